This design comes from an exercise in tuning for small area and a short achievable clock period on the open sky130 flow, not from production work.
Where RTL was checked, it was by simulation tests only, not by an equivalence proof against the original.
Order is by start time. A run may have started before the one above it ended, and the first run may already hold edits.
Not every run is shown, and edits may drop behaviour that the tests do not exercise.
For runs 3 to 6, 13, 29, 30, 40, 45 and 46, only the layout was checked, not whether the RTL still works.
Power figures rest on the tool's default switching activity, not on a simulated workload.

### flow/run.sh
#!/bin/bash
# synth_recipe.tcl (not shown) runs the flow's synth.tcl, then flattens the netlist and writes it again
# the make line also repeats each setting of config.mk as NAME=value (left out here)
make -C /OpenROAD-flow-scripts/flow DESIGN_CONFIG=/design/flow/config.mk WORK_HOME=/design/flow/orfs CLKGATE_MAP_FILE= SYNTH_SCRIPT=/design/flow/synth_recipe.tcl finish
### flow/config.mk
export PLATFORM = sky130hd
export DESIGN_NAME = alu8_top
export DESIGN_NICKNAME = alu8_top
export VERILOG_FILES = /design/flow/design.v
export SDC_FILE = /design/flow/constraint.sdc
export NUM_CORES = 4
export LEC_CHECK = 0
export CAP_MARGIN = 20
export CORE_MARGIN = 2
export CORE_UTILIZATION = 40
export SLEW_MARGIN = 20
### flow/constraint.sdc
create_clock -name core_clock -period 6.0 [get_ports {clk}]
set_input_delay 1.2000 -clock core_clock [delete_from_list [all_inputs] [get_ports {clk}]]
set_output_delay 1.2000 -clock core_clock [all_outputs]
set_load 0.01 [all_outputs]
### flow/design.v
`timescale 1ns / 1ns
module alu8_top(
    input            clk,
    input      [7:0] regA,
    input      [7:0] regB,
    input      [4:0] opcode,
    input      [7:0] flagsIn,
    output reg [7:0] res,
    output reg [7:0] flagsOut
);
    reg [7:0] regA_q, regB_q, flagsIn_q;
    reg [4:0] opcode_q;
    wire [7:0] res_d, flagsOut_d;
    alu8 u_alu(
        .regA(regA_q),
        .regB(regB_q),
        .opcode(opcode_q),
        .flagsIn(flagsIn_q),
        .res(res_d),
        .flagsOut(flagsOut_d)
    );
    always @(posedge clk) begin
        regA_q    <= regA;
        regB_q    <= regB;
        opcode_q  <= opcode;
        flagsIn_q <= flagsIn;
        res       <= res_d;
        flagsOut  <= flagsOut_d;
    end
endmodule

`timescale 1ns / 1ns
module alu8(
    input [7:0] regA, regB,
    input [4:0] opcode,
    input [7:0] flagsIn,
    output reg [7:0] res,
    output reg [7:0] flagsOut
);
    localparam OP_ADD  = 5'b00000;
    localparam OP_ADC  = 5'b00001;
    localparam OP_SUB  = 5'b00010;
    localparam OP_SBC  = 5'b00011;
    localparam OP_CP   = 5'b00100;
    localparam OP_AND  = 5'b00101;
    localparam OP_OR   = 5'b00110;
    localparam OP_XOR  = 5'b00111;
    localparam OP_RL   = 5'b01000;
    localparam OP_RR   = 5'b01001;
    localparam OP_RLA  = 5'b01010;
    localparam OP_RRA  = 5'b01011;
    localparam OP_RLC  = 5'b01100;
    localparam OP_RRC  = 5'b01101;
    localparam OP_RLCA = 5'b01110;
    localparam OP_RRCA = 5'b01111;
    localparam OP_SLA  = 5'b10000;
    localparam OP_SRA  = 5'b10001;
    localparam OP_SRL  = 5'b10010;
    localparam OP_SWAP = 5'b10011;
    localparam OP_BIT  = 5'b10100;
    localparam OP_RES  = 5'b10101;
    localparam OP_SET  = 5'b10110;
    localparam OP_CCF  = 5'b10111;
    localparam OP_SCF  = 5'b11000;
    localparam OP_DAA  = 5'b11001;
    localparam OP_CPL  = 5'b11010;
    reg [4:0] low, high;
    reg [7:0] offsetDAA;
    wire carryInEnable = ((opcode == OP_ADC) || (opcode == OP_SBC)) ? (flagsIn[4]) : 1'b0;
    always @* begin
        res       = 8'b0;
        flagsOut  = 8'b0;
        low       = 5'b0;
        high      = 5'b0;
        offsetDAA = 8'b0;
        case (opcode)
            OP_ADD, OP_ADC: begin
                low = {1'b0, regA[3:0]} + {1'b0, regB[3:0]} + {4'b0000, carryInEnable};
                high = {1'b0, regA[7:4]} + {1'b0, regB[7:4]} + {4'b0000, low[4]};
                {flagsOut[4], res} = {high, low[3:0]};  
                flagsOut[5] = low[4];
                if (res == 0) 
                    flagsOut[7] = 1;
                flagsOut[6] = 0;
            end
            OP_SUB, OP_SBC: begin
                low = {1'b0, regA[3:0]} - {1'b0, regB[3:0]} - {4'b0000, carryInEnable};
                high = {1'b0, regA[7:4]} - {1'b0, regB[7:4]} - {4'b0000, low[4]};
                {flagsOut[4], res} = {high, low[3:0]};  
                flagsOut[5] = low[4];
                if (res == 0) 
                    flagsOut[7] = 1;
                flagsOut[6] = 1;
            end
            OP_CP: begin
                low = {1'b0, regA[3:0]} - {1'b0, regB[3:0]} - {4'b0000, carryInEnable};
                high = {1'b0, regA[7:4]} - {1'b0, regB[7:4]} - {4'b0000, low[4]};
                flagsOut[4] = high[4];
                flagsOut[5] = low[4];
                if ({high[3:0], low[3:0]} == 0)
                    flagsOut[7] = 1;
                flagsOut[6] = 1;
            end
            OP_AND: begin
                res = regA & regB;
                flagsOut[4] = 0;
                flagsOut[5] = 1;
                if (res == 0) 
                    flagsOut[7] = 1;
                flagsOut[6] = 0;
            end
            OP_OR: begin
                res = regA | regB;
                flagsOut[4] = 0;
                flagsOut[5] = 0;
                if (res == 0) 
                    flagsOut[7] = 1;
                flagsOut[6] = 0;
            end
            OP_XOR: begin
                res = regA ^ regB;
                flagsOut[4] = 0;
                flagsOut[5] = 0;
                if (res == 0) 
                    flagsOut[7] = 1;
                flagsOut[6] = 0;
            end
            OP_RL, OP_RLA: begin
                {flagsOut[4], res} = {regA, flagsIn[4]};
                flagsOut[5] = 0;
                flagsOut[7] = (res == 0 && opcode == OP_RL) ? 1'b1 : 1'b0;
                flagsOut[6] = 0;
            end
            OP_RR, OP_RRA: begin 
                {res, flagsOut[4]} = {flagsIn[4], regA};
                flagsOut[5] = 0;
                flagsOut[7] = (res == 0 && opcode == OP_RR) ? 1'b1 : 1'b0;
                flagsOut[6] = 0;
            end
            OP_RLC, OP_RLCA: begin
                {flagsOut[4], res} = {regA, regA[7]};
                flagsOut[5] = 0;
                flagsOut[7] = (res == 0 && opcode == OP_RLC) ? 1'b1 : 1'b0;
                flagsOut[6] = 0;
            end
            OP_RRC, OP_RRCA: begin 
                {res, flagsOut[4]} = {regA[0], regA};
                flagsOut[5] = 0;
                flagsOut[7] = (res == 0 && opcode == OP_RRC) ? 1'b1 : 1'b0;
                flagsOut[6] = 0;
            end
            OP_SLA: begin
                {flagsOut[4], res} = regA << 1;
                flagsOut[5] = 0;
                flagsOut[7] = (res == 0) ? 1'b1 : 1'b0;
                flagsOut[6] = 0;
            end
            OP_SRA, OP_SRL: begin
                {res, flagsOut[4]} = (opcode == OP_SRA) ? {regA[7], regA} : {1'b0, regA};
                flagsOut[5] = 0;
                flagsOut[7] = (res == 0) ? 1'b1 : 1'b0;
                flagsOut[6] = 0;
            end
            OP_SWAP: begin
                res = {regA[3:0], regA[7:4]};
                flagsOut[5] = 0;
                flagsOut[7] = (res == 0) ? 1'b1 : 1'b0;
                flagsOut[6] = 0;
            end
            OP_BIT: begin
                flagsOut[5] = 0;
                flagsOut[6] = 0;
                flagsOut[7] = !(regA[regB[2:0]]);
            end
            OP_RES: begin
                res = regA;
                res[regB[2:0]] = 0;
            end
            OP_SET: begin
                res = regA;
                res[regB[2:0]] = 1;
            end
            OP_CCF: begin
                flagsOut[4] = !flagsIn[4];
                flagsOut[5] = 0;
                flagsOut[6] = 0;
            end
            OP_SCF: begin
                flagsOut[4] = 1;
                flagsOut[5] = 0;
                flagsOut[6] = 0;
            end
            OP_DAA: begin
                if (((flagsIn[6] == 0) && (regA & 8'hF) > 8'h09) || (flagsIn[5] == 1)) begin
                    offsetDAA = offsetDAA | 8'h06;
                end
                if (((flagsIn[6] == 0) && (regA & 8'hF) > 8'h99) || (flagsIn[4] == 1)) begin
                    offsetDAA = offsetDAA | 8'h60;
                end
                if (flagsIn[6] == 0) begin
                    res = regA + offsetDAA;
                end else begin
                    res = regA - offsetDAA;
                    flagsOut[4] = 1;
                end
                flagsOut[5] = 0;
                flagsOut[6] = flagsIn[6];
                flagsOut[7] = !(regA[regB[2:0]]);
            end
            OP_CPL: begin
                res = ~regA;
                flagsOut[5] = 1;
                flagsOut[6] = 1;
            end
            default: begin
            end
        endcase
    end
endmodule
==> results of run 1 <==
[how the worst min path moves through the flow]
stage / from / to / slack [ns] / cells after the start
4_1_cts: flagsIn_q[6] / flagsOut[6] / 0.67 / 2
3_5_place_dp: flagsIn_q[6] / flagsOut[6] / 0.66 / 2
5_1_grt: flagsIn_q[6] / flagsOut[6] / 0.70 / 2
6_report: flagsIn_q[6] / flagsOut[6] / 0.66 / 2
3_3_place_gp: flagsIn_q[6] / flagsOut[6] / 0.66 / 2
2_1_floorplan: regA_q[3] / res[3] / 0.62 / 3
[power by group through the flow]
stage | Combinational (W) | Sequential, W | Clock, W
floorplan | 0.000165 | 0.000280 | 0
global placement | 0.000239 | 0.000292 | 0
detailed placement | 0.000240 | 0.000292 | 0
CTS | 0.000242 | 0.000287 | 0.000195
global route | 0.000266 | 0.000290 | 0.000208
finish | 0.000247 | 0.000287 | 0.000187
[cell usage after synthesis (all sizes together), types with 4 or more instances]
library cell / count
a211o: 4
a21o: 4
a21oi: 25
a221oi: 11
a31oi: 7
buf: 17
clkbuf: 7
dfxtp: 36
fa: 8
ha: 40
inv: 27
nand2: 21
nand2b: 5
nand3: 7
nand4: 7
nor2: 37
nor2b: 6
nor3: 11
nor4: 8
o21ai: 17
o22ai: 7
or4: 4
xnor2: 12
xor2: 8
[sequential cells by signal, summed over array words and instances (netlist names)]
signal,count
regB_q,8
regA_q,8
opcode_q,5
flagsIn_q,3
flagsOut,4
res,8
[metal layers]
layer	wire, µm	share of wire [%]	vias up	GRT usage, %
met3	827	8.0	26	3.45
met5	0	0	-	0
met1	4450	43	1450	33.0
met2	4790	46	173	38.7
li1	-	-	1435	-
met4	244	2.4	0	7.00
[metrics by stage]
stage,total power [W],cell area [µm²],hold WS [ns],utilization (%)
after global routing,0.000764,3690,0.702,47.3
after detailed placement,0.000533,3600,0.657,46.1
after global placement,0.000531,3600,0.662,46.1
after CTS,0.000724,3690,0.669,47.3
after floorplan,0.000445,3250,0.618,-
final,0.000721,3690,0.664,47.3
[layout make-up]
type	count	area [µm²]
fill	768	4110
clock buffer	7	86.3
inverter	27	101
sequential	36	721
timing repair buffer	37	368
multi-input combinational	303	2280
tap	102	128
clock inverter	1	7.51
[cells by family (layout without fill, tap and decap cells)]
logic type	count (synthesis)	in the layout	share of synthesized area [%]
and+or+nand+nor	125	125	20.8
AOI/OAI and AO/OA	99	99	20.3
buffers and inverters	51	72	7.68
adders and majority gates	48	48	20.4
DFF	36	36	22.2
xor gates and xnor gates	20	20	5.41
muxes	7	7	3.01
other	1	4	0.116
[critical path, cell delays in order, from the launching register on]
cell	delay, ns
dfxtp_1	0.46
inv_1	0.15
nor2_1	0.19
nand3_1	0.19
fa_1	0.47
fa_1	0.46
o21a_1	0.21
nor2_1	0.17
xnor2_1	0.21
fa_1	0.50
ha_1	0.20
o21ai_0	0.15
nand2_1	0.10
xor2_1	0.18
o2bb2ai_1	0.14
or4_1	0.43
a211o_1	0.24
==> impl_summary.txt, run 1 <==
----------------------------------------------------
[Logic synthesis]
  Cell types with the largest area share after synthesis ... dfxtp_1, ha_1, fa_1, nor2_1, a21oi_1
  Warning count from the yosys run ... 2
  Unique masters post-synth ... 62
  Post-synth top area cell ... dfxtp_1
  FFs w/ async S/R, synth ... 0%
  Area share of the largest cell type after synthesis ... 22.2%
  Number of enable-type register cells in the synthesized netlist ... 0
  FF+latch count, synth ... 36
  Synth Cell Area ... 0.00324 mm²
  Gate count after technology mapping ... 387
  Per-instance average area after synthesis ... 8.37 µm²
  Share of synthesized area occupied by flip-flops and latches ... 22.2%
  Top FF cell, synth ... dfxtp_1

[Critical path]
  Critical path type ... reg -> reg
  Endpoint of the worst setup timing path ... res[7]
  Reg-to-reg startpoint ... flagsIn_q[4]
  Endpoint class of the critical path ... flop
  Startpoint kind of the worst setup timing path ... flop
  Worst R2R Path Depth ... 16
  Highest fanout seen on the critical path ... 5
  R2R Setup Slk ... 1.43 ns
  Start point of the critical path ... flagsIn_q[4]
  Critical Path RT ... 6.19 ns
  Endpoint of the worst-slack reg-to-reg timing path ... res[7]
  Crit path arrival time ... 4.76 ns

[Flow run]
  Max-capacitance violation count ... 0

[Floorplanning]
  Die height ... 94.0 µm
  Rows ... 32
  Area enclosed by the die boundary ... 0.00884 mm²
  Die width ... 94.0 µm
  Starting density of the core ... 41.5%
  Core area ... 0.00781 mm²
  I/O pin count ... 46

[Route]
  Total vias in the final route ... 3,084
  Drt initial violations ... 333
  DR WL/cell ... 20.1 µm
  Remaining design rule violation count ... 0
  Total wire length after detailed routing ... 10.3 mm
  Detailed-route vias per instance ... 6.01
  Number of iterations in the first detailed-routing pass ... 5
  Count of nets left with antenna violations after detail routing ... 0

[Timing]
  Final Worst Setup Slack ... 1.43 ns
  Final Hold Viols ... 0
  Max Freq ... 219 MHz
  Worst Clk Skew ... 0.00366 ns
  Setup TNS ... 0 ns
  Remaining max-slew budget at the tightest pin ... 34.4%
  Setup Viol. Count Final ... 0
  Minimum period implied by the final worst setup slack ... 4.57 ns
  Share of the cycle needed by the critical path after routing ... 76.2%
  RSZ-0062 raised after global routing ... false
  Worst Max-Slew Pin Slew ... 0.979 ns
  Final max-slew violation count ... 0

[Finish]
  Antenna diode instance count ... 0
  Commonest non-fill, non-tap cell in the layout ... ha_1
  Non-filler instance count after layout ... 513
  Fraction of final layout cells sized beyond drive strength 1 ... 5.35%
  Net count, final ... 488
  Growth of design area from synthesis to finish ... 14.0%
  Most frequent cells in the layout ... ha_1, nor2_1, dfxtp_1, clkdlybuf4s50_1, inv_1

[Place]
  Detailed placement HPWL ... 7.56 mm
  Pre-CTS setup slack ... 1.51 ns
  Input/output buffers ... 36
  GPL Wtd Cong ... 0.922
  Placed cells ... 505

[GRT]
  Total routing resource utilization after global routing ... 23.9%
  Number of global-route vias before repair ... 2,786
  Total global routing overflow ... 0
  Largest net degree at the start of global routing ... 20
  Global-route wire length before repair ... 15.9 mm
  Initial antenna violation count ... 0

[Worst hold path]
  Type of the tightest min-delay check ... reg -> reg

[Power and ir drop]
  Net switching power figure ... 0.000254 W
  Cell leakage power ... 1.54 nW
  Power share of the clock group ... 25.9%
  Sequential cell fraction of total power ... 39.9%
  Switching Fraction ... 35.2%
  Maximum resistive drop on vdd ... 92.2 µV
  Comb power frac ... 34.3%
  Cell Pwr Density ... 195 mW/mm²
  Power Internal ... 0.000467 W

[Clocking]
  Max Root-Sink Buffers ... 2
  Post-CTS Setup Inserts ... 0
  Hold-fix buffers, CTS ... 0
  Root cell of the clock tree ... clkbuf_8
  Number of H-tree levels ... 2
  CTS tree ... built
  Clock transition at the register clock pins on the worst setup and hold paths after CTS ... 0.08 ns
  Number of clock sinks seen by CTS ... 36
  Total clock buffers created by CTS ... 5
  Gates resized, CTS repair ... 0
  Clock latency at the later pin of the worst-skew pair ... 0.30 ns

[Outcome]
  Run status ... timing/DRC/antenna clean

----------------------------------------------------
==> run 2: changes to the inputs <==
==> flow/design.v (replaced) <==
`timescale 1ns / 1ns
module alu8_top(
    input            clk,
    input      [7:0] regA,
    input      [7:0] regB,
    input      [4:0] opcode,
    input      [7:0] flagsIn,
    output reg [7:0] res,
    output reg [7:0] flagsOut
);
    reg [7:0] regA_q, regB_q, flagsIn_q;
    reg [4:0] opcode_q;
    wire [7:0] res_d, flagsOut_d;
    alu8 u_alu(
        .regA(regA_q),
        .regB(regB_q),
        .opcode(opcode_q),
        .flagsIn(flagsIn_q),
        .res(res_d),
        .flagsOut(flagsOut_d)
    );
    always @(posedge clk) begin
        regA_q    <= regA;
        regB_q    <= regB;
        opcode_q  <= opcode;
        flagsIn_q <= flagsIn;
        res       <= res_d;
        flagsOut  <= flagsOut_d;
    end
endmodule

`timescale 1ns / 1ns
module alu8(
    input [7:0] regA, regB,
    input [4:0] opcode,
    input [7:0] flagsIn,
    output [7:0] res,
    output [7:0] flagsOut
);
    wire [7:0] A = regA;
    wire [7:0] B = regB;
    wire [4:0] op = opcode;
    wire cin = flagsIn[4];
    wire hin = flagsIn[5];
    wire nin = flagsIn[6];
    wire hi0 = ~op[4] & ~op[3];            
    wire opArith = hi0 & ~(op[2] & (op[1] | op[0]));   
    wire opAddSub = hi0 & ~op[2];           
    wire opAND = hi0 & op[2] & ~op[1] & op[0];
    wire opOR  = hi0 & op[2] & op[1] & ~op[0];
    wire opXOR = hi0 & op[2] & op[1] & op[0];
    wire opRot = ~op[4] & op[3];            
    wire opSLA = op == 5'd16;
    wire opSRA = op == 5'd17;
    wire opSRL = op == 5'd18;
    wire opSWAP = op == 5'd19;
    wire opBIT = op == 5'd20;
    wire opRES = op == 5'd21;
    wire opSET = op == 5'd22;
    wire opCCF = op == 5'd23;
    wire opSCF = op == 5'd24;
    wire opDAA = op == 5'd25;
    wire opCPL = op == 5'd26;
    wire opLeft  = (opRot & ~op[0]) | opSLA;
    wire opRight = (opRot & op[0]) | opSRA | opSRL;
    wire daaLo = (~nin & A[3] & (A[2] | A[1])) | hin;
    wire daaHi = cin;
    wire sub = opDAA ? nin : (op[1] | op[2]);
    wire useC = ~op[2] & op[0] & ~opDAA;
    wire [7:0] Bop = opDAA ? {1'b0, daaHi, daaHi, 1'b0, 1'b0, daaLo, daaLo, 1'b0} : B;
    wire [7:0] bx = Bop ^ {8{sub}};
    wire c0 = sub ^ (useC & cin);
    wire [4:0] lo = {1'b0, A[3:0]} + {1'b0, bx[3:0]} + {4'b0, c0};
    wire [4:0] hi = {1'b0, A[7:4]} + {1'b0, bx[7:4]} + {4'b0, lo[4]};
    wire [7:0] sum = {hi[3:0], lo[3:0]};
    wire hc = lo[4] ^ sub;
    wire cc = hi[4] ^ sub;
    wire [7:0] p = A ^ bx;
    wire [7:0] t = A | bx;
    wire sumZ = &(~(p ^ {t[6:0], c0}));
    wire lbit = ~op[4] & (op[2] ? A[7] : cin);
    wire rbit = op[4] ? (~op[1] & A[7]) : (op[2] ? A[0] : cin);
    wire [7:0] bsel = 8'b1 << B[2:0];
    wire [7:0] resset = opSET ? (A | bsel) : (A & ~bsel);
    wire [7:0] other =
          ({8{opAND}} & (A & B))
        | ({8{opOR}}  & (A | B))
        | ({8{opXOR}} & (A ^ B))
        | ({8{opLeft}} & {A[6:0], lbit})
        | ({8{opRight}} & {rbit, A[7:1]})
        | ({8{opSWAP}} & {A[3:0], A[7:4]})
        | ({8{opRES | opSET}} & resset)
        | ({8{opCPL}} & ~A);
    assign res = ({8{opAddSub | opDAA}} & sum) | other;
    wire bitZ = ~A[B[2:0]];
    wire otherZEn = (hi0 & op[2] & (op[1] | op[0])) | (opRot & ~op[1]) | opSLA | opSRA | opSRL | opSWAP;
    wire fZ = (opArith & sumZ) | (otherZEn & ~|other) | ((opBIT | opDAA) & bitZ);
    wire fN = (opArith & sub) | opCPL | (opDAA & nin);
    wire fH = (opArith & hc) | opAND | opCPL;
    wire fC = (opArith & cc) | (opLeft & A[7]) | (opRight & A[0]) | (opCCF & ~cin) | opSCF | (opDAA & nin);
    assign flagsOut = {fZ, fN, fH, fC, 4'b0};
endmodule
==> impl_summary.txt, run 2 <==
----------------------------------------------------
[Critical path]
  Cell depth of the worst setup path ... 17
  Worst R2R Path Depth ... 17
  Slowest stage cell on the critical path ... nor2b_2
  Reg-to-reg startpoint ... opcode_q[0]
  Startpoint kind of the worst setup timing path ... flop
  Endpoint of the worst setup timing path ... flagsOut[4]
  Family with the most delay on the worst path ... adder cells
  Critical path type ... reg -> reg
  Highest fanout seen on the critical path ... 8
  Crit path arrival time ... 4.60 ns
  Critical Path RT ... 6.15 ns
  Worst stage delay on the critical path ... 0.45 ns
  R2R Setup Slk ... 1.55 ns
  Cell breakdown of the critical path ... nor2b_2, nand3_1, nor2_1, nor2_1, a31o_2, fa_1, fa_1, a21o_1, a21o_1, fa_1, inv_1, fa_1, inv_1, a21o_1, a21oi_1, xnor2_1, o211ai_1
  Start point of the critical path ... opcode_q[0]
  Most prevalent standard cell on the critical path ... fa_1
  Endpoint of the worst-slack reg-to-reg timing path ... flagsOut[4]
  Endpoint class of the critical path ... flop
  Worst path bufs/invs ... 2

[GRT]
  Total routing resource utilization after global routing ... 21.6%
  Largest net degree at the start of global routing ... 26
  Global-route wire length before repair ... 12.8 mm
  Number of global-route vias before repair ... 2,435
  Total global routing overflow ... 0
  Initial antenna violation count ... 0

[Timing]
  Final max-slew violation count ... 0
  Final hold slack ... 0.694 ns
  Setup TNS ... 0 ns
  Final Hold Viols ... 0
  Share of the cycle needed by the critical path after routing ... 74.2%
  Setup Viol. Count Final ... 0
  Worst Max-Slew Pin Slew ... 0.967 ns
  Worst Clk Skew ... 0.00472 ns
  Max Freq ... 225 MHz
  Remaining max-slew budget at the tightest pin ... 33.9%
  Final Worst Setup Slack ... 1.55 ns
  Minimum period implied by the final worst setup slack ... 4.45 ns
  RSZ-0062 raised after global routing ... false

[Logic synthesis]
  FF+latch count, synth ... 36
  Cell types with the largest area share after synthesis ... dfxtp_1, ha_1, inv_1, xor2_1, fa_1
  Per-instance average area after synthesis ... 8.75 µm²
  Gate count after technology mapping ... 332
  Post-synth top area cell ... dfxtp_1
  Ranking of synthesized cells by instance count ... dfxtp_1, ha_1, inv_1, nor2_1, nand2_1
  Unique masters post-synth ... 67
  FFs w/ async S/R, synth ... 0%
  Number of enable-type register cells in the synthesized netlist ... 0
  Most frequently used cell type in the post-synthesis netlist ... dfxtp_1
  Top FF cell, synth ... dfxtp_1
  Share of synthesized area occupied by flip-flops and latches ... 24.8%
  Area share of the largest cell type after synthesis ... 24.8%
  Synth Cell Area ... 0.00291 mm²
  Warning count from the yosys run ... 1

[Power and ir drop]
  Cell Pwr Density ... 190 mW/mm²
  Switching Fraction ... 32.4%
  Cell leakage power ... 1.44 nW
  Maximum resistive drop on vdd ... 88.5 µV
  Sequential cell fraction of total power ... 43.7%
  Power Internal ... 0.000435 W
  Net switching power figure ... 0.000209 W
  Comb power frac ... 30.9%
  Power share of the clock group ... 25.4%
  Sum of internal, switching and leakage power ... 0.000645 W

[Finish]
  Antenna diode instance count ... 0
  Net count, final ... 424
  Fraction of final layout cells sized beyond drive strength 1 ... 8.03%
  Largest registers ... regA_q (8), regB_q (8), res (8)
  Fill cell instance count of the final layout ... 699
  Final core utilization ... 47.5%
  Final non-filler cell area ... 0.00339 mm²
  Non-filler instance count after layout ... 460
  Growth of design area from synthesis to finish ... 16.6%
  Most frequent cells in the layout ... dfxtp_1, clkdlybuf4s50_1, ha_1

[Floorplanning]
  Area enclosed by the die boundary ... 0.00796 mm²
  Die height ... 89.2 µm
  Starting density of the core ... 40.7%
  Core area ... 0.00714 mm²
  I/O pin count ... 46
  Rows ... 31
  Die width ... 89.2 µm

[Route]
  Total wire length after detailed routing ... 8.12 mm
  Total vias in the final route ... 2,622
  Detailed-route vias per instance ... 5.70
  Count of nets left with antenna violations after detail routing ... 0
  Remaining design rule violation count ... 0
  Number of iterations in the first detailed-routing pass ... 5
  Drt initial violations ... 198
  DR WL/cell ... 17.7 µm

[Place]
  Detailed placement HPWL ... 5.99 mm
  Input/output buffers ... 36
  Standard cell area after detailed placement ... 0.00331 mm²
  GPL Wtd Cong ... 0.927
  Placed cells ... 453
  Pre-CTS setup slack ... 1.57 ns

[Worst hold path]
  Type of the tightest min-delay check ... reg -> reg

[Clocking]
  Number of H-tree levels ... 2
  Total clock buffers created by CTS ... 5
  CTS tree ... built
  Clock latency at the later pin of the worst-skew pair ... 0.29 ns
  Root cell of the clock tree ... clkbuf_8
  Number of clock sinks seen by CTS ... 36
  Hold-fix buffers, CTS ... 0
  Post-CTS Setup Inserts ... 0
  Gates resized, CTS repair ... 0
  Clock transition at the register clock pins on the worst setup and hold paths after CTS ... 0.07 ns
  Max Root-Sink Buffers ... 2

[Flow run]
  Max-capacitance violation count ... 0

[Outcome]
  Run status ... timing/DRC/antenna clean

----------------------------------------------------
## run 2: cell types whose count changed after synthesis, sizes merged, moves of 7 or more
cell,before,now
a211oi,3,10
a21oi,25,14
a221oi,11,2
a31oi,7,0
ha,40,29
nor2,37,18
## run 2: worst register-to-register path, cell delays in order (launching register included)
cell and delay (ns):
dfxtp_1 0.32, nor2b_2 0.45, nand3_1 0.19, nor2_1 0.37
nor2_1 0.08, a31o_2 0.27, fa_1 0.44, fa_1 0.45
a21o_1 0.18, a21o_1 0.21, fa_1 0.43, inv_1 0.09
fa_1 0.21, inv_1 0.05, a21o_1 0.18, a21oi_1 0.17
xnor2_1 0.13, o211ai_1 0.09
## run 2: per-layer routing
metal  vias to the layer above  track usage (%)  share of wire [%]
met5                         -                0                  0
met4                         0             10.7                4.0
met3                        31             4.99                7.0
met2                       115             33.4                 45
met1                      1224             28.1                 44
li1                       1252                -                  -
## run 2: power by group through the flow
stage	Clock, W	Combinational [W]	Sequential (W)
finish	0.000164	0.000199	0.000281
global route	0.000180	0.000220	0.000284
CTS	0.000170	0.000197	0.000281
detailed placement	0	0.000196	0.000286
global placement	0	0.000196	0.000286
floorplan	0	0.000130	0.000283
## run 2: final cells by class
class | count | area, µm² | share of cell area [%]
flip-flops and latches | 36 | 721 | 21.3
well taps | 99 | 124 | 3.65
clock inverters | 1 | 5.00 | 0.148
multi-input cells | 249 | 1960 | 57.8
clock buffers | 6 | 72.6 | 2.14
repair buffers | 42 | 405 | 12.0
inverters | 27 | 101 | 2.99
## run 2: cells by family (layout without fill, tap and decap cells)
family / after synthesis / count (layout) / share of synthesized area [%]
other: 1 / 4 / 0.129
buffers and inverters: 50 / 76 / 8.14
AOI/OAI and AO/OA: 82 / 82 / 22.3
and+or+nand+nor: 104 / 104 / 20.4
DFF: 36 / 36 / 24.8
adders and majority gates: 33 / 33 / 15.2
muxes: 9 / 9 / 3.96
xor gates and xnor gates: 17 / 17 / 5.12
## run 2: worst min path at each step
| stage | startpoint | to | slack (ns) | cells past startpoint |
|---|---|---|---|---|
| 2_1_floorplan | flagsIn_q[6] | flagsOut[6] | 0.54 | 2 |
| 3_3_place_gp | flagsIn_q[6] | flagsOut[4] | 0.67 | 2 |
| 3_5_place_dp | flagsIn_q[6] | flagsOut[4] | 0.67 | 2 |
| 4_1_cts | flagsIn_q[6] | flagsOut[4] | 0.68 | 2 |
| 5_1_grt | flagsIn_q[6] | flagsOut[4] | 0.70 | 2 |
| 6_report | flagsIn_q[6] | flagsOut[4] | 0.69 | 2 |
==> run 3: changes to the inputs <==
==> flow/design.v (replaced) <==
`timescale 1ns / 1ns
module alu8_top(
    input            clk,
    input      [7:0] regA,
    input      [7:0] regB,
    input      [4:0] opcode,
    input      [7:0] flagsIn,
    output reg [7:0] res,
    output reg [7:0] flagsOut
);
    reg [7:0] regA_q, regB_q, flagsIn_q;
    reg [4:0] opcode_q;
    wire [7:0] res_d, flagsOut_d;
    alu8 u_alu(
        .regA(regA_q),
        .regB(regB_q),
        .opcode(opcode_q),
        .flagsIn(flagsIn_q),
        .res(res_d),
        .flagsOut(flagsOut_d)
    );
    always @(posedge clk) begin
        regA_q    <= regA;
        regB_q    <= regB;
        opcode_q  <= opcode;
        flagsIn_q <= flagsIn;
        res       <= res_d;
        flagsOut  <= flagsOut_d;
    end
endmodule

`timescale 1ns / 1ns
module alu8(
    input [7:0] regA, regB,
    input [4:0] opcode,
    input [7:0] flagsIn,
    output [7:0] res,
    output [7:0] flagsOut
);
    wire [7:0] A = regA;
    wire [7:0] B = regB;
    wire [4:0] op = opcode;
    wire cin = flagsIn[4];
    wire hin = flagsIn[5];
    wire nin = flagsIn[6];
    wire hi0 = ~op[4] & ~op[3];                         
    wire opArith = hi0 & ~(op[2] & (op[1] | op[0]));    
    wire opAddSub = hi0 & ~op[2];                       
    wire opAND = hi0 & op[2] & ~op[1] & op[0];
    wire opOR  = hi0 & op[2] & op[1] & ~op[0];
    wire opXOR = hi0 & op[2] & op[1] & op[0];
    wire opRot = ~op[4] & op[3];                        
    wire hi2 = op[4] & ~op[3];                          
    wire opSLA  = hi2 & (op[2:0] == 3'd0);
    wire opSRx  = hi2 & ~op[2] & (op[1] ^ op[0]);       
    wire opSWAP = hi2 & (op[2:0] == 3'd3);
    wire opBIT  = hi2 & (op[2:0] == 3'd4);
    wire opRES  = hi2 & (op[2:0] == 3'd5);
    wire opSET  = hi2 & (op[2:0] == 3'd6);
    wire opCCF  = hi2 & (op[2:0] == 3'd7);
    wire hi3 = op[4] & op[3];                           
    wire opSCF = hi3 & (op[2:0] == 3'd0);
    wire opDAA = hi3 & (op[2:0] == 3'd1);
    wire opCPL = hi3 & (op[2:0] == 3'd2);
    wire opLeft  = (opRot & ~op[0]) | opSLA;
    wire opRight = (opRot & op[0]) | opSRx;
    wire sub = op[1] | op[2];
    wire c0 = sub ^ (~op[2] & op[0] & cin);
    wire [7:0] bx = B ^ {8{sub}};
    wire [7:0] g = A & bx;
    wire [7:0] t = A | bx;
    wire [7:0] p = A ^ bx;
    wire [8:0] c;
    assign c[0] = c0;
    genvar i;
    generate
        for (i = 0; i < 8; i = i + 1) begin : carry
            assign c[i+1] = g[i] | (t[i] & c[i]);
        end
    endgenerate
    wire [7:0] sum = p ^ c[7:0];
    wire hc = c[4] ^ sub;
    wire cc = c[8] ^ sub;
    wire sumZ = &(~(p ^ {t[6:0], c0}));
    wire daaLo = (~nin & A[3] & (A[2] | A[1])) | hin;
    wire [7:0] dOff = {1'b0, cin, cin, 1'b0, 1'b0, daaLo, daaLo, 1'b0} ^ {8{nin}};
    wire [7:0] dg = A & dOff;
    wire [7:0] dt = A | dOff;
    wire [8:0] dc;
    assign dc[0] = nin;
    generate
        for (i = 0; i < 8; i = i + 1) begin : dcarry
            assign dc[i+1] = dg[i] | (dt[i] & dc[i]);
        end
    endgenerate
    wire [7:0] daaRes = A ^ dOff ^ dc[7:0];
    wire lbit = ~op[4] & (op[2] ? A[7] : cin);
    wire rbit = op[4] ? (~op[1] & A[7]) : (op[2] ? A[0] : cin);
    wire [7:0] bsel = 8'b1 << B[2:0];
    wire [7:0] resset = opSET ? (A | bsel) : (A & ~bsel);
    wire [7:0] other =
          ({8{opAND}} & (A & B))
        | ({8{opOR}}  & (A | B))
        | ({8{opXOR}} & (A ^ B))
        | ({8{opLeft}} & {A[6:0], lbit})
        | ({8{opRight}} & {rbit, A[7:1]})
        | ({8{opSWAP}} & {A[3:0], A[7:4]})
        | ({8{opRES | opSET}} & resset)
        | ({8{opCPL}} & ~A);
    assign res = ({8{opAddSub}} & sum) | ({8{opDAA}} & daaRes) | other;
    wire bitZ = ~A[B[2:0]];
    wire otherZEn = (hi0 & op[2] & (op[1] | op[0])) | (opRot & ~op[1]) | opSLA | opSRx | opSWAP;
    wire fZ = (opArith & sumZ) | (otherZEn & ~|other) | ((opBIT | opDAA) & bitZ);
    wire fN = (opArith & sub) | opCPL | (opDAA & nin);
    wire fH = (opArith & hc) | opAND | opCPL;
    wire fC = (opArith & cc) | (opLeft & A[7]) | (opRight & A[0]) | (opCCF & ~cin) | opSCF | (opDAA & nin);
    assign flagsOut = {fZ, fN, fH, fC, 4'b0};
endmodule
==> flow/flow/run.sh (new file) <==
#!/bin/bash
set -o pipefail
bash standard.sh ADDER_MAP_FILE= ABC_AREA=1 "BUFFER_PORTS_ARGS=-buffer_cell sky130_fd_sc_hd__buf_1" finish > flow_make.log 2>&1
==> flow/standard.sh (new file) <==
#!/bin/bash
# synth_recipe.tcl (not shown) runs the flow's synth.tcl, then flattens the netlist and writes it again
# the make line also repeats each setting of config.mk as NAME=value (left out here)
make -C /OpenROAD-flow-scripts/flow DESIGN_CONFIG=/design/flow/config.mk WORK_HOME=/design/flow/orfs CLKGATE_MAP_FILE= SYNTH_SCRIPT=/design/flow/synth_recipe.tcl "${@:-finish}"
--- a/flow/config.mk
+++ b/flow/config.mk
@@ -8,4 +8,5 @@
 export CAP_MARGIN = 20
 export CORE_MARGIN = 2
 export CORE_UTILIZATION = 40
+export SETUP_SLACK_MARGIN = 4.2
 export SLEW_MARGIN = 20
removed: flow/run.sh
==> impl_summary.txt, run 3 <==
----------------------------------------------------
[Outcome]
  Run status ... timing/DRC/antenna clean

[Logic synthesis]
  Area share of the largest cell type after synthesis ... 27.1%
  FFs w/ async S/R, synth ... 0%
  Top FF cell, synth ... dfxtp_1
  Cell types with the largest area share after synthesis ... dfxtp_1, nand2_1, nand3_1, nor2_1, inv_1
  Synth Cell Area ... 0.00266 mm²
  Warning count from the yosys run ... 1
  FF+latch count, synth ... 36
  Unique masters post-synth ... 45
  Post-synth top area cell ... dfxtp_1
  Ranking of synthesized cells by instance count ... nand2_1, nand3_1, dfxtp_1, nor2_1, inv_1
  Per-instance average area after synthesis ... 6.61 µm²
  Share of synthesized area occupied by flip-flops and latches ... 27.1%
  Number of enable-type register cells in the synthesized netlist ... 0
  Most frequently used cell type in the post-synthesis netlist ... nand2_1
  Gate count after technology mapping ... 402

[Timing]
  Share of the cycle needed by the critical path after routing ... 32.2%
  Minimum period implied by the final worst setup slack ... 1.93 ns
  Remaining max-slew budget at the tightest pin ... 56.5%
  Setup TNS ... 0 ns
  Worst Max-Slew Pin Slew ... 0.651 ns
  RSZ-0062 raised after global routing ... true
  Setup Viol. Count Final ... 0
  Worst Clk Skew ... 0.0153 ns
  Max Freq ... 517 MHz
  Final Hold Viols ... 0
  Final max-slew violation count ... 0

[Place]
  Detailed placement HPWL ... 6.41 mm
  GPL Wtd Cong ... 0.939
  Input/output buffers ... 36

[Floorplanning]
  Starting density of the core ... 41.6%
  Core area ... 0.00639 mm²
  Rows ... 29
  Die width ... 85.5 µm
  I/O pin count ... 46
  Area enclosed by the die boundary ... 0.00731 mm²
  Die height ... 85.5 µm

[Route]
  Total wire length after detailed routing ... 9.40 mm
  Total vias in the final route ... 3,199
  Topmost layer with routed signal wires ... met4
  DR WL/cell ... 17.2 µm
  Detailed-route vias per instance ... 5.85
  Met1 WL ... 3.64 mm
  Met3 Routed Length ... 986 µm
  Drt initial violations ... 336
  Number of iterations in the first detailed-routing pass ... 5
  Remaining design rule violation count ... 0
  Count of nets left with antenna violations after detail routing ... 0
  Wire length on met2 ... 4.49 mm

[Power and ir drop]
  Sum of internal, switching and leakage power ... 0.000820 W
  Cell Pwr Density ... 222 mW/mm²
  Cell leakage power ... 1.66 nW
  Maximum resistive drop on vdd ... 128 µV

[Finish]
  Net count, final ... 499
  Most frequent cells in the layout ... nand2_1, nor2_1, nand3_1
  Antenna diode instance count ... 0
  Commonest non-fill, non-tap cell in the layout ... nand2_1
  Largest registers ... regA_q (8), regB_q (8), res (8)
  Fraction of final layout cells sized beyond drive strength 1 ... 37.2%
  Growth of design area from synthesis to finish ... 39.3%
  Final core utilization ... 58.0%

[GRT]
  Largest net degree at the start of global routing ... 14
  Total global routing overflow ... 0
  Initial antenna violation count ... 0
  Number of global-route vias before repair ... 2,709
  Global-route wire length before repair ... 13.8 mm
  Total routing resource utilization after global routing ... 24.4%

[Critical path]
  Family with the most delay on the worst path ... flip-flops
  Highest fanout seen on the critical path ... 1
  Cell breakdown of the critical path ... buf_2
  Endpoint class of the critical path ... output port
  Crit path arrival time ... 0.73 ns
  R2R Setup Slk ... 4.07 ns
  Startpoint kind of the worst setup timing path ... flop
  Worst path bufs/invs ... 1
  Slowest stage cell on the critical path ... dfxtp_1
  Worst stage delay on the critical path ... 0.30 ns
  Critical path type ... reg -> out
  Critical Path RT ... 4.80 ns

[Clocking]
  Number of H-tree levels ... 2
  Hold-fix buffers, CTS ... 0
  Total clock buffers created by CTS ... 5
  Clock latency at the later pin of the worst-skew pair ... 0.30 ns
  Max Root-Sink Buffers ... 2
  Clock transition at the register clock pins on the worst setup and hold paths after CTS ... 0.09 ns
  Number of clock sinks seen by CTS ... 36
  Root cell of the clock tree ... clkbuf_8
  CTS tree ... built

[Worst hold path]
  Type of the tightest min-delay check ... reg -> reg

[Flow run]
  Max-capacitance violation count ... 0

----------------------------------------------------
-- run 3: changes by cell type in the layout (fill, tap and decap cells not counted), moves of 13 or more --
cell | previous run | this run
buf_1 | 0 | 24
buf_4 | 6 | 27
clkdlybuf4s50_1 | 36 | 0
dfxtp_1 | 36 | 23
ha_1 | 29 | 0
inv_2 | 0 | 13
nand2_1 | 16 | 70
nand2_2 | 0 | 18
nand3_1 | 9 | 30
nand3_2 | 0 | 25
-- run 3: power by group --
part | switching (W) | internal (W)
clock | 0.0000991 | 0.000208
sequential | 0.0000205 | 0.000256
combinational | 0.000143 | 0.0000934
-- run 3: path summary, 6_finish.rpt --
check,endpoint,cells past startpoint,start
worst max-delay path,res[3],1,res[3]
worst min-delay path,res[5],4,regA_q[1]
worst max register to register,flagsOut[7],13,opcode_q[1]
worst min register to register,res[5],4,regA_q[1]
-- run 3: layout make-up --
type                            instances  area [µm²]
Fill cell                             595        2690
Clock inverter                          3        90.1
Inverter                               42         183
Clock buffer                            5        68.8
Tap cell                               77        96.3
Multi-Input combinational cell        313        2050
Sequential cell                        36         762
Timing Repair Buffer                   71         452
-- run 3: through the flow --
| step | setup WS [ns] | instance area [µm²] | instances | hold WS [ns] |
|---|---|---|---|---|
| after floorplan | 4.35 | 2670 | 405 | 0.603 |
| after global placement | 3.71 | 2800 | 504 | 0.724 |
| after CTS | 4.06 | 3250 | 522 | 0.731 |
| after global routing | 3.97 | 3700 | 547 | 0.751 |
| after detailed placement | 3.74 | 2800 | 504 | 0.717 |
| final | 4.07 | 3700 | 547 | 0.702 |
-- run 3: cell families after synthesis --
kind of cell	after synthesis	share of synthesized area, %
buffers and inverters	56	9.60
and+or+nand+nor	218	39.5
xor gates and xnor gates	13	4.85
DFF	36	27.1
other	1	0.141
AOI/OAI and AO/OA	78	18.8
-- run 3: timing repair --
item | 4_1_cts | 5_1_grt
cloned | 0 | 0
endpoints found under the hold margin | 0 | 0
setup buffers | 10 | 25
gates resized for setup | 73 | 66
pin swaps | 12 | 23
endpoints found under the setup margin | 24 | 22
-- run 3: metal layers --
metal	GRT usage, %	vias up
li1	-	1513
met1	32.8	1459
met2	39.6	198
met3	4.14	29
met4	8.08	0
met5	0	-
==> run 4: changes to the inputs <==
--- a/flow/config.mk
+++ b/flow/config.mk
@@ -8,5 +8,4 @@
 export CAP_MARGIN = 20
 export CORE_MARGIN = 2
 export CORE_UTILIZATION = 40
-export SETUP_SLACK_MARGIN = 4.2
 export SLEW_MARGIN = 20
==> impl_summary.txt, run 4 <==
----------------------------------------------------
[Place]
  GPL Wtd Cong ... 0.939
  Detailed placement HPWL ... 6.41 mm
  Input/output buffers ... 36

[Power and ir drop]
  Power Internal ... 0.000525 W
  Sequential cell fraction of total power ... 37.0%
  Net switching power figure ... 0.000228 W
  Maximum resistive drop on vdd ... 123 µV
  Cell Pwr Density ... 254 mW/mm²
  Switching Fraction ... 30.3%
  Power share of the clock group ... 40.5%
  Comb power frac ... 22.5%
  Cell leakage power ... 1.32 nW

[Floorplanning]
  Area enclosed by the die boundary ... 0.00731 mm²
  Rows ... 29
  Starting density of the core ... 41.6%
  Core area ... 0.00639 mm²
  Die width ... 85.5 µm
  Die height ... 85.5 µm
  I/O pin count ... 46

[Finish]
  Most frequent cells in the layout ... nand2_1, nand3_1, dfxtp_1, buf_1, nor2_1
  Final core utilization ... 46.4%
  Fill cell instance count of the final layout ... 677
  Net count, final ... 464
  Antenna diode instance count ... 0
  Fraction of final layout cells sized beyond drive strength 1 ... 11.3%
  Commonest non-fill, non-tap cell in the layout ... nand2_1
  Largest registers ... regA_q (8), regB_q (8), res (8)
  Growth of design area from synthesis to finish ... 11.4%

[Logic synthesis]
  Post-synth top area cell ... dfxtp_1
  Largest family of logic cells by synthesized area ... simple AND/OR/NAND/NOR gates
  Synth Cell Area ... 0.00266 mm²
  Area fraction in and, or, nand and nor cells after synthesis ... 39.5%
  Gate count after technology mapping ... 402
  Top FF cell, synth ... dfxtp_1
  Compound-cell area share of the yosys netlist ... 18.8%
  Ranking of synthesized cells by instance count ... nand2_1, nand3_1, dfxtp_1, nor2_1, inv_1
  Most frequently used cell type in the post-synthesis netlist ... nand2_1
  FFs w/ async S/R, synth ... 0%
  Area share of the largest cell type after synthesis ... 27.1%
  Portion of netlist area occupied by mux cells ... 0%
  Share of synthesized area occupied by flip-flops and latches ... 27.1%
  Number of enable-type register cells in the synthesized netlist ... 0
  Unique masters post-synth ... 45
  Area share of fa/ha/maj cells after synthesis ... 0%
  FF+latch count, synth ... 36
  Warning count from the yosys run ... 1
  Per-instance average area after synthesis ... 6.61 µm²
  XOR/XNOR share of the synthesized area ... 4.85%
  Cell types with the largest area share after synthesis ... dfxtp_1, nand2_1, nand3_1, nor2_1, inv_1

[Outcome]
  Run status ... timing/DRC/antenna clean

[Clocking]
  Clock transition at the register clock pins on the worst setup and hold paths after CTS ... 0.09 ns
  Gates resized, CTS repair ... 0
  CTS tree ... built
  Hold-fix buffers, CTS ... 0
  Root cell of the clock tree ... clkbuf_8
  Post-CTS Setup Inserts ... 0
  Clock latency at the later pin of the worst-skew pair ... 0.30 ns
  Number of H-tree levels ... 2
  Total clock buffers created by CTS ... 5
  Number of clock sinks seen by CTS ... 36
  Max Root-Sink Buffers ... 2

[Route]
  Number of iterations in the first detailed-routing pass ... 5
  DR WL/cell ... 16.1 µm
  Total vias in the final route ... 2,917
  Detailed-route vias per instance ... 5.70
  Drt initial violations ... 267
  Remaining design rule violation count ... 0
  Count of nets left with antenna violations after detail routing ... 0
  Total wire length after detailed routing ... 8.25 mm

[Critical path]
  Startpoint kind of the worst setup timing path ... flop
  Critical path type ... reg -> reg
  Endpoint class of the critical path ... flop
  Critical Path RT ... 6.20 ns
  Highest fanout seen on the critical path ... 10
  Crit path arrival time ... 2.58 ns

[GRT]
  Initial antenna violation count ... 0
  Total global routing overflow ... 0
  Total routing resource utilization after global routing ... 23.1%
  Largest net degree at the start of global routing ... 14
  Number of global-route vias before repair ... 2,521
  Global-route wire length before repair ... 13.1 mm

[Worst hold path]
  Type of the tightest min-delay check ... reg -> reg

[Timing]
  Worst Max-Slew Pin Slew ... 0.633 ns
  Max Freq ... 419 MHz
  Share of the cycle needed by the critical path after routing ... 39.8%
  RSZ-0062 raised after global routing ... false
  Remaining max-slew budget at the tightest pin ... 56.7%
  Setup Viol. Count Final ... 0
  Worst Clk Skew ... 0.0133 ns
  Minimum period implied by the final worst setup slack ... 2.39 ns
  Final max-slew violation count ... 0
  Final Hold Viols ... 0
  Setup TNS ... 0 ns
  Final hold slack ... 0.764 ns

[Flow run]
  Max-capacitance violation count ... 0

----------------------------------------------------
==> run 4: cell counts after synthesis <==
No cell type changed its count.
==> run 4: power groups by stage <==
stage / combinational (W) / clock, W / sequential [W]
after global placement: 0.000166 / 0 / 0.000284
after floorplan: 0.000129 / 0 / 0.000278
final: 0.000169 / 0.000305 / 0.000279
after global routing: 0.000188 / 0.000321 / 0.000281
after detailed placement: 0.000166 / 0 / 0.000284
after CTS: 0.000167 / 0.000311 / 0.000278
==> run 4: cells by family (layout without fill, tap and decap cells) <==
family | Yosys count | count (layout)
simple gates | 218 | 218
compound gates | 78 | 78
buf+inv | 56 | 86
flops | 36 | 36
xor+xnor | 13 | 13
other cells | 1 | 4
==> run 4: critical path, stage by stage (launching register included) <==
cell and delay [ns]:
dfxtp_1 0.59, inv_2 0.11, nand2_1 0.09, inv_1 0.07, nand2_1 0.15, inv_2 0.08
o21ai_1 0.13, o211ai_1 0.14, nor4_1 0.49, inv_1 0.09, nor2_1 0.25, nand2_1 0.08
==> run 4: cell type report <==
type,instances,area [µm²],area share (%)
clock buffers,5,68.8,2.32
inverters,42,158,5.32
multi-input cells,313,1690,57.2
clock inverters,3,90.1,3.04
flip-flops and latches,36,721,24.3
repair buffers,36,135,4.56
well taps,77,96.3,3.25
==> run 4: metal layers <==
metal,up-vias,part of all wire (%),global-route usage (%)
li1,1438,-,-
met1,1312,43,31.9
met2,149,45,36.4
met3,18,9.6,4.52
met4,0,2.1,6.93
met5,-,0,0
==> run 4: worst paths after layout <==
kind | depth (start not counted) | slack (ns) | to | startpoint
max | 11 | 3.61 | res[7] | opcode_q[0]
min | 5 | 0.76 | res[1] | flagsIn_q[5]
max reg2reg | 11 | 3.61 | res[7] | opcode_q[0]
min reg2reg | 5 | 0.76 | res[1] | flagsIn_q[5]
==> run 4: metrics by stage <==
step	area [µm²]	worst slack, ns	power (W)	cells
CTS	2960	3.71	0.000756	512
floorplan	2670	4.35	0.000407	405
global placement	2800	3.71	0.000450	504
detailed placement	2800	3.74	0.000450	504
finish	2960	3.61	0.000753	512
global route	2960	3.44	0.000790	512
==> run 5: changes to the inputs <==
==> flow/design.v (replaced) <==
`timescale 1ns / 1ns
module alu8_top(
    input            clk,
    input      [7:0] regA,
    input      [7:0] regB,
    input      [4:0] opcode,
    input      [7:0] flagsIn,
    output reg [7:0] res,
    output reg [7:0] flagsOut
);
    reg [7:0] regA_q, regB_q, flagsIn_q;
    reg [4:0] opcode_q;
    wire [7:0] res_d, flagsOut_d;
    alu8 u_alu(
        .regA(regA_q),
        .regB(regB_q),
        .opcode(opcode_q),
        .flagsIn(flagsIn_q),
        .res(res_d),
        .flagsOut(flagsOut_d)
    );
    always @(posedge clk) begin
        regA_q    <= regA;
        regB_q    <= regB;
        opcode_q  <= opcode;
        flagsIn_q <= flagsIn;
        res       <= res_d;
        flagsOut  <= flagsOut_d;
    end
endmodule

`timescale 1ns / 1ns
module alu8(
    input [7:0] regA, regB,
    input [4:0] opcode,
    input [7:0] flagsIn,
    output [7:0] res,
    output [7:0] flagsOut
);
    wire [7:0] A = regA;
    wire [7:0] B = regB;
    wire [4:0] op = opcode;
    wire cin = flagsIn[4];
    wire hin = flagsIn[5];
    wire nin = flagsIn[6];
    wire hi0 = ~op[4] & ~op[3];                         
    wire opAdd   = hi0 & ~op[2] & ~op[1];               
    wire opSub   = hi0 & ~op[2] & op[1];                
    wire opCP    = hi0 & op[2] & ~op[1] & ~op[0];       
    wire opAND   = hi0 & op[2] & ~op[1] & op[0];        
    wire opOR    = hi0 & op[2] & op[1] & ~op[0];        
    wire opXOR   = hi0 & op[2] & op[1] & op[0];         
    wire opRot   = ~op[4] & op[3];                      
    wire hi2 = op[4] & ~op[3];                          
    wire opSLA  = hi2 & (op[2:0] == 3'd0);
    wire opSRx  = hi2 & ~op[2] & (op[1] ^ op[0]);       
    wire opSWAP = hi2 & (op[2:0] == 3'd3);
    wire opBIT  = hi2 & (op[2:0] == 3'd4);
    wire opRES  = hi2 & (op[2:0] == 3'd5);
    wire opSET  = hi2 & (op[2:0] == 3'd6);
    wire opCCF  = hi2 & (op[2:0] == 3'd7);
    wire hi3 = op[4] & op[3];                           
    wire opSCF = hi3 & (op[2:0] == 3'd0);
    wire opDAA = hi3 & (op[2:0] == 3'd1);
    wire opCPL = hi3 & (op[2:0] == 3'd2);
    wire opArith = opAdd | opSub | opCP;
    wire sub     = opSub | opCP;
    wire opLeft  = (opRot & ~op[0]) | opSLA;
    wire opRight = (opRot & op[0]) | opSRx;
    wire daaLo = (~nin & A[3] & (A[2] | A[1])) | hin;
    wire [7:0] dOff = {1'b0, cin, cin, 1'b0, 1'b0, daaLo, daaLo, 1'b0} ^ {8{nin}};
    wire [7:0] bsel = 8'b1 << B[2:0];
    wire yB  = opAdd | opAND | opOR | opXOR;            
    wire yNB = sub;                                     
    wire [7:0] Y = ({8{yB}} & B) | ({8{yNB}} & ~B) | {8{opCPL}}
                 | ({8{opDAA}} & dOff) | ({8{opSET}} & bsel) | ({8{opRES}} & ~bsel);
    wire c0 = (opAdd & op[0] & cin) | (opSub & ~(op[0] & cin)) | opCP | (opDAA & nin);
    wire [7:0] g = A & Y;
    wire [7:0] t = A | Y;
    wire [7:0] p = A ^ Y;
    wire [8:0] c;
    assign c[0] = c0;
    genvar i;
    generate
        for (i = 0; i < 8; i = i + 1) begin : carry
            assign c[i+1] = g[i] | (t[i] & c[i]);
        end
    endgenerate
    wire [7:0] sum = p ^ c[7:0];
    wire sumZ = &(~(p ^ {t[6:0], c0}));
    wire lbit = ~op[4] & (op[2] ? A[7] : cin);
    wire rbit = op[4] ? (~op[1] & A[7]) : (op[2] ? A[0] : cin);
    wire sumEn = opAdd | opSub | opDAA;
    wire [7:0] other =
          ({8{opAND | opRES}} & g)
        | ({8{opOR | opSET}} & t)
        | ({8{opXOR | opCPL}} & p)
        | ({8{opLeft}} & {A[6:0], lbit})
        | ({8{opRight}} & {rbit, A[7:1]})
        | ({8{opSWAP}} & {A[3:0], A[7:4]});
    assign res = ({8{sumEn}} & sum) | other;
    wire bitZ = ~A[B[2:0]];
    wire otherZEn = opAND | opOR | opXOR | (opRot & ~op[1]) | opSLA | opSRx | opSWAP;
    wire fZ = (opArith & sumZ) | (otherZEn & ~|other) | ((opBIT | opDAA) & bitZ);
    wire fN = sub | opCPL | (opDAA & nin);
    wire fH = (opArith & (c[4] ^ sub)) | opAND | opCPL;
    wire fC = (opArith & (c[8] ^ sub)) | (opLeft & A[7]) | (opRight & A[0]) | (opCCF & ~cin) | opSCF | (opDAA & nin);
    assign flagsOut = {fZ, fN, fH, fC, 4'b0};
endmodule
==> flow/flow/run.sh (replaced) <==
#!/bin/bash
# Own layout flow: the standard ORFS flow (standard.sh), with
#  - adder-cell extraction (ADDER_MAP_FILE) off, so ABC maps all logic,
#  - ABC run with flow/abc.script instead of ORFS's abc_speed/abc_area,
#  - port buffers of a chosen cell, and CTS without dummy loads.
# Each tool's output goes to its own log under orfs/logs; make's output
# goes to flow_make.log.
set -o pipefail
HERE=$(pwd)
source "$HERE/flow/settings.sh"
# ORFS synth.tcl with only the ABC script changed
sed "s#log_cmd abc {\*}\$abc_args#log_cmd abc -script $HERE/flow/abc.script {*}[lrange \$abc_args 2 end]#" \
    "$FLOW_HOME/scripts/synth.tcl" > "$HERE/synth_mod.tcl"
grep -q "flow/abc.script" "$HERE/synth_mod.tcl" || { echo "synth.tcl patch failed"; exit 1; }
# The standard flow's synthesis script, sourcing the patched synth.tcl
sed "s#\$::env(SCRIPTS_DIR)/synth.tcl#$HERE/synth_mod.tcl#" synth_recipe.tcl > "$HERE/my_synth.tcl"
grep -q "synth_mod.tcl" "$HERE/my_synth.tcl" || { echo "synth_recipe.tcl patch failed"; exit 1; }
bash standard.sh SYNTH_SCRIPT="$HERE/my_synth.tcl" ADDER_MAP_FILE= \
    "BUFFER_PORTS_ARGS=$BUFFER_PORTS_ARGS" "CTS_ARGS=$CTS_ARGS" $EXTRA finish > flow_make.log 2>&1
==> flow/flow/abc.script (new file) <==
strash
dch
map -B 0.9
topo
stime -c
buffer -c
upsize -c
dnsize -c
==> flow/flow/settings.sh (new file) <==
BUFFER_PORTS_ARGS="-buffer_cell sky130_fd_sc_hd__buf_1"
CTS_ARGS="-sink_clustering_enable -repair_clock_nets -dont_use_dummy_load"
EXTRA=""
--- a/flow/config.mk
+++ b/flow/config.mk
@@ -8,4 +8,5 @@
 export CAP_MARGIN = 20
 export CORE_MARGIN = 2
 export CORE_UTILIZATION = 40
+export SETUP_SLACK_MARGIN = 3.9
 export SLEW_MARGIN = 20
==> impl_summary.txt, run 5 <==
----------------------------------------------------
[Floorplanning]
  Die width ... 82.1 µm
  Core area ... 0.00592 mm²
  Area enclosed by the die boundary ... 0.00673 mm²
  Die height ... 82.1 µm
  Rows ... 28
  I/O pin count ... 46
  Starting density of the core ... 41.2%

[Worst hold path]
  Origin of the worst min-delay path ... regA_q[0]
  Type of the tightest min-delay check ... reg -> reg

[Logic synthesis]
  XOR/XNOR share of the synthesized area ... 1.80%
  Synth Cell Area ... 0.00244 mm²
  Post-synth top area cell ... dfxtp_1
  Top FF cell, synth ... dfxtp_1
  Area share of the largest cell type after synthesis ... 29.6%
  Area share of fa/ha/maj cells after synthesis ... 0%
  Portion of netlist area occupied by mux cells ... 0%
  Ranking of synthesized cells by instance count ... nand2_1, dfxtp_1, nand3_1, nor2_1, inv_1
  Largest family of logic cells by synthesized area ... simple AND/OR/NAND/NOR gates
  Most frequently used cell type in the post-synthesis netlist ... nand2_1
  Per-instance average area after synthesis ... 7.04 µm²
  Share of synthesized area occupied by flip-flops and latches ... 29.6%
  Warning count from the yosys run ... 1
  Area fraction in and, or, nand and nor cells after synthesis ... 37.8%
  Number of enable-type register cells in the synthesized netlist ... 0
  Compound-cell area share of the yosys netlist ... 21.7%
  Cell types with the largest area share after synthesis ... dfxtp_1, nand2_1, nand3_1, nand3_2, nor2_1
  Gate count after technology mapping ... 346
  Unique masters post-synth ... 49
  FFs w/ async S/R, synth ... 0%
  FF+latch count, synth ... 36

[Finish]
  Fill cell instance count of the final layout ... 540
  Most frequent cells in the layout ... nand2_1, buf_4, buf_1
  Net count, final ... 462
  Growth of design area from synthesis to finish ... 42.8%
  Final core utilization ... 58.8%
  Antenna diode instance count ... 0
  Fraction of final layout cells sized beyond drive strength 1 ... 42.8%
  Largest registers ... regA_q (8), regB_q (8), res (8)
  Commonest non-fill, non-tap cell in the layout ... nand2_1

[Clocking]
  Hold-fix buffers, CTS ... 0
  Number of H-tree levels ... 2
  Max Root-Sink Buffers ... 2
  Clock latency at the later pin of the worst-skew pair ... 0.29 ns
  CTS tree ... built
  Root cell of the clock tree ... clkbuf_8
  Total clock buffers created by CTS ... 5
  Number of clock sinks seen by CTS ... 36
  Clock transition at the register clock pins on the worst setup and hold paths after CTS ... 0.08 ns

[Critical path]
  Highest fanout seen on the critical path ... 6
  Worst path bufs/invs ... 2
  Cell breakdown of the critical path ... nor2_4, buf_6, nand3_4, nand2_4, buf_6, a21oi_2, o2111ai_2, or2_4, nand3_2, nand3_2, nand3_2, nand3_2, nand3_2, nand3_2, nand3_2, nand2_1
  Cell depth of the worst setup path ... 16
  Most prevalent standard cell on the critical path ... nand3_2
  Critical Path RT ... 6.17 ns
  R2R Setup Slk ... 3.69 ns
  Critical path type ... reg -> reg
  Reg-to-reg startpoint ... opcode_q[4]
  Worst stage delay on the critical path ... 0.40 ns
  Startpoint kind of the worst setup timing path ... flop
  Crit path arrival time ... 2.48 ns
  Endpoint class of the critical path ... flop
  Family with the most delay on the worst path ... simple AND/OR/NAND/NOR gates
  Slowest stage cell on the critical path ... dfxtp_4
  Endpoint of the worst-slack reg-to-reg timing path ... flagsOut[4]
  Endpoint of the worst setup timing path ... flagsOut[4]
  Start point of the critical path ... opcode_q[4]
  Worst R2R Path Depth ... 16

[GRT]
  Global-route wire length before repair ... 13.0 mm
  GR Util met2 ... 42.7%
  Met3 GRT Util ... 4.84%
  Number of global-route vias before repair ... 2,654
  Total global routing overflow ... 0
  Met1 Track Usage GR ... 31.8%
  Initial antenna violation count ... 0
  Grt peak-use layer ... met2
  Total routing resource utilization after global routing ... 25.7%
  Largest net degree at the start of global routing ... 13

[Timing]
  Remaining max-slew budget at the tightest pin ... 60.3%
  RSZ-0062 raised after global routing ... true
  Max Freq ... 432 MHz
  Final max-slew violation count ... 0
  Worst Max-Slew Pin Slew ... 0.588 ns
  Minimum period implied by the final worst setup slack ... 2.31 ns
  Worst Clk Skew ... 0.0142 ns
  Setup Viol. Count Final ... 0
  Final hold slack ... 0.620 ns
  Setup TNS ... 0 ns
  Final Hold Viols ... 0
  Share of the cycle needed by the critical path after routing ... 38.6%

[Power and ir drop]
  Maximum resistive drop on vdd ... 121 µV
  Switching Fraction ... 35.3%
  Net switching power figure ... 0.000230 W
  Comb power frac ... 34.2%
  Power Internal ... 0.000421 W
  Cell Pwr Density ... 187 mW/mm²
  Power share of the clock group ... 23.6%
  Cell leakage power ... 1.52 nW
  Sequential cell fraction of total power ... 42.2%
  Sum of internal, switching and leakage power ... 0.000651 W

[Outcome]
  Run status ... timing/DRC/antenna clean

[Route]
  Drt initial violations ... 340
  Number of iterations in the first detailed-routing pass ... 5
  Total wire length after detailed routing ... 8.60 mm
  Total vias in the final route ... 2,851
  Detailed-route vias per instance ... 5.65
  DR WL/cell ... 17.0 µm
  Count of nets left with antenna violations after detail routing ... 0
  Remaining design rule violation count ... 0

[Place]
  GPL Wtd Cong ... 1.02
  Input/output buffers ... 36
  Detailed placement HPWL ... 5.44 mm

[Flow run]
  Max-capacitance violation count ... 0

----------------------------------------------------
[run 5: changes by cell type after synthesis, moves of 4 or more]
cell,previous run,this run
nand2_1,87,61
o31ai_1,0,4
inv_1,31,26
buf_2,6,2
o21ai_1,3,9
a21oi_1,19,13
xor2_1,9,4
o211ai_1,7,1
nand3_1,54,34
nand2_2,9,14
nor4_1,5,1
nor2_1,34,29
or2_4,4,0
nand3_2,3,12
[run 5: timing repair]
action / in CTS / in global routing
resized for setup: 76 / 44
endpoints found under the hold margin: 0 / 0
setup buffers: 31 / 18
pin swaps: 22 / 25
endpoints found under the setup margin: 11 / 11
[run 5: area by class of cell]
type / instances / area [µm²] / area share (%)
timing repair buffer: 85 / 533 / 15.3
tap: 75 / 93.8 / 2.70
multi-input combinational: 264 / 1860 / 53.5
sequential: 36 / 751 / 21.6
clock buffer: 5 / 68.8 / 1.98
inverter: 40 / 173 / 4.96
[run 5: power groups by stage]
stage          clock network, W  registers (W)  logic, W
2_1_floorplan                 0       0.000279  0.000114
3_3_place_gp                  0       0.000278  0.000153
3_5_place_dp                  0       0.000278  0.000153
4_1_cts                0.000160       0.000273  0.000192
5_1_grt                0.000171       0.000277  0.000241
6_report               0.000154       0.000275  0.000222
[run 5: worst min path at each step]
| stage | end | slack (ns) | depth (start not counted) |
|---|---|---|---|
| 3_3_place_gp | flagsOut[4] | 0.57 | 2 |
| 3_5_place_dp | flagsOut[4] | 0.56 | 2 |
| 5_1_grt | flagsOut[4] | 0.66 | 2 |
| 6_report | flagsOut[4] | 0.62 | 2 |
| 2_1_floorplan | flagsOut[4] | 0.47 | 2 |
| 4_1_cts | flagsOut[4] | 0.61 | 2 |
[run 5: cells by family after synthesis]
group	Yosys count
simple gates	175
compound gates	80
buf+inv	49
flops	36
xor+xnor	5
other cells	1
[run 5: layer usage]
layer	part of all wire (%)	vias to the layer above
met5	0	-
met4	5.6	0
met3	6.7	45
met2	48	150
met1	40	1303
li1	-	1353
[run 5: metrics by stage]
stage | setup slack (ns) | instance area (µm²) | instances
floorplan | 3.98 | 2450 | 349
global placement | 3.29 | 2610 | 451
detailed placement | 3.27 | 2610 | 451
CTS | 3.81 | 3180 | 487
global route | 3.57 | 3480 | 505
finish | 3.69 | 3480 | 505
[run 5: worst register-to-register path, stage by stage (launching register included)]
cell and delay, ns:
dfxtp_4 0.40, nor2_4 0.07, buf_6 0.13, nand3_4 0.10, nand2_4 0.09, buf_6 0.13
a21oi_2 0.11, o2111ai_2 0.15, or2_4 0.33, nand3_2 0.09, nand3_2 0.09, nand3_2 0.11
nand3_2 0.09, nand3_2 0.07, nand3_2 0.06, nand3_2 0.10, nand2_1 0.07
==> run 6: changes to the inputs <==
==> flow/flow/abc.script (replaced) <==
strash
dch -f
map -D 1600
topo
stime -c
buffer -c
upsize -D 1600
dnsize -D 1600
--- a/flow/config.mk
+++ b/flow/config.mk
@@ -8,5 +8,4 @@
 export CAP_MARGIN = 20
 export CORE_MARGIN = 2
 export CORE_UTILIZATION = 40
-export SETUP_SLACK_MARGIN = 3.9
 export SLEW_MARGIN = 20
==> impl_summary.txt, run 6 <==
----------------------------------------------------
[GRT]
  Global-route wire length before repair ... 10.0 mm
  Number of global-route vias before repair ... 2,079
  Initial antenna violation count ... 0
  Met1 Track Usage GR ... 27.5%
  Total global routing overflow ... 0
  Grt peak-use layer ... met2
  GR Util met2 ... 33.6%
  Largest net degree at the start of global routing ... 13
  Total routing resource utilization after global routing ... 21.1%
  Met3 GRT Util ... 4.02%

[Finish]
  Antenna diode instance count ... 0
  Fill cell instance count of the final layout ... 599
  Final non-filler cell area ... 0.00245 mm²
  Growth of design area from synthesis to finish ... 11.0%
  Final core utilization ... 45.4%
  Area occupied by registers ... 721 µm²
  Area of the multi-input gates ... 0.00128 mm²
  Largest registers ... regA_q (8), regB_q (8), res (8)
  Commonest non-fill, non-tap cell in the layout ... nand2_1
  Net count, final ... 389
  Most frequent cells in the layout ... nand2_1, inv_1, dfxtp_1, buf_1, nor2_1
  Fraction of final layout cells sized beyond drive strength 1 ... 7.28%

[Route]
  Drt initial violations ... 246
  Total wire length after detailed routing ... 6.37 mm
  Total vias in the final route ... 2,385
  DR WL/cell ... 14.8 µm
  Detailed-route vias per instance ... 5.56
  Count of nets left with antenna violations after detail routing ... 0
  Remaining design rule violation count ... 0
  Number of iterations in the first detailed-routing pass ... 5

[Critical path]
  Endpoint class of the critical path ... flop
  Critical Path RT ... 6.14 ns
  Highest fanout seen on the critical path ... 12
  Worst R2R Path Depth ... 12
  Slowest stage cell on the critical path ... a2111oi_0
  Critical path type ... reg -> reg
  Crit path arrival time ... 3.51 ns
  Worst stage delay on the critical path ... 0.62 ns
  Cell breakdown of the critical path ... nor3_2, a22oi_2, o21ai_1, nand3b_1, or2_1, nand2_2, nor2_1, a2111oi_0, nand3_1, nor4_1, nand2_1, o311ai_1
  Startpoint kind of the worst setup timing path ... flop

[Place]
  Standard cell area after detailed placement ... 0.00238 mm²
  GPL Wtd Cong ... 0.938
  Input/output buffers ... 36
  Detailed placement HPWL ... 5.03 mm

[Clocking]
  Clock latency at the later pin of the worst-skew pair ... 0.28 ns
  Number of H-tree levels ... 2
  Gates resized, CTS repair ... 0
  Post-CTS Setup Inserts ... 0
  Hold-fix buffers, CTS ... 0
  Max Root-Sink Buffers ... 2
  Total clock buffers created by CTS ... 5
  CTS tree ... built
  Clock transition at the register clock pins on the worst setup and hold paths after CTS ... 0.07 ns
  Number of clock sinks seen by CTS ... 36
  Root cell of the clock tree ... clkbuf_8

[Outcome]
  Run status ... timing/DRC/antenna clean

[Worst hold path]
  Type of the tightest min-delay check ... reg -> reg
  Worst hold path cell count ... 2

[Logic synthesis]
  Most frequently used cell type in the post-synthesis netlist ... nand2_1
  FF+latch count, synth ... 36
  Warning count from the yosys run ... 1
  Synth Cell Area ... 0.00221 mm²
  FFs w/ async S/R, synth ... 0%
  Cell types with the largest area share after synthesis ... dfxtp_1, nand2_1, nand3_1, inv_1, nor2_1
  Area share of the largest cell type after synthesis ... 32.6%
  Unique masters post-synth ... 42
  Number of enable-type register cells in the synthesized netlist ... 0
  Post-synth top area cell ... dfxtp_1
  Top FF cell, synth ... dfxtp_1
  Ranking of synthesized cells by instance count ... nand2_1, inv_1, dfxtp_1, nor2_1, nand3_1
  Gate count after technology mapping ... 323
  Share of synthesized area occupied by flip-flops and latches ... 32.6%
  Per-instance average area after synthesis ... 6.84 µm²

[Timing]
  Max Freq ... 297 MHz
  Final Hold Viols ... 0
  Final hold slack ... 0.619 ns
  Worst Max-Slew Pin Slew ... 0.937 ns
  Remaining max-slew budget at the tightest pin ... 37.0%
  Minimum period implied by the final worst setup slack ... 3.37 ns
  Setup TNS ... 0 ns
  Worst Clk Skew ... 0.0110 ns
  Final max-slew violation count ... 0
  Setup Viol. Count Final ... 0
  Share of the cycle needed by the critical path after routing ... 56.2%
  RSZ-0062 raised after global routing ... false

[Power and ir drop]
  Cell leakage power ... 1.07 nW
  Maximum resistive drop on vdd ... 111 µV
  Cell Pwr Density ... 227 mW/mm²

[Floorplanning]
  Die height ... 78.3 µm
  Area enclosed by the die boundary ... 0.00613 mm²
  I/O pin count ... 46
  Starting density of the core ... 40.9%
  Rows ... 27
  Core area ... 0.00541 mm²
  Die width ... 78.3 µm

[Flow run]
  Max-capacitance violation count ... 0

----------------------------------------------------
==> run 6: changes by cell type after synthesis, moves of 6 or more <==
cell,before,now
nand3_1,34,28
nor2_1,29,35
nand2_2,14,3
a21oi_1,13,22
o21ai_0,17,10
o21ai_1,9,1
inv_2,13,4
inv_1,26,37
nand3_2,12,1
==> run 6: logic make-up (layout without fill, tap and decap cells) <==
kind of cell	count (synthesis)	after routing	share of synthesized area, %
AND/OR/NAND/NOR	146	146	29.6
other	1	4	0.170
flip-flops	36	36	32.6
AO/OA/AOI/OAI	84	84	25.9
XOR/XNOR	5	5	1.98
buffers and inverters	51	82	9.74
==> run 6: path summary, 6_finish.rpt <==
check	start	slack (ns)	end
min	regA_q[3]	0.62	res[2]
max	opcode_q[4]	2.63	flagsOut[7]
min reg2reg	regA_q[3]	0.62	res[2]
max reg2reg	opcode_q[4]	2.63	flagsOut[7]
==> run 6: routing by layer <==
| metal | vias to the layer above | routed length (µm) |
|---|---|---|
| li1 | 1191 | - |
| met1 | 1065 | 2820 |
| met2 | 115 | 2910 |
| met3 | 14 | 444 |
| met4 | 0 | 198 |
| met5 | - | 0 |
==> run 6: worst max-delay path, delay by kind of cell, from the launching register on <==
kind / cells / cell delay [ns]
compound gates: 4 / 1.40
flops: 1 / 0.50
simple gates: 8 / 1.33
==> run 6: cell type report <==
type / instances / area share (%)
Multi-Input combinational cell: 239 / 52.4
Sequential cell: 36 / 29.4
Inverter: 41 / 6.27
Timing Repair Buffer: 36 / 5.51
Tap cell: 72 / 3.67
Clock buffer: 5 / 2.80
==> run 6: per-stage QoR <==
| stage | std cells | setup slack [ns] | power, W |
|---|---|---|---|
| after floorplan | 326 | 3.62 | 0.000373 |
| after detailed placement | 424 | 2.76 | 0.000409 |
| after global placement | 424 | 2.76 | 0.000408 |
| after global routing | 429 | 2.46 | 0.000590 |
| final | 429 | 2.63 | 0.000557 |
| after CTS | 429 | 2.72 | 0.000560 |
==> run 6: where the power goes <==
group	internal [W]	leakage (nW)	switching (W)
clock network	0.0000747	0.0359	0.0000758
registers	0.000258	0.302	0.0000144
logic	0.0000455	0.729	0.0000887
==> run 7: changes to the inputs <==
--- a/flow/design.v
+++ b/flow/design.v
@@ -78,14 +78,20 @@
     wire [7:0] g = A & Y;
     wire [7:0] t = A | Y;
     wire [7:0] p = A ^ Y;
-    wire [8:0] c;
-    assign c[0] = c0;
-    genvar i;
-    generate
-        for (i = 0; i < 8; i = i + 1) begin : carry
-            assign c[i+1] = g[i] | (t[i] & c[i]);
-        end
-    endgenerate
+    wire g0 = g[0] | (t[0] & c0);
+    wire G10 = g[1] | (t[1] & g0);
+    wire G32 = g[3] | (t[3] & g[2]), P32 = t[3] & t[2];
+    wire G54 = g[5] | (t[5] & g[4]), P54 = t[5] & t[4];
+    wire G76 = g[7] | (t[7] & g[6]), P76 = t[7] & t[6];
+    wire G20 = g[2] | (t[2] & G10);
+    wire G30 = G32 | (P32 & G10);
+    wire G64 = g[6] | (t[6] & G54), P64 = t[6] & P54;
+    wire G74 = G76 | (P76 & G54), P74 = P76 & P54;
+    wire G40 = g[4] | (t[4] & G30);
+    wire G50 = G54 | (P54 & G30);
+    wire G60 = G64 | (P64 & G30);
+    wire G70 = G74 | (P74 & G30);
+    wire [8:0] c = {G70, G60, G50, G40, G30, G20, G10, g0, c0};
     wire [7:0] sum = p ^ c[7:0];
     wire sumZ = &(~(p ^ {t[6:0], c0}));
     wire lbit = ~op[4] & (op[2] ? A[7] : cin);
==> flow/flow/abc.script (replaced) <==
strash
dch
map -B 0.9
topo
stime -c
buffer -c
upsize -c
dnsize -c
--- a/flow/config.mk
+++ b/flow/config.mk
@@ -8,4 +8,5 @@
 export CAP_MARGIN = 20
 export CORE_MARGIN = 2
 export CORE_UTILIZATION = 40
+export SETUP_SLACK_MARGIN = 3.9
 export SLEW_MARGIN = 20
==> impl_summary.txt, run 7 <==
----------------------------------------------------
[Outcome]
  Run status ... timing/DRC/antenna clean

[GRT]
  Number of global-route vias before repair ... 2,335
  Total routing resource utilization after global routing ... 21.7%
  Initial antenna violation count ... 0
  Largest net degree at the start of global routing ... 11
  Global-route wire length before repair ... 11.2 mm
  Total global routing overflow ... 0

[Worst hold path]
  Origin of the worst min-delay path ... regA_q[7]
  Type of the tightest min-delay check ... reg -> reg
  Worst hold path cell count ... 2
  Capture endpoint of the worst hold path ... flagsOut[4]

[Route]
  Remaining design rule violation count ... 0
  Number of iterations in the first detailed-routing pass ... 5
  DR WL/cell ... 14.0 µm
  Count of nets left with antenna violations after detail routing ... 0
  Detailed-route vias per instance ... 5.36
  Drt initial violations ... 260
  Total wire length after detailed routing ... 7.56 mm
  Total vias in the final route ... 2,898

[Timing]
  Setup Viol. Count Final ... 0
  Minimum period implied by the final worst setup slack ... 2.10 ns
  RSZ-0062 raised after global routing ... true
  Setup TNS ... 0 ns
  Final max-slew violation count ... 0
  Final Hold Viols ... 0
  Worst Clk Skew ... 0.00386 ns
  Share of the cycle needed by the critical path after routing ... 34.9%
  Final Worst Setup Slack ... 3.90 ns
  Remaining max-slew budget at the tightest pin ... 65.5%
  Worst Max-Slew Pin Slew ... 0.511 ns
  Max Freq ... 477 MHz

[Place]
  GPL Wtd Cong ... 0.940
  Detailed placement HPWL ... 5.40 mm
  Input/output buffers ... 36
  Pre-CTS setup slack ... 3.79 ns

[Logic synthesis]
  Synth Cell Area ... 0.00248 mm²
  Top FF cell, synth ... dfxtp_1
  FF+latch count, synth ... 36
  Cell types with the largest area share after synthesis ... dfxtp_1, nand2_1, nand3_1, nor2_1, inv_1
  FFs w/ async S/R, synth ... 0%
  Unique masters post-synth ... 32
  Per-instance average area after synthesis ... 6.15 µm²
  Share of synthesized area occupied by flip-flops and latches ... 29.1%
  Gate count after technology mapping ... 403
  Post-synth top area cell ... dfxtp_1
  Area share of the largest cell type after synthesis ... 29.1%
  Ranking of synthesized cells by instance count ... nand2_1, nand3_1, nor2_1, dfxtp_1, inv_1
  Number of enable-type register cells in the synthesized netlist ... 0
  Most frequently used cell type in the post-synthesis netlist ... nand2_1
  Warning count from the yosys run ... 1

[Critical path]
  Crit path arrival time ... 2.27 ns
  Slowest stage cell on the critical path ... o21ai_1
  Highest fanout seen on the critical path ... 7
  Worst stage delay on the critical path ... 0.43 ns
  Worst R2R Path Depth ... 12
  Reg-to-reg startpoint ... opcode_q[2]
  Family with the most delay on the worst path ... compound AO/OA/AOI/OAI gates
  Most prevalent standard cell on the critical path ... nand3_1
  Critical path type ... reg -> reg
  Startpoint kind of the worst setup timing path ... flop
  Endpoint class of the critical path ... flop
  Critical Path RT ... 6.18 ns
  Worst path bufs/invs ... 1
  Endpoint of the worst-slack reg-to-reg timing path ... flagsOut[7]
  Cell breakdown of the critical path ... inv_2, nand3_1, o21ai_1, o21ai_0, o21ai_0, a21oi_1, nand3_1, nor2_2, nand2_1, nor2_1, nand3_1, nand3_1
  R2R Setup Slk ... 3.90 ns

[Finish]
  Most frequent cells in the layout ... nand2_1, nand3_1, inv_1, buf_1, nor2_1
  Final core utilization ... 54.8%
  Fill cell instance count of the final layout ... 578
  Growth of design area from synthesis to finish ... 31.7%
  Antenna diode instance count ... 0
  Commonest non-fill, non-tap cell in the layout ... nand2_1
  Largest registers ... regA_q (8), regB_q (8), res (8)
  Net count, final ... 498
  Fraction of final layout cells sized beyond drive strength 1 ... 26.8%

[Floorplanning]
  I/O pin count ... 46
  Rows ... 28
  Die height ... 82.7 µm
  Die width ... 82.7 µm
  Area enclosed by the die boundary ... 0.00685 mm²
  Core area ... 0.00596 mm²
  Starting density of the core ... 41.6%

[Clocking]
  Clock latency at the later pin of the worst-skew pair ... 0.29 ns
  Clock transition at the register clock pins on the worst setup and hold paths after CTS ... 0.07 ns
  Max Root-Sink Buffers ... 2
  Total clock buffers created by CTS ... 5
  CTS tree ... built
  Number of clock sinks seen by CTS ... 36
  Number of H-tree levels ... 2
  Root cell of the clock tree ... clkbuf_8

[Power and ir drop]
  Maximum resistive drop on vdd ... 106 µV
  Cell leakage power ... 1.54 nW
  Cell Pwr Density ... 191 mW/mm²

[Flow run]
  Max-capacitance violation count ... 0

----------------------------------------------------
run 7: changes by cell type after synthesis, moves of 6 or more:
cell,before,now
nor2_1,35,43
o21ai_1,1,14
inv_2,4,12
nand2_2,3,9
nand3_2,1,9
nand2_1,61,111
nand3_1,28,49
run 7: layout make-up:
class / count / area [µm²] / area share [%]
well taps: 75 / 93.8 / 2.87
inverters: 48 / 188 / 5.75
repair buffers: 62 / 334 / 10.2
flip-flops and latches: 36 / 743 / 22.8
clock buffers: 5 / 68.8 / 2.11
multi-input cells: 315 / 1840 / 56.3
run 7: logic make-up after synthesis:
group / after synthesis / synth area share [%]
buffers and inverters: 56 / 9.74
muxes: 1 / 0.404
and+or+nand+nor: 244 / 46.0
AOI/OAI and AO/OA: 62 / 13.6
xor gates and xnor gates: 3 / 1.06
DFF: 36 / 29.1
other: 1 / 0.151
run 7: worst max-delay path by stage:
stage	slack, ns	endpoint	from	depth (start not counted)
3_5_place_dp	3.79	res[2]	opcode_q[1]	13
6_report	3.90	flagsOut[7]	opcode_q[2]	12
3_3_place_gp	3.76	res[7]	opcode_q[4]	13
5_1_grt	3.75	flagsOut[7]	opcode_q[3]	14
2_1_floorplan	4.19	res[2]	opcode_q[1]	14
4_1_cts	3.90	flagsOut[7]	opcode_q[0]	13
run 7: metal layers:
layer	GRT usage, %	vias to the layer above	share of wire [%]
met1	28.6	1287	42
met2	35.5	153	47
met3	4.24	20	7.5
li1	-	1438	-
met4	7.54	0	3.1
met5	0	-	0
run 7: worst reg2reg max path: stages, from the launching register on:
cell and delay [ns]:
dfxtp_4 0.39, inv_2 0.14, nand3_1 0.16, o21ai_1 0.43, o21ai_0 0.21, o21ai_0 0.14, a21oi_1 0.07, nand3_1 0.13
nor2_2 0.07, nand2_1 0.07, nor2_1 0.04, nand3_1 0.06, nand3_1 0.06
run 7: repair_timing:
| action | 4_1_cts | 5_1_grt |
|---|---|---|
| hold buffers | 0 | 0 |
| resized for setup | 6 | 83 |
| setup buffers | 7 | 19 |
| cloned | 0 | 1 |
| pin swaps | 2 | 29 |
| setup endpoints to repair | 10 | 10 |
run 7: per-stage QoR:
step	hold slack, ns	total power, W	cells	cell area [µm²]
finish	0.607	0.000623	541	3270
global route	0.618	0.000660	541	3270
CTS	0.604	0.000590	521	2790
detailed placement	0.589	0.000430	509	2660
global placement	0.589	0.000428	509	2660
floorplan	0.501	0.000392	406	2490
run 7: where the power goes:
group          internal, W  total [W]  leakage [nW]  switching, W
registers         0.000258   0.000274         0.304     0.0000163
logic            0.0000698   0.000193          1.20      0.000123
clock network    0.0000749   0.000157        0.0359     0.0000818
==> run 8: changes to the inputs <==
--- a/flow/config.mk
+++ b/flow/config.mk
@@ -8,5 +8,5 @@
 export CAP_MARGIN = 20
 export CORE_MARGIN = 2
 export CORE_UTILIZATION = 40
-export SETUP_SLACK_MARGIN = 3.9
+export SETUP_SLACK_MARGIN = 3.6
 export SLEW_MARGIN = 20
==> impl_summary.txt, run 8 <==
----------------------------------------------------
[Outcome]
  Run status ... timing/DRC/antenna clean

[Place]
  GPL Wtd Cong ... 0.940
  Input/output buffers ... 36
  Pre-CTS setup slack ... 3.79 ns
  Placed cells ... 509
  Detailed placement HPWL ... 5.40 mm

[Worst hold path]
  Capture endpoint of the worst hold path ... flagsOut[4]
  Origin of the worst min-delay path ... regA_q[7]
  Type of the tightest min-delay check ... reg -> reg
  Worst hold path cell count ... 2

[Power and ir drop]
  Cell leakage power ... 1.34 nW
  Maximum resistive drop on vdd ... 98.1 µV
  Sum of internal, switching and leakage power ... 0.000583 W
  Cell Pwr Density ... 212 mW/mm²

[Floorplanning]
  Die width ... 82.7 µm
  Core area ... 0.00596 mm²
  Rows ... 28
  Starting density of the core ... 41.6%
  I/O pin count ... 46
  Die height ... 82.7 µm
  Area enclosed by the die boundary ... 0.00685 mm²

[Timing]
  Final max-slew violation count ... 0
  Final Hold Viols ... 0
  Setup Viol. Count Final ... 0
  Setup TNS ... 0 ns
  Worst Clk Skew ... 0.00312 ns
  RSZ-0062 raised after global routing ... false
  Share of the cycle needed by the critical path after routing ... 36.2%
  Remaining max-slew budget at the tightest pin ... 61.1%
  Final Worst Setup Slack ... 3.83 ns
  Max Freq ... 460 MHz
  Minimum period implied by the final worst setup slack ... 2.17 ns
  Worst Max-Slew Pin Slew ... 0.583 ns

[Critical path]
  Crit path arrival time ... 2.35 ns
  Highest fanout seen on the critical path ... 6
  Endpoint of the worst-slack reg-to-reg timing path ... res[7]
  Startpoint kind of the worst setup timing path ... flop
  Critical Path RT ... 6.18 ns
  R2R Setup Slk ... 3.83 ns
  Critical path type ... reg -> reg
  Worst R2R Path Depth ... 16
  Endpoint class of the critical path ... flop
  Reg-to-reg startpoint ... opcode_q[3]

[Finish]
  Antenna diode instance count ... 0
  Fraction of final layout cells sized beyond drive strength 1 ... 11.8%
  Growth of design area from synthesis to finish ... 10.6%
  Net count, final ... 472
  Most frequent cells in the layout ... nand2_1, nand3_1, nor2_1
  Non-filler instance count after layout ... 515
  Largest registers ... regA_q (8), regB_q (8), res (8)
  Commonest non-fill, non-tap cell in the layout ... nand2_1

[Logic synthesis]
  Most frequently used cell type in the post-synthesis netlist ... nand2_1
  Per-instance average area after synthesis ... 6.15 µm²
  Ranking of synthesized cells by instance count ... nand2_1, nand3_1, nor2_1, dfxtp_1, inv_1
  FF+latch count, synth ... 36
  Number of enable-type register cells in the synthesized netlist ... 0
  Gate count after technology mapping ... 403
  FFs w/ async S/R, synth ... 0%
  Post-synth top area cell ... dfxtp_1
  Unique masters post-synth ... 32
  Area share of the largest cell type after synthesis ... 29.1%
  Synth Cell Area ... 0.00248 mm²
  Warning count from the yosys run ... 1
  Top FF cell, synth ... dfxtp_1
  Share of synthesized area occupied by flip-flops and latches ... 29.1%
  Cell types with the largest area share after synthesis ... dfxtp_1, nand2_1, nand3_1, nor2_1, inv_1

[Route]
  Total wire length after detailed routing ... 6.86 mm
  Drt initial violations ... 178
  Remaining design rule violation count ... 0
  Number of iterations in the first detailed-routing pass ... 5
  Count of nets left with antenna violations after detail routing ... 0
  DR WL/cell ... 13.3 µm
  Total vias in the final route ... 2,703
  Detailed-route vias per instance ... 5.25

[Clocking]
  Max Root-Sink Buffers ... 2
  Hold-fix buffers, CTS ... 0
  Clock transition at the register clock pins on the worst setup and hold paths after CTS ... 0.07 ns
  CTS tree ... built
  Total clock buffers created by CTS ... 5
  Number of clock sinks seen by CTS ... 36
  Root cell of the clock tree ... clkbuf_8
  Clock latency at the later pin of the worst-skew pair ... 0.28 ns
  Number of H-tree levels ... 2

[GRT]
  Largest net degree at the start of global routing ... 11
  Total global routing overflow ... 0
  Total routing resource utilization after global routing ... 21.5%
  Number of global-route vias before repair ... 2,287
  Global-route wire length before repair ... 11.1 mm
  Initial antenna violation count ... 0

[Flow run]
  Max-capacitance violation count ... 0

----------------------------------------------------
run 8: critical path, cell delays in order, from the launching register on:
cell	delay, ns
dfxtp_1	0.47
nor2_4	0.09
buf_4	0.15
nand3_2	0.10
nand2_2	0.10
nand2_1	0.07
nand3_1	0.10
nor2_1	0.24
nand2_2	0.13
nand2_1	0.10
inv_2	0.04
nand3_2	0.09
nand2_2	0.10
nand2_1	0.09
nand3_1	0.06
nand3_1	0.08
nand2_1	0.05
run 8: metrics by stage:
step | hold slack (ns) | util (%) | cell area (µm²)
global placement | 0.589 | 44.6 | 2660
detailed placement | 0.589 | 44.6 | 2660
global route | 0.618 | 46.1 | 2740
floorplan | 0.501 | - | 2490
CTS | 0.604 | 45.8 | 2730
finish | 0.606 | 46.1 | 2740
run 8: power breakdown:
group / total [W] / switching [W] / internal [W]
registers: 0.000273 / 0.0000147 / 0.000259
logic: 0.000155 / 0.000103 / 0.0000514
clock network: 0.000155 / 0.0000801 / 0.0000748
total: 0.000583 / 0.000198 / 0.000385
run 8: final cells by class:
| type | instances | area (µm²) |
|---|---|---|
| Sequential cell | 36 | 726 |
| Fill cell | 632 | 3210 |
| Timing Repair Buffer | 37 | 143 |
| Clock buffer | 5 | 68.8 |
| Multi-Input combinational cell | 314 | 1530 |
| Tap cell | 75 | 93.8 |
| Inverter | 48 | 180 |
run 8: kinds of logic after synthesis:
group,Yosys count,synth area share (%)
other cells,1,0.151
flops,36,29.1
xor+xnor,3,1.06
simple gates,244,46.0
compound gates,62,13.6
buf+inv,56,9.74
mux,1,0.404
run 8: worst max path at each step:
stage / end / startpoint / slack (ns)
CTS: flagsOut[4] / opcode_q[2] / 3.77
floorplan: res[2] / opcode_q[1] / 4.19
detailed placement: res[2] / opcode_q[1] / 3.79
finish: res[7] / opcode_q[3] / 3.83
global route: flagsOut[7] / opcode_q[3] / 3.61
global placement: res[7] / opcode_q[4] / 3.76
run 8: routing by layer:
layer	vias up	global-route usage [%]	wire (µm)
li1	1383	-	-
met1	1184	28.4	3030
met2	122	35.1	3130
met3	14	4.24	562
met4	0	7.05	132
met5	-	0	0
run 8: repair_timing:
item	4_1_cts	5_1_grt
endpoints found under the setup margin	0	7
setup buffers	0	1
gates resized for setup	0	5
==> run 9: changes to the inputs <==
--- a/flow/config.mk
+++ b/flow/config.mk
@@ -8,5 +8,5 @@
 export CAP_MARGIN = 20
 export CORE_MARGIN = 2
 export CORE_UTILIZATION = 40
-export SETUP_SLACK_MARGIN = 3.6
+export SETUP_SLACK_MARGIN = 3.3
 export SLEW_MARGIN = 20
==> impl_summary.txt, run 9 <==
----------------------------------------------------
[Power and ir drop]
  Maximum resistive drop on vdd ... 97.7 µV
  Power share of the clock group ... 26.5%
  Cell Pwr Density ... 213 mW/mm²
  Net switching power figure ... 0.000197 W
  Comb power frac ... 26.5%
  Sequential cell fraction of total power ... 46.9%
  Power Internal ... 0.000384 W
  Switching Fraction ... 33.9%
  Cell leakage power ... 1.34 nW

[Logic synthesis]
  Area share of the largest cell type after synthesis ... 29.1%
  Number of enable-type register cells in the synthesized netlist ... 0
  Synth Cell Area ... 0.00248 mm²
  Most frequently used cell type in the post-synthesis netlist ... nand2_1
  Top FF cell, synth ... dfxtp_1
  Per-instance average area after synthesis ... 6.15 µm²
  Cell types with the largest area share after synthesis ... dfxtp_1, nand2_1, nand3_1, nor2_1, inv_1
  Ranking of synthesized cells by instance count ... nand2_1, nand3_1, nor2_1, dfxtp_1, inv_1
  Unique masters post-synth ... 32
  Share of synthesized area occupied by flip-flops and latches ... 29.1%
  Warning count from the yosys run ... 1
  Post-synth top area cell ... dfxtp_1
  FF+latch count, synth ... 36
  Gate count after technology mapping ... 403
  FFs w/ async S/R, synth ... 0%

[Finish]
  Antenna diode instance count ... 0
  Final core utilization ... 45.8%
  Commonest non-fill, non-tap cell in the layout ... nand2_1
  Most frequent cells in the layout ... nand2_1, nand3_1, nor2_1
  Largest registers ... regA_q (8), regB_q (8), res (8)
  Net count, final ... 471
  Growth of design area from synthesis to finish ... 9.99%
  Fill cell instance count of the final layout ... 633
  Fraction of final layout cells sized beyond drive strength 1 ... 10.5%

[Critical path]
  Most prevalent standard cell on the critical path ... nand2_1
  Family with the most delay on the worst path ... simple AND/OR/NAND/NOR gates
  Critical path type ... reg -> reg
  Slowest stage cell on the critical path ... dfxtp_1
  Worst stage delay on the critical path ... 0.42 ns
  Startpoint kind of the worst setup timing path ... flop
  Cell breakdown of the critical path ... nor2_4, nand3_2, nand2_4, inv_2, nor2_1, nor2_1, nand2_2, nand2_2, nand3_1, nand3_2, nand2_2, nand2_1, nand2_1, nand2_1, nand3_1, nand2_1
  Highest fanout seen on the critical path ... 9
  Critical Path RT ... 6.17 ns
  Worst path bufs/invs ... 1
  Crit path arrival time ... 2.44 ns
  Endpoint class of the critical path ... flop

[Floorplanning]
  Die width ... 82.7 µm
  Starting density of the core ... 41.6%
  Die height ... 82.7 µm
  Area enclosed by the die boundary ... 0.00685 mm²
  I/O pin count ... 46
  Rows ... 28
  Core area ... 0.00596 mm²

[Timing]
  Minimum period implied by the final worst setup slack ... 2.27 ns
  Setup TNS ... 0 ns
  Worst Max-Slew Pin Slew ... 0.612 ns
  Share of the cycle needed by the critical path after routing ... 37.8%
  Remaining max-slew budget at the tightest pin ... 59.2%
  Worst Clk Skew ... 0.00162 ns
  Max Freq ... 441 MHz
  RSZ-0062 raised after global routing ... false
  Setup Viol. Count Final ... 0
  Final max-slew violation count ... 0
  Final Hold Viols ... 0

[GRT]
  Total routing resource utilization after global routing ... 21.5%
  Global-route wire length before repair ... 11.1 mm
  Largest net degree at the start of global routing ... 11
  Number of global-route vias before repair ... 2,287
  Initial antenna violation count ... 0
  Total global routing overflow ... 0

[Route]
  Remaining design rule violation count ... 0
  Drt initial violations ... 234
  Number of iterations in the first detailed-routing pass ... 5
  Count of nets left with antenna violations after detail routing ... 0
  Total wire length after detailed routing ... 6.85 mm
  Detailed-route vias per instance ... 5.27
  DR WL/cell ... 13.3 µm
  Total vias in the final route ... 2,708

[Clocking]
  Clock transition at the register clock pins on the worst setup and hold paths after CTS ... 0.07 ns
  Number of H-tree levels ... 2
  Total clock buffers created by CTS ... 5
  Gates resized, CTS repair ... 0
  CTS tree ... built
  Number of clock sinks seen by CTS ... 36
  Hold-fix buffers, CTS ... 0
  Clock latency at the later pin of the worst-skew pair ... 0.28 ns
  Max Root-Sink Buffers ... 2
  Post-CTS Setup Inserts ... 0
  Root cell of the clock tree ... clkbuf_8

[Place]
  GPL Wtd Cong ... 0.940
  Detailed placement HPWL ... 5.40 mm
  Input/output buffers ... 36

[Worst hold path]
  Type of the tightest min-delay check ... reg -> reg

[Flow run]
  Max-capacitance violation count ... 0

[Outcome]
  Run status ... timing/DRC/antenna clean

----------------------------------------------------
[run 9: cell types whose count changed in the layout (fill, tap and decap cells not counted)]
cell     previous run  this run
buf_4               1         0
dfxtp_2             4         0
dfxtp_1            32        36
o21ai_2             1         0
o21ai_1            13        14
[run 9: cells by family after synthesis]
logic type,after synthesis,synth area share [%]
flops,36,29.1
xor+xnor,3,1.06
compound gates,62,13.6
other cells,1,0.151
mux,1,0.404
simple gates,244,46.0
buf+inv,56,9.74
[run 9: layer usage]
| metal | part of all wire [%] | global-route usage [%] |
|---|---|---|
| met1 | 43 | 28.4 |
| met2 | 45 | 35.1 |
| met3 | 9.0 | 4.24 |
| met4 | 2.2 | 7.05 |
| met5 | 0 | 0 |
[run 9: final cells by class]
type / instances / area, µm² / share of cell area, %
inverters: 48 / 180 / 6.61
repair buffers: 36 / 135 / 4.95
multi-input cells: 314 / 1530 / 56.1
clock buffers: 5 / 68.8 / 2.52
flip-flops and latches: 36 / 721 / 26.4
well taps: 75 / 93.8 / 3.44
[run 9: path summary, 6_finish.rpt]
path	start	endpoint	slack [ns]	cells past startpoint
setup / recovery	opcode_q[4]	res[7]	3.73	16
hold / removal	regA_q[7]	flagsOut[4]	0.61	2
setup reg to reg	opcode_q[4]	res[7]	3.73	16
hold reg to reg	regA_q[7]	flagsOut[4]	0.61	2
[run 9: power groups by stage]
| stage | sequential, W | combinational, W | clock (W) |
|---|---|---|---|
| floorplan | 0.000278 | 0.000114 | 0 |
| global placement | 0.000278 | 0.000150 | 0 |
| detailed placement | 0.000278 | 0.000152 | 0 |
| CTS | 0.000272 | 0.000152 | 0.000162 |
| global route | 0.000276 | 0.000174 | 0.000170 |
| finish | 0.000273 | 0.000154 | 0.000154 |
[run 9: metrics by stage]
step	instances	power, W	hold slack [ns]	setup WS (ns)	cell area (µm²)
after floorplan	406	0.000392	0.501	4.19	2490
after global placement	509	0.000428	0.589	3.76	2660
after detailed placement	509	0.000430	0.589	3.79	2660
after CTS	514	0.000586	0.604	3.77	2730
after global routing	514	0.000620	0.618	3.51	2730
final	514	0.000581	0.613	3.73	2730
[run 9: worst min-delay path, stage by stage, from the launching register on]
cell,delay (ns)
dfxtp_1,0.41
a21oi_1,0.12
nand2_1,0.06
==> run 10: changes to the inputs <==
==> flow/flow/settings.sh (replaced) <==
BUFFER_PORTS_ARGS="-buffer_cell sky130_fd_sc_hd__buf_1"
CTS_ARGS="-sink_clustering_enable -repair_clock_nets -dont_use_dummy_load"
EXTRA=""
CTS_ARGS="-sink_clustering_enable -repair_clock_nets -dont_use_dummy_load -root_buf sky130_fd_sc_hd__clkbuf_16 -buf_list sky130_fd_sc_hd__clkbuf_16 -sink_clustering_size 50 -sink_clustering_max_diameter 300"
--- a/flow/config.mk
+++ b/flow/config.mk
@@ -8,5 +8,5 @@
 export CAP_MARGIN = 20
 export CORE_MARGIN = 2
 export CORE_UTILIZATION = 40
-export SETUP_SLACK_MARGIN = 3.3
+export SETUP_SLACK_MARGIN = 3.6
 export SLEW_MARGIN = 20
==> impl_summary.txt, run 10 <==
----------------------------------------------------
[Place]
  GPL Wtd Cong ... 0.940
  Input/output buffers ... 36
  Detailed placement HPWL ... 5.40 mm

[Logic synthesis]
  Per-instance average area after synthesis ... 6.15 µm²
  Gate count after technology mapping ... 403
  Number of enable-type register cells in the synthesized netlist ... 0
  Share of synthesized area occupied by flip-flops and latches ... 29.1%
  Area share of the largest cell type after synthesis ... 29.1%
  Synth Cell Area ... 0.00248 mm²
  FFs w/ async S/R, synth ... 0%
  Warning count from the yosys run ... 1
  Ranking of synthesized cells by instance count ... nand2_1, nand3_1, nor2_1, dfxtp_1, inv_1
  Most frequently used cell type in the post-synthesis netlist ... nand2_1
  Top FF cell, synth ... dfxtp_1
  FF+latch count, synth ... 36
  Cell types with the largest area share after synthesis ... dfxtp_1, nand2_1, nand3_1, nor2_1, inv_1
  Unique masters post-synth ... 32
  Post-synth top area cell ... dfxtp_1

[Timing]
  Minimum period implied by the final worst setup slack ... 2.20 ns
  Setup TNS ... 0 ns
  Max Freq ... 455 MHz
  Final max-slew violation count ... 0
  Final hold slack ... 0.605 ns
  RSZ-0062 raised after global routing ... false
  Worst Clk Skew ... 0.00253 ns
  Worst Max-Slew Pin Slew ... 0.585 ns
  Share of the cycle needed by the critical path after routing ... 36.6%
  Final Hold Viols ... 0
  Setup Viol. Count Final ... 0
  Remaining max-slew budget at the tightest pin ... 61.0%

[Power and ir drop]
  Sequential cell fraction of total power ... 41.4%
  Sum of internal, switching and leakage power ... 0.000662 W
  Switching Fraction ... 30.9%
  Cell leakage power ... 1.37 nW
  Comb power frac ... 23.5%
  Cell Pwr Density ... 236 mW/mm²
  Power share of the clock group ... 35.1%
  Net switching power figure ... 0.000205 W
  Power Internal ... 0.000457 W
  Maximum resistive drop on vdd ... 112 µV

[Critical path]
  Critical Path RT ... 6.16 ns
  Crit path arrival time ... 2.36 ns
  Critical path type ... reg -> reg
  Highest fanout seen on the critical path ... 6
  Endpoint class of the critical path ... flop
  Startpoint kind of the worst setup timing path ... flop

[Floorplanning]
  Core area ... 0.00596 mm²
  I/O pin count ... 46
  Starting density of the core ... 41.6%
  Rows ... 28
  Die height ... 82.7 µm
  Area enclosed by the die boundary ... 0.00685 mm²
  Die width ... 82.7 µm

[Route]
  Detailed-route vias per instance ... 5.27
  Total wire length after detailed routing ... 6.85 mm
  DR WL/cell ... 13.3 µm
  Total vias in the final route ... 2,712
  Remaining design rule violation count ... 0
  Drt initial violations ... 187
  Number of iterations in the first detailed-routing pass ... 6
  Count of nets left with antenna violations after detail routing ... 0

[Clocking]
  Clock transition at the register clock pins on the worst setup and hold paths after CTS ... 0.05 ns
  Number of clock sinks seen by CTS ... 36
  Number of H-tree levels ... 2
  Total clock buffers created by CTS ... 5
  Hold-fix buffers, CTS ... 0
  Clock latency at the later pin of the worst-skew pair ... 0.27 ns
  CTS tree ... built
  Root cell of the clock tree ... clkbuf_16
  Max Root-Sink Buffers ... 2

[Finish]
  Most frequent cells in the layout ... nand2_1, nand3_1, nor2_1
  Fill cell instance count of the final layout ... 624
  Net count, final ... 472
  Commonest non-fill, non-tap cell in the layout ... nand2_1
  Antenna diode instance count ... 0
  Largest registers ... regA_q (8), regB_q (8), res (8)
  Growth of design area from synthesis to finish ... 13.0%
  Fraction of final layout cells sized beyond drive strength 1 ... 11.8%

[Outcome]
  Run status ... timing/DRC/antenna clean

[GRT]
  Global-route wire length before repair ... 11.1 mm
  Total global routing overflow ... 0
  Initial antenna violation count ... 0
  Total routing resource utilization after global routing ... 21.6%
  Largest net degree at the start of global routing ... 11
  Number of global-route vias before repair ... 2,292

[Worst hold path]
  Type of the tightest min-delay check ... reg -> reg

[Flow run]
  Max-capacitance violation count ... 0

----------------------------------------------------
[run 10: cell counts after synthesis]
Identical to the previous run, type by type.
[run 10: path summary, 6_finish.rpt]
path	slack, ns	to	start	depth (start not counted)
worst min-delay path	0.60	flagsOut[4]	regA_q[7]	2
worst max register to register	3.80	res[7]	opcode_q[3]	16
worst max-delay path	3.80	res[7]	opcode_q[3]	16
worst min register to register	0.60	flagsOut[4]	regA_q[7]	2
[run 10: layer usage]
metal / wire (µm) / up-vias / part of all wire (%) / global-route usage [%]
met5: 0 / - / 0 / 0
met4: 160 / 0 / 2.3 / 7.38
met3: 595 / 18 / 8.7 / 4.67
met2: 3080 / 139 / 45 / 35.0
met1: 3010 / 1173 / 44 / 28.3
li1: - / 1382 / - / -
[run 10: layout make-up]
cell class	count	area [µm²]	share of cell area, %
repair buffers	37	143	5.09
flip-flops and latches	36	724	25.9
inverters	48	180	6.43
well taps	75	93.8	3.35
clock buffers	5	125	4.47
multi-input cells	314	1540	54.8
[run 10: logic make-up after synthesis]
| group | count (synthesis) | share of synthesized area (%) |
|---|---|---|
| AOI/OAI and AO/OA | 62 | 13.6 |
| DFF | 36 | 29.1 |
| muxes | 1 | 0.404 |
| other | 1 | 0.151 |
| and+or+nand+nor | 244 | 46.0 |
| xor gates and xnor gates | 3 | 1.06 |
| buffers and inverters | 56 | 9.74 |
[run 10: worst max-delay path: stages, from the launching register on]
cell and delay [ns]:
dfxtp_1 0.48, nor2_4 0.10, buf_4 0.15, nand3_2 0.11, nand2_2 0.10, nand2_1 0.07, nand3_1 0.10, nor2_1 0.23
nand2_2 0.13, nand2_1 0.10, inv_2 0.04, nand3_2 0.09, nand2_2 0.10, nand2_1 0.09, nand3_1 0.06, nand3_1 0.08
nand2_1 0.05
[run 10: power by group through the flow]
stage	Sequential [W]	Clock, W	Combinational, W
final	0.000274	0.000233	0.000155
after global routing	0.000277	0.000249	0.000176
after CTS	0.000273	0.000241	0.000152
after detailed placement	0.000278	0	0.000152
after global placement	0.000278	0	0.000150
after floorplan	0.000278	0	0.000114
[run 10: through the flow]
stage | setup WS (ns) | util (%) | instance area, µm² | cells
after detailed placement | 3.79 | 44.6 | 2660 | 509
after CTS | 3.77 | 46.7 | 2780 | 514
final | 3.80 | 47.0 | 2800 | 515
after global placement | 3.76 | 44.6 | 2660 | 509
after floorplan | 4.19 | - | 2490 | 406
after global routing | 3.62 | 47.0 | 2800 | 515
[run 10: what timing repair did]
action / in CTS / in global routing
buffers inserted: 0 / 1
hold endpoints to repair: 0 / 0
gates resized for setup: 0 / 5
setup endpoints to repair: 0 / 7
==> run 11: changes to the inputs <==
==> flow/flow/settings.sh (replaced) <==
BUFFER_PORTS_ARGS="-buffer_cell sky130_fd_sc_hd__buf_1"
CTS_ARGS="-sink_clustering_enable -repair_clock_nets -dont_use_dummy_load"
EXTRA=""
--- a/flow/config.mk
+++ b/flow/config.mk
@@ -7,6 +7,7 @@
 export LEC_CHECK = 0
 export CAP_MARGIN = 20
 export CORE_MARGIN = 2
-export CORE_UTILIZATION = 40
+export CORE_UTILIZATION = 65
+export PLACE_DENSITY = 0.75
 export SETUP_SLACK_MARGIN = 3.6
 export SLEW_MARGIN = 20
==> impl_summary.txt, run 11 <==
----------------------------------------------------
[Timing]
  Final max-slew violation count ... 0
  Minimum period implied by the final worst setup slack ... 2.17 ns
  Remaining max-slew budget at the tightest pin ... 60.7%
  Setup Viol. Count Final ... 0
  Final Worst Setup Slack ... 3.83 ns
  Setup TNS ... 0 ns
  RSZ-0062 raised after global routing ... false
  Max Freq ... 461 MHz
  Share of the cycle needed by the critical path after routing ... 36.1%
  Worst Max-Slew Pin Slew ... 0.590 ns
  Worst Clk Skew ... 0.0123 ns
  Final Hold Viols ... 0

[Place]
  Detailed placement HPWL ... 5.44 mm
  Input/output buffers ... 36
  Placed cells ... 482
  Pre-CTS setup slack ... 3.73 ns
  GPL Wtd Cong ... 1.00

[Critical path]
  Cell breakdown of the critical path ... inv_1, nand2_1, nor2_1, inv_1, nand2_1, nand2_1, a21oi_1, nand2_1, nand2_1, inv_2, nor2_2, nand2_1, nand3_1, nor2_1, nand3_1, nand3_1
  Critical path type ... reg -> reg
  Startpoint kind of the worst setup timing path ... flop
  Reg-to-reg startpoint ... regB_q[0]
  Most prevalent standard cell on the critical path ... nand2_1
  Worst R2R Path Depth ... 16
  Crit path arrival time ... 2.34 ns
  Worst stage delay on the critical path ... 0.37 ns
  R2R Setup Slk ... 3.83 ns
  Highest fanout seen on the critical path ... 6
  Endpoint of the worst-slack reg-to-reg timing path ... flagsOut[7]
  Critical Path RT ... 6.17 ns
  Endpoint class of the critical path ... flop
  Slowest stage cell on the critical path ... dfxtp_1

[Floorplanning]
  Die height ... 65.8 µm
  I/O pin count ... 46
  Starting density of the core ... 67.7%
  Rows ... 22
  Area enclosed by the die boundary ... 0.00433 mm²
  Die width ... 65.8 µm
  Core area ... 0.00366 mm²

[Worst hold path]
  Capture endpoint of the worst hold path ... flagsOut[4]
  Worst hold path cell count ... 2
  Type of the tightest min-delay check ... reg -> reg
  Origin of the worst min-delay path ... regA_q[7]

[Route]
  Remaining design rule violation count ... 0
  Detailed-route vias per instance ... 5.75
  DR WL/cell ... 14.0 µm
  Total wire length after detailed routing ... 6.82 mm
  Total vias in the final route ... 2,806
  Drt initial violations ... 293
  Count of nets left with antenna violations after detail routing ... 0
  Number of iterations in the first detailed-routing pass ... 6

[GRT]
  Total global routing overflow ... 0
  Total routing resource utilization after global routing ... 34.3%
  Largest net degree at the start of global routing ... 13
  Initial antenna violation count ... 0
  Global-route wire length before repair ... 11.3 mm
  Number of global-route vias before repair ... 2,529

[Finish]
  Antenna diode instance count ... 0
  Non-filler instance count after layout ... 488
  Growth of design area from synthesis to finish ... 9.38%
  Net count, final ... 472
  Fraction of final layout cells sized beyond drive strength 1 ... 11.8%
  Most frequent cells in the layout ... nand2_1, nand3_1, nor2_1
  Commonest non-fill, non-tap cell in the layout ... nand2_1
  Fill cell instance count of the final layout ... 317
  Largest registers ... regA_q (8), regB_q (8), res (8)

[Logic synthesis]
  Area share of the largest cell type after synthesis ... 29.1%
  Synth Cell Area ... 0.00248 mm²
  FFs w/ async S/R, synth ... 0%
  Most frequently used cell type in the post-synthesis netlist ... nand2_1
  Cell types with the largest area share after synthesis ... dfxtp_1, nand2_1, nand3_1, nor2_1, inv_1
  Unique masters post-synth ... 32
  Share of synthesized area occupied by flip-flops and latches ... 29.1%
  FF+latch count, synth ... 36
  Top FF cell, synth ... dfxtp_1
  Warning count from the yosys run ... 1
  Post-synth top area cell ... dfxtp_1
  Per-instance average area after synthesis ... 6.15 µm²
  Ranking of synthesized cells by instance count ... nand2_1, nand3_1, nor2_1, dfxtp_1, inv_1
  Gate count after technology mapping ... 403
  Number of enable-type register cells in the synthesized netlist ... 0

[Outcome]
  Run status ... timing/DRC/antenna clean

[Clocking]
  Max Root-Sink Buffers ... 2
  CTS tree ... built
  Number of clock sinks seen by CTS ... 36
  Root cell of the clock tree ... clkbuf_8
  Number of H-tree levels ... 2
  Clock transition at the register clock pins on the worst setup and hold paths after CTS ... 0.07 ns
  Hold-fix buffers, CTS ... 0
  Total clock buffers created by CTS ... 5
  Clock latency at the later pin of the worst-skew pair ... 0.29 ns

[Power and ir drop]
  Cell Pwr Density ... 214 mW/mm²
  Maximum resistive drop on vdd ... 188 µV
  Cell leakage power ... 1.34 nW

[Flow run]
  Max-capacitance violation count ... 0

----------------------------------------------------
## run 11: cell counts after synthesis
Identical to the previous run, type by type.
## run 11: final cells by class
| class | count | area (µm²) | area share (%) |
|---|---|---|---|
| timing repair buffer | 37 | 143 | 5.26 |
| tap | 48 | 60.1 | 2.21 |
| clock buffer | 5 | 68.8 | 2.54 |
| multi-input combinational | 314 | 1530 | 56.5 |
| inverter | 48 | 180 | 6.64 |
| sequential | 36 | 727 | 26.8 |
## run 11: kinds of logic (layout without fill, tap and decap cells)
kind of cell    count (synthesis)  in the layout  share of synthesized area, %
compound gates                 62             62                          13.6
buf+inv                        56             90                          9.74
flops                          36             36                          29.1
simple gates                  244            244                          46.0
xor+xnor                        3              3                          1.06
other cells                     1              4                         0.151
mux                             1              1                         0.404
## run 11: critical path, delay by kind of cell (launching register included)
family	cells	cell delay [ns]
AND/OR/NAND/NOR	12	1.22
flip-flops	1	0.37
buffers and inverters	3	0.27
AO/OA/AOI/OAI	1	0.20
## run 11: power by group
group	total, W	switching, W	internal (W)
Sequential	0.000274	0.0000149	0.000259
Clock	0.000152	0.0000770	0.0000747
Combinational	0.000156	0.000105	0.0000510
## run 11: how the worst max path moves through the flow
stage                 from           to  slack, ns  depth (start not counted)
2_1_floorplan  opcode_q[1]       res[2]       4.19                         14
3_3_place_gp   opcode_q[1]  flagsOut[7]       3.77                         13
3_5_place_dp   opcode_q[1]       res[2]       3.73                         13
4_1_cts        opcode_q[1]       res[2]       3.71                         13
5_1_grt        opcode_q[2]  flagsOut[7]       3.60                         14
6_report         regB_q[0]  flagsOut[7]       3.83                         16
## run 11: through the flow
stage          power (W)  hold slack, ns  utilization (%)  area (µm²)
2_1_floorplan   0.000392           0.501                -        2490
3_3_place_gp    0.000425           0.545             71.7        2630
3_5_place_dp    0.000430           0.558             71.7        2630
4_1_cts         0.000578           0.577             73.6        2690
5_1_grt         0.000614           0.661             74.1        2710
6_report        0.000581           0.586             74.1        2710
## run 11: per-layer routing
metal / wire (µm) / GRT usage, % / vias to the layer above
met4: 227 / 15.1 / 0
met1: 2770 / 44.6 / 1210
met3: 738 / 6.85 / 29
li1: - / - / 1387
met2: 3090 / 54.7 / 180
met5: 0 / 0 / -
## run 11: timing repair
action                     in CTS  in global routing
buffers inserted                0                  1
setup endpoints to repair       0                  9
resized for setup               0                  6
==> run 12: changes to the inputs <==
==> flow/flow/abc.script (replaced) <==
strash
dch
map -B 0.9
topo
--- a/flow/config.mk
+++ b/flow/config.mk
@@ -7,7 +7,6 @@
 export LEC_CHECK = 0
 export CAP_MARGIN = 20
 export CORE_MARGIN = 2
-export CORE_UTILIZATION = 65
-export PLACE_DENSITY = 0.75
+export CORE_UTILIZATION = 40
 export SETUP_SLACK_MARGIN = 3.6
 export SLEW_MARGIN = 20
==> impl_summary.txt, run 12 <==
----------------------------------------------------
[Outcome]
  Run status ... timing/DRC/antenna clean

[Timing]
  Final Hold Viols ... 0
  Worst Max-Slew Pin Slew ... 0.639 ns
  Setup TNS ... 0 ns
  Share of the cycle needed by the critical path after routing ... 37.5%
  RSZ-0062 raised after global routing ... true
  Worst Clk Skew ... 0.0149 ns
  Setup Viol. Count Final ... 0
  Minimum period implied by the final worst setup slack ... 2.25 ns
  Final max-slew violation count ... 0
  Max Freq ... 444 MHz
  Remaining max-slew budget at the tightest pin ... 57.4%

[Clocking]
  Hold-fix buffers, CTS ... 0
  Clock latency at the later pin of the worst-skew pair ... 0.29 ns
  Clock transition at the register clock pins on the worst setup and hold paths after CTS ... 0.07 ns
  Root cell of the clock tree ... clkbuf_8
  Number of clock sinks seen by CTS ... 36
  Number of H-tree levels ... 2
  Total clock buffers created by CTS ... 5
  CTS tree ... built
  Max Root-Sink Buffers ... 2

[Finish]
  Fraction of final layout cells sized beyond drive strength 1 ... 14.5%
  Fill cell instance count of the final layout ... 580
  Growth of design area from synthesis to finish ... 22.8%
  Area occupied by registers ... 736 µm²
  Non-filler instance count after layout ... 521
  Commonest non-fill, non-tap cell in the layout ... nand2_1
  Area of the multi-input gates ... 0.00157 mm²
  Antenna diode instance count ... 0
  Most frequent cells in the layout ... nand2_1, nand3_1, clkinv_1
  Net count, final ... 481
  Largest registers ... regA_q (8), regB_q (8), res (8)

[Logic synthesis]
  FFs w/ async S/R, synth ... 0%
  Synth Cell Area ... 0.00233 mm²
  Top FF cell, synth ... dfxtp_1
  Share of synthesized area occupied by flip-flops and latches ... 30.9%
  Ranking of synthesized cells by instance count ... nand2_1, nand3_1, nor2_1, clkinv_1, dfxtp_1
  Unique masters post-synth ... 20
  Area share of the largest cell type after synthesis ... 30.9%
  Gate count after technology mapping ... 399
  Post-synth top area cell ... dfxtp_1
  FF+latch count, synth ... 36
  Per-instance average area after synthesis ... 5.84 µm²
  Most frequently used cell type in the post-synthesis netlist ... nand2_1
  Number of enable-type register cells in the synthesized netlist ... 0
  Cell types with the largest area share after synthesis ... dfxtp_1, nand2_1, nand3_1, nor2_1, clkinv_1
  Warning count from the yosys run ... 1

[Route]
  Number of iterations in the first detailed-routing pass ... 5
  Drt initial violations ... 204
  Remaining design rule violation count ... 0
  Count of nets left with antenna violations after detail routing ... 0
  Detailed-route vias per instance ... 5.26
  DR WL/cell ... 13.5 µm
  Total wire length after detailed routing ... 7.05 mm
  Total vias in the final route ... 2,742

[Critical path]
  Startpoint kind of the worst setup timing path ... flop
  Slowest stage cell on the critical path ... dfxtp_4
  R2R Setup Slk ... 3.75 ns
  Critical Path RT ... 6.17 ns
  Cell breakdown of the critical path ... clkinvlp_4, nand2_4, nand3b_1, nand2_2, nor2_2, nand2_1, nand2_2, clkinv_1, a21oi_2, a21oi_1, or2_2, nand3_1, nand3_1
  Crit path arrival time ... 2.42 ns
  Endpoint class of the critical path ... flop
  Critical path type ... reg -> reg
  Worst stage delay on the critical path ... 0.42 ns
  Highest fanout seen on the critical path ... 8

[GRT]
  Number of global-route vias before repair ... 2,366
  Global-route wire length before repair ... 11.3 mm
  Total routing resource utilization after global routing ... 23.0%
  Initial antenna violation count ... 0
  Total global routing overflow ... 0
  Largest net degree at the start of global routing ... 13

[Floorplanning]
  Core area ... 0.00557 mm²
  Area enclosed by the die boundary ... 0.00645 mm²
  I/O pin count ... 46
  Die width ... 80.3 µm
  Rows ... 27
  Starting density of the core ... 41.8%
  Die height ... 80.3 µm

[Power and ir drop]
  Cell Pwr Density ... 205 mW/mm²
  Cell leakage power ... 1.26 nW
  Sum of internal, switching and leakage power ... 0.000587 W
  Maximum resistive drop on vdd ... 91.3 µV

[Place]
  Detailed placement HPWL ... 5.33 mm
  Placed cells ... 506
  Input/output buffers ... 36
  GPL Wtd Cong ... 0.965

[Flow run]
  Max-capacitance violation count ... 0

[Worst hold path]
  Type of the tightest min-delay check ... reg -> reg

----------------------------------------------------
==> run 12: changes by cell type in the layout (fill, tap and decap cells not counted), moves of 3 or more <==
cell / change
dfxtp_4: +3
inv_1: -36
o21ai_1: -12
nor2_2: +3
o21ai_0: +10
buf_4: +8
inv_2: -9
nor2_1: -3
clkinv_1: +41
==> run 12: final timing paths <==
kind              depth (start not counted)          end   startpoint
setup / recovery                         13       res[2]  opcode_q[1]
hold / removal                            2  flagsOut[4]    regA_q[7]
setup reg to reg                         13       res[2]  opcode_q[1]
hold reg to reg                           2  flagsOut[4]    regA_q[7]
==> run 12: layout make-up <==
| cell class | count | share of cell area (%) |
|---|---|---|
| multi-input cells | 315 | 55.0 |
| repair buffers | 45 | 7.08 |
| well taps | 72 | 3.15 |
| inverters | 48 | 6.65 |
| clock buffers | 5 | 2.40 |
| flip-flops and latches | 36 | 25.7 |
==> run 12: stage by stage <==
step	util, %	setup slack [ns]	area [µm²]	hold WS [ns]
6_report	51.3	3.75	2860	0.626
4_1_cts	48.4	3.62	2700	0.621
3_3_place_gp	45.5	3.04	2540	0.593
5_1_grt	51.3	3.58	2860	0.678
2_1_floorplan	-	3.82	2340	0.508
3_5_place_dp	45.5	3.09	2540	0.590
==> run 12: cells by family after synthesis <==
kind of cell | count (synthesis) | share of synthesized area [%]
buffers and inverters | 52 | 9.02
other | 1 | 0.161
flip-flops | 36 | 30.9
multiplexers | 1 | 0.430
XOR/XNOR | 3 | 1.13
AO/OA/AOI/OAI | 62 | 14.3
AND/OR/NAND/NOR | 244 | 44.0
==> run 12: per-layer routing <==
| metal | track usage [%] | share of wire (%) |
|---|---|---|
| met5 | 0 | 0 |
| met4 | 6.95 | 2.2 |
| met3 | 4.27 | 7.3 |
| met2 | 38.6 | 46 |
| met1 | 29.7 | 44 |
==> run 12: critical path, delay by kind of cell, from the launching register on <==
| kind | cells | cell delay, ns |
|---|---|---|
| AOI/OAI and AO/OA | 2 | 0.26 |
| DFF | 1 | 0.42 |
| and+or+nand+nor | 9 | 1.21 |
| buffers and inverters | 2 | 0.22 |
==> run 12: power breakdown <==
part | internal, W | total [W] | leakage, nW | switching, W
Combinational | 0.0000545 | 0.000161 | 0.920 | 0.000106
Sequential | 0.000258 | 0.000274 | 0.303 | 0.0000156
Clock | 0.0000747 | 0.000153 | 0.0359 | 0.0000780
Total | 0.000387 | 0.000587 | 1.26 | 0.000200
==> run 12: timing repair <==
item                                    in CTS  in global routing
cloned                                       0                  1
pin swaps                                    0                  6
buffers inserted                             0                  9
endpoints found under the setup margin      10                  9
gates resized for setup                     30                 31
==> run 13: changes to the inputs <==
==> flow/design.v: back to that of run 3 <==
==> flow/flow/abc.script (replaced) <==
strash
dch
map -B 0.9
topo
stime -c
buffer -c
upsize -c
dnsize -c
==> impl_summary.txt, run 13 <==
----------------------------------------------------
[Finish]
  Most frequent cells in the layout ... nand2_1, nand3_1, buf_1
  Commonest non-fill, non-tap cell in the layout ... nand2_1
  Fill cell instance count of the final layout ... 688
  Growth of design area from synthesis to finish ... 8.80%
  Net count, final ... 464
  Largest registers ... regA_q (8), regB_q (8), res (8)
  Antenna diode instance count ... 0
  Fraction of final layout cells sized beyond drive strength 1 ... 11.6%
  Non-filler instance count after layout ... 509

[Floorplanning]
  I/O pin count ... 46
  Core area ... 0.00639 mm²
  Starting density of the core ... 41.6%
  Area enclosed by the die boundary ... 0.00731 mm²
  Die height ... 85.5 µm
  Rows ... 29
  Die width ... 85.5 µm

[GRT]
  Global-route wire length before repair ... 12.9 mm
  Largest net degree at the start of global routing ... 14
  Number of global-route vias before repair ... 2,532
  Initial antenna violation count ... 0
  Total global routing overflow ... 0
  Total routing resource utilization after global routing ... 22.9%

[Route]
  Total wire length after detailed routing ... 8.21 mm
  DR WL/cell ... 16.1 µm
  Drt initial violations ... 272
  Remaining design rule violation count ... 0
  Count of nets left with antenna violations after detail routing ... 0
  Number of iterations in the first detailed-routing pass ... 5
  Total vias in the final route ... 2,908
  Detailed-route vias per instance ... 5.71

[Power and ir drop]
  Cell Pwr Density ... 210 mW/mm²
  Maximum resistive drop on vdd ... 115 µV
  Cell leakage power ... 1.29 nW

[Place]
  Detailed placement HPWL ... 6.41 mm
  GPL Wtd Cong ... 0.939
  Input/output buffers ... 36
  Placed cells ... 504

[Logic synthesis]
  Cell types with the largest area share after synthesis ... dfxtp_1, nand2_1, nand3_1, nor2_1, inv_1
  Per-instance average area after synthesis ... 6.61 µm²
  FFs w/ async S/R, synth ... 0%
  Number of enable-type register cells in the synthesized netlist ... 0
  Share of synthesized area occupied by flip-flops and latches ... 27.1%
  FF+latch count, synth ... 36
  Warning count from the yosys run ... 1
  Synth Cell Area ... 0.00266 mm²
  Gate count after technology mapping ... 402
  Unique masters post-synth ... 45
  Top FF cell, synth ... dfxtp_1
  Area share of the largest cell type after synthesis ... 27.1%
  Post-synth top area cell ... dfxtp_1
  Most frequently used cell type in the post-synthesis netlist ... nand2_1
  Ranking of synthesized cells by instance count ... nand2_1, nand3_1, dfxtp_1, nor2_1, inv_1

[Critical path]
  Critical path type ... reg -> reg
  Startpoint kind of the worst setup timing path ... flop
  Endpoint class of the critical path ... flop
  Crit path arrival time ... 2.37 ns
  Highest fanout seen on the critical path ... 11
  Critical Path RT ... 6.14 ns

[Clocking]
  Number of clock sinks seen by CTS ... 36
  CTS tree ... built
  Hold-fix buffers, CTS ... 0
  Total clock buffers created by CTS ... 5
  Clock latency at the later pin of the worst-skew pair ... 0.29 ns
  Clock transition at the register clock pins on the worst setup and hold paths after CTS ... 0.07 ns
  Number of H-tree levels ... 2
  Gates resized, CTS repair ... 0
  Root cell of the clock tree ... clkbuf_8
  Post-CTS Setup Inserts ... 0
  Max Root-Sink Buffers ... 2

[Worst hold path]
  Type of the tightest min-delay check ... reg -> reg

[Timing]
  Worst Clk Skew ... 0.0136 ns
  Share of the cycle needed by the critical path after routing ... 37.2%
  Final Hold Viols ... 0
  Setup Viol. Count Final ... 0
  Max Freq ... 448 MHz
  Final hold slack ... 0.758 ns
  Remaining max-slew budget at the tightest pin ... 44.4%
  RSZ-0062 raised after global routing ... false
  Worst Max-Slew Pin Slew ... 0.813 ns
  Setup TNS ... 0 ns
  Minimum period implied by the final worst setup slack ... 2.23 ns
  Final max-slew violation count ... 0

[Flow run]
  Max-capacitance violation count ... 0

[Outcome]
  Run status ... timing/DRC/antenna clean

----------------------------------------------------
==> run 13: final timing paths <==
path / from / endpoint / slack (ns) / cells past startpoint
setup / recovery: opcode_q[1] / flagsOut[4] / 3.77 / 11
hold / removal: flagsIn_q[5] / res[1] / 0.76 / 5
hold reg to reg: flagsIn_q[5] / res[1] / 0.76 / 5
setup reg to reg: opcode_q[1] / flagsOut[4] / 3.77 / 11
==> run 13: area by class of cell <==
class	instances	area (µm²)	share of cell area, %
multi-input cells	313	1710	59.2
flip-flops and latches	36	722	25.0
inverters	42	158	5.45
repair buffers	36	135	4.67
well taps	77	96.3	3.33
clock buffers	5	68.8	2.38
==> run 13: cells by family (layout without fill, tap and decap cells) <==
family | count (synthesis) | in the layout | share of synthesized area, %
buffers and inverters | 56 | 83 | 9.60
flip-flops | 36 | 36 | 27.1
other | 1 | 4 | 0.141
XOR/XNOR | 13 | 13 | 4.85
AND/OR/NAND/NOR | 218 | 218 | 39.5
AO/OA/AOI/OAI | 78 | 78 | 18.8
==> run 13: worst max-delay path, stage by stage (launching register included) <==
cell and delay, ns:
dfxtp_1 0.42, nor2_4 0.39, xor2_1 0.14, or2_2 0.34, nand3_1 0.11, nand3_1 0.10, nand3_1 0.11, nand3_1 0.09
nand3_1 0.12, nand3_1 0.09, nand3_1 0.09, nand3_1 0.08
==> run 13: where the power goes <==
group / switching [W] / total, W / internal (W)
sequential: 0.0000210 / 0.000279 / 0.000258
clock: 0.0000821 / 0.000157 / 0.0000749
combinational: 0.000111 / 0.000170 / 0.0000593
total: 0.000214 / 0.000606 / 0.000392
==> run 13: metal layers <==
| layer | track usage, % | part of all wire [%] |
|---|---|---|
| met1 | 31.2 | 42 |
| met2 | 36.6 | 46 |
| met3 | 4.62 | 10 |
| met4 | 6.64 | 1.9 |
| met5 | 0 | 0 |
==> run 13: stage by stage <==
| step | area (µm²) | utilization, % | total power (W) | setup WS [ns] |
|---|---|---|---|---|
| after floorplan | 2670 | - | 0.000407 | 4.35 |
| after global placement | 2800 | 43.9 | 0.000450 | 3.71 |
| after detailed placement | 2800 | 43.9 | 0.000450 | 3.74 |
| after CTS | 2870 | 45.0 | 0.000607 | 3.72 |
| after global routing | 2890 | 45.3 | 0.000643 | 3.60 |
| final | 2890 | 45.3 | 0.000606 | 3.77 |
==> run 14: changes to the inputs <==
==> flow/design.v: back to that of run 7 <==
==> flow/flow/abc.script (replaced) <==
strash
balance; rewrite; refactor; balance; rewrite; rewrite -z; balance; refactor -z; rewrite -z; balance
balance; rewrite; refactor; balance; rewrite; rewrite -z; balance; refactor -z; rewrite -z; balance
dch
map -B 0.9
topo
stime -c
buffer -c
upsize -c
dnsize -c
==> impl_summary.txt, run 14 <==
----------------------------------------------------
[Logic synthesis]
  Most frequently used cell type in the post-synthesis netlist ... nand2_1
  Number of enable-type register cells in the synthesized netlist ... 0
  FFs w/ async S/R, synth ... 0%
  Top FF cell, synth ... dfxtp_1
  FF+latch count, synth ... 36
  Area share of the largest cell type after synthesis ... 28.5%
  Per-instance average area after synthesis ... 6.31 µm²
  Warning count from the yosys run ... 1
  Cell types with the largest area share after synthesis ... dfxtp_1, nand2_1, nand3_1, inv_1, nand3_2
  Share of synthesized area occupied by flip-flops and latches ... 28.5%
  Gate count after technology mapping ... 400
  Synth Cell Area ... 0.00252 mm²
  Ranking of synthesized cells by instance count ... nand2_1, inv_1, nand3_1, dfxtp_1, nor2_1
  Unique masters post-synth ... 34
  Post-synth top area cell ... dfxtp_1

[Timing]
  Final Hold Viols ... 0
  Max Freq ... 455 MHz
  Final max-slew violation count ... 0
  Minimum period implied by the final worst setup slack ... 2.20 ns
  Setup TNS ... 0 ns
  Remaining max-slew budget at the tightest pin ... 62.3%
  Setup Viol. Count Final ... 0
  RSZ-0062 raised after global routing ... false
  Share of the cycle needed by the critical path after routing ... 36.6%
  Worst Max-Slew Pin Slew ... 0.562 ns
  Worst Clk Skew ... 0.0180 ns

[Critical path]
  Critical Path RT ... 6.16 ns
  Critical path type ... reg -> reg
  Reg-to-reg startpoint ... opcode_q[3]
  Worst R2R Path Depth ... 13
  Start point of the critical path ... opcode_q[3]
  Endpoint of the worst setup timing path ... flagsOut[4]
  Worst path bufs/invs ... 1
  Worst stage delay on the critical path ... 0.48 ns
  Highest fanout seen on the critical path ... 7
  Endpoint of the worst-slack reg-to-reg timing path ... flagsOut[4]
  R2R Setup Slk ... 3.80 ns
  Family with the most delay on the worst path ... simple AND/OR/NAND/NOR gates
  Cell depth of the worst setup path ... 13
  Slowest stage cell on the critical path ... dfxtp_1
  Endpoint class of the critical path ... flop
  Cell breakdown of the critical path ... nor2_4, nand3_1, nand2_2, o21ai_1, nand4_1, nand2_1, inv_1, nand3_2, nand2_2, nand2_2, nand2_1, nand3_1, nand3_1
  Startpoint kind of the worst setup timing path ... flop
  Crit path arrival time ... 2.35 ns

[Floorplanning]
  Starting density of the core ... 41.9%
  Die height ... 83.5 µm
  I/O pin count ... 46
  Rows ... 28
  Core area ... 0.00603 mm²
  Area enclosed by the die boundary ... 0.00696 mm²
  Die width ... 83.5 µm

[Place]
  GPL Wtd Cong ... 0.964
  Placed cells ... 506
  Input/output buffers ... 36
  Detailed placement HPWL ... 5.75 mm

[Route]
  Count of nets left with antenna violations after detail routing ... 0
  Total vias in the final route ... 2,751
  DR WL/cell ... 14.0 µm
  Remaining design rule violation count ... 0
  Total wire length after detailed routing ... 7.14 mm
  Number of iterations in the first detailed-routing pass ... 5
  Drt initial violations ... 285
  Detailed-route vias per instance ... 5.37

[Power and ir drop]
  Cell leakage power ... 1.41 nW
  Cell Pwr Density ... 212 mW/mm²
  Maximum resistive drop on vdd ... 102 µV

[Finish]
  Commonest non-fill, non-tap cell in the layout ... nand2_1
  Fill cell instance count of the final layout ... 649
  Non-filler instance count after layout ... 512
  Net count, final ... 469
  Fraction of final layout cells sized beyond drive strength 1 ... 14.6%
  Area occupied by registers ... 726 µm²
  Growth of design area from synthesis to finish ... 10.3%
  Antenna diode instance count ... 0
  Most frequent cells in the layout ... nand2_1, inv_1, nand3_1
  Area of the multi-input gates ... 0.00156 mm²
  Largest registers ... regA_q (8), regB_q (8), res (8)

[Clocking]
  Max Root-Sink Buffers ... 2
  Number of H-tree levels ... 2
  Number of clock sinks seen by CTS ... 36
  Root cell of the clock tree ... clkbuf_8
  Total clock buffers created by CTS ... 5
  Clock latency at the later pin of the worst-skew pair ... 0.29 ns
  Clock transition at the register clock pins on the worst setup and hold paths after CTS ... 0.07 ns
  Hold-fix buffers, CTS ... 0
  CTS tree ... built

[Flow run]
  Max-capacitance violation count ... 0

[GRT]
  Initial antenna violation count ... 0
  Number of global-route vias before repair ... 2,455
  Largest net degree at the start of global routing ... 12
  Total global routing overflow ... 0
  Total routing resource utilization after global routing ... 21.1%
  Global-route wire length before repair ... 11.8 mm

[Outcome]
  Run status ... timing/DRC/antenna clean

[Worst hold path]
  Type of the tightest min-delay check ... reg -> reg

----------------------------------------------------
[run 14: report_power, final]
group | leakage (nW) | internal, W | total [W] | switching (W)
clock network | 0.0359 | 0.0000748 | 0.000156 | 0.0000814
logic | 1.07 | 0.0000528 | 0.000159 | 0.000106
registers | 0.302 | 0.000259 | 0.000274 | 0.0000158
total | 1.41 | 0.000386 | 0.000590 | 0.000203
[run 14: worst reg2reg max path, cell delays in order (launching register included)]
cell     delay [ns]
dfxtp_1        0.48
nor2_4         0.09
nand3_1        0.16
nand2_2        0.18
o21ai_1        0.25
nand4_1        0.23
nand2_1        0.13
inv_1          0.05
nand3_2        0.09
nand2_2        0.11
nand2_2        0.10
nand2_1        0.07
nand3_1        0.07
nand3_1        0.08
[run 14: per-stage QoR]
stage	worst slack [ns]	utilization [%]	hold WS (ns)	instance area (µm²)	total power [W]
global placement	3.70	44.9	0.655	2700	0.000433
global route	3.61	46.2	0.776	2790	0.000630
CTS	3.68	46.0	0.686	2770	0.000594
finish	3.80	46.2	0.705	2790	0.000590
floorplan	4.21	-	0.541	2540	0.000395
detailed placement	3.69	44.9	0.655	2700	0.000435
[run 14: worst min path at each step]
stage,startpoint,end,depth (start not counted)
6_report,regA_q[7],flagsOut[4],2
5_1_grt,regA_q[7],flagsOut[4],2
4_1_cts,regA_q[7],flagsOut[4],2
3_5_place_dp,regA_q[7],flagsOut[4],2
3_3_place_gp,regA_q[7],flagsOut[4],2
2_1_floorplan,regA_q[7],flagsOut[4],2
[run 14: area by class of cell]
cell class	count	share of cell area (%)
clock buffers	5	2.47
inverters	52	7.01
multi-input cells	307	56.0
flip-flops and latches	36	26.1
well taps	75	3.37
repair buffers	37	5.12
[run 14: timing repair]
item / in CTS / in global routing
buffers inserted: 0 / 1
gates resized for setup: 0 / 4
endpoints found under the setup margin: 0 / 6
[run 14: logic make-up after synthesis]
| family | Yosys count | synth area share [%] |
|---|---|---|
| AND/OR/NAND/NOR | 233 | 44.4 |
| AO/OA/AOI/OAI | 68 | 16.1 |
| buffers and inverters | 60 | 10.2 |
| other | 1 | 0.149 |
| flip-flops | 36 | 28.5 |
| XOR/XNOR | 2 | 0.694 |
[run 14: routing by layer]
layer  track usage, %  share of wire, %
met5                0                 0
met4             9.53               3.9
met3             3.46               8.1
met2             32.6                43
met1             28.8                45
==> run 15: too many edits to list; what changed since run 14 <==
new, not shown: flow/flow/alu8_syn.v
==> flow/flow/run.sh (replaced) <==
#!/bin/bash
# Own layout flow: the standard ORFS flow (standard.sh) on an equivalent
# description of alu8 (flow/alu8_syn.v) whose adder datapath is given as
# sky130 cells; the wrapper alu8_top is taken unchanged from design.v.
#  - adder-cell extraction (ADDER_MAP_FILE) off,
#  - ABC run with flow/abc.script instead of ORFS's abc_speed/abc_area,
#  - port buffers of a chosen cell, and CTS without dummy loads.
# Each tool's output goes to its own log under orfs/logs; make's output
# goes to flow_make.log.
set -o pipefail
HERE=$(pwd)
source "$HERE/flow/settings.sh"
# design: the wrapper module from design.v, then flow/alu8_syn.v
awk '/^[ \t]*module[ \t]+alu8_top/{p=1} p{print} p&&/^[ \t]*endmodule/{exit}' design.v > "$HERE/design_syn.v"
grep -q "module alu8_top" "$HERE/design_syn.v" || { echo "wrapper extraction failed"; exit 1; }
cat "$HERE/flow/alu8_syn.v" >> "$HERE/design_syn.v"
# ORFS synth.tcl with only the ABC script changed
sed "s#log_cmd abc {\*}\$abc_args#log_cmd abc -script $HERE/flow/abc.script {*}[lrange \$abc_args 2 end]#" \
    "$FLOW_HOME/scripts/synth.tcl" > "$HERE/synth_mod.tcl"
grep -q "flow/abc.script" "$HERE/synth_mod.tcl" || { echo "synth.tcl patch failed"; exit 1; }
sed "s#\$::env(SCRIPTS_DIR)/synth.tcl#$HERE/synth_mod.tcl#" synth_recipe.tcl > "$HERE/my_synth.tcl"
grep -q "synth_mod.tcl" "$HERE/my_synth.tcl" || { echo "synth_recipe.tcl patch failed"; exit 1; }
bash standard.sh VERILOG_FILES="$HERE/design_syn.v" SYNTH_SCRIPT="$HERE/my_synth.tcl" ADDER_MAP_FILE= \
    "BUFFER_PORTS_ARGS=$BUFFER_PORTS_ARGS" "CTS_ARGS=$CTS_ARGS" $EXTRA finish > flow_make.log 2>&1
==> flow/flow/abc.script (replaced) <==
strash
dch
map -B 0.9
topo
stime -c
buffer -c
upsize -c
dnsize -c
==> impl_summary.txt, run 15 <==
----------------------------------------------------
[Critical path]
  Crit path arrival time ... 2.58 ns
  Startpoint kind of the worst setup timing path ... flop
  Slowest stage cell on the critical path ... dfxtp_4
  Critical path type ... reg -> reg
  Start point of the critical path ... opcode_q[1]
  Highest fanout seen on the critical path ... 8
  Most prevalent standard cell on the critical path ... nor2_2
  Family with the most delay on the worst path ... compound AO/OA/AOI/OAI gates
  Cell breakdown of the critical path ... xor2_4, buf_12, xor2_2, nor2_2, nor2_2, nand2_1, o21ai_4, a21oi_2, xnor2_1, a2111oi_1, o221ai_1
  Worst stage delay on the critical path ... 0.36 ns
  Critical Path RT ... 6.16 ns
  Cell depth of the worst setup path ... 11
  R2R Setup Slk ... 3.58 ns
  Endpoint of the worst-slack reg-to-reg timing path ... flagsOut[4]
  Worst R2R Path Depth ... 11
  Endpoint of the worst setup timing path ... flagsOut[4]
  Worst path bufs/invs ... 1
  Reg-to-reg startpoint ... opcode_q[1]
  Endpoint class of the critical path ... flop

[Power and ir drop]
  Cell leakage power ... 1.46 nW
  Sum of internal, switching and leakage power ... 0.000708 W
  Maximum resistive drop on vdd ... 109 µV
  Cell Pwr Density ... 214 mW/mm²

[Floorplanning]
  I/O pin count ... 46
  Die width ... 86.0 µm
  Rows ... 29
  Die height ... 86.0 µm
  Starting density of the core ... 41.8%
  Core area ... 0.00642 mm²
  Area enclosed by the die boundary ... 0.00739 mm²

[Timing]
  Setup TNS ... 0 ns
  Worst Max-Slew Pin Slew ... 0.686 ns
  Final Hold Viols ... 0
  RSZ-0062 raised after global routing ... true
  Setup Viol. Count Final ... 0
  Worst Clk Skew ... 0.0150 ns
  Share of the cycle needed by the critical path after routing ... 40.4%
  Remaining max-slew budget at the tightest pin ... 54.2%
  Final max-slew violation count ... 0
  Max Freq ... 412 MHz
  Minimum period implied by the final worst setup slack ... 2.42 ns

[Clocking]
  Max Root-Sink Buffers ... 2
  Total clock buffers created by CTS ... 5
  CTS tree ... built
  Number of clock sinks seen by CTS ... 36
  Hold-fix buffers, CTS ... 0
  Clock latency at the later pin of the worst-skew pair ... 0.30 ns
  Root cell of the clock tree ... clkbuf_8
  Number of H-tree levels ... 2
  Clock transition at the register clock pins on the worst setup and hold paths after CTS ... 0.08 ns

[Logic synthesis]
  Area share of the largest cell type after synthesis ... 26.8%
  Warning count from the yosys run ... 1
  Gate count after technology mapping ... 419
  Cell types with the largest area share after synthesis ... dfxtp_1, nand2_1, xor2_1, nand3_1, inv_1
  FF+latch count, synth ... 36
  FFs w/ async S/R, synth ... 0%
  Number of enable-type register cells in the synthesized netlist ... 0
  Synth Cell Area ... 0.00269 mm²
  Per-instance average area after synthesis ... 6.41 µm²
  Top FF cell, synth ... dfxtp_1
  Post-synth top area cell ... dfxtp_1
  Most frequently used cell type in the post-synthesis netlist ... nand2_1
  Share of synthesized area occupied by flip-flops and latches ... 26.8%
  Unique masters post-synth ... 31
  Ranking of synthesized cells by instance count ... nand2_1, nand3_1, inv_1, nor2_1, dfxtp_1

[GRT]
  Met3 GRT Util ... 4.43%
  GR Util met2 ... 35.9%
  Total global routing overflow ... 0
  Total routing resource utilization after global routing ... 23.3%
  Global-route wire length before repair ... 13.4 mm
  Largest net degree at the start of global routing ... 13
  Grt peak-use layer ... met2
  Number of global-route vias before repair ... 2,759
  Met1 Track Usage GR ... 31.7%
  Initial antenna violation count ... 0

[Flow run]
  Max-capacitance violation count ... 0

[Route]
  Count of nets left with antenna violations after detail routing ... 0
  Detailed-route vias per instance ... 5.38
  DR WL/cell ... 15.1 µm
  Number of iterations in the first detailed-routing pass ... 5
  Total wire length after detailed routing ... 8.23 mm
  Total vias in the final route ... 2,925
  Remaining design rule violation count ... 0
  Drt initial violations ... 177

[Finish]
  Antenna diode instance count ... 0
  Fraction of final layout cells sized beyond drive strength 1 ... 18.0%
  Net count, final ... 499
  Largest registers ... regA_q (8), regB_q (8), res (8)
  Commonest non-fill, non-tap cell in the layout ... nand2_1
  Most frequent cells in the layout ... nand2_1, nand3_1, inv_1
  Growth of design area from synthesis to finish ... 23.1%

[Place]
  Detailed placement HPWL ... 6.03 mm
  GPL Wtd Cong ... 0.953
  Input/output buffers ... 36

[Outcome]
  Run status ... timing/DRC/antenna clean

[Worst hold path]
  Type of the tightest min-delay check ... reg -> reg

----------------------------------------------------
-- run 15: cells by family (layout without fill, tap and decap cells) --
kind of cell,after synthesis,after routing,share of synthesized area (%)
other cells,1,4,0.140
compound gates,69,69,14.4
buf+inv,62,107,9.68
simple gates,214,214,36.9
xor+xnor,37,37,12.1
flops,36,36,26.8
-- run 15: final cells by class --
type / instances / area, µm²
flip-flops and latches: 36 / 732
fillers: 666 / 3110
well taps: 77 / 96.3
multi-input cells: 324 / 1970
repair buffers: 48 / 241
clock buffers: 5 / 68.8
inverters: 54 / 203
-- run 15: metrics by stage --
step	area, µm²	hold WS (ns)	utilization (%)	instances	worst slack, ns
floorplan	2740	0.637	-	422	3.47
global placement	2910	0.732	45.4	527	2.79
detailed placement	2910	0.733	45.4	527	2.76
CTS	3150	0.742	49.0	539	3.60
global route	3310	0.792	51.5	544	3.49
finish	3310	0.761	51.5	544	3.58
-- run 15: worst min-delay path by stage --
stage                   to    startpoint  cells past startpoint  slack (ns)
2_1_floorplan  flagsOut[4]  flagsIn_q[4]                      3        0.64
3_3_place_gp   flagsOut[4]   opcode_q[4]                      2        0.73
3_5_place_dp   flagsOut[4]   opcode_q[4]                      2        0.73
4_1_cts        flagsOut[4]   opcode_q[4]                      2        0.74
5_1_grt        flagsOut[4]   opcode_q[4]                      2        0.79
6_report       flagsOut[4]   opcode_q[4]                      2        0.76
-- run 15: per-layer routing --
metal,vias up,share of wire [%]
li1,1456,-
met1,1320,45
met2,125,44
met3,24,7.6
met4,0,3.2
met5,-,0
-- run 15: power breakdown --
group          switching, W  total (W)  leakage (nW)  internal [W]
Sequential        0.0000241   0.000284         0.303      0.000260
Clock             0.0000822   0.000157        0.0359     0.0000748
Combinational      0.000162   0.000267          1.12      0.000105
-- run 15: repair_timing --
item / 4_1_cts / 5_1_grt
gates resized for setup: 24 / 24
endpoints found under the hold margin: 0 / 0
pin swaps: 5 / 5
buffers inserted: 7 / 5
setup endpoints to repair: 10 / 4
-- run 15: worst min-delay path, stage by stage (launching register included) --
cell	delay, ns
dfxtp_1	0.37
nand3_1	0.19
o221ai_1	0.14
==> run 16: changes to the inputs <==
--- a/flow/config.mk
+++ b/flow/config.mk
@@ -8,5 +8,5 @@
 export CAP_MARGIN = 20
 export CORE_MARGIN = 2
 export CORE_UTILIZATION = 40
-export SETUP_SLACK_MARGIN = 3.6
+export SETUP_SLACK_MARGIN = 3.9
 export SLEW_MARGIN = 20
==> impl_summary.txt, run 16 <==
----------------------------------------------------
[Route]
  DR WL/cell ... 15.1 µm
  Total wire length after detailed routing ... 8.30 mm
  Detailed-route vias per instance ... 5.41
  Remaining design rule violation count ... 0
  Count of nets left with antenna violations after detail routing ... 0
  Drt initial violations ... 149
  Total vias in the final route ... 2,980
  Number of iterations in the first detailed-routing pass ... 5

[Flow run]
  Max-capacitance violation count ... 0

[Timing]
  Share of the cycle needed by the critical path after routing ... 40.4%
  Minimum period implied by the final worst setup slack ... 2.42 ns
  Max Freq ... 413 MHz
  RSZ-0062 raised after global routing ... true
  Remaining max-slew budget at the tightest pin ... 62.9%
  Worst Max-Slew Pin Slew ... 0.556 ns
  Worst Clk Skew ... 0.0192 ns
  Setup TNS ... 0 ns
  Final Hold Viols ... 0
  Final max-slew violation count ... 0
  Final hold slack ... 0.730 ns
  Setup Viol. Count Final ... 0

[Floorplanning]
  I/O pin count ... 46
  Core area ... 0.00642 mm²
  Die height ... 86.0 µm
  Rows ... 29
  Starting density of the core ... 41.8%
  Area enclosed by the die boundary ... 0.00739 mm²
  Die width ... 86.0 µm

[GRT]
  Global-route wire length before repair ... 13.5 mm
  Number of global-route vias before repair ... 2,763
  Initial antenna violation count ... 0
  Total routing resource utilization after global routing ... 23.4%
  Largest net degree at the start of global routing ... 13
  Total global routing overflow ... 0

[Logic synthesis]
  Gate count after technology mapping ... 419
  Per-instance average area after synthesis ... 6.41 µm²
  Top FF cell, synth ... dfxtp_1
  Unique masters post-synth ... 31
  Area share of fa/ha/maj cells after synthesis ... 0%
  Post-synth top area cell ... dfxtp_1
  FF+latch count, synth ... 36
  Area fraction in and, or, nand and nor cells after synthesis ... 36.9%
  Area share of the largest cell type after synthesis ... 26.8%
  FFs w/ async S/R, synth ... 0%
  Most frequently used cell type in the post-synthesis netlist ... nand2_1
  Share of synthesized area occupied by flip-flops and latches ... 26.8%
  Largest family of logic cells by synthesized area ... simple AND/OR/NAND/NOR gates
  Synth Cell Area ... 0.00269 mm²
  XOR/XNOR share of the synthesized area ... 12.1%
  Ranking of synthesized cells by instance count ... nand2_1, nand3_1, inv_1, nor2_1, dfxtp_1
  Compound-cell area share of the yosys netlist ... 14.4%
  Warning count from the yosys run ... 1
  Portion of netlist area occupied by mux cells ... 0%
  Cell types with the largest area share after synthesis ... dfxtp_1, nand2_1, xor2_1, nand3_1, inv_1
  Number of enable-type register cells in the synthesized netlist ... 0

[Power and ir drop]
  Switching Fraction ... 37.9%
  Sum of internal, switching and leakage power ... 0.000724 W
  Maximum resistive drop on vdd ... 106 µV
  Power Internal ... 0.000450 W
  Comb power frac ... 39.2%
  Sequential cell fraction of total power ... 39.2%
  Net switching power figure ... 0.000274 W
  Power share of the clock group ... 21.6%
  Cell Pwr Density ... 207 mW/mm²
  Cell leakage power ... 1.51 nW

[Worst hold path]
  Type of the tightest min-delay check ... reg -> reg
  Worst hold path cell count ... 2
  Origin of the worst min-delay path ... opcode_q[4]
  Capture endpoint of the worst hold path ... flagsOut[4]

[Critical path]
  Crit path arrival time ... 2.58 ns
  Endpoint class of the critical path ... flop
  Startpoint kind of the worst setup timing path ... flop
  Critical path type ... reg -> reg
  R2R Setup Slk ... 3.58 ns
  Worst R2R Path Depth ... 11
  Endpoint of the worst-slack reg-to-reg timing path ... flagsOut[4]
  Critical Path RT ... 6.16 ns
  Reg-to-reg startpoint ... opcode_q[2]
  Highest fanout seen on the critical path ... 3

[Finish]
  Growth of design area from synthesis to finish ... 30.3%
  Final core utilization ... 54.5%
  Fraction of final layout cells sized beyond drive strength 1 ... 22.6%
  Commonest non-fill, non-tap cell in the layout ... nand2_1
  Most frequent cells in the layout ... nand2_1, nand3_1, inv_1
  Net count, final ... 506
  Largest registers ... regA_q (8), regB_q (8), res (8)
  Non-filler instance count after layout ... 551
  Antenna diode instance count ... 0

[Clocking]
  Number of H-tree levels ... 2
  Root cell of the clock tree ... clkbuf_8
  Clock latency at the later pin of the worst-skew pair ... 0.29 ns
  Max Root-Sink Buffers ... 2
  CTS tree ... built
  Number of clock sinks seen by CTS ... 36
  Clock transition at the register clock pins on the worst setup and hold paths after CTS ... 0.08 ns
  Total clock buffers created by CTS ... 5

[Place]
  Detailed placement HPWL ... 6.05 mm
  GPL Wtd Cong ... 0.953
  Input/output buffers ... 36
  Placed cells ... 527

[Outcome]
  Run status ... timing/DRC/antenna clean

----------------------------------------------------
==> run 16: changes by cell type in the layout (fill, tap and decap cells not counted), moves of 3 or more <==
cell	delta
dfxtp_4	+3
o21ai_0	-3
inv_1	-3
nand2_1	-3
inv_4	+3
nand2_2	+3
xor2_4	+3
buf_4	+6
==> run 16: stage by stage <==
step / area, µm² / setup slack [ns]
after CTS: 3290 / 3.63
after detailed placement: 2910 / 2.72
after floorplan: 2740 / 3.47
after global placement: 2910 / 2.79
after global routing: 3500 / 3.48
final: 3500 / 3.58
==> run 16: kinds of logic (layout without fill, tap and decap cells) <==
kind of cell           after synthesis  count (layout)
AND/OR/NAND/NOR                    214             214
AO/OA/AOI/OAI                       69              69
buffers and inverters               62             114
XOR/XNOR                            37              37
flip-flops                          36              36
other                                1               4
==> run 16: repair_timing <==
action                     4_1_cts  5_1_grt
buffers inserted                 9       10
gates resized for setup         45       34
hold buffers                     0        0
setup endpoints to repair       11        8
pin swaps                        4       14
==> run 16: power by group through the flow <==
| stage | logic, W | clock network, W | registers [W] |
|---|---|---|---|
| after floorplan | 0.000165 | 0 | 0.000285 |
| after global placement | 0.000213 | 0 | 0.000288 |
| after detailed placement | 0.000214 | 0 | 0.000288 |
| after CTS | 0.000254 | 0.000162 | 0.000283 |
| after global routing | 0.000312 | 0.000173 | 0.000287 |
| final | 0.000284 | 0.000156 | 0.000284 |
==> run 16: critical path, cell delays in order, from the launching register on <==
cell,delay [ns]
dfxtp_4,0.36
xor2_4,0.22
buf_12,0.17
xor2_4,0.20
nor2_4,0.07
o21ai_4,0.20
a21oi_4,0.10
o21ai_2,0.20
a21oi_2,0.09
xnor2_1,0.13
a2111oi_1,0.37
o221ai_1,0.19
==> run 16: routing by layer <==
metal,track usage (%),share of wire [%],vias up
met5,0,0,-
met4,9.81,2.3,0
met3,4.14,8.0,18
met2,35.7,45,130
met1,32.4,45,1349
li1,-,-,1483
==> run 16: final cells by class <==
| cell class | instances | area, µm² |
|---|---|---|
| repair buffers | 55 | 307 |
| multi-input cells | 324 | 2070 |
| fillers | 656 | 2920 |
| clock buffers | 5 | 68.8 |
| well taps | 77 | 96.3 |
| inverters | 54 | 214 |
| flip-flops and latches | 36 | 742 |
==> run 16: worst max-delay path by stage <==
stage	slack, ns	startpoint	cells past startpoint	endpoint
after floorplan	3.47	opcode_q[2]	11	flagsOut[4]
after global placement	2.79	opcode_q[2]	10	flagsOut[4]
after detailed placement	2.72	opcode_q[2]	10	flagsOut[4]
after global routing	3.48	opcode_q[2]	11	flagsOut[4]
final	3.58	opcode_q[2]	11	flagsOut[4]
after CTS	3.63	opcode_q[1]	11	flagsOut[4]
==> run 17: changes to the inputs <==
==> flow/flow/abc.script (replaced) <==
strash
dch -f
amap
topo
--- a/flow/flow/alu8_syn.v
+++ b/flow/flow/alu8_syn.v
@@ -45,7 +45,7 @@
     wire opRight = (opRot & op[0]) | opSRx;
 
     // adder controls: Y = B ^ sub, carry in c0 (valid for opcodes 0..4)
-    wire sub = op[1] ^ op[2];
+    wire sub = op[1] | op[2];
     wire c0 = sub ^ (op[0] & ~op[2] & cin);
     wire nc0 = ~c0;
     wire nen_s = ~opAddSub;
@@ -125,7 +125,16 @@
     wire z7;
     wire nzA;
     wire nzB;
-    wire sumZ;
+    wire nh;
+    wire nx;
+    wire fZ;
+    wire fH;
+    wire fC;
+    wire nArith;
+    wire nZrest;
+    wire nHrest;
+    wire nCrest;
+    wire [7:0] nM;
     sky130_fd_sc_hd__xor2_1 h1 (.A(B[0]), .B(sub), .X(Y0));
     sky130_fd_sc_hd__nand2_1 h2 (.A(A[0]), .B(Y0), .Y(ng0));
     sky130_fd_sc_hd__nor2_1 h3 (.A(A[0]), .B(Y0), .Y(nt0));
@@ -209,25 +218,32 @@
     sky130_fd_sc_hd__xor2_1 h81 (.A(p7), .B(nt6), .X(z7));
     sky130_fd_sc_hd__nand4_1 h82 (.A(ns0), .B(z1), .C(z2), .D(z3), .Y(nzA));
     sky130_fd_sc_hd__nand4_1 h83 (.A(z4), .B(z5), .C(z6), .D(z7), .Y(nzB));
-    sky130_fd_sc_hd__nor2_1 h84 (.A(nzA), .B(nzB), .Y(sumZ));
+    sky130_fd_sc_hd__o31ai_1 h84 (.A1(nArith), .A2(nzA), .A3(nzB), .B1(nZrest), .Y(fZ));
+    sky130_fd_sc_hd__xnor2_1 h85 (.A(c4), .B(sub), .Y(nh));
+    sky130_fd_sc_hd__o21ai_1 h86 (.A1(nArith), .A2(nh), .B1(nHrest), .Y(fH));
+    sky130_fd_sc_hd__xor2_1 h87 (.A(nc8), .B(sub), .X(nx));
+    sky130_fd_sc_hd__o21ai_1 h88 (.A1(nArith), .A2(nx), .B1(nCrest), .Y(fC));
 
     wire [7:0] t = ~{nt7, nt6, nt5, nt4, nt3, nt2, nt1, nt0};
     wire [7:0] p = {p7, p6, p5, p4, p3, p2, p1, p0};
 
-    // DAA: A +/- {cin ? 6 : 0, lo ? 6 : 0}
+    // DAA: A +/- {cin ? 6 : 0, lo ? 6 : 0}, low nibble worked out by hand
     wire daaLo = (~nin & A[3] & (A[2] | A[1])) | hin;
-    wire [7:0] dOff = {1'b0, cin, cin, 1'b0, 1'b0, daaLo, daaLo, 1'b0} ^ {8{nin}};
-    wire [7:0] dg = A & dOff;
-    wire [7:0] dt = A | dOff;
-    wire [8:0] dc;
-    assign dc[0] = nin;
+    wire [3:0] dLo;
+    assign dLo[0] = A[0];
+    assign dLo[1] = A[1] ^ daaLo;
+    assign dLo[2] = A[2] ^ (daaLo & ~(A[1] ^ nin));
+    assign dLo[3] = A[3] ^ (daaLo & (nin ? ~(A[1] & A[2]) : (A[1] | A[2])));
+    wire dK = nin ? (hin & ~A[3] & ~(A[2] & A[1])) : (A[3] & (A[2] | A[1]));
+    // high nibble: A[7:4] + {N, C^N, C^N, N} + (N ? ~borrow : carry)
+    wire dCN = cin ^ nin;
+    wire dc4 = nin ^ dK;
+    wire dc5 = (A[4] & nin) | (A[4] & dc4) | (nin & dc4);
+    wire dc6 = (A[5] & dCN) | (A[5] & dc5) | (dCN & dc5);
+    wire dc7 = (A[6] & dCN) | (A[6] & dc6) | (dCN & dc6);
+    wire [3:0] dHi = {A[7] ^ nin ^ dc7, A[6] ^ dCN ^ dc6, A[5] ^ dCN ^ dc5, A[4] ^ nin ^ dc4};
+    wire [7:0] daaRes = {dHi, dLo};
     genvar i;
-    generate
-        for (i = 0; i < 8; i = i + 1) begin : dcarry
-            assign dc[i+1] = dg[i] | (dt[i] & dc[i]);
-        end
-    endgenerate
-    wire [7:0] daaRes = A ^ dOff ^ dc[7:0];
 
     // shifts / rotates
     wire lbit = ~op[4] & (op[2] ? A[7] : cin);
@@ -240,23 +256,24 @@
     // results of everything but ADD/ADC/SUB/SBC (Y = B for OR and XOR)
     wire [7:0] M =
           ({8{opAND}} & (A & B))
-        | ({8{opOR}}  & t)
-        | ({8{opXOR}} & p)
+        | ({8{opOR}}  & (A | B))
+        | ({8{opXOR}} & ~p)
         | ({8{opLeft}} & {A[6:0], lbit})
         | ({8{opRight}} & {rbit, A[7:1]})
         | ({8{opSWAP}} & {A[3:0], A[7:4]})
         | ({8{opRES | opSET}} & resset)
         | ({8{opDAA}} & daaRes)
         | ({8{opCPL}} & ~A);
-    wire [7:0] nM = ~M;
+    assign nM = ~M;
 
     wire bitZ = ~A[B[2:0]];
     wire otherZEn = opAND | opOR | opXOR | (opRot & ~op[1]) | opSLA | opSRx | opSWAP;
 
-    wire fZ = (opArith & sumZ) | (otherZEn & ~|M) | ((opBIT | opDAA) & bitZ);
+    assign nArith = ~opArith;
+    assign nZrest = ~((otherZEn & ~|M) | ((opBIT | opDAA) & bitZ));
+    assign nHrest = ~(opAND | opCPL);
+    assign nCrest = ~((opLeft & A[7]) | (opRight & A[0]) | (opCCF & ~cin) | opSCF | (opDAA & nin));
     wire fN = (opArith & sub) | opCPL | (opDAA & nin);
-    wire fH = (opArith & (c4 ^ sub)) | opAND | opCPL;
-    wire fC = (opArith & (nc8 ^ ~sub)) | (opLeft & A[7]) | (opRight & A[0]) | (opCCF & ~cin) | opSCF | (opDAA & nin);
 
     assign flagsOut = {fZ, fN, fH, fC, 4'b0};
 
==> impl_summary.txt, run 17 <==
----------------------------------------------------
[Critical path]
  Startpoint kind of the worst setup timing path ... flop
  Critical Path RT ... 6.20 ns
  Endpoint class of the critical path ... flop
  Crit path arrival time ... 2.75 ns
  Highest fanout seen on the critical path ... 8
  Critical path type ... reg -> reg

[Flow run]
  Max-capacitance violation count ... 0

[Worst hold path]
  Type of the tightest min-delay check ... reg -> reg

[Floorplanning]
  Die width ... 80.3 µm
  Area enclosed by the die boundary ... 0.00645 mm²
  I/O pin count ... 46
  Core area ... 0.00557 mm²
  Rows ... 27
  Starting density of the core ... 41.8%
  Die height ... 80.3 µm

[Route]
  DR WL/cell ... 16.5 µm
  Topmost layer with routed signal wires ... met4
  Wire length on met2 ... 3.86 mm
  Met3 Routed Length ... 566 µm
  Remaining design rule violation count ... 0
  Total wire length after detailed routing ... 8.00 mm
  Total vias in the final route ... 2,747
  Count of nets left with antenna violations after detail routing ... 0
  Drt initial violations ... 227
  Detailed-route vias per instance ... 5.65
  Number of iterations in the first detailed-routing pass ... 5
  Met1 WL ... 3.45 mm

[Logic synthesis]
  Area share of the largest cell type after synthesis ... 30.9%
  Cell types with the largest area share after synthesis ... dfxtp_1, xor2_1, nor2_1, o21ai_0, clkinv_1
  Warning count from the yosys run ... 1
  Gate count after technology mapping ... 335
  Post-synth top area cell ... dfxtp_1
  Unique masters post-synth ... 31
  Synth Cell Area ... 0.00233 mm²
  Number of enable-type register cells in the synthesized netlist ... 0
  Top FF cell, synth ... dfxtp_1
  Ranking of synthesized cells by instance count ... nor2_1, dfxtp_1, clkinv_1, o21ai_0, xor2_1
  FF+latch count, synth ... 36
  Share of synthesized area occupied by flip-flops and latches ... 30.9%
  Per-instance average area after synthesis ... 6.96 µm²
  FFs w/ async S/R, synth ... 0%
  Most frequently used cell type in the post-synthesis netlist ... nor2_1

[Timing]
  Minimum period implied by the final worst setup slack ... 2.55 ns
  RSZ-0062 raised after global routing ... true
  Remaining max-slew budget at the tightest pin ... 61.6%
  Max Freq ... 392 MHz
  Final max-slew violation count ... 0
  Share of the cycle needed by the critical path after routing ... 42.5%
  Worst Clk Skew ... 0.00437 ns
  Setup Viol. Count Final ... 0
  Worst Max-Slew Pin Slew ... 0.569 ns
  Final Worst Setup Slack ... 3.45 ns
  Setup TNS ... 0 ns
  Final hold slack ... 0.612 ns
  Final Hold Viols ... 0

[Finish]
  Area occupied by registers ... 752 µm²
  Final core utilization ... 62.1%
  Growth of design area from synthesis to finish ... 48.5%
  Fill cell instance count of the final layout ... 508
  Commonest non-fill, non-tap cell in the layout ... nor2_1
  Largest registers ... regA_q (8), regB_q (8), res (8)
  Antenna diode instance count ... 0
  Net count, final ... 446
  Fraction of final layout cells sized beyond drive strength 1 ... 31.6%
  Area of the multi-input gates ... 0.00193 mm²
  Most frequent cells in the layout ... nor2_1, buf_1, buf_4

[Place]
  Input/output buffers ... 36
  Pre-CTS setup slack ... 3.11 ns
  GPL Wtd Cong ... 0.968
  Detailed placement HPWL ... 5.31 mm

[GRT]
  Global-route wire length before repair ... 12.0 mm
  Largest net degree at the start of global routing ... 12
  Total routing resource utilization after global routing ... 23.8%
  Total global routing overflow ... 0
  Initial antenna violation count ... 0
  Number of global-route vias before repair ... 2,440

[Clocking]
  Number of H-tree levels ... 2
  Max Root-Sink Buffers ... 2
  Root cell of the clock tree ... clkbuf_8
  Clock latency at the later pin of the worst-skew pair ... 0.29 ns
  CTS tree ... built
  Number of clock sinks seen by CTS ... 36
  Total clock buffers created by CTS ... 5
  Clock transition at the register clock pins on the worst setup and hold paths after CTS ... 0.07 ns

[Power and ir drop]
  Cell leakage power ... 1.26 nW
  Sum of internal, switching and leakage power ... 0.000682 W
  Maximum resistive drop on vdd ... 103 µV
  Cell Pwr Density ... 197 mW/mm²

[Outcome]
  Run status ... timing/DRC/antenna clean

----------------------------------------------------
==> run 17: kinds of logic (layout without fill, tap and decap cells) <==
logic type	count (synthesis)	in the layout	share of synthesized area, %
flip-flops	36	36	30.9
other	1	4	0.161
AND/OR/NAND/NOR	111	111	20.4
buffers and inverters	44	120	7.73
AO/OA/AOI/OAI	110	110	28.4
XOR/XNOR	33	33	12.4
==> run 17: metrics by stage <==
| stage | cell area, µm² | instances |
|---|---|---|
| 6_report | 3460 | 486 |
| 3_5_place_dp | 2660 | 442 |
| 3_3_place_gp | 2660 | 442 |
| 5_1_grt | 3460 | 486 |
| 4_1_cts | 3100 | 470 |
| 2_1_floorplan | 2470 | 338 |
==> run 17: final timing paths <==
kind	to	cells past startpoint	start	slack, ns
worst max-delay path	flagsOut[7]	12	opcode_q[1]	3.45
worst min-delay path	flagsOut[6]	2	opcode_q[2]	0.61
worst max register to register	flagsOut[7]	12	opcode_q[1]	3.45
worst min register to register	flagsOut[6]	2	opcode_q[2]	0.61
==> run 17: area by class of cell <==
class | instances | share of cell area (%)
multi-input cells | 258 | 55.7
inverters | 40 | 5.24
repair buffers | 75 | 12.8
well taps | 72 | 2.60
clock buffers | 5 | 1.99
flip-flops and latches | 36 | 21.7
==> run 17: report_power, final <==
group	internal (W)	switching [W]	total [W]	leakage, nW
logic	0.000110	0.000135	0.000245	0.924
clock network	0.0000748	0.0000806	0.000155	0.0359
registers	0.000258	0.0000228	0.000281	0.305
total	0.000444	0.000238	0.000682	1.26
==> run 17: worst max-delay path, stage by stage (launching register included) <==
cell	delay (ns)
dfxtp_4	0.37
nor2_4	0.17
inv_8	0.09
buf_4	0.17
xor2_4	0.18
xor2_2	0.17
or2_0	0.15
o311ai_1	0.13
nor4_2	0.40
nand4_1	0.19
nor3_2	0.25
a31oi_1	0.09
o31ai_1	0.09
==> run 17: repair_timing <==
action	in CTS	in global routing
resized for setup	49	54
pin swaps	18	19
setup buffers	23	16
endpoints found under the setup margin	11	11
hold buffers	0	0
==> run 17: routing by layer <==
metal | GRT usage, % | up-vias
met4 | 4.41 | 0
met3 | 3.48 | 16
met1 | 32.8 | 1271
met2 | 39.7 | 130
li1 | - | 1330
met5 | 0 | -
==> run 18: changes to the inputs <==
--- a/flow/config.mk
+++ b/flow/config.mk
@@ -8,5 +8,5 @@
 export CAP_MARGIN = 20
 export CORE_MARGIN = 2
 export CORE_UTILIZATION = 40
-export SETUP_SLACK_MARGIN = 3.9
+export SETUP_SLACK_MARGIN = 3.6
 export SLEW_MARGIN = 20
==> impl_summary.txt, run 18 <==
----------------------------------------------------
[Finish]
  Growth of design area from synthesis to finish ... 36.9%
  Most frequent cells in the layout ... nor2_1, buf_1, buf_4
  Non-filler instance count after layout ... 481
  Net count, final ... 441
  Largest registers ... regA_q (8), regB_q (8), res (8)
  Fraction of final layout cells sized beyond drive strength 1 ... 22.7%
  Area occupied by registers ... 742 µm²
  Antenna diode instance count ... 0
  Final non-filler cell area ... 0.00319 mm²
  Commonest non-fill, non-tap cell in the layout ... nor2_1
  Fill cell instance count of the final layout ... 569
  Area of the multi-input gates ... 0.00172 mm²

[Place]
  Detailed placement HPWL ... 5.19 mm
  Placed cells ... 442
  Standard cell area after detailed placement ... 0.00259 mm²
  GPL Wtd Cong ... 0.950
  Input/output buffers ... 36

[Floorplanning]
  Die width ... 80.3 µm
  Core area ... 0.00557 mm²
  Die height ... 80.3 µm
  Area enclosed by the die boundary ... 0.00645 mm²
  Rows ... 27
  Starting density of the core ... 41.8%
  I/O pin count ... 46

[GRT]
  Total global routing overflow ... 0
  Largest net degree at the start of global routing ... 12
  Number of global-route vias before repair ... 2,445
  Initial antenna violation count ... 0
  Total routing resource utilization after global routing ... 24.0%
  Global-route wire length before repair ... 11.9 mm

[Logic synthesis]
  Per-instance average area after synthesis ... 6.96 µm²
  Share of synthesized area occupied by flip-flops and latches ... 30.9%
  FFs w/ async S/R, synth ... 0%
  Cell types with the largest area share after synthesis ... dfxtp_1, xor2_1, nor2_1, o21ai_0, clkinv_1
  Most frequently used cell type in the post-synthesis netlist ... nor2_1
  Synth Cell Area ... 0.00233 mm²
  Warning count from the yosys run ... 1
  FF+latch count, synth ... 36
  Post-synth top area cell ... dfxtp_1
  Number of enable-type register cells in the synthesized netlist ... 0
  Ranking of synthesized cells by instance count ... nor2_1, dfxtp_1, clkinv_1, o21ai_0, xor2_1
  Gate count after technology mapping ... 335
  Unique masters post-synth ... 31
  Top FF cell, synth ... dfxtp_1
  Area share of the largest cell type after synthesis ... 30.9%

[Clocking]
  Root cell of the clock tree ... clkbuf_8
  Clock transition at the register clock pins on the worst setup and hold paths after CTS ... 0.07 ns
  Max Root-Sink Buffers ... 2
  Number of clock sinks seen by CTS ... 36
  Total clock buffers created by CTS ... 5
  CTS tree ... built
  Number of H-tree levels ... 2
  Hold-fix buffers, CTS ... 0
  Clock latency at the later pin of the worst-skew pair ... 0.30 ns

[Timing]
  Minimum period implied by the final worst setup slack ... 2.63 ns
  Max Freq ... 380 MHz
  Setup TNS ... 0 ns
  Final max-slew violation count ... 0
  Share of the cycle needed by the critical path after routing ... 43.9%
  Worst Max-Slew Pin Slew ... 0.566 ns
  Final Hold Viols ... 0
  Setup Viol. Count Final ... 0
  Remaining max-slew budget at the tightest pin ... 61.8%
  RSZ-0062 raised after global routing ... true
  Worst Clk Skew ... 0.0127 ns

[Power and ir drop]
  Cell Pwr Density ... 206 mW/mm²
  Power share of the clock group ... 23.5%
  Sequential cell fraction of total power ... 42.5%
  Comb power frac ... 33.9%
  Switching Fraction ... 34.3%
  Net switching power figure ... 0.000225 W
  Cell leakage power ... 1.18 nW
  Maximum resistive drop on vdd ... 110 µV
  Power Internal ... 0.000431 W

[Critical path]
  Highest fanout seen on the critical path ... 7
  Endpoint class of the critical path ... flop
  Critical Path RT ... 6.19 ns
  R2R Setup Slk ... 3.37 ns
  Crit path arrival time ... 2.83 ns
  Startpoint kind of the worst setup timing path ... flop
  Worst stage delay on the critical path ... 0.37 ns
  Worst path bufs/invs ... 3
  Cell breakdown of the critical path ... nor2_4, buf_4, clkinv_2, buf_4, xor2_2, xor2_1, o221ai_1, a2111oi_4, nand4_1, nor3_2, a31oi_1, o31ai_1
  Critical path type ... reg -> reg
  Slowest stage cell on the critical path ... dfxtp_2
  Family with the most delay on the worst path ... compound AO/OA/AOI/OAI gates
  Most prevalent standard cell on the critical path ... buf_4

[Route]
  Count of nets left with antenna violations after detail routing ... 0
  Total vias in the final route ... 2,675
  DR WL/cell ... 15.7 µm
  Drt initial violations ... 254
  Number of iterations in the first detailed-routing pass ... 5
  Detailed-route vias per instance ... 5.56
  Total wire length after detailed routing ... 7.58 mm
  Remaining design rule violation count ... 0

[Flow run]
  Max-capacitance violation count ... 0

[Outcome]
  Run status ... timing/DRC/antenna clean

[Worst hold path]
  Type of the tightest min-delay check ... reg -> reg

----------------------------------------------------
==> run 18: worst paths after layout <==
path                                   from           to  cells after the start
worst min register to register  opcode_q[2]  flagsOut[6]                      3
worst min-delay path            opcode_q[2]  flagsOut[6]                      3
worst max-delay path            opcode_q[1]  flagsOut[7]                     12
worst max register to register  opcode_q[1]  flagsOut[7]                     12
==> run 18: area by class of cell <==
| cell class | instances | area share [%] |
|---|---|---|
| multi-input combinational | 258 | 54.0 |
| timing repair inverter | 1 | 0.157 |
| tap | 72 | 2.82 |
| timing repair buffer | 69 | 12.4 |
| clock buffer | 5 | 2.16 |
| inverter | 40 | 5.22 |
| sequential | 36 | 23.3 |
==> run 18: power groups by stage <==
stage | registers (W) | logic (W) | clock network (W)
after CTS | 0.000277 | 0.000194 | 0.000160
after global routing | 0.000281 | 0.000244 | 0.000173
after global placement | 0.000284 | 0.000154 | 0
final | 0.000279 | 0.000222 | 0.000154
after floorplan | 0.000286 | 0.000114 | 0
after detailed placement | 0.000285 | 0.000156 | 0
==> run 18: per-layer routing <==
layer | part of all wire, % | GRT usage [%] | wire [µm]
met1 | 43 | 32.9 | 3250
met2 | 47 | 37.3 | 3600
met3 | 7.0 | 4.04 | 532
met4 | 2.5 | 10.0 | 191
met5 | 0 | 0 | 0
==> run 18: what timing repair did <==
item	CTS	global route
cloned	1	0
endpoints found under the setup margin	11	10
resized for setup	32	37
pin swaps	14	15
setup buffers	25	8
==> run 18: cells by family (layout without fill, tap and decap cells) <==
logic type,count (synthesis),in the layout,synth area share [%]
buffers and inverters,44,115,7.73
xor gates and xnor gates,33,33,12.4
other,1,4,0.161
and+or+nand+nor,111,111,20.4
AOI/OAI and AO/OA,110,110,28.4
DFF,36,36,30.9
==> run 18: stage by stage <==
stage / setup WS [ns] / hold WS, ns / util (%) / power (W)
6_report: 3.37 / 0.728 / 57.2 / 0.000656
5_1_grt: 3.27 / 0.777 / 57.2 / 0.000698
4_1_cts: 3.40 / 0.658 / 53.3 / 0.000631
3_5_place_dp: 2.93 / 0.628 / 46.5 / 0.000441
3_3_place_gp: 3.00 / 0.634 / 46.5 / 0.000438
2_1_floorplan: 3.61 / 0.538 / - / 0.000400
==> run 18: tightest hold or removal path: stages (launching register included) <==
cell     delay (ns)
dfxtp_4        0.36
nor2_4         0.05
buf_4          0.14
o21ai_0        0.14
==> run 19: changes to the inputs <==
==> flow/flow/abc.script (replaced) <==
strash
dch
map -B 0.9
topo
stime -c
buffer -c
upsize -c
dnsize -c
--- a/flow/flow/alu8_syn.v
+++ b/flow/flow/alu8_syn.v
@@ -131,6 +131,7 @@
     wire fH;
     wire fC;
     wire nArith;
+    wire nArithZ;
     wire nZrest;
     wire nHrest;
     wire nCrest;
@@ -218,7 +219,7 @@
     sky130_fd_sc_hd__xor2_1 h81 (.A(p7), .B(nt6), .X(z7));
     sky130_fd_sc_hd__nand4_1 h82 (.A(ns0), .B(z1), .C(z2), .D(z3), .Y(nzA));
     sky130_fd_sc_hd__nand4_1 h83 (.A(z4), .B(z5), .C(z6), .D(z7), .Y(nzB));
-    sky130_fd_sc_hd__o31ai_1 h84 (.A1(nArith), .A2(nzA), .A3(nzB), .B1(nZrest), .Y(fZ));
+    sky130_fd_sc_hd__o31ai_1 h84 (.A1(nArithZ), .A2(nzA), .A3(nzB), .B1(nZrest), .Y(fZ));
     sky130_fd_sc_hd__xnor2_1 h85 (.A(c4), .B(sub), .Y(nh));
     sky130_fd_sc_hd__o21ai_1 h86 (.A1(nArith), .A2(nh), .B1(nHrest), .Y(fH));
     sky130_fd_sc_hd__xor2_1 h87 (.A(nc8), .B(sub), .X(nx));
@@ -267,10 +268,17 @@
     assign nM = ~M;
 
     wire bitZ = ~A[B[2:0]];
-    wire otherZEn = opAND | opOR | opXOR | (opRot & ~op[1]) | opSLA | opSRx | opSWAP;
 
     assign nArith = ~opArith;
-    assign nZrest = ~((otherZEn & ~|M) | ((opBIT | opDAA) & bitZ));
+    // Z for the ops whose result is not the adder's; XOR's Z is the adder's
+    // zero test (A - B == 0), so only early signals feed this
+    wire [7:0] Msh = ({8{opLeft}} & {A[6:0], lbit})
+                   | ({8{opRight}} & {rbit, A[7:1]})
+                   | ({8{opSWAP}} & {A[3:0], A[7:4]});
+    wire zShift = ((opRot & ~op[1]) | opSLA | opSRx | opSWAP) & ~|Msh;
+    wire zLogic = (opAND & ~|(A & B)) | (opOR & ~|(A | B));
+    assign nZrest = ~(zShift | zLogic | ((opBIT | opDAA) & bitZ));
+    assign nArithZ = ~(opArith | opXOR);
     assign nHrest = ~(opAND | opCPL);
     assign nCrest = ~((opLeft & A[7]) | (opRight & A[0]) | (opCCF & ~cin) | opSCF | (opDAA & nin));
     wire fN = (opArith & sub) | opCPL | (opDAA & nin);
==> impl_summary.txt, run 19 <==
----------------------------------------------------
[Timing]
  Share of the cycle needed by the critical path after routing ... 36.6%
  Setup Viol. Count Final ... 0
  Setup TNS ... 0 ns
  Worst Max-Slew Pin Slew ... 0.597 ns
  Final max-slew violation count ... 0
  Final hold slack ... 0.696 ns
  Minimum period implied by the final worst setup slack ... 2.19 ns
  Worst Clk Skew ... 0.0202 ns
  RSZ-0062 raised after global routing ... false
  Final Hold Viols ... 0
  Remaining max-slew budget at the tightest pin ... 60.1%
  Max Freq ... 456 MHz

[Outcome]
  Run status ... timing/DRC/antenna clean

[Finish]
  Commonest non-fill, non-tap cell in the layout ... nand2_1
  Fraction of final layout cells sized beyond drive strength 1 ... 8.20%
  Fill cell instance count of the final layout ... 673
  Growth of design area from synthesis to finish ... 9.18%
  Most frequent cells in the layout ... nand2_1, nor2_1, inv_1
  Antenna diode instance count ... 0
  Largest registers ... regA_q (8), regB_q (8), res (8)
  Net count, final ... 483

[Power and ir drop]
  Maximum resistive drop on vdd ... 150 µV
  Cell leakage power ... 1.29 nW
  Cell Pwr Density ... 208 mW/mm²

[Critical path]
  R2R Setup Slk ... 3.81 ns
  Worst R2R Path Depth ... 11
  Reg-to-reg startpoint ... opcode_q[2]
  Critical path type ... reg -> reg
  Endpoint of the worst-slack reg-to-reg timing path ... res[7]
  Crit path arrival time ... 2.34 ns
  Highest fanout seen on the critical path ... 10
  Endpoint class of the critical path ... flop
  Critical Path RT ... 6.15 ns
  Startpoint kind of the worst setup timing path ... flop

[Logic synthesis]
  Top FF cell, synth ... dfxtp_1
  Most frequently used cell type in the post-synthesis netlist ... nand2_1
  Area share of the largest cell type after synthesis ... 26.7%
  Cell types with the largest area share after synthesis ... dfxtp_1, nand2_1, xor2_1, nor2_1, inv_1
  Gate count after technology mapping ... 419
  Post-synth top area cell ... dfxtp_1
  FF+latch count, synth ... 36
  Share of synthesized area occupied by flip-flops and latches ... 26.7%
  Per-instance average area after synthesis ... 6.44 µm²
  FFs w/ async S/R, synth ... 0%
  Ranking of synthesized cells by instance count ... nand2_1, nor2_1, inv_1, dfxtp_1, xor2_1
  Synth Cell Area ... 0.00270 mm²
  Number of enable-type register cells in the synthesized netlist ... 0
  Unique masters post-synth ... 39
  Warning count from the yosys run ... 1

[GRT]
  Initial antenna violation count ... 0
  Largest net degree at the start of global routing ... 14
  Number of global-route vias before repair ... 2,648
  GR Util met2 ... 33.5%
  Grt peak-use layer ... met2
  Total global routing overflow ... 0
  Global-route wire length before repair ... 12.8 mm
  Met3 GRT Util ... 4.72%
  Total routing resource utilization after global routing ... 22.2%
  Met1 Track Usage GR ... 30.2%

[Clocking]
  Hold-fix buffers, CTS ... 0
  Clock transition at the register clock pins on the worst setup and hold paths after CTS ... 0.07 ns
  Number of clock sinks seen by CTS ... 36
  Number of H-tree levels ... 2
  Max Root-Sink Buffers ... 2
  Root cell of the clock tree ... clkbuf_8
  Clock latency at the later pin of the worst-skew pair ... 0.29 ns
  Total clock buffers created by CTS ... 5
  CTS tree ... built

[Worst hold path]
  Capture endpoint of the worst hold path ... flagsOut[6]
  Type of the tightest min-delay check ... reg -> reg
  Worst hold path cell count ... 2
  Origin of the worst min-delay path ... opcode_q[1]

[Floorplanning]
  Core area ... 0.00642 mm²
  Starting density of the core ... 42.0%
  Area enclosed by the die boundary ... 0.00742 mm²
  I/O pin count ... 46
  Rows ... 29
  Die height ... 86.1 µm
  Die width ... 86.1 µm

[Route]
  Number of iterations in the first detailed-routing pass ... 5
  Total wire length after detailed routing ... 7.76 mm
  Detailed-route vias per instance ... 5.36
  Total vias in the final route ... 2,832
  Drt initial violations ... 344
  Remaining design rule violation count ... 0
  Count of nets left with antenna violations after detail routing ... 0
  DR WL/cell ... 14.7 µm

[Place]
  Input/output buffers ... 36
  Detailed placement HPWL ... 6.14 mm
  GPL Wtd Cong ... 0.971

[Flow run]
  Max-capacitance violation count ... 0

----------------------------------------------------
## run 19: changes by cell type after synthesis, moves of 5 or more
cell	previous run	this run
nand2_1	23	86
inv_1	8	43
clkinv_1	32	0
nand3_1	6	23
o21ai_0	27	15
nand2_2	0	7
o22ai_1	12	5
a211oi_1	7	2
inv_2	0	5
o211ai_1	0	5
or2_0	5	0
## run 19: report_power, final
group	internal, W	switching, W	leakage (nW)
clock network	0.0000746	0.0000753	0.0359
registers	0.000259	0.0000233	0.302
logic	0.0000666	0.000115	0.950
## run 19: worst max-delay path, stage by stage, from the launching register on
cell     delay [ns]
dfxtp_2        0.37
nor2_2         0.20
inv_4          0.13
xor2_1         0.31
xor2_2         0.28
nor2_1         0.08
nor2_1         0.14
nand3_1        0.10
nor3_1         0.24
nand2_1        0.09
inv_1          0.06
o21ai_1        0.05
## run 19: final cells by class
type	instances	area [µm²]	share of cell area [%]
timing repair buffer	37	143	4.84
clock buffer	5	68.8	2.34
inverter	48	183	6.20
sequential	36	723	24.6
multi-input combinational	325	1730	58.8
tap	77	96.3	3.27
## run 19: cell families after synthesis
kind of cell	count (synthesis)	share of synthesized area, %
DFF	36	26.7
xor gates and xnor gates	38	12.3
AOI/OAI and AO/OA	83	18.2
other	1	0.139
and+or+nand+nor	200	32.3
buffers and inverters	61	10.3
## run 19: repair_timing
action	4_1_cts	5_1_grt
setup buffers	1	0
gates resized for setup	4	5
pin swaps	1	0
endpoints found under the setup margin	8	10
endpoints found under the hold margin	0	0
## run 19: layer usage
layer  vias up  wire length (µm)
met5         -                 0
met4         0               223
met3        16               504
met2       107              3400
met1      1279              3640
li1       1430                 -
## run 19: stage by stage
stage / cell area, µm² / worst slack, ns / utilization, % / std cells / total power [W]
finish: 2950 / 3.81 / 45.9 / 528 / 0.000614
global route: 2950 / 3.63 / 45.9 / 528 / 0.000655
CTS: 2930 / 3.61 / 45.7 / 528 / 0.000617
detailed placement: 2840 / 3.09 / 44.3 / 522 / 0.000462
global placement: 2840 / 3.11 / 44.3 / 522 / 0.000461
floorplan: 2710 / 3.77 / - / 422 / 0.000418
## run 19: worst max path at each step
stage,startpoint,cells past startpoint,end
global route,opcode_q[2],11,res[7]
CTS,opcode_q[2],10,flagsOut[4]
finish,opcode_q[2],11,res[7]
global placement,opcode_q[2],10,flagsOut[4]
detailed placement,opcode_q[2],10,flagsOut[4]
floorplan,opcode_q[2],11,flagsOut[4]
==> run 20: changes to the inputs <==
==> flow/flow/abc.script (replaced) <==
strash
dch -f
map -D 1000
topo
==> impl_summary.txt, run 20 <==
----------------------------------------------------
[Route]
  DR WL/cell ... 14.9 µm
  Detailed-route vias per instance ... 5.61
  Drt initial violations ... 246
  Total wire length after detailed routing ... 7.06 mm
  Remaining design rule violation count ... 0
  Number of iterations in the first detailed-routing pass ... 5
  Count of nets left with antenna violations after detail routing ... 0
  Total vias in the final route ... 2,655

[Power and ir drop]
  Cell leakage power ... 1.06 nW
  Maximum resistive drop on vdd ... 103 µV
  Cell Pwr Density ... 214 mW/mm²

[Timing]
  Worst Clk Skew ... 0.00994 ns
  Max Freq ... 436 MHz
  Worst Max-Slew Pin Slew ... 0.625 ns
  Final max-slew violation count ... 0
  Remaining max-slew budget at the tightest pin ... 58.4%
  Setup Viol. Count Final ... 0
  Final hold slack ... 0.693 ns
  RSZ-0062 raised after global routing ... true
  Minimum period implied by the final worst setup slack ... 2.29 ns
  Share of the cycle needed by the critical path after routing ... 38.2%
  Final Hold Viols ... 0
  Final Worst Setup Slack ... 3.71 ns
  Setup TNS ... 0 ns

[Outcome]
  Run status ... timing/DRC/antenna clean

[Clocking]
  Number of H-tree levels ... 2
  Root cell of the clock tree ... clkbuf_8
  Clock transition at the register clock pins on the worst setup and hold paths after CTS ... 0.07 ns
  Clock latency at the later pin of the worst-skew pair ... 0.30 ns
  Number of clock sinks seen by CTS ... 36
  Max Root-Sink Buffers ... 2
  Hold-fix buffers, CTS ... 0
  CTS tree ... built
  Total clock buffers created by CTS ... 5

[Floorplanning]
  Area enclosed by the die boundary ... 0.00674 mm²
  Rows ... 28
  I/O pin count ... 46
  Core area ... 0.00592 mm²
  Die width ... 82.1 µm
  Die height ... 82.1 µm
  Starting density of the core ... 41.2%

[Critical path]
  Startpoint kind of the worst setup timing path ... flop
  Critical Path RT ... 6.16 ns
  Critical path type ... reg -> reg
  Highest fanout seen on the critical path ... 6
  Endpoint class of the critical path ... flop
  Crit path arrival time ... 2.46 ns

[Place]
  Pre-CTS setup slack ... 3.15 ns
  GPL Wtd Cong ... 0.962
  Detailed placement HPWL ... 5.65 mm
  Input/output buffers ... 36
  Standard cell area after detailed placement ... 0.00265 mm²

[GRT]
  Total global routing overflow ... 0
  Number of global-route vias before repair ... 2,261
  Global-route wire length before repair ... 11.3 mm
  Total routing resource utilization after global routing ... 22.3%
  Largest net degree at the start of global routing ... 12
  Initial antenna violation count ... 0

[Logic synthesis]
  Cell types with the largest area share after synthesis ... dfxtp_1, xor2_1, nand2_1, nor2_1, clkinv_1
  Ranking of synthesized cells by instance count ... nand2_1, nor2_1, dfxtp_1, clkinv_1, xor2_1
  Number of enable-type register cells in the synthesized netlist ... 0
  Gate count after technology mapping ... 355
  Area share of the largest cell type after synthesis ... 29.5%
  Unique masters post-synth ... 32
  Most frequently used cell type in the post-synthesis netlist ... nand2_1
  Top FF cell, synth ... dfxtp_1
  Per-instance average area after synthesis ... 6.88 µm²
  Post-synth top area cell ... dfxtp_1
  Synth Cell Area ... 0.00244 mm²
  Share of synthesized area occupied by flip-flops and latches ... 29.5%
  FF+latch count, synth ... 36
  FFs w/ async S/R, synth ... 0%
  Warning count from the yosys run ... 1

[Finish]
  Fill cell instance count of the final layout ... 650
  Final core utilization ... 48.4%
  Net count, final ... 430
  Final non-filler cell area ... 0.00286 mm²
  Fraction of final layout cells sized beyond drive strength 1 ... 9.05%
  Most frequent cells in the layout ... nand2_1, nor2_1, buf_1
  Commonest non-fill, non-tap cell in the layout ... nand2_1
  Largest registers ... regA_q (8), regB_q (8), res (8)
  Antenna diode instance count ... 0
  Growth of design area from synthesis to finish ... 17.3%

[Flow run]
  Max-capacitance violation count ... 0

[Worst hold path]
  Type of the tightest min-delay check ... reg -> reg

----------------------------------------------------
[run 20: worst max-delay path: stages, from the launching register on]
cell	delay (ns)
dfxtp_1	0.38
nor2_2	0.17
clkinv_2	0.15
xor2_1	0.20
nor2_1	0.21
o21ai_2	0.14
a21oi_4	0.24
o21ai_1	0.12
a21oi_1	0.18
xor2_1	0.28
o21ai_1	0.09
[run 20: cell families after synthesis]
group / share of synthesized area [%]
other cells: 0.154
flops: 29.5
xor+xnor: 12.9
compound gates: 27.3
buf+inv: 7.23
simple gates: 22.9
[run 20: per-stage QoR]
step           total power [W]  cells
2_1_floorplan         0.000404    358
4_1_cts               0.000611    473
5_1_grt               0.000656    473
3_3_place_gp          0.000446    465
6_report              0.000612    473
3_5_place_dp          0.000448    465
[run 20: layout make-up]
| cell class | instances | area, µm² | share of cell area [%] |
|---|---|---|---|
| clock buffers | 5 | 68.8 | 2.40 |
| inverters | 39 | 156 | 5.46 |
| multi-input cells | 279 | 1650 | 57.6 |
| flip-flops and latches | 36 | 724 | 25.3 |
| well taps | 75 | 93.8 | 3.28 |
| repair buffers | 39 | 170 | 5.94 |
[run 20: path summary, 6_finish.rpt]
path                                  start     endpoint  slack [ns]  depth (start not counted)
worst min-delay path            opcode_q[1]  flagsOut[6]        0.69                          2
worst min register to register  opcode_q[1]  flagsOut[6]        0.69                          2
worst max-delay path            opcode_q[2]  flagsOut[4]        3.71                         10
worst max register to register  opcode_q[2]  flagsOut[4]        3.71                         10
[run 20: power by group]
part           total (W)  leakage (nW)  internal, W  switching, W
Combinational   0.000177         0.718    0.0000682      0.000109
Sequential      0.000281         0.302     0.000259     0.0000216
Clock           0.000154        0.0359    0.0000747     0.0000791
Total           0.000612          1.06     0.000402      0.000210
[run 20: layer usage]
metal  routed length, µm  track usage (%)
met5                   0                0
met4                 226             8.33
met3                 535             3.59
met2                3080             34.8
met1                3210             31.0
[run 20: what timing repair did]
item                       CTS  global route
resized for setup            7            22
setup endpoints to repair    9             9
pin swaps                    0             1
setup buffers                3             0
==> run 21: changes to the inputs <==
--- a/flow/flow/alu8_syn.v
+++ b/flow/flow/alu8_syn.v
@@ -46,6 +46,7 @@
 
     // adder controls: Y = B ^ sub, carry in c0 (valid for opcodes 0..4)
     wire sub = op[1] | op[2];
+    assign nsub = ~(op[1] | op[2]);
     wire c0 = sub ^ (op[0] & ~op[2] & cin);
     wire nc0 = ~c0;
     wire nen_s = ~opAddSub;
@@ -125,46 +126,47 @@
     wire z7;
     wire nzA;
     wire nzB;
-    wire nh;
-    wire nx;
     wire fZ;
     wire fH;
     wire fC;
     wire nArith;
     wire nArithZ;
     wire nZrest;
-    wire nHrest;
-    wire nCrest;
+    wire H0;
+    wire H1;
+    wire K0;
+    wire K1;
+    wire nsub;
     wire [7:0] nM;
-    sky130_fd_sc_hd__xor2_1 h1 (.A(B[0]), .B(sub), .X(Y0));
+    sky130_fd_sc_hd__xnor2_1 h1 (.A(B[0]), .B(nsub), .Y(Y0));
     sky130_fd_sc_hd__nand2_1 h2 (.A(A[0]), .B(Y0), .Y(ng0));
     sky130_fd_sc_hd__nor2_1 h3 (.A(A[0]), .B(Y0), .Y(nt0));
     sky130_fd_sc_hd__xor2_1 h4 (.A(A[0]), .B(Y0), .X(p0));
-    sky130_fd_sc_hd__xor2_1 h5 (.A(B[1]), .B(sub), .X(Y1));
+    sky130_fd_sc_hd__xnor2_1 h5 (.A(B[1]), .B(nsub), .Y(Y1));
     sky130_fd_sc_hd__nand2_1 h6 (.A(A[1]), .B(Y1), .Y(ng1));
     sky130_fd_sc_hd__nor2_1 h7 (.A(A[1]), .B(Y1), .Y(nt1));
     sky130_fd_sc_hd__xor2_1 h8 (.A(A[1]), .B(Y1), .X(p1));
-    sky130_fd_sc_hd__xor2_1 h9 (.A(B[2]), .B(sub), .X(Y2));
+    sky130_fd_sc_hd__xnor2_1 h9 (.A(B[2]), .B(nsub), .Y(Y2));
     sky130_fd_sc_hd__nand2_1 h10 (.A(A[2]), .B(Y2), .Y(ng2));
     sky130_fd_sc_hd__nor2_1 h11 (.A(A[2]), .B(Y2), .Y(nt2));
     sky130_fd_sc_hd__xor2_1 h12 (.A(A[2]), .B(Y2), .X(p2));
-    sky130_fd_sc_hd__xor2_1 h13 (.A(B[3]), .B(sub), .X(Y3));
+    sky130_fd_sc_hd__xnor2_1 h13 (.A(B[3]), .B(nsub), .Y(Y3));
     sky130_fd_sc_hd__nand2_1 h14 (.A(A[3]), .B(Y3), .Y(ng3));
     sky130_fd_sc_hd__nor2_1 h15 (.A(A[3]), .B(Y3), .Y(nt3));
     sky130_fd_sc_hd__xor2_1 h16 (.A(A[3]), .B(Y3), .X(p3));
-    sky130_fd_sc_hd__xor2_1 h17 (.A(B[4]), .B(sub), .X(Y4));
+    sky130_fd_sc_hd__xnor2_1 h17 (.A(B[4]), .B(nsub), .Y(Y4));
     sky130_fd_sc_hd__nand2_1 h18 (.A(A[4]), .B(Y4), .Y(ng4));
     sky130_fd_sc_hd__nor2_1 h19 (.A(A[4]), .B(Y4), .Y(nt4));
     sky130_fd_sc_hd__xor2_1 h20 (.A(A[4]), .B(Y4), .X(p4));
-    sky130_fd_sc_hd__xor2_1 h21 (.A(B[5]), .B(sub), .X(Y5));
+    sky130_fd_sc_hd__xnor2_1 h21 (.A(B[5]), .B(nsub), .Y(Y5));
     sky130_fd_sc_hd__nand2_1 h22 (.A(A[5]), .B(Y5), .Y(ng5));
     sky130_fd_sc_hd__nor2_1 h23 (.A(A[5]), .B(Y5), .Y(nt5));
     sky130_fd_sc_hd__xor2_1 h24 (.A(A[5]), .B(Y5), .X(p5));
-    sky130_fd_sc_hd__xor2_1 h25 (.A(B[6]), .B(sub), .X(Y6));
+    sky130_fd_sc_hd__xnor2_1 h25 (.A(B[6]), .B(nsub), .Y(Y6));
     sky130_fd_sc_hd__nand2_1 h26 (.A(A[6]), .B(Y6), .Y(ng6));
     sky130_fd_sc_hd__nor2_1 h27 (.A(A[6]), .B(Y6), .Y(nt6));
     sky130_fd_sc_hd__xor2_1 h28 (.A(A[6]), .B(Y6), .X(p6));
-    sky130_fd_sc_hd__xor2_1 h29 (.A(B[7]), .B(sub), .X(Y7));
+    sky130_fd_sc_hd__xnor2_1 h29 (.A(B[7]), .B(nsub), .Y(Y7));
     sky130_fd_sc_hd__nand2_1 h30 (.A(A[7]), .B(Y7), .Y(ng7));
     sky130_fd_sc_hd__nor2_1 h31 (.A(A[7]), .B(Y7), .Y(nt7));
     sky130_fd_sc_hd__xor2_1 h32 (.A(A[7]), .B(Y7), .X(p7));
@@ -220,10 +222,8 @@
     sky130_fd_sc_hd__nand4_1 h82 (.A(ns0), .B(z1), .C(z2), .D(z3), .Y(nzA));
     sky130_fd_sc_hd__nand4_1 h83 (.A(z4), .B(z5), .C(z6), .D(z7), .Y(nzB));
     sky130_fd_sc_hd__o31ai_1 h84 (.A1(nArithZ), .A2(nzA), .A3(nzB), .B1(nZrest), .Y(fZ));
-    sky130_fd_sc_hd__xnor2_1 h85 (.A(c4), .B(sub), .Y(nh));
-    sky130_fd_sc_hd__o21ai_1 h86 (.A1(nArith), .A2(nh), .B1(nHrest), .Y(fH));
-    sky130_fd_sc_hd__xor2_1 h87 (.A(nc8), .B(sub), .X(nx));
-    sky130_fd_sc_hd__o21ai_1 h88 (.A1(nArith), .A2(nx), .B1(nCrest), .Y(fC));
+    sky130_fd_sc_hd__mux2_1 h85 (.A0(H0), .A1(H1), .S(c4), .X(fH));
+    sky130_fd_sc_hd__mux2_1 h86 (.A0(K1), .A1(K0), .S(nc8), .X(fC));
 
     wire [7:0] t = ~{nt7, nt6, nt5, nt4, nt3, nt2, nt1, nt0};
     wire [7:0] p = {p7, p6, p5, p4, p3, p2, p1, p0};
@@ -267,7 +267,7 @@
         | ({8{opCPL}} & ~A);
     assign nM = ~M;
 
-    wire bitZ = ~A[B[2:0]];
+    wire bitZ = ~|(A & bsel);
 
     assign nArith = ~opArith;
     // Z for the ops whose result is not the adder's; XOR's Z is the adder's
@@ -279,8 +279,13 @@
     wire zLogic = (opAND & ~|(A & B)) | (opOR & ~|(A | B));
     assign nZrest = ~(zShift | zLogic | ((opBIT | opDAA) & bitZ));
     assign nArithZ = ~(opArith | opXOR);
-    assign nHrest = ~(opAND | opCPL);
-    assign nCrest = ~((opLeft & A[7]) | (opRight & A[0]) | (opCCF & ~cin) | opSCF | (opDAA & nin));
+    // H and C flags for each value of the carry out of bit 3 / bit 7
+    wire hRest = opAND | opCPL;
+    wire cRest = (opLeft & A[7]) | (opRight & A[0]) | (opCCF & ~cin) | opSCF | (opDAA & nin);
+    assign H0 = (opArith & sub) | hRest;
+    assign H1 = (opArith & ~sub) | hRest;
+    assign K0 = (opArith & sub) | cRest;
+    assign K1 = (opArith & ~sub) | cRest;
     wire fN = (opArith & sub) | opCPL | (opDAA & nin);
 
     assign flagsOut = {fZ, fN, fH, fC, 4'b0};
--- a/flow/config.mk
+++ b/flow/config.mk
@@ -8,5 +8,5 @@
 export CAP_MARGIN = 20
 export CORE_MARGIN = 2
 export CORE_UTILIZATION = 40
-export SETUP_SLACK_MARGIN = 3.6
+export SETUP_SLACK_MARGIN = 3.8
 export SLEW_MARGIN = 20
==> impl_summary.txt, run 21 <==
----------------------------------------------------
[Critical path]
  Worst path bufs/invs ... 0
  Cell depth of the worst setup path ... 8
  Start point of the critical path ... opcode_q[1]
  Endpoint class of the critical path ... flop
  Family with the most delay on the worst path ... compound AO/OA/AOI/OAI gates
  Worst stage delay on the critical path ... 0.36 ns
  R2R Setup Slk ... 3.88 ns
  Crit path arrival time ... 2.30 ns
  Critical Path RT ... 6.18 ns
  Cell breakdown of the critical path ... nor2_4, a31oi_1, a31oi_1, o21ai_2, a21oi_4, o21ai_2, a21oi_1, mux2_1
  Startpoint kind of the worst setup timing path ... flop
  Endpoint of the worst-slack reg-to-reg timing path ... flagsOut[4]
  Slowest stage cell on the critical path ... dfxtp_2
  Reg-to-reg startpoint ... opcode_q[1]
  Endpoint of the worst setup timing path ... flagsOut[4]
  Worst R2R Path Depth ... 8
  Critical path type ... reg -> reg
  Highest fanout seen on the critical path ... 6

[Timing]
  Worst Max-Slew Pin Slew ... 0.672 ns
  Setup TNS ... 0 ns
  RSZ-0062 raised after global routing ... true
  Minimum period implied by the final worst setup slack ... 2.12 ns
  Max Freq ... 472 MHz
  Final hold slack ... 0.702 ns
  Worst Clk Skew ... 0.0186 ns
  Remaining max-slew budget at the tightest pin ... 54.9%
  Final Hold Viols ... 0
  Final Worst Setup Slack ... 3.88 ns
  Setup Viol. Count Final ... 0
  Share of the cycle needed by the critical path after routing ... 35.3%
  Final max-slew violation count ... 0

[Finish]
  Largest registers ... regA_q (8), regB_q (8), res (8)
  Fill cell instance count of the final layout ... 618
  Area of the multi-input gates ... 0.00170 mm²
  Most frequent cells in the layout ... nand2_1, buf_1, nor2_1, dfxtp_1, a21oi_1
  Antenna diode instance count ... 0
  Net count, final ... 437
  Commonest non-fill, non-tap cell in the layout ... nand2_1
  Non-filler instance count after layout ... 480
  Growth of design area from synthesis to finish ... 20.5%
  Fraction of final layout cells sized beyond drive strength 1 ... 14.3%
  Area occupied by registers ... 736 µm²

[Logic synthesis]
  Cell types with the largest area share after synthesis ... dfxtp_1, nand2_1, xor2_1, nor2_1, a21oi_1
  Area share of the largest cell type after synthesis ... 29.3%
  Ranking of synthesized cells by instance count ... nand2_1, nor2_1, dfxtp_1, clkinv_1, a21oi_1
  Post-synth top area cell ... dfxtp_1
  Share of synthesized area occupied by flip-flops and latches ... 29.3%
  Unique masters post-synth ... 35
  Most frequently used cell type in the post-synthesis netlist ... nand2_1
  Largest family of logic cells by synthesized area ... compound AO/OA/AOI/OAI gates
  Area share of fa/ha/maj cells after synthesis ... 0%
  Synth Cell Area ... 0.00246 mm²
  Number of enable-type register cells in the synthesized netlist ... 0
  Per-instance average area after synthesis ... 6.89 µm²
  Area fraction in and, or, nand and nor cells after synthesis ... 23.0%
  Warning count from the yosys run ... 1
  XOR/XNOR share of the synthesized area ... 12.5%
  Gate count after technology mapping ... 357
  FFs w/ async S/R, synth ... 0%
  Compound-cell area share of the yosys netlist ... 27.2%
  Top FF cell, synth ... dfxtp_1
  Portion of netlist area occupied by mux cells ... 0.916%
  FF+latch count, synth ... 36

[Place]
  Placed cells ... 468
  GPL Wtd Cong ... 0.937
  Pre-CTS setup slack ... 3.34 ns
  Detailed placement HPWL ... 5.63 mm
  Input/output buffers ... 36

[GRT]
  Grt peak-use layer ... met2
  Total global routing overflow ... 0
  Met1 Track Usage GR ... 30.4%
  Met3 GRT Util ... 5.22%
  Largest net degree at the start of global routing ... 13
  GR Util met2 ... 36.7%
  Initial antenna violation count ... 0
  Total routing resource utilization after global routing ... 23.1%
  Global-route wire length before repair ... 11.6 mm
  Number of global-route vias before repair ... 2,294

[Power and ir drop]
  Sequential cell fraction of total power ... 45.1%
  Cell leakage power ... 1.11 nW
  Comb power frac ... 30.4%
  Maximum resistive drop on vdd ... 108 µV
  Power share of the clock group ... 24.5%
  Net switching power figure ... 0.000214 W
  Power Internal ... 0.000408 W
  Switching Fraction ... 34.4%
  Sum of internal, switching and leakage power ... 0.000622 W
  Cell Pwr Density ... 210 mW/mm²

[Clocking]
  Max Root-Sink Buffers ... 2
  Clock latency at the later pin of the worst-skew pair ... 0.29 ns
  Clock transition at the register clock pins on the worst setup and hold paths after CTS ... 0.07 ns
  CTS tree ... built
  Root cell of the clock tree ... clkbuf_8
  Hold-fix buffers, CTS ... 0
  Number of clock sinks seen by CTS ... 36
  Total clock buffers created by CTS ... 5
  Number of H-tree levels ... 2

[Floorplanning]
  Die width ... 82.4 µm
  Starting density of the core ... 41.5%
  Area enclosed by the die boundary ... 0.00679 mm²
  Rows ... 28
  Die height ... 82.4 µm
  Core area ... 0.00592 mm²
  I/O pin count ... 46

[Route]
  Count of nets left with antenna violations after detail routing ... 0
  Detailed-route vias per instance ... 5.67
  DR WL/cell ... 15.9 µm
  Remaining design rule violation count ... 0
  Total wire length after detailed routing ... 7.62 mm
  Drt initial violations ... 205
  Total vias in the final route ... 2,722
  Number of iterations in the first detailed-routing pass ... 5

[Flow run]
  Max-capacitance violation count ... 0

[Worst hold path]
  Type of the tightest min-delay check ... reg -> reg
  Worst hold path cell count ... 2

[Outcome]
  Run status ... timing/DRC/antenna clean

----------------------------------------------------
run 21: power groups by stage:
stage | Clock (W) | Combinational (W) | Sequential [W]
floorplan | 0 | 0.000120 | 0.000286
global placement | 0 | 0.000165 | 0.000284
detailed placement | 0 | 0.000166 | 0.000284
CTS | 0.000159 | 0.000175 | 0.000280
global route | 0.000167 | 0.000208 | 0.000283
finish | 0.000152 | 0.000189 | 0.000280
run 21: worst reg2reg max path, delay by kind of cell, from the launching register on:
| family | cells | cell delay [ns] |
|---|---|---|
| AO/OA/AOI/OAI | 6 | 1.06 |
| flip-flops | 1 | 0.36 |
| multiplexers | 1 | 0.33 |
| AND/OR/NAND/NOR | 1 | 0.26 |
run 21: worst min-delay path by stage:
stage                       from     endpoint  slack (ns)
floorplan           flagsIn_q[5]       res[1]        0.63
global placement       regB_q[5]       res[5]        0.72
detailed placement  flagsIn_q[5]       res[1]        0.73
CTS                 flagsIn_q[6]  flagsOut[6]        0.70
global route        flagsIn_q[6]  flagsOut[6]        0.72
finish              flagsIn_q[6]  flagsOut[6]        0.70
run 21: cells by family (layout without fill, tap and decap cells):
| group | Yosys count | after routing |
|---|---|---|
| other cells | 1 | 4 |
| xor+xnor | 35 | 35 |
| mux | 2 | 2 |
| compound gates | 108 | 108 |
| buf+inv | 42 | 87 |
| simple gates | 133 | 133 |
| flops | 36 | 36 |
run 21: timing repair:
action / 4_1_cts / 5_1_grt
buffers inserted: 4 / 3
pin swaps: 3 / 5
setup endpoints to repair: 11 / 11
hold endpoints to repair: 0 / 0
cloned: 0 / 0
resized for setup: 15 / 33
run 21: cell type report:
| cell class | instances | share of cell area [%] |
|---|---|---|
| clock buffers | 5 | 2.32 |
| inverters | 38 | 5.15 |
| flip-flops and latches | 36 | 24.8 |
| multi-input cells | 282 | 57.5 |
| repair buffers | 44 | 7.01 |
| well taps | 75 | 3.17 |
run 21: metrics by stage:
step                instance area [µm²]  util, %
floorplan                          2480        -
global placement                   2680     45.2
detailed placement                 2680     45.3
CTS                                2820     47.7
global route                       2960     50.0
finish                             2960     50.0
run 21: per-layer routing:
layer / up-vias / share of wire [%]
li1: 1367 / -
met1: 1249 / 46
met2: 95 / 46
met3: 11 / 6.4
met4: 0 / 1.5
met5: - / 0
==> run 22: changes to the inputs <==
--- a/flow/config.mk
+++ b/flow/config.mk
@@ -8,5 +8,5 @@
 export CAP_MARGIN = 20
 export CORE_MARGIN = 2
 export CORE_UTILIZATION = 40
-export SETUP_SLACK_MARGIN = 3.8
+export SETUP_SLACK_MARGIN = 3.6
 export SLEW_MARGIN = 20
==> impl_summary.txt, run 22 <==
----------------------------------------------------
[Timing]
  Minimum period implied by the final worst setup slack ... 2.33 ns
  Setup Viol. Count Final ... 0
  RSZ-0062 raised after global routing ... true
  Share of the cycle needed by the critical path after routing ... 38.8%
  Final Hold Viols ... 0
  Final max-slew violation count ... 0
  Setup TNS ... 0 ns
  Final hold slack ... 0.730 ns
  Max Freq ... 430 MHz
  Worst Clk Skew ... 0.0143 ns
  Worst Max-Slew Pin Slew ... 0.646 ns
  Remaining max-slew budget at the tightest pin ... 56.6%

[Logic synthesis]
  Ranking of synthesized cells by instance count ... nand2_1, nor2_1, dfxtp_1, clkinv_1, a21oi_1
  Warning count from the yosys run ... 1
  Unique masters post-synth ... 35
  Synth Cell Area ... 0.00246 mm²
  Top FF cell, synth ... dfxtp_1
  Number of enable-type register cells in the synthesized netlist ... 0
  Portion of netlist area occupied by mux cells ... 0.916%
  Area fraction in and, or, nand and nor cells after synthesis ... 23.0%
  Per-instance average area after synthesis ... 6.89 µm²
  Gate count after technology mapping ... 357
  FFs w/ async S/R, synth ... 0%
  XOR/XNOR share of the synthesized area ... 12.5%
  Compound-cell area share of the yosys netlist ... 27.2%
  Area share of the largest cell type after synthesis ... 29.3%
  Area share of fa/ha/maj cells after synthesis ... 0%
  Most frequently used cell type in the post-synthesis netlist ... nand2_1
  Post-synth top area cell ... dfxtp_1
  FF+latch count, synth ... 36
  Share of synthesized area occupied by flip-flops and latches ... 29.3%
  Cell types with the largest area share after synthesis ... dfxtp_1, nand2_1, xor2_1, nor2_1, a21oi_1
  Largest family of logic cells by synthesized area ... compound AO/OA/AOI/OAI gates

[Place]
  GPL Wtd Cong ... 0.935
  Detailed placement HPWL ... 5.64 mm
  Input/output buffers ... 36
  Placed cells ... 468

[Worst hold path]
  Type of the tightest min-delay check ... reg -> reg
  Capture endpoint of the worst hold path ... res[1]
  Origin of the worst min-delay path ... flagsIn_q[5]
  Worst hold path cell count ... 4

[Critical path]
  Worst R2R Path Depth ... 8
  Slowest stage cell on the critical path ... dfxtp_2
  Critical Path RT ... 6.18 ns
  Endpoint of the worst-slack reg-to-reg timing path ... flagsOut[4]
  Startpoint kind of the worst setup timing path ... flop
  Endpoint class of the critical path ... flop
  Family with the most delay on the worst path ... compound AO/OA/AOI/OAI gates
  Most prevalent standard cell on the critical path ... o21ai_1
  Highest fanout seen on the critical path ... 7
  Worst path bufs/invs ... 0
  Worst stage delay on the critical path ... 0.38 ns
  Cell breakdown of the critical path ... nor2_4, xnor2_1, nor2_1, o21ai_1, a21oi_2, o21ai_1, a21oi_1, mux2_1
  Critical path type ... reg -> reg
  Reg-to-reg startpoint ... opcode_q[2]
  R2R Setup Slk ... 3.67 ns
  Crit path arrival time ... 2.50 ns

[Finish]
  Growth of design area from synthesis to finish ... 17.2%
  Final core utilization ... 48.6%
  Antenna diode instance count ... 0
  Largest registers ... regA_q (8), regB_q (8), res (8)
  Most frequent cells in the layout ... nand2_1, nor2_1, buf_1
  Fraction of final layout cells sized beyond drive strength 1 ... 10.1%
  Net count, final ... 437
  Commonest non-fill, non-tap cell in the layout ... nand2_1
  Non-filler instance count after layout ... 480

[GRT]
  Initial antenna violation count ... 0
  Largest net degree at the start of global routing ... 12
  Total routing resource utilization after global routing ... 23.7%
  Number of global-route vias before repair ... 2,368
  Global-route wire length before repair ... 12.0 mm
  Total global routing overflow ... 0

[Flow run]
  Max-capacitance violation count ... 0

[Route]
  Detailed-route vias per instance ... 5.67
  Total wire length after detailed routing ... 7.73 mm
  Remaining design rule violation count ... 0
  Topmost layer with routed signal wires ... met4
  Count of nets left with antenna violations after detail routing ... 0
  Met3 Routed Length ... 519 µm
  Drt initial violations ... 287
  Met1 WL ... 3.49 mm
  Total vias in the final route ... 2,722
  Wire length on met2 ... 3.58 mm
  Number of iterations in the first detailed-routing pass ... 8
  DR WL/cell ... 16.1 µm

[Clocking]
  Clock latency at the later pin of the worst-skew pair ... 0.29 ns
  CTS tree ... built
  Clock transition at the register clock pins on the worst setup and hold paths after CTS ... 0.07 ns
  Hold-fix buffers, CTS ... 0
  Root cell of the clock tree ... clkbuf_8
  Number of clock sinks seen by CTS ... 36
  Total clock buffers created by CTS ... 5
  Max Root-Sink Buffers ... 2
  Number of H-tree levels ... 2

[Outcome]
  Run status ... timing/DRC/antenna clean

[Floorplanning]
  Die width ... 82.4 µm
  Core area ... 0.00592 mm²
  Area enclosed by the die boundary ... 0.00679 mm²
  Starting density of the core ... 41.5%
  Rows ... 28
  I/O pin count ... 46
  Die height ... 82.4 µm

[Power and ir drop]
  Sum of internal, switching and leakage power ... 0.000616 W
  Cell leakage power ... 1.07 nW
  Cell Pwr Density ... 214 mW/mm²
  Maximum resistive drop on vdd ... 125 µV

----------------------------------------------------
[run 22: cell counts after synthesis]
Identical to the previous run, type by type.
[run 22: what timing repair did]
| item | in CTS | in global routing |
|---|---|---|
| pin swaps | 1 | 1 |
| setup endpoints to repair | 9 | 11 |
| gates resized for setup | 9 | 17 |
| setup buffers | 1 | 6 |
[run 22: how the worst max path moves through the flow]
stage | startpoint | to | slack, ns | cells after the start
6_report | opcode_q[2] | flagsOut[4] | 3.67 | 8
5_1_grt | opcode_q[2] | flagsOut[4] | 3.52 | 8
4_1_cts | opcode_q[2] | flagsOut[4] | 3.55 | 8
3_5_place_dp | opcode_q[2] | flagsOut[4] | 3.07 | 8
3_3_place_gp | opcode_q[2] | flagsOut[4] | 3.07 | 8
2_1_floorplan | opcode_q[2] | flagsOut[4] | 3.76 | 8
[run 22: kinds of logic (layout without fill, tap and decap cells)]
group / count (synthesis) / in the layout
simple gates: 133 / 133
compound gates: 108 / 108
buf+inv: 42 / 87
flops: 36 / 36
xor+xnor: 35 / 35
mux: 2 / 2
other cells: 1 / 4
[run 22: worst reg2reg max path: stages, from the launching register on]
cell	delay, ns
dfxtp_2	0.38
nor2_4	0.24
xnor2_1	0.20
nor2_1	0.11
o21ai_1	0.32
a21oi_2	0.18
o21ai_1	0.33
a21oi_1	0.14
mux2_1	0.32
[run 22: report_power, final]
| group | switching [W] | internal (W) |
|---|---|---|
| registers | 0.0000210 | 0.000260 |
| logic | 0.000111 | 0.0000700 |
| clock network | 0.0000794 | 0.0000748 |
[run 22: stage by stage]
stage | setup slack [ns] | instance area (µm²)
2_1_floorplan | 3.76 | 2470
3_3_place_gp | 3.07 | 2670
3_5_place_dp | 3.07 | 2680
4_1_cts | 3.55 | 2780
5_1_grt | 3.52 | 2880
6_report | 3.67 | 2880
[run 22: layout make-up]
class	count	area, µm²
Tap cell	75	93.8
Inverter	38	158
Clock buffer	5	68.8
Sequential cell	36	728
Fill cell	630	3040
Multi-Input combinational cell	282	1630
Timing Repair Buffer	44	205
[run 22: layer usage]
| metal | vias to the layer above | track usage, % |
|---|---|---|
| li1 | 1357 | - |
| met1 | 1241 | 33.3 |
| met2 | 106 | 37.7 |
| met3 | 18 | 4.46 |
| met4 | 0 | 5.50 |
| met5 | - | 0 |
==> run 23: changes to the inputs <==
==> flow/flow/alu8_syn.v (replaced) <==
`timescale 1ns / 1ns

// alu8 for layout: the adder (generate/propagate terms, carries, sum, zero
// test and the last gate of each output bit) is given as sky130 cells; the
// rest, including the adder's second operand Y, is left to synthesis.
// Same function as rtl/alu8.v.
module alu8(
    input [7:0] regA, regB,
    input [4:0] opcode,
    input [7:0] flagsIn,

    output [7:0] res,
    output [7:0] flagsOut
);

    wire [7:0] A = regA;
    wire [7:0] B = regB;
    wire [4:0] op = opcode;
    wire cin = flagsIn[4];
    wire hin = flagsIn[5];
    wire nin = flagsIn[6];

    // opcode decode
    wire hi0 = ~op[4] & ~op[3];                        // 0..7
    wire opAdd   = hi0 & ~op[2] & ~op[1];              // 0, 1
    wire opSub   = hi0 & ~op[2] & op[1];               // 2, 3
    wire opCP    = hi0 & op[2] & ~op[1] & ~op[0];      // 4
    wire opAND   = hi0 & op[2] & ~op[1] & op[0];       // 5
    wire opOR    = hi0 & op[2] & op[1] & ~op[0];       // 6
    wire opXOR   = hi0 & op[2] & op[1] & op[0];        // 7
    wire opRot   = ~op[4] & op[3];                     // 8..15
    wire hi2 = op[4] & ~op[3];                         // 16..23
    wire opSLA  = hi2 & (op[2:0] == 3'd0);
    wire opSRx  = hi2 & ~op[2] & (op[1] ^ op[0]);      // 17, 18
    wire opSWAP = hi2 & (op[2:0] == 3'd3);
    wire opBIT  = hi2 & (op[2:0] == 3'd4);
    wire opRES  = hi2 & (op[2:0] == 3'd5);
    wire opSET  = hi2 & (op[2:0] == 3'd6);
    wire opCCF  = hi2 & (op[2:0] == 3'd7);
    wire hi3 = op[4] & op[3];                          // 24..31
    wire opSCF = hi3 & (op[2:0] == 3'd0);
    wire opDAA = hi3 & (op[2:0] == 3'd1);
    wire opCPL = hi3 & (op[2:0] == 3'd2);

    wire opArith = opAdd | opSub | opCP;
    wire sub     = opSub | opCP;
    wire opLeft  = (opRot & ~op[0]) | opSLA;
    wire opRight = (opRot & op[0]) | opSRx;

    // second operand: B for ADD/ADC/AND/OR, ~B for SUB/SBC/CP/XOR (so that
    // XOR's zero flag is the adder's A - B == 0), all ones for CPL, the DAA
    // correction, or the RES/SET bit mask
    wire daaLo = (~nin & A[3] & (A[2] | A[1])) | hin;
    wire [7:0] dOff = {1'b0, cin, cin, 1'b0, 1'b0, daaLo, daaLo, 1'b0} ^ {8{nin}};
    wire [7:0] bsel = 8'b1 << B[2:0];
    wire yB  = opAdd | opAND | opOR;
    wire yNB = sub | opXOR;
    wire [7:0] Y = ({8{yB}} & B) | ({8{yNB}} & ~B) | {8{opCPL}}
                 | ({8{opDAA}} & dOff) | ({8{opSET}} & bsel) | ({8{opRES}} & ~bsel);
    wire c0 = (opAdd & op[0] & cin) | (opSub & ~(op[0] & cin)) | opCP | opXOR | (opDAA & nin);
    assign nc0 = ~c0;
    assign nen_s = ~(opAdd | opSub | opDAA);

        wire ng0;
    wire nt0;
    wire p0;
    wire ng1;
    wire nt1;
    wire p1;
    wire ng2;
    wire nt2;
    wire p2;
    wire ng3;
    wire nt3;
    wire p3;
    wire ng4;
    wire nt4;
    wire p4;
    wire ng5;
    wire nt5;
    wire p5;
    wire ng6;
    wire nt6;
    wire p6;
    wire ng7;
    wire nt7;
    wire p7;
    wire c1;
    wire G21;
    wire T21;
    wire G43;
    wire T43;
    wire G65;
    wire T65;
    wire g1;
    wire t1;
    wire g5;
    wire t5;
    wire nc2;
    wire nc3;
    wire nG63;
    wire nT63;
    wire nG53;
    wire nT53;
    wire nG43;
    wire nT43;
    wire c4;
    wire c5;
    wire c6;
    wire c7;
    wire g7;
    wire t7;
    wire nc8;
    wire ns0;
    wire ns1;
    wire ns2;
    wire ns3;
    wire ns4;
    wire ns5;
    wire ns6;
    wire ns7;
    wire z1;
    wire z2;
    wire z3;
    wire z4;
    wire z5;
    wire z6;
    wire z7;
    wire nzA;
    wire nzB;
    wire fZ;
    wire fH;
    wire fC;
    wire nArith;
    wire nArithZ;
    wire nZrest;
    wire H0;
    wire H1;
    wire K0;
    wire K1;
    wire nc0;
    wire nen_s;
    wire [7:0] nM;
    sky130_fd_sc_hd__nand2_1 h1 (.A(A[0]), .B(Y[0]), .Y(ng0));
    sky130_fd_sc_hd__nor2_1 h2 (.A(A[0]), .B(Y[0]), .Y(nt0));
    sky130_fd_sc_hd__xor2_1 h3 (.A(A[0]), .B(Y[0]), .X(p0));
    sky130_fd_sc_hd__nand2_1 h4 (.A(A[1]), .B(Y[1]), .Y(ng1));
    sky130_fd_sc_hd__nor2_1 h5 (.A(A[1]), .B(Y[1]), .Y(nt1));
    sky130_fd_sc_hd__xor2_1 h6 (.A(A[1]), .B(Y[1]), .X(p1));
    sky130_fd_sc_hd__nand2_1 h7 (.A(A[2]), .B(Y[2]), .Y(ng2));
    sky130_fd_sc_hd__nor2_1 h8 (.A(A[2]), .B(Y[2]), .Y(nt2));
    sky130_fd_sc_hd__xor2_1 h9 (.A(A[2]), .B(Y[2]), .X(p2));
    sky130_fd_sc_hd__nand2_1 h10 (.A(A[3]), .B(Y[3]), .Y(ng3));
    sky130_fd_sc_hd__nor2_1 h11 (.A(A[3]), .B(Y[3]), .Y(nt3));
    sky130_fd_sc_hd__xor2_1 h12 (.A(A[3]), .B(Y[3]), .X(p3));
    sky130_fd_sc_hd__nand2_1 h13 (.A(A[4]), .B(Y[4]), .Y(ng4));
    sky130_fd_sc_hd__nor2_1 h14 (.A(A[4]), .B(Y[4]), .Y(nt4));
    sky130_fd_sc_hd__xor2_1 h15 (.A(A[4]), .B(Y[4]), .X(p4));
    sky130_fd_sc_hd__nand2_1 h16 (.A(A[5]), .B(Y[5]), .Y(ng5));
    sky130_fd_sc_hd__nor2_1 h17 (.A(A[5]), .B(Y[5]), .Y(nt5));
    sky130_fd_sc_hd__xor2_1 h18 (.A(A[5]), .B(Y[5]), .X(p5));
    sky130_fd_sc_hd__nand2_1 h19 (.A(A[6]), .B(Y[6]), .Y(ng6));
    sky130_fd_sc_hd__nor2_1 h20 (.A(A[6]), .B(Y[6]), .Y(nt6));
    sky130_fd_sc_hd__xor2_1 h21 (.A(A[6]), .B(Y[6]), .X(p6));
    sky130_fd_sc_hd__nand2_1 h22 (.A(A[7]), .B(Y[7]), .Y(ng7));
    sky130_fd_sc_hd__nor2_1 h23 (.A(A[7]), .B(Y[7]), .Y(nt7));
    sky130_fd_sc_hd__xor2_1 h24 (.A(A[7]), .B(Y[7]), .X(p7));
    sky130_fd_sc_hd__o21ai_1 h25 (.A1(nt0), .A2(nc0), .B1(ng0), .Y(c1));
    sky130_fd_sc_hd__o21ai_1 h26 (.A1(nt2), .A2(ng1), .B1(ng2), .Y(G21));
    sky130_fd_sc_hd__nor2_1 h27 (.A(nt2), .B(nt1), .Y(T21));
    sky130_fd_sc_hd__o21ai_1 h28 (.A1(nt4), .A2(ng3), .B1(ng4), .Y(G43));
    sky130_fd_sc_hd__nor2_1 h29 (.A(nt4), .B(nt3), .Y(T43));
    sky130_fd_sc_hd__o21ai_1 h30 (.A1(nt6), .A2(ng5), .B1(ng6), .Y(G65));
    sky130_fd_sc_hd__nor2_1 h31 (.A(nt6), .B(nt5), .Y(T65));
    sky130_fd_sc_hd__inv_1 h32 (.A(ng1), .Y(g1));
    sky130_fd_sc_hd__inv_1 h33 (.A(nt1), .Y(t1));
    sky130_fd_sc_hd__inv_1 h34 (.A(ng5), .Y(g5));
    sky130_fd_sc_hd__inv_1 h35 (.A(nt5), .Y(t5));
    sky130_fd_sc_hd__a21oi_1 h36 (.A1(t1), .A2(c1), .B1(g1), .Y(nc2));
    sky130_fd_sc_hd__a21oi_1 h37 (.A1(T21), .A2(c1), .B1(G21), .Y(nc3));
    sky130_fd_sc_hd__a21oi_1 h38 (.A1(T65), .A2(G43), .B1(G65), .Y(nG63));
    sky130_fd_sc_hd__nand2_1 h39 (.A(T65), .B(T43), .Y(nT63));
    sky130_fd_sc_hd__a21oi_1 h40 (.A1(t5), .A2(G43), .B1(g5), .Y(nG53));
    sky130_fd_sc_hd__nand2_1 h41 (.A(t5), .B(T43), .Y(nT53));
    sky130_fd_sc_hd__inv_1 h42 (.A(G43), .Y(nG43));
    sky130_fd_sc_hd__inv_1 h43 (.A(T43), .Y(nT43));
    sky130_fd_sc_hd__o21ai_1 h44 (.A1(nt3), .A2(nc3), .B1(ng3), .Y(c4));
    sky130_fd_sc_hd__o21ai_1 h45 (.A1(nT43), .A2(nc3), .B1(nG43), .Y(c5));
    sky130_fd_sc_hd__o21ai_1 h46 (.A1(nT53), .A2(nc3), .B1(nG53), .Y(c6));
    sky130_fd_sc_hd__o21ai_1 h47 (.A1(nT63), .A2(nc3), .B1(nG63), .Y(c7));
    sky130_fd_sc_hd__inv_1 h48 (.A(ng7), .Y(g7));
    sky130_fd_sc_hd__inv_1 h49 (.A(nt7), .Y(t7));
    sky130_fd_sc_hd__a21oi_1 h50 (.A1(t7), .A2(c7), .B1(g7), .Y(nc8));
    sky130_fd_sc_hd__xor2_1 h51 (.A(p0), .B(nc0), .X(ns0));
    sky130_fd_sc_hd__xnor2_1 h52 (.A(p1), .B(c1), .Y(ns1));
    sky130_fd_sc_hd__xor2_1 h53 (.A(p2), .B(nc2), .X(ns2));
    sky130_fd_sc_hd__xor2_1 h54 (.A(p3), .B(nc3), .X(ns3));
    sky130_fd_sc_hd__xnor2_1 h55 (.A(p4), .B(c4), .Y(ns4));
    sky130_fd_sc_hd__xnor2_1 h56 (.A(p5), .B(c5), .Y(ns5));
    sky130_fd_sc_hd__xnor2_1 h57 (.A(p6), .B(c6), .Y(ns6));
    sky130_fd_sc_hd__xnor2_1 h58 (.A(p7), .B(c7), .Y(ns7));
    sky130_fd_sc_hd__o21ai_1 h59 (.A1(nen_s), .A2(ns0), .B1(nM[0]), .Y(res[0]));
    sky130_fd_sc_hd__o21ai_1 h60 (.A1(nen_s), .A2(ns1), .B1(nM[1]), .Y(res[1]));
    sky130_fd_sc_hd__o21ai_1 h61 (.A1(nen_s), .A2(ns2), .B1(nM[2]), .Y(res[2]));
    sky130_fd_sc_hd__o21ai_1 h62 (.A1(nen_s), .A2(ns3), .B1(nM[3]), .Y(res[3]));
    sky130_fd_sc_hd__o21ai_1 h63 (.A1(nen_s), .A2(ns4), .B1(nM[4]), .Y(res[4]));
    sky130_fd_sc_hd__o21ai_1 h64 (.A1(nen_s), .A2(ns5), .B1(nM[5]), .Y(res[5]));
    sky130_fd_sc_hd__o21ai_1 h65 (.A1(nen_s), .A2(ns6), .B1(nM[6]), .Y(res[6]));
    sky130_fd_sc_hd__o21ai_1 h66 (.A1(nen_s), .A2(ns7), .B1(nM[7]), .Y(res[7]));
    sky130_fd_sc_hd__xor2_1 h67 (.A(p1), .B(nt0), .X(z1));
    sky130_fd_sc_hd__xor2_1 h68 (.A(p2), .B(nt1), .X(z2));
    sky130_fd_sc_hd__xor2_1 h69 (.A(p3), .B(nt2), .X(z3));
    sky130_fd_sc_hd__xor2_1 h70 (.A(p4), .B(nt3), .X(z4));
    sky130_fd_sc_hd__xor2_1 h71 (.A(p5), .B(nt4), .X(z5));
    sky130_fd_sc_hd__xor2_1 h72 (.A(p6), .B(nt5), .X(z6));
    sky130_fd_sc_hd__xor2_1 h73 (.A(p7), .B(nt6), .X(z7));
    sky130_fd_sc_hd__nand4_1 h74 (.A(ns0), .B(z1), .C(z2), .D(z3), .Y(nzA));
    sky130_fd_sc_hd__nand4_1 h75 (.A(z4), .B(z5), .C(z6), .D(z7), .Y(nzB));
    sky130_fd_sc_hd__o31ai_1 h76 (.A1(nArithZ), .A2(nzA), .A3(nzB), .B1(nZrest), .Y(fZ));
    sky130_fd_sc_hd__mux2_1 h77 (.A0(H0), .A1(H1), .S(c4), .X(fH));
    sky130_fd_sc_hd__mux2_1 h78 (.A0(K1), .A1(K0), .S(nc8), .X(fC));

    wire [7:0] g = ~{ng7, ng6, ng5, ng4, ng3, ng2, ng1, ng0};
    wire [7:0] t = ~{nt7, nt6, nt5, nt4, nt3, nt2, nt1, nt0};
    wire [7:0] p = {p7, p6, p5, p4, p3, p2, p1, p0};

    // shifts / rotates
    wire lbit = ~op[4] & (op[2] ? A[7] : cin);
    wire rbit = op[4] ? (~op[1] & A[7]) : (op[2] ? A[0] : cin);
    wire [7:0] Msh = ({8{opLeft}} & {A[6:0], lbit})
                   | ({8{opRight}} & {rbit, A[7:1]})
                   | ({8{opSWAP}} & {A[3:0], A[7:4]});

    // results of everything but ADD/ADC/SUB/SBC/DAA
    wire [7:0] M = ({8{opAND | opRES}} & g)
                 | ({8{opOR | opSET}} & t)
                 | ({8{opXOR}} & ~p)
                 | ({8{opCPL}} & p)
                 | Msh;
    assign nM = ~M;

    // Z for the ops whose Z is not the adder's zero test (early signals only)
    wire bitZ = ~|(A & bsel);
    wire zShift = ((opRot & ~op[1]) | opSLA | opSRx | opSWAP) & ~|Msh;
    wire zLogic = (opAND & ~|(A & B)) | (opOR & ~|(A | B));
    assign nZrest = ~(zShift | zLogic | ((opBIT | opDAA) & bitZ));
    assign nArithZ = ~(opArith | opXOR);

    // H and C flags for each value of the carry out of bit 3 / bit 7
    wire hRest = opAND | opCPL;
    wire cRest = (opLeft & A[7]) | (opRight & A[0]) | (opCCF & ~cin) | opSCF | (opDAA & nin);
    assign H0 = (opArith & sub) | hRest;
    assign H1 = (opArith & ~sub) | hRest;
    assign K0 = (opArith & sub) | cRest;
    assign K1 = (opArith & ~sub) | cRest;
    wire fN = sub | opCPL | (opDAA & nin);

    assign flagsOut = {fZ, fN, fH, fC, 4'b0};

endmodule
==> impl_summary.txt, run 23 <==
----------------------------------------------------
[Finish]
  Area occupied by registers ... 751 µm²
  Most frequent cells in the layout ... nand2_1, buf_1, dfxtp_1
  Final core utilization ... 62.3%
  Antenna diode instance count ... 0
  Area of the multi-input gates ... 0.00195 mm²
  Commonest non-fill, non-tap cell in the layout ... nand2_1
  Fill cell instance count of the final layout ... 456
  Net count, final ... 413
  Largest registers ... regA_q (8), regB_q (8), res (8)
  Growth of design area from synthesis to finish ... 52.7%
  Fraction of final layout cells sized beyond drive strength 1 ... 34.1%

[Logic synthesis]
  Cell types with the largest area share after synthesis ... dfxtp_1, nand2_1, xor2_1, nor2_1, a22oi_1
  Area share of fa/ha/maj cells after synthesis ... 0%
  Post-synth top area cell ... dfxtp_1
  Unique masters post-synth ... 28
  FFs w/ async S/R, synth ... 0%
  Share of synthesized area occupied by flip-flops and latches ... 32.7%
  Top FF cell, synth ... dfxtp_1
  Ranking of synthesized cells by instance count ... nand2_1, nor2_1, dfxtp_1, clkinv_1, xor2_1
  Number of enable-type register cells in the synthesized netlist ... 0
  Warning count from the yosys run ... 1
  Compound-cell area share of the yosys netlist ... 26.1%
  Area fraction in and, or, nand and nor cells after synthesis ... 24.1%
  Per-instance average area after synthesis ... 7.00 µm²
  Most frequently used cell type in the post-synthesis netlist ... nand2_1
  Area share of the largest cell type after synthesis ... 32.7%
  FF+latch count, synth ... 36
  Portion of netlist area occupied by mux cells ... 1.02%
  Gate count after technology mapping ... 315
  XOR/XNOR share of the synthesized area ... 9.13%
  Synth Cell Area ... 0.00221 mm²
  Largest family of logic cells by synthesized area ... compound AO/OA/AOI/OAI gates

[Clocking]
  Max Root-Sink Buffers ... 2
  Root cell of the clock tree ... clkbuf_8
  CTS tree ... built
  Total clock buffers created by CTS ... 5
  Number of H-tree levels ... 2
  Hold-fix buffers, CTS ... 0
  Clock latency at the later pin of the worst-skew pair ... 0.29 ns
  Number of clock sinks seen by CTS ... 36
  Clock transition at the register clock pins on the worst setup and hold paths after CTS ... 0.07 ns

[Timing]
  Share of the cycle needed by the critical path after routing ... 43.0%
  Minimum period implied by the final worst setup slack ... 2.58 ns
  Setup TNS ... 0 ns
  Final max-slew violation count ... 0
  Worst Max-Slew Pin Slew ... 0.966 ns
  Worst Clk Skew ... 0.0136 ns
  RSZ-0062 raised after global routing ... true
  Max Freq ... 387 MHz
  Final Hold Viols ... 0
  Remaining max-slew budget at the tightest pin ... 34.9%
  Setup Viol. Count Final ... 0

[Route]
  Drt initial violations ... 193
  Remaining design rule violation count ... 0
  Count of nets left with antenna violations after detail routing ... 0
  Number of iterations in the first detailed-routing pass ... 5
  Total wire length after detailed routing ... 7.44 mm
  Detailed-route vias per instance ... 5.74
  Total vias in the final route ... 2,601
  DR WL/cell ... 16.4 µm

[GRT]
  Met3 GRT Util ... 3.68%
  Global-route wire length before repair ... 11.6 mm
  GR Util met2 ... 41.1%
  Total routing resource utilization after global routing ... 24.1%
  Grt peak-use layer ... met2
  Total global routing overflow ... 0
  Largest net degree at the start of global routing ... 14
  Met1 Track Usage GR ... 29.8%
  Number of global-route vias before repair ... 2,434
  Initial antenna violation count ... 0

[Floorplanning]
  Starting density of the core ... 40.8%
  Rows ... 27
  I/O pin count ... 46
  Die width ... 78.3 µm
  Area enclosed by the die boundary ... 0.00612 mm²
  Core area ... 0.00541 mm²
  Die height ... 78.3 µm

[Power and ir drop]
  Maximum resistive drop on vdd ... 118 µV
  Cell leakage power ... 1.30 nW
  Cell Pwr Density ... 199 mW/mm²

[Critical path]
  Critical path type ... reg -> reg
  Endpoint of the worst-slack reg-to-reg timing path ... flagsOut[4]
  Crit path arrival time ... 2.76 ns
  Critical Path RT ... 6.18 ns
  Worst R2R Path Depth ... 13
  R2R Setup Slk ... 3.42 ns
  Reg-to-reg startpoint ... opcode_q[2]
  Endpoint class of the critical path ... flop
  Startpoint kind of the worst setup timing path ... flop
  Highest fanout seen on the critical path ... 8

[Worst hold path]
  Capture endpoint of the worst hold path ... flagsOut[6]
  Type of the tightest min-delay check ... reg -> reg
  Worst hold path cell count ... 4
  Origin of the worst min-delay path ... opcode_q[1]

[Place]
  Detailed placement HPWL ... 4.76 mm
  Input/output buffers ... 36
  GPL Wtd Cong ... 0.882

[Outcome]
  Run status ... timing/DRC/antenna clean

[Flow run]
  Max-capacitance violation count ... 0

----------------------------------------------------
## run 23: cell count changes in the layout (fill, tap and decap cells not counted), moves of 11 or more
cell / change
a21oi_1: -18
a22oi_1: +12
buf_4: +16
nand2_1: -14
nor2_1: -18
o21ai_0: -11
## run 23: through the flow
step / worst slack, ns / cell area, µm² / hold WS (ns) / std cells / power (W)
after floorplan: 3.60 / 2320 / 0.628 / 318 / 0.000398
after global placement: 2.92 / 2520 / 0.743 / 422 / 0.000436
after detailed placement: 2.92 / 2520 / 0.731 / 422 / 0.000438
after CTS: 3.54 / 3130 / 0.728 / 446 / 0.000639
after global routing: 3.31 / 3370 / 0.771 / 453 / 0.000703
final: 3.42 / 3370 / 0.735 / 453 / 0.000670
## run 23: how the worst max path moves through the flow
stage                 from     endpoint  slack [ns]  cells past startpoint
2_1_floorplan  opcode_q[2]  flagsOut[4]        3.60                     12
3_3_place_gp   opcode_q[3]  flagsOut[5]        2.92                      9
3_5_place_dp   opcode_q[3]  flagsOut[5]        2.92                      9
4_1_cts        opcode_q[3]  flagsOut[4]        3.54                     11
5_1_grt        opcode_q[2]  flagsOut[4]        3.31                     13
6_report       opcode_q[2]  flagsOut[4]        3.42                     13
## run 23: logic make-up after synthesis
group | after synthesis
simple gates | 127
xor+xnor | 23
buf+inv | 36
other cells | 1
compound gates | 90
flops | 36
mux | 2
## run 23: layer usage
| layer | share of wire (%) | wire length, µm |
|---|---|---|
| met5 | 0 | 0 |
| met4 | 3.2 | 236 |
| met3 | 7.5 | 558 |
| met2 | 49 | 3630 |
| met1 | 40 | 3010 |
## run 23: area by class of cell
type / count / share of cell area [%]
flip-flops and latches: 36 / 22.3
multi-input cells: 246 / 57.8
clock buffers: 5 / 2.04
inverters: 32 / 4.38
well taps: 72 / 2.67
repair buffers: 62 / 10.8
## run 23: timing repair
action,in CTS,in global routing
gates resized for setup,88,39
setup buffers,19,7
setup endpoints to repair,11,11
pin swaps,23,15
## run 23: critical path: stages, from the launching register on
cell       delay, ns
dfxtp_4         0.38
clkinv_4        0.07
nor3_4          0.32
buf_4           0.19
nand2_4         0.07
nand3_4         0.17
nand2_1         0.12
o2111ai_4       0.16
nor2_2          0.12
nor2_2          0.17
nand2_1         0.11
o21ai_4         0.20
a21oi_4         0.10
mux2_4          0.29
## run 23: power breakdown
group | total, W | switching (W) | internal (W)
clock | 0.000155 | 0.0000802 | 0.0000748
combinational | 0.000230 | 0.000130 | 0.000100
sequential | 0.000285 | 0.0000263 | 0.000259
total | 0.000670 | 0.000236 | 0.000434
==> run 24: changes to the inputs <==
--- a/flow/config.mk
+++ b/flow/config.mk
@@ -8,5 +8,5 @@
 export CAP_MARGIN = 20
 export CORE_MARGIN = 2
 export CORE_UTILIZATION = 40
-export SETUP_SLACK_MARGIN = 3.6
+export SETUP_SLACK_MARGIN = 3.8
 export SLEW_MARGIN = 20
==> impl_summary.txt, run 24 <==
----------------------------------------------------
[Route]
  DR WL/cell ... 16.5 µm
  Drt initial violations ... 250
  Remaining design rule violation count ... 0
  Detailed-route vias per instance ... 5.78
  Total wire length after detailed routing ... 7.72 mm
  Count of nets left with antenna violations after detail routing ... 0
  Number of iterations in the first detailed-routing pass ... 7
  Total vias in the final route ... 2,703

[Power and ir drop]
  Sequential cell fraction of total power ... 41.6%
  Comb power frac ... 36.1%
  Switching Fraction ... 35.0%
  Maximum resistive drop on vdd ... 129 µV
  Power share of the clock group ... 22.3%
  Net switching power figure ... 0.000240 W
  Power Internal ... 0.000445 W
  Cell leakage power ... 1.37 nW
  Cell Pwr Density ... 196 mW/mm²

[Timing]
  Setup TNS ... 0 ns
  Share of the cycle needed by the critical path after routing ... 42.7%
  Final Hold Viols ... 0
  RSZ-0062 raised after global routing ... true
  Minimum period implied by the final worst setup slack ... 2.56 ns
  Final Worst Setup Slack ... 3.44 ns
  Worst Max-Slew Pin Slew ... 1.03 ns
  Setup Viol. Count Final ... 0
  Remaining max-slew budget at the tightest pin ... 30.6%
  Final max-slew violation count ... 0
  Max Freq ... 390 MHz
  Worst Clk Skew ... 0.0146 ns

[Place]
  Detailed placement HPWL ... 4.77 mm
  Input/output buffers ... 36
  Pre-CTS setup slack ... 3.01 ns
  GPL Wtd Cong ... 0.887
  Placed cells ... 422

[Logic synthesis]
  Area share of the largest cell type after synthesis ... 32.7%
  Cell types with the largest area share after synthesis ... dfxtp_1, nand2_1, xor2_1, nor2_1, a22oi_1
  Share of synthesized area occupied by flip-flops and latches ... 32.7%
  Top FF cell, synth ... dfxtp_1
  Most frequently used cell type in the post-synthesis netlist ... nand2_1
  Post-synth top area cell ... dfxtp_1
  Gate count after technology mapping ... 315
  FF+latch count, synth ... 36
  Unique masters post-synth ... 28
  Ranking of synthesized cells by instance count ... nand2_1, nor2_1, dfxtp_1, clkinv_1, xor2_1
  Warning count from the yosys run ... 1
  Per-instance average area after synthesis ... 7.00 µm²
  Synth Cell Area ... 0.00221 mm²
  FFs w/ async S/R, synth ... 0%
  Number of enable-type register cells in the synthesized netlist ... 0

[Flow run]
  Max-capacitance violation count ... 0

[Floorplanning]
  I/O pin count ... 46
  Core area ... 0.00541 mm²
  Starting density of the core ... 40.8%
  Rows ... 27
  Die height ... 78.3 µm
  Area enclosed by the die boundary ... 0.00612 mm²
  Die width ... 78.3 µm

[Critical path]
  Endpoint class of the critical path ... flop
  Endpoint of the worst-slack reg-to-reg timing path ... flagsOut[4]
  Worst R2R Path Depth ... 11
  Startpoint kind of the worst setup timing path ... flop
  Critical Path RT ... 6.17 ns
  R2R Setup Slk ... 3.44 ns
  Reg-to-reg startpoint ... opcode_q[4]
  Crit path arrival time ... 2.73 ns
  Critical path type ... reg -> reg
  Highest fanout seen on the critical path ... 8

[GRT]
  Largest net degree at the start of global routing ... 12
  Global-route wire length before repair ... 12.0 mm
  Initial antenna violation count ... 0
  Total global routing overflow ... 0
  Total routing resource utilization after global routing ... 24.9%
  Number of global-route vias before repair ... 2,512

[Worst hold path]
  Worst hold path cell count ... 3
  Origin of the worst min-delay path ... opcode_q[2]
  Type of the tightest min-delay check ... reg -> reg
  Capture endpoint of the worst hold path ... flagsOut[7]

[Clocking]
  Hold-fix buffers, CTS ... 0
  CTS tree ... built
  Number of H-tree levels ... 2
  Number of clock sinks seen by CTS ... 36
  Clock transition at the register clock pins on the worst setup and hold paths after CTS ... 0.07 ns
  Clock latency at the later pin of the worst-skew pair ... 0.28 ns
  Max Root-Sink Buffers ... 2
  Total clock buffers created by CTS ... 5
  Root cell of the clock tree ... clkbuf_8

[Finish]
  Growth of design area from synthesis to finish ... 58.5%
  Non-filler instance count after layout ... 468
  Largest registers ... regA_q (8), regB_q (8), res (8)
  Fraction of final layout cells sized beyond drive strength 1 ... 36.4%
  Antenna diode instance count ... 0
  Fill cell instance count of the final layout ... 459
  Final core utilization ... 64.7%
  Net count, final ... 428
  Most frequent cells in the layout ... nand2_1, buf_4, buf_1
  Commonest non-fill, non-tap cell in the layout ... nand2_1

[Outcome]
  Run status ... timing/DRC/antenna clean

----------------------------------------------------
run 24: cell counts after synthesis:
No cell type changed its count.
run 24: cells by family (layout without fill, tap and decap cells):
group                     Yosys count  count (layout)  synth area share [%]
other                               1               4                 0.170
and+or+nand+nor                   127             127                  24.1
DFF                                36              36                  32.7
xor gates and xnor gates           23              23                  9.13
muxes                               2               2                  1.02
AOI/OAI and AO/OA                  90              90                  26.1
buffers and inverters              36             114                  6.81
run 24: what timing repair did:
item	4_1_cts	5_1_grt
setup buffers	30	11
resized for setup	75	37
setup endpoints to repair	11	11
pin swaps	28	19
run 24: worst max-delay path by stage:
stage                      startpoint          end  slack, ns
final                     opcode_q[4]  flagsOut[4]       3.44
after global routing      opcode_q[4]  flagsOut[4]       3.34
after CTS                 opcode_q[4]  flagsOut[4]       3.55
after detailed placement  opcode_q[3]  flagsOut[5]       3.01
after global placement    opcode_q[3]  flagsOut[5]       3.01
after floorplan           opcode_q[1]  flagsOut[4]       3.68
run 24: area by class of cell:
class	instances	area, µm²	area share (%)
Sequential cell	36	749	21.4
Tap cell	72	90.1	2.58
Clock buffer	5	68.8	1.97
Multi-Input combinational cell	246	1990	57.0
Inverter	32	141	4.04
Timing Repair Buffer	77	454	13.0
run 24: per-layer routing:
metal / wire, µm / GRT usage (%) / share of wire [%]
met5: 0 / 0 / 0
met4: 324 / 10.9 / 4.2
met3: 584 / 4.02 / 7.6
met2: 3880 / 43.9 / 50
met1: 2940 / 29.9 / 38
run 24: power groups by stage:
stage | registers (W) | logic (W) | clock network, W
floorplan | 0.000287 | 0.000114 | 0
global placement | 0.000285 | 0.000154 | 0
detailed placement | 0.000285 | 0.000155 | 0
CTS | 0.000283 | 0.000214 | 0.000158
global route | 0.000287 | 0.000266 | 0.000171
finish | 0.000285 | 0.000247 | 0.000153
run 24: stage by stage:
stage / area [µm²] / power, W / hold WS (ns)
floorplan: 2380 / 0.000401 / 0.641
global placement: 2570 / 0.000439 / 0.710
detailed placement: 2570 / 0.000441 / 0.696
CTS: 3230 / 0.000655 / 0.689
global route: 3500 / 0.000724 / 0.737
finish: 3500 / 0.000685 / 0.690
run 24: worst max-delay path, cell delays in order, from the launching register on:
cell,delay (ns)
dfxtp_4,0.39
nor3_2,0.08
nand2_1,0.11
nand2_2,0.11
nor2_4,0.44
o2111ai_4,0.25
nor2_4,0.22
nor2_4,0.07
a21oi_4,0.22
o21ai_2,0.11
a21oi_2,0.15
mux2_4,0.31
## Run 25: large edit since run 24, in outline
changed, not shown: flow/flow/alu8_syn.v
--- a/flow/config.mk
+++ b/flow/config.mk
@@ -8,5 +8,5 @@
 export CAP_MARGIN = 20
 export CORE_MARGIN = 2
 export CORE_UTILIZATION = 40
-export SETUP_SLACK_MARGIN = 3.8
+export SETUP_SLACK_MARGIN = 3.6
 export SLEW_MARGIN = 20
==> impl_summary.txt, run 25 <==
----------------------------------------------------
[GRT]
  Initial antenna violation count ... 0
  Number of global-route vias before repair ... 2,425
  Grt peak-use layer ... met2
  Met1 Track Usage GR ... 31.4%
  GR Util met2 ... 37.2%
  Global-route wire length before repair ... 11.6 mm
  Met3 GRT Util ... 4.09%
  Total global routing overflow ... 0
  Largest net degree at the start of global routing ... 13
  Total routing resource utilization after global routing ... 23.9%

[Logic synthesis]
  Unique masters post-synth ... 31
  Synth Cell Area ... 0.00223 mm²
  FF+latch count, synth ... 36
  Ranking of synthesized cells by instance count ... nor2_1, nand2_1, dfxtp_1, clkinv_1, o21ai_0
  Area share of the largest cell type after synthesis ... 32.3%
  Cell types with the largest area share after synthesis ... dfxtp_1, xor2_1, nor2_1, nand2_1, o21ai_0
  Number of enable-type register cells in the synthesized netlist ... 0
  Top FF cell, synth ... dfxtp_1
  Warning count from the yosys run ... 1
  Post-synth top area cell ... dfxtp_1
  Share of synthesized area occupied by flip-flops and latches ... 32.3%
  Per-instance average area after synthesis ... 7.32 µm²
  Most frequently used cell type in the post-synthesis netlist ... nor2_1
  Gate count after technology mapping ... 305
  FFs w/ async S/R, synth ... 0%

[Place]
  Standard cell area after detailed placement ... 0.00248 mm²
  Detailed placement HPWL ... 4.76 mm
  Input/output buffers ... 36
  GPL Wtd Cong ... 0.921
  Placed cells ... 412

[Power and ir drop]
  Cell Pwr Density ... 204 mW/mm²
  Power Internal ... 0.000460 W
  Comb power frac ... 39.3%
  Cell leakage power ... 1.36 nW
  Sequential cell fraction of total power ... 39.1%
  Sum of internal, switching and leakage power ... 0.000715 W
  Maximum resistive drop on vdd ... 110 µV
  Switching Fraction ... 35.7%
  Net switching power figure ... 0.000255 W
  Power share of the clock group ... 21.6%

[Route]
  Number of iterations in the first detailed-routing pass ... 5
  DR WL/cell ... 16.3 µm
  Count of nets left with antenna violations after detail routing ... 0
  Drt initial violations ... 201
  Remaining design rule violation count ... 0
  Detailed-route vias per instance ... 5.77
  Total wire length after detailed routing ... 7.56 mm
  Total vias in the final route ... 2,676

[Clocking]
  Clock latency at the later pin of the worst-skew pair ... 0.29 ns
  Number of clock sinks seen by CTS ... 36
  Clock transition at the register clock pins on the worst setup and hold paths after CTS ... 0.07 ns
  Number of H-tree levels ... 2
  Total clock buffers created by CTS ... 5
  Hold-fix buffers, CTS ... 0
  Max Root-Sink Buffers ... 2
  Root cell of the clock tree ... clkbuf_8
  CTS tree ... built

[Critical path]
  Cell depth of the worst setup path ... 14
  Reg-to-reg startpoint ... opcode_q[0]
  Startpoint kind of the worst setup timing path ... flop
  Critical path type ... reg -> reg
  Critical Path RT ... 6.18 ns
  Slowest stage cell on the critical path ... dfxtp_4
  Endpoint class of the critical path ... flop
  Cell breakdown of the critical path ... clkinv_4, nor2_4, nand4_1, nor2_4, nor2_4, o21ai_1, a31oi_1, nand2_2, nor2_4, o21ai_4, a21oi_4, o21ai_4, a21oi_4, mux2_4
  Family with the most delay on the worst path ... compound AO/OA/AOI/OAI gates
  Worst R2R Path Depth ... 14
  Endpoint of the worst setup timing path ... flagsOut[4]
  Crit path arrival time ... 2.69 ns
  R2R Setup Slk ... 3.48 ns
  Most prevalent standard cell on the critical path ... nor2_4
  Worst path bufs/invs ... 1
  Worst stage delay on the critical path ... 0.37 ns
  Start point of the critical path ... opcode_q[0]
  Highest fanout seen on the critical path ... 4
  Endpoint of the worst-slack reg-to-reg timing path ... flagsOut[4]

[Timing]
  Worst Clk Skew ... 0.0131 ns
  Setup TNS ... 0 ns
  Setup Viol. Count Final ... 0
  Final hold slack ... 0.723 ns
  Final max-slew violation count ... 0
  Max Freq ... 397 MHz
  Share of the cycle needed by the critical path after routing ... 42.0%
  RSZ-0062 raised after global routing ... true
  Final Hold Viols ... 0
  Remaining max-slew budget at the tightest pin ... 36.4%
  Minimum period implied by the final worst setup slack ... 2.52 ns
  Worst Max-Slew Pin Slew ... 0.950 ns

[Finish]
  Final non-filler cell area ... 0.00351 mm²
  Most frequent cells in the layout ... buf_4, buf_1, nand2_1, dfxtp_1, nor2_1
  Commonest non-fill, non-tap cell in the layout ... buf_4
  Antenna diode instance count ... 0
  Net count, final ... 424
  Fraction of final layout cells sized beyond drive strength 1 ... 38.3%
  Growth of design area from synthesis to finish ... 57.2%
  Non-filler instance count after layout ... 464
  Largest registers ... regA_q (8), regB_q (8), res (8)

[Floorplanning]
  Die width ... 78.7 µm
  Starting density of the core ... 41.0%
  Die height ... 78.7 µm
  Core area ... 0.00544 mm²
  Area enclosed by the die boundary ... 0.00619 mm²
  Rows ... 27
  I/O pin count ... 46

[Worst hold path]
  Type of the tightest min-delay check ... reg -> reg
  Origin of the worst min-delay path ... opcode_q[1]

[Flow run]
  Max-capacitance violation count ... 0

[Outcome]
  Run status ... timing/DRC/antenna clean

----------------------------------------------------
==> run 25: metrics by stage <==
| stage | worst slack (ns) | utilization, % |
|---|---|---|
| after detailed placement | 2.90 | 45.5 |
| after CTS | 3.54 | 57.4 |
| after floorplan | 3.60 | - |
| after global placement | 2.89 | 45.5 |
| final | 3.48 | 64.5 |
| after global routing | 3.37 | 64.5 |
==> run 25: kinds of logic after synthesis <==
family / Yosys count / synth area share, %
XOR/XNOR: 25 / 9.81
other: 1 / 0.168
AO/OA/AOI/OAI: 91 / 26.0
flip-flops: 36 / 32.3
multiplexers: 11 / 5.04
buffers and inverters: 34 / 6.39
AND/OR/NAND/NOR: 107 / 20.3
==> run 25: timing repair <==
action                                 in CTS  in global routing
setup buffers                              26                 21
setup endpoints to repair                  11                 11
pin swaps                                  25                 36
endpoints found under the hold margin       0                  0
gates resized for setup                    95                 55
==> run 25: worst reg2reg max path: stages (launching register included) <==
cell	delay [ns]
dfxtp_4	0.37
clkinv_4	0.07
nor2_4	0.04
nand4_1	0.16
nor2_4	0.07
nor2_4	0.16
o21ai_1	0.08
a31oi_1	0.20
nand2_2	0.16
nor2_4	0.17
o21ai_4	0.08
a21oi_4	0.23
o21ai_4	0.10
a21oi_4	0.20
mux2_4	0.31
==> run 25: per-layer routing <==
layer	wire (µm)	part of all wire [%]	up-vias
li1	-	-	1270
met4	182	2.4	0
met2	3760	50	134
met1	3090	41	1257
met3	526	7.0	15
met5	0	0	-
==> run 25: area by class of cell <==
type / instances / area (µm²)
sequential: 36 / 752
multi-input combinational: 238 / 1960
tap: 72 / 90.1
inverter: 30 / 131
clock buffer: 5 / 68.8
timing repair buffer: 83 / 512
fill: 446 / 1930
==> run 25: worst min path at each step <==
| stage | to | slack, ns | depth (start not counted) |
|---|---|---|---|
| after floorplan | flagsOut[6] | 0.62 | 2 |
| after global placement | flagsOut[6] | 0.73 | 2 |
| after detailed placement | flagsOut[6] | 0.72 | 2 |
| after CTS | flagsOut[6] | 0.71 | 3 |
| after global routing | flagsOut[6] | 0.76 | 3 |
| final | flagsOut[6] | 0.72 | 3 |
==> run 25: power by group through the flow <==
stage          sequential, W  clock [W]  combinational (W)
6_report            0.000280   0.000155           0.000281
5_1_grt             0.000282   0.000166           0.000303
4_1_cts             0.000282   0.000159           0.000216
3_5_place_dp        0.000284          0           0.000161
3_3_place_gp        0.000284          0           0.000160
2_1_floorplan       0.000287          0           0.000117
==> run 26: changes to the inputs <==
--- a/flow/config.mk
+++ b/flow/config.mk
@@ -8,5 +8,5 @@
 export CAP_MARGIN = 20
 export CORE_MARGIN = 2
 export CORE_UTILIZATION = 40
-export SETUP_SLACK_MARGIN = 3.6
+export SETUP_SLACK_MARGIN = 3.8
 export SLEW_MARGIN = 20
==> impl_summary.txt, run 26 <==
----------------------------------------------------
[Outcome]
  Run status ... timing/DRC/antenna clean

[Place]
  Placed cells ... 412
  Detailed placement HPWL ... 4.76 mm
  Input/output buffers ... 36
  GPL Wtd Cong ... 0.938
  Pre-CTS setup slack ... 2.97 ns

[Power and ir drop]
  Sequential power ... 0.000284 W
  Sum of internal, switching and leakage power ... 0.000730 W
  Cell leakage power ... 1.40 nW
  Comb power frac ... 39.9%
  Net switching power figure ... 0.000260 W
  Power share of the clock group ... 21.2%
  Clock network power ... 0.000155 W
  Largest Pwr Group ... combinational cells
  Power consumed by combinational cells ... 0.000292 W
  Switching Fraction ... 35.6%
  Cell Pwr Density ... 204 mW/mm²
  Power Internal ... 0.000470 W
  Maximum resistive drop on vdd ... 134 µV
  Sequential cell fraction of total power ... 38.9%

[Route]
  DR WL/cell ... 17.0 µm
  Detailed-route vias per instance ... 5.81
  Remaining design rule violation count ... 0
  Number of iterations in the first detailed-routing pass ... 5
  Total wire length after detailed routing ... 8.09 mm
  Count of nets left with antenna violations after detail routing ... 0
  Total vias in the final route ... 2,759
  Drt initial violations ... 175

[Finish]
  Growth of design area from synthesis to finish ... 60.5%
  Antenna diode instance count ... 0
  Fill cell instance count of the final layout ... 433
  Fraction of final layout cells sized beyond drive strength 1 ... 39.7%
  Largest registers ... regA_q (8), regB_q (8), res (8)
  Net count, final ... 435
  Most frequent cells in the layout ... buf_4, buf_1, dfxtp_1
  Non-filler instance count after layout ... 475
  Commonest non-fill, non-tap cell in the layout ... buf_4

[Floorplanning]
  Area enclosed by the die boundary ... 0.00619 mm²
  Die height ... 78.7 µm
  Starting density of the core ... 41.0%
  Core area ... 0.00544 mm²
  Rows ... 27
  I/O pin count ... 46
  Die width ... 78.7 µm

[Critical path]
  Worst R2R Path Depth ... 13
  Endpoint class of the critical path ... flop
  Reg-to-reg startpoint ... opcode_q[0]
  Endpoint of the worst-slack reg-to-reg timing path ... flagsOut[4]
  Endpoint of the worst setup timing path ... flagsOut[4]
  Highest fanout seen on the critical path ... 4
  Startpoint kind of the worst setup timing path ... flop
  Start point of the critical path ... opcode_q[0]
  Critical path type ... reg -> reg
  Crit path arrival time ... 2.81 ns
  Critical Path RT ... 6.18 ns
  R2R Setup Slk ... 3.37 ns

[Timing]
  Setup Viol. Count Final ... 0
  Max Freq ... 380 MHz
  Worst Max-Slew Pin Slew ... 0.854 ns
  RSZ-0062 raised after global routing ... true
  Final hold slack ... 0.694 ns
  Final max-slew violation count ... 0
  Remaining max-slew budget at the tightest pin ... 42.7%
  Worst Clk Skew ... 0.0122 ns
  Minimum period implied by the final worst setup slack ... 2.63 ns
  Final Worst Setup Slack ... 3.37 ns
  Share of the cycle needed by the critical path after routing ... 43.9%
  Setup TNS ... 0 ns
  Final Hold Viols ... 0

[Clocking]
  Number of clock sinks seen by CTS ... 36
  Number of H-tree levels ... 2
  Root cell of the clock tree ... clkbuf_8
  Clock latency at the later pin of the worst-skew pair ... 0.29 ns
  Total clock buffers created by CTS ... 5
  Clock transition at the register clock pins on the worst setup and hold paths after CTS ... 0.07 ns
  Max Root-Sink Buffers ... 2
  CTS tree ... built
  Hold-fix buffers, CTS ... 0

[GRT]
  Largest net degree at the start of global routing ... 12
  Initial antenna violation count ... 0
  Total routing resource utilization after global routing ... 26.3%
  Global-route wire length before repair ... 12.7 mm
  Total global routing overflow ... 0
  Number of global-route vias before repair ... 2,632

[Logic synthesis]
  Post-synth top area cell ... dfxtp_1
  Ranking of synthesized cells by instance count ... nor2_1, nand2_1, dfxtp_1, clkinv_1, o21ai_0
  Gate count after technology mapping ... 305
  Area share of the largest cell type after synthesis ... 32.3%
  Most frequently used cell type in the post-synthesis netlist ... nor2_1
  Warning count from the yosys run ... 1
  Top FF cell, synth ... dfxtp_1
  Cell types with the largest area share after synthesis ... dfxtp_1, xor2_1, nor2_1, nand2_1, o21ai_0
  FF+latch count, synth ... 36
  Number of enable-type register cells in the synthesized netlist ... 0
  FFs w/ async S/R, synth ... 0%
  Unique masters post-synth ... 31
  Per-instance average area after synthesis ... 7.32 µm²
  Share of synthesized area occupied by flip-flops and latches ... 32.3%
  Synth Cell Area ... 0.00223 mm²

[Flow run]
  Max-capacitance violation count ... 0

[Worst hold path]
  Type of the tightest min-delay check ... reg -> reg

----------------------------------------------------
==> run 26: cell count changes in the layout (fill, tap and decap cells not counted), moves of 3 or more <==
| cell | before | now |
|---|---|---|
| o21ai_0 | 7 | 10 |
| clkinv_2 | 5 | 2 |
| nand2_2 | 10 | 13 |
| buf_4 | 43 | 49 |
| o21ai_2 | 5 | 8 |
| clkinv_4 | 2 | 5 |
| a2111oi_2 | 8 | 5 |
| o21ai_1 | 17 | 14 |
| buf_6 | 3 | 9 |
| o21ai_4 | 6 | 3 |
==> run 26: cells by family (layout without fill, tap and decap cells) <==
logic type                Yosys count  in the layout  share of synthesized area (%)
other                               1              4                          0.168
and+or+nand+nor                   107            107                           20.3
DFF                                36             36                           32.3
muxes                              11             11                           5.04
AOI/OAI and AO/OA                  91             91                           26.0
xor gates and xnor gates           25             25                           9.81
buffers and inverters              34            129                           6.39
==> run 26: timing repair <==
action	in CTS	in global routing
setup buffers	51	7
resized for setup	116	25
setup endpoints to repair	11	11
pin swaps	37	27
gates cloned	0	0
==> run 26: worst min path at each step <==
| stage | start | end | slack (ns) | depth (start not counted) |
|---|---|---|---|---|
| floorplan | opcode_q[1] | flagsOut[6] | 0.57 | 2 |
| global placement | opcode_q[1] | flagsOut[6] | 0.64 | 2 |
| detailed placement | opcode_q[1] | flagsOut[6] | 0.62 | 2 |
| CTS | opcode_q[1] | flagsOut[6] | 0.68 | 3 |
| global route | opcode_q[1] | flagsOut[6] | 0.72 | 3 |
| finish | opcode_q[1] | flagsOut[6] | 0.69 | 3 |
==> run 26: metrics by stage <==
step | utilization, % | area (µm²)
2_1_floorplan | - | 2300
3_3_place_gp | 45.9 | 2500
3_5_place_dp | 45.9 | 2500
4_1_cts | 62.9 | 3420
5_1_grt | 65.9 | 3580
6_report | 65.9 | 3580
==> run 26: area by class of cell <==
type                       count  area, µm²  share of cell area (%)
clock buffer                   5       68.8                    1.92
multi-input combinational    238       1930                    53.9
tap                           72       90.1                    2.51
timing repair buffer          94        604                    16.9
sequential                    36        749                    20.9
inverter                      30        140                    3.91
==> run 26: per-layer routing <==
metal / track usage (%) / wire [µm] / vias up
met5: 0 / 0 / -
met4: 13.0 / 249 / 0
met3: 4.66 / 519 / 22
met2: 45.1 / 4050 / 143
met1: 31.6 / 3280 / 1304
li1: - / - / 1290
==> run 26: critical path: stages (launching register included) <==
cell and delay, ns:
dfxtp_4 0.37, clkinv_4 0.07, nor2_4 0.03, nand4_1 0.24, buf_4 0.20, o21ai_4 0.07, a311oi_2 0.25, nand2_2 0.17
nor2_4 0.16, nor2_2 0.07, a21oi_4 0.22, o21ai_2 0.11, a21oi_2 0.23, mux2_4 0.32
==> run 27: changes to the inputs <==
==> flow/flow/abc.script (replaced) <==
strash
dch
map -B 0.9
topo
stime -c
buffer -c
upsize -c
dnsize -c
--- a/flow/config.mk
+++ b/flow/config.mk
@@ -8,5 +8,5 @@
 export CAP_MARGIN = 20
 export CORE_MARGIN = 2
 export CORE_UTILIZATION = 40
-export SETUP_SLACK_MARGIN = 3.8
+export SETUP_SLACK_MARGIN = 3.6
 export SLEW_MARGIN = 20
==> impl_summary.txt, run 27 <==
----------------------------------------------------
[Finish]
  Largest registers ... regA_q (8), regB_q (8), res (8)
  Area of the multi-input gates ... 0.00201 mm²
  Fill cell instance count of the final layout ... 560
  Final non-filler cell area ... 0.00343 mm²
  Commonest non-fill, non-tap cell in the layout ... nand2_1
  Area occupied by registers ... 754 µm²
  Fraction of final layout cells sized beyond drive strength 1 ... 35.2%
  Non-filler instance count after layout ... 498
  Most frequent cells in the layout ... nand2_1, buf_1, nor2_1
  Net count, final ... 455
  Growth of design area from synthesis to finish ... 37.0%
  Antenna diode instance count ... 0

[Critical path]
  Highest fanout seen on the critical path ... 4
  Endpoint class of the critical path ... flop
  Startpoint kind of the worst setup timing path ... flop
  Start point of the critical path ... opcode_q[1]
  R2R Setup Slk ... 3.57 ns
  Critical Path RT ... 6.18 ns
  Critical path type ... reg -> reg
  Reg-to-reg startpoint ... opcode_q[1]
  Crit path arrival time ... 2.61 ns

[Floorplanning]
  Die width ... 83.1 µm
  Area enclosed by the die boundary ... 0.00691 mm²
  Core area ... 0.00599 mm²
  Rows ... 28
  Starting density of the core ... 41.8%
  Die height ... 83.1 µm
  I/O pin count ... 46

[Timing]
  Final max-slew violation count ... 0
  Remaining max-slew budget at the tightest pin ... 52.8%
  RSZ-0062 raised after global routing ... true
  Setup Viol. Count Final ... 0
  Worst Clk Skew ... 0.00516 ns
  Setup TNS ... 0 ns
  Final Hold Viols ... 0
  Minimum period implied by the final worst setup slack ... 2.43 ns
  Worst Max-Slew Pin Slew ... 0.705 ns
  Share of the cycle needed by the critical path after routing ... 40.5%
  Max Freq ... 411 MHz

[GRT]
  Total routing resource utilization after global routing ... 21.2%
  Number of global-route vias before repair ... 2,472
  Largest net degree at the start of global routing ... 13
  Total global routing overflow ... 0
  Global-route wire length before repair ... 11.8 mm
  Initial antenna violation count ... 0

[Logic synthesis]
  Synth Cell Area ... 0.00250 mm²
  Most frequently used cell type in the post-synthesis netlist ... nand2_1
  FFs w/ async S/R, synth ... 0%
  Area share of the largest cell type after synthesis ... 28.8%
  Share of synthesized area occupied by flip-flops and latches ... 28.8%
  Cell types with the largest area share after synthesis ... dfxtp_1, nand2_1, xor2_1, nor2_1, inv_1
  Top FF cell, synth ... dfxtp_1
  FF+latch count, synth ... 36
  Ranking of synthesized cells by instance count ... nand2_1, nor2_1, dfxtp_1, inv_1, o21ai_1
  Per-instance average area after synthesis ... 7.02 µm²
  Warning count from the yosys run ... 1
  Gate count after technology mapping ... 357
  Post-synth top area cell ... dfxtp_1
  Number of enable-type register cells in the synthesized netlist ... 0
  Unique masters post-synth ... 37

[Place]
  Placed cells ... 465
  Standard cell area after detailed placement ... 0.00272 mm²
  Detailed placement HPWL ... 5.06 mm
  Input/output buffers ... 36
  GPL Wtd Cong ... 0.931

[Power and ir drop]
  Maximum resistive drop on vdd ... 139 µV
  Cell leakage power ... 1.47 nW
  Cell Pwr Density ... 199 mW/mm²

[Route]
  Detailed-route vias per instance ... 5.50
  DR WL/cell ... 15.5 µm
  Total wire length after detailed routing ... 7.71 mm
  Drt initial violations ... 194
  Count of nets left with antenna violations after detail routing ... 0
  Remaining design rule violation count ... 0
  Total vias in the final route ... 2,739
  Number of iterations in the first detailed-routing pass ... 5

[Clocking]
  Total clock buffers created by CTS ... 5
  Root cell of the clock tree ... clkbuf_8
  Hold-fix buffers, CTS ... 0
  Max Root-Sink Buffers ... 2
  Clock latency at the later pin of the worst-skew pair ... 0.28 ns
  Number of clock sinks seen by CTS ... 36
  Clock transition at the register clock pins on the worst setup and hold paths after CTS ... 0.07 ns
  CTS tree ... built
  Number of H-tree levels ... 2

[Outcome]
  Run status ... timing/DRC/antenna clean

[Worst hold path]
  Type of the tightest min-delay check ... reg -> reg
  Origin of the worst min-delay path ... regA_q[1]

[Flow run]
  Max-capacitance violation count ... 0

----------------------------------------------------
run 27: cell types whose count changed in the layout (fill, tap and decap cells not counted), sizes merged, moves of 10 or more:
| cell | previous run | this run |
|---|---|---|
| a22oi | 11 | 1 |
| clkinv | 22 | 0 |
| o21ai | 35 | 25 |
| buf | 94 | 64 |
| inv | 8 | 37 |
| a2111oi | 10 | 0 |
| nand2 | 37 | 84 |
run 27: report_power, final:
group / total, W / internal [W] / switching [W]
registers: 0.000285 / 0.000259 / 0.0000256
clock network: 0.000156 / 0.0000749 / 0.0000813
logic: 0.000241 / 0.000101 / 0.000140
total: 0.000682 / 0.000435 / 0.000246
run 27: cell type report:
class	count	share of cell area, %
Clock buffer	5	2.01
Inverter	37	4.34
Multi-Input combinational cell	281	58.5
Sequential cell	36	22.0
Tap cell	75	2.74
Timing Repair Buffer	64	10.4
run 27: final timing paths:
check / end / cells after the start
worst max-delay path: flagsOut[4] / 15
worst min-delay path: res[2] / 4
worst max register to register: flagsOut[4] / 15
worst min register to register: res[2] / 4
run 27: what timing repair did:
item	CTS	global route
hold endpoints to repair	0	0
endpoints found under the setup margin	11	9
pin swaps	24	24
gates resized for setup	66	41
setup buffers	20	8
run 27: worst max-delay path: stages (launching register included):
cell and delay (ns):
dfxtp_4 0.39, inv_2 0.07, nand2_4 0.06, inv_1 0.06, nand2_2 0.13, inv_2 0.06, nand2_1 0.07, o21ai_2 0.08
a211oi_2 0.19, nand2_2 0.16, nor2_4 0.16, nor2_2 0.07, a21oi_4 0.21, o21ai_2 0.09, a21oi_2 0.20, mux2_4 0.32
run 27: metrics by stage:
stage               setup WS (ns)  utilization, %  hold slack [ns]  power (W)
floorplan                    3.61               -            0.660   0.000416
global placement             2.93            45.4            0.767   0.000457
detailed placement           2.89            45.4            0.764   0.000458
CTS                          3.58            53.0            0.764   0.000653
global route                 3.45            57.3            0.845   0.000720
finish                       3.57            57.3            0.787   0.000682
run 27: cell families (layout without fill, tap and decap cells):
| kind of cell | count (synthesis) | count (layout) | share of synthesized area (%) |
|---|---|---|---|
| other cells | 1 | 4 | 0.150 |
| mux | 11 | 11 | 4.50 |
| compound gates | 66 | 66 | 16.2 |
| buf+inv | 43 | 106 | 7.39 |
| simple gates | 176 | 176 | 34.6 |
| xor+xnor | 24 | 24 | 8.39 |
| flops | 36 | 36 | 28.8 |
run 27: per-layer routing:
metal  global-route usage [%]  wire, µm  part of all wire [%]
met1                     26.7      3210                    42
met5                        0         0                     0
met3                     3.08       548                   7.1
met2                     37.0      3820                    49
met4                     7.15       138                   1.8
==> run 28: changes to the inputs <==
==> flow/flow/run.sh (replaced) <==
#!/bin/bash
# Own layout flow: the standard ORFS flow (standard.sh), with
#  - adder-cell extraction (ADDER_MAP_FILE) off, so ABC maps all logic,
#  - ABC run with flow/abc.script instead of ORFS's abc_speed/abc_area,
#  - port buffers of a chosen cell, and CTS without dummy loads.
# Each tool's output goes to its own log under orfs/logs; make's output
# goes to flow_make.log.
set -o pipefail
HERE=$(pwd)
source "$HERE/flow/settings.sh"
# ORFS synth.tcl with only the ABC script changed
sed "s#log_cmd abc {\*}\$abc_args#log_cmd abc -script $HERE/flow/abc.script {*}[lrange \$abc_args 2 end]#" \
    "$FLOW_HOME/scripts/synth.tcl" > "$HERE/synth_mod.tcl"
grep -q "flow/abc.script" "$HERE/synth_mod.tcl" || { echo "synth.tcl patch failed"; exit 1; }
# The standard flow's synthesis script, sourcing the patched synth.tcl
sed "s#\$::env(SCRIPTS_DIR)/synth.tcl#$HERE/synth_mod.tcl#" synth_recipe.tcl > "$HERE/my_synth.tcl"
grep -q "synth_mod.tcl" "$HERE/my_synth.tcl" || { echo "synth_recipe.tcl patch failed"; exit 1; }
bash standard.sh SYNTH_SCRIPT="$HERE/my_synth.tcl" ADDER_MAP_FILE= \
    "BUFFER_PORTS_ARGS=$BUFFER_PORTS_ARGS" "CTS_ARGS=$CTS_ARGS" $EXTRA finish > flow_make.log 2>&1
--- a/flow/config.mk
+++ b/flow/config.mk
@@ -8,5 +8,5 @@
 export CAP_MARGIN = 20
 export CORE_MARGIN = 2
 export CORE_UTILIZATION = 40
-export SETUP_SLACK_MARGIN = 3.6
+export SETUP_SLACK_MARGIN = 3.7
 export SLEW_MARGIN = 20
removed: flow/flow/alu8_syn.v
==> impl_summary.txt, run 28 <==
----------------------------------------------------
[Outcome]
  Run status ... timing/DRC/antenna clean

[Critical path]
  Cell breakdown of the critical path ... inv_2, nand3_1, o21ai_1, o21ai_0, o21ai_0, a21oi_1, nand3_1, nor2_1, nand2_1, nor2_1, nand3_1, nand3_1
  Reg-to-reg startpoint ... opcode_q[2]
  Critical Path RT ... 6.23 ns
  Slowest stage cell on the critical path ... dfxtp_2
  Crit path arrival time ... 2.35 ns
  Worst stage delay on the critical path ... 0.46 ns
  Family with the most delay on the worst path ... simple AND/OR/NAND/NOR gates
  Most prevalent standard cell on the critical path ... nand3_1
  Worst R2R Path Depth ... 12
  Startpoint kind of the worst setup timing path ... flop
  R2R Setup Slk ... 3.88 ns
  Endpoint class of the critical path ... flop
  Endpoint of the worst-slack reg-to-reg timing path ... flagsOut[7]
  Critical path type ... reg -> reg
  Worst path bufs/invs ... 1
  Highest fanout seen on the critical path ... 8

[Floorplanning]
  I/O pin count ... 46
  Rows ... 28
  Core area ... 0.00596 mm²
  Die height ... 82.7 µm
  Area enclosed by the die boundary ... 0.00685 mm²
  Starting density of the core ... 41.6%
  Die width ... 82.7 µm

[Timing]
  Share of the cycle needed by the critical path after routing ... 35.3%
  RSZ-0062 raised after global routing ... true
  Final max-slew violation count ... 0
  Setup TNS ... 0 ns
  Final Hold Viols ... 0
  Minimum period implied by the final worst setup slack ... 2.12 ns
  Max Freq ... 472 MHz
  Remaining max-slew budget at the tightest pin ... 61.1%
  Worst Clk Skew ... 0.00266 ns
  Final Worst Setup Slack ... 3.88 ns
  Worst Max-Slew Pin Slew ... 0.583 ns
  Setup Viol. Count Final ... 0

[Clocking]
  Number of H-tree levels ... 2
  Max Root-Sink Buffers ... 2
  CTS tree ... built
  Number of clock sinks seen by CTS ... 36
  Root cell of the clock tree ... clkbuf_8
  Total clock buffers created by CTS ... 5
  Clock transition at the register clock pins on the worst setup and hold paths after CTS ... 0.07 ns
  Clock latency at the later pin of the worst-skew pair ... 0.28 ns

[GRT]
  Number of global-route vias before repair ... 2,287
  Global-route wire length before repair ... 11.1 mm
  Total routing resource utilization after global routing ... 21.5%
  Initial antenna violation count ... 0
  Largest net degree at the start of global routing ... 11
  Total global routing overflow ... 0

[Finish]
  Commonest non-fill, non-tap cell in the layout ... nand2_1
  Antenna diode instance count ... 0
  Fraction of final layout cells sized beyond drive strength 1 ... 14.2%
  Final core utilization ... 47.0%
  Non-filler instance count after layout ... 518
  Most frequent cells in the layout ... nand2_1, nand3_1, nor2_1
  Net count, final ... 475
  Growth of design area from synthesis to finish ... 12.8%
  Largest registers ... regA_q (8), regB_q (8), res (8)
  Fill cell instance count of the final layout ... 629

[Logic synthesis]
  Synth Cell Area ... 0.00248 mm²
  Share of synthesized area occupied by flip-flops and latches ... 29.1%
  FFs w/ async S/R, synth ... 0%
  Per-instance average area after synthesis ... 6.15 µm²
  Top FF cell, synth ... dfxtp_1
  Area share of the largest cell type after synthesis ... 29.1%
  Unique masters post-synth ... 32
  Cell types with the largest area share after synthesis ... dfxtp_1, nand2_1, nand3_1, nor2_1, inv_1
  Warning count from the yosys run ... 1
  Most frequently used cell type in the post-synthesis netlist ... nand2_1
  Number of enable-type register cells in the synthesized netlist ... 0
  Gate count after technology mapping ... 403
  Post-synth top area cell ... dfxtp_1
  Ranking of synthesized cells by instance count ... nand2_1, nand3_1, nor2_1, dfxtp_1, inv_1
  FF+latch count, synth ... 36

[Place]
  Input/output buffers ... 36
  Placed cells ... 509
  GPL Wtd Cong ... 0.940
  Detailed placement HPWL ... 5.40 mm
  Pre-CTS setup slack ... 3.79 ns

[Route]
  Total wire length after detailed routing ... 6.88 mm
  Total vias in the final route ... 2,723
  Remaining design rule violation count ... 0
  DR WL/cell ... 13.3 µm
  Drt initial violations ... 224
  Count of nets left with antenna violations after detail routing ... 0
  Number of iterations in the first detailed-routing pass ... 5
  Detailed-route vias per instance ... 5.26

[Worst hold path]
  Type of the tightest min-delay check ... reg -> reg
  Origin of the worst min-delay path ... regA_q[7]
  Worst hold path cell count ... 2
  Capture endpoint of the worst hold path ... flagsOut[4]

[Power and ir drop]
  Cell Pwr Density ... 209 mW/mm²
  Cell leakage power ... 1.36 nW
  Maximum resistive drop on vdd ... 98.3 µV

[Flow run]
  Max-capacitance violation count ... 0

----------------------------------------------------
-- run 28: kinds of logic (layout without fill, tap and decap cells) --
logic type | count (synthesis) | in the layout | share of synthesized area [%]
xor gates and xnor gates | 3 | 3 | 1.06
muxes | 1 | 1 | 0.404
buffers and inverters | 56 | 93 | 9.74
other | 1 | 4 | 0.151
AOI/OAI and AO/OA | 62 | 62 | 13.6
DFF | 36 | 36 | 29.1
and+or+nand+nor | 244 | 244 | 46.0
-- run 28: what timing repair did --
action                     CTS  global route
resized for setup            0            16
hold buffers                 0             0
buffers inserted             0             4
setup endpoints to repair    0            10
-- run 28: how the worst max path moves through the flow --
stage / startpoint / endpoint / cells after the start
after floorplan: opcode_q[1] / res[2] / 14
after global placement: opcode_q[4] / res[7] / 13
after detailed placement: opcode_q[1] / res[2] / 13
after CTS: opcode_q[2] / flagsOut[4] / 13
after global routing: opcode_q[1] / res[6] / 16
final: opcode_q[2] / flagsOut[7] / 12
-- run 28: through the flow --
stage	hold slack, ns	total power (W)	instance area (µm²)
2_1_floorplan	0.501	0.000392	2490
3_3_place_gp	0.589	0.000428	2660
3_5_place_dp	0.589	0.000430	2660
4_1_cts	0.604	0.000586	2730
5_1_grt	0.618	0.000624	2800
6_report	0.606	0.000585	2800
-- run 28: power by group --
group          switching (W)  leakage, nW  internal, W
Sequential         0.0000149        0.303     0.000259
Clock              0.0000797       0.0359    0.0000748
Combinational       0.000105         1.02    0.0000526
Total               0.000199         1.36     0.000386
-- run 28: tightest hold or removal path, stage by stage, from the launching register on --
cell and delay, ns:
dfxtp_1 0.41, a21oi_1 0.11, nand2_1 0.06
-- run 28: cell type report --
cell class                 count  area, µm²  area share [%]
tap                           75       93.8            3.35
inverter                      48        180            6.44
multi-input combinational    314       1560            55.7
timing repair buffer          40        165            5.90
sequential                    36        732            26.2
clock buffer                   5       68.8            2.46
-- run 28: layer usage --
layer,global-route usage (%),part of all wire [%],up-vias
met5,0,0,-
met4,7.05,2.1,0
met3,4.24,8.2,14
met2,35.1,46,122
met1,28.4,44,1195
li1,-,-,1392
==> run 29: changes to the inputs <==
--- a/flow/design.v
+++ b/flow/design.v
@@ -70,11 +70,12 @@
     wire daaLo = (~nin & A[3] & (A[2] | A[1])) | hin;
     wire [7:0] dOff = {1'b0, cin, cin, 1'b0, 1'b0, daaLo, daaLo, 1'b0} ^ {8{nin}};
     wire [7:0] bsel = 8'b1 << B[2:0];
-    wire yB  = opAdd | opAND | opOR | opXOR;            
-    wire yNB = sub;                                     
+    wire mB  = op[2] ? (op[1] ^ op[0]) : ~op[1];
+    wire yB  = hi0 & mB;                                
+    wire yNB = hi0 & ~mB;                               
     wire [7:0] Y = ({8{yB}} & B) | ({8{yNB}} & ~B) | {8{opCPL}}
                  | ({8{opDAA}} & dOff) | ({8{opSET}} & bsel) | ({8{opRES}} & ~bsel);
-    wire c0 = (opAdd & op[0] & cin) | (opSub & ~(op[0] & cin)) | opCP | (opDAA & nin);
+    wire c0 = (opAdd & op[0] & cin) | (opSub & ~(op[0] & cin)) | opCP | opXOR | (opDAA & nin);
     wire [7:0] g = A & Y;
     wire [7:0] t = A | Y;
     wire [7:0] p = A ^ Y;
@@ -100,14 +101,19 @@
     wire [7:0] other =
           ({8{opAND | opRES}} & g)
         | ({8{opOR | opSET}} & t)
-        | ({8{opXOR | opCPL}} & p)
+        | ({8{opXOR}} & ~p)
+        | ({8{opCPL}} & p)
         | ({8{opLeft}} & {A[6:0], lbit})
         | ({8{opRight}} & {rbit, A[7:1]})
         | ({8{opSWAP}} & {A[3:0], A[7:4]});
     assign res = ({8{sumEn}} & sum) | other;
     wire bitZ = ~A[B[2:0]];
-    wire otherZEn = opAND | opOR | opXOR | (opRot & ~op[1]) | opSLA | opSRx | opSWAP;
-    wire fZ = (opArith & sumZ) | (otherZEn & ~|other) | ((opBIT | opDAA) & bitZ);
+    wire [7:0] sh = ({8{opLeft}} & {A[6:0], lbit})
+                  | ({8{opRight}} & {rbit, A[7:1]})
+                  | ({8{opSWAP}} & {A[3:0], A[7:4]});
+    wire zShift = ((opRot & ~op[1]) | opSLA | opSRx | opSWAP) & ~|sh;
+    wire zLogic = (opAND & ~|(A & B)) | (opOR & ~|(A | B));
+    wire fZ = ((opArith | opXOR) & sumZ) | zShift | zLogic | ((opBIT | opDAA) & bitZ);
     wire fN = sub | opCPL | (opDAA & nin);
     wire fH = (opArith & (c[4] ^ sub)) | opAND | opCPL;
     wire fC = (opArith & (c[8] ^ sub)) | (opLeft & A[7]) | (opRight & A[0]) | (opCCF & ~cin) | opSCF | (opDAA & nin);
--- a/flow/config.mk
+++ b/flow/config.mk
@@ -8,5 +8,5 @@
 export CAP_MARGIN = 20
 export CORE_MARGIN = 2
 export CORE_UTILIZATION = 40
-export SETUP_SLACK_MARGIN = 3.7
+export SETUP_SLACK_MARGIN = 3.6
 export SLEW_MARGIN = 20
==> impl_summary.txt, run 29 <==
----------------------------------------------------
[Outcome]
  Run status ... timing/DRC/antenna clean

[Logic synthesis]
  Cell types with the largest area share after synthesis ... dfxtp_1, nand2_1, nor2_1, inv_1, nand3_1
  Per-instance average area after synthesis ... 6.05 µm²
  Gate count after technology mapping ... 424
  FFs w/ async S/R, synth ... 0%
  Warning count from the yosys run ... 1
  Top FF cell, synth ... dfxtp_1
  Number of enable-type register cells in the synthesized netlist ... 0
  Area share of the largest cell type after synthesis ... 28.1%
  Synth Cell Area ... 0.00257 mm²
  Post-synth top area cell ... dfxtp_1
  Most frequently used cell type in the post-synthesis netlist ... nand2_1
  Share of synthesized area occupied by flip-flops and latches ... 28.1%
  Ranking of synthesized cells by instance count ... nand2_1, nor2_1, inv_1, dfxtp_1, nand3_1
  FF+latch count, synth ... 36
  Unique masters post-synth ... 39

[Place]
  Pre-CTS setup slack ... 3.46 ns
  Input/output buffers ... 36
  GPL Wtd Cong ... 0.937
  Placed cells ... 530
  Standard cell area after detailed placement ... 0.00275 mm²
  Detailed placement HPWL ... 6.07 mm

[Floorplanning]
  Die height ... 84.1 µm
  Core area ... 0.00628 mm²
  Die width ... 84.1 µm
  I/O pin count ... 46
  Area enclosed by the die boundary ... 0.00707 mm²
  Starting density of the core ... 40.9%
  Rows ... 29

[Critical path]
  Reg-to-reg startpoint ... opcode_q[4]
  Start point of the critical path ... opcode_q[4]
  Endpoint class of the critical path ... flop
  Worst R2R Path Depth ... 14
  Cell depth of the worst setup path ... 14
  Worst stage delay on the critical path ... 0.39 ns
  Worst path bufs/invs ... 1
  Critical path type ... reg -> reg
  Endpoint of the worst setup timing path ... flagsOut[4]
  Endpoint of the worst-slack reg-to-reg timing path ... flagsOut[4]
  R2R Setup Slk ... 3.73 ns
  Slowest stage cell on the critical path ... dfxtp_4
  Most prevalent standard cell on the critical path ... nand2_1
  Critical Path RT ... 6.16 ns
  Startpoint kind of the worst setup timing path ... flop
  Family with the most delay on the worst path ... simple AND/OR/NAND/NOR gates
  Cell breakdown of the critical path ... nor2_4, inv_1, nor2_1, o21ai_0, nand4_1, nand2_1, nand3_1, nand3_1, nand2_2, nand2_1, nand2_1, nand2_1, nand3_1, nand2_1
  Highest fanout seen on the critical path ... 8
  Crit path arrival time ... 2.43 ns

[GRT]
  Largest net degree at the start of global routing ... 11
  Initial antenna violation count ... 0
  Global-route wire length before repair ... 12.6 mm
  Total global routing overflow ... 0
  Number of global-route vias before repair ... 2,655
  Total routing resource utilization after global routing ... 22.4%

[Timing]
  Setup TNS ... 0 ns
  Worst Clk Skew ... 0.00429 ns
  Share of the cycle needed by the critical path after routing ... 37.8%
  Final max-slew violation count ... 0
  RSZ-0062 raised after global routing ... true
  Max Freq ... 441 MHz
  Minimum period implied by the final worst setup slack ... 2.27 ns
  Worst Max-Slew Pin Slew ... 0.687 ns
  Final Worst Setup Slack ... 3.73 ns
  Remaining max-slew budget at the tightest pin ... 53.9%
  Setup Viol. Count Final ... 0
  Final Hold Viols ... 0

[Route]
  Total wire length after detailed routing ... 7.73 mm
  Detailed-route vias per instance ... 5.39
  Count of nets left with antenna violations after detail routing ... 0
  Total vias in the final route ... 2,910
  Number of iterations in the first detailed-routing pass ... 5
  Remaining design rule violation count ... 0
  DR WL/cell ... 14.3 µm
  Drt initial violations ... 229

[Clocking]
  Clock transition at the register clock pins on the worst setup and hold paths after CTS ... 0.07 ns
  Number of clock sinks seen by CTS ... 36
  CTS tree ... built
  Total clock buffers created by CTS ... 5
  Clock latency at the later pin of the worst-skew pair ... 0.29 ns
  Root cell of the clock tree ... clkbuf_8
  Max Root-Sink Buffers ... 2
  Number of H-tree levels ... 2

[Power and ir drop]
  Comb power frac ... 26.0%
  Sequential cell fraction of total power ... 47.0%
  Power share of the clock group ... 27.0%
  Power Internal ... 0.000385 W
  Cell Pwr Density ... 200 mW/mm²
  Maximum resistive drop on vdd ... 97.6 µV
  Sum of internal, switching and leakage power ... 0.000587 W
  Cell leakage power ... 1.38 nW
  Net switching power figure ... 0.000202 W
  Switching Fraction ... 34.5%

[Finish]
  Fraction of final layout cells sized beyond drive strength 1 ... 11.4%
  Growth of design area from synthesis to finish ... 14.6%
  Net count, final ... 495
  Antenna diode instance count ... 0
  Non-filler instance count after layout ... 540
  Final non-filler cell area ... 0.00294 mm²
  Largest registers ... regA_q (8), regB_q (8), res (8)
  Most frequent cells in the layout ... nand2_1, nor2_1, inv_1
  Commonest non-fill, non-tap cell in the layout ... nand2_1

[Flow run]
  Max-capacitance violation count ... 0

[Worst hold path]
  Type of the tightest min-delay check ... reg -> reg

----------------------------------------------------
==> run 29: cell count changes in the layout (fill, tap and decap cells not counted), sizes merged, moves of 6 or more <==
| cell | delta |
|---|---|
| o22ai | -6 |
| inv | +10 |
| nor4 | +6 |
| nand2 | +6 |
| nand3 | -20 |
| o211ai | +8 |
| nand4 | +6 |
| a21oi | -12 |
==> run 29: worst register-to-register path, delay by kind of cell (launching register included) <==
kind                   cells  cell delay (ns)
and+or+nand+nor           12             1.47
buffers and inverters      1             0.08
DFF                        1             0.39
AOI/OAI and AO/OA          1             0.19
==> run 29: final cells by class <==
cell class,count,area (µm²)
Tap cell,77,96.3
Clock buffer,5,68.8
Inverter,58,223
Sequential cell,36,738
Fill cell,684,3340
Multi-Input combinational cell,323,1640
Timing Repair Buffer,41,173
==> run 29: kinds of logic (layout without fill, tap and decap cells) <==
kind of cell | count (synthesis) | in the layout | synth area share (%)
AO/OA/AOI/OAI | 67 | 67 | 16.9
other | 1 | 4 | 0.146
flip-flops | 36 | 36 | 28.1
AND/OR/NAND/NOR | 248 | 248 | 42.5
XOR/XNOR | 4 | 4 | 1.37
buffers and inverters | 68 | 104 | 11.0
==> run 29: worst min-delay path by stage <==
stage,depth (start not counted),end,start,slack [ns]
global placement,2,flagsOut[4],regA_q[0],0.64
CTS,2,flagsOut[4],regA_q[0],0.67
detailed placement,2,flagsOut[4],regA_q[0],0.64
global route,2,flagsOut[4],regA_q[0],0.69
floorplan,2,flagsOut[4],regA_q[0],0.52
finish,2,flagsOut[4],regA_q[0],0.66
==> run 29: metal layers <==
metal	vias up	track usage [%]	part of all wire (%)
li1	1478	-	-
met1	1299	29.0	44
met2	117	37.2	46
met3	16	3.46	6.9
met4	0	9.09	2.6
met5	-	0	0
==> run 29: repair_timing <==
item / in CTS / in global routing
buffers inserted: 0 / 5
gates resized for setup: 7 / 22
endpoints found under the hold margin: 0 / 0
pin swaps: 0 / 5
gates cloned: 0 / 0
endpoints found under the setup margin: 3 / 9
hold buffers: 0 / 0
==> run 29: power by group through the flow <==
stage               logic, W  registers (W)  clock network, W
CTS                 0.000145       0.000275          0.000162
finish              0.000153       0.000276          0.000158
global route        0.000172       0.000278          0.000173
global placement    0.000142       0.000280                 0
detailed placement  0.000143       0.000280                 0
floorplan           0.000107       0.000278                 0
==> run 29: per-stage QoR <==
step           utilization, %  hold slack (ns)
2_1_floorplan               -            0.519
3_3_place_gp             43.8            0.645
6_report                 46.8            0.663
5_1_grt                  46.8            0.690
4_1_cts                  45.1            0.669
3_5_place_dp             43.8            0.645
==> run 30: changes to the inputs <==
--- a/flow/design.v
+++ b/flow/design.v
@@ -70,12 +70,12 @@
     wire daaLo = (~nin & A[3] & (A[2] | A[1])) | hin;
     wire [7:0] dOff = {1'b0, cin, cin, 1'b0, 1'b0, daaLo, daaLo, 1'b0} ^ {8{nin}};
     wire [7:0] bsel = 8'b1 << B[2:0];
-    wire mB  = op[2] ? (op[1] ^ op[0]) : ~op[1];
+    wire mB  = op[2] ? (op[1] | op[0]) : ~op[1];
     wire yB  = hi0 & mB;                                
     wire yNB = hi0 & ~mB;                               
     wire [7:0] Y = ({8{yB}} & B) | ({8{yNB}} & ~B) | {8{opCPL}}
                  | ({8{opDAA}} & dOff) | ({8{opSET}} & bsel) | ({8{opRES}} & ~bsel);
-    wire c0 = (opAdd & op[0] & cin) | (opSub & ~(op[0] & cin)) | opCP | opXOR | (opDAA & nin);
+    wire c0 = (opAdd & op[0] & cin) | (opSub & ~(op[0] & cin)) | opCP | (opDAA & nin);
     wire [7:0] g = A & Y;
     wire [7:0] t = A | Y;
     wire [7:0] p = A ^ Y;
@@ -101,19 +101,14 @@
     wire [7:0] other =
           ({8{opAND | opRES}} & g)
         | ({8{opOR | opSET}} & t)
-        | ({8{opXOR}} & ~p)
-        | ({8{opCPL}} & p)
+        | ({8{opXOR | opCPL}} & p)
         | ({8{opLeft}} & {A[6:0], lbit})
         | ({8{opRight}} & {rbit, A[7:1]})
         | ({8{opSWAP}} & {A[3:0], A[7:4]});
     assign res = ({8{sumEn}} & sum) | other;
     wire bitZ = ~A[B[2:0]];
-    wire [7:0] sh = ({8{opLeft}} & {A[6:0], lbit})
-                  | ({8{opRight}} & {rbit, A[7:1]})
-                  | ({8{opSWAP}} & {A[3:0], A[7:4]});
-    wire zShift = ((opRot & ~op[1]) | opSLA | opSRx | opSWAP) & ~|sh;
-    wire zLogic = (opAND & ~|(A & B)) | (opOR & ~|(A | B));
-    wire fZ = ((opArith | opXOR) & sumZ) | zShift | zLogic | ((opBIT | opDAA) & bitZ);
+    wire otherZEn = opAND | opOR | opXOR | (opRot & ~op[1]) | opSLA | opSRx | opSWAP;
+    wire fZ = (opArith & sumZ) | (otherZEn & ~|other) | ((opBIT | opDAA) & bitZ);
     wire fN = sub | opCPL | (opDAA & nin);
     wire fH = (opArith & (c[4] ^ sub)) | opAND | opCPL;
     wire fC = (opArith & (c[8] ^ sub)) | (opLeft & A[7]) | (opRight & A[0]) | (opCCF & ~cin) | opSCF | (opDAA & nin);
==> impl_summary.txt, run 30 <==
----------------------------------------------------
[Timing]
  Worst Max-Slew Pin Slew ... 0.824 ns
  Final max-slew violation count ... 0
  Share of the cycle needed by the critical path after routing ... 37.4%
  Minimum period implied by the final worst setup slack ... 2.25 ns
  Setup TNS ... 0 ns
  Max Freq ... 445 MHz
  Worst Clk Skew ... 0.00820 ns
  Remaining max-slew budget at the tightest pin ... 44.5%
  Setup Viol. Count Final ... 0
  Final Hold Viols ... 0
  RSZ-0062 raised after global routing ... true

[Logic synthesis]
  Cell types with the largest area share after synthesis ... dfxtp_1, nand2_1, nand3_1, nor2_1, inv_1
  XOR/XNOR share of the synthesized area ... 1.42%
  Share of synthesized area occupied by flip-flops and latches ... 29.3%
  FF+latch count, synth ... 36
  Gate count after technology mapping ... 396
  Warning count from the yosys run ... 1
  Portion of netlist area occupied by mux cells ... 0%
  Most frequently used cell type in the post-synthesis netlist ... nand2_1
  Number of enable-type register cells in the synthesized netlist ... 0
  Synth Cell Area ... 0.00246 mm²
  Ranking of synthesized cells by instance count ... nand2_1, nor2_1, inv_1, dfxtp_1, nand3_1
  FFs w/ async S/R, synth ... 0%
  Post-synth top area cell ... dfxtp_1
  Per-instance average area after synthesis ... 6.21 µm²
  Compound-cell area share of the yosys netlist ... 16.1%
  Largest family of logic cells by synthesized area ... simple AND/OR/NAND/NOR gates
  Area share of the largest cell type after synthesis ... 29.3%
  Area share of fa/ha/maj cells after synthesis ... 0%
  Area fraction in and, or, nand and nor cells after synthesis ... 44.6%
  Unique masters post-synth ... 37
  Top FF cell, synth ... dfxtp_1

[Power and ir drop]
  Maximum resistive drop on vdd ... 114 µV
  Sum of internal, switching and leakage power ... 0.000595 W
  Cell Pwr Density ... 214 mW/mm²
  Cell leakage power ... 1.40 nW

[Clocking]
  CTS tree ... built
  Total clock buffers created by CTS ... 5
  Hold-fix buffers, CTS ... 0
  Number of clock sinks seen by CTS ... 36
  Clock latency at the later pin of the worst-skew pair ... 0.30 ns
  Number of H-tree levels ... 2
  Root cell of the clock tree ... clkbuf_8
  Max Root-Sink Buffers ... 2
  Clock transition at the register clock pins on the worst setup and hold paths after CTS ... 0.07 ns

[Critical path]
  Cell depth of the worst setup path ... 12
  Highest fanout seen on the critical path ... 7
  Reg-to-reg startpoint ... opcode_q[1]
  R2R Setup Slk ... 3.75 ns
  Family with the most delay on the worst path ... compound AO/OA/AOI/OAI gates
  Worst stage delay on the critical path ... 0.44 ns
  Cell breakdown of the critical path ... inv_2, nand2_2, inv_1, o21ai_0, o21ai_0, inv_1, o22ai_1, a21oi_1, nand4_1, nor2_1, nand3_1, nand2_1
  Worst R2R Path Depth ... 12
  Crit path arrival time ... 2.49 ns
  Endpoint class of the critical path ... flop
  Critical path type ... reg -> reg
  Start point of the critical path ... opcode_q[1]
  Startpoint kind of the worst setup timing path ... flop
  Worst path bufs/invs ... 3
  Critical Path RT ... 6.25 ns
  Slowest stage cell on the critical path ... dfxtp_2
  Endpoint of the worst-slack reg-to-reg timing path ... flagsOut[7]

[Finish]
  Antenna diode instance count ... 0
  Growth of design area from synthesis to finish ... 13.3%
  Final core utilization ... 47.1%
  Final non-filler cell area ... 0.00279 mm²
  Non-filler instance count after layout ... 510
  Fraction of final layout cells sized beyond drive strength 1 ... 12.9%
  Most frequent cells in the layout ... nand2_1, nor2_1, inv_1
  Largest registers ... regA_q (8), regB_q (8), res (8)
  Net count, final ... 467
  Commonest non-fill, non-tap cell in the layout ... nand2_1
  Fill cell instance count of the final layout ... 642

[Floorplanning]
  Core area ... 0.00592 mm²
  Starting density of the core ... 41.5%
  Die width ... 82.4 µm
  Area enclosed by the die boundary ... 0.00679 mm²
  Rows ... 28
  Die height ... 82.4 µm
  I/O pin count ... 46

[Route]
  Remaining design rule violation count ... 0
  Number of iterations in the first detailed-routing pass ... 5
  DR WL/cell ... 14.0 µm
  Detailed-route vias per instance ... 5.29
  Count of nets left with antenna violations after detail routing ... 0
  Total vias in the final route ... 2,696
  Total wire length after detailed routing ... 7.16 mm
  Drt initial violations ... 252

[Place]
  Standard cell area after detailed placement ... 0.00266 mm²
  Detailed placement HPWL ... 5.62 mm
  Input/output buffers ... 36
  GPL Wtd Cong ... 0.922
  Placed cells ... 505

[Worst hold path]
  Type of the tightest min-delay check ... reg -> reg
  Worst hold path cell count ... 2
  Origin of the worst min-delay path ... flagsIn_q[6]
  Capture endpoint of the worst hold path ... flagsOut[6]

[GRT]
  Total routing resource utilization after global routing ... 22.9%
  Number of global-route vias before repair ... 2,328
  Total global routing overflow ... 0
  Largest net degree at the start of global routing ... 11
  Global-route wire length before repair ... 11.6 mm
  Initial antenna violation count ... 0

[Flow run]
  Max-capacitance violation count ... 0

[Outcome]
  Run status ... timing/DRC/antenna clean

----------------------------------------------------
## run 30: layout make-up
type	count	area [µm²]	area share (%)
Tap cell	75	93.8	3.37
Timing Repair Buffer	36	135	4.85
Sequential cell	36	726	26.0
Multi-Input combinational cell	312	1590	57.1
Clock buffer	5	68.8	2.47
Inverter	46	173	6.20
## run 30: how the worst max path moves through the flow
stage | end
after CTS | flagsOut[7]
after floorplan | flagsOut[4]
after detailed placement | flagsOut[7]
after global routing | flagsOut[7]
final | flagsOut[7]
after global placement | flagsOut[7]
## run 30: what timing repair did
item                                    CTS  global route
gates resized for setup                   0            18
setup buffers                             0             0
endpoints found under the setup margin    0             6
## run 30: metrics by stage
stage,hold slack (ns),worst slack (ns)
6_report,0.580,3.75
5_1_grt,0.634,3.59
4_1_cts,0.593,3.74
3_5_place_dp,0.578,3.77
3_3_place_gp,0.585,3.73
2_1_floorplan,0.522,4.21
## run 30: cell families (layout without fill, tap and decap cells)
group / after synthesis / count (layout)
xor+xnor: 4 / 4
other cells: 1 / 4
flops: 36 / 36
compound gates: 65 / 65
simple gates: 239 / 239
buf+inv: 51 / 87
## run 30: power breakdown
part | switching (W) | internal (W) | total (W)
registers | 0.0000151 | 0.000259 | 0.000274
logic | 0.000106 | 0.0000528 | 0.000159
clock network | 0.0000874 | 0.0000749 | 0.000162
## run 30: layer usage
| metal | vias to the layer above | track usage [%] | part of all wire, % |
|---|---|---|---|
| met5 | - | 0 | 0 |
| met4 | 0 | 6.17 | 1.3 |
| met3 | 9 | 4.78 | 6.6 |
| met2 | 111 | 35.8 | 45 |
| met1 | 1200 | 31.9 | 47 |
| li1 | 1376 | - | - |
## run 30: worst reg2reg max path: cells and delay by family, from the launching register on
family,cells,cell delay [ns]
buffers and inverters,3,0.43
flip-flops,1,0.44
AND/OR/NAND/NOR,5,0.65
AO/OA/AOI/OAI,4,0.67
==> run 31: changes to the inputs <==
--- a/flow/design.v
+++ b/flow/design.v
@@ -70,9 +70,8 @@
     wire daaLo = (~nin & A[3] & (A[2] | A[1])) | hin;
     wire [7:0] dOff = {1'b0, cin, cin, 1'b0, 1'b0, daaLo, daaLo, 1'b0} ^ {8{nin}};
     wire [7:0] bsel = 8'b1 << B[2:0];
-    wire mB  = op[2] ? (op[1] | op[0]) : ~op[1];
-    wire yB  = hi0 & mB;                                
-    wire yNB = hi0 & ~mB;                               
+    wire yB  = opAdd | opAND | opOR | opXOR;            
+    wire yNB = sub;                                     
     wire [7:0] Y = ({8{yB}} & B) | ({8{yNB}} & ~B) | {8{opCPL}}
                  | ({8{opDAA}} & dOff) | ({8{opSET}} & bsel) | ({8{opRES}} & ~bsel);
     wire c0 = (opAdd & op[0] & cin) | (opSub & ~(op[0] & cin)) | opCP | (opDAA & nin);
==> flow/flow/abc.script (replaced) <==
strash
&get -n
&deepsyn -J 200
&put
dch
map -B 0.9
topo
stime -c
buffer -c
upsize -c
dnsize -c
==> impl_summary.txt, run 31 <==
----------------------------------------------------
[Floorplanning]
  Core area ... 0.00547 mm²
  I/O pin count ... 46
  Area enclosed by the die boundary ... 0.00623 mm²
  Rows ... 27
  Die height ... 78.9 µm
  Die width ... 78.9 µm
  Starting density of the core ... 41.0%

[Critical path]
  Highest fanout seen on the critical path ... 8
  Reg-to-reg startpoint ... opcode_q[3]
  Critical path type ... reg -> reg
  Crit path arrival time ... 2.68 ns
  Critical Path RT ... 6.17 ns
  Worst R2R Path Depth ... 24
  R2R Setup Slk ... 3.49 ns
  Endpoint of the worst-slack reg-to-reg timing path ... flagsOut[4]
  Endpoint class of the critical path ... flop
  Startpoint kind of the worst setup timing path ... flop

[Worst hold path]
  Capture endpoint of the worst hold path ... flagsOut[5]
  Origin of the worst min-delay path ... opcode_q[1]
  Type of the tightest min-delay check ... reg -> reg
  Worst hold path cell count ... 3

[Clocking]
  CTS tree ... built
  Max Root-Sink Buffers ... 2
  Number of clock sinks seen by CTS ... 36
  Clock latency at the later pin of the worst-skew pair ... 0.29 ns
  Total clock buffers created by CTS ... 5
  Number of H-tree levels ... 2
  Root cell of the clock tree ... clkbuf_8
  Hold-fix buffers, CTS ... 0
  Clock transition at the register clock pins on the worst setup and hold paths after CTS ... 0.07 ns

[Finish]
  Commonest non-fill, non-tap cell in the layout ... nand2_1
  Fraction of final layout cells sized beyond drive strength 1 ... 30.4%
  Antenna diode instance count ... 0
  Net count, final ... 430
  Final core utilization ... 55.0%
  Growth of design area from synthesis to finish ... 34.1%
  Most frequent cells in the layout ... nand2_1, inv_1, buf_1
  Largest registers ... regA_q (8), regB_q (8), res (8)

[Logic synthesis]
  Number of enable-type register cells in the synthesized netlist ... 0
  Ranking of synthesized cells by instance count ... nand2_1, inv_1, dfxtp_1, nor2_1, o21ai_0
  Area share of fa/ha/maj cells after synthesis ... 0%
  Share of synthesized area occupied by flip-flops and latches ... 32.1%
  Synth Cell Area ... 0.00224 mm²
  FF+latch count, synth ... 36
  Compound-cell area share of the yosys netlist ... 19.0%
  Post-synth top area cell ... dfxtp_1
  XOR/XNOR share of the synthesized area ... 0.390%
  Area fraction in and, or, nand and nor cells after synthesis ... 36.8%
  Cell types with the largest area share after synthesis ... dfxtp_1, nand2_1, inv_1, o21ai_0, nor2_1
  Area share of the largest cell type after synthesis ... 32.1%
  Gate count after technology mapping ... 332
  Most frequently used cell type in the post-synthesis netlist ... nand2_1
  Per-instance average area after synthesis ... 6.76 µm²
  FFs w/ async S/R, synth ... 0%
  Largest family of logic cells by synthesized area ... simple AND/OR/NAND/NOR gates
  Top FF cell, synth ... dfxtp_1
  Warning count from the yosys run ... 1
  Unique masters post-synth ... 42
  Portion of netlist area occupied by mux cells ... 0%

[Timing]
  Final Hold Viols ... 0
  Worst Clk Skew ... 0.0108 ns
  Setup TNS ... 0 ns
  RSZ-0062 raised after global routing ... true
  Setup Viol. Count Final ... 0
  Worst Max-Slew Pin Slew ... 0.714 ns
  Remaining max-slew budget at the tightest pin ... 51.9%
  Share of the cycle needed by the critical path after routing ... 41.9%
  Minimum period implied by the final worst setup slack ... 2.51 ns
  Max Freq ... 398 MHz
  Final max-slew violation count ... 0

[Route]
  Remaining design rule violation count ... 0
  Number of iterations in the first detailed-routing pass ... 6
  Detailed-route vias per instance ... 5.34
  Topmost layer with routed signal wires ... met4
  Total vias in the final route ... 2,511
  Count of nets left with antenna violations after detail routing ... 0
  Met1 WL ... 2.71 mm
  Wire length on met2 ... 3.19 mm
  Drt initial violations ... 185
  Total wire length after detailed routing ... 6.66 mm
  Met3 Routed Length ... 449 µm
  DR WL/cell ... 14.2 µm

[GRT]
  Total global routing overflow ... 0
  Largest net degree at the start of global routing ... 11
  Grt peak-use layer ... met2
  Global-route wire length before repair ... 10.4 mm
  Met3 GRT Util ... 4.20%
  GR Util met2 ... 35.1%
  Met1 Track Usage GR ... 26.7%
  Initial antenna violation count ... 0
  Number of global-route vias before repair ... 2,276
  Total routing resource utilization after global routing ... 21.3%

[Power and ir drop]
  Maximum resistive drop on vdd ... 98.0 µV
  Cell Pwr Density ... 209 mW/mm²
  Cell leakage power ... 1.41 nW

[Place]
  GPL Wtd Cong ... 0.909
  Detailed placement HPWL ... 4.64 mm
  Input/output buffers ... 36

[Outcome]
  Run status ... timing/DRC/antenna clean

[Flow run]
  Max-capacitance violation count ... 0

----------------------------------------------------
## run 31: cell types whose count changed after synthesis, sizes merged, moves of 3 or more
cell,delta
nor2,-22
a221oi,+3
nand3,-24
o221ai,+4
nor3,+6
nand2,-32
o31ai,+3
buf,+4
o22ai,-4
## run 31: cell type report
class	count	area, µm²
fillers	551	2460
multi-input cells	243	1520
flip-flops and latches	36	746
repair buffers	67	393
inverters	47	191
well taps	72	90.1
clock buffers	5	68.8
## run 31: logic make-up after synthesis
family / count (synthesis)
xor gates and xnor gates: 1
AOI/OAI and AO/OA: 68
other: 1
and+or+nand+nor: 170
buffers and inverters: 56
DFF: 36
## run 31: worst max-delay path by stage
stage	slack, ns	endpoint	start	depth (start not counted)
3_5_place_dp	3.24	flagsOut[4]	opcode_q[2]	25
2_1_floorplan	3.70	flagsOut[4]	opcode_q[4]	27
4_1_cts	3.57	flagsOut[4]	opcode_q[3]	24
3_3_place_gp	3.24	flagsOut[4]	opcode_q[0]	23
5_1_grt	3.29	flagsOut[4]	opcode_q[0]	23
6_report	3.49	flagsOut[4]	opcode_q[3]	24
## run 31: power by group
group / internal, W / total, W / switching (W)
registers: 0.000259 / 0.000276 / 0.0000172
logic: 0.0000798 / 0.000198 / 0.000119
clock network: 0.0000748 / 0.000154 / 0.0000797
total: 0.000413 / 0.000629 / 0.000215
## run 31: what timing repair did
action	in CTS	in global routing
setup buffers	23	8
gates resized for setup	52	34
pin swaps	14	18
endpoints found under the setup margin	7	5
hold endpoints to repair	0	0
## run 31: worst max-delay path, cell delays in order, from the launching register on
cell,delay (ns)
dfxtp_4,0.38
inv_6,0.08
nand2_4,0.06
nor2_4,0.14
nand2_8,0.11
buf_12,0.15
o21ai_0,0.14
inv_1,0.08
nand4_1,0.14
buf_4,0.15
inv_1,0.06
nor2_4,0.12
nand2_2,0.07
nand2_2,0.06
nand2_2,0.05
nand2_2,0.06
nand2_2,0.06
nand2_2,0.07
nand2_2,0.06
nand2_2,0.06
nand2_2,0.06
nand2_1,0.07
nand2_1,0.06
nand2_1,0.06
nand2_1,0.04
## run 31: stage by stage
step / worst slack, ns / hold slack (ns) / instances / cell area, µm² / total power (W)
floorplan: 3.70 / 0.535 / 335 / 2260 / 0.000389
global placement: 3.24 / 0.647 / 434 / 2400 / 0.000423
detailed placement: 3.24 / 0.661 / 434 / 2400 / 0.000424
CTS: 3.57 / 0.677 / 462 / 2810 / 0.000607
global route: 3.29 / 0.741 / 470 / 3010 / 0.000666
finish: 3.49 / 0.694 / 470 / 3010 / 0.000629
==> run 32: changes to the inputs <==
--- a/flow/config.mk
+++ b/flow/config.mk
@@ -8,5 +8,5 @@
 export CAP_MARGIN = 20
 export CORE_MARGIN = 2
 export CORE_UTILIZATION = 40
-export SETUP_SLACK_MARGIN = 3.6
+export SETUP_SLACK_MARGIN = 3.8
 export SLEW_MARGIN = 20
==> impl_summary.txt, run 32 <==
----------------------------------------------------
[Logic synthesis]
  Synth Cell Area ... 0.00224 mm²
  FFs w/ async S/R, synth ... 0%
  Number of enable-type register cells in the synthesized netlist ... 0
  Gate count after technology mapping ... 332
  Top FF cell, synth ... dfxtp_1
  Area share of the largest cell type after synthesis ... 32.1%
  Warning count from the yosys run ... 1
  Ranking of synthesized cells by instance count ... nand2_1, inv_1, dfxtp_1, nor2_1, o21ai_0
  Post-synth top area cell ... dfxtp_1
  FF+latch count, synth ... 36
  Cell types with the largest area share after synthesis ... dfxtp_1, nand2_1, inv_1, o21ai_0, nor2_1
  Share of synthesized area occupied by flip-flops and latches ... 32.1%
  Unique masters post-synth ... 42
  Most frequently used cell type in the post-synthesis netlist ... nand2_1
  Per-instance average area after synthesis ... 6.76 µm²

[Finish]
  Fill cell instance count of the final layout ... 536
  Most frequent cells in the layout ... nand2_1, inv_1, buf_1
  Net count, final ... 438
  Growth of design area from synthesis to finish ... 38.7%
  Area occupied by registers ... 743 µm²
  Antenna diode instance count ... 0
  Final non-filler cell area ... 0.00311 mm²
  Fraction of final layout cells sized beyond drive strength 1 ... 33.7%
  Final core utilization ... 56.9%
  Largest registers ... regA_q (8), regB_q (8), res (8)
  Area of the multi-input gates ... 0.00158 mm²
  Non-filler instance count after layout ... 478
  Commonest non-fill, non-tap cell in the layout ... nand2_1

[Clocking]
  Total clock buffers created by CTS ... 5
  Number of H-tree levels ... 2
  CTS tree ... built
  Clock latency at the later pin of the worst-skew pair ... 0.29 ns
  Root cell of the clock tree ... clkbuf_8
  Number of clock sinks seen by CTS ... 36
  Hold-fix buffers, CTS ... 0
  Clock transition at the register clock pins on the worst setup and hold paths after CTS ... 0.07 ns
  Max Root-Sink Buffers ... 2

[Floorplanning]
  Die height ... 78.9 µm
  Starting density of the core ... 41.0%
  Area enclosed by the die boundary ... 0.00623 mm²
  I/O pin count ... 46
  Rows ... 27
  Core area ... 0.00547 mm²
  Die width ... 78.9 µm

[Route]
  Remaining design rule violation count ... 0
  Detailed-route vias per instance ... 5.18
  Count of nets left with antenna violations after detail routing ... 0
  Number of iterations in the first detailed-routing pass ... 5
  Drt initial violations ... 130
  Total wire length after detailed routing ... 6.59 mm
  Total vias in the final route ... 2,475
  DR WL/cell ... 13.8 µm

[Critical path]
  R2R Setup Slk ... 3.50 ns
  Endpoint class of the critical path ... flop
  Reg-to-reg startpoint ... opcode_q[3]
  Endpoint of the worst-slack reg-to-reg timing path ... res[7]
  Critical Path RT ... 6.23 ns
  Crit path arrival time ... 2.72 ns
  Highest fanout seen on the critical path ... 6
  Worst R2R Path Depth ... 23
  Startpoint kind of the worst setup timing path ... flop
  Critical path type ... reg -> reg

[Timing]
  Setup TNS ... 0 ns
  Share of the cycle needed by the critical path after routing ... 41.6%
  Setup Viol. Count Final ... 0
  Final max-slew violation count ... 0
  Final hold slack ... 0.694 ns
  Worst Max-Slew Pin Slew ... 0.694 ns
  Worst Clk Skew ... 0.00881 ns
  Final Hold Viols ... 0
  Remaining max-slew budget at the tightest pin ... 53.3%
  Max Freq ... 400 MHz
  Final Worst Setup Slack ... 3.50 ns
  Minimum period implied by the final worst setup slack ... 2.50 ns
  RSZ-0062 raised after global routing ... true

[Worst hold path]
  Capture endpoint of the worst hold path ... res[0]
  Type of the tightest min-delay check ... reg -> reg
  Worst hold path cell count ... 2
  Origin of the worst min-delay path ... regA_q[4]

[Power and ir drop]
  Sum of internal, switching and leakage power ... 0.000643 W
  Net switching power figure ... 0.000220 W
  Power Internal ... 0.000423 W
  Sequential cell fraction of total power ... 43.0%
  Maximum resistive drop on vdd ... 110 µV
  Power share of the clock group ... 23.8%
  Comb power frac ... 33.2%
  Cell leakage power ... 1.45 nW
  Cell Pwr Density ... 206 mW/mm²
  Switching Fraction ... 34.2%

[GRT]
  Largest net degree at the start of global routing ... 11
  Number of global-route vias before repair ... 2,240
  Initial antenna violation count ... 0
  Global-route wire length before repair ... 10.5 mm
  Total routing resource utilization after global routing ... 21.7%
  Total global routing overflow ... 0

[Place]
  Pre-CTS setup slack ... 3.19 ns
  Standard cell area after detailed placement ... 0.00245 mm²
  Detailed placement HPWL ... 4.63 mm
  Input/output buffers ... 36
  GPL Wtd Cong ... 0.887
  Placed cells ... 434

[Outcome]
  Run status ... timing/DRC/antenna clean

[Flow run]
  Max-capacitance violation count ... 0

----------------------------------------------------
==> run 32: cell counts after synthesis <==
Identical to the previous run, type by type.
==> run 32: what timing repair did <==
item                                    in CTS  in global routing
cloned                                       1                  0
endpoints found under the setup margin       9                  9
resized for setup                           53                 36
pin swaps                                   22                 20
hold endpoints to repair                     0                  0
setup buffers                               27                 11
==> run 32: power by group through the flow <==
stage | logic (W) | registers (W) | clock network, W
2_1_floorplan | 0.000113 | 0.000281 | 0
3_5_place_dp | 0.000148 | 0.000280 | 0
6_report | 0.000213 | 0.000276 | 0.000153
5_1_grt | 0.000234 | 0.000278 | 0.000168
4_1_cts | 0.000184 | 0.000275 | 0.000160
3_3_place_gp | 0.000147 | 0.000280 | 0
==> run 32: cell families (layout without fill, tap and decap cells) <==
family / Yosys count / after routing / synth area share [%]
AND/OR/NAND/NOR: 170 / 171 / 36.8
AO/OA/AOI/OAI: 68 / 68 / 19.0
buffers and inverters: 56 / 126 / 11.6
flip-flops: 36 / 36 / 32.1
other: 1 / 4 / 0.167
XOR/XNOR: 1 / 1 / 0.390
==> run 32: routing by layer <==
metal / up-vias / global-route usage, % / wire length, µm / part of all wire (%)
met1: 1092 / 26.1 / 2840 / 43
met2: 106 / 36.8 / 3040 / 46
met3: 25 / 3.98 / 458 / 7.0
met5: - / 0 / 0 / 0
met4: 0 / 11.6 / 252 / 3.8
li1: 1252 / - / - / -
==> run 32: layout make-up <==
class	instances	area share (%)
Inverter	47	6.11
Sequential cell	36	23.9
Tap cell	72	2.89
Clock buffer	5	2.21
Timing Repair Buffer	74	14.3
Multi-Input combinational cell	244	50.7
==> run 32: worst max-delay path, stage by stage (launching register included) <==
cell	delay (ns)
dfxtp_4	0.39
inv_6	0.09
nand2_4	0.06
nor2_4	0.19
nand2_8	0.10
nand2_8	0.10
nand2_8	0.07
nand2_4	0.07
nand4_1	0.18
nand3_4	0.15
nand3_4	0.10
nand3_4	0.08
nand3_4	0.08
nand2_4	0.07
nand2_2	0.05
nand2_2	0.07
nand2_2	0.06
nand2_2	0.07
nand2_2	0.06
nand2_2	0.06
buf_4	0.11
buf_6	0.08
nand2_1	0.04
o21ai_1	0.13
==> run 32: how the worst max path moves through the flow <==
stage	start	end	slack, ns	cells past startpoint
finish	opcode_q[3]	res[7]	3.50	23
global route	opcode_q[3]	flagsOut[4]	3.30	24
CTS	opcode_q[1]	flagsOut[4]	3.59	26
detailed placement	opcode_q[2]	flagsOut[4]	3.19	23
global placement	opcode_q[2]	flagsOut[4]	3.23	23
floorplan	opcode_q[4]	flagsOut[4]	3.77	27
==> run 33: changes to the inputs <==
==> flow/flow/abc.script (replaced) <==
strash
dch
map -B 0.9
topo
stime -c
buffer -c
upsize -c
dnsize -c
==> flow/flow/settings.sh (replaced) <==
BUFFER_PORTS_ARGS="-buffer_cell sky130_fd_sc_hd__buf_1"
CTS_ARGS="-sink_clustering_enable -repair_clock_nets -dont_use_dummy_load"
EXTRA=""
EXTRA="SETUP_MOVE_SEQUENCE=unbuffer,sizeup,swap,buffer"
==> impl_summary.txt, run 33 <==
----------------------------------------------------
[Worst hold path]
  Type of the tightest min-delay check ... reg -> reg

[Timing]
  Final max-slew violation count ... 0
  Final hold slack ... 0.626 ns
  Final Hold Viols ... 0
  Worst Max-Slew Pin Slew ... 0.592 ns
  Minimum period implied by the final worst setup slack ... 2.10 ns
  Final Worst Setup Slack ... 3.90 ns
  Share of the cycle needed by the critical path after routing ... 35.0%
  Setup Viol. Count Final ... 0
  Remaining max-slew budget at the tightest pin ... 60.5%
  Setup TNS ... 0 ns
  Max Freq ... 476 MHz
  Worst Clk Skew ... 0.00223 ns
  RSZ-0062 raised after global routing ... true

[GRT]
  Global-route wire length before repair ... 11.1 mm
  Total global routing overflow ... 0
  Largest net degree at the start of global routing ... 11
  Number of global-route vias before repair ... 2,287
  Initial antenna violation count ... 0
  Total routing resource utilization after global routing ... 21.5%

[Finish]
  Non-filler instance count after layout ... 529
  Growth of design area from synthesis to finish ... 22.4%
  Largest registers ... regA_q (8), regB_q (8), res (8)
  Antenna diode instance count ... 0
  Most frequent cells in the layout ... nand2_1, nand3_1, inv_1, buf_1, nor2_1
  Commonest non-fill, non-tap cell in the layout ... nand2_1
  Net count, final ... 486
  Fraction of final layout cells sized beyond drive strength 1 ... 20.7%
  Final non-filler cell area ... 0.00303 mm²
  Fill cell instance count of the final layout ... 611

[Critical path]
  Critical path type ... reg -> reg
  Start point of the critical path ... opcode_q[0]
  Critical Path RT ... 6.17 ns
  Cell depth of the worst setup path ... 13
  Startpoint kind of the worst setup timing path ... flop
  Endpoint of the worst setup timing path ... flagsOut[7]
  Worst stage delay on the critical path ... 0.43 ns
  Family with the most delay on the worst path ... compound AO/OA/AOI/OAI gates
  Endpoint of the worst-slack reg-to-reg timing path ... flagsOut[7]
  Slowest stage cell on the critical path ... dfxtp_2
  Cell breakdown of the critical path ... inv_2, nand2_2, nand2_1, o21ai_1, o21ai_0, o21ai_0, a21oi_1, nand3_1, nor2_2, nand2_1, nor2_1, nand3_1, nand3_1
  Worst R2R Path Depth ... 13
  Endpoint class of the critical path ... flop
  Crit path arrival time ... 2.27 ns
  R2R Setup Slk ... 3.90 ns
  Highest fanout seen on the critical path ... 7
  Worst path bufs/invs ... 1
  Most prevalent standard cell on the critical path ... nand3_1
  Reg-to-reg startpoint ... opcode_q[0]

[Floorplanning]
  Die height ... 82.7 µm
  Starting density of the core ... 41.6%
  I/O pin count ... 46
  Die width ... 82.7 µm
  Area enclosed by the die boundary ... 0.00685 mm²
  Rows ... 28
  Core area ... 0.00596 mm²

[Logic synthesis]
  Post-synth top area cell ... dfxtp_1
  Number of enable-type register cells in the synthesized netlist ... 0
  Ranking of synthesized cells by instance count ... nand2_1, nand3_1, nor2_1, dfxtp_1, inv_1
  FFs w/ async S/R, synth ... 0%
  Share of synthesized area occupied by flip-flops and latches ... 29.1%
  Synth Cell Area ... 0.00248 mm²
  Area share of the largest cell type after synthesis ... 29.1%
  Gate count after technology mapping ... 403
  Most frequently used cell type in the post-synthesis netlist ... nand2_1
  Top FF cell, synth ... dfxtp_1
  Warning count from the yosys run ... 1
  Cell types with the largest area share after synthesis ... dfxtp_1, nand2_1, nand3_1, nor2_1, inv_1
  Unique masters post-synth ... 32
  Per-instance average area after synthesis ... 6.15 µm²
  FF+latch count, synth ... 36

[Power and ir drop]
  Maximum resistive drop on vdd ... 99.9 µV
  Cell leakage power ... 1.45 nW
  Cell Pwr Density ... 199 mW/mm²

[Outcome]
  Run status ... timing/DRC/antenna clean

[Flow run]
  Max-capacitance violation count ... 0

[Clocking]
  Number of clock sinks seen by CTS ... 36
  Hold-fix buffers, CTS ... 0
  Max Root-Sink Buffers ... 2
  CTS tree ... built
  Root cell of the clock tree ... clkbuf_8
  Clock latency at the later pin of the worst-skew pair ... 0.28 ns
  Number of H-tree levels ... 2
  Total clock buffers created by CTS ... 5
  Clock transition at the register clock pins on the worst setup and hold paths after CTS ... 0.07 ns

[Place]
  Placed cells ... 509
  GPL Wtd Cong ... 0.940
  Detailed placement HPWL ... 5.40 mm
  Standard cell area after detailed placement ... 0.00266 mm²
  Pre-CTS setup slack ... 3.79 ns
  Input/output buffers ... 36

[Route]
  Total vias in the final route ... 2,833
  DR WL/cell ... 13.9 µm
  Drt initial violations ... 249
  Remaining design rule violation count ... 0
  Total wire length after detailed routing ... 7.36 mm
  Count of nets left with antenna violations after detail routing ... 0
  Number of iterations in the first detailed-routing pass ... 6
  Detailed-route vias per instance ... 5.36

----------------------------------------------------
[run 33: cell types whose count changed in the layout (fill, tap and decap cells not counted), sizes merged, moves of 3 or more]
cell	before	now
nand3	21	59
a21oi	15	19
o31ai	3	0
o221ai	5	0
nand2	101	121
buf	74	51
nor2	29	50
nand4	7	3
a221oi	4	0
nor3	8	4
o22ai	3	10
[run 33: final cells by class]
| cell class | count | area, µm² | share of cell area (%) |
|---|---|---|---|
| inverters | 48 | 180 | 5.94 |
| well taps | 75 | 93.8 | 3.09 |
| flip-flops and latches | 36 | 738 | 24.3 |
| multi-input cells | 314 | 1700 | 56.1 |
| repair buffers | 51 | 251 | 8.29 |
| clock buffers | 5 | 68.8 | 2.27 |
[run 33: logic make-up after synthesis]
kind of cell	after synthesis	share of synthesized area (%)
simple gates	244	46.0
compound gates	62	13.6
buf+inv	56	9.74
flops	36	29.1
xor+xnor	3	1.06
mux	1	0.404
other cells	1	0.151
[run 33: through the flow]
step                power, W  utilization, %
finish              0.000604            50.9
CTS                 0.000587            45.9
floorplan           0.000392               -
global placement    0.000428            44.6
global route        0.000642            50.9
detailed placement  0.000430            44.6
[run 33: worst min path at each step]
stage | startpoint | end | slack [ns] | depth (start not counted)
finish | regA_q[7] | flagsOut[4] | 0.63 | 2
global route | regA_q[7] | flagsOut[4] | 0.62 | 2
CTS | regA_q[7] | flagsOut[4] | 0.60 | 2
detailed placement | regA_q[7] | flagsOut[4] | 0.59 | 2
global placement | regA_q[7] | flagsOut[4] | 0.59 | 2
floorplan | regA_q[7] | flagsOut[4] | 0.50 | 2
[run 33: worst register-to-register path, stage by stage, from the launching register on]
cell,delay (ns)
dfxtp_2,0.43
inv_2,0.11
nand2_2,0.14
nand2_1,0.07
o21ai_1,0.39
o21ai_0,0.21
o21ai_0,0.15
a21oi_1,0.07
nand3_1,0.13
nor2_2,0.07
nand2_1,0.06
nor2_1,0.04
nand3_1,0.07
nand3_1,0.06
[run 33: repair_timing]
action / in CTS / in global routing
cloned: 0 / 0
pin swaps: 1 / 13
setup endpoints to repair: 5 / 10
resized for setup: 4 / 51
buffers inserted: 0 / 15
[run 33: layer usage]
metal	vias to the layer above	track usage [%]	part of all wire, %
li1	1414	-	-
met5	-	0	0
met3	27	4.24	8.2
met4	0	7.05	2.5
met2	145	35.1	47
met1	1247	28.4	42
[run 33: power breakdown]
part           internal (W)  leakage (nW)  switching [W]
clock             0.0000748        0.0359      0.0000804
combinational     0.0000613          1.11       0.000115
sequential         0.000258         0.303      0.0000149
==> run 34: changes to the inputs <==
==> flow/flow/settings.sh (replaced) <==
BUFFER_PORTS_ARGS="-buffer_cell sky130_fd_sc_hd__buf_1"
CTS_ARGS="-sink_clustering_enable -repair_clock_nets -dont_use_dummy_load"
EXTRA=""
EXTRA="SETUP_MOVE_SEQUENCE=unbuffer,sizeup,swap"
==> impl_summary.txt, run 34 <==
----------------------------------------------------
[Critical path]
  Slowest stage cell on the critical path ... o21ai_1
  Cell breakdown of the critical path ... inv_2, nand3_1, o21ai_1, o21ai_0, o21ai_0, a21oi_1, nand3_1, nor2_2, nand2_1, nor2_1, nand3_1, nand3_1
  Startpoint kind of the worst setup timing path ... flop
  Family with the most delay on the worst path ... compound AO/OA/AOI/OAI gates
  Worst stage delay on the critical path ... 0.45 ns
  Worst path bufs/invs ... 1
  Critical path type ... reg -> reg
  Most prevalent standard cell on the critical path ... nand3_1
  Highest fanout seen on the critical path ... 8
  Critical Path RT ... 6.17 ns
  Endpoint class of the critical path ... flop
  Crit path arrival time ... 2.32 ns

[Logic synthesis]
  Cell types with the largest area share after synthesis ... dfxtp_1, nand2_1, nand3_1, nor2_1, inv_1
  Portion of netlist area occupied by mux cells ... 0.404%
  Compound-cell area share of the yosys netlist ... 13.6%
  Top FF cell, synth ... dfxtp_1
  Area share of the largest cell type after synthesis ... 29.1%
  Warning count from the yosys run ... 1
  Per-instance average area after synthesis ... 6.15 µm²
  Synth Cell Area ... 0.00248 mm²
  Number of enable-type register cells in the synthesized netlist ... 0
  Most frequently used cell type in the post-synthesis netlist ... nand2_1
  Area share of fa/ha/maj cells after synthesis ... 0%
  XOR/XNOR share of the synthesized area ... 1.06%
  Gate count after technology mapping ... 403
  FF+latch count, synth ... 36
  FFs w/ async S/R, synth ... 0%
  Ranking of synthesized cells by instance count ... nand2_1, nand3_1, nor2_1, dfxtp_1, inv_1
  Share of synthesized area occupied by flip-flops and latches ... 29.1%
  Largest family of logic cells by synthesized area ... simple AND/OR/NAND/NOR gates
  Post-synth top area cell ... dfxtp_1
  Area fraction in and, or, nand and nor cells after synthesis ... 46.0%
  Unique masters post-synth ... 32

[Outcome]
  Run status ... timing/DRC/antenna clean

[Finish]
  Antenna diode instance count ... 0
  Fill cell instance count of the final layout ... 616
  Largest registers ... regA_q (8), regB_q (8), res (8)
  Final core utilization ... 49.4%
  Net count, final ... 471
  Fraction of final layout cells sized beyond drive strength 1 ... 17.5%
  Growth of design area from synthesis to finish ... 18.7%
  Commonest non-fill, non-tap cell in the layout ... nand2_1
  Most frequent cells in the layout ... nand2_1, nand3_1, inv_1, buf_1, nor2_1

[GRT]
  Global-route wire length before repair ... 11.1 mm
  Total routing resource utilization after global routing ... 21.5%
  Largest net degree at the start of global routing ... 11
  Initial antenna violation count ... 0
  Total global routing overflow ... 0
  Number of global-route vias before repair ... 2,287

[Route]
  Detailed-route vias per instance ... 5.30
  Total vias in the final route ... 2,722
  Count of nets left with antenna violations after detail routing ... 0
  Drt initial violations ... 216
  DR WL/cell ... 13.7 µm
  Number of iterations in the first detailed-routing pass ... 6
  Total wire length after detailed routing ... 7.07 mm
  Remaining design rule violation count ... 0

[Place]
  Input/output buffers ... 36
  Detailed placement HPWL ... 5.40 mm
  GPL Wtd Cong ... 0.940

[Clocking]
  Max Root-Sink Buffers ... 2
  Total clock buffers created by CTS ... 5
  Number of H-tree levels ... 2
  Root cell of the clock tree ... clkbuf_8
  Clock transition at the register clock pins on the worst setup and hold paths after CTS ... 0.07 ns
  Clock latency at the later pin of the worst-skew pair ... 0.28 ns
  CTS tree ... built
  Post-CTS Setup Inserts ... 0
  Number of clock sinks seen by CTS ... 36

[Power and ir drop]
  Sum of internal, switching and leakage power ... 0.000599 W
  Cell leakage power ... 1.38 nW
  Cell Pwr Density ... 203 mW/mm²
  Maximum resistive drop on vdd ... 104 µV

[Timing]
  Worst Max-Slew Pin Slew ... 0.579 ns
  Remaining max-slew budget at the tightest pin ... 61.4%
  Setup TNS ... 0 ns
  Share of the cycle needed by the critical path after routing ... 35.9%
  Max Freq ... 465 MHz
  RSZ-0062 raised after global routing ... true
  Setup Viol. Count Final ... 0
  Minimum period implied by the final worst setup slack ... 2.15 ns
  Final max-slew violation count ... 0
  Worst Clk Skew ... 0.00286 ns
  Final Hold Viols ... 0

[Floorplanning]
  Core area ... 0.00596 mm²
  Starting density of the core ... 41.6%
  Rows ... 28
  Die width ... 82.7 µm
  I/O pin count ... 46
  Area enclosed by the die boundary ... 0.00685 mm²
  Die height ... 82.7 µm

[Worst hold path]
  Type of the tightest min-delay check ... reg -> reg

[Flow run]
  Max-capacitance violation count ... 0

----------------------------------------------------
[run 34: cell type report]
cell class	instances	area, µm²	share of cell area, %
flip-flops and latches	36	737	25.0
repair buffers	36	135	4.59
well taps	75	93.8	3.19
multi-input cells	314	1720	58.4
inverters	48	190	6.46
clock buffers	5	68.8	2.34
[run 34: kinds of logic after synthesis]
group                  Yosys count
AO/OA/AOI/OAI                   62
XOR/XNOR                         3
buffers and inverters           56
flip-flops                      36
multiplexers                     1
other                            1
AND/OR/NAND/NOR                244
[run 34: metrics by stage]
step                cells  worst slack (ns)  cell area [µm²]  hold slack, ns
CTS                   514              3.84             2740           0.604
global route          514              3.68             2940           0.618
detailed placement    509              3.79             2660           0.589
global placement      509              3.76             2660           0.589
finish                514              3.85             2940           0.615
floorplan             406              4.19             2490           0.501
[run 34: routing by layer]
metal  global-route usage, %  part of all wire, %  vias to the layer above
met1                    28.4                   44                     1182
met5                       0                    0                        -
met3                    4.24                  7.9                       23
met2                    35.1                   46                      130
li1                        -                    -                     1387
met4                    7.05                  2.7                        0
[run 34: where the power goes]
part           switching, W  total (W)  internal (W)
sequential        0.0000160   0.000274      0.000258
clock             0.0000803   0.000155     0.0000748
combinational      0.000113   0.000170     0.0000567
total              0.000209   0.000599      0.000390
[run 34: what timing repair did]
item	4_1_cts	5_1_grt
hold buffers	0	0
pin swaps	1	15
setup endpoints to repair	5	10
hold endpoints to repair	0	0
resized for setup	4	54
[run 34: path summary, 6_finish.rpt]
kind	from	to	slack (ns)	cells past startpoint
min	regA_q[7]	flagsOut[4]	0.61	2
max reg2reg	opcode_q[2]	flagsOut[7]	3.85	12
max	opcode_q[2]	flagsOut[7]	3.85	12
min reg2reg	regA_q[7]	flagsOut[4]	0.61	2
[run 34: worst register-to-register path, delay by kind of cell, from the launching register on]
| kind | cells | cell delay (ns) |
|---|---|---|
| simple gates | 7 | 0.60 |
| buf+inv | 1 | 0.15 |
| compound gates | 4 | 0.89 |
| flops | 1 | 0.40 |
==> run 35: changes to the inputs <==
==> flow/flow/settings.sh (replaced) <==
BUFFER_PORTS_ARGS="-buffer_cell sky130_fd_sc_hd__buf_1"
CTS_ARGS="-sink_clustering_enable -repair_clock_nets -dont_use_dummy_load"
EXTRA=""
CTS_ARGS="-sink_clustering_enable -repair_clock_nets -dont_use_dummy_load -buf_list sky130_fd_sc_hd__clkbuf_4 -root_buf sky130_fd_sc_hd__clkbuf_4"
--- a/flow/config.mk
+++ b/flow/config.mk
@@ -8,5 +8,5 @@
 export CAP_MARGIN = 20
 export CORE_MARGIN = 2
 export CORE_UTILIZATION = 40
-export SETUP_SLACK_MARGIN = 3.8
+export SETUP_SLACK_MARGIN = 3.6
 export SLEW_MARGIN = 20
==> impl_summary.txt, run 35 <==
----------------------------------------------------
[Route]
  Drt initial violations ... 185
  Total vias in the final route ... 2,698
  Number of iterations in the first detailed-routing pass ... 7
  Total wire length after detailed routing ... 6.86 mm
  DR WL/cell ... 13.3 µm
  Detailed-route vias per instance ... 5.24
  Remaining design rule violation count ... 0
  Count of nets left with antenna violations after detail routing ... 0

[Clocking]
  Hold-fix buffers, CTS ... 0
  Number of clock sinks seen by CTS ... 36
  Max Root-Sink Buffers ... 2
  Number of H-tree levels ... 2
  Root cell of the clock tree ... clkbuf_4
  Clock latency at the later pin of the worst-skew pair ... 0.33 ns
  CTS tree ... built
  Total clock buffers created by CTS ... 5
  Clock transition at the register clock pins on the worst setup and hold paths after CTS ... 0.10 ns

[Critical path]
  Startpoint kind of the worst setup timing path ... flop
  R2R Setup Slk ... 3.81 ns
  Worst R2R Path Depth ... 16
  Endpoint of the worst-slack reg-to-reg timing path ... res[7]
  Endpoint class of the critical path ... flop
  Critical Path RT ... 6.23 ns
  Crit path arrival time ... 2.42 ns
  Highest fanout seen on the critical path ... 6
  Critical path type ... reg -> reg
  Reg-to-reg startpoint ... opcode_q[3]

[Logic synthesis]
  Share of synthesized area occupied by flip-flops and latches ... 29.1%
  Gate count after technology mapping ... 403
  Cell types with the largest area share after synthesis ... dfxtp_1, nand2_1, nand3_1, nor2_1, inv_1
  Unique masters post-synth ... 32
  FFs w/ async S/R, synth ... 0%
  Synth Cell Area ... 0.00248 mm²
  FF+latch count, synth ... 36
  Ranking of synthesized cells by instance count ... nand2_1, nand3_1, nor2_1, dfxtp_1, inv_1
  Warning count from the yosys run ... 1
  Most frequently used cell type in the post-synthesis netlist ... nand2_1
  Top FF cell, synth ... dfxtp_1
  Number of enable-type register cells in the synthesized netlist ... 0
  Per-instance average area after synthesis ... 6.15 µm²
  Area share of the largest cell type after synthesis ... 29.1%
  Post-synth top area cell ... dfxtp_1

[GRT]
  Largest net degree at the start of global routing ... 11
  Global-route wire length before repair ... 11.1 mm
  Total global routing overflow ... 0
  Total routing resource utilization after global routing ... 21.5%
  Initial antenna violation count ... 0
  Number of global-route vias before repair ... 2,291

[Timing]
  RSZ-0062 raised after global routing ... false
  Share of the cycle needed by the critical path after routing ... 36.5%
  Final max-slew violation count ... 0
  Setup TNS ... 0 ns
  Worst Clk Skew ... 0.00366 ns
  Setup Viol. Count Final ... 0
  Remaining max-slew budget at the tightest pin ... 60.7%
  Max Freq ... 456 MHz
  Final hold slack ... 0.622 ns
  Final Hold Viols ... 0
  Worst Max-Slew Pin Slew ... 0.590 ns
  Minimum period implied by the final worst setup slack ... 2.19 ns

[Floorplanning]
  Die width ... 82.7 µm
  Rows ... 28
  I/O pin count ... 46
  Core area ... 0.00596 mm²
  Die height ... 82.7 µm
  Area enclosed by the die boundary ... 0.00685 mm²
  Starting density of the core ... 41.6%

[Power and ir drop]
  Cell Pwr Density ... 200 mW/mm²
  Maximum resistive drop on vdd ... 96.2 µV
  Cell leakage power ... 1.33 nW

[Finish]
  Antenna diode instance count ... 0
  Fraction of final layout cells sized beyond drive strength 1 ... 11.8%
  Most frequent cells in the layout ... nand2_1, nand3_1, nor2_1
  Non-filler instance count after layout ... 515
  Commonest non-fill, non-tap cell in the layout ... nand2_1
  Net count, final ... 472
  Largest registers ... regA_q (8), regB_q (8), res (8)
  Growth of design area from synthesis to finish ... 9.38%

[Worst hold path]
  Capture endpoint of the worst hold path ... flagsOut[4]
  Worst hold path cell count ... 2
  Origin of the worst min-delay path ... regA_q[7]
  Type of the tightest min-delay check ... reg -> reg

[Place]
  GPL Wtd Cong ... 0.940
  Detailed placement HPWL ... 5.40 mm
  Input/output buffers ... 36
  Placed cells ... 509

[Flow run]
  Max-capacitance violation count ... 0

[Outcome]
  Run status ... timing/DRC/antenna clean

----------------------------------------------------
## run 35: cell types whose count changed in the layout (fill, tap and decap cells not counted), sizes merged
| cell | previous run | this run |
|---|---|---|
| buf | 36 | 37 |
## run 35: power breakdown
group	switching (W)	total, W	internal (W)
registers	0.0000147	0.000273	0.000258
clock network	0.0000745	0.000114	0.0000392
logic	0.000104	0.000155	0.0000514
## run 35: logic make-up after synthesis
family                 after synthesis  share of synthesized area [%]
multiplexers                         1                          0.404
AND/OR/NAND/NOR                    244                           46.0
flip-flops                          36                           29.1
buffers and inverters               56                           9.74
XOR/XNOR                             3                           1.06
AO/OA/AOI/OAI                       62                           13.6
other                                1                          0.151
## run 35: layer usage
layer,up-vias,global-route usage (%),routed length (µm)
met5,-,0,0
met4,0,6.07,106
met3,14,4.24,592
met2,139,34.7,3140
met1,1166,29.0,3020
li1,1379,-,-
## run 35: through the flow
step                util (%)  setup WS, ns  total power, W  instance area (µm²)
floorplan                  -          4.19        0.000392                 2490
global route            45.5          3.61        0.000583                 2710
finish                  45.5          3.81        0.000542                 2710
detailed placement      44.6          3.79        0.000430                 2660
global placement        44.6          3.76        0.000428                 2660
CTS                     45.3          3.75        0.000547                 2700
## run 35: cell type report
| cell class | count | area [µm²] |
|---|---|---|
| tap | 75 | 93.8 |
| timing repair buffer | 37 | 143 |
| sequential | 36 | 726 |
| inverter | 48 | 180 |
| fill | 635 | 3240 |
| clock buffer | 5 | 37.5 |
| multi-input combinational | 314 | 1530 |
## run 35: worst max-delay path, cell delays in order, from the launching register on
cell     delay (ns)
dfxtp_1        0.49
nor2_4         0.09
buf_4          0.15
nand3_2        0.10
nand2_2        0.10
nand2_1        0.07
nand3_1        0.10
nor2_1         0.24
nand2_2        0.13
nand2_1        0.10
inv_2          0.04
nand3_2        0.09
nand2_2        0.10
nand2_1        0.09
nand3_1        0.06
nand3_1        0.08
nand2_1        0.05
## run 35: worst max path at each step
stage | start | to | slack [ns] | cells past startpoint
2_1_floorplan | opcode_q[1] | res[2] | 4.19 | 14
5_1_grt | opcode_q[3] | flagsOut[7] | 3.61 | 16
4_1_cts | opcode_q[1] | flagsOut[7] | 3.75 | 13
6_report | opcode_q[3] | res[7] | 3.81 | 16
3_3_place_gp | opcode_q[4] | res[7] | 3.76 | 13
3_5_place_dp | opcode_q[1] | res[2] | 3.79 | 13
## run 35: what timing repair did
action / in CTS / in global routing
setup endpoints to repair: 0 / 7
endpoints found under the hold margin: 0 / 0
buffers inserted: 0 / 1
gates resized for setup: 0 / 5
==> run 36: changes to the inputs <==
==> flow/flow/abc.script (replaced) <==
strash
&get -n
&deepsyn -J 200
&if -g -K 6
&synch2
&put
dch
map -B 0.9
topo
stime -c
buffer -c
upsize -c
dnsize -c
==> flow/flow/settings.sh (replaced) <==
BUFFER_PORTS_ARGS="-buffer_cell sky130_fd_sc_hd__buf_1"
CTS_ARGS="-sink_clustering_enable -repair_clock_nets -dont_use_dummy_load"
EXTRA=""
==> impl_summary.txt, run 36 <==
----------------------------------------------------
[Outcome]
  Run status ... timing/DRC/antenna clean

[Critical path]
  Critical Path RT ... 6.24 ns
  Highest fanout seen on the critical path ... 6
  Crit path arrival time ... 2.54 ns
  Startpoint kind of the worst setup timing path ... flop
  Family with the most delay on the worst path ... simple AND/OR/NAND/NOR gates
  Slowest stage cell on the critical path ... dfxtp_4
  Worst stage delay on the critical path ... 0.43 ns
  Critical path type ... reg -> reg
  Worst path bufs/invs ... 1
  Cell breakdown of the critical path ... nand2_4, nand2_4, nor2_4, buf_6, or2_1, nand3_2, nand4_1, or2_1, nand2_2, o21bai_1, nor3_1, nand3_1, nor2_1, nor2_1, nand2_1
  Endpoint class of the critical path ... flop

[Timing]
  Remaining max-slew budget at the tightest pin ... 66.5%
  Final Hold Viols ... 0
  Share of the cycle needed by the critical path after routing ... 38.5%
  RSZ-0062 raised after global routing ... true
  Setup Viol. Count Final ... 0
  Final Worst Setup Slack ... 3.69 ns
  Final max-slew violation count ... 0
  Final hold slack ... 0.686 ns
  Minimum period implied by the final worst setup slack ... 2.31 ns
  Worst Max-Slew Pin Slew ... 0.502 ns
  Max Freq ... 433 MHz
  Worst Clk Skew ... 0.0108 ns
  Setup TNS ... 0 ns

[Logic synthesis]
  Per-instance average area after synthesis ... 6.36 µm²
  Synth Cell Area ... 0.00228 mm²
  Gate count after technology mapping ... 359
  FFs w/ async S/R, synth ... 0%
  FF+latch count, synth ... 36
  Number of enable-type register cells in the synthesized netlist ... 0
  Share of synthesized area occupied by flip-flops and latches ... 31.6%
  Ranking of synthesized cells by instance count ... nand2_1, nor2_1, dfxtp_1, inv_1, nand3_1
  Area share of the largest cell type after synthesis ... 31.6%
  Top FF cell, synth ... dfxtp_1
  Warning count from the yosys run ... 1
  Cell types with the largest area share after synthesis ... dfxtp_1, nand2_1, nand3_1, nor2_1, inv_1
  Unique masters post-synth ... 35
  Post-synth top area cell ... dfxtp_1
  Most frequently used cell type in the post-synthesis netlist ... nand2_1

[Flow run]
  Max-capacitance violation count ... 0

[Floorplanning]
  Rows ... 27
  Die width ... 79.6 µm
  Area enclosed by the die boundary ... 0.00633 mm²
  Starting density of the core ... 41.5%
  Core area ... 0.00551 mm²
  I/O pin count ... 46
  Die height ... 79.6 µm

[GRT]
  Total routing resource utilization after global routing ... 22.0%
  Number of global-route vias before repair ... 2,227
  Initial antenna violation count ... 0
  Total global routing overflow ... 0
  Largest net degree at the start of global routing ... 12
  Global-route wire length before repair ... 10.7 mm

[Power and ir drop]
  Cell Pwr Density ... 216 mW/mm²
  Cell leakage power ... 1.27 nW
  Maximum resistive drop on vdd ... 106 µV

[Finish]
  Antenna diode instance count ... 0
  Final non-filler cell area ... 0.00283 mm²
  Largest registers ... regA_q (8), regB_q (8), res (8)
  Growth of design area from synthesis to finish ... 23.8%
  Net count, final ... 435
  Commonest non-fill, non-tap cell in the layout ... nand2_1
  Most frequent cells in the layout ... nand2_1, buf_1, inv_1
  Fraction of final layout cells sized beyond drive strength 1 ... 22.6%

[Place]
  Pre-CTS setup slack ... 3.25 ns
  Input/output buffers ... 36
  Detailed placement HPWL ... 5.04 mm
  Standard cell area after detailed placement ... 0.00243 mm²
  GPL Wtd Cong ... 0.915

[Clocking]
  Root cell of the clock tree ... clkbuf_8
  Clock latency at the later pin of the worst-skew pair ... 0.29 ns
  Number of clock sinks seen by CTS ... 36
  Number of H-tree levels ... 2
  CTS tree ... built
  Max Root-Sink Buffers ... 2
  Clock transition at the register clock pins on the worst setup and hold paths after CTS ... 0.07 ns
  Hold-fix buffers, CTS ... 0
  Total clock buffers created by CTS ... 5

[Worst hold path]
  Type of the tightest min-delay check ... reg -> reg

[Route]
  DR WL/cell ... 13.9 µm
  Remaining design rule violation count ... 0
  Total vias in the final route ... 2,462
  Detailed-route vias per instance ... 5.18
  Drt initial violations ... 149
  Total wire length after detailed routing ... 6.61 mm
  Number of iterations in the first detailed-routing pass ... 4
  Count of nets left with antenna violations after detail routing ... 0

----------------------------------------------------
## run 36: cells by family after synthesis
family                    count (synthesis)  share of synthesized area, %
buffers and inverters                    52                          10.5
AOI/OAI and AO/OA                        73                          19.1
DFF                                      36                          31.6
other                                     1                         0.164
and+or+nand+nor                         192                          36.8
xor gates and xnor gates                  5                          1.92
## run 36: path summary, 6_finish.rpt
path	slack, ns	endpoint	startpoint	cells past startpoint
setup / recovery	3.69	flagsOut[7]	opcode_q[2]	15
hold / removal	0.69	flagsOut[5]	opcode_q[4]	2
setup reg to reg	3.69	flagsOut[7]	opcode_q[2]	15
hold reg to reg	0.69	flagsOut[5]	opcode_q[4]	2
## run 36: metrics by stage
| step | cells | utilization [%] | power [W] |
|---|---|---|---|
| floorplan | 362 | - | 0.000391 |
| global placement | 458 | 44.1 | 0.000426 |
| detailed placement | 458 | 44.1 | 0.000428 |
| CTS | 465 | 46.3 | 0.000588 |
| global route | 475 | 51.4 | 0.000650 |
| finish | 475 | 51.4 | 0.000610 |
## run 36: layout make-up
class	count	area [µm²]
Clock buffer	5	68.8
Timing Repair Buffer	47	221
Multi-Input combinational cell	275	1550
Fill cell	582	2680
Inverter	40	154
Tap cell	72	90.1
Sequential cell	36	746
## run 36: power breakdown
| group | internal [W] | leakage (nW) | total, W | switching [W] |
|---|---|---|---|---|
| Clock | 0.0000748 | 0.0359 | 0.000155 | 0.0000800 |
| Combinational | 0.0000652 | 0.934 | 0.000179 | 0.000114 |
| Sequential | 0.000259 | 0.305 | 0.000276 | 0.0000174 |
| Total | 0.000399 | 1.27 | 0.000610 | 0.000211 |
## run 36: worst reg2reg max path, cell delays in order, from the launching register on
cell and delay (ns):
dfxtp_4 0.43, nand2_4 0.10, nand2_4 0.09, nor2_4 0.06, buf_6 0.12, or2_1 0.23
nand3_2 0.06, nand4_1 0.16, or2_1 0.31, nand2_2 0.10, o21bai_1 0.09, nor3_1 0.17
nand3_1 0.09, nor2_1 0.10, nor2_1 0.06, nand2_1 0.07
## run 36: per-layer routing
metal / up-vias / part of all wire, % / track usage [%]
met4: 0 / 2.0 / 8.79
met2: 77 / 47 / 35.0
met5: - / 0 / 0
met3: 12 / 6.4 / 3.73
met1: 1102 / 45 / 29.4
li1: 1271 / - / -
## run 36: timing repair
item,in CTS,in global routing
gates resized for setup,15,61
endpoints found under the setup margin,8,6
setup buffers,1,10
pin swaps,1,14
cloned,1,0
==> run 37: changes to the inputs <==
==> flow/flow/abc.script (replaced) <==
strash
dch
map -B 0.9
topo
stime -c
buffer -c
upsize -c
dnsize -c
--- a/flow/config.mk
+++ b/flow/config.mk
@@ -8,5 +8,6 @@
 export CAP_MARGIN = 20
 export CORE_MARGIN = 2
 export CORE_UTILIZATION = 40
+export GPL_TIMING_DRIVEN = 1
 export SETUP_SLACK_MARGIN = 3.6
 export SLEW_MARGIN = 20
==> impl_summary.txt, run 37 <==
----------------------------------------------------
[Outcome]
  Run status ... timing/DRC/antenna clean

[Critical path]
  Startpoint kind of the worst setup timing path ... flop
  Critical path type ... reg -> reg
  Endpoint class of the critical path ... flop
  Most prevalent standard cell on the critical path ... nand2_1
  Highest fanout seen on the critical path ... 6
  Worst stage delay on the critical path ... 0.47 ns
  Crit path arrival time ... 2.35 ns
  Worst R2R Path Depth ... 16
  Cell breakdown of the critical path ... nor2_4, buf_4, nand3_2, nand2_2, nand2_1, nand3_1, nor2_1, nand2_2, nand2_1, inv_2, nand3_2, nand2_2, nand2_1, nand3_1, nand3_1, nand2_1
  Endpoint of the worst-slack reg-to-reg timing path ... res[7]
  Critical Path RT ... 6.18 ns
  Reg-to-reg startpoint ... opcode_q[3]
  Slowest stage cell on the critical path ... dfxtp_1
  R2R Setup Slk ... 3.83 ns

[Logic synthesis]
  Number of enable-type register cells in the synthesized netlist ... 0
  Cell types with the largest area share after synthesis ... dfxtp_1, nand2_1, nand3_1, nor2_1, inv_1
  Gate count after technology mapping ... 403
  Ranking of synthesized cells by instance count ... nand2_1, nand3_1, nor2_1, dfxtp_1, inv_1
  Top FF cell, synth ... dfxtp_1
  Area share of the largest cell type after synthesis ... 29.1%
  Post-synth top area cell ... dfxtp_1
  Warning count from the yosys run ... 1
  Per-instance average area after synthesis ... 6.15 µm²
  FFs w/ async S/R, synth ... 0%
  Most frequently used cell type in the post-synthesis netlist ... nand2_1
  Share of synthesized area occupied by flip-flops and latches ... 29.1%
  Synth Cell Area ... 0.00248 mm²
  Unique masters post-synth ... 32
  FF+latch count, synth ... 36

[Power and ir drop]
  Comb power frac ... 26.6%
  Switching Fraction ... 34.0%
  Sequential cell fraction of total power ... 46.9%
  Cell leakage power ... 1.34 nW
  Power share of the clock group ... 26.6%
  Power Internal ... 0.000385 W
  Maximum resistive drop on vdd ... 98.1 µV
  Net switching power figure ... 0.000198 W
  Cell Pwr Density ... 212 mW/mm²
  Sum of internal, switching and leakage power ... 0.000583 W

[Timing]
  Share of the cycle needed by the critical path after routing ... 36.2%
  Minimum period implied by the final worst setup slack ... 2.17 ns
  Setup Viol. Count Final ... 0
  Worst Max-Slew Pin Slew ... 0.583 ns
  Worst Clk Skew ... 0.00312 ns
  Max Freq ... 460 MHz
  Setup TNS ... 0 ns
  Final hold slack ... 0.606 ns
  Remaining max-slew budget at the tightest pin ... 61.1%
  Final max-slew violation count ... 0
  RSZ-0062 raised after global routing ... false
  Final Worst Setup Slack ... 3.83 ns
  Final Hold Viols ... 0

[Finish]
  Fill cell instance count of the final layout ... 632
  Area of the multi-input gates ... 0.00153 mm²
  Growth of design area from synthesis to finish ... 10.6%
  Most frequent cells in the layout ... nand2_1, nand3_1, nor2_1
  Net count, final ... 472
  Area occupied by registers ... 726 µm²
  Largest registers ... regA_q (8), regB_q (8), res (8)
  Commonest non-fill, non-tap cell in the layout ... nand2_1
  Antenna diode instance count ... 0
  Fraction of final layout cells sized beyond drive strength 1 ... 11.8%
  Final core utilization ... 46.1%

[Place]
  GPL Wtd Cong ... 0.940
  Input/output buffers ... 36
  Pre-CTS setup slack ... 3.79 ns
  Detailed placement HPWL ... 5.40 mm

[Floorplanning]
  Area enclosed by the die boundary ... 0.00685 mm²
  Core area ... 0.00596 mm²
  Rows ... 28
  Die height ... 82.7 µm
  Die width ... 82.7 µm
  Starting density of the core ... 41.6%
  I/O pin count ... 46

[Route]
  Total vias in the final route ... 2,703
  Count of nets left with antenna violations after detail routing ... 0
  Detailed-route vias per instance ... 5.25
  DR WL/cell ... 13.3 µm
  Drt initial violations ... 178
  Number of iterations in the first detailed-routing pass ... 5
  Remaining design rule violation count ... 0
  Total wire length after detailed routing ... 6.86 mm

[GRT]
  Global-route wire length before repair ... 11.1 mm
  Number of global-route vias before repair ... 2,287
  Initial antenna violation count ... 0
  Largest net degree at the start of global routing ... 11
  Total routing resource utilization after global routing ... 21.5%
  Total global routing overflow ... 0

[Clocking]
  Hold-fix buffers, CTS ... 0
  Number of clock sinks seen by CTS ... 36
  Root cell of the clock tree ... clkbuf_8
  Number of H-tree levels ... 2
  Clock latency at the later pin of the worst-skew pair ... 0.28 ns
  CTS tree ... built
  Clock transition at the register clock pins on the worst setup and hold paths after CTS ... 0.07 ns
  Total clock buffers created by CTS ... 5
  Max Root-Sink Buffers ... 2

[Worst hold path]
  Capture endpoint of the worst hold path ... flagsOut[4]
  Origin of the worst min-delay path ... regA_q[7]
  Type of the tightest min-delay check ... reg -> reg
  Worst hold path cell count ... 2

[Flow run]
  Max-capacitance violation count ... 0

----------------------------------------------------
run 37: worst max path at each step:
stage | from | to | depth (start not counted)
after floorplan | opcode_q[1] | res[2] | 14
after global placement | opcode_q[4] | res[7] | 13
after detailed placement | opcode_q[1] | res[2] | 13
after CTS | opcode_q[2] | flagsOut[4] | 13
after global routing | opcode_q[3] | flagsOut[7] | 16
final | opcode_q[3] | res[7] | 16
run 37: kinds of logic (layout without fill, tap and decap cells):
| group | count (synthesis) | count (layout) | synth area share, % |
|---|---|---|---|
| AND/OR/NAND/NOR | 244 | 244 | 46.0 |
| AO/OA/AOI/OAI | 62 | 62 | 13.6 |
| buffers and inverters | 56 | 90 | 9.74 |
| flip-flops | 36 | 36 | 29.1 |
| XOR/XNOR | 3 | 3 | 1.06 |
| other | 1 | 4 | 0.151 |
| multiplexers | 1 | 1 | 0.404 |
run 37: critical path: cells and delay by family, from the launching register on:
kind | cells | cell delay [ns]
and+or+nand+nor | 14 | 1.40
buffers and inverters | 2 | 0.19
DFF | 1 | 0.47
run 37: through the flow:
step / instance area, µm² / cells
after floorplan: 2490 / 406
after global placement: 2660 / 509
after detailed placement: 2660 / 509
after CTS: 2730 / 514
after global routing: 2740 / 515
final: 2740 / 515
run 37: timing repair:
action	4_1_cts	5_1_grt
endpoints found under the hold margin	0	0
endpoints found under the setup margin	0	7
setup buffers	0	1
resized for setup	0	5
run 37: cell type report:
| cell class | instances | share of cell area, % |
|---|---|---|
| Multi-Input combinational cell | 314 | 55.9 |
| Sequential cell | 36 | 26.4 |
| Inverter | 48 | 6.57 |
| Timing Repair Buffer | 37 | 5.20 |
| Tap cell | 75 | 3.42 |
| Clock buffer | 5 | 2.51 |
run 37: layer usage:
metal	GRT usage (%)	wire length, µm	vias up
li1	-	-	1383
met1	28.4	3030	1184
met2	35.1	3130	122
met3	4.24	562	14
met4	7.05	132	0
met5	0	0	-
run 37: power groups by stage:
stage          sequential (W)  clock [W]  combinational [W]
2_1_floorplan        0.000278          0           0.000114
3_3_place_gp         0.000278          0           0.000150
3_5_place_dp         0.000278          0           0.000152
4_1_cts              0.000272   0.000162           0.000152
5_1_grt              0.000276   0.000170           0.000175
6_report             0.000273   0.000155           0.000155
==> run 38: changes to the inputs <==
--- a/flow/config.mk
+++ b/flow/config.mk
@@ -8,6 +8,6 @@
 export CAP_MARGIN = 20
 export CORE_MARGIN = 2
 export CORE_UTILIZATION = 40
-export GPL_TIMING_DRIVEN = 1
+export PLACE_DENSITY = 0.9
 export SETUP_SLACK_MARGIN = 3.6
 export SLEW_MARGIN = 20
==> impl_summary.txt, run 38 <==
----------------------------------------------------
[Outcome]
  Run status ... timing/DRC/antenna clean

[Critical path]
  Endpoint class of the critical path ... flop
  Critical Path RT ... 6.22 ns
  Crit path arrival time ... 2.42 ns
  Startpoint kind of the worst setup timing path ... flop
  Critical path type ... reg -> reg
  Highest fanout seen on the critical path ... 8

[Finish]
  Most frequent cells in the layout ... nand2_1, nand3_1, nor2_1
  Non-filler instance count after layout ... 514
  Commonest non-fill, non-tap cell in the layout ... nand2_1
  Fraction of final layout cells sized beyond drive strength 1 ... 11.8%
  Antenna diode instance count ... 0
  Area occupied by registers ... 727 µm²
  Growth of design area from synthesis to finish ... 10.4%
  Area of the multi-input gates ... 0.00153 mm²
  Fill cell instance count of the final layout ... 639
  Net count, final ... 471
  Largest registers ... regA_q (8), regB_q (8), res (8)

[GRT]
  Initial antenna violation count ... 0
  Global-route wire length before repair ... 11.1 mm
  Total routing resource utilization after global routing ... 21.2%
  Total global routing overflow ... 0
  Number of global-route vias before repair ... 2,472
  Largest net degree at the start of global routing ... 13

[Floorplanning]
  Die height ... 82.7 µm
  Die width ... 82.7 µm
  Starting density of the core ... 41.6%
  Rows ... 28
  Area enclosed by the die boundary ... 0.00685 mm²
  I/O pin count ... 46
  Core area ... 0.00596 mm²

[Logic synthesis]
  Cell types with the largest area share after synthesis ... dfxtp_1, nand2_1, nand3_1, nor2_1, inv_1
  FF+latch count, synth ... 36
  FFs w/ async S/R, synth ... 0%
  Share of synthesized area occupied by flip-flops and latches ... 29.1%
  Per-instance average area after synthesis ... 6.15 µm²
  Unique masters post-synth ... 32
  Most frequently used cell type in the post-synthesis netlist ... nand2_1
  Ranking of synthesized cells by instance count ... nand2_1, nand3_1, nor2_1, dfxtp_1, inv_1
  Top FF cell, synth ... dfxtp_1
  Gate count after technology mapping ... 403
  Number of enable-type register cells in the synthesized netlist ... 0
  Post-synth top area cell ... dfxtp_1
  Synth Cell Area ... 0.00248 mm²
  Area share of the largest cell type after synthesis ... 29.1%
  Warning count from the yosys run ... 1

[Flow run]
  Max-capacitance violation count ... 0

[Place]
  Detailed placement HPWL ... 5.36 mm
  Placed cells ... 509
  GPL Wtd Cong ... 0.974
  Input/output buffers ... 36
  Pre-CTS setup slack ... 3.77 ns

[Clocking]
  Number of clock sinks seen by CTS ... 36
  Root cell of the clock tree ... clkbuf_8
  CTS tree ... built
  Total clock buffers created by CTS ... 5
  Max Root-Sink Buffers ... 2
  Hold-fix buffers, CTS ... 0
  Clock latency at the later pin of the worst-skew pair ... 0.29 ns
  Number of H-tree levels ... 2
  Clock transition at the register clock pins on the worst setup and hold paths after CTS ... 0.08 ns

[Power and ir drop]
  Net switching power figure ... 0.000198 W
  Maximum resistive drop on vdd ... 123 µV
  Power share of the clock group ... 26.5%
  Cell leakage power ... 1.34 nW
  Sequential cell fraction of total power ... 46.9%
  Power Internal ... 0.000384 W
  Switching Fraction ... 34.0%
  Comb power frac ... 26.6%
  Cell Pwr Density ... 213 mW/mm²

[Timing]
  Share of the cycle needed by the critical path after routing ... 36.7%
  Setup TNS ... 0 ns
  Final Worst Setup Slack ... 3.80 ns
  Minimum period implied by the final worst setup slack ... 2.20 ns
  Remaining max-slew budget at the tightest pin ... 53.7%
  Final Hold Viols ... 0
  RSZ-0062 raised after global routing ... false
  Max Freq ... 454 MHz
  Setup Viol. Count Final ... 0
  Worst Max-Slew Pin Slew ... 0.685 ns
  Worst Clk Skew ... 0.0174 ns
  Final max-slew violation count ... 0

[Route]
  Number of iterations in the first detailed-routing pass ... 5
  Detailed-route vias per instance ... 5.35
  Count of nets left with antenna violations after detail routing ... 0
  Drt initial violations ... 236
  Total wire length after detailed routing ... 6.71 mm
  DR WL/cell ... 13.1 µm
  Remaining design rule violation count ... 0
  Total vias in the final route ... 2,749

[Worst hold path]
  Type of the tightest min-delay check ... reg -> reg

----------------------------------------------------
run 38: changes by cell type in the layout (fill, tap and decap cells not counted), sizes merged:
cell  previous run  this run
buf             37        36
run 38: area by class of cell:
| cell class | instances | share of cell area (%) |
|---|---|---|
| clock buffer | 5 | 2.51 |
| inverter | 48 | 6.58 |
| multi-input combinational | 314 | 56.0 |
| timing repair buffer | 36 | 4.94 |
| sequential | 36 | 26.6 |
| tap | 75 | 3.43 |
run 38: final timing paths:
check	from	endpoint	slack, ns	depth (start not counted)
setup / recovery	opcode_q[1]	flagsOut[7]	3.80	13
hold / removal	regA_q[7]	flagsOut[4]	0.62	2
setup reg to reg	opcode_q[1]	flagsOut[7]	3.80	13
hold reg to reg	regA_q[7]	flagsOut[4]	0.62	2
run 38: layer usage:
layer  routed length (µm)  global-route usage (%)
met5                    0                       0
met4                  156                    8.69
met3                  652                    3.15
met2                 3080                    34.0
met1                 2830                    28.5
run 38: kinds of logic (layout without fill, tap and decap cells):
| kind of cell | after synthesis | after routing | share of synthesized area (%) |
|---|---|---|---|
| simple gates | 244 | 244 | 46.0 |
| compound gates | 62 | 62 | 13.6 |
| buf+inv | 56 | 89 | 9.74 |
| flops | 36 | 36 | 29.1 |
| xor+xnor | 3 | 3 | 1.06 |
| other cells | 1 | 4 | 0.151 |
| mux | 1 | 1 | 0.404 |
run 38: power groups by stage:
| stage | Combinational [W] | Clock, W | Sequential (W) |
|---|---|---|---|
| 2_1_floorplan | 0.000114 | 0 | 0.000278 |
| 3_3_place_gp | 0.000148 | 0 | 0.000277 |
| 3_5_place_dp | 0.000152 | 0 | 0.000278 |
| 4_1_cts | 0.000153 | 0.000159 | 0.000272 |
| 5_1_grt | 0.000177 | 0.000168 | 0.000276 |
| 6_report | 0.000155 | 0.000154 | 0.000273 |
run 38: critical path, cell delays in order (launching register included):
cell      delay (ns)
dfxtp_2         0.43
inv_2           0.08
nand2_2         0.13
nand3b_1        0.24
nand2_2         0.13
nor2_1          0.16
nand3_1         0.17
nand2_1         0.18
nor2_1          0.05
nor2_1          0.21
nand2_1         0.08
nor2_1          0.11
nand3_1         0.08
nand3_1         0.07
run 38: per-stage QoR:
stage               total power (W)  util [%]  instance area [µm²]  hold WS [ns]
CTS                        0.000584      45.8                 2730         0.600
detailed placement         0.000430      44.6                 2660         0.572
finish                     0.000583      46.0                 2740         0.623
global placement           0.000426      44.6                 2660         0.571
global route               0.000621      46.0                 2740         0.635
floorplan                  0.000392         -                 2490         0.501
run 38: repair_timing:
action	CTS	global route
gates resized for setup	0	6
endpoints found under the setup margin	0	9
endpoints found under the hold margin	0	0
setup buffers	0	0
==> run 39: changes to the inputs <==
==> flow/flow/abc.script (replaced) <==
strash
&get -n
&st
&if -g -K 6
&synch2
&put
dch
map -B 0.9
topo
stime -c
buffer -c
upsize -c
dnsize -c
--- a/flow/config.mk
+++ b/flow/config.mk
@@ -8,6 +8,5 @@
 export CAP_MARGIN = 20
 export CORE_MARGIN = 2
 export CORE_UTILIZATION = 40
-export PLACE_DENSITY = 0.9
 export SETUP_SLACK_MARGIN = 3.6
 export SLEW_MARGIN = 20
==> impl_summary.txt, run 39 <==
----------------------------------------------------
[Floorplanning]
  Area enclosed by the die boundary ... 0.00685 mm²
  Starting density of the core ... 41.7%
  Die height ... 82.8 µm
  I/O pin count ... 46
  Die width ... 82.8 µm
  Core area ... 0.00596 mm²
  Rows ... 28

[Logic synthesis]
  Per-instance average area after synthesis ... 6.53 µm²
  Number of enable-type register cells in the synthesized netlist ... 0
  Area share of the largest cell type after synthesis ... 29.0%
  Synth Cell Area ... 0.00248 mm²
  Post-synth top area cell ... dfxtp_1
  FF+latch count, synth ... 36
  Top FF cell, synth ... dfxtp_1
  Most frequently used cell type in the post-synthesis netlist ... nand2_1
  Cell types with the largest area share after synthesis ... dfxtp_1, nand2_1, nand3_1, nor2_1, inv_1
  Warning count from the yosys run ... 1
  FFs w/ async S/R, synth ... 0%
  Share of synthesized area occupied by flip-flops and latches ... 29.0%
  Unique masters post-synth ... 43
  Ranking of synthesized cells by instance count ... nand2_1, nor2_1, inv_1, dfxtp_1, nand3_1
  Gate count after technology mapping ... 380

[Critical path]
  Worst stage delay on the critical path ... 0.42 ns
  Startpoint kind of the worst setup timing path ... flop
  Endpoint class of the critical path ... flop
  Highest fanout seen on the critical path ... 10
  Critical Path RT ... 6.23 ns
  Crit path arrival time ... 2.46 ns
  Slowest stage cell on the critical path ... dfxtp_4
  Cell breakdown of the critical path ... inv_2, nand2_1, nor2_1, inv_1, nand2_1, nor2_1, o21ai_1, or2_1, nand2_2, inv_2, a21oi_2, nand2_1, nor2_1, nand3_1, nand3_1
  Critical path type ... reg -> reg

[Finish]
  Growth of design area from synthesis to finish ... 12.3%
  Antenna diode instance count ... 0
  Largest registers ... regA_q (8), regB_q (8), res (8)
  Fraction of final layout cells sized beyond drive strength 1 ... 14.9%
  Final non-filler cell area ... 0.00279 mm²
  Net count, final ... 448
  Commonest non-fill, non-tap cell in the layout ... nand2_1
  Most frequent cells in the layout ... nand2_1, nor2_1, inv_1

[Timing]
  Final Worst Setup Slack ... 3.77 ns
  Share of the cycle needed by the critical path after routing ... 37.1%
  Setup Viol. Count Final ... 0
  Setup TNS ... 0 ns
  Final Hold Viols ... 0
  Max Freq ... 449 MHz
  Final hold slack ... 0.643 ns
  Minimum period implied by the final worst setup slack ... 2.23 ns
  Worst Clk Skew ... 0.0171 ns
  RSZ-0062 raised after global routing ... true
  Final max-slew violation count ... 0

[GRT]
  GR Util met2 ... 34.2%
  Met3 GRT Util ... 4.24%
  Initial antenna violation count ... 0
  Total global routing overflow ... 0
  Grt peak-use layer ... met2
  Largest net degree at the start of global routing ... 13
  Global-route wire length before repair ... 11.1 mm
  Total routing resource utilization after global routing ... 21.8%
  Met1 Track Usage GR ... 29.9%
  Number of global-route vias before repair ... 2,228

[Clocking]
  Hold-fix buffers, CTS ... 0
  Number of clock sinks seen by CTS ... 36
  Clock latency at the later pin of the worst-skew pair ... 0.29 ns
  Total clock buffers created by CTS ... 5
  Max Root-Sink Buffers ... 2
  CTS tree ... built
  Number of H-tree levels ... 2
  Clock transition at the register clock pins on the worst setup and hold paths after CTS ... 0.07 ns
  Root cell of the clock tree ... clkbuf_8

[Power and ir drop]
  Cell Pwr Density ... 210 mW/mm²
  Sequential cell fraction of total power ... 47.0%
  Switching Fraction ... 34.0%
  Power share of the clock group ... 26.1%
  Power Internal ... 0.000386 W
  Comb power frac ... 26.9%
  Maximum resistive drop on vdd ... 132 µV
  Cell leakage power ... 1.28 nW
  Net switching power figure ... 0.000199 W

[Route]
  Count of nets left with antenna violations after detail routing ... 0
  Total vias in the final route ... 2,579
  Drt initial violations ... 255
  Total wire length after detailed routing ... 6.84 mm
  Detailed-route vias per instance ... 5.25
  Number of iterations in the first detailed-routing pass ... 5
  Remaining design rule violation count ... 0
  DR WL/cell ... 13.9 µm

[Flow run]
  Max-capacitance violation count ... 0

[Place]
  Pre-CTS setup slack ... 3.57 ns
  Detailed placement HPWL ... 5.47 mm
  GPL Wtd Cong ... 0.917
  Input/output buffers ... 36
  Standard cell area after detailed placement ... 0.00265 mm²

[Worst hold path]
  Type of the tightest min-delay check ... reg -> reg

[Outcome]
  Run status ... timing/DRC/antenna clean

----------------------------------------------------
## run 39: area by class of cell
class	count	area (µm²)
Fill cell	659	3170
Tap cell	75	93.8
Inverter	47	179
Sequential cell	36	737
Timing Repair Buffer	37	143
Multi-Input combinational cell	291	1570
Clock buffer	5	68.8
## run 39: final timing paths
path	start	to	slack, ns	depth (start not counted)
setup reg to reg	opcode_q[0]	flagsOut[7]	3.77	15
hold / removal	opcode_q[1]	flagsOut[5]	0.64	3
hold reg to reg	opcode_q[1]	flagsOut[5]	0.64	3
setup / recovery	opcode_q[0]	flagsOut[7]	3.77	15
## run 39: cell families after synthesis
kind of cell,share of synthesized area (%)
simple gates,40.9
compound gates,17.6
buf+inv,10.2
flops,29.0
xor+xnor,2.12
other cells,0.151
## run 39: layer usage
layer	share of wire, %	vias up
met5	0	-
met4	2.4	0
met3	7.5	12
met2	45	103
met1	45	1152
li1	-	1312
## run 39: what timing repair did
action	4_1_cts	5_1_grt
buffers inserted	0	1
endpoints found under the setup margin	4	7
gates resized for setup	4	16
pin swaps	1	2
## run 39: power by group through the flow
stage / Clock [W] / Combinational (W) / Sequential (W)
after floorplan: 0 / 0.000116 / 0.000278
after global placement: 0 / 0.000151 / 0.000280
after detailed placement: 0 / 0.000152 / 0.000280
after CTS: 0.000160 / 0.000153 / 0.000275
after global routing: 0.000171 / 0.000179 / 0.000278
final: 0.000153 / 0.000158 / 0.000275
## run 39: worst max-delay path, delay by kind of cell, from the launching register on
| family | cells | cell delay (ns) |
|---|---|---|
| compound gates | 2 | 0.28 |
| buf+inv | 3 | 0.26 |
| flops | 1 | 0.42 |
| simple gates | 10 | 1.20 |
## run 39: stage by stage
step / utilization, % / total power (W) / std cells
4_1_cts: 45.7 / 0.000588 / 490
3_3_place_gp: 44.4 / 0.000431 / 485
6_report: 46.8 / 0.000585 / 491
2_1_floorplan: - / 0.000394 / 383
5_1_grt: 46.8 / 0.000628 / 491
3_5_place_dp: 44.4 / 0.000432 / 485
==> run 40: changes to the inputs <==
--- a/flow/design.v
+++ b/flow/design.v
@@ -73,7 +73,7 @@
     wire yB  = opAdd | opAND | opOR | opXOR;            
     wire yNB = sub;                                     
     wire [7:0] Y = ({8{yB}} & B) | ({8{yNB}} & ~B) | {8{opCPL}}
-                 | ({8{opDAA}} & dOff) | ({8{opSET}} & bsel) | ({8{opRES}} & ~bsel);
+                 | ({8{opDAA}} & dOff);
     wire c0 = (opAdd & op[0] & cin) | (opSub & ~(op[0] & cin)) | opCP | (opDAA & nin);
     wire [7:0] g = A & Y;
     wire [7:0] t = A | Y;
@@ -98,8 +98,9 @@
     wire rbit = op[4] ? (~op[1] & A[7]) : (op[2] ? A[0] : cin);
     wire sumEn = opAdd | opSub | opDAA;
     wire [7:0] other =
-          ({8{opAND | opRES}} & g)
-        | ({8{opOR | opSET}} & t)
+          ({8{opAND}} & g)
+        | ({8{opOR}} & t)
+        | ({8{opRES}} & (A & ~bsel)) | ({8{opSET}} & (A | bsel))
         | ({8{opXOR | opCPL}} & p)
         | ({8{opLeft}} & {A[6:0], lbit})
         | ({8{opRight}} & {rbit, A[7:1]})
==> flow/flow/abc.script (replaced) <==
strash
dch
map -B 0.9
topo
stime -c
buffer -c
upsize -c
dnsize -c
==> impl_summary.txt, run 40 <==
----------------------------------------------------
[Clocking]
  Total clock buffers created by CTS ... 5
  Post-CTS Setup Inserts ... 0
  Number of H-tree levels ... 2
  CTS tree ... built
  Clock latency at the later pin of the worst-skew pair ... 0.29 ns
  Root cell of the clock tree ... clkbuf_8
  Number of clock sinks seen by CTS ... 36
  Clock transition at the register clock pins on the worst setup and hold paths after CTS ... 0.07 ns
  Max Root-Sink Buffers ... 2

[Finish]
  Growth of design area from synthesis to finish ... 9.61%
  Most frequent cells in the layout ... nand2_1, nor2_1, nand3_1, buf_1
  Fraction of final layout cells sized beyond drive strength 1 ... 13.3%
  Final core utilization ... 44.6%
  Final non-filler cell area ... 0.00278 mm²
  Antenna diode instance count ... 0
  Largest registers ... regA_q (8), regB_q (8), res (8)
  Commonest non-fill, non-tap cell in the layout ... nand2_1
  Net count, final ... 468

[Power and ir drop]
  Power Internal ... 0.000381 W
  Cell Pwr Density ... 207 mW/mm²
  Switching Fraction ... 33.9%
  Cell leakage power ... 1.29 nW
  Net switching power figure ... 0.000195 W
  Comb power frac ... 24.9%
  Sequential cell fraction of total power ... 47.5%
  Maximum resistive drop on vdd ... 97.7 µV
  Power share of the clock group ... 27.5%

[Timing]
  Max Freq ... 460 MHz
  Final hold slack ... 0.677 ns
  Worst Max-Slew Pin Slew ... 0.582 ns
  Share of the cycle needed by the critical path after routing ... 36.2%
  Setup Viol. Count Final ... 0
  Final max-slew violation count ... 0
  Setup TNS ... 0 ns
  Worst Clk Skew ... 0.00295 ns
  Remaining max-slew budget at the tightest pin ... 61.0%
  Final Hold Viols ... 0
  Minimum period implied by the final worst setup slack ... 2.17 ns
  RSZ-0062 raised after global routing ... false

[Floorplanning]
  I/O pin count ... 46
  Starting density of the core ... 40.7%
  Die height ... 83.7 µm
  Core area ... 0.00624 mm²
  Die width ... 83.7 µm
  Area enclosed by the die boundary ... 0.00700 mm²
  Rows ... 29

[Critical path]
  Critical path type ... reg -> reg
  Crit path arrival time ... 2.35 ns
  Highest fanout seen on the critical path ... 11
  Endpoint class of the critical path ... flop
  Worst path bufs/invs ... 1
  Startpoint kind of the worst setup timing path ... flop
  Family with the most delay on the worst path ... simple AND/OR/NAND/NOR gates
  Cell breakdown of the critical path ... inv_1, nand3_2, nand2_2, nand2_1, nand2_1, o21ai_1, nand2_1, xor2_1, nand2_1, nor2_1, a21oi_1, nand2_1
  Critical Path RT ... 6.18 ns
  Most prevalent standard cell on the critical path ... nand2_1
  Reg-to-reg startpoint ... opcode_q[2]
  Slowest stage cell on the critical path ... dfxtp_2
  Worst stage delay on the critical path ... 0.45 ns
  Start point of the critical path ... opcode_q[2]

[Logic synthesis]
  Most frequently used cell type in the post-synthesis netlist ... nand2_1
  Compound-cell area share of the yosys netlist ... 14.0%
  Post-synth top area cell ... dfxtp_1
  Ranking of synthesized cells by instance count ... nand2_1, nor2_1, dfxtp_1, nand3_1, inv_1
  Gate count after technology mapping ... 402
  Area share of the largest cell type after synthesis ... 28.4%
  Share of synthesized area occupied by flip-flops and latches ... 28.4%
  Area share of fa/ha/maj cells after synthesis ... 0%
  FFs w/ async S/R, synth ... 0%
  Largest family of logic cells by synthesized area ... simple AND/OR/NAND/NOR gates
  XOR/XNOR share of the synthesized area ... 1.72%
  Portion of netlist area occupied by mux cells ... 0%
  FF+latch count, synth ... 36
  Per-instance average area after synthesis ... 6.32 µm²
  Synth Cell Area ... 0.00254 mm²
  Cell types with the largest area share after synthesis ... dfxtp_1, nand2_1, nand3_1, nor2_1, inv_1
  Number of enable-type register cells in the synthesized netlist ... 0
  Warning count from the yosys run ... 1
  Unique masters post-synth ... 38
  Area fraction in and, or, nand and nor cells after synthesis ... 46.5%
  Top FF cell, synth ... dfxtp_1

[Route]
  Count of nets left with antenna violations after detail routing ... 0
  Total wire length after detailed routing ... 7.04 mm
  Detailed-route vias per instance ... 5.28
  Drt initial violations ... 229
  Remaining design rule violation count ... 0
  DR WL/cell ... 13.7 µm
  Total vias in the final route ... 2,710
  Number of iterations in the first detailed-routing pass ... 5

[Place]
  Detailed placement HPWL ... 5.40 mm
  Standard cell area after detailed placement ... 0.00271 mm²
  GPL Wtd Cong ... 0.932
  Input/output buffers ... 36

[GRT]
  Total global routing overflow ... 0
  Largest net degree at the start of global routing ... 12
  Number of global-route vias before repair ... 2,297
  Global-route wire length before repair ... 11.4 mm
  Initial antenna violation count ... 0
  Total routing resource utilization after global routing ... 20.4%

[Worst hold path]
  Origin of the worst min-delay path ... regA_q[7]
  Type of the tightest min-delay check ... reg -> reg

[Outcome]
  Run status ... timing/DRC/antenna clean

[Flow run]
  Max-capacitance violation count ... 0

----------------------------------------------------
-- run 40: cell type report --
class | instances | area (µm²)
clock buffer | 5 | 68.8
inverter | 44 | 165
tap | 77 | 96.3
sequential | 36 | 723
timing repair buffer | 36 | 135
multi-input combinational | 315 | 1600
fill | 668 | 3460
-- run 40: path summary, 6_finish.rpt --
path	cells past startpoint	slack [ns]	endpoint
worst max-delay path	12	3.83	flagsOut[7]
worst min-delay path	2	0.68	flagsOut[4]
worst max register to register	12	3.83	flagsOut[7]
worst min register to register	2	0.68	flagsOut[4]
-- run 40: metrics by stage --
| step | worst slack [ns] | total power (W) | instances |
|---|---|---|---|
| 2_1_floorplan | 4.23 | 0.000385 | 405 |
| 3_3_place_gp | 3.69 | 0.000420 | 508 |
| 3_5_place_dp | 3.68 | 0.000421 | 508 |
| 4_1_cts | 3.66 | 0.000577 | 513 |
| 5_1_grt | 3.62 | 0.000614 | 513 |
| 6_report | 3.83 | 0.000576 | 513 |
-- run 40: cells by family (layout without fill, tap and decap cells) --
logic type,count (synthesis),count (layout)
buffers and inverters,54,85
xor gates and xnor gates,5,5
AOI/OAI and AO/OA,60,60
DFF,36,36
other,1,4
and+or+nand+nor,246,246
-- run 40: repair_timing --
item,in CTS,in global routing
endpoints found under the setup margin,0,8
hold buffers,0,0
gates resized for setup,0,2
-- run 40: worst register-to-register path: stages, from the launching register on --
cell     delay, ns
dfxtp_2       0.45
inv_1         0.16
nand3_2       0.12
nand2_2       0.19
nand2_1       0.12
nand2_1       0.08
o21ai_1       0.29
nand2_1       0.17
xor2_1        0.17
nand2_1       0.07
nor2_1        0.04
a21oi_1       0.15
nand2_1       0.06
-- run 40: power groups by stage --
stage / registers, W / logic, W / clock network (W)
after global routing: 0.000276 / 0.000161 / 0.000176
after floorplan: 0.000278 / 0.000107 / 0
final: 0.000274 / 0.000144 / 0.000159
after CTS: 0.000273 / 0.000142 / 0.000161
after detailed placement: 0.000279 / 0.000142 / 0
after global placement: 0.000279 / 0.000141 / 0
-- run 40: metal layers --
layer / vias to the layer above / global-route usage (%) / wire, µm
li1: 1380 / - / -
met1: 1204 / 28.9 / 3240
met2: 115 / 31.9 / 3140
met3: 11 / 3.76 / 525
met4: 0 / 5.43 / 133
met5: - / 0 / 0
==> run 41: changes to the inputs <==
--- a/flow/design.v
+++ b/flow/design.v
@@ -73,7 +73,7 @@
     wire yB  = opAdd | opAND | opOR | opXOR;            
     wire yNB = sub;                                     
     wire [7:0] Y = ({8{yB}} & B) | ({8{yNB}} & ~B) | {8{opCPL}}
-                 | ({8{opDAA}} & dOff);
+                 | ({8{opDAA}} & dOff) | ({8{opSET}} & bsel) | ({8{opRES}} & ~bsel);
     wire c0 = (opAdd & op[0] & cin) | (opSub & ~(op[0] & cin)) | opCP | (opDAA & nin);
     wire [7:0] g = A & Y;
     wire [7:0] t = A | Y;
@@ -98,9 +98,8 @@
     wire rbit = op[4] ? (~op[1] & A[7]) : (op[2] ? A[0] : cin);
     wire sumEn = opAdd | opSub | opDAA;
     wire [7:0] other =
-          ({8{opAND}} & g)
-        | ({8{opOR}} & t)
-        | ({8{opRES}} & (A & ~bsel)) | ({8{opSET}} & (A | bsel))
+          ({8{opAND | opRES}} & g)
+        | ({8{opOR | opSET}} & t)
         | ({8{opXOR | opCPL}} & p)
         | ({8{opLeft}} & {A[6:0], lbit})
         | ({8{opRight}} & {rbit, A[7:1]})
==> flow/flow/abc.script (replaced) <==
strash
dch -f
map -B 0.9
topo
stime -c
buffer -c
upsize -c
dnsize -c
==> impl_summary.txt, run 41 <==
----------------------------------------------------
[Power and ir drop]
  Cell leakage power ... 1.34 nW
  Maximum resistive drop on vdd ... 111 µV
  Sum of internal, switching and leakage power ... 0.000580 W
  Cell Pwr Density ... 209 mW/mm²

[Logic synthesis]
  Post-synth top area cell ... dfxtp_1
  Most frequently used cell type in the post-synthesis netlist ... nand2_1
  Top FF cell, synth ... dfxtp_1
  Synth Cell Area ... 0.00243 mm²
  FF+latch count, synth ... 36
  Cell types with the largest area share after synthesis ... dfxtp_1, nand2_1, nand3_1, nor2_1, inv_1
  Warning count from the yosys run ... 1
  Per-instance average area after synthesis ... 6.07 µm²
  Number of enable-type register cells in the synthesized netlist ... 0
  Gate count after technology mapping ... 401
  Unique masters post-synth ... 31
  Share of synthesized area occupied by flip-flops and latches ... 29.6%
  Ranking of synthesized cells by instance count ... nand2_1, nand3_1, nor2_1, dfxtp_1, inv_1
  FFs w/ async S/R, synth ... 0%
  Area share of the largest cell type after synthesis ... 29.6%

[Timing]
  Minimum period implied by the final worst setup slack ... 2.24 ns
  Worst Max-Slew Pin Slew ... 0.601 ns
  Final Worst Setup Slack ... 3.76 ns
  Setup Viol. Count Final ... 0
  RSZ-0062 raised after global routing ... false
  Worst Clk Skew ... 0.0134 ns
  Setup TNS ... 0 ns
  Final Hold Viols ... 0
  Remaining max-slew budget at the tightest pin ... 59.6%
  Max Freq ... 447 MHz
  Share of the cycle needed by the critical path after routing ... 37.3%
  Final max-slew violation count ... 0

[Finish]
  Growth of design area from synthesis to finish ... 13.8%
  Largest registers ... regA_q (8), regB_q (8), res (8)
  Fill cell instance count of the final layout ... 660
  Fraction of final layout cells sized beyond drive strength 1 ... 12.1%
  Final non-filler cell area ... 0.00277 mm²
  Antenna diode instance count ... 0
  Commonest non-fill, non-tap cell in the layout ... nand2_1
  Net count, final ... 471
  Most frequent cells in the layout ... nand2_1, nand3_1, nor2_1
  Non-filler instance count after layout ... 514

[Critical path]
  Critical path type ... reg -> reg
  Endpoint class of the critical path ... flop
  Startpoint kind of the worst setup timing path ... flop
  Highest fanout seen on the critical path ... 9
  Crit path arrival time ... 2.41 ns
  Critical Path RT ... 6.17 ns

[GRT]
  Largest net degree at the start of global routing ... 13
  Total global routing overflow ... 0
  Number of global-route vias before repair ... 2,323
  Initial antenna violation count ... 0
  Global-route wire length before repair ... 10.9 mm
  Total routing resource utilization after global routing ... 21.5%

[Route]
  Drt initial violations ... 251
  Topmost layer with routed signal wires ... met4
  Remaining design rule violation count ... 0
  Met3 Routed Length ... 416 µm
  Total vias in the final route ... 2,715
  Met1 WL ... 3.18 mm
  Count of nets left with antenna violations after detail routing ... 0
  Detailed-route vias per instance ... 5.28
  DR WL/cell ... 13.1 µm
  Total wire length after detailed routing ... 6.76 mm
  Wire length on met2 ... 3.01 mm
  Number of iterations in the first detailed-routing pass ... 5

[Floorplanning]
  Core area ... 0.00589 mm²
  I/O pin count ... 46
  Rows ... 28
  Die height ... 82.0 µm
  Starting density of the core ... 41.4%
  Die width ... 82.0 µm
  Area enclosed by the die boundary ... 0.00673 mm²

[Clocking]
  Hold-fix buffers, CTS ... 0
  Number of clock sinks seen by CTS ... 36
  CTS tree ... built
  Number of H-tree levels ... 2
  Clock transition at the register clock pins on the worst setup and hold paths after CTS ... 0.07 ns
  Clock latency at the later pin of the worst-skew pair ... 0.29 ns
  Total clock buffers created by CTS ... 5
  Root cell of the clock tree ... clkbuf_8
  Max Root-Sink Buffers ... 2

[Outcome]
  Run status ... timing/DRC/antenna clean

[Place]
  Standard cell area after detailed placement ... 0.00263 mm²
  Placed cells ... 508
  Input/output buffers ... 36
  GPL Wtd Cong ... 0.922
  Pre-CTS setup slack ... 3.62 ns
  Detailed placement HPWL ... 5.31 mm

[Worst hold path]
  Type of the tightest min-delay check ... reg -> reg

[Flow run]
  Max-capacitance violation count ... 0

----------------------------------------------------
-- run 41: changes by cell type after synthesis, sizes merged, moves of 4 or more --
cell / delta
nand3: +17
nor3: -5
o21ai: +5
a21oi: -4
nand4: -4
nor2: -4
o211ai: -4
o22ai: +4
-- run 41: worst paths after layout --
| check | startpoint | to | slack [ns] | depth (start not counted) |
|---|---|---|---|---|
| min | opcode_q[2] | flagsOut[5] | 0.60 | 2 |
| max | opcode_q[3] | flagsOut[4] | 3.76 | 16 |
| min reg2reg | opcode_q[2] | flagsOut[5] | 0.60 | 2 |
| max reg2reg | opcode_q[3] | flagsOut[4] | 3.76 | 16 |
-- run 41: logic make-up (layout without fill, tap and decap cells) --
logic type,Yosys count,count (layout),synth area share (%)
AND/OR/NAND/NOR,249,249,45.7
AO/OA/AOI/OAI,62,62,14.3
buffers and inverters,48,83,8.38
flip-flops,36,36,29.6
XOR/XNOR,4,4,1.44
other,1,4,0.154
multiplexers,1,1,0.411
-- run 41: per-layer routing --
layer / GRT usage (%) / vias to the layer above
li1: - / 1392
met1: 28.7 / 1200
met2: 34.0 / 113
met3: 4.73 / 10
met4: 7.83 / 0
met5: 0 / -
-- run 41: cell type report --
type,instances,area [µm²],area share [%]
sequential,36,737,26.6
clock buffer,5,68.8,2.48
timing repair buffer,37,143,5.15
inverter,41,158,5.69
tap,75,93.8,3.39
multi-input combinational,320,1570,56.7
-- run 41: through the flow --
step	util, %	hold WS (ns)
2_1_floorplan	-	0.497
3_3_place_gp	44.6	0.587
3_5_place_dp	44.6	0.579
4_1_cts	45.8	0.599
5_1_grt	47.1	0.633
6_report	47.1	0.601
-- run 41: where the power goes --
| group | internal [W] | total (W) | switching (W) |
|---|---|---|---|
| Clock | 0.0000747 | 0.000153 | 0.0000787 |
| Sequential | 0.000258 | 0.000272 | 0.0000143 |
| Combinational | 0.0000512 | 0.000155 | 0.000104 |
| Total | 0.000384 | 0.000580 | 0.000197 |
-- run 41: worst max-delay path, cell delays in order (launching register included) --
cell	delay (ns)
dfxtp_2	0.36
nor2_4	0.23
nand3_2	0.20
nand2_4	0.19
inv_2	0.09
nor2_1	0.09
nor2_1	0.06
nand2_2	0.09
nand2_2	0.09
nand3_1	0.09
nand3_1	0.11
nand2_2	0.13
nand2_1	0.08
nand2_1	0.07
nand2_1	0.05
nand3_1	0.11
nand2_1	0.07
-- run 41: what timing repair did --
item | 4_1_cts | 5_1_grt
buffers inserted | 0 | 1
pin swaps | 0 | 1
endpoints found under the hold margin | 0 | 0
resized for setup | 1 | 20
setup endpoints to repair | 1 | 9
gates cloned | 0 | 0
==> run 42: changes to the inputs <==
--- a/flow/config.mk
+++ b/flow/config.mk
@@ -8,5 +8,5 @@
 export CAP_MARGIN = 20
 export CORE_MARGIN = 2
 export CORE_UTILIZATION = 40
-export SETUP_SLACK_MARGIN = 3.6
+export SETUP_SLACK_MARGIN = 3.8
 export SLEW_MARGIN = 20
==> impl_summary.txt, run 42 <==
----------------------------------------------------
[Outcome]
  Run status ... timing/DRC/antenna clean

[Route]
  Number of iterations in the first detailed-routing pass ... 5
  DR WL/cell ... 13.7 µm
  Detailed-route vias per instance ... 5.37
  Count of nets left with antenna violations after detail routing ... 0
  Remaining design rule violation count ... 0
  Total wire length after detailed routing ... 7.26 mm
  Total vias in the final route ... 2,836
  Drt initial violations ... 193

[Floorplanning]
  I/O pin count ... 46
  Area enclosed by the die boundary ... 0.00673 mm²
  Rows ... 28
  Die height ... 82.0 µm
  Starting density of the core ... 41.4%
  Core area ... 0.00589 mm²
  Die width ... 82.0 µm

[Flow run]
  Max-capacitance violation count ... 0

[Worst hold path]
  Type of the tightest min-delay check ... reg -> reg

[Place]
  Detailed placement HPWL ... 5.31 mm
  GPL Wtd Cong ... 0.922
  Placed cells ... 508
  Input/output buffers ... 36

[Power and ir drop]
  Cell Pwr Density ... 197 mW/mm²
  Maximum resistive drop on vdd ... 112 µV
  Cell leakage power ... 1.46 nW

[Critical path]
  Endpoint of the worst-slack reg-to-reg timing path ... flagsOut[4]
  Crit path arrival time ... 2.34 ns
  Start point of the critical path ... opcode_q[2]
  Worst R2R Path Depth ... 13
  Startpoint kind of the worst setup timing path ... flop
  Endpoint class of the critical path ... flop
  Critical path type ... reg -> reg
  Reg-to-reg startpoint ... opcode_q[2]
  Highest fanout seen on the critical path ... 7
  Endpoint of the worst setup timing path ... flagsOut[4]
  R2R Setup Slk ... 3.84 ns
  Critical Path RT ... 6.18 ns

[GRT]
  Global-route wire length before repair ... 11.0 mm
  Total routing resource utilization after global routing ... 21.6%
  Largest net degree at the start of global routing ... 13
  Number of global-route vias before repair ... 2,334
  Total global routing overflow ... 0
  Initial antenna violation count ... 0

[Logic synthesis]
  Post-synth top area cell ... dfxtp_1
  Synth Cell Area ... 0.00243 mm²
  Gate count after technology mapping ... 401
  Cell types with the largest area share after synthesis ... dfxtp_1, nand2_1, nand3_1, nor2_1, inv_1
  Ranking of synthesized cells by instance count ... nand2_1, nand3_1, nor2_1, dfxtp_1, inv_1
  Area share of the largest cell type after synthesis ... 29.6%
  Top FF cell, synth ... dfxtp_1
  Unique masters post-synth ... 31
  Most frequently used cell type in the post-synthesis netlist ... nand2_1
  Warning count from the yosys run ... 1
  Share of synthesized area occupied by flip-flops and latches ... 29.6%
  FF+latch count, synth ... 36
  FFs w/ async S/R, synth ... 0%
  Number of enable-type register cells in the synthesized netlist ... 0
  Per-instance average area after synthesis ... 6.07 µm²

[Clocking]
  Number of clock sinks seen by CTS ... 36
  Number of H-tree levels ... 2
  CTS tree ... built
  Clock latency at the later pin of the worst-skew pair ... 0.29 ns
  Hold-fix buffers, CTS ... 0
  Max Root-Sink Buffers ... 2
  Root cell of the clock tree ... clkbuf_8
  Total clock buffers created by CTS ... 5
  Clock transition at the register clock pins on the worst setup and hold paths after CTS ... 0.07 ns

[Timing]
  Setup TNS ... 0 ns
  Max Freq ... 462 MHz
  Remaining max-slew budget at the tightest pin ... 60.0%
  Final max-slew violation count ... 0
  Minimum period implied by the final worst setup slack ... 2.16 ns
  Setup Viol. Count Final ... 0
  Share of the cycle needed by the critical path after routing ... 36.1%
  RSZ-0062 raised after global routing ... true
  Worst Max-Slew Pin Slew ... 0.597 ns
  Worst Clk Skew ... 0.0128 ns
  Final Hold Viols ... 0

[Finish]
  Final core utilization ... 52.5%
  Most frequent cells in the layout ... nand2_1, nand3_1, buf_1
  Fraction of final layout cells sized beyond drive strength 1 ... 22.1%
  Non-filler instance count after layout ... 528
  Fill cell instance count of the final layout ... 615
  Growth of design area from synthesis to finish ... 26.9%
  Antenna diode instance count ... 0
  Net count, final ... 485
  Largest registers ... regA_q (8), regB_q (8), res (8)
  Commonest non-fill, non-tap cell in the layout ... nand2_1

----------------------------------------------------
-- run 42: through the flow --
step                      setup WS [ns]  hold WS (ns)  power, W  area (µm²)
after global placement             3.60         0.587  0.000425        2630
final                              3.84         0.667  0.000608        3090
after CTS                          3.81         0.599  0.000583        2720
after floorplan                    4.15         0.497  0.000389        2450
after detailed placement           3.62         0.579  0.000427        2630
after global routing               3.68         0.671  0.000650        3090
-- run 42: worst min-delay path by stage --
stage	from	to	slack (ns)	depth (start not counted)
after CTS	opcode_q[2]	flagsOut[5]	0.60	2
after detailed placement	regA_q[0]	flagsOut[4]	0.58	2
after global placement	regA_q[0]	flagsOut[4]	0.59	2
after floorplan	regA_q[0]	flagsOut[4]	0.50	2
final	regA_q[0]	flagsOut[4]	0.67	2
after global routing	regA_q[0]	flagsOut[4]	0.67	2
-- run 42: repair_timing --
action	4_1_cts	5_1_grt
pin swaps	1	15
gates resized for setup	9	66
endpoints found under the setup margin	9	10
setup buffers	1	14
-- run 42: cells by family after synthesis --
| kind of cell | share of synthesized area, % |
|---|---|
| and+or+nand+nor | 45.7 |
| AOI/OAI and AO/OA | 14.3 |
| buffers and inverters | 8.38 |
| DFF | 29.6 |
| xor gates and xnor gates | 1.44 |
| muxes | 0.411 |
| other | 0.154 |
-- run 42: report_power, final --
group | internal (W) | switching (W) | total, W | leakage, nW
Sequential | 0.000258 | 0.0000153 | 0.000273 | 0.304
Clock | 0.0000747 | 0.0000804 | 0.000155 | 0.0359
Combinational | 0.0000631 | 0.000117 | 0.000180 | 1.12
-- run 42: layer usage --
| layer | vias to the layer above | global-route usage, % | wire length [µm] |
|---|---|---|---|
| li1 | 1424 | - | - |
| met1 | 1267 | 28.9 | 3240 |
| met2 | 124 | 34.0 | 3380 |
| met3 | 21 | 4.84 | 453 |
| met4 | 0 | 8.00 | 184 |
| met5 | - | 0 | 0 |
-- run 42: final cells by class --
cell class	instances	area [µm²]	share of cell area, %
sequential	36	737	23.9
multi-input combinational	320	1780	57.6
tap	75	93.8	3.04
clock buffer	5	68.8	2.23
inverter	41	163	5.27
timing repair buffer	51	248	8.02
-- run 42: critical path, cell delays in order (launching register included) --
cell and delay [ns]:
dfxtp_4 0.44, clkinvlp_4 0.23, nand3_1 0.14, nor2_2 0.06
nand2_1 0.05, nand2_1 0.13, nor2_4 0.22, nand3_2 0.16
nand2_1 0.13, inv_1 0.06, a21oi_2 0.14, nand3_1 0.09
nand3_1 0.13, nand2_1 0.07
==> run 43: changes to the inputs <==
==> flow/run.sh (new file) <==
#!/bin/bash
# synth_recipe.tcl (not shown) runs the flow's synth.tcl, then flattens the netlist and writes it again
# the make line also repeats each setting of config.mk as NAME=value (left out here)
make -C /OpenROAD-flow-scripts/flow DESIGN_CONFIG=/design/flow/config.mk WORK_HOME=/design/flow/orfs CLKGATE_MAP_FILE= SYNTH_SCRIPT=/design/flow/synth_recipe.tcl finish
--- a/flow/config.mk
+++ b/flow/config.mk
@@ -5,8 +5,9 @@
 export SDC_FILE = /design/flow/constraint.sdc
 export NUM_CORES = 4
 export LEC_CHECK = 0
+export ABC_AREA = 1
 export CAP_MARGIN = 20
 export CORE_MARGIN = 2
 export CORE_UTILIZATION = 40
-export SETUP_SLACK_MARGIN = 3.8
+export SETUP_SLACK_MARGIN = 3.6
 export SLEW_MARGIN = 20
removed: flow/flow/run.sh
removed: flow/flow/abc.script
removed: flow/flow/settings.sh
removed: flow/standard.sh
==> impl_summary.txt, run 43 <==
----------------------------------------------------
[GRT]
  Total routing resource utilization after global routing ... 22.2%
  Global-route wire length before repair ... 12.6 mm
  Largest net degree at the start of global routing ... 13
  Initial antenna violation count ... 0
  Total global routing overflow ... 0
  Number of global-route vias before repair ... 2,601

[Timing]
  RSZ-0062 raised after global routing ... true
  Final Hold Viols ... 0
  Max Freq ... 350 MHz
  Final hold slack ... 0.691 ns
  Share of the cycle needed by the critical path after routing ... 47.7%
  Final max-slew violation count ... 0
  Setup TNS ... 0 ns
  Minimum period implied by the final worst setup slack ... 2.86 ns
  Worst Max-Slew Pin Slew ... 0.530 ns
  Worst Clk Skew ... 0.00467 ns
  Setup Viol. Count Final ... 0
  Remaining max-slew budget at the tightest pin ... 64.5%

[Critical path]
  Most prevalent standard cell on the critical path ... fa_2
  Worst stage delay on the critical path ... 0.40 ns
  Worst R2R Path Depth ... 13
  Slowest stage cell on the critical path ... fa_2
  Endpoint class of the critical path ... flop
  Critical Path RT ... 6.21 ns
  Endpoint of the worst-slack reg-to-reg timing path ... res[5]
  R2R Setup Slk ... 3.14 ns
  Startpoint kind of the worst setup timing path ... flop
  Crit path arrival time ... 3.07 ns
  Reg-to-reg startpoint ... opcode_q[1]
  Cell breakdown of the critical path ... buf_6, buf_4, o21ai_4, o21a_1, o211ai_1, fa_2, fa_2, a21oi_4, o21ai_4, fa_2, nand2_1, inv_1, o31ai_2
  Family with the most delay on the worst path ... adder cells
  Critical path type ... reg -> reg
  Highest fanout seen on the critical path ... 7
  Worst path bufs/invs ... 3

[Power and ir drop]
  Sum of internal, switching and leakage power ... 0.000688 W
  Cell Pwr Density ... 192 mW/mm²
  Maximum resistive drop on vdd ... 99.6 µV
  Cell leakage power ... 1.67 nW

[Logic synthesis]
  Synth Cell Area ... 0.00258 mm²
  Ranking of synthesized cells by instance count ... nand2_1, inv_1, dfxtp_1, nand3_1, nor2_1
  Cell types with the largest area share after synthesis ... dfxtp_1, nand2_1, ha_1, inv_1, nand3_1
  Unique masters post-synth ... 39
  Most frequently used cell type in the post-synthesis netlist ... nand2_1
  Area share of the largest cell type after synthesis ... 27.9%
  Warning count from the yosys run ... 1
  Gate count after technology mapping ... 370
  Post-synth top area cell ... dfxtp_1
  FF+latch count, synth ... 36
  Per-instance average area after synthesis ... 6.98 µm²
  Number of enable-type register cells in the synthesized netlist ... 0
  Top FF cell, synth ... dfxtp_1
  FFs w/ async S/R, synth ... 0%
  Share of synthesized area occupied by flip-flops and latches ... 27.9%

[Place]
  Input/output buffers ... 36
  Detailed placement HPWL ... 5.68 mm
  Placed cells ... 481
  GPL Wtd Cong ... 0.968

[Outcome]
  Run status ... timing/DRC/antenna clean

[Clocking]
  Number of H-tree levels ... 2
  Max Root-Sink Buffers ... 2
  Hold-fix buffers, CTS ... 0
  Clock latency at the later pin of the worst-skew pair ... 0.29 ns
  Clock transition at the register clock pins on the worst setup and hold paths after CTS ... 0.07 ns
  Root cell of the clock tree ... clkbuf_8
  Number of clock sinks seen by CTS ... 36
  Total clock buffers created by CTS ... 5
  CTS tree ... built

[Finish]
  Antenna diode instance count ... 0
  Net count, final ... 488
  Largest registers ... regA_q (8), regB_q (8), res (8)
  Fill cell instance count of the final layout ... 608
  Growth of design area from synthesis to finish ... 38.6%
  Most frequent cells in the layout ... nand2_1, clkdlybuf4s50_1, inv_1
  Commonest non-fill, non-tap cell in the layout ... nand2_1
  Non-filler instance count after layout ... 512
  Fraction of final layout cells sized beyond drive strength 1 ... 27.6%

[Worst hold path]
  Capture endpoint of the worst hold path ... res[4]
  Origin of the worst min-delay path ... regA_q[5]
  Worst hold path cell count ... 4
  Type of the tightest min-delay check ... reg -> reg

[Flow run]
  Max-capacitance violation count ... 0

[Route]
  Total vias in the final route ... 2,738
  DR WL/cell ... 15.0 µm
  Detailed-route vias per instance ... 5.35
  Total wire length after detailed routing ... 7.67 mm
  Drt initial violations ... 230
  Number of iterations in the first detailed-routing pass ... 5
  Remaining design rule violation count ... 0
  Count of nets left with antenna violations after detail routing ... 0

[Floorplanning]
  Core area ... 0.00631 mm²
  Die height ... 84.4 µm
  Rows ... 29
  Area enclosed by the die boundary ... 0.00711 mm²
  Die width ... 84.4 µm
  I/O pin count ... 46
  Starting density of the core ... 40.9%

----------------------------------------------------
-- run 43: how the worst max path moves through the flow --
stage	start	endpoint	slack, ns	cells after the start
after floorplan	opcode_q[1]	res[7]	3.17	19
after global placement	opcode_q[1]	res[7]	2.84	19
after detailed placement	opcode_q[1]	res[7]	2.78	19
after CTS	opcode_q[1]	res[5]	3.06	14
after global routing	opcode_q[1]	res[7]	3.00	17
final	opcode_q[1]	res[5]	3.14	13
-- run 43: worst min-delay path, delay by kind of cell, from the launching register on --
family,cells,cell delay (ns)
flip-flops,1,0.40
AND/OR/NAND/NOR,4,0.27
-- run 43: cells by family after synthesis --
group | count (synthesis) | share of synthesized area, %
buffers and inverters | 64 | 9.98
and+or+nand+nor | 186 | 35.6
other | 1 | 0.145
xor gates and xnor gates | 4 | 1.36
adders and majority gates | 24 | 12.8
DFF | 36 | 27.9
AOI/OAI and AO/OA | 55 | 12.3
-- run 43: through the flow --
step           setup WS (ns)  area, µm²  utilization [%]
2_1_floorplan           3.17       2690                -
3_3_place_gp            2.84       3110             49.2
3_5_place_dp            2.78       3110             49.2
4_1_cts                 3.06       3430             54.4
5_1_grt                 3.00       3580             56.7
6_report                3.14       3580             56.7
-- run 43: layout make-up --
class	count	area (µm²)	area share [%]
clock buffers	8	100	2.80
inverters	59	236	6.61
multi-input cells	273	1870	52.2
flip-flops and latches	36	739	20.7
well taps	77	96.3	2.69
repair buffers	59	537	15.0
-- run 43: timing repair --
action	4_1_cts	5_1_grt
gates cloned	0	0
buffers inserted	14	9
setup endpoints to repair	10	11
pin swaps	11	17
gates resized for setup	25	25
-- run 43: power by group --
group | switching (W) | leakage [nW] | internal [W]
clock network | 0.0000878 | 0.0515 | 0.000105
registers | 0.0000155 | 0.304 | 0.000258
logic | 0.000117 | 1.31 | 0.000105
total | 0.000220 | 1.67 | 0.000467
-- run 43: routing by layer --
layer	part of all wire (%)	track usage (%)	wire, µm
met1	42	28.7	3210
met3	7.1	3.24	546
met5	0	0	0
met4	2.1	8.08	159
met2	49	37.6	3750
==> run 44: changes to the inputs <==
==> flow/flow/run.sh (new file) <==
#!/bin/bash
# Own layout flow: the standard ORFS flow (standard.sh), with
#  - adder-cell extraction (ADDER_MAP_FILE) off, so ABC maps all logic,
#  - ABC run with flow/abc.script instead of ORFS's abc_speed/abc_area,
#  - port buffers of a chosen cell, and CTS without dummy loads.
# Each tool's output goes to its own log under orfs/logs; make's output
# goes to flow_make.log.
set -o pipefail
HERE=$(pwd)
source "$HERE/flow/settings.sh"
# ORFS synth.tcl with only the ABC script changed
sed "s#log_cmd abc {\*}\$abc_args#log_cmd abc -script $HERE/flow/abc.script {*}[lrange \$abc_args 2 end]#" \
    "$FLOW_HOME/scripts/synth.tcl" > "$HERE/synth_mod.tcl"
grep -q "flow/abc.script" "$HERE/synth_mod.tcl" || { echo "synth.tcl patch failed"; exit 1; }
# The standard flow's synthesis script, sourcing the patched synth.tcl
sed "s#\$::env(SCRIPTS_DIR)/synth.tcl#$HERE/synth_mod.tcl#" synth_recipe.tcl > "$HERE/my_synth.tcl"
grep -q "synth_mod.tcl" "$HERE/my_synth.tcl" || { echo "synth_recipe.tcl patch failed"; exit 1; }
bash standard.sh SYNTH_SCRIPT="$HERE/my_synth.tcl" ADDER_MAP_FILE= \
    "BUFFER_PORTS_ARGS=$BUFFER_PORTS_ARGS" "CTS_ARGS=$CTS_ARGS" $EXTRA finish > flow_make.log 2>&1
==> flow/flow/abc.script (new file) <==
strash
dch
map -B 0.9
topo
stime -c
buffer -c
upsize -c
dnsize -c
==> flow/flow/settings.sh (new file) <==
BUFFER_PORTS_ARGS="-buffer_cell sky130_fd_sc_hd__buf_1"
CTS_ARGS="-sink_clustering_enable -repair_clock_nets -dont_use_dummy_load"
EXTRA=""
==> flow/standard.sh (new file) <==
#!/bin/bash
# synth_recipe.tcl (not shown) runs the flow's synth.tcl, then flattens the netlist and writes it again
# the make line also repeats each setting of config.mk as NAME=value (left out here)
make -C /OpenROAD-flow-scripts/flow DESIGN_CONFIG=/design/flow/config.mk WORK_HOME=/design/flow/orfs CLKGATE_MAP_FILE= SYNTH_SCRIPT=/design/flow/synth_recipe.tcl "${@:-finish}"
--- a/flow/config.mk
+++ b/flow/config.mk
@@ -5,9 +5,8 @@
 export SDC_FILE = /design/flow/constraint.sdc
 export NUM_CORES = 4
 export LEC_CHECK = 0
-export ABC_AREA = 1
 export CAP_MARGIN = 20
 export CORE_MARGIN = 2
 export CORE_UTILIZATION = 40
-export SETUP_SLACK_MARGIN = 3.6
+export SETUP_SLACK_MARGIN = 3.5
 export SLEW_MARGIN = 20
removed: flow/run.sh
==> impl_summary.txt, run 44 <==
----------------------------------------------------
[Outcome]
  Run status ... timing/DRC/antenna clean

[GRT]
  Total global routing overflow ... 0
  Global-route wire length before repair ... 11.1 mm
  Largest net degree at the start of global routing ... 11
  Initial antenna violation count ... 0
  Total routing resource utilization after global routing ... 21.5%
  Number of global-route vias before repair ... 2,287

[Critical path]
  Startpoint kind of the worst setup timing path ... flop
  Most prevalent standard cell on the critical path ... nand2_1
  Critical path type ... reg -> reg
  Family with the most delay on the worst path ... simple AND/OR/NAND/NOR gates
  Critical Path RT ... 6.17 ns
  Highest fanout seen on the critical path ... 9
  Crit path arrival time ... 2.44 ns
  Endpoint class of the critical path ... flop
  Worst path bufs/invs ... 1
  Cell breakdown of the critical path ... nor2_4, nand3_2, nand2_4, inv_2, nor2_1, nor2_1, nand2_2, nand2_2, nand3_1, nand3_2, nand2_2, nand2_1, nand2_1, nand2_1, nand3_1, nand2_1
  Worst stage delay on the critical path ... 0.42 ns
  Slowest stage cell on the critical path ... dfxtp_1

[Power and ir drop]
  Maximum resistive drop on vdd ... 97.7 µV
  Cell leakage power ... 1.34 nW
  Cell Pwr Density ... 213 mW/mm²
  Sum of internal, switching and leakage power ... 0.000581 W

[Place]
  Standard cell area after detailed placement ... 0.00266 mm²
  Input/output buffers ... 36
  GPL Wtd Cong ... 0.940
  Detailed placement HPWL ... 5.40 mm

[Clocking]
  Clock latency at the later pin of the worst-skew pair ... 0.28 ns
  CTS tree ... built
  Gates resized, CTS repair ... 0
  Hold-fix buffers, CTS ... 0
  Number of clock sinks seen by CTS ... 36
  Number of H-tree levels ... 2
  Post-CTS Setup Inserts ... 0
  Max Root-Sink Buffers ... 2
  Clock transition at the register clock pins on the worst setup and hold paths after CTS ... 0.07 ns
  Total clock buffers created by CTS ... 5
  Root cell of the clock tree ... clkbuf_8

[Floorplanning]
  Die width ... 82.7 µm
  Core area ... 0.00596 mm²
  Rows ... 28
  Area enclosed by the die boundary ... 0.00685 mm²
  I/O pin count ... 46
  Starting density of the core ... 41.6%
  Die height ... 82.7 µm

[Logic synthesis]
  Share of synthesized area occupied by flip-flops and latches ... 29.1%
  Compound-cell area share of the yosys netlist ... 13.6%
  Unique masters post-synth ... 32
  Area share of the largest cell type after synthesis ... 29.1%
  Ranking of synthesized cells by instance count ... nand2_1, nand3_1, nor2_1, dfxtp_1, inv_1
  Post-synth top area cell ... dfxtp_1
  Synth Cell Area ... 0.00248 mm²
  FF+latch count, synth ... 36
  FFs w/ async S/R, synth ... 0%
  Top FF cell, synth ... dfxtp_1
  Gate count after technology mapping ... 403
  Portion of netlist area occupied by mux cells ... 0.404%
  Cell types with the largest area share after synthesis ... dfxtp_1, nand2_1, nand3_1, nor2_1, inv_1
  Per-instance average area after synthesis ... 6.15 µm²
  Area share of fa/ha/maj cells after synthesis ... 0%
  Warning count from the yosys run ... 1
  XOR/XNOR share of the synthesized area ... 1.06%
  Most frequently used cell type in the post-synthesis netlist ... nand2_1
  Number of enable-type register cells in the synthesized netlist ... 0
  Largest family of logic cells by synthesized area ... simple AND/OR/NAND/NOR gates
  Area fraction in and, or, nand and nor cells after synthesis ... 46.0%

[Finish]
  Largest registers ... regA_q (8), regB_q (8), res (8)
  Fraction of final layout cells sized beyond drive strength 1 ... 10.5%
  Net count, final ... 471
  Area of the multi-input gates ... 0.00153 mm²
  Antenna diode instance count ... 0
  Commonest non-fill, non-tap cell in the layout ... nand2_1
  Growth of design area from synthesis to finish ... 9.99%
  Final non-filler cell area ... 0.00273 mm²
  Final core utilization ... 45.8%
  Most frequent cells in the layout ... nand2_1, nand3_1, nor2_1
  Fill cell instance count of the final layout ... 633
  Area occupied by registers ... 721 µm²

[Route]
  Drt initial violations ... 234
  Detailed-route vias per instance ... 5.27
  DR WL/cell ... 13.3 µm
  Number of iterations in the first detailed-routing pass ... 5
  Remaining design rule violation count ... 0
  Total vias in the final route ... 2,708
  Total wire length after detailed routing ... 6.85 mm
  Count of nets left with antenna violations after detail routing ... 0

[Timing]
  Max Freq ... 441 MHz
  Final Hold Viols ... 0
  Setup TNS ... 0 ns
  Share of the cycle needed by the critical path after routing ... 37.8%
  RSZ-0062 raised after global routing ... false
  Worst Max-Slew Pin Slew ... 0.612 ns
  Final max-slew violation count ... 0
  Setup Viol. Count Final ... 0
  Worst Clk Skew ... 0.00162 ns
  Remaining max-slew budget at the tightest pin ... 59.2%
  Minimum period implied by the final worst setup slack ... 2.27 ns

[Flow run]
  Max-capacitance violation count ... 0

[Worst hold path]
  Type of the tightest min-delay check ... reg -> reg

----------------------------------------------------
[run 44: cell types whose count changed after synthesis, sizes merged, moves of 6 or more]
cell and change:
nor2 +21, nor3 -10, nand3 +27, ha -20
inv -11, o22ai +6, nand2 +30
[run 44: metal layers]
metal / vias to the layer above / share of wire, % / track usage (%)
li1: 1383 / - / -
met1: 1165 / 43 / 28.4
met2: 144 / 45 / 35.1
met3: 16 / 9.0 / 4.24
met4: 0 / 2.2 / 7.05
met5: - / 0 / 0
[run 44: logic make-up after synthesis]
logic type / Yosys count
AOI/OAI and AO/OA: 62
xor gates and xnor gates: 3
buffers and inverters: 56
DFF: 36
muxes: 1
other: 1
and+or+nand+nor: 244
[run 44: metrics by stage]
| stage | cells | worst slack [ns] | hold slack (ns) |
|---|---|---|---|
| floorplan | 406 | 4.19 | 0.501 |
| global placement | 509 | 3.76 | 0.589 |
| detailed placement | 509 | 3.79 | 0.589 |
| CTS | 514 | 3.77 | 0.604 |
| global route | 514 | 3.51 | 0.618 |
| finish | 514 | 3.73 | 0.613 |
[run 44: area by class of cell]
class	count	share of cell area (%)
repair buffers	36	4.95
flip-flops and latches	36	26.4
well taps	75	3.44
multi-input cells	314	56.1
inverters	48	6.61
clock buffers	5	2.52
[run 44: path summary, 6_finish.rpt]
path                             startpoint           to  slack [ns]  cells past startpoint
worst max-delay path            opcode_q[4]       res[7]        3.73                     16
worst min-delay path              regA_q[7]  flagsOut[4]        0.61                      2
worst max register to register  opcode_q[4]       res[7]        3.73                     16
worst min register to register    regA_q[7]  flagsOut[4]        0.61                      2
[run 44: worst min-delay path, delay by kind of cell, from the launching register on]
| family | cells | cell delay [ns] |
|---|---|---|
| simple gates | 1 | 0.06 |
| flops | 1 | 0.41 |
| compound gates | 1 | 0.12 |
[run 44: where the power goes]
part / switching [W] / total (W) / internal [W]
Combinational: 0.000103 / 0.000154 / 0.0000508
Sequential: 0.0000144 / 0.000273 / 0.000258
Clock: 0.0000793 / 0.000154 / 0.0000748
Total: 0.000197 / 0.000581 / 0.000384
==> run 45: changes to the inputs <==
--- a/flow/design.v
+++ b/flow/design.v
@@ -78,20 +78,14 @@
     wire [7:0] g = A & Y;
     wire [7:0] t = A | Y;
     wire [7:0] p = A ^ Y;
-    wire g0 = g[0] | (t[0] & c0);
-    wire G10 = g[1] | (t[1] & g0);
-    wire G32 = g[3] | (t[3] & g[2]), P32 = t[3] & t[2];
-    wire G54 = g[5] | (t[5] & g[4]), P54 = t[5] & t[4];
-    wire G76 = g[7] | (t[7] & g[6]), P76 = t[7] & t[6];
-    wire G20 = g[2] | (t[2] & G10);
-    wire G30 = G32 | (P32 & G10);
-    wire G64 = g[6] | (t[6] & G54), P64 = t[6] & P54;
-    wire G74 = G76 | (P76 & G54), P74 = P76 & P54;
-    wire G40 = g[4] | (t[4] & G30);
-    wire G50 = G54 | (P54 & G30);
-    wire G60 = G64 | (P64 & G30);
-    wire G70 = G74 | (P74 & G30);
-    wire [8:0] c = {G70, G60, G50, G40, G30, G20, G10, g0, c0};
+    wire [8:0] c;
+    assign c[0] = c0;
+    genvar i;
+    generate
+        for (i = 0; i < 8; i = i + 1) begin : carry
+            assign c[i+1] = g[i] | (t[i] & c[i]);
+        end
+    endgenerate
     wire [7:0] sum = p ^ c[7:0];
     wire sumZ = &(~(p ^ {t[6:0], c0}));
     wire lbit = ~op[4] & (op[2] ? A[7] : cin);
--- a/flow/config.mk
+++ b/flow/config.mk
@@ -8,5 +8,5 @@
 export CAP_MARGIN = 20
 export CORE_MARGIN = 2
 export CORE_UTILIZATION = 40
-export SETUP_SLACK_MARGIN = 3.5
+export SETUP_SLACK_MARGIN = 3.6
 export SLEW_MARGIN = 20
==> impl_summary.txt, run 45 <==
----------------------------------------------------
[Outcome]
  Run status ... timing/DRC/antenna clean

[Finish]
  Commonest non-fill, non-tap cell in the layout ... nand2_1
  Net count, final ... 437
  Most frequent cells in the layout ... nand2_1, buf_1, dfxtp_1
  Antenna diode instance count ... 0
  Largest registers ... regA_q (8), regB_q (8), res (8)
  Final non-filler cell area ... 0.00317 mm²
  Fraction of final layout cells sized beyond drive strength 1 ... 35.6%
  Growth of design area from synthesis to finish ... 30.1%
  Final core utilization ... 53.6%

[Clocking]
  Clock transition at the register clock pins on the worst setup and hold paths after CTS ... 0.07 ns
  Number of H-tree levels ... 2
  Total clock buffers created by CTS ... 5
  Clock latency at the later pin of the worst-skew pair ... 0.29 ns
  CTS tree ... built
  Max Root-Sink Buffers ... 2
  Hold-fix buffers, CTS ... 0
  Root cell of the clock tree ... clkbuf_8
  Number of clock sinks seen by CTS ... 36

[Logic synthesis]
  Unique masters post-synth ... 49
  Number of enable-type register cells in the synthesized netlist ... 0
  Gate count after technology mapping ... 346
  Synth Cell Area ... 0.00244 mm²
  Area share of the largest cell type after synthesis ... 29.6%
  Share of synthesized area occupied by flip-flops and latches ... 29.6%
  Ranking of synthesized cells by instance count ... nand2_1, dfxtp_1, nand3_1, nor2_1, inv_1
  Most frequently used cell type in the post-synthesis netlist ... nand2_1
  FFs w/ async S/R, synth ... 0%
  FF+latch count, synth ... 36
  Per-instance average area after synthesis ... 7.04 µm²
  Warning count from the yosys run ... 1
  Post-synth top area cell ... dfxtp_1
  Cell types with the largest area share after synthesis ... dfxtp_1, nand2_1, nand3_1, nand3_2, nor2_1
  Top FF cell, synth ... dfxtp_1

[Power and ir drop]
  Sequential cell fraction of total power ... 43.7%
  Net switching power figure ... 0.000220 W
  Switching Fraction ... 35.1%
  Sum of internal, switching and leakage power ... 0.000626 W
  Power Internal ... 0.000407 W
  Cell leakage power ... 1.36 nW
  Power share of the clock group ... 24.8%
  Maximum resistive drop on vdd ... 123 µV
  Comb power frac ... 31.5%
  Cell Pwr Density ... 198 mW/mm²

[GRT]
  Global-route wire length before repair ... 11.5 mm
  Largest net degree at the start of global routing ... 13
  Initial antenna violation count ... 0
  Number of global-route vias before repair ... 2,291
  Total routing resource utilization after global routing ... 22.9%
  Total global routing overflow ... 0

[Critical path]
  Critical path type ... reg -> reg
  Startpoint kind of the worst setup timing path ... flop
  Highest fanout seen on the critical path ... 7
  Worst R2R Path Depth ... 14
  Endpoint of the worst-slack reg-to-reg timing path ... res[1]
  Critical Path RT ... 6.17 ns
  Reg-to-reg startpoint ... opcode_q[2]
  Endpoint class of the critical path ... flop
  R2R Setup Slk ... 3.69 ns
  Crit path arrival time ... 2.48 ns

[Timing]
  RSZ-0062 raised after global routing ... true
  Minimum period implied by the final worst setup slack ... 2.31 ns
  Worst Clk Skew ... 0.0130 ns
  Remaining max-slew budget at the tightest pin ... 60.9%
  Max Freq ... 433 MHz
  Final hold slack ... 0.594 ns
  Worst Max-Slew Pin Slew ... 0.579 ns
  Share of the cycle needed by the critical path after routing ... 38.5%
  Final Hold Viols ... 0
  Setup Viol. Count Final ... 0
  Setup TNS ... 0 ns
  Final max-slew violation count ... 0

[Route]
  Drt initial violations ... 239
  Remaining design rule violation count ... 0
  Total wire length after detailed routing ... 7.76 mm
  Detailed-route vias per instance ... 5.62
  Count of nets left with antenna violations after detail routing ... 0
  DR WL/cell ... 16.2 µm
  Number of iterations in the first detailed-routing pass ... 5
  Total vias in the final route ... 2,697

[Floorplanning]
  Die height ... 82.1 µm
  Area enclosed by the die boundary ... 0.00673 mm²
  Die width ... 82.1 µm
  Starting density of the core ... 41.2%
  Core area ... 0.00592 mm²
  Rows ... 28
  I/O pin count ... 46

[Worst hold path]
  Origin of the worst min-delay path ... regA_q[0]
  Type of the tightest min-delay check ... reg -> reg
  Worst hold path cell count ... 2
  Capture endpoint of the worst hold path ... flagsOut[4]

[Place]
  Detailed placement HPWL ... 5.44 mm
  Input/output buffers ... 36
  Standard cell area after detailed placement ... 0.00261 mm²
  GPL Wtd Cong ... 1.02

[Flow run]
  Max-capacitance violation count ... 0

----------------------------------------------------
==> run 45: area by class of cell <==
| type | count | area, µm² |
|---|---|---|
| tap | 75 | 93.8 |
| inverter | 40 | 164 |
| sequential | 36 | 744 |
| multi-input combinational | 264 | 1780 |
| fill | 596 | 2750 |
| timing repair buffer | 60 | 315 |
| clock buffer | 5 | 68.8 |
==> run 45: per-layer routing <==
layer,global-route usage [%],vias to the layer above,part of all wire [%]
met1,30.4,1249,42
met2,36.9,123,49
li1,-,1303,-
met4,8.67,0,3.7
met3,4.18,22,5.5
met5,0,-,0
==> run 45: metrics by stage <==
step / std cells / setup slack (ns)
3_5_place_dp: 451 / 3.27
2_1_floorplan: 349 / 3.98
3_3_place_gp: 451 / 3.29
6_report: 480 / 3.69
4_1_cts: 459 / 3.60
5_1_grt: 480 / 3.53
==> run 45: timing repair <==
| action | in CTS | in global routing |
|---|---|---|
| resized for setup | 12 | 71 |
| setup endpoints to repair | 9 | 8 |
| pin swaps | 2 | 18 |
| setup buffers | 3 | 21 |
==> run 45: kinds of logic after synthesis <==
family                    count (synthesis)  share of synthesized area (%)
DFF                                      36                           29.6
xor gates and xnor gates                  5                           1.80
and+or+nand+nor                         175                           37.8
buffers and inverters                    49                           8.98
other                                     1                          0.154
AOI/OAI and AO/OA                        80                           21.7
==> run 45: worst max-delay path by stage <==
stage	from	end	slack, ns	cells after the start
floorplan	opcode_q[1]	flagsOut[4]	3.98	19
global placement	opcode_q[2]	flagsOut[4]	3.29	15
detailed placement	opcode_q[2]	flagsOut[4]	3.27	15
CTS	opcode_q[1]	flagsOut[4]	3.60	19
global route	opcode_q[2]	flagsOut[4]	3.53	17
finish	opcode_q[2]	res[1]	3.69	14
==> run 45: power groups by stage <==
stage          logic [W]  registers (W)  clock network, W
6_report        0.000197       0.000274          0.000155
5_1_grt         0.000217       0.000276          0.000172
4_1_cts         0.000157       0.000273          0.000160
3_5_place_dp    0.000153       0.000278                 0
3_3_place_gp    0.000153       0.000278                 0
2_1_floorplan   0.000114       0.000279                 0
==> run 45: critical path, stage by stage (launching register included) <==
cell        delay (ns)
dfxtp_4           0.42
clkinvlp_4        0.17
nand3_4           0.14
nand2_4           0.09
inv_8             0.08
nor2_4            0.03
nor2_2            0.11
nand2_2           0.11
inv_2             0.10
nand2_4           0.08
buf_4             0.15
a211oi_2          0.16
o2111ai_1         0.19
buf_4             0.18
o21bai_1          0.15
==> run 46: changes to the inputs <==
--- a/flow/design.v
+++ b/flow/design.v
@@ -78,14 +78,20 @@
     wire [7:0] g = A & Y;
     wire [7:0] t = A | Y;
     wire [7:0] p = A ^ Y;
-    wire [8:0] c;
-    assign c[0] = c0;
-    genvar i;
-    generate
-        for (i = 0; i < 8; i = i + 1) begin : carry
-            assign c[i+1] = g[i] | (t[i] & c[i]);
-        end
-    endgenerate
+    wire g0 = g[0] | (t[0] & c0);
+    wire G10 = g[1] | (t[1] & g0);
+    wire G32 = g[3] | (t[3] & g[2]), P32 = t[3] & t[2];
+    wire G54 = g[5] | (t[5] & g[4]), P54 = t[5] & t[4];
+    wire G76 = g[7] | (t[7] & g[6]), P76 = t[7] & t[6];
+    wire G20 = g[2] | (t[2] & G10);
+    wire G30 = G32 | (P32 & G10);
+    wire G64 = g[6] | (t[6] & G54), P64 = t[6] & P54;
+    wire G74 = G76 | (P76 & G54), P74 = P76 & P54;
+    wire G40 = g[4] | (t[4] & G30);
+    wire G50 = G54 | (P54 & G30);
+    wire G60 = G64 | (P64 & G30);
+    wire G70 = G74 | (P74 & G30);
+    wire [8:0] c = {G70, G60, G50, G40, G30, G20, G10, g0, c0};
     wire [7:0] sum = p ^ c[7:0];
     wire sumZ = &(~(p ^ {t[6:0], c0}));
     wire lbit = ~op[4] & (op[2] ? A[7] : cin);
@@ -98,7 +104,9 @@
         | ({8{opLeft}} & {A[6:0], lbit})
         | ({8{opRight}} & {rbit, A[7:1]})
         | ({8{opSWAP}} & {A[3:0], A[7:4]});
-    assign res = ({8{sumEn}} & sum) | other;
+    wire [7:0] r1 = ({8{sumEn}} & ~p) | other;
+    wire [7:0] r0 = ({8{sumEn}} & p) | other;
+    assign res = (c[7:0] & r1) | (~c[7:0] & r0);
     wire bitZ = ~A[B[2:0]];
     wire otherZEn = opAND | opOR | opXOR | (opRot & ~op[1]) | opSLA | opSRx | opSWAP;
     wire fZ = (opArith & sumZ) | (otherZEn & ~|other) | ((opBIT | opDAA) & bitZ);
==> impl_summary.txt, run 46 <==
----------------------------------------------------
[Outcome]
  Run status ... timing/DRC/antenna clean

[Route]
  Detailed-route vias per instance ... 5.17
  Met1 WL ... 3.09 mm
  Number of iterations in the first detailed-routing pass ... 5
  Remaining design rule violation count ... 0
  Total vias in the final route ... 2,672
  Total wire length after detailed routing ... 6.84 mm
  Count of nets left with antenna violations after detail routing ... 0
  Topmost layer with routed signal wires ... met4
  Drt initial violations ... 230
  Wire length on met2 ... 3.06 mm
  Met3 Routed Length ... 536 µm
  DR WL/cell ... 13.2 µm

[Finish]
  Commonest non-fill, non-tap cell in the layout ... nand2_1
  Net count, final ... 472
  Growth of design area from synthesis to finish ... 10.9%
  Final non-filler cell area ... 0.00283 mm²
  Non-filler instance count after layout ... 517
  Most frequent cells in the layout ... nand2_1, nand3_1, nor2_1
  Largest registers ... regA_q (8), regB_q (8), res (8)
  Fraction of final layout cells sized beyond drive strength 1 ... 15.0%
  Antenna diode instance count ... 0
  Fill cell instance count of the final layout ... 691

[Critical path]
  Slowest stage cell on the critical path ... dfxtp_2
  Family with the most delay on the worst path ... simple AND/OR/NAND/NOR gates
  Worst path bufs/invs ... 2
  R2R Setup Slk ... 3.83 ns
  Endpoint of the worst setup timing path ... flagsOut[4]
  Endpoint class of the critical path ... flop
  Most prevalent standard cell on the critical path ... nand2_1
  Crit path arrival time ... 2.33 ns
  Worst stage delay on the critical path ... 0.42 ns
  Cell depth of the worst setup path ... 13
  Critical Path RT ... 6.16 ns
  Endpoint of the worst-slack reg-to-reg timing path ... flagsOut[4]
  Start point of the critical path ... opcode_q[0]
  Startpoint kind of the worst setup timing path ... flop
  Worst R2R Path Depth ... 13
  Reg-to-reg startpoint ... opcode_q[0]
  Highest fanout seen on the critical path ... 7
  Cell breakdown of the critical path ... inv_2, nand2_1, inv_2, nand2_2, nand2_1, nor2_1, nand2_1, nand2_1, nand2_1, a21oi_2, nand3_1, nand3_1, nand2_1
  Critical path type ... reg -> reg

[Timing]
  Max Freq ... 461 MHz
  Worst Max-Slew Pin Slew ... 0.623 ns
  Setup Viol. Count Final ... 0
  Share of the cycle needed by the critical path after routing ... 36.2%
  Remaining max-slew budget at the tightest pin ... 57.9%
  Final Hold Viols ... 0
  Final hold slack ... 0.671 ns
  Setup TNS ... 0 ns
  Worst Clk Skew ... 0.0188 ns
  Final max-slew violation count ... 0
  RSZ-0062 raised after global routing ... false
  Minimum period implied by the final worst setup slack ... 2.17 ns

[GRT]
  Largest net degree at the start of global routing ... 13
  Number of global-route vias before repair ... 2,348
  Initial antenna violation count ... 0
  Total routing resource utilization after global routing ... 20.0%
  Global-route wire length before repair ... 11.2 mm
  Total global routing overflow ... 0

[Floorplanning]
  I/O pin count ... 46
  Rows ... 29
  Core area ... 0.00628 mm²
  Die width ... 83.9 µm
  Die height ... 83.9 µm
  Starting density of the core ... 40.7%
  Area enclosed by the die boundary ... 0.00705 mm²

[Logic synthesis]
  Share of synthesized area occupied by flip-flops and latches ... 28.2%
  Top FF cell, synth ... dfxtp_1
  Ranking of synthesized cells by instance count ... nand2_1, nand3_1, nor2_1, dfxtp_1, inv_1
  Area share of the largest cell type after synthesis ... 28.2%
  Number of enable-type register cells in the synthesized netlist ... 0
  Warning count from the yosys run ... 1
  Gate count after technology mapping ... 403
  Most frequently used cell type in the post-synthesis netlist ... nand2_1
  Post-synth top area cell ... dfxtp_1
  Synth Cell Area ... 0.00256 mm²
  Cell types with the largest area share after synthesis ... dfxtp_1, nand2_1, nand3_1, nand3_2, nor2_1
  FFs w/ async S/R, synth ... 0%
  FF+latch count, synth ... 36
  Unique masters post-synth ... 37
  Per-instance average area after synthesis ... 6.34 µm²

[Worst hold path]
  Type of the tightest min-delay check ... reg -> reg

[Clocking]
  Number of H-tree levels ... 2
  Root cell of the clock tree ... clkbuf_8
  Number of clock sinks seen by CTS ... 36
  CTS tree ... built
  Clock transition at the register clock pins on the worst setup and hold paths after CTS ... 0.07 ns
  Max Root-Sink Buffers ... 2
  Post-CTS Setup Inserts ... 0
  Total clock buffers created by CTS ... 5
  Clock latency at the later pin of the worst-skew pair ... 0.30 ns

[Flow run]
  Max-capacitance violation count ... 0

[Place]
  Input/output buffers ... 36
  Detailed placement HPWL ... 5.52 mm
  GPL Wtd Cong ... 0.946
  Placed cells ... 512
  Standard cell area after detailed placement ... 0.00275 mm²

[Power and ir drop]
  Cell Pwr Density ... 210 mW/mm²
  Cell leakage power ... 1.39 nW
  Maximum resistive drop on vdd ... 98.8 µV
  Sum of internal, switching and leakage power ... 0.000596 W

----------------------------------------------------
==> run 46: cell count changes after synthesis, moves of 5 or more <==
cell and change:
o2111ai_1 -5, inv_1 +9, nand3_1 +10, nand2_2 -6, nand2_1 +55, nor2_1 +9
==> run 46: metal layers <==
| layer | track usage (%) | vias to the layer above |
|---|---|---|
| met5 | 0 | - |
| met4 | 7.77 | 0 |
| met3 | 3.17 | 12 |
| met2 | 31.6 | 115 |
| met1 | 27.3 | 1156 |
| li1 | - | 1389 |
==> run 46: cells by family (layout without fill, tap and decap cells) <==
family / Yosys count / count (layout) / share of synthesized area, %
XOR/XNOR: 6 / 6 / 2.06
AO/OA/AOI/OAI: 63 / 63 / 14.9
AND/OR/NAND/NOR: 244 / 244 / 46.0
flip-flops: 36 / 36 / 28.2
other: 1 / 4 / 0.147
buffers and inverters: 53 / 87 / 8.71
==> run 46: layout make-up <==
cell class	instances	area, µm²	share of cell area [%]
multi-input cells	317	1630	57.7
flip-flops and latches	36	727	25.7
clock buffers	5	68.8	2.43
well taps	77	96.3	3.40
inverters	46	173	6.09
repair buffers	36	135	4.77
==> run 46: worst min-delay path by stage <==
stage	cells past startpoint	slack, ns	end	startpoint
2_1_floorplan	2	0.53	flagsOut[4]	regA_q[0]
3_3_place_gp	2	0.64	flagsOut[6]	flagsIn_q[6]
6_report	3	0.67	res[5]	regA_q[4]
3_5_place_dp	2	0.64	flagsOut[6]	flagsIn_q[6]
4_1_cts	3	0.68	res[5]	regA_q[4]
5_1_grt	2	0.72	flagsOut[5]	opcode_q[2]
==> run 46: power by group <==
part / switching (W) / internal (W) / total [W] / leakage, nW
Combinational: 0.000110 / 0.0000563 / 0.000166 / 1.05
Sequential: 0.0000148 / 0.000260 / 0.000275 / 0.302
Clock: 0.0000805 / 0.0000747 / 0.000155 / 0.0359
==> run 46: what timing repair did <==
item | 4_1_cts | 5_1_grt
setup endpoints to repair | 0 | 8
gates resized for setup | 0 | 8
hold buffers | 0 | 0
==> run 46: worst register-to-register path, stage by stage (launching register included) <==
cell	delay, ns
dfxtp_2	0.42
inv_2	0.06
nand2_1	0.14
inv_2	0.08
nand2_2	0.17
nand2_1	0.13
nor2_1	0.17
nand2_1	0.11
nand2_1	0.15
nand2_1	0.14
a21oi_2	0.23
nand3_1	0.10
nand3_1	0.09
nand2_1	0.05
==> run 46: stage by stage <==
step	setup WS (ns)	utilization [%]
after floorplan	4.21	-
after global placement	3.74	43.8
after detailed placement	3.70	43.8
after CTS	3.68	44.9
after global routing	3.63	45.1
final	3.83	45.1
==> run 47: too many edits to list; what changed since run 46 <==
new, not shown: flow/flow/alu8_syn.v
--- a/flow/design.v
+++ b/flow/design.v
@@ -104,9 +104,7 @@
         | ({8{opLeft}} & {A[6:0], lbit})
         | ({8{opRight}} & {rbit, A[7:1]})
         | ({8{opSWAP}} & {A[3:0], A[7:4]});
-    wire [7:0] r1 = ({8{sumEn}} & ~p) | other;
-    wire [7:0] r0 = ({8{sumEn}} & p) | other;
-    assign res = (c[7:0] & r1) | (~c[7:0] & r0);
+    assign res = ({8{sumEn}} & sum) | other;
     wire bitZ = ~A[B[2:0]];
     wire otherZEn = opAND | opOR | opXOR | (opRot & ~op[1]) | opSLA | opSRx | opSWAP;
     wire fZ = (opArith & sumZ) | (otherZEn & ~|other) | ((opBIT | opDAA) & bitZ);
==> flow/flow/run.sh (replaced) <==
#!/bin/bash
# Own layout flow: the standard ORFS flow (standard.sh) on an equivalent
# description of alu8 (flow/alu8_syn.v) whose adder datapath is given as
# sky130 cells; the wrapper alu8_top is taken unchanged from design.v.
#  - adder-cell extraction (ADDER_MAP_FILE) off,
#  - ABC run with flow/abc.script instead of ORFS's abc_speed/abc_area,
#  - port buffers of a chosen cell, and CTS without dummy loads.
# Each tool's output goes to its own log under orfs/logs; make's output
# goes to flow_make.log.
set -o pipefail
HERE=$(pwd)
source "$HERE/flow/settings.sh"
# design: the wrapper module from design.v, then flow/alu8_syn.v
awk '/^[ \t]*module[ \t]+alu8_top/{p=1} p{print} p&&/^[ \t]*endmodule/{exit}' design.v > "$HERE/design_syn.v"
grep -q "module alu8_top" "$HERE/design_syn.v" || { echo "wrapper extraction failed"; exit 1; }
cat "$HERE/flow/alu8_syn.v" >> "$HERE/design_syn.v"
# ORFS synth.tcl with only the ABC script changed
sed "s#log_cmd abc {\*}\$abc_args#log_cmd abc -script $HERE/flow/abc.script {*}[lrange \$abc_args 2 end]#" \
    "$FLOW_HOME/scripts/synth.tcl" > "$HERE/synth_mod.tcl"
grep -q "flow/abc.script" "$HERE/synth_mod.tcl" || { echo "synth.tcl patch failed"; exit 1; }
sed "s#\$::env(SCRIPTS_DIR)/synth.tcl#$HERE/synth_mod.tcl#" synth_recipe.tcl > "$HERE/my_synth.tcl"
grep -q "synth_mod.tcl" "$HERE/my_synth.tcl" || { echo "synth_recipe.tcl patch failed"; exit 1; }
bash standard.sh VERILOG_FILES="$HERE/design_syn.v" SYNTH_SCRIPT="$HERE/my_synth.tcl" ADDER_MAP_FILE= \
    "BUFFER_PORTS_ARGS=$BUFFER_PORTS_ARGS" "CTS_ARGS=$CTS_ARGS" $EXTRA finish > flow_make.log 2>&1
==> flow/flow/abc.script (replaced) <==
strash
dch -f
map -D 1000
topo
--- a/flow/config.mk
+++ b/flow/config.mk
@@ -8,5 +8,5 @@
 export CAP_MARGIN = 20
 export CORE_MARGIN = 2
 export CORE_UTILIZATION = 40
-export SETUP_SLACK_MARGIN = 3.6
+export SETUP_SLACK_MARGIN = 3.8
 export SLEW_MARGIN = 20
==> impl_summary.txt, run 47 <==
----------------------------------------------------
[Outcome]
  Run status ... timing/DRC/antenna clean

[Floorplanning]
  Rows ... 27
  Starting density of the core ... 41.6%
  I/O pin count ... 46
  Area enclosed by the die boundary ... 0.00638 mm²
  Die height ... 79.9 µm
  Die width ... 79.9 µm
  Core area ... 0.00554 mm²

[Power and ir drop]
  Cell leakage power ... 1.48 nW
  Sequential cell fraction of total power ... 39.0%
  Switching Fraction ... 36.9%
  Maximum resistive drop on vdd ... 157 µV
  Net switching power figure ... 0.000270 W
  Comb power frac ... 38.5%
  Cell Pwr Density ... 195 mW/mm²
  Power Internal ... 0.000462 W
  Power share of the clock group ... 22.5%

[Clocking]
  Max Root-Sink Buffers ... 2
  CTS tree ... built
  Clock transition at the register clock pins on the worst setup and hold paths after CTS ... 0.08 ns
  Total clock buffers created by CTS ... 5
  Root cell of the clock tree ... clkbuf_8
  Number of clock sinks seen by CTS ... 36
  Number of H-tree levels ... 2
  Clock latency at the later pin of the worst-skew pair ... 0.30 ns
  Hold-fix buffers, CTS ... 0

[Critical path]
  Start point of the critical path ... opcode_q[1]
  Slowest stage cell on the critical path ... dfxtp_4
  Worst R2R Path Depth ... 11
  Worst stage delay on the critical path ... 0.38 ns
  Family with the most delay on the worst path ... multiplexers
  Crit path arrival time ... 2.63 ns
  Cell breakdown of the critical path ... xnor2_2, mux2i_2, nor2_4, mux2i_1, nand2_4, nor2_4, o21ai_2, a21oi_4, o21ai_2, a21oi_2, mux2_4
  Critical Path RT ... 6.19 ns
  Highest fanout seen on the critical path ... 7
  Critical path type ... reg -> reg
  R2R Setup Slk ... 3.56 ns
  Endpoint class of the critical path ... flop
  Endpoint of the worst-slack reg-to-reg timing path ... flagsOut[4]
  Worst path bufs/invs ... 0
  Startpoint kind of the worst setup timing path ... flop
  Reg-to-reg startpoint ... opcode_q[1]

[Flow run]
  Max-capacitance violation count ... 0

[Timing]
  Max Freq ... 409 MHz
  Remaining max-slew budget at the tightest pin ... 38.7%
  RSZ-0062 raised after global routing ... true
  Setup Viol. Count Final ... 0
  Worst Clk Skew ... 0.0167 ns
  Minimum period implied by the final worst setup slack ... 2.44 ns
  Share of the cycle needed by the critical path after routing ... 40.7%
  Setup TNS ... 0 ns
  Final Hold Viols ... 0
  Worst Max-Slew Pin Slew ... 0.916 ns
  Final max-slew violation count ... 0

[Logic synthesis]
  FF+latch count, synth ... 36
  Unique masters post-synth ... 29
  Top FF cell, synth ... dfxtp_1
  Post-synth top area cell ... dfxtp_1
  Number of enable-type register cells in the synthesized netlist ... 0
  Per-instance average area after synthesis ... 7.27 µm²
  Ranking of synthesized cells by instance count ... nor2_1, dfxtp_1, clkinv_1, nand2_1, xor2_1
  Area share of the largest cell type after synthesis ... 31.3%
  Cell types with the largest area share after synthesis ... dfxtp_1, nor2_1, xor2_1, clkinv_1, nand2_1
  Share of synthesized area occupied by flip-flops and latches ... 31.3%
  FFs w/ async S/R, synth ... 0%
  Warning count from the yosys run ... 1
  Synth Cell Area ... 0.00230 mm²
  Gate count after technology mapping ... 317
  Most frequently used cell type in the post-synthesis netlist ... nor2_1

[Worst hold path]
  Worst hold path cell count ... 4
  Origin of the worst min-delay path ... flagsIn_q[6]
  Capture endpoint of the worst hold path ... flagsOut[6]
  Type of the tightest min-delay check ... reg -> reg

[Place]
  Input/output buffers ... 36
  Detailed placement HPWL ... 4.71 mm
  Placed cells ... 424
  GPL Wtd Cong ... 0.918

[Finish]
  Net count, final ... 444
  Commonest non-fill, non-tap cell in the layout ... buf_4
  Non-filler instance count after layout ... 484
  Largest registers ... regA_q (8), regB_q (8), res (8)
  Antenna diode instance count ... 0
  Growth of design area from synthesis to finish ... 62.8%
  Most frequent cells in the layout ... buf_4, buf_1, dfxtp_1
  Fraction of final layout cells sized beyond drive strength 1 ... 42.0%

[GRT]
  Number of global-route vias before repair ... 2,606
  Initial antenna violation count ... 0
  Total routing resource utilization after global routing ... 24.5%
  Global-route wire length before repair ... 12.2 mm
  Total global routing overflow ... 0
  Largest net degree at the start of global routing ... 14

[Route]
  Drt initial violations ... 157
  Count of nets left with antenna violations after detail routing ... 0
  Total vias in the final route ... 2,781
  DR WL/cell ... 16.3 µm
  Total wire length after detailed routing ... 7.89 mm
  Number of iterations in the first detailed-routing pass ... 5
  Remaining design rule violation count ... 0
  Detailed-route vias per instance ... 5.75

----------------------------------------------------
==> run 47: cell types whose count changed after synthesis, sizes merged, moves of 9 or more <==
| cell | change |
|---|---|
| inv | -38 |
| nand3 | -51 |
| mux2i | +9 |
| nand2 | -93 |
| mux2 | +10 |
| xor2 | +16 |
| a22oi | +12 |
| clkinv | +35 |
| nor3 | +11 |
==> run 47: worst register-to-register path: cells and delay by family (launching register included) <==
family,cells,cell delay (ns)
muxes,3,0.83
AOI/OAI and AO/OA,4,0.59
xor gates and xnor gates,1,0.14
and+or+nand+nor,3,0.39
DFF,1,0.38
==> run 47: cell families (layout without fill, tap and decap cells) <==
group,after synthesis,after routing,share of synthesized area [%]
AND/OR/NAND/NOR,110,112,20.4
flip-flops,36,36,31.3
other,1,4,0.163
buffers and inverters,47,137,8.31
multiplexers,19,19,8.80
AO/OA/AOI/OAI,80,80,21.9
XOR/XNOR,24,24,9.12
==> run 47: worst max path at each step <==
stage / end / slack [ns] / cells past startpoint
6_report: flagsOut[4] / 3.56 / 11
5_1_grt: flagsOut[4] / 3.46 / 11
4_1_cts: flagsOut[4] / 3.67 / 11
3_5_place_dp: flagsOut[4] / 3.28 / 12
3_3_place_gp: flagsOut[4] / 3.27 / 10
2_1_floorplan: flagsOut[4] / 3.76 / 13
==> run 47: power by group through the flow <==
stage	Sequential (W)	Clock, W	Combinational [W]
3_5_place_dp	0.000286	0	0.000169
2_1_floorplan	0.000288	0	0.000126
4_1_cts	0.000284	0.000166	0.000242
5_1_grt	0.000289	0.000181	0.000305
6_report	0.000286	0.000165	0.000282
3_3_place_gp	0.000286	0	0.000167
==> run 47: repair_timing <==
item / in CTS / in global routing
pin swaps: 30 / 22
resized for setup: 94 / 38
setup endpoints to repair: 11 / 12
gates cloned: 2 / 0
buffers inserted: 41 / 12
==> run 47: layout make-up <==
type                    count  area [µm²]
multi-input cells         239        2060
fillers                   450        1790
flip-flops and latches     36         759
repair buffers             89         549
inverters                  43         220
well taps                  72        90.1
clock buffers               5        68.8
==> run 47: stage by stage <==
step | util (%) | instance area, µm² | hold slack [ns] | total power (W) | setup WS (ns)
final | 67.7 | 3750 | 0.668 | 0.000733 | 3.56
after detailed placement | 48.4 | 2680 | 0.632 | 0.000455 | 3.28
after floorplan | - | 2480 | 0.568 | 0.000414 | 3.76
after global routing | 67.7 | 3750 | 0.710 | 0.000774 | 3.46
after global placement | 48.4 | 2680 | 0.638 | 0.000454 | 3.27
after CTS | 62.8 | 3480 | 0.668 | 0.000693 | 3.67
==> run 47: layer usage <==
layer	up-vias	routed length, µm	track usage, %
li1	1314	-	-
met1	1302	3200	31.2
met2	135	3990	40.2
met3	30	495	4.52
met4	0	208	11.0
met5	-	0	0
==> run 48: changes to the inputs <==
--- a/flow/config.mk
+++ b/flow/config.mk
@@ -8,5 +8,5 @@
 export CAP_MARGIN = 20
 export CORE_MARGIN = 2
 export CORE_UTILIZATION = 40
-export SETUP_SLACK_MARGIN = 3.8
+export SETUP_SLACK_MARGIN = 3.6
 export SLEW_MARGIN = 20
==> impl_summary.txt, run 48 <==
----------------------------------------------------
[Floorplanning]
  Die width ... 79.9 µm
  Area enclosed by the die boundary ... 0.00638 mm²
  I/O pin count ... 46
  Rows ... 27
  Starting density of the core ... 41.6%
  Die height ... 79.9 µm
  Core area ... 0.00554 mm²

[Logic synthesis]
  Cell types with the largest area share after synthesis ... dfxtp_1, nor2_1, xor2_1, clkinv_1, nand2_1
  FFs w/ async S/R, synth ... 0%
  FF+latch count, synth ... 36
  Ranking of synthesized cells by instance count ... nor2_1, dfxtp_1, clkinv_1, nand2_1, xor2_1
  Per-instance average area after synthesis ... 7.27 µm²
  Share of synthesized area occupied by flip-flops and latches ... 31.3%
  Area share of the largest cell type after synthesis ... 31.3%
  Synth Cell Area ... 0.00230 mm²
  Number of enable-type register cells in the synthesized netlist ... 0
  Post-synth top area cell ... dfxtp_1
  Warning count from the yosys run ... 1
  Most frequently used cell type in the post-synthesis netlist ... nor2_1
  Top FF cell, synth ... dfxtp_1
  Gate count after technology mapping ... 317
  Unique masters post-synth ... 29

[Critical path]
  Endpoint of the worst setup timing path ... flagsOut[4]
  Worst stage delay on the critical path ... 0.38 ns
  Endpoint class of the critical path ... flop
  Startpoint kind of the worst setup timing path ... flop
  Worst R2R Path Depth ... 12
  Highest fanout seen on the critical path ... 7
  Critical Path RT ... 6.18 ns
  Endpoint of the worst-slack reg-to-reg timing path ... flagsOut[4]
  R2R Setup Slk ... 3.50 ns
  Slowest stage cell on the critical path ... dfxtp_4
  Cell breakdown of the critical path ... xnor2_2, mux2i_2, nor2b_4, buf_4, mux2i_4, nand2_4, nor2_4, o21ai_2, a21oi_4, o21ai_4, a21oi_2, mux2_4
  Crit path arrival time ... 2.68 ns
  Critical path type ... reg -> reg
  Start point of the critical path ... opcode_q[1]
  Reg-to-reg startpoint ... opcode_q[1]

[Power and ir drop]
  Net switching power figure ... 0.000275 W
  Power share of the clock group ... 21.3%
  Cell Pwr Density ... 192 mW/mm²
  Maximum resistive drop on vdd ... 115 µV
  Comb power frac ... 39.9%
  Sequential cell fraction of total power ... 38.8%
  Switching Fraction ... 37.3%
  Power Internal ... 0.000461 W
  Cell leakage power ... 1.47 nW

[Clocking]
  Clock latency at the later pin of the worst-skew pair ... 0.29 ns
  Number of H-tree levels ... 2
  Max Root-Sink Buffers ... 2
  Root cell of the clock tree ... clkbuf_8
  Clock transition at the register clock pins on the worst setup and hold paths after CTS ... 0.07 ns
  Number of clock sinks seen by CTS ... 36
  CTS tree ... built
  Total clock buffers created by CTS ... 5

[Route]
  Detailed-route vias per instance ... 6.02
  DR WL/cell ... 18.9 µm
  Remaining design rule violation count ... 0
  Number of iterations in the first detailed-routing pass ... 6
  Total vias in the final route ... 2,859
  Drt initial violations ... 256
  Total wire length after detailed routing ... 8.98 mm
  Count of nets left with antenna violations after detail routing ... 0

[Timing]
  Worst Max-Slew Pin Slew ... 0.992 ns
  Share of the cycle needed by the critical path after routing ... 41.7%
  Final Hold Viols ... 0
  Remaining max-slew budget at the tightest pin ... 33.5%
  RSZ-0062 raised after global routing ... true
  Final max-slew violation count ... 0
  Max Freq ... 400 MHz
  Final hold slack ... 0.685 ns
  Setup TNS ... 0 ns
  Minimum period implied by the final worst setup slack ... 2.50 ns
  Worst Clk Skew ... 0.00633 ns
  Setup Viol. Count Final ... 0

[GRT]
  Largest net degree at the start of global routing ... 12
  Number of global-route vias before repair ... 2,616
  Total routing resource utilization after global routing ... 25.2%
  Global-route wire length before repair ... 12.4 mm
  Total global routing overflow ... 0
  Initial antenna violation count ... 0

[Finish]
  Antenna diode instance count ... 0
  Net count, final ... 435
  Commonest non-fill, non-tap cell in the layout ... buf_4
  Final non-filler cell area ... 0.00383 mm²
  Fraction of final layout cells sized beyond drive strength 1 ... 43.2%
  Final core utilization ... 69.1%
  Fill cell instance count of the final layout ... 430
  Growth of design area from synthesis to finish ... 66.0%
  Largest registers ... regA_q (8), regB_q (8), res (8)
  Non-filler instance count after layout ... 475
  Most frequent cells in the layout ... buf_4, buf_1, dfxtp_1

[Place]
  Standard cell area after detailed placement ... 0.00257 mm²
  Placed cells ... 424
  GPL Wtd Cong ... 0.929
  Detailed placement HPWL ... 4.75 mm
  Input/output buffers ... 36

[Outcome]
  Run status ... timing/DRC/antenna clean

[Flow run]
  Max-capacitance violation count ... 0

[Worst hold path]
  Type of the tightest min-delay check ... reg -> reg

----------------------------------------------------
==> run 48: per-layer routing <==
metal / routed length (µm) / up-vias / track usage (%)
met4: 476 / 0 / 12.7
li1: - / 1291 / -
met2: 4490 / 174 / 43.3
met3: 623 / 51 / 3.73
met5: 0 / - / 0
met1: 3400 / 1343 / 30.5
==> run 48: final cells by class <==
type,instances,area [µm²],share of cell area (%)
Clock buffer,5,68.8,1.80
Tap cell,72,90.1,2.35
Timing Repair Buffer,80,523,13.7
Multi-Input combinational cell,239,2180,57.1
Inverter,43,200,5.23
Sequential cell,36,759,19.8
==> run 48: worst min path at each step <==
| stage | start | to | slack (ns) | cells past startpoint |
|---|---|---|---|---|
| finish | flagsIn_q[6] | flagsOut[6] | 0.68 | 4 |
| detailed placement | flagsIn_q[6] | flagsOut[6] | 0.67 | 4 |
| CTS | flagsIn_q[6] | flagsOut[6] | 0.64 | 4 |
| floorplan | flagsIn_q[6] | flagsOut[6] | 0.57 | 4 |
| global placement | flagsIn_q[6] | flagsOut[6] | 0.66 | 4 |
| global route | flagsIn_q[6] | flagsOut[6] | 0.72 | 4 |
==> run 48: logic make-up after synthesis <==
group / Yosys count / share of synthesized area (%)
other: 1 / 0.163
DFF: 36 / 31.3
AOI/OAI and AO/OA: 80 / 21.9
muxes: 19 / 8.80
xor gates and xnor gates: 24 / 9.12
and+or+nand+nor: 110 / 20.4
buffers and inverters: 47 / 8.31
==> run 48: power by group through the flow <==
stage	Clock, W	Combinational [W]	Sequential [W]
6_report	0.000157	0.000294	0.000286
5_1_grt	0.000169	0.000314	0.000288
4_1_cts	0.000159	0.000216	0.000281
3_5_place_dp	0	0.000165	0.000285
3_3_place_gp	0	0.000163	0.000285
2_1_floorplan	0	0.000121	0.000287
==> run 48: repair_timing <==
action / CTS / global route
gates cloned: 2 / 0
pin swaps: 17 / 35
gates resized for setup: 95 / 93
setup endpoints to repair: 11 / 11
buffers inserted: 24 / 20
hold buffers: 0 / 0
==> run 48: metrics by stage <==
step	total power, W	setup WS [ns]
6_report	0.000736	3.50
3_5_place_dp	0.000451	3.02
3_3_place_gp	0.000448	2.97
4_1_cts	0.000656	3.60
2_1_floorplan	0.000409	3.61
5_1_grt	0.000771	3.44
==> run 48: critical path: cells and delay by family (launching register included) <==
family                 cells  cell delay [ns]
XOR/XNOR                   1             0.17
AND/OR/NAND/NOR            3             0.45
flip-flops                 1             0.38
AO/OA/AOI/OAI              4             0.63
multiplexers               3             0.63
buffers and inverters      1             0.14

static timing again, ports no longer ideal:
The results above use ideal ports. As a check the final layouts listed here were re-extracted and re-timed, cells and wires unchanged. Step 1 sets driving cells, clkbuf_16 on the clock port and buf_2 on the other inputs (assumed; they add their load-dependent delay and slew). Step 2 also shifts input and output timing later by t, the mid clock arrival at the registers, as if the neighbouring blocks saw the same clock. Three values: ideal ports, drivers, drivers and shift; two values: the first two.
| run | t, ns | slack for setup (ns) | hold WS [ns] | slew at the worst register clock pin (ns) | worst data-port slew with drivers (ns) |
|---|---|---|---|---|---|
| run 1 | 0.325 | 1.429 / 1.429 / 1.429 | 0.664 / 0.664 / 0.664 | 0.08 / 0.08 | 0.03 |
| run 2 | 0.318 | 1.546 / 1.546 / 1.546 | 0.694 / 0.694 / 0.694 | 0.07 / 0.07 | 0.03 |
| run 3 | 0.326 | 4.067 / 4.037 / 4.074 | 0.702 / 0.702 / 0.702 | 0.09 / 0.09 | 0.03 |
| run 4 | 0.324 | 3.612 / 3.612 / 3.612 | 0.764 / 0.764 / 0.764 | 0.09 / 0.09 | 0.03 |
| run 5 | 0.313 | 3.686 / 3.686 / 3.686 | 0.620 / 0.620 / 0.620 | 0.08 / 0.08 | 0.03 |
| run 6 | 0.309 | 2.629 / 2.629 / 2.629 | 0.619 / 0.619 / 0.619 | 0.07 / 0.07 | 0.03 |
| run 7 | 0.316 | 3.905 / 3.905 / 3.905 | 0.607 / 0.607 / 0.607 | 0.07 / 0.07 | 0.03 |
| run 8 | 0.315 | 3.825 / 3.825 / 3.825 | 0.606 / 0.606 / 0.606 | 0.07 / 0.07 | 0.03 |
| run 9 | 0.312 | 3.731 / 3.731 / 3.731 | 0.613 / 0.613 / 0.613 | 0.07 / 0.07 | 0.03 |
| run 10 | 0.309 | 3.802 / 3.802 / 3.802 | 0.605 / 0.605 / 0.605 | 0.05 / 0.05 | 0.03 |
| run 11 | 0.306 | 3.832 / 3.832 / 3.832 | 0.586 / 0.586 / 0.586 | 0.07 / 0.07 | 0.03 |
| run 12 | 0.318 | 3.750 / 3.750 / 3.750 | 0.626 / 0.626 / 0.626 | 0.07 / 0.07 | 0.03 |
| run 13 | 0.316 | 3.766 / 3.766 / 3.766 | 0.758 / 0.758 / 0.758 | 0.08 / 0.08 | 0.03 |
| run 14 | 0.316 | 3.802 / 3.802 / 3.802 | 0.705 / 0.705 / 0.705 | 0.07 / 0.07 | 0.03 |
| run 15 | 0.321 | 3.575 / 3.575 / 3.575 | 0.761 / 0.761 / 0.761 | 0.08 / 0.08 | 0.03 |
| run 16 | 0.314 | 3.577 / 3.577 / 3.577 | 0.730 / 0.730 / 0.730 | 0.08 / 0.08 | 0.03 |
| run 17 | 0.316 | 3.448 / 3.448 / 3.448 | 0.612 / 0.612 / 0.612 | 0.07 / 0.07 | 0.03 |
| run 18 | 0.321 | 3.368 / 3.368 / 3.368 | 0.728 / 0.728 / 0.728 | 0.07 / 0.07 | 0.03 |
| run 19 | 0.307 | 3.807 / 3.807 / 3.807 | 0.696 / 0.696 / 0.696 | 0.07 / 0.07 | 0.03 |
| run 20 | 0.318 | 3.706 / 3.706 / 3.706 | 0.693 / 0.693 / 0.693 | 0.07 / 0.07 | 0.03 |
| run 21 | 0.309 | 3.883 / 3.883 / 3.883 | 0.702 / 0.702 / 0.702 | 0.07 / 0.07 | 0.03 |
| run 22 | 0.312 | 3.674 / 3.674 / 3.674 | 0.730 / 0.730 / 0.730 | 0.07 / 0.07 | 0.03 |
| run 23 | 0.314 | 3.418 / 3.418 / 3.418 | 0.735 / 0.735 / 0.735 | 0.07 / 0.07 | 0.03 |
| run 24 | 0.308 | 3.436 / 3.436 / 3.436 | 0.690 / 0.690 / 0.690 | 0.07 / 0.07 | 0.03 |
| run 25 | 0.314 | 3.482 / 3.482 / 3.482 | 0.723 / 0.723 / 0.723 | 0.07 / 0.07 | 0.03 |
| run 26 | 0.308 | 3.365 / 3.365 / 3.365 | 0.694 / 0.694 / 0.694 | 0.07 / 0.07 | 0.03 |
| run 27 | 0.311 | 3.568 / 3.568 / 3.568 | 0.787 / 0.787 / 0.787 | 0.07 / 0.07 | 0.03 |
| run 28 | 0.312 | 3.879 / 3.879 / 3.879 | 0.606 / 0.606 / 0.606 | 0.07 / 0.07 | 0.03 |
| run 29 | 0.322 | 3.734 / 3.734 / 3.734 | 0.663 / 0.663 / 0.663 | 0.07 / 0.07 | 0.03 |
| run 30 | 0.324 | 3.753 / 3.753 / 3.753 | 0.580 / 0.580 / 0.580 | 0.07 / 0.07 | 0.03 |
| run 31 | 0.314 | 3.489 / 3.489 / 3.489 | 0.694 / 0.694 / 0.694 | 0.07 / 0.07 | 0.03 |
| run 32 | 0.315 | 3.502 / 3.502 / 3.502 | 0.694 / 0.694 / 0.694 | 0.07 / 0.07 | 0.03 |
| run 33 | 0.314 | 3.901 / 3.901 / 3.901 | 0.626 / 0.626 / 0.626 | 0.07 / 0.07 | 0.03 |
| run 34 | 0.314 | 3.848 / 3.848 / 3.848 | 0.615 / 0.615 / 0.615 | 0.07 / 0.07 | 0.03 |
| run 35 | 0.355 | 3.807 / 3.807 / 3.807 | 0.622 / 0.622 / 0.622 | 0.10 / 0.10 | 0.03 |
| run 36 | 0.316 | 3.693 / 3.693 / 3.693 | 0.686 / 0.686 / 0.686 | 0.07 / 0.07 | 0.03 |
| run 37 | 0.315 | 3.825 / 3.825 / 3.825 | 0.606 / 0.606 / 0.606 | 0.07 / 0.07 | 0.03 |
| run 38 | 0.312 | 3.799 / 3.799 / 3.799 | 0.623 / 0.623 / 0.623 | 0.08 / 0.08 | 0.03 |
| run 39 | 0.308 | 3.773 / 3.773 / 3.773 | 0.643 / 0.643 / 0.643 | 0.07 / 0.07 | 0.03 |
| run 40 | 0.317 | 3.827 / 3.827 / 3.827 | 0.677 / 0.677 / 0.677 | 0.07 / 0.07 | 0.03 |
| run 41 | 0.314 | 3.761 / 3.761 / 3.761 | 0.601 / 0.601 / 0.601 | 0.07 / 0.07 | 0.03 |
| run 42 | 0.318 | 3.836 / 3.836 / 3.836 | 0.667 / 0.667 / 0.667 | 0.07 / 0.07 | 0.03 |
| run 43 | 0.319 | 3.141 / 3.141 / 3.141 | 0.691 / 0.691 / 0.691 | 0.07 / 0.07 | 0.03 |
| run 44 | 0.312 | 3.731 / 3.731 / 3.731 | 0.613 / 0.613 / 0.613 | 0.07 / 0.07 | 0.03 |
| run 45 | 0.316 | 3.691 / 3.691 / 3.691 | 0.594 / 0.594 / 0.594 | 0.07 / 0.07 | 0.03 |
| run 46 | 0.316 | 3.830 / 3.830 / 3.830 | 0.671 / 0.671 / 0.671 | 0.07 / 0.07 | 0.03 |
| run 47 | 0.317 | 3.556 / 3.556 / 3.556 | 0.668 / 0.668 / 0.668 | 0.08 / 0.08 | 0.03 |
| run 48 | 0.314 | 3.500 / 3.500 / 3.500 | 0.685 / 0.685 / 0.685 | 0.07 / 0.07 | 0.03 |
After both steps every run listed still meets setup and hold.
